This is an optimization exercise on Yosys and OpenROAD, whose aim is small area, a short achievable clock period and few clock cycles per item, not a production implementation. At most, simulation tests tie the RTL to the original design; equivalence was not proved. The runs stand in the order in which they began. Some may have run side by side, so a run need not build on the results above it, and the first need not be the original design. Some runs may be left out. An edit can pass the tests and still lose a function that they never use. Function not checked in runs 1, 2, 4, 6 to 10, 12 to 14, 16 to 20 and 26: the RTL went through the layout flow alone. Power is estimated from default activity; no workload was simulated.

<file path="design.v">
module hft_div (
    input  wire        clk,
    input  wire        rst_n,
    input  wire        start,
    input  wire [31:0] dividend,
    input  wire [31:0] divisor,
    output reg         busy,
    output reg         done,
    output reg  [31:0] quotient
);
    reg [31:0] rem;
    reg [31:0] dvs;
    reg [5:0]  count;
    wire [32:0] trial = {rem, quotient[31]} - {1'b0, dvs};
    always @(posedge clk) begin
        if (!rst_n) begin
            busy  <= 0;
            done  <= 0;
            count <= 0;
        end else begin
            done <= 0;
            if (!busy) begin
                if (start) begin
                    busy     <= 1;
                    rem      <= 0;
                    quotient <= dividend;
                    dvs      <= divisor;
                    count    <= 0;
                end
            end else begin
                if (trial[32]) begin
                    rem      <= {rem[30:0], quotient[31]};
                    quotient <= {quotient[30:0], 1'b0};
                end else begin
                    rem      <= trial[31:0];
                    quotient <= {quotient[30:0], 1'b1};
                end
                count <= count + 1;
                if (count == 31) begin
                    busy <= 0;
                    done <= 1;
                end
            end
        end
    end
endmodule
module hft #(
    parameter N_SHORT = 12,
    parameter N_LONG  = 26,
    parameter N_RSI = 14
)(
    input  wire        s_aclk,
    input  wire        s_aresetn,
    input  wire        s_axis_tvalid,
    input  wire        m_axis_tready,
    input  wire        s_axis_tlast,
    input  wire [31:0] s_axis_tdata,
    output reg         s_axis_tready,
    output reg         m_axis_tvalid,
    output reg         m_axis_tlast,
    output reg [31:0]  m_axis_macd_tdata,
    output reg [31:0]  m_axis_rsi_tdata
);
    reg [31:0] samples_short [0:N_SHORT-1];
    reg [31:0] samples_long  [0:N_LONG-1];
    reg [$clog2(N_SHORT)-1:0] wr_ptr_short;
    reg [$clog2(N_LONG)-1:0]  wr_ptr_long;
    reg [31:0]  prev_price;
    reg [31:0]  gains [0:N_RSI-1];
    reg [31:0]  losses[0:N_RSI-1];
    reg [$clog2(N_RSI)-1:0] wr_ptr;
    reg [31:0]  delta;
    reg [31:0]  avg_gain, avg_loss;
    reg [31:0]  numerator, denominator;
    reg [31+$clog2(N_SHORT):0] sum_short;
    reg [31+$clog2(N_LONG):0]  sum_long;
    reg [31+$clog2(N_RSI):0]  gain_sum;
    reg [31+$clog2(N_RSI):0]  loss_sum;
    reg [31:0] inData;
    reg isLast;
    integer i;
    reg         div_start;
    wire        div_busy;
    wire        div_done;
    wire [31:0] div_quotient;
    hft_div u_div (
        .clk      (s_aclk),
        .rst_n    (s_aresetn),
        .start    (div_start),
        .dividend (numerator),
        .divisor  (denominator),
        .busy     (div_busy),
        .done     (div_done),
        .quotient (div_quotient)
    );
    localparam  IDLE       = 0,
                READ       = 1,
                RSI_DELTA  = 2,
                RSI_UPDATE = 3,
                RSI_AVG    = 4,
                RSI_RATIO  = 5,
                RSI_OUTPUT = 6,
                COMPUTE    = 7,
                DIVIDER    = 10,
                WRITE      = 11;
    reg [3:0] state;
    always @(posedge s_aclk) begin
        if (!s_aresetn) begin
            wr_ptr_short <= 0;
            wr_ptr_long  <= 0;
            sum_short    <= 0;
            sum_long     <= 0;
            s_axis_tready <= 0;
            m_axis_macd_tdata <= 0;
            m_axis_rsi_tdata <= 0;
            m_axis_tvalid <= 0;
            m_axis_tlast  <= 0;
            wr_ptr <= 0;
            gain_sum <= 0;
            loss_sum <= 0;
            prev_price <= 0;
            div_start <= 0;
            state <= IDLE;
            for (i = 0; i < N_SHORT; i = i+1) samples_short[i] <= 0;
            for (i = 0; i < N_LONG;  i = i+1) samples_long[i]  <= 0;
            for (i = 0; i < N_RSI; i = i+1) begin
                gains[i] <= 0;
                losses[i] <= 0;
            end
        end else begin
            case (state)
                IDLE: begin
                    if (s_axis_tready && s_axis_tvalid) begin
                        s_axis_tready <= 0;
                        inData <= s_axis_tdata;
                        isLast <= s_axis_tlast;
                        state  <= READ;
                    end else begin
                        s_axis_tready <= 1;
                    end
                end
                READ: begin
                    sum_short <= sum_short - samples_short[wr_ptr_short] + inData;
                    sum_long  <= sum_long  - samples_long[wr_ptr_long]  + inData;
                    samples_short[wr_ptr_short] <= inData;
                    samples_long[wr_ptr_long]   <= inData;
                    wr_ptr_short <= (wr_ptr_short == N_SHORT-1) ? 0 : wr_ptr_short + 1;
                    wr_ptr_long  <= (wr_ptr_long  == N_LONG-1)  ? 0 : wr_ptr_long  + 1;
                    state <= RSI_DELTA;
                end
                RSI_DELTA: begin
                    if (prev_price != 0) begin
                        if (inData > prev_price)
                            delta <= inData - prev_price;
                        else
                            delta <= prev_price - inData;
                    end
                    state <= RSI_UPDATE;
                end
                RSI_UPDATE: begin
                    if (prev_price != 0) begin
                        if (inData > prev_price) begin
                            gain_sum <= gain_sum - gains[wr_ptr] + delta;
                            loss_sum <= loss_sum - losses[wr_ptr];
                            gains[wr_ptr] <= delta;
                            losses[wr_ptr] <= 0;
                        end else begin
                            gain_sum <= gain_sum - gains[wr_ptr];
                            loss_sum <= loss_sum - losses[wr_ptr] + delta;
                            gains[wr_ptr] <= 0;
                            losses[wr_ptr] <= delta;
                        end
                    end
                    wr_ptr <= (wr_ptr == N_RSI-1) ? 0 : wr_ptr + 1;
                    state <= RSI_AVG;
                end
                RSI_AVG: begin
                    avg_gain <= (gain_sum * 73) / 1024;
                    avg_loss <= (loss_sum * 73) / 1024;
                    prev_price <= inData;
                    state <= RSI_RATIO;
                end
                RSI_RATIO: begin
                if (avg_loss == 0) begin
                    numerator  <= 100;
                    denominator <= 1;
                end else begin
                    numerator  <= 100 * avg_gain;
                    denominator <= avg_loss + avg_gain;
                end
                state <= RSI_OUTPUT;
                end
                RSI_OUTPUT: begin
                m_axis_macd_tdata <= (sum_short * 85 / 1024) - (sum_long * 39 / 1024);
                div_start <= 1;
                state <= COMPUTE;
                end
                COMPUTE: begin
                    div_start <= 0;
                    state <= DIVIDER;
                end
                DIVIDER: begin
                    if (div_done) begin
                        m_axis_rsi_tdata <= div_quotient;
                        m_axis_tlast <= isLast;
                        m_axis_tvalid <= 1;
                        state <= WRITE;
                    end
                end
                WRITE: begin
                    if (m_axis_tready) begin
                        m_axis_tvalid <= 0;
                        s_axis_tready <= 1;
                        state <= IDLE;
                    end
                end
                default: state <= IDLE;
            endcase
        end
    end
endmodule
</file>
<file path="run.sh">
#!/bin/bash
# synth_recipe.tcl (not shown) runs the flow's synth.tcl, then flattens the netlist and writes it again
# the make line also repeats each setting of config.mk as NAME=value (left out here)
make -C /OpenROAD-flow-scripts/flow DESIGN_CONFIG=/design/flow/config.mk WORK_HOME=/design/flow/orfs CLKGATE_MAP_FILE= SYNTH_SCRIPT=/design/flow/synth_recipe.tcl finish
</file>
<file path="config.mk">
export PLATFORM = sky130hd
export DESIGN_NAME = hft
export DESIGN_NICKNAME = hft
export VERILOG_FILES = /design/flow/design.v
export SDC_FILE = /design/flow/constraint.sdc
export NUM_CORES = 4
export LEC_CHECK = 0
export CAP_MARGIN = 20
export CORE_MARGIN = 2
export CORE_UTILIZATION = 40
export SLEW_MARGIN = 20
</file>
<file path="constraint.sdc">
create_clock -name core_clock -period 8.0 [get_ports {s_aclk}]
set_input_delay 1.6000 -clock core_clock [delete_from_list [all_inputs] [get_ports {s_aclk}]]
set_output_delay 1.6000 -clock core_clock [all_outputs]
set_load 0.01 [all_outputs]
</file>
==> run summary, run 1 <==
* Vias in the first global route at between 100k and 150k
* Synth Cell Area at 164000 sq um
* Clk buf depth at 4
* Pwr dens at 309 nW/um^2
* Clock Skew at 0.0705 ns
* Nets at 13925
* Leakage at roughly 68 nW
* Tot Pwr at ~57 mW
* Arrival time of the worst setup path at 8.21 ns
* Area delta synth->final at 11.6%
* CTS tree: built
* Post-DP Area at 172000 sq um
* Dpl ws at 0.732 ns
* Post-CTS resize count at 0
* WHS Endpoint: u_div.dvs[6]$_DFFE_PP_
* # hold bufs at CTS at 0
* Final setup margin at 0.652 ns
* Routability cong. at 0.936
* Post-synth top area cell: edfxtp_1
* Synth cell count leaders: 2825 x edfxtp_1, 1277 x nor2_1, 1094 x inv_1
* R2r endpoint: gain_sum[35]$_SDFFE_PN0P_
* Largest net degree at the start of global routing at between 100 and 150
* Asr flop ratio synth at 0%
* H-tree depth at 5
* Worst reg-to-reg setup slack at about 0.65 ns
* Fillers at between 30000 and 40000
* Setup_tns at 0 ns
* Postcts setup bufs at 0
* Final ANT Viol Nets at 0
* Final Cell Area at 184000 sq um
* Final setup fails at 0
* Min-Delay Path Class: flip-flop to flip-flop
* Final wirelength at between 400 and 500 mm
* Boundary Pins at 104
* Worst EP required at 8.86 ns
* Routed via count at about 110k
* Worst Min Path Start: denominator[6]$_SDFFCE_PN0P_
* GR Util All Layers at between 20% and 30%
* Post-Syn Area per Cell at 12.7 sq um
* Kind of cell adding the most delay to the critical path: compound AO/OA/AOI/OAI gates
* Peak Freq at 136 MHz
* Clock slew at reported path FFs at 0.06 ns
* # rows at 235
* Synthesized flop and latch total at 3104
* Critical Path Max Stage Delay at 0.56 ns
* First-pass GRT wire length at 725 mm
* Congestion Overflow GR at 0
* Critical path endpoint category: flip-flop
* Register area share after synthesis at a little over half
* Worst slew margin at between 15 and 20%
* HPWL after DPL at roughly 310 mm
* Buffers and inverters on the worst path at 3
* CTS Root Cell: clkbuf_16
* Dpl cells at ~18000
* Unrepaired setup endpoints after global routing: no
* Fin. max-slew vios at 0
* # Max-Cap Violations at 0
* Slowest CP cell: mux4_2
* DIE AREA at approximately 420000 sq um
* Skew-Pair Late Insertion Delay at 1.00 ns
* DRC violations left at 0
* Max IR drop VDD at 716 uV
* Layout cells sized above 1 at 14.2%
* Iter 0 DRT Violations at 12361
* Synth Instances at 12979
* Synth Flop Type: edfxtp_1
* Synth area leaders: edfxtp_1 52%, mux4_2 11%, ha_1 5.9%
* Top cell type's share of synthesized area at 51.6%
* Status: finished clean
* Die W at 645 um
* Final hold slack at 0.371 ns
* Routed len/inst at roughly 27 um
* Hold Fails Final Rpt at 0
* Fin crit share at between 90% and 100%
* Clock period minus worst slack at 7.35 ns
* Critical path peak fanout at 32
* Yosys cell types at 110
* Final Util at about 45%
* Clock Sinks at 3104
* Initial antenna violation count at 23
* Worst Reg-to-Reg Cells at 26
* Yosys warnings at 2
* Num CTS Buffers at about 340
* Hold path cells at 0
* Setup Crit Path Kind: flip-flop to flip-flop
* EDFF count, synth at 2825
* DRT Pass-1 Iters at 5
* Core area at ~410000 sq um
* Setup crit start kind: flip-flop
* Starting Density at roughly 40%
* Buffers on Ports at slightly above 100
* Die Ht at 645 um
* Vias per std cell at 5.82
* Most frequent cell after synthesis: edfxtp_1
* Non-filler cells, final at around 19000
* Worst Tran Pin Value at 1.23 ns
[layout make-up]
cell class              count  area (sq um)  share of cell area [%]
clock inverters           212          2080                    1.13
inverters                1130          4250                    2.32
flip-flops and latches   3104         90500                    49.3
repair buffers            410          3700                    2.01
diodes                     15          37.5                  0.0205
multi-input cells        7855         67100                    36.5
clock buffers             424          9110                    4.96
well taps                5451          6820                    3.72
[metal layers]
metal	global-route usage (%)	up-vias	share of wire (%)
met5	0	-	0.0066
met4	7.84	6	3.7
met3	3.86	712	8.9
met2	36.0	4821	45
met1	33.8	55238	43
li1	-	47440	-
[how the worst max path moves through the flow]
| stage | startpoint | end | slack [ns] | cells after the start |
|---|---|---|---|---|
| global route | flip-flop | gain_sum[34]$_SDFFE_PN0P_ | 0.21 | 24 |
| floorplan | s_aresetn | gains[15][0]$_DFFE_PP_ | 0.99 | 3 |
| detailed placement | flip-flop | gain_sum[35]$_SDFFE_PN0P_ | 0.73 | 26 |
| CTS | flip-flop | gain_sum[35]$_SDFFE_PN0P_ | 0.69 | 26 |
| finish | flip-flop | gain_sum[35]$_SDFFE_PN0P_ | 0.65 | 26 |
| global placement | flip-flop | gain_sum[35]$_SDFFE_PN0P_ | 0.76 | 26 |
[worst reg2reg max path, cell delays in order, from the launching register on]
cell	delay, ns
dfxtp_4	0.53
buf_12	0.33
buf_4	0.53
mux4_2	0.56
mux4_2	0.51
inv_1	0.09
ha_1	0.28
a211oi_1	0.39
o21bai_1	0.25
a41oi_2	0.45
o21ai_2	0.14
a41o_1	0.30
o41ai_2	0.31
o21ba_2	0.23
o21bai_1	0.10
a21oi_1	0.18
xnor2_1	0.08
ha_1	0.40
nand3_1	0.15
nor2_1	0.16
o21ai_0	0.10
o32ai_1	0.11
nor2b_1	0.13
a211o_1	0.30
a211oi_1	0.30
a21oi_1	0.08
nor4_1	0.26
[power by group]
group / switching [mW] / internal (mW) / total [mW]
sequential: 0.733 / 18.4 / 19.2
clock: 6.84 / 9.06 / 15.9
combinational: 12.7 / 8.96 / 21.7
total: 20.3 / 36.5 / 56.8
[logic make-up (layout without fill, tap and decap cells)]
| family | Yosys count | after routing | share of synthesized area [%] |
|---|---|---|---|
| adders and majority gates | 1044 | 1044 | 9.20 |
| AOI/OAI and AO/OA | 1667 | 1667 | 6.50 |
| DFF | 3104 | 3104 | 55.0 |
| xor gates and xnor gates | 367 | 367 | 1.96 |
| other | 0 | 15 | 0 |
| buffers and inverters | 2020 | 2176 | 4.69 |
| muxes | 900 | 900 | 11.6 |
| and+or+nand+nor | 3877 | 3877 | 11.0 |
[placed cells by master (no fill, tap or decap), types with 123 or more instances in the layout]
cell type	count
nor2_1	1263
nor3_1	950
nand2_1	665
xnor2_1	259
a21o_1	172
ha_1	765
nand3_1	123
buf_4	280
fa_1	275
clkbuf_16	349
and2_1	156
edfxtp_1	2825
inv_1	1094
dfxtp_1	265
and3_1	294
a21oi_1	568
o21ai_0	280
mux4_2	800
[flip-flops by register name, summed over array words and instances (netlist names), 28 cells and up, named ones only]
signal and count:
numerator 30, prev_price 32, loss_sum 36, gain_sum 36, sum_short 36, delta 32, samples_long 1024, losses 512
u_div.quotient 32, gains 512, m_axis_macd_tdata 28, sum_long 37, samples_short 512, u_div.rem 32, inData 32, m_axis_rsi_tdata 32
==> inputs of run 2 (changes only) <==
==> design.v (replaced) <==
module hft_div (
    input  wire        clk,
    input  wire        rst_n,
    input  wire        en,
    input  wire        in_v,
    input  wire [31:0] num,
    input  wire [26:0] den,
    input  wire [28:0] side_in,
    output wire        out_v,
    output wire [6:0]  quotient,
    output wire [28:0] side_out
);
    function [27:0] step;
        input [26:0] r;
        input        b;
        input [26:0] d;
        reg   [28:0] t;
        begin
            t = {1'b0, r, b} - {2'b0, d};
            if (t[28]) step = {1'b0, r[25:0], b};
            else       step = {1'b1, t[26:0]};
        end
    endfunction
    reg        va, vb, vc, vd;
    reg [26:0] ra, rb, rc;
    reg [26:0] da, db, dc;
    reg [4:0]  na;   
    reg [2:0]  nb;   
    reg        nc;   
    reg [1:0]  qa;
    reg [3:0]  qb;
    reg [5:0]  qc;
    reg [6:0]  qd;
    reg [28:0] sa, sb, sc, sd;
    wire [27:0] a6 = step({2'b0, num[31:7]}, num[6], den);
    wire [27:0] a5 = step(a6[26:0], num[5], den);
    wire [27:0] b4 = step(ra, na[4], da);
    wire [27:0] b3 = step(b4[26:0], na[3], da);
    wire [27:0] c2 = step(rb, nb[2], db);
    wire [27:0] c1 = step(c2[26:0], nb[1], db);
    wire [27:0] d0 = step(rc, nc, dc);
    always @(posedge clk) begin
        if (!rst_n) begin
            va <= 0; vb <= 0; vc <= 0; vd <= 0;
        end else if (en) begin
            va <= in_v; vb <= va; vc <= vb; vd <= vc;
        end
    end
    always @(posedge clk) begin
        if (en) begin
            ra <= a5[26:0]; da <= den; na <= num[4:0]; qa <= {a6[27], a5[27]}; sa <= side_in;
            rb <= b3[26:0]; db <= da;  nb <= na[2:0];  qb <= {qa, b4[27], b3[27]}; sb <= sa;
            rc <= c1[26:0]; dc <= db;  nc <= nb[0];    qc <= {qb, c2[27], c1[27]}; sc <= sb;
            qd <= {qc, d0[27]}; sd <= sc;
        end
    end
    assign out_v    = vd;
    assign quotient = qd;
    assign side_out = sd;
endmodule
module hft #(
    parameter N_SHORT = 12,
    parameter N_LONG  = 26,
    parameter N_RSI = 14
)(
    input  wire        s_aclk,
    input  wire        s_aresetn,
    input  wire        s_axis_tvalid,
    input  wire        m_axis_tready,
    input  wire        s_axis_tlast,
    input  wire [31:0] s_axis_tdata,
    output wire        s_axis_tready,
    output wire        m_axis_tvalid,
    output wire        m_axis_tlast,
    output wire [31:0] m_axis_macd_tdata,
    output wire [31:0] m_axis_rsi_tdata
);
    integer i;
    reg        ov, kv;
    reg [27:0] o_macd, k_macd;
    reg [6:0]  o_rsi, k_rsi;
    reg        o_last, k_last;
    wire adv = ~kv;
    assign s_axis_tready = ~kv;
    reg        v0, t0;
    reg [31:0] x0;
    always @(posedge s_aclk) begin
        if (!s_aresetn) v0 <= 0;
        else if (adv)   v0 <= s_axis_tvalid;
        if (adv) begin
            x0 <= s_axis_tdata;
            t0 <= s_axis_tlast;
        end
    end
    reg [31:0] w [0:N_LONG-1];
    reg [4:0]  cnt;                  
    reg        f1, f12, f14, f26;    
    reg [35:0] s12;
    reg [36:0] s26;
    reg        v1, t1, pnz1, sv1;
    reg [32:0] d1;
    wire [31:0] prev  = f1  ? w[0]  : 32'd0;
    wire [31:0] old12 = f12 ? w[N_SHORT-1] : 32'd0;
    wire [31:0] old26 = f26 ? w[N_LONG-1]  : 32'd0;
    wire        go1   = adv & v0;
    wire [4:0]  cnt_n = (cnt == 5'd26) ? cnt : cnt + 5'd1;
    always @(posedge s_aclk) begin
        if (go1) begin
            w[0] <= x0;
            for (i = 1; i < N_LONG; i = i + 1) w[i] <= w[i-1];
        end
        if (adv) begin
            d1   <= {1'b0, x0} - {1'b0, prev};
            pnz1 <= |prev;
            sv1  <= f14;
            t1   <= t0;
        end
    end
    always @(posedge s_aclk) begin
        if (!s_aresetn) begin
            cnt <= 0; f1 <= 0; f12 <= 0; f14 <= 0; f26 <= 0;
            s12 <= 0; s26 <= 0; v1 <= 0;
        end else begin
            if (adv) v1 <= v0;
            if (go1) begin
                cnt <= cnt_n;
                f1  <= 1'b1;
                f12 <= cnt_n >= 5'd12;
                f14 <= cnt_n >= 5'd14;
                f26 <= cnt_n >= 5'd26;
                s12 <= s12 + {4'd0, x0} - {4'd0, old12};
                s26 <= s26 + {5'd0, x0} - {5'd0, old26};
            end
        end
    end
    reg [32:0] sl [0:N_RSI-1];
    reg [35:0] gs, ls;
    reg        v2, t2;
    reg [26:0] ah2, bh2;
    wire [32:0] sold = sv1 ? sl[N_RSI-1] : 33'd0;
    wire        go2  = adv & v1;
    wire [35:0] g_new = d1[32]   ? 36'd0 : {4'd0, d1[31:0]};
    wire [35:0] g_old = sold[32] ? 36'd0 : {4'd0, sold[31:0]};
    wire [35:0] m_new = d1[32]   ? {{3{1'b1}}, d1}   : 36'd0;    
    wire [35:0] m_old = sold[32] ? {{3{1'b1}}, sold} : 36'd0;
    wire [36:0] a_full = ({1'b0, s12} << 6) + ({1'b0, s12} << 4) + ({1'b0, s12} << 2) + {1'b0, s12};
    wire [36:0] b_full = (s26 << 5) + (s26 << 2) + (s26 << 1) + s26;
    always @(posedge s_aclk) begin
        if (go2) begin
            sl[0] <= pnz1 ? d1 : sold;
            for (i = 1; i < N_RSI; i = i + 1) sl[i] <= sl[i-1];
        end
        if (adv) begin
            ah2 <= a_full[36:10];
            bh2 <= b_full[36:10];
            t2  <= t1;
        end
    end
    always @(posedge s_aclk) begin
        if (!s_aresetn) begin
            gs <= 0; ls <= 0; v2 <= 0;
        end else begin
            if (adv) v2 <= v1;
            if (go2 && pnz1) begin
                gs <= gs + g_new - g_old;
                ls <= ls - m_new + m_old;
            end
        end
    end
    reg        v3, t3;
    reg [25:0] ag3, al3;
    reg [27:0] macd3;
    wire [35:0] ag_full = (gs << 6) + (gs << 3) + gs;
    wire [35:0] al_full = (ls << 6) + (ls << 3) + ls;
    always @(posedge s_aclk) begin
        if (!s_aresetn) v3 <= 0;
        else if (adv)   v3 <= v2;
        if (adv) begin
            ag3   <= ag_full[35:10];
            al3   <= al_full[35:10];
            macd3 <= {1'b0, ah2} - {1'b0, bh2};
            t3    <= t2;
        end
    end
    reg        v4, t4, lz4;
    reg [31:0] num4;
    reg [26:0] den4;
    reg [27:0] macd4;
    wire [31:0] ag3w = {6'd0, ag3};
    wire [31:0] num_full = (ag3w << 6) + (ag3w << 5) + (ag3w << 2);
    always @(posedge s_aclk) begin
        if (!s_aresetn) v4 <= 0;
        else if (adv)   v4 <= v3;
        if (adv) begin
            num4  <= num_full;
            den4  <= {1'b0, ag3} + {1'b0, al3};
            lz4   <= ~|al3;
            macd4 <= macd3;
            t4    <= t3;
        end
    end
    wire        vq;
    wire [6:0]  q;
    wire [28:0] side;
    hft_div u_div (
        .clk      (s_aclk),
        .rst_n    (s_aresetn),
        .en       (adv),
        .in_v     (v4),
        .num      (num4),
        .den      (den4),
        .side_in  ({t4, macd4}),
        .out_v    (vq),
        .quotient (q),
        .side_out (side)
    );
    reg         lz5, lz6, lz7, lz8;
    always @(posedge s_aclk) if (adv) begin
        lz5 <= lz4; lz6 <= lz5; lz7 <= lz6; lz8 <= lz7;
    end
    wire [6:0]  rsi_n  = lz8 ? 7'd100 : q;
    wire [27:0] macd_n = side[27:0];
    wire        last_n = side[28];
    wire push   = adv & vq;
    wire o_load = ~ov | m_axis_tready;
    always @(posedge s_aclk) begin
        if (!s_aresetn) begin
            ov <= 0; kv <= 0;
        end else begin
            if (o_load) begin
                ov <= kv | push;
                kv <= 1'b0;
            end else if (push) begin
                kv <= 1'b1;
            end
        end
        if (o_load) begin
            o_macd <= kv ? k_macd : macd_n;
            o_rsi  <= kv ? k_rsi  : rsi_n;
            o_last <= kv ? k_last : last_n;
        end
        if (adv) begin
            k_macd <= macd_n;
            k_rsi  <= rsi_n;
            k_last <= last_n;
        end
    end
    assign m_axis_tvalid     = ov;
    assign m_axis_tlast      = o_last;
    assign m_axis_macd_tdata = {{4{o_macd[27]}}, o_macd};
    assign m_axis_rsi_tdata  = {25'd0, o_rsi};
endmodule
--- a/config.mk
+++ b/config.mk
@@ -5,7 +5,9 @@
 export SDC_FILE = /design/flow/constraint.sdc
 export NUM_CORES = 4
 export LEC_CHECK = 0
+export ABC_CLOCK_PERIOD_IN_PS = 2500
 export CAP_MARGIN = 20
 export CORE_MARGIN = 2
-export CORE_UTILIZATION = 40
+export CORE_UTILIZATION = 55
+export SETUP_SLACK_MARGIN = 5
 export SLEW_MARGIN = 20
==> run 2 against run 1 <==
Wire length decreased by 54%. Setup slack improved by 1.1 ns. Global-route usage rose by 0.16 points. Cell area decreased by 32%. Highest routed layer is now met4.
==> run summary, run 2 <==
* Status: finished clean
* HPWL after DPL at between 100 and 150 mm
* Most frequent cell after synthesis: edfxtp_1
* Clock Sinks at 2128
* Layout cells sized above 1 at 23.8%
* First-pass GRT wire length at 349 mm
* Vias in the first global route at 61158
* Yosys cell types at 95
* Setup crit start kind: flip-flop
* Nets at around 9300
* Clock Skew at just over 0.08 ns
* Biggest regs: w: 832 flops, sl: 462 flops, s26: 37 flops
* Top cell type's share of synthesized area at 56.5%
* Worst EP required at 8.59 ns
* Max reg flops at around 830
* Routed via count at 61240
* # Max-Cap Violations at 0
* Final ANT Viol Nets at 0
* Critical path endpoint category: flip-flop
* Buffers on Ports at a little under 80
* Peak Freq at 160 MHz
* DRC violations left at 0
* Min-Delay Path Class: flip-flop to flip-flop
* Routed len/inst at 20.7 um
* Synth Flop Type: edfxtp_1
* Dpl cells at approximately 10000
* # rows at between 150 and 200
* Final setup fails at 0
* H-tree depth at 4
* Final wirelength at 228 mm
* Largest net degree at the start of global routing at about 210
* Largest Register: w
* CTS Root Cell: clkbuf_16
* DRT Pass-1 Iters at 6
* Num CTS Buffers at between 200 and 250
* Synth Cell Area at 102000 sq um
* Vias per std cell at 5.57
* Core area at 185000 sq um
* Routability cong. at 0.891
* Boundary Pins at 104
* Synth Instances at 7602
* Arrival time of the worst setup path at 6.85 ns
* Starting Density at 55.2%
* DIE AREA at between 150000 and 200000 sq um
* Most frequent cells in the layout: 1927 x edfxtp_1, 651 x inv_1, 444 x ha_1, 442 x nand2_1, 339 x buf_4
* Iter 0 DRT Violations at 4755
* GR Util All Layers at roughly a quarter
* Initial antenna violation count at 8
* Synthesized flop and latch total at 2128
* Clk buf depth at 3
* Hold Fails Final Rpt at 0
* Yosys warnings at 4
* Clock period minus worst slack at 6.25 ns
* Setup Crit Path Kind: flip-flop to flip-flop
* Fin. max-slew vios at 0
* Die W at between 400 and 500 um
* EDFF count, synth at slightly below 2000
* Clock slew at reported path FFs at 0.06 ns
* Asr flop ratio synth at 0%
* Worst slew margin at ~25%
* Post-synth top area cell: edfxtp_1
* Final Cell Area at 125000 sq um
* Area delta synth->final at 21.7%
* Critical path peak fanout at 8
* Most common cell after layout, fill and taps aside: edfxtp_1
* Post-Syn Area per Cell at 13.5 sq um
* Fillers at 13083
* CTS tree: built
* Worst Tran Pin Value at ~1.1 ns
* Synth area leaders: edfxtp_1 57%, ha_1 7.1%, fa_1 6.8%
* Skew-Pair Late Insertion Delay at 0.89 ns
* Register area share after synthesis at 60.5%
* Congestion Overflow GR at 0
* Fin crit share at approximately four fifths
* Synth cell count leaders: 1927 x edfxtp_1, 691 x inv_1, 583 x ha_1
* Final Util at 67.3%
* Die Ht at 435 um
* Unrepaired setup endpoints after global routing: yes
* Post-DP Area at 106000 sq um
* Non-filler cells, final at roughly 11000
run 2: timing repair:
action / in CTS / in global routing
hold buffers: 0 / 0
cloned: 18 / 3
setup endpoints to repair: 1021 / 1068
pin swaps: 476 / 375
buffers inserted: 356 / 157
resized for setup: 1281 / 467
run 2: cell families after synthesis:
logic type | Yosys count | share of synthesized area (%)
flip-flops | 2128 | 60.5
AND/OR/NAND/NOR | 1633 | 7.69
AO/OA/AOI/OAI | 1477 | 9.28
adder cells (fa/ha/maj) | 929 | 13.9
buffers and inverters | 854 | 3.29
XOR/XNOR | 410 | 3.51
multiplexers | 170 | 1.86
other | 1 | 0.00366
run 2: routing by layer:
metal / GRT usage (%) / wire, um / vias up
met4: 8.18 / 7730 / 0
met1: 33.7 / 104000 / 30460
met3: 2.90 / 9760 / 400
met5: 0 / 0 / -
li1: - / - / 29010
met2: 37.6 / 106000 / 1370
run 2: worst max-delay path, cell delays in order (launching register included):
cell and delay (ns):
edfxtp_1 0.43, ha_4 0.20, fa_2 0.42, nor2b_4 0.15, o31ai_4 0.09, a211oi_2 0.18
buf_4 0.17, o41ai_4 0.08, buf_4 0.16, o311ai_4 0.36, o22ai_2 0.17, o21ai_4 0.24
buf_12 0.17, mux2_4 0.32, ha_4 0.23, a21o_1 0.20, a21o_1 0.16, a221o_1 0.35
or3b_4 0.40, o221ai_4 0.22, o21ai_4 0.09, a41oi_2 0.21, or3b_4 0.49, buf_12 0.18
mux2_4 0.29
run 2: path summary, 6_finish.rpt:
kind | start | to | slack [ns] | cells past startpoint
min | w[24][16]$_DFFE_PP_ | w[25][16]$_DFFE_PP_ | 0.38 | 0
max reg2reg | u_div.da[0]$_DFFE_PN_ | u_div.rb[19]$_DFFE_PN_ | 1.75 | 24
max | u_div.da[0]$_DFFE_PN_ | u_div.rb[19]$_DFFE_PN_ | 1.75 | 24
min reg2reg | w[24][16]$_DFFE_PP_ | w[25][16]$_DFFE_PP_ | 0.38 | 0
run 2: metrics by stage:
step | TNS [ns] | hold slack [ns] | setup slack [ns]
global route | 0 | 0.390 | 1.61
detailed placement | 0 | 0.405 | 0.510
CTS | 0 | 0.380 | 1.73
floorplan | -3902.01 | 0.400 | -3.09
global placement | 0 | 0.400 | 0.644
finish | 0 | 0.384 | 1.75
run 2: final cells by class:
cell class	count	area [sq um]	area share (%)
clock inverter	142	1730	1.39
tap	2480	3100	2.49
antenna	1	2.50	0.00201
sequential	2128	62100	49.9
clock buffer	262	5610	4.50
timing repair inverter	1	8.76	0.00703
timing repair buffer	652	6390	5.13
multi-input combinational	4646	43000	34.5
inverter	692	2640	2.12
Power of run 2 is not shown: the default activity estimate is doubtful for this run.
==> inputs of run 3 (changes only) <==
--- a/design.v
+++ b/design.v
@@ -1,62 +1,54 @@
-module hft_div (
-    input  wire        clk,
-    input  wire        rst_n,
-    input  wire        en,
-    input  wire        in_v,
-    input  wire [31:0] num,
-    input  wire [26:0] den,
-    input  wire [28:0] side_in,
-    output wire        out_v,
-    output wire [6:0]  quotient,
-    output wire [28:0] side_out
+module hft_div #(
+    parameter SW = 30
+)(
+    input  wire          clk,
+    input  wire          rst_n,
+    input  wire          en,
+    input  wire          in_v,
+    input  wire [31:0]   num,
+    input  wire [26:0]   den,
+    input  wire [SW-1:0] side_in,
+    output wire          out_v,
+    output wire [6:0]    quotient,
+    output wire [SW-1:0] side_out
 );
-    function [27:0] step;
-        input [26:0] r;
-        input        b;
-        input [26:0] d;
-        reg   [28:0] t;
-        begin
-            t = {1'b0, r, b} - {2'b0, d};
-            if (t[28]) step = {1'b0, r[25:0], b};
-            else       step = {1'b1, t[26:0]};
-        end
-    endfunction
-    reg        va, vb, vc, vd;
-    reg [26:0] ra, rb, rc;
-    reg [26:0] da, db, dc;
-    reg [4:0]  na;   
-    reg [2:0]  nb;   
-    reg        nc;   
-    reg [1:0]  qa;
-    reg [3:0]  qb;
-    reg [5:0]  qc;
-    reg [6:0]  qd;
-    reg [28:0] sa, sb, sc, sd;
-    wire [27:0] a6 = step({2'b0, num[31:7]}, num[6], den);
-    wire [27:0] a5 = step(a6[26:0], num[5], den);
-    wire [27:0] b4 = step(ra, na[4], da);
-    wire [27:0] b3 = step(b4[26:0], na[3], da);
-    wire [27:0] c2 = step(rb, nb[2], db);
-    wire [27:0] c1 = step(c2[26:0], nb[1], db);
-    wire [27:0] d0 = step(rc, nc, dc);
+    reg [26:0]   r  [0:6];
+    reg [26:0]   d  [0:6];
+    reg [6:0]    nq [0:6];    
+    reg [SW-1:0] sd [0:6];
+    reg [6:0]    v;
+    integer k;
+    reg [26:0] ri, di;
+    reg [6:0]  ni;
+    reg [28:0] t;
     always @(posedge clk) begin
-        if (!rst_n) begin
-            va <= 0; vb <= 0; vc <= 0; vd <= 0;
-        end else if (en) begin
-            va <= in_v; vb <= va; vc <= vb; vd <= vc;
-        end
+        if (!rst_n)  v <= 0;
+        else if (en) v <= {v[5:0], in_v};
     end
     always @(posedge clk) begin
         if (en) begin
-            ra <= a5[26:0]; da <= den; na <= num[4:0]; qa <= {a6[27], a5[27]}; sa <= side_in;
-            rb <= b3[26:0]; db <= da;  nb <= na[2:0];  qb <= {qa, b4[27], b3[27]}; sb <= sa;
-            rc <= c1[26:0]; dc <= db;  nc <= nb[0];    qc <= {qb, c2[27], c1[27]}; sc <= sb;
-            qd <= {qc, d0[27]}; sd <= sc;
-        end
-    end
-    assign out_v    = vd;
-    assign quotient = qd;
-    assign side_out = sd;
+            for (k = 0; k < 7; k = k + 1) begin
+                if (k == 0) begin
+                    ri = {2'b0, num[31:7]};
+                    di = den;
+                    ni = num[6:0];
+                    sd[0] <= side_in;
+                end else begin
+                    ri = r[k-1];
+                    di = d[k-1];
+                    ni = nq[k-1];
+                    sd[k] <= sd[k-1];
+                end
+                t = {1'b0, ri, ni[6]} - {2'b0, di};
+                r[k]  <= t[28] ? {ri[25:0], ni[6]} : t[26:0];
+                nq[k] <= {ni[5:0], ~t[28]};
+                d[k]  <= di;
+            end
+        end
+    end
+    assign out_v    = v[6];
+    assign quotient = nq[6];
+    assign side_out = sd[6];
 endmodule
 module hft #(
     parameter N_SHORT = 12,
@@ -201,24 +193,20 @@
     end
     wire        vq;
     wire [6:0]  q;
-    wire [28:0] side;
-    hft_div u_div (
+    wire [29:0] side;
+    hft_div #(.SW(30)) u_div (
         .clk      (s_aclk),
         .rst_n    (s_aresetn),
         .en       (adv),
         .in_v     (v4),
         .num      (num4),
         .den      (den4),
-        .side_in  ({t4, macd4}),
+        .side_in  ({lz4, t4, macd4}),
         .out_v    (vq),
         .quotient (q),
         .side_out (side)
     );
-    reg         lz5, lz6, lz7, lz8;
-    always @(posedge s_aclk) if (adv) begin
-        lz5 <= lz4; lz6 <= lz5; lz7 <= lz6; lz8 <= lz7;
-    end
-    wire [6:0]  rsi_n  = lz8 ? 7'd100 : q;
+    wire [6:0]  rsi_n  = side[29] ? 7'd100 : q;
     wire [27:0] macd_n = side[27:0];
     wire        last_n = side[28];
     wire push   = adv & vq;
--- a/config.mk
+++ b/config.mk
@@ -5,9 +5,7 @@
 export SDC_FILE = /design/flow/constraint.sdc
 export NUM_CORES = 4
 export LEC_CHECK = 0
-export ABC_CLOCK_PERIOD_IN_PS = 2500
 export CAP_MARGIN = 20
 export CORE_MARGIN = 2
 export CORE_UTILIZATION = 55
-export SETUP_SLACK_MARGIN = 5
 export SLEW_MARGIN = 20
==> run 3 against run 2 <==
Still clean. Setup slack improved by 0.97 ns. First-iteration DRC count fell by 9.5%. Die area rose by 8.0%. Register-to-register slack improved by 0.97 ns. Utilization fell by 6.0 points. Sequential share of layout area rose by 7.3 points. Area after synthesis rose by 8.1%.
==> run summary, run 3 <==
* Status: finished clean
* Max IR drop VDD at 237 uV
* Final wirelength at roughly 210 mm
* Register area share after synthesis at 63.2%
* Dpl ws at roughly 2.8 ns
* # Max-Cap Violations at 0
* # rows at 164
* CTS tree: built
* Arrival time of the worst setup path at 5.95 ns
* Worst EP required at slightly below 9 ns
* # hold bufs at CTS at 0
* EDFF count, synth at 2194
* Worst reg-to-reg setup slack at 2.71 ns
* Switching portion of total power at 32.3%
* Worst Reg-to-Reg Cells at 18
* Worst Tran Pin Value at roughly 1.1 ns
* Pwr dens at between 300 and 400 nW/um^2
* Most common cell after layout, fill and taps aside: edfxtp_1
* Min-Delay Path Class: flip-flop to flip-flop
* Skew-Pair Late Insertion Delay at 0.91 ns
* Area delta synth->final at 10.7%
* Synth Cell Area at between 100000 and 150000 sq um
* Max reg flops at roughly 830
* Synth area leaders: edfxtp_1 60%, ha_1 6.6%, fa_1 6.2%
* Postcts setup bufs at 0
* Top sig layer: met4
* Synth Instances at 8046
* Vias per std cell at 5.34
* Largest net degree at the start of global routing at 198
* Dpl cells at 10676
* R2r endpoint: gs[35]$_SDFFE_PN0P_
* Nets at 9226
* Die W at between 400 and 500 um
* Post-CTS resize count at 0
* WHS Endpoint: w[18][6]$_DFFE_PP_
* Int Power at 30.7 mW
* Setup crit start kind: flip-flop
* Hold Fails Final Rpt at 0
* Fin. max-slew vios at 0
* GR Util All Layers at 20.6%
* Starting Density at 55.4%
* Iter 0 DRT Violations at 4302
* Peak Freq at 189 MHz
* Final setup margin at 2.71 ns
* Post-Syn Area per Cell at 13.8 sq um
* DIE AREA at 205000 sq um
* HPWL after DPL at 148 mm
* Worst slew margin at between 20 and 30%
* DRC violations left at 0
* Non-filler cells, final at approximately 11000
* Final ANT Viol Nets at 0
* Post-DP Area at 114000 sq um
* Buffers on Ports at between 70 and 80
* Clock Sinks at 2398
* Sw power at 14.7 mW
* Die Ht at 453 um
* Yosys warnings at 8
* Most frequent cells in the layout: 2194 x edfxtp_1, 896 x inv_1, 585 x ha_1, 569 x nand2_1, 481 x a21oi_1
* Routed via count at slightly below 60000
* Setup Crit Path Kind: flip-flop to flip-flop
* First-pass GRT wire length at 330 mm
* Metal-1 WL at 101 mm
* Final Cell Area at roughly 120000 sq um
* Core area at 200000 sq um
* Synth Flop Type: edfxtp_1
* Num CTS Buffers at 238
* Routed len/inst at 18.8 um
* Largest Register: w
* H-tree depth at 4
* Worst Min Path Start: w[17][6]$_DFFE_PP_
* Synth cell count leaders: 2194 x edfxtp_1, 898 x inv_1, 585 x ha_1
* Most frequent cell after synthesis: edfxtp_1
* Congestion Overflow GR at 0
* Yosys cell types at between 90 and 100
* Final setup fails at 0
* Clock Skew at around 0.092 ns
* Hold path cells at 0
* Critical path peak fanout at 33
* Setup_tns at 0 ns
* Layout cells sized above 1 at 6.45%
* Unrepaired setup endpoints after global routing: no
* CTS Root Cell: clkbuf_16
* Vias in the first global route at 59813
* Routability cong. at 0.862
* Metal2 WL at around 96 mm
* Initial antenna violation count at 10
* Biggest regs: w: 832 flops, sl: 462 flops, u_div.sd: 210 flops
* Synthesized flop and latch total at 2398
* Combinational power share at 34.6%
* Critical path endpoint category: flip-flop
* Post-synth top area cell: edfxtp_1
* Fin crit share at 66.1%
* Clk buf depth at 3
* Clock network power share at about a quarter
* DRT Pass-1 Iters at 5
* Seq pwr share at about two fifths
* RR Startpoint: sv1$_DFFE_PN_
* Boundary Pins at 104
* Leakage at 48.4 nW
* Top cell type's share of synthesized area at about three fifths
* Clock period minus worst slack at 5.29 ns
* Asr flop ratio synth at 0%
* Met3 routed WL at 7.61 mm
* Clock slew at reported path FFs at 0.06 ns
-- run 3: critical path, cell delays in order (launching register included) --
cell and delay [ns]:
edfxtp_1 0.35, buf_4 0.41, nor2b_1 0.19, buf_4 0.29
and2_1 0.19, fa_1 0.41, inv_1 0.10, ha_1 0.23
a21oi_1 0.20, o21ai_0 0.18, a31oi_1 0.32, a31oi_1 0.21
nor4_1 0.65, o21ai_0 0.41, a32oi_1 0.41, o21bai_1 0.17
mux2i_1 0.22, a21o_1 0.14, a21oi_1 0.06
-- run 3: power by group through the flow --
stage | Combinational (mW) | Sequential, mW | Clock, mW
final | 15.7 | 18.6 | 11.1
after global routing | 17.7 | 18.9 | 11.9
after CTS | 15.7 | 18.6 | 11.4
after detailed placement | 15.6 | 18.9 | 0
after global placement | 15.2 | 18.8 | 0
after floorplan | 12.4 | 18.4 | 0
-- run 3: cell families (layout without fill, tap and decap cells) --
kind of cell | count (synthesis) | count (layout) | share of synthesized area, %
buffers and inverters | 1068 | 1462 | 3.78
xor gates and xnor gates | 426 | 426 | 3.37
AOI/OAI and AO/OA | 1546 | 1546 | 8.84
adders and majority gates | 929 | 929 | 12.8
other | 1 | 28 | 0.00339
and+or+nand+nor | 1569 | 1569 | 6.80
DFF | 2398 | 2398 | 63.2
muxes | 109 | 109 | 1.14
-- run 3: stage by stage --
step                      utilization, %  hold WS, ns  power [mW]
after floorplan                        -        0.400        30.8
after global placement              57.3        0.400        34.0
after detailed placement            57.3        0.405        34.5
after CTS                           61.3        0.342        45.8
after global routing                61.3        0.347        48.5
final                               61.3        0.344        45.3
-- run 3: metal layers --
layer / GRT usage, % / vias to the layer above
li1: - / 29250
met1: 30.4 / 28884
met2: 32.6 / 949
met3: 2.73 / 265
met4: 5.26 / 0
met5: 0 / -
-- run 3: worst max-delay path by stage --
stage | from | endpoint | slack [ns] | depth (start not counted)
floorplan | kv$_SDFFE_PP0P_ | w[0][0]$_DFFE_PP_ | -7.11 | 6
global placement | sl[13][32]$_DFFE_PP_ | ls[34]$_SDFFE_PN0P_ | 2.86 | 16
detailed placement | sv1$_DFFE_PN_ | gs[35]$_SDFFE_PN0P_ | 2.83 | 18
CTS | sv1$_DFFE_PN_ | gs[35]$_SDFFE_PN0P_ | 2.82 | 18
global route | sv1$_DFFE_PN_ | gs[35]$_SDFFE_PN0P_ | 2.32 | 18
finish | sv1$_DFFE_PN_ | gs[35]$_SDFFE_PN0P_ | 2.71 | 18
-- run 3: cell type report --
cell class | instances | area [sq um]
antenna | 2 | 5.00
clock buffer | 290 | 6230
clock inverter | 155 | 1740
fill | 15286 | 77400
inverter | 899 | 3390
multi-input combinational | 4605 | 36600
sequential | 2398 | 70000
tap | 2656 | 3320
timing repair buffer | 118 | 1160
Testbench counts for the RTL of run 3, summed over its fixed seeds: cycles 2,152, items 2,048.
==> inputs of run 4 (changes only) <==
--- a/design.v
+++ b/design.v
@@ -68,12 +68,12 @@
     output wire [31:0] m_axis_rsi_tdata
 );
     integer i;
-    reg        ov, kv;
+    reg        ov, kv, rdy;
     reg [27:0] o_macd, k_macd;
     reg [6:0]  o_rsi, k_rsi;
     reg        o_last, k_last;
     wire adv = ~kv;
-    assign s_axis_tready = ~kv;
+    assign s_axis_tready = rdy;      
     reg        v0, t0;
     reg [31:0] x0;
     always @(posedge s_aclk) begin
@@ -87,10 +87,8 @@
     reg [31:0] w [0:N_LONG-1];
     reg [4:0]  cnt;                  
     reg        f1, f12, f14, f26;    
-    reg [35:0] s12;
-    reg [36:0] s26;
     reg        v1, t1, pnz1, sv1;
-    reg [32:0] d1;
+    reg [32:0] d1, e12, e26;
     wire [31:0] prev  = f1  ? w[0]  : 32'd0;
     wire [31:0] old12 = f12 ? w[N_SHORT-1] : 32'd0;
     wire [31:0] old26 = f26 ? w[N_LONG-1]  : 32'd0;
@@ -103,6 +101,8 @@
         end
         if (adv) begin
             d1   <= {1'b0, x0} - {1'b0, prev};
+            e12  <= {1'b0, x0} - {1'b0, old12};
+            e26  <= {1'b0, x0} - {1'b0, old26};
             pnz1 <= |prev;
             sv1  <= f14;
             t1   <= t0;
@@ -110,8 +110,7 @@
     end
     always @(posedge s_aclk) begin
         if (!s_aresetn) begin
-            cnt <= 0; f1 <= 0; f12 <= 0; f14 <= 0; f26 <= 0;
-            s12 <= 0; s26 <= 0; v1 <= 0;
+            cnt <= 0; f1 <= 0; f12 <= 0; f14 <= 0; f26 <= 0; v1 <= 0;
         end else begin
             if (adv) v1 <= v0;
             if (go1) begin
@@ -120,75 +119,95 @@
                 f12 <= cnt_n >= 5'd12;
                 f14 <= cnt_n >= 5'd14;
                 f26 <= cnt_n >= 5'd26;
-                s12 <= s12 + {4'd0, x0} - {4'd0, old12};
-                s26 <= s26 + {5'd0, x0} - {5'd0, old26};
             end
         end
     end
     reg [32:0] sl [0:N_RSI-1];
-    reg [35:0] gs, ls;
+    reg [35:0] s12;
+    reg [36:0] s26;
     reg        v2, t2;
-    reg [26:0] ah2, bh2;
+    reg [32:0] gd2, ld2;
     wire [32:0] sold = sv1 ? sl[N_RSI-1] : 33'd0;
     wire        go2  = adv & v1;
-    wire [35:0] g_new = d1[32]   ? 36'd0 : {4'd0, d1[31:0]};
-    wire [35:0] g_old = sold[32] ? 36'd0 : {4'd0, sold[31:0]};
-    wire [35:0] m_new = d1[32]   ? {{3{1'b1}}, d1}   : 36'd0;    
-    wire [35:0] m_old = sold[32] ? {{3{1'b1}}, sold} : 36'd0;
-    wire [36:0] a_full = ({1'b0, s12} << 6) + ({1'b0, s12} << 4) + ({1'b0, s12} << 2) + {1'b0, s12};
-    wire [36:0] b_full = (s26 << 5) + (s26 << 2) + (s26 << 1) + s26;
+    wire [32:0] g_new = (pnz1 & ~d1[32])   ? {1'b0, d1[31:0]}   : 33'd0;
+    wire [32:0] g_old = (pnz1 & ~sold[32]) ? {1'b0, sold[31:0]} : 33'd0;
+    wire [32:0] m_new = (pnz1 & d1[32])    ? d1   : 33'd0;    
+    wire [32:0] m_old = (pnz1 & sold[32])  ? sold : 33'd0;
     always @(posedge s_aclk) begin
         if (go2) begin
             sl[0] <= pnz1 ? d1 : sold;
             for (i = 1; i < N_RSI; i = i + 1) sl[i] <= sl[i-1];
         end
         if (adv) begin
-            ah2 <= a_full[36:10];
-            bh2 <= b_full[36:10];
+            gd2 <= g_new - g_old;       
+            ld2 <= m_old - m_new;       
             t2  <= t1;
         end
     end
     always @(posedge s_aclk) begin
         if (!s_aresetn) begin
-            gs <= 0; ls <= 0; v2 <= 0;
+            s12 <= 0; s26 <= 0; v2 <= 0;
         end else begin
             if (adv) v2 <= v1;
-            if (go2 && pnz1) begin
-                gs <= gs + g_new - g_old;
-                ls <= ls - m_new + m_old;
-            end
-        end
-    end
+            if (go2) begin
+                s12 <= s12 + {{3{e12[32]}}, e12};
+                s26 <= s26 + {{4{e26[32]}}, e26};
+            end
+        end
+    end
+    reg [35:0] gs, ls;
+    reg [36:0] p3, q3;
     reg        v3, t3;
-    reg [25:0] ag3, al3;
-    reg [27:0] macd3;
-    wire [35:0] ag_full = (gs << 6) + (gs << 3) + gs;
+    wire       go3 = adv & v2;
+    always @(posedge s_aclk) begin
+        if (!s_aresetn) begin
+            gs <= 0; ls <= 0; v3 <= 0;
+        end else begin
+            if (adv) v3 <= v2;
+            if (go3) begin
+                gs <= gs + {{3{gd2[32]}}, gd2};
+                ls <= ls + {{3{ld2[32]}}, ld2};
+            end
+        end
+        if (adv) begin
+            p3 <= {1'b0, s12} + ({1'b0, s12} << 2);
+            q3 <= s26 + (s26 << 1);
+            t3 <= t2;
+        end
+    end
+    reg        v4, t4;
+    reg [25:0] ag4, al4;
+    reg [26:0] ah4, bh4;
+    wire [35:0] ag_full = (gs << 6) + (gs << 3) + gs;    
     wire [35:0] al_full = (ls << 6) + (ls << 3) + ls;
-    always @(posedge s_aclk) begin
-        if (!s_aresetn) v3 <= 0;
-        else if (adv)   v3 <= v2;
-        if (adv) begin
-            ag3   <= ag_full[35:10];
-            al3   <= al_full[35:10];
-            macd3 <= {1'b0, ah2} - {1'b0, bh2};
-            t3    <= t2;
-        end
-    end
-    reg        v4, t4, lz4;
-    reg [31:0] num4;
-    reg [26:0] den4;
-    reg [27:0] macd4;
-    wire [31:0] ag3w = {6'd0, ag3};
-    wire [31:0] num_full = (ag3w << 6) + (ag3w << 5) + (ag3w << 2);
+    wire [36:0] a_full  = p3 + (p3 << 4);                
+    wire [36:0] b_full  = q3 + (q3 << 2) + (q3 << 3);    
     always @(posedge s_aclk) begin
         if (!s_aresetn) v4 <= 0;
         else if (adv)   v4 <= v3;
         if (adv) begin
-            num4  <= num_full;
-            den4  <= {1'b0, ag3} + {1'b0, al3};
-            lz4   <= ~|al3;
-            macd4 <= macd3;
-            t4    <= t3;
+            ag4 <= ag_full[35:10];
+            al4 <= al_full[35:10];
+            ah4 <= a_full[36:10];
+            bh4 <= b_full[36:10];
+            t4  <= t3;
+        end
+    end
+    reg        v5, t5, lz5;
+    reg [31:0] num5;
+    reg [26:0] den5;
+    reg [27:0] macd5;
+    wire [31:0] ag4w = {6'd0, ag4};
+    wire [31:0] num_full = (ag4w << 6) + (ag4w << 5) + (ag4w << 2);
+    always @(posedge s_aclk) begin
+        if (!s_aresetn) v5 <= 0;
+        else if (adv)   v5 <= v4;
+        if (adv) begin
+            num5  <= num_full;
+            den5  <= {1'b0, ag4} + {1'b0, al4};
+            lz5   <= ~|al4;
+            macd5 <= {1'b0, ah4} - {1'b0, bh4};
+            t5    <= t4;
         end
     end
     wire        vq;
@@ -198,10 +217,10 @@
         .clk      (s_aclk),
         .rst_n    (s_aresetn),
         .en       (adv),
-        .in_v     (v4),
-        .num      (num4),
-        .den      (den4),
-        .side_in  ({lz4, t4, macd4}),
+        .in_v     (v5),
+        .num      (num5),
+        .den      (den5),
+        .side_in  ({lz5, t5, macd5}),
         .out_v    (vq),
         .quotient (q),
         .side_out (side)
@@ -213,13 +232,15 @@
     wire o_load = ~ov | m_axis_tready;
     always @(posedge s_aclk) begin
         if (!s_aresetn) begin
-            ov <= 0; kv <= 0;
+            ov <= 0; kv <= 0; rdy <= 1'b1;
         end else begin
             if (o_load) begin
-                ov <= kv | push;
-                kv <= 1'b0;
+                ov  <= kv | push;
+                kv  <= 1'b0;
+                rdy <= 1'b1;
             end else if (push) begin
-                kv <= 1'b1;
+                kv  <= 1'b1;
+                rdy <= 1'b0;
             end
         end
         if (o_load) begin
--- a/config.mk
+++ b/config.mk
@@ -8,4 +8,5 @@
 export CAP_MARGIN = 20
 export CORE_MARGIN = 2
 export CORE_UTILIZATION = 55
+export SETUP_SLACK_MARGIN = 4.8
 export SLEW_MARGIN = 20
==> run 4 against run 3 <==
Area after synthesis rose by 7.2%. Via count is 18% higher. Clock skew decreased by 0.0033 ns. Non-clock buffer count grew 499. Cell area grew 16%. Worst hold slack better by 0.033 ns. Utilization grew 5.1 points. Flip-flop and latch count grew 181. Sequential power rose by 5%. First-iteration DRC count rose by 5.1%. Highest routed layer unchanged. Critical path type unchanged.
==> run summary, run 4 <==
* Boundary Pins at 104
* Layout cells sized above 1 at 19.9%
* Vias per std cell at 5.59
* Synth Instances at slightly below 9000
* Synth cell count leaders: 2373 x edfxtp_1, 769 x ha_1, 689 x a21oi_1
* DIE AREA at between 200000 and 250000 sq um
* Most frequent cells in the layout: 2373 x edfxtp_1, 680 x ha_1, 581 x nand2_1, 532 x a21oi_1, 411 x inv_1
* Largest Register: w
* Most common cell after layout, fill and taps aside: edfxtp_1
* Tot Pwr at 49.7 mW
* Routed via count at roughly 70000
* Worst Tran Pin Value at 1.14 ns
* Nets at 10450
* Worst slew margin at 23.7%
* Vias in the first global route at 69393
* Asr flop ratio synth at 0%
* Peak Freq at 254 MHz
* # rows at 170
* Critical path endpoint category: flip-flop
* Die W at 468 um
* Core area at about 210000 sq um
* Clock period minus worst slack at 3.94 ns
* Max reg flops at 832
* Hold Fails Final Rpt at 0
* Max IR drop VDD at 243 uV
* Final ANT Viol Nets at 0
* Synth Cell Area at 119000 sq um
* Synth Flop Type: edfxtp_1
* Congestion Overflow GR at 0
* Arrival time of the worst setup path at 4.57 ns
* Yosys cell types at 103
* Clock Sinks at 2579
* Die Ht at 468 um
* Starting Density at 55.3%
* Area of the multi-input gates at 46200 sq um
* Unrepaired setup endpoints after global routing: yes
* Top cell type's share of synthesized area at about three fifths
* FF+latch area at around 76000 sq um
* Register area share after synthesis at about 64%
* GR Util All Layers at roughly 21%
* First-pass GRT wire length at approximately 370 mm
* DRC violations left at 0
* Yosys warnings at 8
* Largest net degree at the start of global routing at ~190
* Num CTS Buffers at 286
* Setup Crit Path Kind: flip-flop to flip-flop
* Status: finished clean
* EDFF count, synth at 2373
* Fin crit share at 49.2%
* Leakage at 56.2 nW
* Routability cong. at just under 0.9
* Fillers at 15220
* Initial antenna violation count at 8
* Setup crit start kind: flip-flop
* Setup_tns at 0 ns
* Worst EP required at 8.63 ns
* Clock slew at reported path FFs at 0.07 ns
* DRT Pass-1 Iters at 6
* Post-synth top area cell: edfxtp_1
* Most frequent cell after synthesis: edfxtp_1
* Post-Syn Area per Cell at between 10 and 15 sq um
* Clk buf depth at 4
* # Max-Cap Violations at 0
* Critical path peak fanout at 8
* Area delta synth->final at 20.0%
* Fin. max-slew vios at 0
* Skew-Pair Late Insertion Delay at 0.96 ns
* Post-DP Area at between 100000 and 150000 sq um
* Synthesized flop and latch total at between 2000 and 3000
* CTS tree: built
* Routed len/inst at roughly 19 um
* Final wirelength at approximately 240 mm
* Synth area leaders: edfxtp_1 60%, ha_1 8.1%, dfxtp_1 3.5%
* Final Cell Area at about 140000 sq um
* HPWL after DPL at 154 mm
* Iter 0 DRT Violations at 4522
* H-tree depth at 5
* Min-Delay Path Class: flip-flop to flip-flop
* Biggest regs: w: 832 flops, sl: 462 flops, u_div.sd: 210 flops
* Clock Skew at 0.0889 ns
* CTS Root Cell: clkbuf_16
* Pwr dens at around 350 nW/um^2
* Buffers on Ports at 78
* Final setup fails at 0
run 4: logic make-up after synthesis:
family,after synthesis,synth area share [%]
simple gates,1887,7.49
buf+inv,624,2.11
flops,2579,63.6
other cells,1,0.00316
compound gates,2079,11.3
fa+ha+maj,902,10.4
mux,86,0.811
xor+xnor,595,4.39
run 4: path summary, 6_finish.rpt:
path,startpoint,endpoint,slack (ns),depth (start not counted)
hold / removal,sl[11][18]$_DFFE_PP_,sl[12][18]$_DFFE_PP_,0.38,0
hold reg to reg,sl[11][18]$_DFFE_PP_,sl[12][18]$_DFFE_PP_,0.38,0
setup / recovery,pnz1$_DFFE_PN_,ld2[32]$_DFFE_PN_,4.06,16
setup reg to reg,pnz1$_DFFE_PN_,ld2[32]$_DFFE_PN_,4.06,16
run 4: stage by stage:
stage	instances	worst slack, ns	hold WS, ns	util (%)
final	12558	4.06	0.377	66.4
after floorplan	8778	-20.91	0.400	-
after detailed placement	11561	3.00	0.405	57.2
after global routing	12557	3.93	0.376	66.4
after CTS	12377	4.04	0.366	64.5
after global placement	11561	2.96	0.400	57.2
run 4: area by class of cell:
cell class / instances / share of cell area [%]
timing repair inverter: 1 / 0.00351
sequential: 2579 / 53.0
clock buffer: 370 / 5.41
inverter: 443 / 1.19
antenna: 4 / 0.00703
tap: 2838 / 2.49
clock inverter: 123 / 0.850
timing repair buffer: 617 / 4.57
multi-input combinational: 5583 / 32.4
run 4: power by group:
part           switching (mW)  internal (mW)  leakage (nW)
Sequential               1.40           18.2          25.6
Combinational            9.08           8.49          26.2
Clock                    5.01           7.50          4.36
run 4: critical path, stage by stage (launching register included):
cell and delay [ns]:
edfxtp_1 0.42, buf_12 0.17, and3_4 0.16, buf_12 0.14, buf_8 0.14, and2_1 0.16
ha_2 0.35, a21o_1 0.22, a211oi_2 0.28, a21oi_2 0.11, a41oi_2 0.28, o31ai_2 0.13
or4b_4 0.53, a31oi_4 0.24, o221ai_2 0.12, a21oi_2 0.14, xnor2_1 0.07
run 4: what timing repair did:
item,CTS,global route
pin swaps,335,390
hold buffers,0,0
resized for setup,938,617
endpoints found under the hold margin,0,0
gates cloned,37,11
setup buffers,286,165
endpoints found under the setup margin,1223,1193
run 4: layer usage:
metal  global-route usage, %  wire length [um]
met5                       0                 0
met4                    8.19              9190
met3                    2.75              8660
met2                    35.9            117000
met1                    28.8            109000
==> inputs of run 5 (changes only) <==
==> design.v: back to that of run 3 <==
--- a/config.mk
+++ b/config.mk
@@ -8,5 +8,5 @@
 export CAP_MARGIN = 20
 export CORE_MARGIN = 2
 export CORE_UTILIZATION = 55
-export SETUP_SLACK_MARGIN = 4.8
+export SETUP_SLACK_MARGIN = 5
 export SLEW_MARGIN = 20
==> run 5 against run 4 <==
Via count shrank 9.3%. Power grew 6.5%. Critical endpoint is now s26[36]$_SDFFE_PN0P_. Worst hold slack lost 0.032 ns. Critical path type unchanged. Count of clock-buffer cells in the layout shrank 80. Non-clock buffer count grew 149. Setup slack lost 0.28 ns. Wire length shrank 3.2%. Synthesized cell count shrank 8.1%. Area after synthesis shrank 6.7%. Global-route usage grew 1.3 points. Final cell count shrank 6.2%.
==> run summary, run 5 <==
* Status: finished clean
* Arrival time of the worst setup path at 5.01 ns
* Final Cell Area at 136000 sq um
* Yosys warnings at 8
* Area delta synth->final at 22.9%
* Post-synth top area cell: edfxtp_1
* Synth cell count leaders: 2194 x edfxtp_1, 898 x inv_1, 585 x ha_1
* HPWL after DPL at 148 mm
* Core area at around 200000 sq um
* Final hold slack at 0.345 ns
* Iter 0 DRT Violations at 4330
* Die Ht at 453 um
* H-tree depth at 4
* Synth Instances at between 8000 and 9000
* Max IR drop VDD at 241 uV
* Pwr dens at around 390 nW/um^2
* Largest net degree at the start of global routing at 198
* DRT Pass-1 Iters at 7
* Critical path endpoint category: flip-flop
* Critical Path Max Stage Delay at roughly 0.56 ns
* DIE AREA at 205000 sq um
* Setup Crit Path Kind: flip-flop to flip-flop
* Fin. max-slew vios at 0
* Critical path peak fanout at 3
* Die W at 453 um
* DRC violations left at 0
* Clock Sinks at 2398
* Vias in the first global route at around 64000
* Top cell type's share of synthesized area at between 50 and 60%
* Synth Flop Type: edfxtp_1
* Fillers at 13873
* Biggest regs: w: 832 flops, sl: 462 flops, u_div.sd: 210 flops
* Final wirelength at 236 mm
* Largest Register: w
* First-pass GRT wire length at between 300 and 400 mm
* Synth Cell Area at between 100000 and 150000 sq um
* Unrepaired setup endpoints after global routing: yes
* Final ANT Viol Nets at 0
* Setup crit start kind: flip-flop
* Slowest CP cell: fa_1
* Clk buf depth at 3
* Initial antenna violation count at 9
* Most frequent cells in the layout: 2194 x edfxtp_1, 811 x inv_1, 480 x nand2_1, 476 x ha_1, 404 x buf_4
* Num CTS Buffers at 238
* Layout cells sized above 1 at 25.0%
* Final Util at just under 70%
* Worst EP required at 8.79 ns
* Worst reg-to-reg setup slack at roughly 3.8 ns
* Min-Delay Path Class: flip-flop to flip-flop
* GR Util All Layers at 22.7%
* Routability cong. at 0.862
* Nets at about 9900
* EDFF count, synth at 2194
* Starting Density at a little under three fifths
* Setup_tns at 0 ns
* Hold Fails Final Rpt at 0
* Worst Tran Pin Value at 1.09 ns
* Most common cell after layout, fill and taps aside: edfxtp_1
* # hold bufs at CTS at 0
* Peak Freq at 237 MHz
* Routed via count at 63707
* Tot Pwr at 52.9 mW
* Leakage at 54.0 nW
* Synth area leaders: edfxtp_1 60%, ha_1 6.6%, fa_1 6.2%
* Synthesized flop and latch total at 2398
* Congestion Overflow GR at 0
* Routed len/inst at 20.0 um
* Skew-Pair Late Insertion Delay at 0.92 ns
* Vias per std cell at 5.41
* Boundary Pins at approximately 100
* Register area share after synthesis at 63.2%
* Yosys cell types at between 90 and 100
* Critical path cell sequence: clkinvlp_4 -> fa_1 -> inv_2 -> ha_4 -> o21a_1 -> o211ai_1 -> buf_4 -> o32ai_4 -> o211ai_1 -> buf_4 -> o21ai_4 -> a41oi_2 -> nor4b_4 -> o31ai_2 -> xnor2_1 -> or3_1 -> a21oi_1
* Most frequent cell after synthesis: edfxtp_1
* CTS Root Cell: clkbuf_16
* # Max-Cap Violations at 0
* CTS tree: built
* Fin crit share at 52.7%
* Post-Syn Area per Cell at roughly 14 sq um
* Buffers on Ports at 78
* Post-DP Area at 114000 sq um
* Max reg flops at 832
* Asr flop ratio synth at 0%
* Clock slew at reported path FFs at 0.06 ns
* Clock Skew at 0.0903 ns
* Final setup fails at 0
* # rows at 164
* Worst slew margin at 27.1%
* Clock period minus worst slack at 4.22 ns
==> run 5: worst max-delay path, delay by kind of cell, from the launching register on <==
family / cells / cell delay (ns)
DFF: 1 / 0.52
and+or+nand+nor: 2 / 0.50
AOI/OAI and AO/OA: 8 / 1.44
xor gates and xnor gates: 1 / 0.11
buffers and inverters: 4 / 0.72
adders and majority gates: 2 / 0.81
==> run 5: cells by family (layout without fill, tap and decap cells) <==
family | count (synthesis) | count (layout) | synth area share (%)
compound gates | 1546 | 1546 | 8.84
mux | 109 | 109 | 1.14
buf+inv | 1068 | 2112 | 3.78
fa+ha+maj | 929 | 929 | 12.8
xor+xnor | 426 | 426 | 3.37
other cells | 1 | 28 | 0.00339
simple gates | 1569 | 1570 | 6.80
flops | 2398 | 2398 | 63.2
==> run 5: report_power, final <==
group	switching, mW	leakage, nW	internal, mW
Sequential	1.40	23.6	17.3
Clock	4.79	3.84	6.33
Combinational	11.7	26.5	11.3
Total	17.9	54.0	35.0
==> run 5: routing by layer <==
layer	global-route usage [%]	share of wire (%)	vias to the layer above
li1	-	-	30595
met1	32.2	45	31538
met2	36.9	48	1214
met3	3.00	4.0	360
met4	7.17	2.9	0
met5	0	0	-
==> run 5: final timing paths <==
check	endpoint	cells past startpoint	start
max	s26[36]$_SDFFE_PN0P_	17	x0[6]$_DFFE_PN_
min reg2reg	w[18][6]$_DFFE_PP_	0	w[17][6]$_DFFE_PP_
min	w[18][6]$_DFFE_PP_	0	w[17][6]$_DFFE_PP_
max reg2reg	s26[36]$_SDFFE_PN0P_	17	x0[6]$_DFFE_PN_
==> run 5: stage by stage <==
| step | instances | setup slack (ns) |
|---|---|---|
| after CTS | 11595 | 3.84 |
| final | 11774 | 3.78 |
| after detailed placement | 10676 | 2.83 |
| after global placement | 10676 | 2.86 |
| after global routing | 11773 | 3.66 |
| after floorplan | 8071 | -7.11 |
==> run 5: final cells by class <==
cell class | count | area (sq um) | area share [%]
Clock inverter | 155 | 1740 | 1.28
Clock buffer | 290 | 6230 | 4.58
Multi-Input combinational cell | 4606 | 42900 | 31.6
Antenna cell | 2 | 5.00 | 0.00368
Timing Repair inverter | 2 | 10.0 | 0.00736
Tap cell | 2656 | 3320 | 2.44
Inverter | 899 | 3530 | 2.59
Sequential cell | 2398 | 70100 | 51.6
Timing Repair Buffer | 766 | 8040 | 5.92
==> run 5: repair_timing <==
action	in CTS	in global routing
gates resized for setup	1502	557
pin swaps	608	408
endpoints found under the setup margin	2302	756
hold endpoints to repair	0	0
buffers inserted	425	172
gates cloned	49	4
Testbench counts for the RTL of run 5, summed over its fixed seeds: cycles 2,152, items 2,048.
==> inputs of run 6 (changes only) <==
==> design.v (replaced) <==
module hft_div #(
    parameter SW = 30
)(
    input  wire          clk,
    input  wire          rst_n,
    input  wire          en,
    input  wire          in_v,
    input  wire [31:0]   num,
    input  wire [26:0]   den,
    input  wire [SW-1:0] side_in,
    output wire          out_v,
    output wire [6:0]    quotient,
    output wire [SW-1:0] side_out
);
    reg [27:0]   r  [0:6];    
    reg [26:0]   d  [0:6];
    reg [6:0]    nq [0:6];    
    reg [SW-1:0] sd [0:6];
    reg [6:0]    v;
    integer k;
    reg [27:0] ri;
    reg [26:0] di;
    reg [6:0]  ni;
    reg [28:0] t;
    always @(posedge clk) begin
        if (!rst_n)  v <= 0;
        else if (en) v <= {v[5:0], in_v};
    end
    always @(posedge clk) begin
        if (en) begin
            for (k = 0; k < 7; k = k + 1) begin
                if (k == 0) begin
                    ri = {3'b0, num[31:7]};
                    di = den;
                    ni = num[6:0];
                    sd[0] <= side_in;
                end else begin
                    ri = r[k-1];
                    di = d[k-1];
                    ni = nq[k-1];
                    sd[k] <= sd[k-1];
                end
                if (ri[27]) t = {ri, ni[6]} + {2'b0, di};
                else        t = {ri, ni[6]} - {2'b0, di};
                r[k]  <= t[27:0];
                nq[k] <= {ni[5:0], ~t[28]};
                d[k]  <= di;
            end
        end
    end
    assign out_v    = v[6];
    assign quotient = nq[6];
    assign side_out = sd[6];
endmodule
module hft #(
    parameter N_SHORT = 12,
    parameter N_LONG  = 26,
    parameter N_RSI = 14
)(
    input  wire        s_aclk,
    input  wire        s_aresetn,
    input  wire        s_axis_tvalid,
    input  wire        m_axis_tready,
    input  wire        s_axis_tlast,
    input  wire [31:0] s_axis_tdata,
    output wire        s_axis_tready,
    output wire        m_axis_tvalid,
    output wire        m_axis_tlast,
    output wire [31:0] m_axis_macd_tdata,
    output wire [31:0] m_axis_rsi_tdata
);
    integer i;
    reg        ov, kv, rdy;
    reg [27:0] o_macd, k_macd;
    reg [6:0]  o_rsi, k_rsi;
    reg        o_last, k_last;
    wire adv = ~kv;
    assign s_axis_tready = rdy;      
    reg        v0, t0;
    reg [31:0] x0;
    always @(posedge s_aclk) begin
        if (!s_aresetn) v0 <= 0;
        else if (adv)   v0 <= s_axis_tvalid;
        if (adv) begin
            x0 <= s_axis_tdata;
            t0 <= s_axis_tlast;
        end
    end
    reg [31:0] w [0:N_LONG-1];
    reg [4:0]  cnt;                  
    reg        f1, f12, f14, f26;    
    reg        v1, t1, pnz1;
    reg [32:0] d1, e12, e26, so1;
    reg [32:0] sl [0:N_RSI-1];
    wire [31:0] prev  = f1  ? w[0]  : 32'd0;
    wire [31:0] old12 = f12 ? w[N_SHORT-1] : 32'd0;
    wire [31:0] old26 = f26 ? w[N_LONG-1]  : 32'd0;
    wire        go1   = adv & v0;
    wire [4:0]  cnt_n = (cnt == 5'd26) ? cnt : cnt + 5'd1;
    always @(posedge s_aclk) begin
        if (go1) begin
            w[0] <= x0;
            for (i = 1; i < N_LONG; i = i + 1) w[i] <= w[i-1];
        end
        if (adv) begin
            d1   <= {1'b0, x0} - {1'b0, prev};
            e12  <= {1'b0, x0} - {1'b0, old12};
            e26  <= {1'b0, x0} - {1'b0, old26};
            pnz1 <= |prev;
            so1  <= f14 ? (v1 ? sl[N_RSI-2] : sl[N_RSI-1]) : 33'd0;
            t1   <= t0;
        end
    end
    always @(posedge s_aclk) begin
        if (!s_aresetn) begin
            cnt <= 0; f1 <= 0; f12 <= 0; f14 <= 0; f26 <= 0; v1 <= 0;
        end else begin
            if (adv) v1 <= v0;
            if (go1) begin
                cnt <= cnt_n;
                f1  <= 1'b1;
                f12 <= cnt_n >= 5'd12;
                f14 <= cnt_n >= 5'd14;
                f26 <= cnt_n >= 5'd26;
            end
        end
    end
    reg [35:0] s12;
    reg [36:0] s26;
    reg        v2, t2, pnz2;
    reg [32:0] gd2, ld2;
    wire        go2  = adv & v1;
    wire [32:0] g_new = d1[32]  ? 33'd0 : {1'b0, d1[31:0]};
    wire [32:0] g_old = so1[32] ? 33'd0 : {1'b0, so1[31:0]};
    wire [32:0] m_new = d1[32]  ? d1  : 33'd0;    
    wire [32:0] m_old = so1[32] ? so1 : 33'd0;
    always @(posedge s_aclk) begin
        if (go2) begin
            sl[0] <= pnz1 ? d1 : so1;
            for (i = 1; i < N_RSI; i = i + 1) sl[i] <= sl[i-1];
        end
        if (adv) begin
            gd2 <= g_new - g_old;       
            pnz2 <= pnz1;
            ld2 <= m_old - m_new;       
            t2  <= t1;
        end
    end
    always @(posedge s_aclk) begin
        if (!s_aresetn) begin
            s12 <= 0; s26 <= 0; v2 <= 0;
        end else begin
            if (adv) v2 <= v1;
            if (go2) begin
                s12 <= s12 + {{3{e12[32]}}, e12};
                s26 <= s26 + {{4{e26[32]}}, e26};
            end
        end
    end
    reg [35:0] gs, ls;
    reg [36:0] p3, q3;
    reg        v3, t3;
    wire       go3 = adv & v2 & pnz2;
    always @(posedge s_aclk) begin
        if (!s_aresetn) begin
            gs <= 0; ls <= 0; v3 <= 0;
        end else begin
            if (adv) v3 <= v2;
            if (go3) begin
                gs <= gs + {{3{gd2[32]}}, gd2};
                ls <= ls + {{3{ld2[32]}}, ld2};
            end
        end
        if (adv) begin
            p3 <= {1'b0, s12} + ({1'b0, s12} << 2);
            q3 <= s26 + (s26 << 1);
            t3 <= t2;
        end
    end
    reg        v4, t4;
    reg [25:0] ag4, al4;
    reg [26:0] ah4, bh4;
    wire [35:0] ag_full = (gs << 6) + (gs << 3) + gs;    
    wire [35:0] al_full = (ls << 6) + (ls << 3) + ls;
    wire [36:0] a_full  = p3 + (p3 << 4);                
    wire [36:0] b_full  = q3 + (q3 << 2) + (q3 << 3);    
    always @(posedge s_aclk) begin
        if (!s_aresetn) v4 <= 0;
        else if (adv)   v4 <= v3;
        if (adv) begin
            ag4 <= ag_full[35:10];
            al4 <= al_full[35:10];
            ah4 <= a_full[36:10];
            bh4 <= b_full[36:10];
            t4  <= t3;
        end
    end
    reg        v5, t5, lz5;
    reg [31:0] num5;
    reg [26:0] den5;
    reg [27:0] macd5;
    wire [31:0] ag4w = {6'd0, ag4};
    wire [31:0] num_full = (ag4w << 6) + (ag4w << 5) + (ag4w << 2);
    always @(posedge s_aclk) begin
        if (!s_aresetn) v5 <= 0;
        else if (adv)   v5 <= v4;
        if (adv) begin
            num5  <= num_full;
            den5  <= {1'b0, ag4} + {1'b0, al4};
            lz5   <= ~|al4;
            macd5 <= {1'b0, ah4} - {1'b0, bh4};
            t5    <= t4;
        end
    end
    wire        vq;
    wire [6:0]  q;
    wire [29:0] side;
    hft_div #(.SW(30)) u_div (
        .clk      (s_aclk),
        .rst_n    (s_aresetn),
        .en       (adv),
        .in_v     (v5),
        .num      (num5),
        .den      (den5),
        .side_in  ({lz5, t5, macd5}),
        .out_v    (vq),
        .quotient (q),
        .side_out (side)
    );
    wire [6:0]  rsi_n  = side[29] ? 7'd100 : q;
    wire [27:0] macd_n = side[27:0];
    wire        last_n = side[28];
    wire push   = adv & vq;
    wire o_load = ~ov | m_axis_tready;
    always @(posedge s_aclk) begin
        if (!s_aresetn) begin
            ov <= 0; kv <= 0; rdy <= 1'b1;
        end else begin
            if (o_load) begin
                ov  <= kv | push;
                kv  <= 1'b0;
                rdy <= 1'b1;
            end else if (push) begin
                kv  <= 1'b1;
                rdy <= 1'b0;
            end
        end
        if (o_load) begin
            o_macd <= kv ? k_macd : macd_n;
            o_rsi  <= kv ? k_rsi  : rsi_n;
            o_last <= kv ? k_last : last_n;
        end
        if (adv) begin
            k_macd <= macd_n;
            k_rsi  <= rsi_n;
            k_last <= last_n;
        end
    end
    assign m_axis_tvalid     = ov;
    assign m_axis_tlast      = o_last;
    assign m_axis_macd_tdata = {{4{o_macd[27]}}, o_macd};
    assign m_axis_rsi_tdata  = {25'd0, o_rsi};
endmodule
--- a/config.mk
+++ b/config.mk
@@ -8,5 +8,5 @@
 export CAP_MARGIN = 20
 export CORE_MARGIN = 2
 export CORE_UTILIZATION = 55
-export SETUP_SLACK_MARGIN = 5
+export SETUP_SLACK_MARGIN = 4.8
 export SLEW_MARGIN = 20
==> run 6 against run 5 <==
Clock skew up 0.0043 ns. Register-to-register slack about the same. Synthesized cell count up 12%. First-iteration DRC count up 9.9%. Critical path type unchanged. Highest routed layer is now met5.
==> run summary, run 6 <==
* Status: finished clean
* Post-Syn Area per Cell at 13.5 sq um
* Boundary Pins at approximately 100
* WHS Endpoint: w[21][7]$_DFFE_PP_
* Routability cong. at about 0.9
* Clock Sinks at ~2600
* Dpl ws at 2.99 ns
* Most frequent cell after synthesis: edfxtp_1
* Largest Register: w
* Routed via count at 73837
* # hold bufs at CTS at 0
* Die W at 475 um
* Synth area leaders: edfxtp_1 59%, ha_1 8.2%, dfxtp_1 3.4%
* Num CTS Buffers at 290
* # Max-Cap Violations at 0
* Worst reg-to-reg setup slack at 3.79 ns
* Hold Fails Final Rpt at 0
* Min-Delay Path Class: flip-flop to flip-flop
* DIE AREA at 225000 sq um
* Vias per std cell at 5.64
* Register area share after synthesis at between 60% and 70%
* Max reg flops at 832
* Critical path peak fanout at 4
* First-pass GRT wire length at 410 mm
* GR Util All Layers at a little under a quarter
* Most common cell after layout, fill and taps aside: edfxtp_1
* Met3 Track Usage GR at 3.03%
* Fin crit share at about 53%
* Hold path cells at 0
* Worst EP required at 8.63 ns
* Clk buf depth at 4
* Nets at 10877
* HPWL after DPL at 179 mm
* Most frequent cells in the layout: 2411 x edfxtp_1, 695 x ha_1, 559 x a21oi_1, 553 x nand2_1, 478 x nor2_1
* Fillers at between 15000 and 20000
* EDFF count, synth at approximately 2400
* Yosys warnings at 8
* Worst slew margin at 30.0%
* Peak Freq at around 240 MHz
* Layout cells sized above 1 at between 20% and 30%
* Vias in the first global route at 73237
* Final ANT Viol Nets at 0
* Clock Skew at 0.0946 ns
* Largest net degree at the start of global routing at 187
* Final setup margin at approximately 3.8 ns
* Initial antenna violation count at 7
* Congestion Overflow GR at 0
* Synth Instances at 9034
* RR Startpoint: u_div.d[4][4]$_DFFE_PN_
* Area delta synth->final at 20.3%
* Final setup fails at 0
* Worst Tran Pin Value at ~1.0 ns
* Met1 capacity usage during global routing at between 30 and 40%
* Final Util at 66.6%
* R2r endpoint: u_div.r[5][25]$_DFFE_PN_
* CTS tree: built
* Buffers on Ports at 78
* Synth Flop Type: edfxtp_1
* Top cell type's share of synthesized area at 59.5%
* # rows at 172
* Yosys cell types at 90
* Fin. max-slew vios at 0
* Arrival time of the worst setup path at 4.83 ns
* Leakage at 57.7 nW
* Die Ht at ~470 um
* Routing usage on met2 at roughly 40%
* Unrepaired setup endpoints after global routing: yes
* Skew-Pair Late Insertion Delay at about 0.96 ns
* Critical path endpoint category: flip-flop
* Synth Cell Area at 122000 sq um
* Final wirelength at 270 mm
* Asr flop ratio synth at 0%
* Synth cell count leaders: 2411 x edfxtp_1, 795 x ha_1, 725 x a21oi_1
* Synthesized flop and latch total at about 2600
* GR peak layer: met2
* Starting Density at a little under three fifths
* CTS Root Cell: clkbuf_16
* Pwr dens at around 360 nW/um^2
* Max IR drop VDD at 215 uV
* Worst Min Path Start: w[20][7]$_DFFE_PP_
* Clock period minus worst slack at ~4.2 ns
* Setup crit start kind: flip-flop
* Biggest regs: w: 832 flops, sl: 462 flops, u_div.sd: 210 flops
* Routed len/inst at 20.7 um
* DRT Pass-1 Iters at 7
* Worst Reg-to-Reg Cells at 18
* CP Launch Point: u_div.d[4][4]$_DFFE_PN_
* H-tree depth at 5
* DRC violations left at 0
* Post-synth top area cell: edfxtp_1
* Core area at 220000 sq um
* Clock slew at reported path FFs at approximately 0.06 ns
* Setup Crit Path Kind: flip-flop to flip-flop
* Iter 0 DRT Violations at 4759
-- run 6: changes by cell type after synthesis, sizes merged, moves of 195 or more --
cell / before / now
a21oi: 482 / 726
edfxtp: 2194 / 2411
fa: 344 / 133
ha: 585 / 795
inv: 899 / 362
nor2: 312 / 530
xnor2: 266 / 461
-- run 6: layer usage --
metal	vias to the layer above	share of wire [%]	routed length, um
li1	35465	-	-
met1	36291	43	115000
met2	1510	50	135000
met3	569	3.9	10400
met4	2	3.8	10200
met5	-	0.0048	13
-- run 6: cells by family after synthesis --
logic type / after synthesis / synth area share [%]
flops: 2617 / 62.8
simple gates: 2102 / 8.33
compound gates: 1987 / 10.3
fa+ha+maj: 928 / 10.4
xor+xnor: 751 / 5.40
buf+inv: 530 / 1.73
mux: 118 / 1.04
other cells: 1 / 0.00308
-- run 6: worst max path at each step --
stage                          endpoint  slack, ns  depth (start not counted)
6_report       u_div.r[5][25]$_DFFE_PN_       3.79                         18
5_1_grt        u_div.r[5][25]$_DFFE_PN_       3.61                         20
4_1_cts        u_div.r[5][25]$_DFFE_PN_       3.66                         20
3_5_place_dp   u_div.r[4][25]$_DFFE_PN_       2.99                         14
3_3_place_gp   u_div.r[5][25]$_DFFE_PN_       2.94                         20
2_1_floorplan         w[0][0]$_DFFE_PP_      -7.95                          4
-- run 6: final cells by class --
cell class | instances | area, sq um | share of cell area (%)
Antenna cell | 5 | 12.5 | 0.00854
Timing Repair Buffer | 726 | 6700 | 4.58
Inverter | 364 | 1410 | 0.963
Timing Repair inverter | 2 | 21.3 | 0.0145
Multi-Input combinational cell | 5911 | 48800 | 33.3
Tap cell | 2958 | 3700 | 2.53
Sequential cell | 2617 | 76700 | 52.4
Clock inverter | 132 | 1290 | 0.881
Clock buffer | 368 | 7820 | 5.34
-- run 6: per-stage QoR --
step / TNS, ns / hold WS, ns / power (mW) / area [sq um] / std cells
2_1_floorplan: -6665.95 / 0.400 / 31.4 / 122000 / 9058
3_3_place_gp: 0 / 0.400 / 35.0 / 126000 / 11990
3_5_place_dp: 0 / 0.405 / 35.2 / 126000 / 11991
4_1_cts: 0 / 0.340 / 50.7 / 142000 / 12867
5_1_grt: 0 / 0.342 / 55.8 / 146000 / 13080
6_report: 0 / 0.342 / 52.7 / 146000 / 13083
-- run 6: power breakdown --
part | switching [mW] | internal, mW
logic | 10.4 | 9.38
registers | 1.47 | 18.6
clock network | 5.19 | 7.61
total | 17.1 | 35.6
-- run 6: worst max-delay path: stages (launching register included) --
cell and delay [ns]:
edfxtp_1 0.39, nor3_2 0.22, nand2_1 0.10, or3_4 0.35
buf_4 0.16, nor4_4 0.18, a21oi_1 0.12, xor2_1 0.15
ha_1 0.38, a211o_1 0.32, a211o_1 0.25, a221oi_2 0.30
nand2b_4 0.20, a21oi_4 0.08, o41ai_4 0.26, a2bb2oi_2 0.20
nand2b_1 0.08, a21oi_2 0.15, xnor2_1 0.08
-- run 6: repair_timing --
item	4_1_cts	5_1_grt
pin swaps	469	482
setup endpoints to repair	1961	781
endpoints found under the hold margin	0	0
resized for setup	978	605
cloned	10	4
buffers inserted	366	207
==> inputs of run 7 (changes only) <==
--- a/design.v
+++ b/design.v
@@ -76,6 +76,8 @@
     reg        o_last, k_last;
     wire adv = ~kv;
     assign s_axis_tready = rdy;      
+    reg clr;
+    always @(posedge s_aclk) clr <= ~s_aresetn;
     reg        v0, t0;
     reg [31:0] x0;
     always @(posedge s_aclk) begin
@@ -87,15 +89,18 @@
         end
     end
     reg [31:0] w [0:N_LONG-1];
+    reg [32:0] sl [0:N_RSI-1];
     reg [4:0]  cnt;                  
     reg        f1, f12, f14, f26;    
     reg        v1, t1, pnz1;
-    reg [32:0] d1, e12, e26, so1;
-    reg [32:0] sl [0:N_RSI-1];
+    reg [32:0] d1, so1;
+    reg [35:0] s12;
+    reg [36:0] s26;
     wire [31:0] prev  = f1  ? w[0]  : 32'd0;
-    wire [31:0] old12 = f12 ? w[N_SHORT-1] : 32'd0;
-    wire [31:0] old26 = f26 ? w[N_LONG-1]  : 32'd0;
     wire        go1   = adv & v0;
+    wire [31:0] in1   = go1 ? x0 : 32'd0;
+    wire [31:0] old12 = (go1 & f12) ? w[N_SHORT-1] : 32'd0;
+    wire [31:0] old26 = (go1 & f26) ? w[N_LONG-1]  : 32'd0;
     wire [4:0]  cnt_n = (cnt == 5'd26) ? cnt : cnt + 5'd1;
     always @(posedge s_aclk) begin
         if (go1) begin
@@ -104,12 +109,12 @@
         end
         if (adv) begin
             d1   <= {1'b0, x0} - {1'b0, prev};
-            e12  <= {1'b0, x0} - {1'b0, old12};
-            e26  <= {1'b0, x0} - {1'b0, old26};
             pnz1 <= |prev;
             so1  <= f14 ? (v1 ? sl[N_RSI-2] : sl[N_RSI-1]) : 33'd0;
             t1   <= t0;
         end
+        s12 <= (clr ? 36'd0 : s12) + {4'd0, in1} - {4'd0, old12};
+        s26 <= (clr ? 37'd0 : s26) + {5'd0, in1} - {5'd0, old26};
     end
     always @(posedge s_aclk) begin
         if (!s_aresetn) begin
@@ -125,91 +130,65 @@
             end
         end
     end
-    reg [35:0] s12;
-    reg [36:0] s26;
-    reg        v2, t2, pnz2;
-    reg [32:0] gd2, ld2;
-    wire        go2  = adv & v1;
-    wire [32:0] g_new = d1[32]  ? 33'd0 : {1'b0, d1[31:0]};
-    wire [32:0] g_old = so1[32] ? 33'd0 : {1'b0, so1[31:0]};
-    wire [32:0] m_new = d1[32]  ? d1  : 33'd0;    
-    wire [32:0] m_old = so1[32] ? so1 : 33'd0;
+    reg [35:0] gs, ls;
+    reg [36:0] p2, q2;
+    reg        v2, t2;
+    wire        go2   = adv & v1;
+    wire        wr2   = go2 & pnz1;           
+    wire [31:0] g_new = (wr2 & ~d1[32])  ? d1[31:0]  : 32'd0;
+    wire [31:0] g_old = (wr2 & ~so1[32]) ? so1[31:0] : 32'd0;
+    wire [32:0] m_new = (wr2 & d1[32])   ? d1  : 33'd0;    
+    wire [32:0] m_old = (wr2 & so1[32])  ? so1 : 33'd0;
     always @(posedge s_aclk) begin
         if (go2) begin
             sl[0] <= pnz1 ? d1 : so1;
             for (i = 1; i < N_RSI; i = i + 1) sl[i] <= sl[i-1];
         end
         if (adv) begin
-            gd2 <= g_new - g_old;       
-            pnz2 <= pnz1;
-            ld2 <= m_old - m_new;       
-            t2  <= t1;
-        end
-    end
-    always @(posedge s_aclk) begin
-        if (!s_aresetn) begin
-            s12 <= 0; s26 <= 0; v2 <= 0;
-        end else begin
-            if (adv) v2 <= v1;
-            if (go2) begin
-                s12 <= s12 + {{3{e12[32]}}, e12};
-                s26 <= s26 + {{4{e26[32]}}, e26};
-            end
-        end
-    end
-    reg [35:0] gs, ls;
-    reg [36:0] p3, q3;
+            p2 <= {1'b0, s12} + ({1'b0, s12} << 2);
+            q2 <= s26 + (s26 << 1);
+            t2 <= t1;
+        end
+        gs <= (clr ? 36'd0 : gs) + {4'd0, g_new} - {4'd0, g_old};
+        ls <= (clr ? 36'd0 : ls) - {{3{m_new[32]}}, m_new} + {{3{m_old[32]}}, m_old};
+    end
+    always @(posedge s_aclk) begin
+        if (!s_aresetn) v2 <= 0;
+        else if (adv)   v2 <= v1;
+    end
     reg        v3, t3;
-    wire       go3 = adv & v2 & pnz2;
-    always @(posedge s_aclk) begin
-        if (!s_aresetn) begin
-            gs <= 0; ls <= 0; v3 <= 0;
-        end else begin
-            if (adv) v3 <= v2;
-            if (go3) begin
-                gs <= gs + {{3{gd2[32]}}, gd2};
-                ls <= ls + {{3{ld2[32]}}, ld2};
-            end
-        end
-        if (adv) begin
-            p3 <= {1'b0, s12} + ({1'b0, s12} << 2);
-            q3 <= s26 + (s26 << 1);
-            t3 <= t2;
-        end
-    end
-    reg        v4, t4;
-    reg [25:0] ag4, al4;
-    reg [26:0] ah4, bh4;
+    reg [25:0] ag3, al3;
+    reg [26:0] ah3, bh3;
     wire [35:0] ag_full = (gs << 6) + (gs << 3) + gs;    
     wire [35:0] al_full = (ls << 6) + (ls << 3) + ls;
-    wire [36:0] a_full  = p3 + (p3 << 4);                
-    wire [36:0] b_full  = q3 + (q3 << 2) + (q3 << 3);    
+    wire [36:0] a_full  = p2 + (p2 << 4);                
+    wire [36:0] b_full  = q2 + (q2 << 2) + (q2 << 3);    
+    always @(posedge s_aclk) begin
+        if (!s_aresetn) v3 <= 0;
+        else if (adv)   v3 <= v2;
+        if (adv) begin
+            ag3 <= ag_full[35:10];
+            al3 <= al_full[35:10];
+            ah3 <= a_full[36:10];
+            bh3 <= b_full[36:10];
+            t3  <= t2;
+        end
+    end
+    reg        v4, t4, lz4;
+    reg [31:0] num4;
+    reg [26:0] den4;
+    reg [27:0] macd4;
+    wire [31:0] ag3w = {6'd0, ag3};
+    wire [31:0] num_full = (ag3w << 6) + (ag3w << 5) + (ag3w << 2);
     always @(posedge s_aclk) begin
         if (!s_aresetn) v4 <= 0;
         else if (adv)   v4 <= v3;
         if (adv) begin
-            ag4 <= ag_full[35:10];
-            al4 <= al_full[35:10];
-            ah4 <= a_full[36:10];
-            bh4 <= b_full[36:10];
-            t4  <= t3;
-        end
-    end
-    reg        v5, t5, lz5;
-    reg [31:0] num5;
-    reg [26:0] den5;
-    reg [27:0] macd5;
-    wire [31:0] ag4w = {6'd0, ag4};
-    wire [31:0] num_full = (ag4w << 6) + (ag4w << 5) + (ag4w << 2);
-    always @(posedge s_aclk) begin
-        if (!s_aresetn) v5 <= 0;
-        else if (adv)   v5 <= v4;
-        if (adv) begin
-            num5  <= num_full;
-            den5  <= {1'b0, ag4} + {1'b0, al4};
-            lz5   <= ~|al4;
-            macd5 <= {1'b0, ah4} - {1'b0, bh4};
-            t5    <= t4;
+            num4  <= num_full;
+            den4  <= {1'b0, ag3} + {1'b0, al3};
+            lz4   <= ~|al3;
+            macd4 <= {1'b0, ah3} - {1'b0, bh3};
+            t4    <= t3;
         end
     end
     wire        vq;
@@ -219,10 +198,10 @@
         .clk      (s_aclk),
         .rst_n    (s_aresetn),
         .en       (adv),
-        .in_v     (v5),
-        .num      (num5),
-        .den      (den5),
-        .side_in  ({lz5, t5, macd5}),
+        .in_v     (v4),
+        .num      (num4),
+        .den      (den4),
+        .side_in  ({lz4, t4, macd4}),
         .out_v    (vq),
         .quotient (q),
         .side_out (side)
==> run 7 against run 6 <==
Still clean. Wire length fell by 11%. Register-to-register slack improved by 0.09 ns. Flip-flop and latch count fell by 134. Setup slack improved by 0.094 ns. Die area fell by 5.7%. Sequential share of layout area fell by 0.40 points. Utilization rose by 0.82 points. Synthesized cell count fell by 8.8%. Area after synthesis fell by 5.7%. Non-clock buffer count rose by 1. Largest cell class unchanged.
==> run summary, run 7 <==
* Max reg flops at 832
* Clock Sinks at between 2000 and 2500
* Most frequent cells in the layout: 2277 x edfxtp_1, 509 x ha_1, 473 x inv_1, 467 x buf_4, 400 x nor2_1
* Starting Density at 55.4%
* Worst EP required at 8.75 ns
* Final setup fails at 0
* # hold bufs at CTS at 0
* Synth Instances at roughly 8200
* Boundary Pins at 104
* Biggest regs: w: 832 flops, sl: 462 flops, u_div.sd: 210 flops
* Final hold slack at between 0.3 and 0.4 ns
* Setup crit start kind: flip-flop
* Most frequent cell after synthesis: edfxtp_1
* Critical Path Max Stage Delay at roughly 0.52 ns
* First-pass GRT wire length at 368 mm
* Clock Skew at 0.0736 ns
* Peak Freq at 243 MHz
* DIE AREA at 212000 sq um
* Critical path endpoint category: flip-flop
* Kind of cell adding the most delay to the critical path: simple AND/OR/NAND/NOR gates
* Nets at 10076
* Asr flop ratio synth at 0%
* Slowest CP cell: fa_1
* Dpl ws at 1.82 ns
* Skew-Pair Late Insertion Delay at 0.93 ns
* Final ANT Viol Nets at 0
* Largest Register: w
* Yosys warnings at 8
* Critical path peak fanout at 6
* CTS tree: built
* Buffers on Ports at 78
* H-tree depth at 5
* Buffers and inverters on the worst path at 7
* Synth Flop Type: edfxtp_1
* Core area at 207000 sq um
* Num CTS Buffers at 279
* Clk buf depth at 4
* Fin crit share at 51.4%
* Routed via count at 66837
* CTS Root Cell: clkbuf_16
* Fillers at 14421
* Die Ht at ~460 um
* Vias per std cell at around 5.5
* Vias in the first global route at 66180
* HPWL after DPL at approximately 160 mm
* Die W at 461 um
* Setup Crit Path Kind: flip-flop to flip-flop
* Most common cell after layout, fill and taps aside: edfxtp_1
* Fin. max-slew vios at 0
* Worst reg-to-reg setup slack at 3.89 ns
* Unrepaired setup endpoints after global routing: yes
* Final setup margin at 3.89 ns
* # rows at around 170
* Iter 0 DRT Violations at 4548
* DRC violations left at 0
* Congestion Overflow GR at 0
* Register area share after synthesis at 63.1%
* Post-synth top area cell: edfxtp_1
* Synth area leaders: edfxtp_1 60%, ha_1 7.2%, fa_1 4.5%
* Layout cells sized above 1 at 22.8%
* Initial antenna violation count at 13
* Critical path cell sequence: buf_12 -> nor2b_4 -> buf_12 -> nand2_8 -> nor2_4 -> buf_6 -> buf_12 -> nand2_4 -> fa_1 -> inv_2 -> ha_4 -> nand3_4 -> buf_4 -> a21oi_2 -> o211ai_1 -> nand3_2 -> a41oi_4 -> nor2_2 -> nor4bb_4 -> buf_4 -> o21ai_2 -> a31o_1 -> xor2_1
* Post-Syn Area per Cell at 13.9 sq um
* EDFF count, synth at approximately 2300
* Synthesized flop and latch total at 2483
* Synth Cell Area at 115000 sq um
* Arrival time of the worst setup path at 4.87 ns
* Routed len/inst at 19.9 um
* DRT Pass-1 Iters at 6
* Status: finished clean
* # Max-Cap Violations at 0
* Worst slew margin at 27.3%
* Yosys cell types at 86
* Clock slew at reported path FFs at 0.06 ns
* Setup_tns at 0 ns
* Hold Fails Final Rpt at 0
* Worst Tran Pin Value at ~1.1 ns
* GR Util All Layers at about 22%
* Min-Delay Path Class: flip-flop to flip-flop
* Top cell type's share of synthesized area at approximately three fifths
* Clock period minus worst slack at 4.11 ns
* Largest net degree at the start of global routing at 204
* Area delta synth->final at 21.7%
* Routability cong. at roughly 0.85
* Synth cell count leaders: 2277 x edfxtp_1, 657 x ha_1, 548 x a21oi_1
* CP most frequent cell: buf_12
* Final wirelength at 241 mm
## run 7: changes by cell type after synthesis, sizes merged, moves of 79 or more
cell    change
a21oi     -178
edfxtp    -134
fa        +123
ha        -138
inv       +146
nand2     -241
nand2b     +82
nor2       -79
o21ai      -95
## run 7: final timing paths
| path | end | cells past startpoint | startpoint |
|---|---|---|---|
| min reg2reg | w[13][2]$_DFFE_PN_ | 0 | w[12][2]$_DFFE_PN_ |
| max reg2reg | gs[35]$_DFF_P_ | 23 | kv$_SDFFE_PP0P_ |
| min | w[13][2]$_DFFE_PN_ | 0 | w[12][2]$_DFFE_PN_ |
| max | gs[35]$_DFF_P_ | 23 | kv$_SDFFE_PP0P_ |
## run 7: final cells by class
class | instances | area, sq um | area share [%]
Timing Repair Buffer | 727 | 6830 | 4.89
Clock inverter | 134 | 1170 | 0.840
Sequential cell | 2483 | 72600 | 52.0
Antenna cell | 1 | 2.50 | 0.00179
Timing Repair inverter | 7 | 78.8 | 0.0564
Multi-Input combinational cell | 5119 | 46100 | 33.0
Inverter | 509 | 1940 | 1.39
Tap cell | 2788 | 3490 | 2.50
Clock buffer | 347 | 7500 | 5.36
## run 7: logic make-up (layout without fill, tap and decap cells)
family / count (synthesis) / after routing / share of synthesized area, %
flip-flops: 2483 / 2483 / 63.1
buffers and inverters: 660 / 1724 / 2.25
other: 1 / 26 / 0.00327
AO/OA/AOI/OAI: 1608 / 1608 / 8.97
XOR/XNOR: 673 / 673 / 5.13
adder cells (fa/ha/maj): 913 / 913 / 11.6
multiplexers: 115 / 115 / 1.08
AND/OR/NAND/NOR: 1784 / 1785 / 7.79
## run 7: through the flow
stage	utilization, %	area (sq um)	std cells
floorplan	-	115000	8261
global placement	57.5	119000	11021
detailed placement	57.5	119000	11021
CTS	65.5	136000	11902
global route	67.4	140000	12115
finish	67.4	140000	12115
## run 7: per-layer routing
metal	global-route usage (%)	share of wire (%)	vias up
met5	0	0	-
met4	8.28	3.8	0
met3	2.73	3.8	487
met2	34.7	46	1361
met1	32.0	46	32907
li1	-	-	32082
## run 7: worst reg2reg max path, delay by kind of cell (launching register included)
family,cells,cell delay (ns)
xor+xnor,1,0.13
simple gates,8,1.00
flops,1,0.36
fa+ha+maj,2,0.83
compound gates,5,0.75
buf+inv,7,0.90
## run 7: repair_timing
action / in CTS / in global routing
hold endpoints to repair: 0 / 0
setup endpoints to repair: 1547 / 527
pin swaps: 511 / 496
setup buffers: 380 / 210
resized for setup: 1028 / 534
cloned: 20 / 2
Power of run 7 is left out: the tool's default activity adds up to more than one toggle a clock period on the data nets, which glitch-free logic cannot reach.
==> inputs of run 8 (changes only) <==
--- a/design.v
+++ b/design.v
@@ -12,14 +12,13 @@
     output wire [6:0]    quotient,
     output wire [SW-1:0] side_out
 );
-    reg [27:0]   r  [0:6];    
+    reg [26:0]   r  [0:6];
     reg [26:0]   d  [0:6];
     reg [6:0]    nq [0:6];    
     reg [SW-1:0] sd [0:6];
     reg [6:0]    v;
     integer k;
-    reg [27:0] ri;
-    reg [26:0] di;
+    reg [26:0] ri, di;
     reg [6:0]  ni;
     reg [28:0] t;
     always @(posedge clk) begin
@@ -30,7 +29,7 @@
         if (en) begin
             for (k = 0; k < 7; k = k + 1) begin
                 if (k == 0) begin
-                    ri = {3'b0, num[31:7]};
+                    ri = {2'b0, num[31:7]};
                     di = den;
                     ni = num[6:0];
                     sd[0] <= side_in;
@@ -40,9 +39,8 @@
                     ni = nq[k-1];
                     sd[k] <= sd[k-1];
                 end
-                if (ri[27]) t = {ri, ni[6]} + {2'b0, di};
-                else        t = {ri, ni[6]} - {2'b0, di};
-                r[k]  <= t[27:0];
+                t = {1'b0, ri, ni[6]} - {2'b0, di};
+                r[k]  <= t[28] ? {ri[25:0], ni[6]} : t[26:0];
                 nq[k] <= {ni[5:0], ~t[28]};
                 d[k]  <= di;
             end
@@ -76,8 +74,6 @@
     reg        o_last, k_last;
     wire adv = ~kv;
     assign s_axis_tready = rdy;      
-    reg clr;
-    always @(posedge s_aclk) clr <= ~s_aresetn;
     reg        v0, t0;
     reg [31:0] x0;
     always @(posedge s_aclk) begin
@@ -89,18 +85,15 @@
         end
     end
     reg [31:0] w [0:N_LONG-1];
-    reg [32:0] sl [0:N_RSI-1];
     reg [4:0]  cnt;                  
     reg        f1, f12, f14, f26;    
     reg        v1, t1, pnz1;
-    reg [32:0] d1, so1;
-    reg [35:0] s12;
-    reg [36:0] s26;
+    reg [32:0] d1, e12, e26, so1;
+    reg [32:0] sl [0:N_RSI-1];
     wire [31:0] prev  = f1  ? w[0]  : 32'd0;
+    wire [31:0] old12 = f12 ? w[N_SHORT-1] : 32'd0;
+    wire [31:0] old26 = f26 ? w[N_LONG-1]  : 32'd0;
     wire        go1   = adv & v0;
-    wire [31:0] in1   = go1 ? x0 : 32'd0;
-    wire [31:0] old12 = (go1 & f12) ? w[N_SHORT-1] : 32'd0;
-    wire [31:0] old26 = (go1 & f26) ? w[N_LONG-1]  : 32'd0;
     wire [4:0]  cnt_n = (cnt == 5'd26) ? cnt : cnt + 5'd1;
     always @(posedge s_aclk) begin
         if (go1) begin
@@ -109,12 +102,12 @@
         end
         if (adv) begin
             d1   <= {1'b0, x0} - {1'b0, prev};
+            e12  <= {1'b0, x0} - {1'b0, old12};
+            e26  <= {1'b0, x0} - {1'b0, old26};
             pnz1 <= |prev;
             so1  <= f14 ? (v1 ? sl[N_RSI-2] : sl[N_RSI-1]) : 33'd0;
             t1   <= t0;
         end
-        s12 <= (clr ? 36'd0 : s12) + {4'd0, in1} - {4'd0, old12};
-        s26 <= (clr ? 37'd0 : s26) + {5'd0, in1} - {5'd0, old26};
     end
     always @(posedge s_aclk) begin
         if (!s_aresetn) begin
@@ -130,65 +123,91 @@
             end
         end
     end
-    reg [35:0] gs, ls;
-    reg [36:0] p2, q2;
-    reg        v2, t2;
-    wire        go2   = adv & v1;
-    wire        wr2   = go2 & pnz1;           
-    wire [31:0] g_new = (wr2 & ~d1[32])  ? d1[31:0]  : 32'd0;
-    wire [31:0] g_old = (wr2 & ~so1[32]) ? so1[31:0] : 32'd0;
-    wire [32:0] m_new = (wr2 & d1[32])   ? d1  : 33'd0;    
-    wire [32:0] m_old = (wr2 & so1[32])  ? so1 : 33'd0;
+    reg [35:0] s12;
+    reg [36:0] s26;
+    reg        v2, t2, pnz2;
+    reg [32:0] gd2, ld2;
+    wire        go2  = adv & v1;
+    wire [32:0] g_new = d1[32]  ? 33'd0 : {1'b0, d1[31:0]};
+    wire [32:0] g_old = so1[32] ? 33'd0 : {1'b0, so1[31:0]};
+    wire [32:0] m_new = d1[32]  ? d1  : 33'd0;    
+    wire [32:0] m_old = so1[32] ? so1 : 33'd0;
     always @(posedge s_aclk) begin
         if (go2) begin
             sl[0] <= pnz1 ? d1 : so1;
             for (i = 1; i < N_RSI; i = i + 1) sl[i] <= sl[i-1];
         end
         if (adv) begin
-            p2 <= {1'b0, s12} + ({1'b0, s12} << 2);
-            q2 <= s26 + (s26 << 1);
-            t2 <= t1;
-        end
-        gs <= (clr ? 36'd0 : gs) + {4'd0, g_new} - {4'd0, g_old};
-        ls <= (clr ? 36'd0 : ls) - {{3{m_new[32]}}, m_new} + {{3{m_old[32]}}, m_old};
-    end
-    always @(posedge s_aclk) begin
-        if (!s_aresetn) v2 <= 0;
-        else if (adv)   v2 <= v1;
-    end
+            gd2 <= g_new - g_old;       
+            pnz2 <= pnz1;
+            ld2 <= m_old - m_new;       
+            t2  <= t1;
+        end
+    end
+    always @(posedge s_aclk) begin
+        if (!s_aresetn) begin
+            s12 <= 0; s26 <= 0; v2 <= 0;
+        end else begin
+            if (adv) v2 <= v1;
+            if (go2) begin
+                s12 <= s12 + {{3{e12[32]}}, e12};
+                s26 <= s26 + {{4{e26[32]}}, e26};
+            end
+        end
+    end
+    reg [35:0] gs, ls;
+    reg [36:0] p3, q3;
     reg        v3, t3;
-    reg [25:0] ag3, al3;
-    reg [26:0] ah3, bh3;
+    wire       go3 = adv & v2 & pnz2;
+    always @(posedge s_aclk) begin
+        if (!s_aresetn) begin
+            gs <= 0; ls <= 0; v3 <= 0;
+        end else begin
+            if (adv) v3 <= v2;
+            if (go3) begin
+                gs <= gs + {{3{gd2[32]}}, gd2};
+                ls <= ls + {{3{ld2[32]}}, ld2};
+            end
+        end
+        if (adv) begin
+            p3 <= {1'b0, s12} + ({1'b0, s12} << 2);
+            q3 <= s26 + (s26 << 1);
+            t3 <= t2;
+        end
+    end
+    reg        v4, t4;
+    reg [25:0] ag4, al4;
+    reg [26:0] ah4, bh4;
     wire [35:0] ag_full = (gs << 6) + (gs << 3) + gs;    
     wire [35:0] al_full = (ls << 6) + (ls << 3) + ls;
-    wire [36:0] a_full  = p2 + (p2 << 4);                
-    wire [36:0] b_full  = q2 + (q2 << 2) + (q2 << 3);    
-    always @(posedge s_aclk) begin
-        if (!s_aresetn) v3 <= 0;
-        else if (adv)   v3 <= v2;
-        if (adv) begin
-            ag3 <= ag_full[35:10];
-            al3 <= al_full[35:10];
-            ah3 <= a_full[36:10];
-            bh3 <= b_full[36:10];
-            t3  <= t2;
-        end
-    end
-    reg        v4, t4, lz4;
-    reg [31:0] num4;
-    reg [26:0] den4;
-    reg [27:0] macd4;
-    wire [31:0] ag3w = {6'd0, ag3};
-    wire [31:0] num_full = (ag3w << 6) + (ag3w << 5) + (ag3w << 2);
+    wire [36:0] a_full  = p3 + (p3 << 4);                
+    wire [36:0] b_full  = q3 + (q3 << 2) + (q3 << 3);    
     always @(posedge s_aclk) begin
         if (!s_aresetn) v4 <= 0;
         else if (adv)   v4 <= v3;
         if (adv) begin
-            num4  <= num_full;
-            den4  <= {1'b0, ag3} + {1'b0, al3};
-            lz4   <= ~|al3;
-            macd4 <= {1'b0, ah3} - {1'b0, bh3};
-            t4    <= t3;
+            ag4 <= ag_full[35:10];
+            al4 <= al_full[35:10];
+            ah4 <= a_full[36:10];
+            bh4 <= b_full[36:10];
+            t4  <= t3;
+        end
+    end
+    reg        v5, t5, lz5;
+    reg [31:0] num5;
+    reg [26:0] den5;
+    reg [27:0] macd5;
+    wire [31:0] ag4w = {6'd0, ag4};
+    wire [31:0] num_full = (ag4w << 6) + (ag4w << 5) + (ag4w << 2);
+    always @(posedge s_aclk) begin
+        if (!s_aresetn) v5 <= 0;
+        else if (adv)   v5 <= v4;
+        if (adv) begin
+            num5  <= num_full;
+            den5  <= {1'b0, ag4} + {1'b0, al4};
+            lz5   <= ~|al4;
+            macd5 <= {1'b0, ah4} - {1'b0, bh4};
+            t5    <= t4;
         end
     end
     wire        vq;
@@ -198,10 +217,10 @@
         .clk      (s_aclk),
         .rst_n    (s_aresetn),
         .en       (adv),
-        .in_v     (v4),
-        .num      (num4),
-        .den      (den4),
-        .side_in  ({lz4, t4, macd4}),
+        .in_v     (v5),
+        .num      (num5),
+        .den      (den5),
+        .side_in  ({lz5, t5, macd5}),
         .out_v    (vq),
         .quotient (q),
         .side_out (side)
==> run 8 against run 7 <==
Still clean on timing, DRC and antenna. Global-route usage down 0.88 points. Non-clock buffer count down 17. Register-to-register slack better by 0.30 ns. Count of clock-buffer cells in the layout up 29. Critical path depth down 8. Final cell count up 5.5%. Sequential share of layout area up 0.42 points. Maximum frequency up 7.9%. Die area up 4.8%. Synthesized cell count up 7.7%. Critical endpoint is now gd2[31]$_DFFE_PN_.
==> run summary, run 8 <==
* Status: finished clean
* # hold bufs at CTS at 0
* Yosys warnings at 8
* Nets at between 10000 and 15000
* Seq pwr share at between 30% and 40%
* Worst Tran Pin Value at between 0.9 and 1 ns
* Worst EP required at 8.61 ns
* Vias per std cell at 5.58
* Critical path cell sequence: buf_6 -> buf_12 -> nor2b_2 -> ha_4 -> a21o_1 -> a211oi_2 -> nor2_2 -> a2bb2o_4 -> a311o_1 -> o31a_1 -> a41o_1 -> o21bai_2 -> a21boi_2 -> o41a_1 -> xor2_1
* Max IR drop VDD at 263 uV
* Area delta synth->final at 21.4%
* # Max-Cap Violations at 0
* DRC violations left at 0
* Final setup margin at between 4 and 5 ns
* Arrival time of the worst setup path at 4.42 ns
* Dpl cells at 11690
* Final hold slack at 0.388 ns
* # rows at 171
* Iter 0 DRT Violations at 5116
* Worst reg-to-reg setup slack at between 4 and 5 ns
* Non-filler cells, final at 12777
* RR Startpoint: d1[32]$_DFFE_PN_
* Largest Register: w
* Core area at 217000 sq um
* Min-Delay Path Class: flip-flop to flip-flop
* Largest net degree at the start of global routing at 203
* Clk buf depth at 4
* Setup_tns at 0 ns
* Die Ht at 472 um
* Routability cong. at approximately 0.9
* Critical path endpoint category: flip-flop
* Pwr dens at approximately 340 nW/um^2
* Max reg flops at 832
* Post-synth top area cell: edfxtp_1
* Setup Crit Path Kind: flip-flop to flip-flop
* Buffers on Ports at 78
* Clock period minus worst slack at 3.81 ns
* Fin. max-slew vios at 0
* CTS tree: built
* Critical path peak fanout at 5
* Fillers at roughly 15000
* Layout cells sized above 1 at a little over a fifth
* Most frequent cell after synthesis: edfxtp_1
* Skew-Pair Late Insertion Delay at 0.94 ns
* Slowest CP cell: edfxtp_1
* Hold Fails Final Rpt at 0
* Initial antenna violation count at 7
* Final ANT Viol Nets at 0
* Most common cell after layout, fill and taps aside: edfxtp_1
* Fin crit share at 47.6%
* Critical Path Max Stage Delay at approximately 0.39 ns
* Synth cell count leaders: 2406 x edfxtp_1, 769 x ha_1, 597 x nand2_1
* Synth Flop Type: edfxtp_1
* First-pass GRT wire length at 377 mm
* Dpl ws at ~3.3 ns
* Int Power at 34.0 mW
* Combinational power share at 34.2%
* Worst slew margin at 36.5%
* CTS Root Cell: clkbuf_16
* Peak Freq at between 200 and 300 MHz
* Post-Syn Area per Cell at 13.6 sq um
* Asr flop ratio synth at 0%
* Top cell type's share of synthesized area at between 60% and 70%
* DRT Pass-1 Iters at 6
* FF+latch area at between 70000 and 80000 sq um
* H-tree depth at 5
* R2r endpoint: gd2[31]$_DFFE_PN_
* Sw power at 15.1 mW
* Biggest regs: w: 832 flops, sl: 462 flops, u_div.sd: 210 flops
* Unrepaired setup endpoints after global routing: yes
* Synth area leaders: edfxtp_1 60%, ha_1 8.0%, dfxtp_1 3.4%
* Synth Instances at 8871
* Final setup fails at 0
* Hold path cells at 0
* Num CTS Buffers at approximately 290
* Routed len/inst at 19.3 um
* Clock Sinks at 2612
* Die W at 472 um
* Setup crit start kind: flip-flop
* DIE AREA at 223000 sq um
* Congestion Overflow GR at 0
* Synthesized flop and latch total at about 2600
* Worst Reg-to-Reg Cells at 15
* Area of the multi-input gates at approximately 48000 sq um
* Starting Density at 55.4%
* Final wirelength at around 250 mm
* Switching portion of total power at 30.7%
* Vias in the first global route at approximately 70000
* Clock network power share at 25.9%
* Boundary Pins at 104
* Yosys cell types at 97
* Register area share after synthesis at 63.4%
* Synth Cell Area at 120000 sq um
* Most frequent cells in the layout: 2406 x edfxtp_1, 638 x ha_1, 514 x nand2_1, 433 x a21oi_1, 405 x buf_4
* WHS Endpoint: w[4][5]$_DFFE_PP_
* Clock Skew at 0.0957 ns
* Routed via count at 71312
* Worst Min Path Start: w[3][5]$_DFFE_PP_
* Clock slew at reported path FFs at 0.06 ns
* HPWL after DPL at 155 mm
* Leakage at 57.3 nW
* GR Util All Layers at 21.3%
* EDFF count, synth at 2406
[run 8: cell types whose count changed after synthesis, sizes merged, moves of 49 or more]
cell,previous run,this run
nand2b,211,148
o21ai,246,476
and3,120,46
inv,508,428
nand2,346,598
and2,103,152
fa,256,133
nor2b,111,189
edfxtp,2277,2406
ha,657,769
[run 8: metrics by stage]
step	util [%]	cell area [sq um]	total power, mW
4_1_cts	65.3	142000	47.5
3_5_place_dp	57.3	125000	31.2
6_report	67.2	146000	49.1
2_1_floorplan	-	121000	28.3
5_1_grt	67.2	146000	51.7
3_3_place_gp	57.3	125000	30.8
[run 8: power by group through the flow]
stage | combinational (mW) | clock [mW] | sequential, mW
floorplan | 9.10 | 0 | 19.2
global placement | 11.2 | 0 | 19.6
detailed placement | 11.5 | 0 | 19.7
CTS | 15.0 | 13.1 | 19.5
global route | 18.3 | 13.6 | 19.8
finish | 16.8 | 12.7 | 19.6
[run 8: worst max-delay path by stage]
stage                              to        startpoint  slack (ns)
floorplan           w[0][0]$_DFFE_PP_   kv$_SDFFE_PP0P_       -7.86
CTS                 bh4[26]$_DFFE_PN_  q3[11]$_DFFE_PN_        4.20
finish              gd2[31]$_DFFE_PN_  d1[32]$_DFFE_PN_        4.19
global route        gd2[31]$_DFFE_PN_  d1[32]$_DFFE_PN_        4.12
global placement    bh4[26]$_DFFE_PN_   q3[4]$_DFFE_PN_        3.35
detailed placement  bh4[26]$_DFFE_PN_   q3[4]$_DFFE_PN_        3.28
[run 8: cell type report]
class                      count  share of cell area [%]
clock buffer                 376                    5.39
antenna                        1                 0.00171
tap                         2854                    2.44
sequential                  2612                    52.4
multi-input combinational   5668                    32.6
timing repair buffer         710                    5.16
clock inverter               123                   0.839
inverter                     430                    1.15
timing repair inverter         3                  0.0180
[run 8: timing repair]
| action | in CTS | in global routing |
|---|---|---|
| endpoints found under the setup margin | 1312 | 948 |
| setup buffers | 361 | 178 |
| pin swaps | 389 | 367 |
| gates resized for setup | 1176 | 647 |
| gates cloned | 42 | 6 |
[run 8: cells by family after synthesis]
logic type | count (synthesis) | share of synthesized area [%]
buf+inv | 616 | 2.01
flops | 2612 | 63.4
compound gates | 2013 | 10.6
simple gates | 1984 | 8.08
fa+ha+maj | 902 | 10.2
mux | 136 | 1.22
other cells | 1 | 0.00311
xor+xnor | 607 | 4.42
[run 8: critical path, delay by kind of cell (launching register included)]
family                     cells  cell delay (ns)
adders and majority gates      1             0.24
buffers and inverters          2             0.33
and+or+nand+nor                2             0.26
AOI/OAI and AO/OA              9             2.13
xor gates and xnor gates       1             0.15
DFF                            1             0.39
[run 8: layer usage]
layer / global-route usage (%) / routed length, um
met4: 8.08 / 9300
met2: 34.5 / 116000
met5: 0 / 9
met3: 2.95 / 9560
met1: 29.4 / 112000
==> inputs of run 9 (changes only) <==
==> design.v (replaced) <==
module hft_div #(
    parameter SW = 30
)(
    input  wire          clk,
    input  wire          rst_n,
    input  wire          en,
    input  wire          in_v,
    input  wire [31:0]   num,
    input  wire [26:0]   den,
    input  wire [SW-1:0] side_in,
    output wire          out_v,
    output wire [6:0]    quotient,
    output wire [SW-1:0] side_out
);
    reg [27:0]   r  [0:6];    
    reg [26:0]   d  [0:6];
    reg [6:0]    nq [0:6];    
    reg [SW-1:0] sd [0:6];
    reg [6:0]    v;
    integer k;
    reg [27:0] ri;
    reg [26:0] di;
    reg [6:0]  ni;
    reg [28:0] t;
    always @(posedge clk) begin
        if (!rst_n)  v <= 0;
        else if (en) v <= {v[5:0], in_v};
    end
    always @(posedge clk) begin
        if (en) begin
            for (k = 0; k < 7; k = k + 1) begin
                if (k == 0) begin
                    ri = {3'b0, num[31:7]};
                    di = den;
                    ni = num[6:0];
                    sd[0] <= side_in;
                end else begin
                    ri = r[k-1];
                    di = d[k-1];
                    ni = nq[k-1];
                    sd[k] <= sd[k-1];
                end
                if (ri[27]) t = {ri, ni[6]} + {2'b0, di};
                else        t = {ri, ni[6]} - {2'b0, di};
                r[k]  <= t[27:0];
                nq[k] <= {ni[5:0], ~t[28]};
                d[k]  <= di;
            end
        end
    end
    assign out_v    = v[6];
    assign quotient = nq[6];
    assign side_out = sd[6];
endmodule
module hft #(
    parameter N_SHORT = 12,
    parameter N_LONG  = 26,
    parameter N_RSI = 14
)(
    input  wire        s_aclk,
    input  wire        s_aresetn,
    input  wire        s_axis_tvalid,
    input  wire        m_axis_tready,
    input  wire        s_axis_tlast,
    input  wire [31:0] s_axis_tdata,
    output wire        s_axis_tready,
    output wire        m_axis_tvalid,
    output wire        m_axis_tlast,
    output wire [31:0] m_axis_macd_tdata,
    output wire [31:0] m_axis_rsi_tdata
);
    integer i;
    reg        ov, kv, rdy;
    reg [27:0] o_macd, k_macd;
    reg [6:0]  o_rsi, k_rsi;
    reg        o_last, k_last;
    wire adv = ~kv;
    assign s_axis_tready = rdy;      
    reg clr;
    always @(posedge s_aclk) clr <= ~s_aresetn;
    reg        v0, t0;
    reg [31:0] x0;
    always @(posedge s_aclk) begin
        if (!s_aresetn) v0 <= 0;
        else if (adv)   v0 <= s_axis_tvalid;
        if (adv) begin
            x0 <= s_axis_tdata;
            t0 <= s_axis_tlast;
        end
    end
    reg [31:0] w [0:N_LONG-1];
    reg [32:0] sl [0:N_RSI-1];
    reg [4:0]  cnt;                  
    reg        f1, f12, f14, f26;    
    reg        v1, t1, pnz1;
    reg [32:0] d1, so1;
    reg [35:0] s12;
    reg [36:0] s26;
    wire [31:0] prev  = f1  ? w[0]  : 32'd0;
    wire        go1   = adv & v0;
    wire        ac1   = rdy & v0;
    wire [31:0] in1   = ac1 ? x0 : 32'd0;
    wire [31:0] old12 = (ac1 & f12) ? w[N_SHORT-1] : 32'd0;
    wire [31:0] old26 = (ac1 & f26) ? w[N_LONG-1]  : 32'd0;
    wire [4:0]  cnt_n = (cnt == 5'd26) ? cnt : cnt + 5'd1;
    always @(posedge s_aclk) begin
        if (go1) begin
            w[0] <= x0;
            for (i = 1; i < N_LONG; i = i + 1) w[i] <= w[i-1];
        end
        if (adv) begin
            d1   <= {1'b0, x0} - {1'b0, prev};
            pnz1 <= |prev;
            so1  <= f14 ? (v1 ? sl[N_RSI-2] : sl[N_RSI-1]) : 33'd0;
            t1   <= t0;
        end
        s12 <= (clr ? 36'd0 : s12) + {4'd0, in1} - {4'd0, old12};
        s26 <= (clr ? 37'd0 : s26) + {5'd0, in1} - {5'd0, old26};
    end
    always @(posedge s_aclk) begin
        if (!s_aresetn) begin
            cnt <= 0; f1 <= 0; f12 <= 0; f14 <= 0; f26 <= 0; v1 <= 0;
        end else begin
            if (adv) v1 <= v0;
            if (go1) begin
                cnt <= cnt_n;
                f1  <= 1'b1;
                f12 <= cnt_n >= 5'd12;
                f14 <= cnt_n >= 5'd14;
                f26 <= cnt_n >= 5'd26;
            end
        end
    end
    reg [35:0] gs, ls;
    reg [36:0] p2, q2;
    reg        v2, t2;
    wire        go2   = adv & v1;
    wire        wr2   = rdy & v1 & pnz1;    
    wire [31:0] g_new = (wr2 & ~d1[32])  ? d1[31:0]  : 32'd0;
    wire [31:0] g_old = (wr2 & ~so1[32]) ? so1[31:0] : 32'd0;
    wire [32:0] m_new = (wr2 & d1[32])   ? d1  : 33'd0;    
    wire [32:0] m_old = (wr2 & so1[32])  ? so1 : 33'd0;
    always @(posedge s_aclk) begin
        if (go2) begin
            sl[0] <= pnz1 ? d1 : so1;
            for (i = 1; i < N_RSI; i = i + 1) sl[i] <= sl[i-1];
        end
        if (adv) begin
            p2 <= {1'b0, s12} + ({1'b0, s12} << 2);
            q2 <= s26 + (s26 << 1);
            t2 <= t1;
        end
        gs <= (clr ? 36'd0 : gs) + {4'd0, g_new} - {4'd0, g_old};
        ls <= (clr ? 36'd0 : ls) - {{3{m_new[32]}}, m_new} + {{3{m_old[32]}}, m_old};
    end
    always @(posedge s_aclk) begin
        if (!s_aresetn) v2 <= 0;
        else if (adv)   v2 <= v1;
    end
    reg        v3, t3;
    reg [25:0] ag3, al3;
    reg [26:0] ah3, bh3;
    wire [35:0] ag_full = (gs << 6) + (gs << 3) + gs;    
    wire [35:0] al_full = (ls << 6) + (ls << 3) + ls;
    wire [36:0] a_full  = p2 + (p2 << 4);                
    wire [36:0] b_full  = q2 + (q2 << 2) + (q2 << 3);    
    always @(posedge s_aclk) begin
        if (!s_aresetn) v3 <= 0;
        else if (adv)   v3 <= v2;
        if (adv) begin
            ag3 <= ag_full[35:10];
            al3 <= al_full[35:10];
            ah3 <= a_full[36:10];
            bh3 <= b_full[36:10];
            t3  <= t2;
        end
    end
    reg        v4, t4, lz4;
    reg [31:0] num4;
    reg [26:0] den4;
    reg [27:0] macd4;
    wire [31:0] ag3w = {6'd0, ag3};
    wire [31:0] num_full = (ag3w << 6) + (ag3w << 5) + (ag3w << 2);
    always @(posedge s_aclk) begin
        if (!s_aresetn) v4 <= 0;
        else if (adv)   v4 <= v3;
        if (adv) begin
            num4  <= num_full;
            den4  <= {1'b0, ag3} + {1'b0, al3};
            lz4   <= ~|al3;
            macd4 <= {1'b0, ah3} - {1'b0, bh3};
            t4    <= t3;
        end
    end
    wire        vq;
    wire [6:0]  q;
    wire [29:0] side;
    hft_div #(.SW(30)) u_div (
        .clk      (s_aclk),
        .rst_n    (s_aresetn),
        .en       (adv),
        .in_v     (v4),
        .num      (num4),
        .den      (den4),
        .side_in  ({lz4, t4, macd4}),
        .out_v    (vq),
        .quotient (q),
        .side_out (side)
    );
    wire [6:0]  rsi_n  = side[29] ? 7'd100 : q;
    wire [27:0] macd_n = side[27:0];
    wire        last_n = side[28];
    wire push   = adv & vq;
    wire o_load = ~ov | m_axis_tready;
    always @(posedge s_aclk) begin
        if (!s_aresetn) begin
            ov <= 0; kv <= 0; rdy <= 1'b1;
        end else begin
            if (o_load) begin
                ov  <= kv | push;
                kv  <= 1'b0;
                rdy <= 1'b1;
            end else if (push) begin
                kv  <= 1'b1;
                rdy <= 1'b0;
            end
        end
        if (o_load) begin
            o_macd <= kv ? k_macd : macd_n;
            o_rsi  <= kv ? k_rsi  : rsi_n;
            o_last <= kv ? k_last : last_n;
        end
        if (adv) begin
            k_macd <= macd_n;
            k_rsi  <= rsi_n;
            k_last <= last_n;
        end
    end
    assign m_axis_tvalid     = ov;
    assign m_axis_tlast      = o_last;
    assign m_axis_macd_tdata = {{4{o_macd[27]}}, o_macd};
    assign m_axis_rsi_tdata  = {25'd0, o_rsi};
endmodule
==> run 9 against run 8 <==
Still clean. Utilization grew 0.092 points. Clock skew fell by 0.016 ns. Global-route usage grew 1.7 points. Area after synthesis down 4.2%. Register-to-register slack worse by 0.34 ns. Wire length grew 2.5%. Critical path depth increased by 3. Sequential share of layout area down 0.74 points. Critical path type unchanged.
==> run summary, run 9 <==
* Status: finished clean
* Layout cells sized above 1 at 22.9%
* Setup_tns at 0 ns
* Top cell type's share of synthesized area at 59.3%
* Vias in the first global route at between 60000 and 70000
* Most frequent cell after synthesis: edfxtp_1
* Critical path peak fanout at 7
* Nets at roughly 10000
* Starting Density at 55.2%
* DRT Pass-1 Iters at 5
* Congestion Overflow GR at 0
* Buffers on Ports at 78
* Worst EP required at 8.87 ns
* Min-Delay Path Class: flip-flop to flip-flop
* Iter 0 DRT Violations at 4589
* Vias per std cell at 5.57
* Critical path endpoint category: flip-flop
* Synthesized flop and latch total at 2483
* Num CTS Buffers at roughly 280
* # hold bufs at CTS at 0
* Arrival time of the worst setup path at around 5 ns
* Die W at 462 um
* GR Util All Layers at a little under a quarter
* Core area at 209000 sq um
* R2r endpoint: ls[21]$_DFF_P_
* First-pass GRT wire length at 381 mm
* Hold Fails Final Rpt at 0
* Most frequent cells in the layout: 2277 x edfxtp_1, 526 x ha_1, 474 x inv_1, 462 x buf_4, 405 x nor2_1
* CTS Root Cell: clkbuf_16
* Asr flop ratio synth at 0%
* # Max-Cap Violations at 0
* Worst slew margin at 34.4%
* Synth Instances at 8341
* Unrepaired setup endpoints after global routing: yes
* CTS tree: built
* DRC violations left at 0
* Final wirelength at 252 mm
* # rows at around 170
* Register area share after synthesis at about 63%
* Post-synth top area cell: edfxtp_1
* Yosys warnings at 8
* Routed len/inst at 20.6 um
* Max reg flops at 832
* Clock Skew at 0.0798 ns
* Largest net degree at the start of global routing at roughly 210
* Area delta synth->final at 21.9%
* Worst reg-to-reg setup slack at a little under 4 ns
* Clk buf depth at 4
* Synth Flop Type: edfxtp_1
* RR Startpoint: pnz1$_DFFE_PN_
* Worst Tran Pin Value at 0.985 ns
* Setup Crit Path Kind: flip-flop to flip-flop
* Clock period minus worst slack at 4.16 ns
* Clock Sinks at between 2000 and 2500
* Clock slew at reported path FFs at 0.07 ns
* Die Ht at 462 um
* CP Launch Point: pnz1$_DFFE_PN_
* Fin. max-slew vios at 0
* Final setup fails at 0
* Initial antenna violation count at 11
* Setup crit start kind: flip-flop
* Yosys cell types at 98
* Routability cong. at around 0.87
* Post-Syn Area per Cell at 13.8 sq um
* Skew-Pair Late Insertion Delay at between 0.9 and 1 ns
* Synth area leaders: edfxtp_1 59%, ha_1 7.1%, fa_1 4.4%
* Most common cell after layout, fill and taps aside: edfxtp_1
* Peak Freq at 241 MHz
* Worst Reg-to-Reg Cells at 18
* Fin crit share at 51.9%
* Routed via count at 68272
* Largest Register: w
* Setup crit end: ls[21]$_DFF_P_
* Boundary Pins at around 100
* DIE AREA at between 200000 and 250000 sq um
* EDFF count, synth at 2277
* Final ANT Viol Nets at 0
* Biggest regs: w: 832 flops, sl: 462 flops, u_div.sd: 210 flops
* Synth cell count leaders: 2277 x edfxtp_1, 657 x ha_1, 576 x a21oi_1
* H-tree depth at 5
* HPWL after DPL at about 170 mm
* Synth Cell Area at about 120000 sq um
## run 9: final cells by class
| type | instances | area, sq um |
|---|---|---|
| inverters | 513 | 1940 |
| clock inverters | 111 | 1030 |
| multi-input cells | 5210 | 46500 |
| fillers | 14868 | 68300 |
| well taps | 2805 | 3510 |
| flip-flops and latches | 2483 | 72600 |
| repair inverters | 1 | 5.00 |
| diodes | 4 | 10.0 |
| clock buffers | 359 | 7530 |
| repair buffers | 768 | 7470 |
## run 9: worst max-delay path: stages (launching register included)
cell	delay, ns
edfxtp_1	0.39
buf_12	0.14
and3_4	0.22
buf_12	0.12
and2_4	0.20
nand2_2	0.07
fa_1	0.53
inv_2	0.05
ha_4	0.24
a21oi_2	0.13
o21ai_2	0.08
or4_4	0.49
a21oi_4	0.19
o21bai_4	0.08
or3_4	0.36
a31oi_4	0.20
o21bai_4	0.09
or4_1	0.41
nand4_1	0.10
## run 9: logic make-up (layout without fill, tap and decap cells)
kind of cell | Yosys count | after routing | share of synthesized area (%)
muxes | 116 | 116 | 1.08
and+or+nand+nor | 1834 | 1840 | 8.02
xor gates and xnor gates | 655 | 655 | 4.97
adders and majority gates | 913 | 913 | 11.6
other | 1 | 29 | 0.00325
buffers and inverters | 678 | 1752 | 2.30
DFF | 2483 | 2483 | 62.8
AOI/OAI and AO/OA | 1661 | 1661 | 9.22
## run 9: worst min path at each step
stage / from / to / slack (ns) / depth (start not counted)
global route: sl[10][9]$_DFFE_PP_ / sl[11][9]$_DFFE_PP_ / 0.37 / 0
floorplan: sl[9][0]$_DFFE_PP_ / sl[10][0]$_DFFE_PP_ / 0.40 / 0
CTS: sl[10][9]$_DFFE_PP_ / sl[11][9]$_DFFE_PP_ / 0.36 / 0
detailed placement: sl[9][15]$_DFFE_PP_ / sl[10][15]$_DFFE_PP_ / 0.40 / 0
finish: sl[10][9]$_DFFE_PP_ / sl[11][9]$_DFFE_PP_ / 0.36 / 0
global placement: w[10][6]$_DFFE_PP_ / w[11][6]$_DFFE_PP_ / 0.40 / 0
## run 9: metal layers
| metal | track usage, % | wire, um | vias up |
|---|---|---|---|
| li1 | - | - | 32565 |
| met1 | 32.2 | 113000 | 33820 |
| met2 | 37.7 | 121000 | 1431 |
| met3 | 3.01 | 9760 | 456 |
| met4 | 7.40 | 8130 | 0 |
| met5 | 0 | 0 | - |
## run 9: stage by stage
stage | utilization (%) | hold slack [ns] | cells | setup slack, ns | instance area, sq um
after CTS | 65.3 | 0.364 | 12047 | 3.88 | 136000
final | 67.3 | 0.358 | 12254 | 3.84 | 141000
after floorplan | - | 0.400 | 8365 | -19.35 | 115000
after global placement | 57.2 | 0.400 | 11128 | 2.34 | 119000
after global routing | 67.3 | 0.374 | 12252 | 3.73 | 141000
after detailed placement | 57.2 | 0.405 | 11128 | 2.33 | 119000
## run 9: what timing repair did
| item | 4_1_cts | 5_1_grt |
|---|---|---|
| setup buffers | 430 | 198 |
| pin swaps | 516 | 437 |
| endpoints found under the setup margin | 1758 | 760 |
| gates cloned | 19 | 3 |
| resized for setup | 1091 | 570 |
Power of run 9 is not shown: default switching activity piles up to over one toggle a cycle in this logic, so the estimate is an artifact.
==> inputs of run 10 (changes only) <==
==> design.v: back to that of run 8 <==
--- a/config.mk
+++ b/config.mk
@@ -8,5 +8,8 @@
 export CAP_MARGIN = 20
 export CORE_MARGIN = 2
 export CORE_UTILIZATION = 55
+export CTS_BUF_LIST = sky130_fd_sc_hd__clkbuf_8 sky130_fd_sc_hd__clkbuf_16
+export CTS_CLUSTER_DIAMETER = 80
+export CTS_CLUSTER_SIZE = 30
 export SETUP_SLACK_MARGIN = 4.8
 export SLEW_MARGIN = 20
==> run 10 against run 9 <==
Still clean on timing, DRC and antenna. Non-clock buffer count decreased by 68. Count of clock-buffer cells in the layout decreased by 208. Worst hold slack improved by 0.039 ns. Setup slack improved by 0.38 ns. Maximum frequency increased by 10%. Sequential share of layout area increased by 2.6 points. Area after synthesis increased by 4.4%. Via count increased by 3.2%. Die area increased by 4.3%. First-iteration DRC count increased by 16%. Cell area increased by 0.37%. Synthesized cell count increased by 6.4%.
==> run summary, run 10 <==
* Vias in the first global route at 68775
* # Max-Cap Violations at 0
* Status: finished clean
* Clock Skew at 0.0561 ns
* Clock Sinks at 2612
* Worst Tran Pin Value at 0.982 ns
* Area delta synth->final at 17.3%
* DIE AREA at 223000 sq um
* Largest net degree at the start of global routing at ~200
* Boundary Pins at 104
* Fin. max-slew vios at 0
* Starting Density at 55.4%
* Yosys warnings at 8
* Clock network power share at 18.9%
* Synthesized flop and latch total at 2612
* Clock period minus worst slack at 3.77 ns
* Synth area leaders: edfxtp_1 60%, ha_1 8.0%, dfxtp_1 3.4%
* Register area share after synthesis at 63.4%
* Fin crit share at between 40% and 50%
* Nets at 10496
* Critical path cell sequence: fa_1 -> ha_4 -> and3_4 -> a221o_1 -> a221oi_2 -> o211ai_1 -> o31ai_4 -> o21ai_2 -> or2_4 -> a21o_1 -> a21oi_2 -> xnor2_1
* Layout cells sized above 1 at 19.8%
* Max IR drop VDD at 237 uV
* Dpl ws at 3.28 ns
* Critical path peak fanout at 3
* Min-Delay Path Class: flip-flop to flip-flop
* Post-synth top area cell: edfxtp_1
* DRT Pass-1 Iters at 6
* Clock slew at reported path FFs at 0.11 ns
* Skew-Pair Late Insertion Delay at 0.84 ns
* Synth Flop Type: edfxtp_1
* CTS tree: built
* Num CTS Buffers at 142
* Max reg flops at 832
* H-tree depth at 4
* Post-Syn Area per Cell at 13.6 sq um
* Int Power at 29.9 mW
* Asr flop ratio synth at 0%
* CTS Root Cell: clkbuf_16
* Most frequent cell after synthesis: edfxtp_1
* Worst EP required at 8.58 ns
* Critical path endpoint category: flip-flop
* Initial antenna violation count at 4
* Synth cell count leaders: 2406 x edfxtp_1, 769 x ha_1, 597 x nand2_1
* First-pass GRT wire length at 370 mm
* Final setup margin at 4.23 ns
* GR Util All Layers at 20.9%
* Setup Crit Path Kind: flip-flop to flip-flop
* Final wirelength at between 200 and 250 mm
* Slowest CP cell: fa_1
* Iter 0 DRT Violations at 5327
* Buffers on Ports at between 70 and 80
* Routed via count at approximately 70000
* Congestion Overflow GR at 0
* Final Cell Area at 141000 sq um
* Most common cell after layout, fill and taps aside: edfxtp_1
* Sw power at about 14 mW
* Final setup fails at 0
* HPWL after DPL at 155 mm
* Clk buf depth at 3
* Die W at ~470 um
* Unrepaired setup endpoints after global routing: yes
* Tot Pwr at 44.2 mW
* # rows at 171
* EDFF count, synth at 2406
* # hold bufs at CTS at 0
* Final ANT Viol Nets at 0
* Hold Fails Final Rpt at 0
* Die Ht at 472 um
* Core area at 217000 sq um
* Switching portion of total power at between 30% and 40%
* Largest Register: w
* DRC violations left at 0
* Setup_tns at 0 ns
* Combinational power share at between 30% and 40%
* Critical Path Max Stage Delay at 0.61 ns
* Pwr dens at approximately 310 nW/um^2
* Peak Freq at about 270 MHz
* Worst slew margin at 34.5%
* Biggest regs: w: 832 flops, sl: 462 flops, u_div.sd: 210 flops
* Synth Instances at 8871
* Routability cong. at 0.888
* Leakage at 55.1 nW
* Arrival time of the worst setup path at around 4.4 ns
* Setup crit start kind: flip-flop
* Routed len/inst at 19.2 um
* Post-DP Area at 125000 sq um
* Most frequent cells in the layout: 2406 x edfxtp_1, 651 x ha_1, 525 x nand2_1, 465 x a21oi_1, 409 x buf_4
* Synth Cell Area at 120000 sq um
* Yosys cell types at 97
* Top cell type's share of synthesized area at 60.0%
* Seq pwr share at roughly 44%
* Vias per std cell at between 5 and 6
[run 10: layout make-up]
cell class / count / area, sq um
Timing Repair inverter: 3 / 26.3
Clock buffer: 151 / 3760
Multi-Input combinational cell: 5668 / 47200
Tap cell: 2854 / 3570
Antenna cell: 1 / 2.50
Clock inverter: 90 / 1110
Sequential cell: 2612 / 76600
Inverter: 430 / 1680
Fill cell: 15435 / 76200
Timing Repair Buffer: 700 / 7250
[run 10: repair_timing]
| item | CTS | global route |
|---|---|---|
| resized for setup | 1020 | 658 |
| gates cloned | 36 | 6 |
| endpoints found under the setup margin | 1312 | 1022 |
| pin swaps | 371 | 390 |
| buffers inserted | 370 | 165 |
[run 10: critical path, delay by kind of cell, from the launching register on]
kind	cells	cell delay (ns)
compound gates	7	1.73
simple gates	2	0.42
xor+xnor	1	0.07
flops	1	0.48
fa+ha+maj	2	0.83
[run 10: final timing paths]
kind / startpoint / endpoint / slack (ns) / cells after the start
setup / recovery: q3[11]$_DFFE_PN_ / bh4[26]$_DFFE_PN_ / 4.23 / 12
hold / removal: w[23][1]$_DFFE_PP_ / w[24][1]$_DFFE_PP_ / 0.40 / 0
setup reg to reg: q3[11]$_DFFE_PN_ / bh4[26]$_DFFE_PN_ / 4.23 / 12
hold reg to reg: w[23][1]$_DFFE_PP_ / w[24][1]$_DFFE_PP_ / 0.40 / 0
[run 10: through the flow]
stage | util [%] | hold slack, ns | instances
global placement | 57.3 | 0.400 | 11690
finish | 64.9 | 0.397 | 12509
global route | 64.9 | 0.396 | 12509
detailed placement | 57.3 | 0.405 | 11690
CTS | 63.1 | 0.405 | 12337
floorplan | - | 0.400 | 8896
[run 10: logic make-up (layout without fill, tap and decap cells)]
logic type	after synthesis	in the layout	synth area share [%]
DFF	2612	2612	63.4
AOI/OAI and AO/OA	2013	2013	10.6
and+or+nand+nor	1984	1984	8.08
adders and majority gates	902	902	10.2
buffers and inverters	616	1374	2.01
xor gates and xnor gates	607	607	4.42
muxes	136	136	1.22
other	1	27	0.00311
[run 10: per-layer routing]
metal  vias up  share of wire, %  GRT usage, %
met5         -                 0             0
met4         0               3.3          7.09
met3       410               3.0          2.13
met2      1238                47          34.3
met1     34496                46          29.3
li1      34286                 -             -
[run 10: power groups by stage]
stage / registers, mW / clock network [mW] / logic, mW
floorplan: 19.2 / 0 / 9.10
global placement: 19.6 / 0 / 11.2
detailed placement: 19.7 / 0 / 11.5
CTS: 19.4 / 8.62 / 14.6
global route: 19.7 / 9.06 / 17.9
finish: 19.5 / 8.34 / 16.4
==> inputs of run 11 (changes only) <==
--- a/design.v
+++ b/design.v
@@ -3,52 +3,68 @@
 )(
     input  wire          clk,
     input  wire          rst_n,
-    input  wire          en,
+    input  wire          full,       
     input  wire          in_v,
     input  wire [31:0]   num,
     input  wire [26:0]   den,
     input  wire [SW-1:0] side_in,
-    output wire          out_v,
+    output wire          adv,        
+    output wire          out_v,      
     output wire [6:0]    quotient,
     output wire [SW-1:0] side_out
 );
-    reg [26:0]   r  [0:6];
-    reg [26:0]   d  [0:6];
+    reg [26:0]   r  [0:5];
+    reg [26:0]   d  [0:5];
     reg [6:0]    nq [0:6];    
     reg [SW-1:0] sd [0:6];
-    reg [6:0]    v;
+    reg [6:0]    v;           
+    reg [6:0]    p;           
+    reg [2:0]    wt;          
+    wire rot = (wt != 3'd0) | (v[6] & full);
+    assign adv      = ~rot;
+    assign out_v    = v[6] & ~rot;
+    assign quotient = nq[6];
+    assign side_out = sd[6];
     integer k;
     reg [26:0] ri, di;
     reg [6:0]  ni;
     reg [28:0] t;
     always @(posedge clk) begin
-        if (!rst_n)  v <= 0;
-        else if (en) v <= {v[5:0], in_v};
+        if (!rst_n) begin
+            v  <= 0;
+            wt <= 0;
+        end else begin
+            v <= {v[5:0], rot ? v[6] : in_v};
+            if (wt != 3'd0)          wt <= wt - 3'd1;
+            else if (v[6] & full)    wt <= 3'd6;
+        end
     end
     always @(posedge clk) begin
-        if (en) begin
-            for (k = 0; k < 7; k = k + 1) begin
-                if (k == 0) begin
-                    ri = {2'b0, num[31:7]};
-                    di = den;
-                    ni = num[6:0];
-                    sd[0] <= side_in;
-                end else begin
-                    ri = r[k-1];
-                    di = d[k-1];
-                    ni = nq[k-1];
-                    sd[k] <= sd[k-1];
-                end
-                t = {1'b0, ri, ni[6]} - {2'b0, di};
-                r[k]  <= t[28] ? {ri[25:0], ni[6]} : t[26:0];
-                nq[k] <= {ni[5:0], ~t[28]};
-                d[k]  <= di;
-            end
-        end
-    end
-    assign out_v    = v[6];
-    assign quotient = nq[6];
-    assign side_out = sd[6];
+        p <= {p[5:0], rot};
+        for (k = 0; k < 7; k = k + 1) begin
+            if (k == 0) begin
+                ri = {2'b0, num[31:7]};
+                di = den;
+                ni = num[6:0];
+            end else begin
+                ri = r[k-1];
+                di = d[k-1];
+                ni = nq[k-1];
+            end
+            t = {1'b0, ri, ni[6]} - {2'b0, di};
+            if (k < 6) begin
+                r[k] <= t[28] ? {ri[25:0], ni[6]} : t[26:0];
+                d[k] <= di;
+            end
+            if (k == 0) begin
+                nq[0] <= rot ? {nq[6][5:0], nq[6][6]} : {ni[5:0], ~t[28]};
+                sd[0] <= rot ? sd[6] : side_in;
+            end else begin
+                nq[k] <= {ni[5:0], p[k-1] ? ni[6] : ~t[28]};
+                sd[k] <= sd[k-1];
+            end
+        end
+    end
 endmodule
 module hft #(
     parameter N_SHORT = 12,
@@ -68,12 +84,12 @@
     output wire [31:0] m_axis_rsi_tdata
 );
     integer i;
-    reg        ov, kv, rdy;
+    reg        ov, kv;
     reg [27:0] o_macd, k_macd;
     reg [6:0]  o_rsi, k_rsi;
     reg        o_last, k_last;
-    wire adv = ~kv;
-    assign s_axis_tready = rdy;      
+    wire adv;                        
+    assign s_axis_tready = adv;
     reg        v0, t0;
     reg [31:0] x0;
     always @(posedge s_aclk) begin
@@ -216,11 +232,12 @@
     hft_div #(.SW(30)) u_div (
         .clk      (s_aclk),
         .rst_n    (s_aresetn),
-        .en       (adv),
+        .full     (kv),
         .in_v     (v5),
         .num      (num5),
         .den      (den5),
         .side_in  ({lz5, t5, macd5}),
+        .adv      (adv),
         .out_v    (vq),
         .quotient (q),
         .side_out (side)
@@ -228,19 +245,17 @@
     wire [6:0]  rsi_n  = side[29] ? 7'd100 : q;
     wire [27:0] macd_n = side[27:0];
     wire        last_n = side[28];
-    wire push   = adv & vq;
+    wire push   = vq;
     wire o_load = ~ov | m_axis_tready;
     always @(posedge s_aclk) begin
         if (!s_aresetn) begin
-            ov <= 0; kv <= 0; rdy <= 1'b1;
+            ov <= 0; kv <= 0;
         end else begin
             if (o_load) begin
                 ov  <= kv | push;
                 kv  <= 1'b0;
-                rdy <= 1'b1;
             end else if (push) begin
                 kv  <= 1'b1;
-                rdy <= 1'b0;
             end
         end
         if (o_load) begin
@@ -248,7 +263,7 @@
             o_rsi  <= kv ? k_rsi  : rsi_n;
             o_last <= kv ? k_last : last_n;
         end
-        if (adv) begin
+        if (!kv) begin
             k_macd <= macd_n;
             k_rsi  <= rsi_n;
             k_last <= last_n;
--- a/config.mk
+++ b/config.mk
@@ -8,8 +8,5 @@
 export CAP_MARGIN = 20
 export CORE_MARGIN = 2
 export CORE_UTILIZATION = 55
-export CTS_BUF_LIST = sky130_fd_sc_hd__clkbuf_8 sky130_fd_sc_hd__clkbuf_16
-export CTS_CLUSTER_DIAMETER = 80
-export CTS_CLUSTER_SIZE = 30
 export SETUP_SLACK_MARGIN = 4.8
 export SLEW_MARGIN = 20
==> run 11 against run 10 <==
Die area down 3.2%. Via count up 3.1%. Area after synthesis decreased by 3.3%. Synthesized cell count rose by 3.1%. Cell area decreased by 1.8%. Maximum frequency up 5.3%. Global-route usage grew 4.1 points. Utilization up 1.1 points. Wire length is 16% higher. Worst hold slack lost 0.11 ns. Largest cell class unchanged. Non-clock buffer count decreased by 176.
==> run summary, run 11 <==
* Clock Skew at between 0.09 and 0.1 ns
* DRC violations left at 0
* Arrival time of the worst setup path at slightly below 2 ns
* Asr flop ratio synth at 0%
* Min-Delay Path Class: flip-flop to flip-flop
* Post-Syn Area per Cell at 12.7 sq um
* Yosys cell types at 97
* GR Util All Layers at between 20% and 30%
* Boundary Pins at roughly 100
* Hold path cells at 0
* Met3 Track Usage GR at roughly 3.4%
* Critical path endpoint category: output port
* Largest Register: w
* Compound-Gate Fraction of Synth Area at 11.5%
* DIE AREA at 215000 sq um
* Routed via count at 72613
* Synth area leaders: edfxtp_1 47%, dfxtp_1 14%, ha_1 8.3%
* Routed len/inst at around 22 um
* # rows at 168
* Simple-gate area share of the yosys netlist at between 8 and 9%
* Buffers and inverters on the worst path at 4
* Biggest regs: w: 832 flops, sl: 462 flops, u_div.sd: 210 flops
* Largest family of logic cells by synthesized area: compound AO/OA/AOI/OAI gates
* CTS tree: built
* Worst EP required at 6.40 ns
* Congestion Overflow GR at 0
* Skew-Pair Late Insertion Delay at 0.95 ns
* Initial antenna violation count at 6
* Starting Density at a little under three fifths
* Top cell type's share of synthesized area at 47.3%
* H-tree depth at 5
* Largest net degree at the start of global routing at 145
* Num CTS Buffers at 289
* Synth Cell Area at 116000 sq um
* Vias per std cell at 5.67
* Most common cell after layout, fill and taps aside: edfxtp_1
* Status: finished clean
* Setup Crit Path Kind: flip-flop to output port
* Synthesized flop and latch total at 2631
* Final Util at 66.0%
* Xor and xnor fraction of the mapped netlist area at 4.30%
* Clock Sinks at 2631
* Layout cells sized above 1 at 18.3%
* Yosys warnings at 8
* First-pass GRT wire length at 416 mm
* Kind of cell adding the most delay to the critical path: buffers and inverters
* Register area share after synthesis at 61.0%
* Area delta synth->final at 19.0%
* Met1 capacity usage during global routing at 31.7%
* Cell count along the critical path at 7
* Final setup fails at 0
* Critical Path Max Stage Delay at 0.32 ns
* Fin. max-slew vios at 0
* Mux cell area share after synthesis at under 10%
* Synth cell count leaders: 1834 x edfxtp_1, 797 x dfxtp_1, 772 x ha_1
* Routability cong. at 0.897
* # hold bufs at CTS at 0
* DRT Pass-1 Iters at 10
* Clock slew at reported path FFs at 0.06 ns
* Setup_tns at 0 ns
* HPWL after DPL at between 150 and 200 mm
* Core area at 210000 sq um
* Fin crit share at 44.8%
* Max reg flops at 832
* Post-synth top area cell: edfxtp_1
* Routing usage on met2 at 43.2%
* Most frequent cell after synthesis: edfxtp_1
* CTS Root Cell: clkbuf_16
* Fillers at 15177
* Nets at 10738
* Worst Tran Pin Value at about 1.1 ns
* Final hold slack at between 0.2 and 0.3 ns
* Clk buf depth at 4
* Final wirelength at ~280 mm
* Unrepaired setup endpoints after global routing: yes
* Vias in the first global route at 71698
* Clock period minus worst slack at 3.58 ns
* Critical path cell sequence: inv_2 -> ha_4 -> nor2b_4 -> nand2_4 -> buf_12 -> clkinv_16 -> buf_8
* Hold Fails Final Rpt at 0
* Setup crit start kind: flip-flop
* Most frequent cells in the layout: 1834 x edfxtp_1, 726 x nand2_1, 717 x dfxtp_1, 672 x ha_1, 559 x a21oi_1
* GR peak layer: met2
* Worst Reg-to-Reg Cells at 13
* Worst slew margin at a little over a quarter
* Synth Flop Type: edfxtp_1
* Iter 0 DRT Violations at 4470
* Die W at ~460 um
* Slowest CP cell: dfxtp_2
* EDFF count, synth at about 1800
* Buffers on Ports at 78
* Critical path peak fanout at 2
* # Max-Cap Violations at 0
* Peak Freq at 279 MHz
* Synth Instances at 9147
* Post-Synth Adder-Cell Area at 10.6%
* Die Ht at between 400 and 500 um
* Final ANT Viol Nets at 0
## run 11: cell types whose count changed after synthesis, sizes merged, moves of 45 or more
cell / previous run / this run
nand2: 598 / 766
o21ai: 476 / 370
xor2: 234 / 189
nor2: 421 / 488
edfxtp: 2406 / 1834
dfxtp: 206 / 797
a21oi: 593 / 655
and2: 152 / 67
## run 11: path summary, 6_finish.rpt
kind                                                from                      end  slack (ns)
worst max-delay path            u_div.wt[1]$_SDFFE_PN0N_            s_axis_tready        4.42
worst max register to register          q3[11]$_DFFE_PP_        bh4[26]$_DFFE_PP_        4.49
worst min-delay path             u_div.sd[5][29]$_DFF_P_  u_div.sd[6][29]$_DFF_P_        0.29
worst min register to register   u_div.sd[5][29]$_DFF_P_  u_div.sd[6][29]$_DFF_P_        0.29
## run 11: worst reg2reg max path, stage by stage, from the launching register on
cell and delay [ns]:
edfxtp_1 0.45, buf_4 0.17, fa_1 0.49, ha_4 0.20
a2111oi_4 0.31, o21ai_2 0.12, a32oi_2 0.23, o31ai_4 0.14
a21oi_4 0.21, o31ai_4 0.09, a221o_1 0.34, buf_4 0.16
o41ai_2 0.24, xnor2_1 0.09
## run 11: cell type report
class / count / area [sq um] / share of cell area (%)
Timing Repair inverter: 3 / 48.8 / 0.0352
Inverter: 425 / 1660 / 1.20
Sequential cell: 2631 / 71200 / 51.4
Tap cell: 2805 / 3510 / 2.53
Clock buffer: 372 / 7870 / 5.67
Multi-Input combinational cell: 5922 / 47500 / 34.3
Timing Repair Buffer: 524 / 5620 / 4.05
Antenna cell: 7 / 17.5 / 0.0126
Clock inverter: 126 / 1160 / 0.836
## run 11: kinds of logic (layout without fill, tap and decap cells)
group                      count (synthesis)  in the layout
xor gates and xnor gates                 572            572
and+or+nand+nor                         2170           2171
AOI/OAI and AO/OA                       2072           2072
buffers and inverters                    619           1450
adders and majority gates                905            905
other                                      1             32
DFF                                     2631           2631
muxes                                    177            177
## run 11: what timing repair did
action	CTS	global route
buffers inserted	206	151
setup endpoints to repair	1739	754
cloned	40	8
resized for setup	889	472
hold endpoints to repair	0	0
pin swaps	279	312
## run 11: metal layers
layer  up-vias  wire (um)
li1      34846          -
met1     35662     117000
met2      1539     138000
met3       562      10500
met4         4      12600
met5         -         25
## run 11: per-stage QoR
| stage | instances | cell area, sq um | setup WS, ns |
|---|---|---|---|
| 6_report | 12815 | 139000 | 4.42 |
| 5_1_grt | 12811 | 139000 | 4.33 |
| 4_1_cts | 12649 | 135000 | 4.34 |
| 3_5_place_dp | 11905 | 120000 | 3.74 |
| 3_3_place_gp | 11905 | 120000 | 3.73 |
| 2_1_floorplan | 9171 | 117000 | 4.28 |
Testbench counts for the RTL of run 11, summed over its fixed seeds: cycles 2,160, items 2,048.
Power of run 11 is not shown: the default activity estimate is doubtful for this run.
==> inputs of run 12 (changes only) <==
--- a/design.v
+++ b/design.v
@@ -4,11 +4,13 @@
     input  wire          clk,
     input  wire          rst_n,
     input  wire          full,       
+    input  wire          full_nx,    
     input  wire          in_v,
     input  wire [31:0]   num,
     input  wire [26:0]   den,
     input  wire [SW-1:0] side_in,
     output wire          adv,        
+    output reg           rdy,        
     output wire          out_v,      
     output wire [6:0]    quotient,
     output wire [SW-1:0] side_out
@@ -29,14 +31,16 @@
     reg [26:0] ri, di;
     reg [6:0]  ni;
     reg [28:0] t;
+    wire [2:0] wt_nx = (wt != 3'd0) ? wt - 3'd1 : ((v[6] & full) ? 3'd6 : 3'd0);
     always @(posedge clk) begin
         if (!rst_n) begin
-            v  <= 0;
-            wt <= 0;
-        end else begin
-            v <= {v[5:0], rot ? v[6] : in_v};
-            if (wt != 3'd0)          wt <= wt - 3'd1;
-            else if (v[6] & full)    wt <= 3'd6;
+            v   <= 0;
+            wt  <= 0;
+            rdy <= 1'b1;
+        end else begin
+            v   <= {v[5:0], rot ? v[6] : in_v};
+            wt  <= wt_nx;
+            rdy <= ~((wt_nx != 3'd0) | (v[5] & full_nx));
         end
     end
     always @(posedge clk) begin
@@ -89,7 +93,8 @@
     reg [6:0]  o_rsi, k_rsi;
     reg        o_last, k_last;
     wire adv;                        
-    assign s_axis_tready = adv;
+    wire rdy;                        
+    assign s_axis_tready = rdy;
     reg        v0, t0;
     reg [31:0] x0;
     always @(posedge s_aclk) begin
@@ -227,17 +232,20 @@
         end
     end
     wire        vq;
+    wire        kv_nx = ~(~ov | m_axis_tready) & (kv | vq);    
     wire [6:0]  q;
     wire [29:0] side;
     hft_div #(.SW(30)) u_div (
         .clk      (s_aclk),
         .rst_n    (s_aresetn),
         .full     (kv),
+        .full_nx  (kv_nx),
         .in_v     (v5),
         .num      (num5),
         .den      (den5),
         .side_in  ({lz5, t5, macd5}),
         .adv      (adv),
+        .rdy      (rdy),
         .out_v    (vq),
         .quotient (q),
         .side_out (side)
--- a/config.mk
+++ b/config.mk
@@ -8,5 +8,8 @@
 export CAP_MARGIN = 20
 export CORE_MARGIN = 2
 export CORE_UTILIZATION = 55
+export CTS_BUF_LIST = sky130_fd_sc_hd__clkbuf_8 sky130_fd_sc_hd__clkbuf_16
+export CTS_CLUSTER_DIAMETER = 80
+export CTS_CLUSTER_SIZE = 30
 export SETUP_SLACK_MARGIN = 4.8
 export SLEW_MARGIN = 20
==> run 12 against run 11 <==
Still clean. Setup slack worse by 0.29 ns. Via count down 5.3%. Synthesized cell count down 3.6%. Wire length down 6.8%. Flip-flop and latch count up 1. Cell area down 2.6%. Register-to-register slack worse by 0.36 ns. Worst hold slack better by 0.041 ns. Sequential share of layout area up 1.4 points. Largest cell class unchanged.
==> run summary, run 12 <==
* Status: finished clean
* Max reg flops at around 830
* RR Startpoint: so1[32]$_SDFFCE_PN0P_
* H-tree depth at 4
* Worst reg-to-reg setup slack at 4.13 ns
* Routed via count at 68747
* Biggest regs: w: 832 flops, sl: 462 flops, u_div.sd: 210 flops
* Routed len/inst at 20.9 um
* EDFF count, synth at 1834
* Worst slew margin at 25.8%
* First-pass GRT wire length at 386 mm
* Slowest CP cell: edfxtp_1
* Yosys cell types at 98
* Hold Fails Final Rpt at 0
* Peak Freq at roughly 260 MHz
* CTS tree: built
* Num CTS Buffers at 141
* Fin. max-slew vios at 0
* DRC violations left at 0
* Arrival time of the worst setup path at 4.45 ns
* Yosys warnings at 8
* Routability cong. at 0.919
* Vias per std cell at 5.55
* # rows at roughly 170
* Final setup fails at 0
* Most frequent cells in the layout: 1834 x edfxtp_1, 708 x dfxtp_1, 667 x nand2_1, 661 x ha_1, 499 x a21oi_1
* Synth Flop Type: edfxtp_1
* Starting Density at around 55%
* Setup_tns at 0 ns
* Unrepaired setup endpoints after global routing: yes
* Clock Sinks at 2632
* Post-synth top area cell: edfxtp_1
* Worst Tran Pin Value at 1.11 ns
* Nets at between 10000 and 15000
* Most frequent cell after synthesis: edfxtp_1
* Area delta synth->final at 17.7%
* Boundary Pins at 104
* Clock slew at reported path FFs at between 0.1 and 0.15 ns
* Post-Syn Area per Cell at approximately 13 sq um
* Critical path endpoint category: flip-flop
* Asr flop ratio synth at 0%
* Vias in the first global route at between 60000 and 70000
* Buffers on Ports at 78
* Dpl ws at 3.34 ns
* Clock Skew at 0.0540 ns
* Setup Crit Path Kind: flip-flop to flip-flop
* Worst EP required at 8.57 ns
* Register area share after synthesis at 61.9%
* Top cell type's share of synthesized area at 48.0%
* Fin crit share at 48.4%
* Non-filler cells, final at ~12000
* Die W at 461 um
* Congestion Overflow GR at 0
* Core area at 207000 sq um
* Skew-Pair Late Insertion Delay at 0.85 ns
* Largest Register: w
* Final wirelength at roughly 260 mm
* Synthesized flop and latch total at 2632
* Hold path cells at 0
* Post-DP Area at 119000 sq um
* Buffers and inverters on the worst path at 1
* # Max-Cap Violations at 0
* Iter 0 DRT Violations at 4502
* Critical path cell sequence: nand2_2 -> ha_4 -> inv_2 -> fa_2 -> a21o_1 -> a21oi_2 -> o21ai_2 -> a2111oi_4 -> a211oi_2 -> o2111ai_2 -> a21oi_2 -> or2_1 -> a221o_1 -> a41o_1 -> mux2i_1 -> nand4_1
* CP most frequent cell: a21oi_2
* Synth area leaders: edfxtp_1 48%, dfxtp_1 14%, ha_1 8.4%
* R2r endpoint: ld2[32]$_DFFE_PP_
* DIE AREA at around 210000 sq um
* DRT Pass-1 Iters at 5
* Clock period minus worst slack at just under 4 ns
* Die Ht at 461 um
* Final Cell Area at 135000 sq um
* CTS Root Cell: clkbuf_16
* Layout cells sized above 1 at 20.3%
* Largest net degree at the start of global routing at 200
* Setup crit start kind: flip-flop
* Initial antenna violation count at 7
* Synth Cell Area at 115000 sq um
* Synth Instances at 8822
* HPWL after DPL at approximately 170 mm
* Kind of cell adding the most delay to the critical path: compound AO/OA/AOI/OAI gates
* GR Util All Layers at 23.6%
* Critical Path Max Stage Delay at ~0.5 ns
* Final ANT Viol Nets at 0
* Synth cell count leaders: 1834 x edfxtp_1, 798 x dfxtp_1, 772 x ha_1
* Clk buf depth at 3
* Most common cell after layout, fill and taps aside: edfxtp_1
* Worst Min Path Start: u_div.nq[3][0]$_DFF_P_
* Fillers at between 15000 and 20000
* Min-Delay Path Class: flip-flop to flip-flop
* Final setup margin at 4.13 ns
* Worst Reg-to-Reg Cells at 16
* Dpl cells at 11582
* Critical path peak fanout at 6
* WHS Endpoint: u_div.nq[4][1]$_DFF_P_
run 12: cell count changes after synthesis, moves of 18 or more:
cell / before / now
o21ai_2: 22 / 1
o31ai_1: 42 / 24
mux2_1: 40 / 5
clkbuf_1: 143 / 114
xnor2_1: 383 / 430
mux2_2: 79 / 134
nand4_1: 68 / 44
o211ai_1: 46 / 18
nor2b_1: 165 / 186
a211oi_1: 96 / 59
nor3_1: 122 / 89
nor2_1: 487 / 411
nand2_1: 748 / 726
run 12: through the flow:
stage / util [%] / hold WS [ns]
after floorplan: - / 0.310
after global placement: 57.3 / 0.310
after detailed placement: 57.3 / 0.312
after CTS: 63.2 / 0.326
after global routing: 65.2 / 0.332
final: 65.2 / 0.327
run 12: cell type report:
type	instances	area [sq um]	area share [%]
multi-input combinational	5610	47000	34.8
timing repair buffer	663	6740	4.99
antenna	4	10.0	0.00741
sequential	2632	71200	52.8
tap	2788	3490	2.58
timing repair inverter	1	11.3	0.00834
inverter	436	1730	1.28
clock buffer	145	3620	2.68
clock inverter	99	1200	0.888
run 12: cells by family after synthesis:
kind of cell | after synthesis | share of synthesized area, %
flip-flops | 2632 | 61.9
AND/OR/NAND/NOR | 1982 | 8.19
AO/OA/AOI/OAI | 1884 | 10.5
adder cells (fa/ha/maj) | 905 | 10.7
XOR/XNOR | 619 | 4.73
buffers and inverters | 607 | 2.10
multiplexers | 192 | 1.83
other | 1 | 0.00327
run 12: worst reg2reg max path, stage by stage (launching register included):
cell,delay [ns]
edfxtp_1,0.50
nand2_2,0.14
ha_4,0.15
inv_2,0.04
fa_2,0.34
a21o_1,0.17
a21oi_2,0.18
o21ai_2,0.11
a2111oi_4,0.34
a211oi_2,0.11
o2111ai_2,0.28
a21oi_2,0.12
or2_1,0.24
a221o_1,0.37
a41o_1,0.24
mux2i_1,0.17
nand4_1,0.09
run 12: worst max path at each step:
stage | slack (ns) | from | cells past startpoint | end
global route | 4.02 | so1[32]$_SDFFCE_PN0P_ | 16 | ld2[32]$_DFFE_PP_
detailed placement | 3.34 | f1$_SDFFE_PN0P_ | 16 | d1[32]$_DFFE_PP_
CTS | 4.07 | d1[32]$_DFFE_PP_ | 16 | ld2[32]$_DFFE_PP_
finish | 4.13 | so1[32]$_SDFFCE_PN0P_ | 16 | ld2[32]$_DFFE_PP_
global placement | 3.38 | f1$_SDFFE_PN0P_ | 16 | d1[32]$_DFFE_PP_
floorplan | 4.29 | so1[32]$_SDFFCE_PN0P_ | 18 | ld2[32]$_DFFE_PP_
run 12: timing repair:
item	4_1_cts	5_1_grt
hold buffers	0	0
endpoints found under the hold margin	0	0
endpoints found under the setup margin	995	1287
cloned	29	16
pin swaps	447	446
setup buffers	321	182
resized for setup	1085	568
run 12: layer usage:
metal,part of all wire [%],GRT usage [%]
met5,0.0050,0
met4,4.9,10.2
met3,2.8,2.56
met2,52,43.2
met1,41,28.1
Power of run 12 is not shown: the default activity estimate is doubtful for this run.
==> inputs of run 13 (changes only) <==
--- a/design.v
+++ b/design.v
@@ -144,15 +144,19 @@
             end
         end
     end
-    reg [35:0] s12;
-    reg [36:0] s26;
+    reg clr;
+    always @(posedge s_aclk) clr <= ~s_aresetn;
+    reg [36:0] p2, q2;               
     reg        v2, t2, pnz2;
     reg [32:0] gd2, ld2;
     wire        go2  = adv & v1;
+    wire        ac2  = rdy & v1;     
     wire [32:0] g_new = d1[32]  ? 33'd0 : {1'b0, d1[31:0]};
     wire [32:0] g_old = so1[32] ? 33'd0 : {1'b0, so1[31:0]};
     wire [32:0] m_new = d1[32]  ? d1  : 33'd0;    
     wire [32:0] m_old = so1[32] ? so1 : 33'd0;
+    wire [36:0] e12x  = ac2 ? {{4{e12[32]}}, e12} : 37'd0;
+    wire [36:0] e26x  = ac2 ? {{4{e26[32]}}, e26} : 37'd0;
     always @(posedge s_aclk) begin
         if (go2) begin
             sl[0] <= pnz1 ? d1 : so1;
@@ -164,54 +168,43 @@
             ld2 <= m_old - m_new;       
             t2  <= t1;
         end
-    end
-    always @(posedge s_aclk) begin
-        if (!s_aresetn) begin
-            s12 <= 0; s26 <= 0; v2 <= 0;
-        end else begin
-            if (adv) v2 <= v1;
-            if (go2) begin
-                s12 <= s12 + {{3{e12[32]}}, e12};
-                s26 <= s26 + {{4{e26[32]}}, e26};
-            end
-        end
+        p2 <= (clr ? 37'd0 : p2) + e12x + (e12x << 2);
+        q2 <= (clr ? 37'd0 : q2) + e26x + (e26x << 1);
+    end
+    always @(posedge s_aclk) begin
+        if (!s_aresetn) v2 <= 0;
+        else if (adv)   v2 <= v1;
     end
     reg [35:0] gs, ls;
-    reg [36:0] p3, q3;
+    reg [26:0] ah3, bh3;
     reg        v3, t3;
-    wire       go3 = adv & v2 & pnz2;
-    always @(posedge s_aclk) begin
-        if (!s_aresetn) begin
-            gs <= 0; ls <= 0; v3 <= 0;
-        end else begin
-            if (adv) v3 <= v2;
-            if (go3) begin
-                gs <= gs + {{3{gd2[32]}}, gd2};
-                ls <= ls + {{3{ld2[32]}}, ld2};
-            end
-        end
-        if (adv) begin
-            p3 <= {1'b0, s12} + ({1'b0, s12} << 2);
-            q3 <= s26 + (s26 << 1);
-            t3 <= t2;
+    wire       ac3 = rdy & v2 & pnz2;
+    wire [36:0] a_full = p2 + (p2 << 4);                
+    wire [36:0] b_full = q2 + (q2 << 2) + (q2 << 3);    
+    always @(posedge s_aclk) begin
+        if (!s_aresetn) v3 <= 0;
+        else if (adv)   v3 <= v2;
+        gs <= (clr ? 36'd0 : gs) + (ac3 ? {{3{gd2[32]}}, gd2} : 36'd0);
+        ls <= (clr ? 36'd0 : ls) + (ac3 ? {{3{ld2[32]}}, ld2} : 36'd0);
+        if (adv) begin
+            ah3 <= a_full[36:10];
+            bh3 <= b_full[36:10];
+            t3  <= t2;
         end
     end
     reg        v4, t4;
     reg [25:0] ag4, al4;
-    reg [26:0] ah4, bh4;
+    reg [27:0] macd4;
     wire [35:0] ag_full = (gs << 6) + (gs << 3) + gs;    
     wire [35:0] al_full = (ls << 6) + (ls << 3) + ls;
-    wire [36:0] a_full  = p3 + (p3 << 4);                
-    wire [36:0] b_full  = q3 + (q3 << 2) + (q3 << 3);    
     always @(posedge s_aclk) begin
         if (!s_aresetn) v4 <= 0;
         else if (adv)   v4 <= v3;
         if (adv) begin
-            ag4 <= ag_full[35:10];
-            al4 <= al_full[35:10];
-            ah4 <= a_full[36:10];
-            bh4 <= b_full[36:10];
-            t4  <= t3;
+            ag4   <= ag_full[35:10];
+            al4   <= al_full[35:10];
+            macd4 <= {1'b0, ah3} - {1'b0, bh3};
+            t4    <= t3;
         end
     end
     reg        v5, t5, lz5;
@@ -227,7 +220,7 @@
             num5  <= num_full;
             den5  <= {1'b0, ag4} + {1'b0, al4};
             lz5   <= ~|al4;
-            macd5 <= {1'b0, ah4} - {1'b0, bh4};
+            macd5 <= macd4;
             t5    <= t4;
         end
     end
==> run 13 against run 12 <==
Still clean. Sequential share of layout area is 1.0 points lower. Synthesized cell count is 5.3% lower. Count of clock-buffer cells in the layout is 3 lower.
==> run summary, run 13 <==
* Status: finished clean
* Congestion Overflow GR at 0
* Final setup fails at 0
* Post-Synth Adder-Cell Area at 11.4%
* Yosys warnings at 8
* Vias per std cell at 5.51
* Met3 Track Usage GR at approximately 2.7%
* CTS Root Cell: clkbuf_16
* Hold Fails Final Rpt at 0
* Biggest regs: w: 832 flops, sl: 462 flops, u_div.sd: 210 flops
* Fin crit share at 51.9%
* Nets at 10125
* Clock slew at reported path FFs at 0.10 ns
* Most frequent cells in the layout: 1788 x edfxtp_1, 714 x dfxtp_1, 564 x ha_1, 475 x buf_4, 469 x nand2_1
* Fin. max-slew vios at 0
* Die W at 455 um
* Clock Sinks at 2588
* Final ANT Viol Nets at 0
* Routing usage on met2 at 38.6%
* Top cell type's share of synthesized area at between 40 and 50%
* Worst Tran Pin Value at 0.970 ns
* Post-DP Area at ~120000 sq um
* Mux cell area share after synthesis at under 10%
* Arrival time of the worst setup path at 4.87 ns
* Final wirelength at approximately 250 mm
* Setup crit start kind: flip-flop
* DIE AREA at 207000 sq um
* Most common cell after layout, fill and taps aside: edfxtp_1
* Synth area leaders: edfxtp_1 48%, dfxtp_1 14%, ha_1 7.9%
* WHS Endpoint: u_div.nq[6][4]$_DFF_P_
* # rows at 165
* Synth cell count leaders: 1788 x edfxtp_1, 800 x dfxtp_1, 709 x ha_1
* Vias in the first global route at 64997
* Synth Flop Type: edfxtp_1
* Peak Freq at 241 MHz
* Most frequent cell after synthesis: edfxtp_1
* Min-Delay Path Class: flip-flop to flip-flop
* Iter 0 DRT Violations at approximately 4300
* Hold path cells at 0
* Worst slew margin at between 30% and 40%
* Buffers on Ports at 78
* Setup Crit Path Kind: flip-flop to flip-flop
* Skew-Pair Late Insertion Delay at 0.83 ns
* Core area at 202000 sq um
* Post-synth top area cell: edfxtp_1
* Synth Instances at 8353
* Routability cong. at 0.864
* Worst EP required at roughly 8.7 ns
* HPWL after DPL at 158 mm
* # Max-Cap Violations at 0
* Synth Cell Area at 112000 sq um
* Num CTS Buffers at about 130
* Routed via count at 65879
* Clock period minus worst slack at 4.16 ns
* Synthesized flop and latch total at 2588
* Worst Reg-to-Reg Cells at 22
* Routed len/inst at ~21 um
* Register area share after synthesis at 62.4%
* Worst reg-to-reg setup slack at 3.84 ns
* Initial antenna violation count at 3
* R2r endpoint: p2[36]$_DFF_P_
* Largest family of logic cells by synthesized area: adder cells
* Clock Skew at ~0.036 ns
* Die Ht at 455 um
* Area delta synth->final at 20.9%
* Largest Register: w
* Layout cells sized above 1 at between 20% and 30%
* EDFF count, synth at 1788
* Largest net degree at the start of global routing at 156
* Worst Min Path Start: u_div.nq[5][3]$_DFF_P_
* Met1 capacity usage during global routing at 31.9%
* Starting Density at roughly 55%
* Max reg flops at 832
* DRT Pass-1 Iters at 6
* Simple-gate area share of the yosys netlist at 8.65%
* Final Cell Area at 135000 sq um
* First-pass GRT wire length at roughly 370 mm
* Critical path peak fanout at 8
* Boundary Pins at roughly 100
* GR Util All Layers at between 20% and 30%
* Post-Syn Area per Cell at 13.4 sq um
* GR peak layer: met2
* H-tree depth at 4
* Yosys cell types at 88
* Xor and xnor fraction of the mapped netlist area at 4.31%
* Asr flop ratio synth at 0%
* DRC violations left at 0
* Critical path endpoint category: flip-flop
* Compound-Gate Fraction of Synth Area at 9.22%
* RR Startpoint: v1$_SDFFE_PN0P_
* Unrepaired setup endpoints after global routing: yes
* CTS tree: built
* Clk buf depth at 3
run 13: cell count changes after synthesis, moves of 46 or more:
cell	change
nor2b_1	+139
a21oi_1	-132
nand3_1	-52
and2_1	+63
fa_1	+59
edfxtp_1	-46
and3_1	+53
ha_1	-63
nand2_1	-200
a21o_1	-50
run 13: worst max-delay path: stages, from the launching register on:
cell      delay (ns)
dfxtp_4         0.39
buf_12          0.13
buf_16          0.12
and3_4          0.18
inv_2           0.04
fa_1            0.49
inv_2           0.05
buf_6           0.11
buf_6           0.10
buf_6           0.11
ha_4            0.25
a21o_1          0.15
a21oi_4         0.07
o211ai_1        0.34
a21oi_2         0.12
o31a_1          0.31
o21ai_2         0.18
nand4_1         0.11
nand4b_1        0.14
a21oi_2         0.10
o21ai_2         0.24
a41oi_2         0.15
xnor2_1         0.14
run 13: per-stage QoR:
stage          worst slack [ns]  hold slack [ns]  instances  utilization, %  TNS (ns)
3_3_place_gp               2.19            0.310      10994            57.2         0
4_1_cts                    3.96            0.322      11735            64.7         0
2_1_floorplan            -0.337            0.310       8377               -   -155.86
3_5_place_dp               2.24            0.312      10994            57.2         0
5_1_grt                    3.71            0.318      11944            66.9         0
6_report                   3.84            0.318      11946            66.9         0
run 13: cell type report:
cell class / instances / area, sq um
Sequential cell: 2588 / 69900
Timing Repair inverter: 2 / 21.3
Inverter: 416 / 1620
Timing Repair Buffer: 844 / 9080
Multi-Input combinational cell: 5201 / 46500
Tap cell: 2672 / 3340
Clock buffer: 142 / 3530
Antenna cell: 3 / 7.51
Fill cell: 14302 / 66900
Clock inverter: 78 / 1110
run 13: cells by family (layout without fill, tap and decap cells):
logic type,after synthesis,after routing
buffers and inverters,589,1482
AOI/OAI and AO/OA,1610,1610
and+or+nand+nor,1922,1923
other,1,28
muxes,192,192
DFF,2588,2588
xor gates and xnor gates,550,550
adders and majority gates,901,901
run 13: metal layers:
metal / part of all wire (%) / wire length [um] / vias up
met5: 0 / 0 / -
met4: 4.2 / 10400 / 0
met3: 3.2 / 7960 / 393
met2: 48 / 119000 / 1155
met1: 45 / 112000 / 32546
li1: - / - / 31785
run 13: how the worst max path moves through the flow:
stage / startpoint / to
floorplan: u_div.wt[0]$_SDFF_PN0_ / sl[0][0]$_DFFE_PP_
global placement: v1$_SDFFE_PN0P_ / p2[33]$_DFF_P_
detailed placement: v1$_SDFFE_PN0P_ / p2[33]$_DFF_P_
CTS: v1$_SDFFE_PN0P_ / p2[35]$_DFF_P_
global route: v1$_SDFFE_PN0P_ / p2[30]$_DFF_P_
finish: v1$_SDFFE_PN0P_ / p2[36]$_DFF_P_
run 13: what timing repair did:
| item | in CTS | in global routing |
|---|---|---|
| gates cloned | 47 | 6 |
| setup endpoints to repair | 1616 | 659 |
| pin swaps | 532 | 479 |
| hold buffers | 0 | 0 |
| buffers inserted | 474 | 202 |
| resized for setup | 1344 | 614 |
Power of run 13 is not shown: the default activity estimate is doubtful for this run.
==> inputs of run 14 (changes only) <==
--- a/config.mk
+++ b/config.mk
@@ -11,5 +11,5 @@
 export CTS_BUF_LIST = sky130_fd_sc_hd__clkbuf_8 sky130_fd_sc_hd__clkbuf_16
 export CTS_CLUSTER_DIAMETER = 80
 export CTS_CLUSTER_SIZE = 30
-export SETUP_SLACK_MARGIN = 4.8
+export SETUP_SLACK_MARGIN = 4.5
 export SLEW_MARGIN = 20
==> run 14 against run 13 <==
Critical endpoint is now p2[29]$_DFF_P_. Still clean. Clock skew rose by 0.0070 ns. Final cell count fell by 2.5%. Area after synthesis did not move. Worst hold slack got worse by 0.0050 ns. Largest cell class unchanged. Sequential share of layout area rose by 2.5 points. Die area did not move. Register-to-register slack improved by 0.21 ns. Flip-flop and latch count did not move. Wire length fell by 6.1%. Setup slack improved by 0.21 ns. Maximum frequency rose by 5.3%.
==> run summary, run 14 <==
* Critical path peak fanout at 4
* Setup Crit Path Kind: flip-flop to flip-flop
* Largest family of logic cells by synthesized area: adder cells
* Congestion Overflow GR at 0
* Min-Delay Path Class: flip-flop to flip-flop
* Largest net degree at the start of global routing at 179
* Nets at between 9000 and 10000
* Non-filler cells, final at 11651
* Clk buf depth at 3
* Most common cell after layout, fill and taps aside: edfxtp_1
* Num CTS Buffers at 131
* Post-synth top area cell: edfxtp_1
* Final ANT Viol Nets at 0
* Synth Flop Type: edfxtp_1
* Clock Skew at 0.0433 ns
* Dpl ws at 2.30 ns
* # rows at around 170
* Synth Cell Area at 112000 sq um
* HPWL after DPL at ~160 mm
* Arrival time of the worst setup path at 4.65 ns
* Final setup fails at 0
* Hold path cells at 0
* Worst Min Path Start: u_div.nq[0][5]$_DFF_P_
* Status: finished clean
* WHS Endpoint: u_div.nq[1][6]$_DFF_P_
* Post-Synth Adder-Cell Area at 11.4%
* First-pass GRT wire length at roughly 350 mm
* CTS tree: built
* Most frequent cells in the layout: 1788 x edfxtp_1, 734 x dfxtp_1, 620 x ha_1, 501 x nand2_1, 407 x a21oi_1
* Unrepaired setup endpoints after global routing: yes
* Critical path endpoint category: flip-flop
* Yosys cell types at 88
* Final wirelength at 234 mm
* Slowest CP cell: fa_1
* Xor and xnor fraction of the mapped netlist area at between 4 and 5%
* DIE AREA at 207000 sq um
* Dpl cells at 10996
* Die Ht at 455 um
* Skew-Pair Late Insertion Delay at around 0.81 ns
* Worst Reg-to-Reg Cells at 19
* Worst reg-to-reg setup slack at 4.05 ns
* Routed len/inst at around 20 um
* GR Util All Layers at 21.9%
* Starting Density at ~55%
* Worst Tran Pin Value at ~0.99 ns
* DRT Pass-1 Iters at 5
* Final setup margin at 4.05 ns
* Asr flop ratio synth at 0%
* Clock period minus worst slack at 3.95 ns
* EDFF count, synth at 1788
* Synthesized flop and latch total at 2588
* Final Cell Area at approximately 130000 sq um
* Post-Syn Area per Cell at 13.4 sq um
* Top cell type's share of synthesized area at roughly half
* Setup_tns at 0 ns
* Iter 0 DRT Violations at 4439
* Clock slew at reported path FFs at 0.11 ns
* Vias in the first global route at ~62000
* Setup crit start kind: flip-flop
* RR Startpoint: u_div.rdy$_SDFF_PN1_
* Die W at 455 um
* Synth Instances at around 8400
* Area delta synth->final at 15.3%
* Worst EP required at 8.71 ns
* Fin. max-slew vios at 0
* Most frequent cell after synthesis: edfxtp_1
* # Max-Cap Violations at 0
* Fillers at 15114
* Boundary Pins at 104
* R2r endpoint: p2[29]$_DFF_P_
* Largest Register: w
* Synth cell count leaders: 1788 x edfxtp_1, 800 x dfxtp_1, 709 x ha_1
* Routed via count at 63897
* Register area share after synthesis at 62.4%
* Compound-Gate Fraction of Synth Area at 9.22%
* Max reg flops at between 800 and 900
* Routability cong. at 0.901
* # hold bufs at CTS at 0
* Layout cells sized above 1 at 17.0%
* Initial antenna violation count at 8
* DRC violations left at 0
* Biggest regs: w: 832 flops, sl: 462 flops, u_div.sd: 210 flops
* Simple-gate area share of the yosys netlist at 8.65%
* Critical path cell sequence: buf_12 -> buf_12 -> and3_4 -> inv_2 -> fa_1 -> inv_2 -> fa_2 -> a21oi_4 -> o31ai_2 -> a21oi_2 -> o21ai_2 -> o21ai_1 -> buf_4 -> a32oi_4 -> a2111o_1 -> a31oi_2 -> o21ai_1 -> a21oi_1 -> xnor2_1
* H-tree depth at 4
* CTS Root Cell: clkbuf_16
* Critical Path Max Stage Delay at 0.52 ns
* Buffers on Ports at 78
* Yosys warnings at 8
* Post-DP Area at around 120000 sq um
* Hold Fails Final Rpt at 0
* Peak Freq at about 250 MHz
* Clock Sinks at 2588
* Core area at approximately 200000 sq um
* Vias per std cell at ~5.5
* Fin crit share at about half
* Synth area leaders: edfxtp_1 48%, dfxtp_1 14%, ha_1 7.9%
* Worst slew margin at 34.0%
* Mux cell area share after synthesis at roughly 1.9%
-- run 14: cell counts after synthesis --
Identical to the previous run, type by type.
-- run 14: critical path, delay by kind of cell (launching register included) --
| kind | cells | cell delay (ns) |
|---|---|---|
| AO/OA/AOI/OAI | 10 | 1.77 |
| XOR/XNOR | 1 | 0.15 |
| adder cells (fa/ha/maj) | 2 | 0.90 |
| buffers and inverters | 5 | 0.45 |
| AND/OR/NAND/NOR | 1 | 0.19 |
| flip-flops | 1 | 0.41 |
-- run 14: how the worst max path moves through the flow --
stage / start / endpoint / slack [ns] / depth (start not counted)
after floorplan: u_div.wt[0]$_SDFF_PN0_ / sl[0][0]$_DFFE_PP_ / -0.34 / 8
after global placement: v1$_SDFFE_PN0P_ / p2[33]$_DFF_P_ / 2.22 / 18
after detailed placement: v1$_SDFFE_PN0P_ / p2[33]$_DFF_P_ / 2.30 / 18
after CTS: u_div.rdy$_SDFF_PN1_ / p2[35]$_DFF_P_ / 4.05 / 19
after global routing: u_div.rdy$_SDFF_PN1_ / p2[33]$_DFF_P_ / 3.89 / 20
final: u_div.rdy$_SDFF_PN1_ / p2[29]$_DFF_P_ / 4.05 / 19
-- run 14: final cells by class --
| type | instances | area [sq um] | area share [%] |
|---|---|---|---|
| Tap cell | 2672 | 3340 | 2.60 |
| Timing Repair Buffer | 554 | 5850 | 4.54 |
| Clock buffer | 139 | 3470 | 2.69 |
| Clock inverter | 77 | 987 | 0.766 |
| Sequential cell | 2588 | 69800 | 54.2 |
| Inverter | 416 | 1620 | 1.26 |
| Multi-Input combinational cell | 5201 | 43700 | 33.9 |
| Antenna cell | 2 | 5.00 | 0.00389 |
| Timing Repair inverter | 2 | 16.3 | 0.0126 |
-- run 14: through the flow --
stage | utilization (%) | hold slack, ns
after floorplan | - | 0.310
after global placement | 57.2 | 0.310
after detailed placement | 57.2 | 0.312
after CTS | 62.0 | 0.327
after global routing | 63.8 | 0.339
final | 63.8 | 0.313
-- run 14: what timing repair did --
action | CTS | global route
buffers inserted | 241 | 158
pin swaps | 272 | 337
endpoints found under the setup margin | 1379 | 709
gates cloned | 24 | 14
resized for setup | 618 | 475
-- run 14: cells by family after synthesis --
group / after synthesis
mux: 192
fa+ha+maj: 901
buf+inv: 589
compound gates: 1610
flops: 2588
other cells: 1
simple gates: 1922
xor+xnor: 550
-- run 14: routing by layer --
layer	share of wire [%]	track usage [%]
met5	0	0
met4	3.3	6.69
met3	3.4	2.49
met2	47	35.6
met1	46	30.9
Power of run 14 is not shown: the default activity estimate is doubtful for this run.
==> inputs of run 15 (changes only) <==
==> design.v: back to that of run 11 <==
--- a/config.mk
+++ b/config.mk
@@ -11,5 +11,5 @@
 export CTS_BUF_LIST = sky130_fd_sc_hd__clkbuf_8 sky130_fd_sc_hd__clkbuf_16
 export CTS_CLUSTER_DIAMETER = 80
 export CTS_CLUSTER_SIZE = 30
-export SETUP_SLACK_MARGIN = 4.5
+export SETUP_SLACK_MARGIN = 4.8
 export SLEW_MARGIN = 20
==> run 15 against run 14 <==
Sequential share of layout area fell by 1.2 points. Via count rose by 12%. Worst hold slack got worse by 0.010 ns. Setup slack improved by 0.42 ns. Critical endpoint is now s_axis_tready. Wire length rose by 17%. Global-route usage rose by 2.6 points. Synthesized cell count rose by 9.5%. Critical path depth fell by 12. Still clean on timing, DRC and antenna. Utilization rose by 0.12 points. First-iteration DRC count rose by 5.5%. Die area rose by 4.2%.
==> run summary, run 15 <==
* Status: finished clean
* Final wirelength at ~270 mm
* Setup crit start kind: flip-flop
* Synth Cell Area at around 120000 sq um
* Worst Reg-to-Reg Cells at 12
* Num CTS Buffers at 141
* Starting Density at 55.5%
* Nets at 10584
* Critical path endpoint category: output port
* Area of the multi-input gates at 47500 sq um
* Worst Tran Pin Value at 1.01 ns
* EDFF count, synth at 1834
* Fin crit share at 44.1%
* # Max-Cap Violations at 0
* Clock Sinks at 2631
* GR Util All Layers at 24.5%
* H-tree depth at 4
* Largest net degree at the start of global routing at 215
* Skew-Pair Late Insertion Delay at 0.85 ns
* Peak Freq at 283 MHz
* Synth area leaders: edfxtp_1 47%, dfxtp_1 14%, ha_1 8.3%
* Vias in the first global route at 69757
* # hold bufs at CTS at 0
* Synthesized flop and latch total at 2631
* Vias per std cell at 5.68
* Boundary Pins at between 100 and 150
* Congestion Overflow GR at 0
* Fillers at 15615
* Arrival time of the worst setup path at 1.93 ns
* Post-synth top area cell: edfxtp_1
* Final ANT Viol Nets at 0
* Worst EP required at 6.40 ns
* # rows at 168
* Critical path peak fanout at 5
* Clock Skew at 0.0525 ns
* Most frequent cells in the layout: 1834 x edfxtp_1, 727 x nand2_1, 714 x dfxtp_1, 662 x ha_1, 555 x a21oi_1
* Register area share after synthesis at 61.0%
* Dpl ws at ~3.7 ns
* Asr flop ratio synth at 0%
* Synth Instances at between 9000 and 10000
* HPWL after DPL at about 180 mm
* Layout cells sized above 1 at 16.6%
* Max reg flops at 832
* Min-Delay Path Class: flip-flop to flip-flop
* Most frequent cell after synthesis: edfxtp_1
* Setup_tns at 0 ns
* Clock period minus worst slack at 3.53 ns
* Core area at 210000 sq um
* Routed len/inst at 21.7 um
* Routed via count at ~71000
* Synth cell count leaders: 1834 x edfxtp_1, 797 x dfxtp_1, 772 x ha_1
* DIE AREA at 215000 sq um
* Post-DP Area at 120000 sq um
* Buffers on Ports at 78
* Die Ht at 464 um
* Biggest regs: w: 832 flops, sl: 462 flops, u_div.sd: 210 flops
* Final Cell Area at 134000 sq um
* Synth Flop Type: edfxtp_1
* Area delta synth->final at 15.2%
* DRT Pass-1 Iters at 6
* Post-Syn Area per Cell at around 13 sq um
* Hold path cells at 0
* Yosys cell types at 97
* Final setup margin at 4.47 ns
* CTS tree: built
* Iter 0 DRT Violations at 4681
* Final setup fails at 0
* Hold Fails Final Rpt at 0
* First-pass GRT wire length at about 400 mm
* Top cell type's share of synthesized area at 47.3%
* Unrepaired setup endpoints after global routing: yes
* Setup Crit Path Kind: flip-flop to output port
* DRC violations left at 0
* Die W at ~460 um
* Worst slew margin at 32.9%
* Most common cell after layout, fill and taps aside: edfxtp_1
* CTS Root Cell: clkbuf_16
* Initial antenna violation count at 3
* Fin. max-slew vios at 0
* Routability cong. at 0.897
* Largest Register: w
* Yosys warnings at 8
* Clock slew at reported path FFs at roughly 0.1 ns
* FF+latch area at 71200 sq um
* Clk buf depth at 3
run 15: cell types whose count changed after synthesis, moves of 46 or more:
| cell | delta |
|---|---|
| ha_1 | +63 |
| a211oi_1 | +66 |
| edfxtp_1 | +46 |
| a21o_1 | +52 |
| nor3_1 | +54 |
| a21oi_1 | +137 |
| nand2_1 | +222 |
| nor2_1 | +89 |
| nor2b_1 | -160 |
| and3_1 | -56 |
| nand3_1 | +54 |
| fa_1 | -59 |
| and2_1 | -67 |
run 15: final timing paths:
path	from	end	slack (ns)
max reg2reg	q3[11]$_DFFE_PP_	bh4[26]$_DFFE_PP_	4.48
min	u_div.sd[5][21]$_DFF_P_	u_div.sd[6][21]$_DFF_P_	0.30
max	u_div.wt[0]$_SDFFE_PN0N_	s_axis_tready	4.47
min reg2reg	u_div.sd[5][21]$_DFF_P_	u_div.sd[6][21]$_DFF_P_	0.30
run 15: timing repair:
item,4_1_cts,5_1_grt
pin swaps,292,271
buffers inserted,219,138
gates cloned,35,7
endpoints found under the setup margin,1752,880
gates resized for setup,844,450
run 15: critical path: stages (launching register included):
cell	delay, ns
dfxtp_2	0.36
inv_2	0.05
ha_4	0.15
nor2b_4	0.13
nand2_4	0.07
buf_12	0.13
clkinv_16	0.06
buf_8	0.13
run 15: layout make-up:
type                            count  share of cell area, %
Inverter                          425                   1.23
Clock buffer                      150                   2.77
Sequential cell                  2631                   53.1
Multi-Input combinational cell   5922                   35.4
Antenna cell                        2                0.00373
Clock inverter                     90                  0.867
Timing Repair Buffer              518                   4.02
Tap cell                         2805                   2.62
Timing Repair inverter              3                 0.0364
run 15: cells by family after synthesis:
logic type	Yosys count	share of synthesized area (%)
flip-flops	2631	61.0
other	1	0.00322
XOR/XNOR	572	4.30
AND/OR/NAND/NOR	2170	8.84
AO/OA/AOI/OAI	2072	11.5
multiplexers	177	1.65
adder cells (fa/ha/maj)	905	10.6
buffers and inverters	619	2.14
run 15: through the flow:
stage	utilization [%]	hold WS, ns	cells
floorplan	-	0.310	9171
global placement	57.4	0.309	11905
detailed placement	57.4	0.312	11905
CTS	62.3	0.301	12399
global route	63.9	0.309	12545
finish	63.9	0.303	12546
run 15: layer usage:
| layer | up-vias | part of all wire (%) | global-route usage (%) |
|---|---|---|---|
| met3 | 434 | 3.0 | 2.51 |
| met4 | 0 | 4.5 | 9.40 |
| met1 | 35069 | 43 | 31.4 |
| met5 | - | 0 | 0 |
| li1 | 34431 | - | - |
| met2 | 1323 | 50 | 42.6 |
Testbench counts for the RTL of run 15, summed over its fixed seeds: cycles 2,160, items 2,048.
Power of run 15 is not shown: the default activity estimate is doubtful for this run.
==> inputs of run 16 (changes only) <==
--- a/design.v
+++ b/design.v
@@ -4,11 +4,13 @@
     input  wire          clk,
     input  wire          rst_n,
     input  wire          full,       
+    input  wire          full_nx,    
     input  wire          in_v,
     input  wire [31:0]   num,
     input  wire [26:0]   den,
     input  wire [SW-1:0] side_in,
     output wire          adv,        
+    output reg           rdy,        
     output wire          out_v,      
     output wire [6:0]    quotient,
     output wire [SW-1:0] side_out
@@ -29,14 +31,16 @@
     reg [26:0] ri, di;
     reg [6:0]  ni;
     reg [28:0] t;
+    wire [2:0] wt_nx = (wt != 3'd0) ? wt - 3'd1 : ((v[6] & full) ? 3'd6 : 3'd0);
     always @(posedge clk) begin
         if (!rst_n) begin
-            v  <= 0;
-            wt <= 0;
-        end else begin
-            v <= {v[5:0], rot ? v[6] : in_v};
-            if (wt != 3'd0)          wt <= wt - 3'd1;
-            else if (v[6] & full)    wt <= 3'd6;
+            v   <= 0;
+            wt  <= 0;
+            rdy <= 1'b1;
+        end else begin
+            v   <= {v[5:0], rot ? v[6] : in_v};
+            wt  <= wt_nx;
+            rdy <= ~((wt_nx != 3'd0) | (v[5] & full_nx));
         end
     end
     always @(posedge clk) begin
@@ -89,7 +93,8 @@
     reg [6:0]  o_rsi, k_rsi;
     reg        o_last, k_last;
     wire adv;                        
-    assign s_axis_tready = adv;
+    wire rdy;                        
+    assign s_axis_tready = rdy;
     reg        v0, t0;
     reg [31:0] x0;
     always @(posedge s_aclk) begin
@@ -227,17 +232,20 @@
         end
     end
     wire        vq;
+    wire        kv_nx = ~(~ov | m_axis_tready) & (kv | vq);    
     wire [6:0]  q;
     wire [29:0] side;
     hft_div #(.SW(30)) u_div (
         .clk      (s_aclk),
         .rst_n    (s_aresetn),
         .full     (kv),
+        .full_nx  (kv_nx),
         .in_v     (v5),
         .num      (num5),
         .den      (den5),
         .side_in  ({lz5, t5, macd5}),
         .adv      (adv),
+        .rdy      (rdy),
         .out_v    (vq),
         .quotient (q),
         .side_out (side)
--- a/config.mk
+++ b/config.mk
@@ -11,5 +11,5 @@
 export CTS_BUF_LIST = sky130_fd_sc_hd__clkbuf_8 sky130_fd_sc_hd__clkbuf_16
 export CTS_CLUSTER_DIAMETER = 80
 export CTS_CLUSTER_SIZE = 30
-export SETUP_SLACK_MARGIN = 4.8
+export SETUP_SLACK_MARGIN = 4.2
 export SLEW_MARGIN = 20
==> run 16 against run 15 <==
Still clean. First-iteration DRC count fell by 2.1%. Area after synthesis fell by 1.5%. Non-clock buffer count fell by 287. Wire length fell by 14%. Flip-flop and latch count rose by 1. Sequential share of layout area rose by 3.5 points. Synthesized cell count fell by 3.6%.
==> run summary, run 16 <==
* CTS Root Cell: clkbuf_16
* Most frequent cells in the layout: 1834 x edfxtp_1, 760 x ha_1, 759 x dfxtp_1, 722 x nand2_1, 624 x a21oi_1
* HPWL after DPL at between 150 and 200 mm
* GR peak layer: met2
* Num CTS Buffers at 138
* Final wirelength at 233 mm
* DRC violations left at 0
* Skew-Pair Late Insertion Delay at 0.84 ns
* Routing usage on met2 at 36.7%
* First-pass GRT wire length at around 360 mm
* Most common cell after layout, fill and taps aside: edfxtp_1
* Largest Register: w
* Core area at between 200000 and 250000 sq um
* Met1 capacity usage during global routing at around 30%
* Most frequent cell after synthesis: edfxtp_1
* EDFF count, synth at 1834
* Synth Cell Area at 115000 sq um
* Met3 Track Usage GR at 2.40%
* Die Ht at 461 um
* Worst Tran Pin Value at 1.10 ns
* Critical path peak fanout at 5
* CTS tree: built
* FF+latch area at 71100 sq um
* Clock slew at reported path FFs at 0.10 ns
* Area of the multi-input gates at roughly 42000 sq um
* Worst EP required at 8.59 ns
* Layout cells sized above 1 at roughly 8.6%
* Status: finished clean
* Arrival time of the worst setup path at 4.54 ns
* Post-Syn Area per Cell at 13.0 sq um
* Congestion Overflow GR at 0
* H-tree depth at 4
* Area delta synth->final at 9.68%
* Post-synth top area cell: edfxtp_1
* DIE AREA at 212000 sq um
* Biggest regs: w: 832 flops, sl: 462 flops, u_div.sd: 210 flops
* Final setup fails at 0
* Min-Delay Path Class: flip-flop to flip-flop
* Iter 0 DRT Violations at 4581
* DRT Pass-1 Iters at 5
* Clock Sinks at 2632
* Vias per std cell at 5.51
* Synth Instances at 8822
* Buffers on Ports at 78
* Largest net degree at the start of global routing at 220
* Synth cell count leaders: 1834 x edfxtp_1, 798 x dfxtp_1, 772 x ha_1
* Asr flop ratio synth at 0%
* Register area share after synthesis at 61.9%
* Final ANT Viol Nets at 0
* Yosys warnings at 8
* Starting Density at 55.3%
* Yosys cell types at 98
* Vias in the first global route at 64443
* Setup_tns at 0 ns
* Synth area leaders: edfxtp_1 48%, dfxtp_1 14%, ha_1 8.4%
* Max reg flops at 832
* Clk buf depth at 3
* Synth Flop Type: edfxtp_1
* Fillers at 16217
* Synthesized flop and latch total at 2632
* # Max-Cap Violations at 0
* Setup Crit Path Kind: flip-flop to flip-flop
* Peak Freq at 253 MHz
* Hold Fails Final Rpt at 0
* Die W at 461 um
* # rows at 167
* Fin. max-slew vios at 0
* Routed via count at 65806
* Setup crit start kind: flip-flop
* Fin crit share at 49.4%
* Worst slew margin at 26.8%
* Unrepaired setup endpoints after global routing: yes
* Clock period minus worst slack at ~4 ns
* Routed len/inst at 19.5 um
* Initial antenna violation count at 2
* Top cell type's share of synthesized area at between 40% and 50%
* Clock Skew at between 0.04 and 0.05 ns
* Routability cong. at about 0.89
* Boundary Pins at between 100 and 150
* GR Util All Layers at between 20% and 30%
* Critical path endpoint category: flip-flop
* Nets at 9989
[run 16: changes by cell type in the layout (fill, tap and decap cells not counted), sizes merged, moves of 24 or more]
cell / change
nand2: -38
nor2: -76
clkdlybuf4s50: +42
a211oi: -37
nor3: -33
inv: +30
nand4: -24
o211ai: -28
xnor2: +47
buf: -303
[run 16: final timing paths]
| check | end | slack, ns | depth (start not counted) | from |
|---|---|---|---|---|
| worst max-delay path | ld2[30]$_DFFE_PP_ | 4.05 | 17 | so1[32]$_SDFFCE_PN0P_ |
| worst min-delay path | u_div.sd[1][14]$_DFF_P_ | 0.31 | 0 | u_div.sd[0][14]$_DFF_P_ |
| worst max register to register | ld2[30]$_DFFE_PP_ | 4.05 | 17 | so1[32]$_SDFFCE_PN0P_ |
| worst min register to register | u_div.sd[1][14]$_DFF_P_ | 0.31 | 0 | u_div.sd[0][14]$_DFF_P_ |
[run 16: critical path: stages (launching register included)]
cell       delay, ns
edfxtp_1        0.51
buf_6           0.18
nand2_4         0.05
ha_4            0.12
inv_2           0.04
fa_2            0.36
a21o_1          0.18
a21oi_2         0.18
o21ai_2         0.11
a2111oi_4       0.39
a211oi_2        0.11
o2111ai_2       0.28
a21oi_2         0.12
or2_1           0.24
a221o_1         0.35
a41o_1          0.22
buf_4           0.14
xor2_1          0.13
[run 16: stage by stage]
| stage | hold slack (ns) | area, sq um | std cells | util (%) | setup WS [ns] |
|---|---|---|---|---|---|
| 3_3_place_gp | 0.310 | 119000 | 11584 | 57.3 | 3.43 |
| 6_report | 0.310 | 126000 | 11937 | 60.7 | 4.05 |
| 5_1_grt | 0.321 | 126000 | 11937 | 60.7 | 3.88 |
| 4_1_cts | 0.314 | 125000 | 11875 | 60.1 | 4.16 |
| 3_5_place_dp | 0.312 | 119000 | 11584 | 57.3 | 3.44 |
| 2_1_floorplan | 0.310 | 115000 | 8846 | - | 3.92 |
[run 16: kinds of logic after synthesis]
group                      Yosys count  share of synthesized area, %
other                                1                       0.00327
buffers and inverters              607                          2.10
muxes                              192                          1.83
and+or+nand+nor                   1982                          8.19
xor gates and xnor gates           619                          4.73
adders and majority gates          905                          10.7
AOI/OAI and AO/OA                 1884                          10.5
DFF                               2632                          61.9
[run 16: layout make-up]
class	instances	area share [%]
Clock buffer	147	2.90
Sequential cell	2632	56.5
Tap cell	2788	2.77
Multi-Input combinational cell	5608	33.7
Clock inverter	94	0.848
Antenna cell	1	0.00199
Inverter	436	1.34
Timing Repair Buffer	231	1.86
[run 16: repair_timing]
item / in CTS / in global routing
setup buffers: 47 / 56
hold buffers: 0 / 0
resized for setup: 162 / 169
gates cloned: 3 / 4
hold endpoints to repair: 0 / 0
setup endpoints to repair: 328 / 529
pin swaps: 59 / 91
[run 16: routing by layer]
metal	part of all wire, %	wire, um
met3	3.2	7530
met2	48	112000
met1	46	106000
met5	0	0
met4	3.2	7380
Power of run 16 is not shown: the default activity estimate is doubtful for this run.
==> inputs of run 17 (changes only) <==
--- a/config.mk
+++ b/config.mk
@@ -11,5 +11,5 @@
 export CTS_BUF_LIST = sky130_fd_sc_hd__clkbuf_8 sky130_fd_sc_hd__clkbuf_16
 export CTS_CLUSTER_DIAMETER = 80
 export CTS_CLUSTER_SIZE = 30
-export SETUP_SLACK_MARGIN = 4.2
+export SETUP_SLACK_MARGIN = 4.5
 export SLEW_MARGIN = 20
==> run 17 against run 16 <==
Highest routed layer is now met5. Count of clock-buffer cells in the layout is 1 higher. Global-route usage up 0.51 points. Final cell count increased by 1.4%. Critical path type unchanged. Now fails the layout checks on capacitance limit, slew limit. Area after synthesis stayed put. Clock skew is 0.0084 ns higher. Critical path depth shrank 1.
==> run summary, run 17 <==
* Synth area leaders: edfxtp_1 48%, dfxtp_1 14%, ha_1 8.4%
* Clock period minus worst slack at 3.84 ns
* Worst slew margin at -19.3%
* # Max-Cap Violations at 1
* Vias in the first global route at between 60000 and 70000
* Final setup margin at 4.16 ns
* DRC violations left at 0
* Boundary Pins at 104
* Critical path peak fanout at 5
* Biggest regs: w: 832 flops, sl: 462 flops, u_div.sd: 210 flops
* CTS tree: built
* Die Ht at 461 um
* Initial antenna violation count at 4
* Setup crit end: ld2[32]$_DFFE_PP_
* Worst Tran Pin Value at 1.78 ns
* Compound-Gate Fraction of Synth Area at 10.5%
* HPWL after DPL at 165 mm
* Area delta synth->final at 12.9%
* Met1 capacity usage during global routing at 30.4%
* Vias per std cell at 5.50
* Clock slew at reported path FFs at 0.11 ns
* CTS Root Cell: clkbuf_16
* Final wirelength at ~240 mm
* Unrepaired setup endpoints after global routing: yes
* Congestion Overflow GR at 0
* GR Util All Layers at 22.3%
* First-pass GRT wire length at 367 mm
* DIE AREA at 212000 sq um
* Slowest CP cell: edfxtp_1
* Top cell type's share of synthesized area at 48.0%
* Hold Fails Final Rpt at 0
* DRT Pass-1 Iters at 7
* Critical Path Max Stage Delay at 0.50 ns
* Arrival time of the worst setup path at 4.41 ns
* Max reg flops at 832
* Asr flop ratio synth at 0%
* RR Startpoint: so1[32]$_SDFFCE_PN0P_
* Setup_tns at 0 ns
* Core area at 207000 sq um
* Routing usage on met2 at 37.3%
* Clk buf depth at 3
* Setup Crit Path Kind: flip-flop to flip-flop
* Cell count along the critical path at 16
* Mux cell area share after synthesis at 1.83%
* Synth Flop Type: edfxtp_1
* Die W at 461 um
* Clock Skew at 0.0499 ns
* # rows at 167
* Yosys warnings at 8
* Worst reg-to-reg setup slack at around 4.2 ns
* Most frequent cells in the layout: 1834 x edfxtp_1, 726 x dfxtp_1, 713 x nand2_1, 707 x ha_1, 571 x a21oi_1
* Worst EP required at around 8.6 ns
* Synth Cell Area at 115000 sq um
* Routability cong. at around 0.90
* Kind of cell adding the most delay to the critical path: compound AO/OA/AOI/OAI gates
* Setup crit start kind: flip-flop
* Most frequent cell after synthesis: edfxtp_1
* Most common cell after layout, fill and taps aside: edfxtp_1
* Num CTS Buffers at 140
* Synth cell count leaders: 1834 x edfxtp_1, 798 x dfxtp_1, 772 x ha_1
* Fail Reasons: capacitance limit, slew limit
* Met3 Track Usage GR at under 10%
* Critical path endpoint category: flip-flop
* Post-synth top area cell: edfxtp_1
* Iter 0 DRT Violations at ~4400
* Nets at 10168
* H-tree depth at 4
* Post-Syn Area per Cell at 13.0 sq um
* Dpl ws at 3.34 ns
* GR peak layer: met2
* CP Launch Point: so1[32]$_SDFFCE_PN0P_
* R2r endpoint: ld2[32]$_DFFE_PP_
* Post-DP Area at 119000 sq um
* Largest Register: w
* Synth Instances at 8822
* Post-Synth Adder-Cell Area at 10.7%
* Largest family of logic cells by synthesized area: adder cells
* Critical path cell sequence: nand2_1 -> ha_2 -> inv_2 -> fa_2 -> a21o_1 -> a21oi_4 -> o21ai_4 -> a2111oi_4 -> a211oi_2 -> o2111ai_2 -> a21oi_2 -> or2_1 -> a221o_1 -> a41o_1 -> mux2i_1 -> nand4_1
* # hold bufs at CTS at 0
* Status: complete, but fails checks
* Routed len/inst at about 20 um
* Xor and xnor fraction of the mapped netlist area at 4.73%
* Routed via count at 66645
* Worst Reg-to-Reg Cells at 16
* Starting Density at 55.3%
* Buffers on Ports at between 70 and 80
* EDFF count, synth at 1834
* Register area share after synthesis at roughly three fifths
* Synthesized flop and latch total at 2632
* Buffers and inverters on the worst path at 1
* Largest net degree at the start of global routing at 196
* Final setup fails at 0
* Peak Freq at between 200 and 300 MHz
* Simple-gate area share of the yosys netlist at 8.19%
* Clock Sinks at 2632
* Fin. max-slew vios at 6
* Final Cell Area at 130000 sq um
* Fin crit share at 48.0%
* Layout cells sized above 1 at about an eighth
* Yosys cell types at 98
* Min-Delay Path Class: flip-flop to flip-flop
* Final ANT Viol Nets at 0
* Skew-Pair Late Insertion Delay at 0.84 ns
## run 17: cell counts after synthesis
No cell type changed its count.
## run 17: worst reg2reg max path, cell delays in order, from the launching register on
cell	delay (ns)
edfxtp_1	0.50
nand2_1	0.12
ha_2	0.19
inv_2	0.04
fa_2	0.34
a21o_1	0.19
a21oi_4	0.19
o21ai_4	0.10
a2111oi_4	0.32
a211oi_2	0.11
o2111ai_2	0.29
a21oi_2	0.13
or2_1	0.26
a221o_1	0.34
a41o_1	0.22
mux2i_1	0.17
nand4_1	0.09
## run 17: worst min-delay path by stage
stage	startpoint	end	slack [ns]	cells past startpoint
CTS	u_div.sd[2][29]$_DFF_P_	u_div.sd[3][29]$_DFF_P_	0.32	0
global route	u_div.sd[0][23]$_DFF_P_	u_div.sd[1][23]$_DFF_P_	0.33	0
finish	u_div.sd[2][29]$_DFF_P_	u_div.sd[3][29]$_DFF_P_	0.32	0
global placement	u_div.sd[3][9]$_DFF_P_	u_div.sd[4][9]$_DFF_P_	0.31	0
detailed placement	u_div.nq[5][1]$_DFF_P_	u_div.nq[6][2]$_DFF_P_	0.31	0
floorplan	u_div.nq[0][0]$_DFF_P_	u_div.nq[1][1]$_DFF_P_	0.31	0
## run 17: logic make-up after synthesis
kind of cell               Yosys count
AOI/OAI and AO/OA                 1884
xor gates and xnor gates           619
adders and majority gates          905
buffers and inverters              607
DFF                               2632
muxes                              192
other                                1
and+or+nand+nor                   1982
## run 17: through the flow
stage | instances | util, % | hold slack, ns
after floorplan | 8846 | - | 0.310
after global placement | 11583 | 57.3 | 0.310
after detailed placement | 11583 | 57.3 | 0.312
after CTS | 11981 | 61.1 | 0.325
after global routing | 12108 | 62.5 | 0.328
final | 12109 | 62.5 | 0.324
## run 17: layer usage
layer	vias up	part of all wire (%)
met5	-	0.0054
met1	32410	46
met3	377	3.2
met2	1088	48
li1	32768	-
met4	2	3.7
## run 17: cell type report
type	count	area (sq um)
fillers	15800	77800
flip-flops and latches	2632	71200
clock inverters	86	1100
multi-input cells	5610	44200
clock buffers	148	3680
well taps	2788	3490
inverters	436	1700
repair buffers	406	4160
diodes	3	7.51
## run 17: timing repair
| action | CTS | global route |
|---|---|---|
| gates cloned | 14 | 8 |
| buffers inserted | 150 | 117 |
| pin swaps | 155 | 232 |
| setup endpoints to repair | 1001 | 707 |
| resized for setup | 401 | 379 |
Power of run 17 is not shown: the default activity estimate is doubtful for this run.
==> inputs of run 18 (changes only) <==
--- a/config.mk
+++ b/config.mk
@@ -11,5 +11,5 @@
 export CTS_BUF_LIST = sky130_fd_sc_hd__clkbuf_8 sky130_fd_sc_hd__clkbuf_16
 export CTS_CLUSTER_DIAMETER = 80
 export CTS_CLUSTER_SIZE = 30
-export SETUP_SLACK_MARGIN = 4.5
+export SETUP_SLACK_MARGIN = 3.8
 export SLEW_MARGIN = 20
==> run 18 against run 17 <==
The run now finishes clean. Maximum frequency is 4.7% lower. Non-clock buffer count fell by 269. Register-to-register slack got worse by 0.19 ns. Die area unchanged. Flip-flop and latch count stayed put. Utilization down 2.6 points. Via count is 2.5% lower.
==> run summary, run 18 <==
* Status: finished clean
* Dpl ws at 3.34 ns
* # rows at 167
* Most common cell after layout, fill and taps aside: edfxtp_1
* Initial antenna violation count at 2
* # hold bufs at CTS at 0
* Fin. max-slew vios at 0
* Setup_tns at 0 ns
* Critical path peak fanout at 5
* Synth area leaders: edfxtp_1 48%, dfxtp_1 14%, ha_1 8.4%
* Fillers at approximately 16000
* Num CTS Buffers at 141
* DIE AREA at 212000 sq um
* Final Util at 59.9%
* CP most frequent cell: inv_1
* DRC violations left at 0
* Iter 0 DRT Violations at between 4000 and 5000
* Vias per std cell at 5.49
* Worst EP required at around 8.6 ns
* Routed via count at around 65000
* Post-Syn Area per Cell at 13.0 sq um
* Clock Skew at between 0.04 and 0.05 ns
* WHS Endpoint: u_div.nq[3][3]$_DFF_P_
* Synth cell count leaders: 1834 x edfxtp_1, 798 x dfxtp_1, 772 x ha_1
* Final setup fails at 0
* Vias in the first global route at about 64000
* Congestion Overflow GR at 0
* Non-filler cells, final at 11842
* H-tree depth at 4
* FF+latch area at between 70000 and 80000 sq um
* Layout cells sized above 1 at 6.11%
* Clock Sinks at 2632
* Boundary Pins at 104
* Critical path endpoint category: flip-flop
* Hold path cells at 0
* Synth Flop Type: edfxtp_1
* Worst reg-to-reg setup slack at 3.97 ns
* Unrepaired setup endpoints after global routing: yes
* Post-synth top area cell: edfxtp_1
* Area delta synth->final at 8.17%
* Setup Crit Path Kind: flip-flop to flip-flop
* EDFF count, synth at approximately 1800
* CTS tree: built
* DRT Pass-1 Iters at 7
* Worst Min Path Start: u_div.nq[2][2]$_DFF_P_
* Buffers on Ports at 78
* Die Ht at ~460 um
* Slowest CP cell: fa_1
* Setup crit start kind: flip-flop
* Worst Tran Pin Value at 1.02 ns
* Synth Cell Area at around 110000 sq um
* Worst slew margin at 32.2%
* Critical Path Max Stage Delay at around 0.54 ns
* Worst Reg-to-Reg Cells at 16
* Dpl cells at 11585
* Yosys warnings at 8
* HPWL after DPL at 166 mm
* Most frequent cells in the layout: 1834 x edfxtp_1, 783 x dfxtp_1, 772 x ha_1, 724 x nand2_1, 643 x a21oi_1
* Critical path cell sequence: inv_1 -> fa_1 -> inv_1 -> ha_1 -> a41o_1 -> a221oi_1 -> o21a_1 -> nor3b_1 -> o31a_1 -> a31o_4 -> nand4b_1 -> and3_1 -> o21ai_0 -> or2_2 -> a21oi_2 -> xnor2_1
* Skew-Pair Late Insertion Delay at 0.84 ns
* Clock period minus worst slack at 4.03 ns
* Yosys cell types at 98
* Core area at approximately 210000 sq um
* # Max-Cap Violations at 0
* Arrival time of the worst setup path at 4.62 ns
* Min-Delay Path Class: flip-flop to flip-flop
* Synthesized flop and latch total at 2632
* First-pass GRT wire length at ~350 mm
* Hold Fails Final Rpt at 0
* CTS Root Cell: clkbuf_16
* Fin crit share at 50.4%
* Routability cong. at 0.887
* Clock slew at reported path FFs at 0.11 ns
* Peak Freq at between 200 and 250 MHz
* Final setup margin at 3.97 ns
* RR Startpoint: q3[2]$_DFFE_PP_
* Largest net degree at the start of global routing at 203
* Final wirelength at 229 mm
* Synth Instances at 8822
* Max reg flops at 832
* Register area share after synthesis at 61.9%
* Biggest regs: w: 832 flops, sl: 462 flops, u_div.sd: 210 flops
* Final ANT Viol Nets at 0
* Largest Register: w
* Nets at 9897
* Area of the multi-input gates at around 42000 sq um
* GR Util All Layers at 21.5%
* Most frequent cell after synthesis: edfxtp_1
* R2r endpoint: bh4[26]$_DFFE_PP_
* Routed len/inst at around 19 um
* Die W at 461 um
* Top cell type's share of synthesized area at 48.0%
* Clk buf depth at 3
* Starting Density at approximately 55%
* Asr flop ratio synth at 0%
-- run 18: critical path, delay by kind of cell (launching register included) --
family	cells	cell delay, ns
compound gates	7	1.70
xor+xnor	1	0.07
fa+ha+maj	2	0.80
buf+inv	2	0.13
flops	1	0.37
simple gates	4	0.73
-- run 18: worst max-delay path by stage --
stage | from | endpoint | depth (start not counted)
after CTS | ls[7]$_SDFFE_PN0P_ | al4[25]$_DFFE_PP_ | 16
final | q3[2]$_DFFE_PP_ | bh4[26]$_DFFE_PP_ | 16
after detailed placement | f26$_SDFFE_PN0P_ | e26[30]$_DFFE_PP_ | 16
after global routing | f26$_SDFFE_PN0P_ | e26[30]$_DFFE_PP_ | 16
after floorplan | u_div.wt[0]$_SDFF_PN0_ | s26[21]$_SDFFE_PN0P_ | 10
after global placement | f26$_SDFFE_PN0P_ | e26[30]$_DFFE_PP_ | 16
-- run 18: metal layers --
| metal | routed length (um) | GRT usage (%) |
|---|---|---|
| met3 | 6160 | 2.19 |
| met4 | 7430 | 7.04 |
| met1 | 106000 | 29.2 |
| met2 | 110000 | 36.3 |
| met5 | 0 | 0 |
-- run 18: cells by family (layout without fill, tap and decap cells) --
kind of cell               count (synthesis)  count (layout)  synth area share, %
other                                      1              28              0.00327
buffers and inverters                    607             812                 2.10
DFF                                     2632            2632                 61.9
and+or+nand+nor                         1982            1982                 8.19
AOI/OAI and AO/OA                       1884            1884                 10.5
adders and majority gates                905             905                 10.7
xor gates and xnor gates                 619             619                 4.73
muxes                                    192             192                 1.83
-- run 18: final cells by class --
cell class,count,area share [%]
diodes,3,0.00605
clock buffers,149,2.99
clock inverters,90,0.914
inverters,436,1.35
multi-input cells,5607,33.5
flip-flops and latches,2632,57.3
well taps,2788,2.81
repair buffers,137,1.10
-- run 18: per-stage QoR --
| stage | cell area (sq um) | hold slack (ns) |
|---|---|---|
| finish | 124000 | 0.315 |
| detailed placement | 119000 | 0.312 |
| CTS | 124000 | 0.317 |
| floorplan | 115000 | 0.310 |
| global placement | 119000 | 0.310 |
| global route | 124000 | 0.325 |
-- run 18: what timing repair did --
| item | in CTS | in global routing |
|---|---|---|
| buffers inserted | 3 | 10 |
| endpoints found under the setup margin | 133 | 395 |
| pin swaps | 2 | 15 |
| gates resized for setup | 34 | 51 |
| cloned | 0 | 2 |
Power of run 18 is not shown: the default activity estimate is doubtful for this run.
==> inputs of run 19 (changes only) <==
--- a/config.mk
+++ b/config.mk
@@ -11,5 +11,6 @@
 export CTS_BUF_LIST = sky130_fd_sc_hd__clkbuf_8 sky130_fd_sc_hd__clkbuf_16
 export CTS_CLUSTER_DIAMETER = 80
 export CTS_CLUSTER_SIZE = 30
-export SETUP_SLACK_MARGIN = 3.8
+export SETUP_SLACK_MARGIN = 4.2
 export SLEW_MARGIN = 20
+export TNS_END_PERCENT = 5
==> run 19 against run 18 <==
Setup slack improved by 0.14 ns. Flip-flop and latch count is the same. Register-to-register slack improved by 0.14 ns. Synthesized cell count unchanged. Final cell count is 0.30% higher. Non-clock buffer count grew 35. Global-route usage increased by 0.22 points. Highest routed layer unchanged.
==> run summary, run 19 <==
* Die Ht at 461 um
* Worst EP required at 8.59 ns
* Status: finished clean
* Setup Crit Path Kind: flip-flop to flip-flop
* Boundary Pins at between 100 and 150
* CP most frequent cell: inv_1
* Routed via count at 65230
* Final wirelength at ~230 mm
* Clock Skew at 0.0455 ns
* # rows at roughly 170
* Largest Register: w
* Critical path peak fanout at 4
* RR Startpoint: q3[2]$_DFFE_PP_
* Max reg flops at 832
* # Max-Cap Violations at 0
* Fin. max-slew vios at 0
* Setup crit start kind: flip-flop
* Non-filler cells, final at 11878
* Die W at 461 um
* R2r endpoint: bh4[26]$_DFFE_PP_
* Worst Min Path Start: u_div.nq[2][2]$_DFF_P_
* Worst slew margin at 31.1%
* Clock period minus worst slack at 3.89 ns
* WHS Endpoint: u_div.nq[3][3]$_DFF_P_
* Final Cell Area at ~120000 sq um
* Critical path endpoint category: flip-flop
* Clock slew at reported path FFs at 0.11 ns
* Routability cong. at 0.887
* Layout cells sized above 1 at under 10%
* Fillers at approximately 16000
* Skew-Pair Late Insertion Delay at 0.84 ns
* Vias in the first global route at 64043
* Buffers on Ports at 78
* # hold bufs at CTS at 0
* Nets at just under 10000
* Vias per std cell at 5.49
* Most frequent cells in the layout: 1834 x edfxtp_1, 771 x dfxtp_1, 769 x ha_1, 724 x nand2_1, 634 x a21oi_1
* Critical Path Max Stage Delay at approximately 0.54 ns
* Post-Syn Area per Cell at 13.0 sq um
* Top cell type's share of synthesized area at ~48%
* DRT Pass-1 Iters at 7
* Yosys warnings at 8
* Synthesized flop and latch total at roughly 2600
* Starting Density at 55.3%
* HPWL after DPL at 166 mm
* GR Util All Layers at 21.7%
* Num CTS Buffers at 141
* Worst Tran Pin Value at approximately 1.0 ns
* Initial antenna violation count at 2
* Synth cell count leaders: 1834 x edfxtp_1, 798 x dfxtp_1, 772 x ha_1
* Post-DP Area at 119000 sq um
* Synth area leaders: edfxtp_1 48%, dfxtp_1 14%, ha_1 8.4%
* Most frequent cell after synthesis: edfxtp_1
* Synth Cell Area at 115000 sq um
* Iter 0 DRT Violations at 4497
* CTS tree: built
* Yosys cell types at 98
* Final setup fails at 0
* Clk buf depth at 3
* Core area at 207000 sq um
* Clock Sinks at 2632
* Worst Reg-to-Reg Cells at 16
* Fin crit share at 48.6%
* Area delta synth->final at 8.87%
* DIE AREA at 212000 sq um
* Worst reg-to-reg setup slack at between 4 and 5 ns
* Asr flop ratio synth at 0%
* Peak Freq at ~260 MHz
* Hold path cells at 0
* Setup_tns at 0 ns
* DRC violations left at 0
* H-tree depth at 4
* CTS Root Cell: clkbuf_16
* Synth Instances at 8822
* Slowest CP cell: fa_1
* Final ANT Viol Nets at 0
* Min-Delay Path Class: flip-flop to flip-flop
* EDFF count, synth at 1834
* Most common cell after layout, fill and taps aside: edfxtp_1
* Register area share after synthesis at roughly three fifths
* Hold Fails Final Rpt at 0
* Critical path cell sequence: inv_1 -> fa_1 -> inv_1 -> ha_1 -> a41o_1 -> a221oi_2 -> o21a_1 -> nor3b_1 -> o31a_1 -> a31o_2 -> nand4b_1 -> and3_4 -> o21ai_0 -> or2_2 -> a21oi_2 -> xnor2_1
* Unrepaired setup endpoints after global routing: yes
* Biggest regs: w: 832 flops, sl: 462 flops, u_div.sd: 210 flops
* Post-synth top area cell: edfxtp_1
* Congestion Overflow GR at 0
* Synth Flop Type: edfxtp_1
* Largest net degree at the start of global routing at 187
* Arrival time of the worst setup path at 4.48 ns
* First-pass GRT wire length at 358 mm
* Routed len/inst at 19.6 um
* Dpl cells at 11585
-- run 19: cell count changes in the layout (fill, tap and decap cells not counted), sizes merged --
| cell | change |
|---|---|
| buf | +30 |
| clkinv | +1 |
| bufbuf | +5 |
| nand2 | +1 |
| inv | -1 |
-- run 19: worst max path at each step --
stage | from | endpoint | slack (ns) | depth (start not counted)
floorplan | u_div.wt[0]$_SDFF_PN0_ | s26[21]$_SDFFE_PN0P_ | 3.92 | 10
global placement | f26$_SDFFE_PN0P_ | e26[30]$_DFFE_PP_ | 3.39 | 16
detailed placement | f26$_SDFFE_PN0P_ | e26[30]$_DFFE_PP_ | 3.34 | 16
CTS | u_div.wt[0]$_SDFF_PN0_ | den5[7]$_DFFE_PP_ | 4.02 | 8
global route | gd2[4]$_DFFE_PP_ | gs[33]$_SDFFE_PN0P_ | 3.95 | 13
finish | q3[2]$_DFFE_PP_ | bh4[26]$_DFFE_PP_ | 4.11 | 16
-- run 19: through the flow --
stage               hold WS, ns  util, %  setup WS (ns)
global route              0.325     60.2           3.95
CTS                       0.317     60.0           4.02
floorplan                 0.310        -           3.92
finish                    0.316     60.2           4.11
global placement          0.310     57.3           3.39
detailed placement        0.312     57.3           3.34
-- run 19: final cells by class --
type                            instances  area (sq um)  share of cell area (%)
Clock buffer                          149          3710                    2.97
Antenna cell                            3          7.51                 0.00601
Timing Repair Buffer                  172          1850                    1.48
Multi-Input combinational cell       5608         41900                    33.6
Inverter                              436          1690                    1.35
Clock inverter                         90          1130                   0.908
Sequential cell                      2632         71100                    56.9
Tap cell                             2788          3490                    2.79
-- run 19: what timing repair did --
action / 4_1_cts / 5_1_grt
pin swaps: 41 / 30
buffers inserted: 28 / 15
gates cloned: 6 / 2
resized for setup: 106 / 88
endpoints found under the setup margin: 623 / 929
-- run 19: per-layer routing --
| layer | global-route usage [%] | wire length [um] |
|---|---|---|
| met1 | 29.3 | 106000 |
| met2 | 36.9 | 112000 |
| met3 | 2.21 | 6500 |
| met4 | 7.09 | 7530 |
| met5 | 0 | 0 |
-- run 19: cells by family after synthesis --
logic type / count (synthesis) / synth area share [%]
flip-flops: 2632 / 61.9
AND/OR/NAND/NOR: 1982 / 8.19
AO/OA/AOI/OAI: 1884 / 10.5
adder cells (fa/ha/maj): 905 / 10.7
XOR/XNOR: 619 / 4.73
buffers and inverters: 607 / 2.10
multiplexers: 192 / 1.83
other: 1 / 0.00327
-- run 19: critical path: cells and delay by family, from the launching register on --
kind,cells,cell delay (ns)
flip-flops,1,0.37
AO/OA/AOI/OAI,7,1.56
buffers and inverters,2,0.13
adder cells (fa/ha/maj),2,0.80
AND/OR/NAND/NOR,4,0.73
XOR/XNOR,1,0.07
Power of run 19 is not shown: the default activity estimate is doubtful for this run.
==> inputs of run 20 (changes only) <==
--- a/config.mk
+++ b/config.mk
@@ -11,6 +11,6 @@
 export CTS_BUF_LIST = sky130_fd_sc_hd__clkbuf_8 sky130_fd_sc_hd__clkbuf_16
 export CTS_CLUSTER_DIAMETER = 80
 export CTS_CLUSTER_SIZE = 30
-export SETUP_SLACK_MARGIN = 4.2
+export SETUP_SLACK_MARGIN = 4.8
 export SLEW_MARGIN = 20
 export TNS_END_PERCENT = 5
==> run 20 against run 19 <==
Count of clock-buffer cells in the layout decreased by 2. Utilization grew 1.5 points. Clock skew is 0.0057 ns higher. Area after synthesis unchanged. Critical path depth did not move. Synthesized cell count unchanged.
==> run summary, run 20 <==
* Status: finished clean
* Final setup fails at 0
* Dpl cells at 11581
* Kind of cell adding the most delay to the critical path: compound AO/OA/AOI/OAI gates
* Worst Tran Pin Value at ~1.2 ns
* Register area share after synthesis at 61.9%
* Largest Register: w
* Setup_tns at 0 ns
* Yosys cell types at 98
* Arrival time of the worst setup path at 4.41 ns
* Critical path peak fanout at 8
* Synth cell count leaders: 1834 x edfxtp_1, 798 x dfxtp_1, 772 x ha_1
* Cell count along the critical path at 16
* Synth Cell Area at between 100000 and 150000 sq um
* Critical Path Max Stage Delay at 0.53 ns
* Setup crit end: ld2[32]$_DFFE_PP_
* Setup crit start kind: flip-flop
* Layout cells sized above 1 at 11.0%
* Buffers on Ports at 78
* Iter 0 DRT Violations at 4773
* Most common cell after layout, fill and taps aside: edfxtp_1
* Met3 routed WL at about 7.1 mm
* HPWL after DPL at 167 mm
* Fin crit share at 48.1%
* Asr flop ratio synth at 0%
* CP most frequent cell: a21oi_2
* Final ANT Viol Nets at 0
* Top cell type's share of synthesized area at 48.0%
* Routed via count at roughly 67000
* CTS Root Cell: clkbuf_16
* DRC violations left at 0
* Most frequent cells in the layout: 1834 x edfxtp_1, 749 x dfxtp_1, 717 x nand2_1, 717 x ha_1, 609 x a21oi_1
* Most frequent cell after synthesis: edfxtp_1
* Clock Sinks at 2632
* Routed len/inst at 20.3 um
* Worst Reg-to-Reg Cells at 16
* CTS tree: built
* Peak Freq at 260 MHz
* Hold Fails Final Rpt at 0
* Skew-Pair Late Insertion Delay at around 0.85 ns
* Routability cong. at 0.884
* Metal-1 WL at 105 mm
* Max reg flops at between 800 and 900
* Core area at 207000 sq um
* Die W at 461 um
* DIE AREA at 212000 sq um
* Biggest regs: w: 832 flops, sl: 462 flops, u_div.sd: 210 flops
* Post-Syn Area per Cell at around 13 sq um
* DRT Pass-1 Iters at 5
* Congestion Overflow GR at 0
* Setup Crit Path Kind: flip-flop to flip-flop
* Clock Skew at 0.0512 ns
* Non-filler cells, final at about 12000
* Top sig layer: met4
* Area delta synth->final at 11.6%
* Critical path endpoint category: flip-flop
* Critical path cell sequence: nand2_1 -> ha_2 -> inv_2 -> fa_2 -> a21o_1 -> a21oi_2 -> o21ai_2 -> a2111oi_4 -> a211oi_2 -> o2111ai_2 -> a21oi_2 -> or2_1 -> a221o_1 -> a41o_1 -> mux2i_1 -> nand4_1
* H-tree depth at 4
* First-pass GRT wire length at 370 mm
* Starting Density at a little under three fifths
* EDFF count, synth at roughly 1800
* Largest net degree at the start of global routing at 204
* GR Util All Layers at 22.5%
* Worst EP required at between 8 and 9 ns
* # rows at 167
* Synth area leaders: edfxtp_1 48%, dfxtp_1 14%, ha_1 8.4%
* Nets at 10102
* Fin. max-slew vios at 0
* R2r endpoint: ld2[32]$_DFFE_PP_
* Vias per std cell at 5.54
* Num CTS Buffers at 141
* # Max-Cap Violations at 0
* Vias in the first global route at 65993
* Initial antenna violation count at 3
* Yosys warnings at 8
* Buffers and inverters on the worst path at 1
* Post-synth top area cell: edfxtp_1
* Unrepaired setup endpoints after global routing: yes
* Worst reg-to-reg setup slack at roughly 4.2 ns
* Metal2 WL at 122 mm
* Final wirelength at 244 mm
* Min-Delay Path Class: flip-flop to flip-flop
* RR Startpoint: so1[32]$_SDFFCE_PN0P_
* Synth Instances at 8822
* Worst slew margin at 18.2%
* Clock period minus worst slack at 3.85 ns
* Slowest CP cell: edfxtp_1
* Synthesized flop and latch total at 2632
* Boundary Pins at between 100 and 150
* Synth Flop Type: edfxtp_1
* CP Launch Point: so1[32]$_SDFFCE_PN0P_
* Clock slew at reported path FFs at approximately 0.11 ns
* Clk buf depth at 3
* Die Ht at 461 um
## run 20: cell counts after synthesis
No cell type changed its count.
## run 20: worst reg2reg max path, cell delays in order (launching register included)
cell	delay, ns
edfxtp_1	0.53
nand2_1	0.12
ha_2	0.19
inv_2	0.04
fa_2	0.33
a21o_1	0.18
a21oi_2	0.17
o21ai_2	0.10
a2111oi_4	0.32
a211oi_2	0.09
o2111ai_2	0.31
a21oi_2	0.12
or2_1	0.23
a221o_1	0.34
a41o_1	0.24
mux2i_1	0.16
nand4_1	0.09
## run 20: routing by layer
metal / GRT usage [%] / up-vias
met5: 0 / -
met4: 8.15 / 0
met3: 2.40 / 400
met2: 39.6 / 1097
met1: 28.9 / 32609
li1: - / 32629
## run 20: kinds of logic (layout without fill, tap and decap cells)
logic type / after synthesis / after routing / share of synthesized area, %
adders and majority gates: 905 / 905 / 10.7
muxes: 192 / 192 / 1.83
and+or+nand+nor: 1982 / 1985 / 8.19
AOI/OAI and AO/OA: 1884 / 1884 / 10.5
buffers and inverters: 607 / 1015 / 2.10
xor gates and xnor gates: 619 / 619 / 4.73
other: 1 / 28 / 0.00327
DFF: 2632 / 2632 / 61.9
## run 20: per-stage QoR
stage	setup WS [ns]	hold WS (ns)	instance area, sq um	util, %
floorplan	4.29	0.310	115000	-
global placement	3.52	0.310	119000	57.3
detailed placement	3.50	0.312	119000	57.3
CTS	4.01	0.321	126000	60.9
global route	3.96	0.332	128000	61.8
finish	4.15	0.322	128000	61.8
## run 20: what timing repair did
item,CTS,global route
pin swaps,125,116
setup endpoints to repair,1261,1494
resized for setup,305,221
gates cloned,12,11
setup buffers,128,72
hold buffers,0,0
## run 20: cell type report
class / instances / area [sq um]
Timing Repair Buffer: 339 / 3500
Antenna cell: 3 / 7.51
Inverter: 436 / 1710
Multi-Input combinational cell: 5610 / 43400
Tap cell: 2788 / 3490
Clock inverter: 93 / 1190
Fill cell: 15974 / 79200
Clock buffer: 147 / 3640
Sequential cell: 2632 / 71200
## run 20: worst min path at each step
stage,start,endpoint,cells after the start
global placement,u_div.sd[3][26]$_DFF_P_,u_div.sd[4][26]$_DFF_P_,0
finish,u_div.sd[5][5]$_DFF_P_,u_div.sd[6][5]$_DFF_P_,0
detailed placement,u_div.nq[0][4]$_DFF_P_,u_div.nq[1][5]$_DFF_P_,0
global route,u_div.sd[5][5]$_DFF_P_,u_div.sd[6][5]$_DFF_P_,0
floorplan,u_div.nq[0][0]$_DFF_P_,u_div.nq[1][1]$_DFF_P_,0
CTS,u_div.sd[5][5]$_DFF_P_,u_div.sd[6][5]$_DFF_P_,0
Power of run 20 is not shown: the default activity estimate is doubtful for this run.
==> inputs of run 21 (changes only) <==
--- a/design.v
+++ b/design.v
@@ -4,13 +4,11 @@
     input  wire          clk,
     input  wire          rst_n,
     input  wire          full,       
-    input  wire          full_nx,    
     input  wire          in_v,
     input  wire [31:0]   num,
     input  wire [26:0]   den,
     input  wire [SW-1:0] side_in,
     output wire          adv,        
-    output reg           rdy,        
     output wire          out_v,      
     output wire [6:0]    quotient,
     output wire [SW-1:0] side_out
@@ -31,16 +29,14 @@
     reg [26:0] ri, di;
     reg [6:0]  ni;
     reg [28:0] t;
-    wire [2:0] wt_nx = (wt != 3'd0) ? wt - 3'd1 : ((v[6] & full) ? 3'd6 : 3'd0);
     always @(posedge clk) begin
         if (!rst_n) begin
-            v   <= 0;
-            wt  <= 0;
-            rdy <= 1'b1;
-        end else begin
-            v   <= {v[5:0], rot ? v[6] : in_v};
-            wt  <= wt_nx;
-            rdy <= ~((wt_nx != 3'd0) | (v[5] & full_nx));
+            v  <= 0;
+            wt <= 0;
+        end else begin
+            v <= {v[5:0], rot ? v[6] : in_v};
+            if (wt != 3'd0)          wt <= wt - 3'd1;
+            else if (v[6] & full)    wt <= 3'd6;
         end
     end
     always @(posedge clk) begin
@@ -93,8 +89,7 @@
     reg [6:0]  o_rsi, k_rsi;
     reg        o_last, k_last;
     wire adv;                        
-    wire rdy;                        
-    assign s_axis_tready = rdy;
+    assign s_axis_tready = adv;
     reg        v0, t0;
     reg [31:0] x0;
     always @(posedge s_aclk) begin
@@ -232,20 +227,17 @@
         end
     end
     wire        vq;
-    wire        kv_nx = ~(~ov | m_axis_tready) & (kv | vq);    
     wire [6:0]  q;
     wire [29:0] side;
     hft_div #(.SW(30)) u_div (
         .clk      (s_aclk),
         .rst_n    (s_aresetn),
         .full     (kv),
-        .full_nx  (kv_nx),
         .in_v     (v5),
         .num      (num5),
         .den      (den5),
         .side_in  ({lz5, t5, macd5}),
         .adv      (adv),
-        .rdy      (rdy),
         .out_v    (vq),
         .quotient (q),
         .side_out (side)
--- a/config.mk
+++ b/config.mk
@@ -11,6 +11,6 @@
 export CTS_BUF_LIST = sky130_fd_sc_hd__clkbuf_8 sky130_fd_sc_hd__clkbuf_16
 export CTS_CLUSTER_DIAMETER = 80
 export CTS_CLUSTER_SIZE = 30
-export SETUP_SLACK_MARGIN = 4.8
+export SETUP_SLACK_MARGIN = 4.2
 export SLEW_MARGIN = 20
 export TNS_END_PERCENT = 5
==> run 21 against run 20 <==
Register-to-register slack better by 0.08 ns. Utilization down 1.9 points. Die area up 1.5%. Still clean on timing, DRC and antenna. Flip-flop and latch count down 1. Clock skew about the same. Setup slack better by 0.061 ns. Synthesized cell count up 3.7%. Cell area down 1.8%. Global-route usage up 0.13 points. Critical path type is now flip-flop to output port. Area after synthesis up 1.5%. Via count up 2.6%.
==> run summary, run 21 <==
* Starting Density at a little under three fifths
* Worst slew margin at 26.8%
* Clock Sinks at 2631
* Fin. max-slew vios at 0
* Setup crit start kind: flip-flop
* DRC violations left at 0
* Routing usage on met2 at 39.3%
* Largest Register: w
* Post-DP Area at between 100000 and 150000 sq um
* Asr flop ratio synth at 0%
* # Max-Cap Violations at 0
* Critical path peak fanout at 29
* Post-Syn Area per Cell at approximately 13 sq um
* Num CTS Buffers at 139
* Post-synth top area cell: edfxtp_1
* Die W at 464 um
* Most frequent cell after synthesis: edfxtp_1
* Layout cells sized above 1 at 5.71%
* Final setup fails at 0
* Vias per std cell at roughly 5.6
* H-tree depth at 4
* Dpl cells at roughly 12000
* Unrepaired setup endpoints after global routing: yes
* Max reg flops at 832
* Synthesized flop and latch total at 2631
* Synth cell count leaders: 1834 x edfxtp_1, 797 x dfxtp_1, 772 x ha_1
* Hold Fails Final Rpt at 0
* CTS tree: built
* Boundary Pins at 104
* Peak Freq at about 260 MHz
* Yosys cell types at 97
* Most frequent cells in the layout: 1834 x edfxtp_1, 781 x dfxtp_1, 772 x ha_1, 745 x nand2_1, 650 x a21oi_1
* Area delta synth->final at 7.99%
* Clock slew at reported path FFs at 0.09 ns
* Yosys warnings at 8
* Skew-Pair Late Insertion Delay at 0.84 ns
* Largest net degree at the start of global routing at around 190
* Routed len/inst at ~20 um
* DRT Pass-1 Iters at 7
* Routed via count at 68456
* Fin crit share at between 40% and 50%
* Final wirelength at ~250 mm
* Iter 0 DRT Violations at 4545
* Final Cell Area at 126000 sq um
* Routability cong. at 0.895
* Final ANT Viol Nets at 0
* CTS Root Cell: clkbuf_16
* Biggest regs: w: 832 flops, sl: 462 flops, u_div.sd: 210 flops
* Non-filler cells, final at 12165
* Fillers at around 16000
* Met1 capacity usage during global routing at between 20% and 30%
* Congestion Overflow GR at 0
* Critical path endpoint category: output port
* GR peak layer: met2
* GR Util All Layers at 22.7%
* Register area share after synthesis at 61.0%
* DIE AREA at ~220000 sq um
* Min-Delay Path Class: flip-flop to flip-flop
* Area of the multi-input gates at 43400 sq um
* Top cell type's share of synthesized area at 47.3%
* Buffers on Ports at ~80
* Die Ht at 464 um
* Met3 Track Usage GR at 2.54%
* Arrival time of the worst setup path at 2.19 ns
* FF+latch area at 71100 sq um
* Worst EP required at ~6.4 ns
* Core area at between 200000 and 250000 sq um
* Worst Tran Pin Value at about 1.1 ns
* First-pass GRT wire length at between 300 and 400 mm
* EDFF count, synth at ~1800
* Nets at ~10000
* Synth area leaders: edfxtp_1 47%, dfxtp_1 14%, ha_1 8.3%
* # hold bufs at CTS at 0
* Vias in the first global route at 66499
* Setup_tns at 0 ns
* Setup Crit Path Kind: flip-flop to output port
* Initial antenna violation count at 6
* Status: finished clean
* Clk buf depth at 3
* Clock Skew at 0.0509 ns
* HPWL after DPL at 183 mm
* Most common cell after layout, fill and taps aside: edfxtp_1
* Clock period minus worst slack at 3.79 ns
* Synth Instances at 9147
* # rows at 168
* Synth Cell Area at 116000 sq um
* Synth Flop Type: edfxtp_1
## run 21: cell count changes in the layout (fill, tap and decap cells not counted), sizes merged, moves of 15 or more
cell	delta
xnor2	-47
nand4	+24
a211oi	+37
nor2	+76
o211ai	+28
o31ai	+15
buf	-183
nor3	+33
o21ai	+17
nor2b	-21
o21bai	+16
mux2	-20
nand2	+36
## run 21: cells by family (layout without fill, tap and decap cells)
logic type / count (synthesis) / in the layout / synth area share (%)
muxes: 177 / 177 / 1.65
DFF: 2631 / 2631 / 61.0
buffers and inverters: 619 / 804 / 2.14
other: 1 / 29 / 0.00322
AOI/OAI and AO/OA: 2072 / 2072 / 11.5
xor gates and xnor gates: 572 / 572 / 4.30
and+or+nand+nor: 2170 / 2170 / 8.84
adders and majority gates: 905 / 905 / 10.6
## run 21: final cells by class
class                      instances  share of cell area, %
inverter                         425                   1.30
timing repair inverter             1                0.00696
multi-input combinational       5921                   34.5
clock buffer                     143                   2.83
antenna                            4                0.00796
sequential                      2631                   56.5
timing repair buffer             146                   1.16
tap                             2805                   2.79
clock inverter                    89                  0.892
## run 21: timing repair
action,4_1_cts,5_1_grt
cloned,2,2
setup buffers,3,18
setup endpoints to repair,386,795
resized for setup,21,78
endpoints found under the hold margin,0,0
pin swaps,3,17
## run 21: final timing paths
check,slack [ns],cells after the start,endpoint,startpoint
max,4.21,6,s_axis_tready,u_div.wt[0]$_SDFFE_PN0N_
max reg2reg,4.23,11,q3[34]$_DFFE_PP_,s26[1]$_SDFFE_PN0P_
min reg2reg,0.30,0,u_div.sd[3][18]$_DFF_P_,u_div.sd[2][18]$_DFF_P_
min,0.30,0,u_div.sd[3][18]$_DFF_P_,u_div.sd[2][18]$_DFF_P_
## run 21: layer usage
metal  part of all wire [%]  wire, um  up-vias
met2                     50    123000     1139
met3                    2.9      7240      354
met4                    3.2      7860        2
met1                     44    110000    33294
li1                       -         -    33667
met5                 0.0052        13        -
## run 21: per-stage QoR
stage | utilization [%] | hold WS [ns] | setup WS [ns]
finish | 59.9 | 0.301 | 4.21
global placement | 57.3 | 0.309 | 3.60
global route | 59.9 | 0.308 | 4.02
detailed placement | 57.3 | 0.312 | 3.54
CTS | 59.6 | 0.303 | 3.88
floorplan | - | 0.310 | 4.16
## run 21: worst max-delay path, cell delays in order (launching register included)
cell and delay [ns]:
dfxtp_1 0.37, inv_1 0.07, ha_1 0.23, nor2b_4 0.15, nand2_4 0.17, clkinv_16 0.15, buf_2 0.21
Testbench counts for the RTL of run 21, summed over its fixed seeds: cycles 2,160, items 2,048.
Power of run 21 is not shown: the default activity estimate is doubtful for this run.
==> inputs of run 22 (changes only) <==
--- a/config.mk
+++ b/config.mk
@@ -11,6 +11,6 @@
 export CTS_BUF_LIST = sky130_fd_sc_hd__clkbuf_8 sky130_fd_sc_hd__clkbuf_16
 export CTS_CLUSTER_DIAMETER = 80
 export CTS_CLUSTER_SIZE = 30
-export SETUP_SLACK_MARGIN = 4.2
+export SETUP_SLACK_MARGIN = 4.8
 export SLEW_MARGIN = 20
 export TNS_END_PERCENT = 5
==> run 22 against run 21 <==
Still clean on timing, DRC and antenna. Critical path depth is 5 higher. Worst hold slack better by 0.00083 ns. Global-route usage is 1.0 points higher. Synthesized cell count stayed put. Wire length is 6.2% higher. Non-clock buffer count is 201 higher. Via count is 2.4% higher. Final cell count is 1.8% higher. Setup slack better by 0.20 ns.
==> run summary, run 22 <==
* Biggest regs: w: 832 flops, sl: 462 flops, u_div.sd: 210 flops
* Fillers at 16011
* CTS tree: built
* Final setup fails at 0
* DIE AREA at 215000 sq um
* Fin crit share at 44.8%
* CP most frequent cell: a21oi_1
* Register area share after synthesis at about three fifths
* Most common cell after layout, fill and taps aside: edfxtp_1
* CP Launch Point: x0[5]$_DFFE_PP_
* Dpl ws at 3.74 ns
* # Max-Cap Violations at 0
* Hold path cells at 0
* Skew-Pair Late Insertion Delay at about 0.86 ns
* Final wirelength at 264 mm
* EDFF count, synth at 1834
* Critical path peak fanout at 4
* Clock Sinks at around 2600
* H-tree depth at 4
* Mux cell area share after synthesis at under 10%
* Arrival time of the worst setup path at approximately 4.2 ns
* Final Util at 62.2%
* Fin. max-slew vios at 0
* Critical path cell sequence: ha_1 -> o21a_1 -> o211ai_1 -> a31o_2 -> a21oi_1 -> nor2_1 -> o31ai_1 -> or4_1 -> nand3_1 -> a21oi_1 -> xor2_1
* Asr flop ratio synth at 0%
* Die Ht at 464 um
* Post-Syn Area per Cell at 12.7 sq um
* Min-Delay Path Class: flip-flop to flip-flop
* Num CTS Buffers at 141
* Cell count along the critical path at 11
* Congestion Overflow GR at 0
* Starting Density at between 50 and 60%
* Final ANT Viol Nets at 0
* Routability cong. at 0.897
* Largest family of logic cells by synthesized area: compound AO/OA/AOI/OAI gates
* Setup crit start kind: flip-flop
* Synth cell count leaders: 1834 x edfxtp_1, 797 x dfxtp_1, 772 x ha_1
* Worst slew margin at a little over a quarter
* Worst Min Path Start: u_div.sd[5][21]$_DFF_P_
* Top cell type's share of synthesized area at 47.3%
* Final hold slack at 0.302 ns
* Hold Fails Final Rpt at 0
* Yosys warnings at 8
* First-pass GRT wire length at 395 mm
* Area of the multi-input gates at 45700 sq um
* CTS Root Cell: clkbuf_16
* Post-synth top area cell: edfxtp_1
* Routed len/inst at 21.3 um
* Clk buf depth at 3
* Buffers and inverters on the worst path at 0
* Clock period minus worst slack at 3.58 ns
* Yosys cell types at 97
* Critical path endpoint category: flip-flop
* Vias in the first global route at 68537
* Most frequent cells in the layout: 1834 x edfxtp_1, 735 x nand2_1, 733 x dfxtp_1, 704 x ha_1, 605 x a21oi_1
* Worst Tran Pin Value at 1.11 ns
* Synth Flop Type: edfxtp_1
* Kind of cell adding the most delay to the critical path: compound AO/OA/AOI/OAI gates
* Routed via count at 70116
* Nets at 10412
* Core area at ~210000 sq um
* Worst Reg-to-Reg Cells at 11
* R2r endpoint: e12[31]$_DFFE_PP_
* Critical Path Max Stage Delay at 0.59 ns
* Peak Freq at 279 MHz
* Area delta synth->final at 12.1%
* Die W at 464 um
* Synth area leaders: edfxtp_1 47%, dfxtp_1 14%, ha_1 8.3%
* RR Startpoint: x0[5]$_DFFE_PP_
* Iter 0 DRT Violations at 4665
* Most frequent cell after synthesis: edfxtp_1
* Compound-Gate Fraction of Synth Area at between 10% and 20%
* Clock Skew at 0.0534 ns
* Slowest CP cell: edfxtp_1
* Worst EP required at 8.59 ns
* Buffers on Ports at 78
* DRC violations left at 0
* Largest net degree at the start of global routing at around 220
* Simple-gate area share of the yosys netlist at slightly below 9%
* DRT Pass-1 Iters at 5
* Synth Cell Area at between 100000 and 150000 sq um
* Initial antenna violation count at 5
* Worst reg-to-reg setup slack at 4.42 ns
* Synthesized flop and latch total at 2631
* Status: finished clean
* Clock slew at reported path FFs at 0.10 ns
* Layout cells sized above 1 at a little under an eighth
* HPWL after DPL at between 150 and 200 mm
* Largest Register: w
* Final setup margin at 4.42 ns
* GR Util All Layers at 23.7%
* FF+latch area at 71200 sq um
* Synth Instances at 9147
* # rows at roughly 170
* Unrepaired setup endpoints after global routing: yes
* Setup crit end: e12[31]$_DFFE_PP_
* Vias per std cell at 5.66
* Post-Synth Adder-Cell Area at 10.6%
* Setup_tns at 0 ns
* Setup Crit Path Kind: flip-flop to flip-flop
* Xor and xnor fraction of the mapped netlist area at 4.30%
* Max reg flops at 832
* Boundary Pins at 104
## run 22: routing by layer
| layer | vias up | track usage (%) | wire, um |
|---|---|---|---|
| met1 | 34386 | 31.0 | 114000 |
| met3 | 388 | 2.47 | 8120 |
| met5 | - | 0 | 0 |
| met2 | 1270 | 40.8 | 131000 |
| li1 | 34072 | - | - |
| met4 | 0 | 8.49 | 10400 |
## run 22: area by class of cell
| cell class | count | share of cell area [%] |
|---|---|---|
| clock inverter | 90 | 0.891 |
| timing repair buffer | 347 | 2.77 |
| multi-input combinational | 5921 | 35.0 |
| inverter | 425 | 1.26 |
| tap | 2805 | 2.69 |
| clock buffer | 150 | 2.85 |
| sequential | 2631 | 54.5 |
| antenna | 8 | 0.0153 |
| timing repair inverter | 3 | 0.0374 |
## run 22: cells by family (layout without fill, tap and decap cells)
group / Yosys count / in the layout
AO/OA/AOI/OAI: 2072 / 2072
XOR/XNOR: 572 / 572
adder cells (fa/ha/maj): 905 / 905
buffers and inverters: 619 / 1015
flip-flops: 2631 / 2631
multiplexers: 177 / 177
other: 1 / 33
AND/OR/NAND/NOR: 2170 / 2170
## run 22: per-stage QoR
stage / cell area, sq um / instances
after floorplan: 117000 / 9171
after global placement: 120000 / 11905
after detailed placement: 120000 / 11905
after CTS: 128000 / 12286
after global routing: 131000 / 12379
final: 131000 / 12380
## run 22: worst min path at each step
stage                              endpoint  slack, ns
finish              u_div.sd[6][21]$_DFF_P_       0.30
CTS                 u_div.sd[6][21]$_DFF_P_       0.30
floorplan            u_div.nq[1][1]$_DFF_P_       0.31
global placement    u_div.sd[5][17]$_DFF_P_       0.31
global route        u_div.sd[6][21]$_DFF_P_       0.31
detailed placement   u_div.sd[6][3]$_DFF_P_       0.31
## run 22: repair_timing
action,4_1_cts,5_1_grt
buffers inserted,125,73
endpoints found under the hold margin,0,0
pin swaps,156,141
gates cloned,16,11
gates resized for setup,402,299
hold buffers,0,0
setup endpoints to repair,1752,1309
Power of run 22 is not shown: the default activity estimate is doubtful for this run.
==> inputs of run 23 (changes only) <==
--- a/config.mk
+++ b/config.mk
@@ -11,6 +11,6 @@
 export CTS_BUF_LIST = sky130_fd_sc_hd__clkbuf_8 sky130_fd_sc_hd__clkbuf_16
 export CTS_CLUSTER_DIAMETER = 80
 export CTS_CLUSTER_SIZE = 30
-export SETUP_SLACK_MARGIN = 4.8
+export SETUP_SLACK_MARGIN = 4.5
 export SLEW_MARGIN = 20
 export TNS_END_PERCENT = 5
==> run 23 against run 22 <==
Still clean. Via count fell by 1.8%. First-iteration DRC count rose by 1.5%. Critical path depth fell by 10. Flip-flop and latch count did not move. Sequential share of layout area rose by 1.4 points. Setup slack got worse by 0.13 ns. Die area did not move. Count of clock-buffer cells in the layout rose by 8. Synthesized cell count did not move. Largest cell class unchanged.
==> run summary, run 23 <==
* Most frequent cells in the layout: 1834 x edfxtp_1, 765 x ha_1, 762 x dfxtp_1, 745 x nand2_1, 637 x a21oi_1
* Synthesized flop and latch total at 2631
* Status: finished clean
* Largest net degree at the start of global routing at around 190
* # Max-Cap Violations at 0
* Top cell type's share of synthesized area at 47.3%
* Non-filler cells, final at 12224
* Final ANT Viol Nets at 0
* Worst EP required at 6.40 ns
* Synth Flop Type: edfxtp_1
* Routed via count at ~69000
* Num CTS Buffers at around 140
* Synth area leaders: edfxtp_1 47%, dfxtp_1 14%, ha_1 8.3%
* Dpl cells at 11914
* EDFF count, synth at 1834
* Worst Tran Pin Value at 1.02 ns
* Core area at around 210000 sq um
* Min-Delay Path Class: flip-flop to flip-flop
* Setup crit start kind: flip-flop
* Largest Register: w
* Critical path cell sequence: clkdlybuf4s50_1
* Buffers on Ports at 78
* Unrepaired setup endpoints after global routing: yes
* Synth cell count leaders: 1834 x edfxtp_1, 797 x dfxtp_1, 772 x ha_1
* # rows at 168
* Yosys cell types at 97
* Iter 0 DRT Violations at 4735
* Initial antenna violation count at 9
* Clock Skew at 0.0497 ns
* Yosys warnings at 8
* Met3 routed WL at 7.98 mm
* Clk buf depth at 3
* Fin crit share at 46.4%
* Routed len/inst at slightly above 20 um
* Clock slew at reported path FFs at 0.10 ns
* HPWL after DPL at 179 mm
* Setup_tns at 0 ns
* Final hold slack at between 0.3 and 0.4 ns
* Most frequent cell after synthesis: edfxtp_1
* Critical path peak fanout at 2
* Vias in the first global route at 68469
* Top sig layer: met4
* Final setup fails at 0
* Area delta synth->final at 9.13%
* Setup Crit Path Kind: flip-flop to output port
* CTS Root Cell: clkbuf_16
* DRC violations left at 0
* Final Util at between 60% and 70%
* CTS tree: built
* Starting Density at 55.5%
* Buffers and inverters on the worst path at 1
* Max reg flops at 832
* Critical Path Max Stage Delay at around 0.66 ns
* Synth Instances at about 9100
* Post-Syn Area per Cell at roughly 13 sq um
* Synth Cell Area at 116000 sq um
* Routability cong. at between 0.9 and 1
* Register area share after synthesis at 61.0%
* Hold Fails Final Rpt at 0
* H-tree depth at 4
* DRT Pass-1 Iters at 8
* Metal2 WL at around 120 mm
* Fillers at 16395
* GR Util All Layers at 22.6%
* Clock period minus worst slack at 3.71 ns
* Die Ht at 464 um
* Vias per std cell at 5.63
* Worst slew margin at 32.0%
* Final wirelength at 247 mm
* Peak Freq at 269 MHz
* First-pass GRT wire length at 381 mm
* Nets at 10253
* Boundary Pins at 104
* Congestion Overflow GR at 0
* Slowest CP cell: dfxtp_1
* Asr flop ratio synth at 0%
* Die W at 464 um
* Metal-1 WL at approximately 110 mm
* DIE AREA at 215000 sq um
* Post-synth top area cell: edfxtp_1
* Arrival time of the worst setup path at 2.11 ns
* Most common cell after layout, fill and taps aside: edfxtp_1
* Critical path endpoint category: output port
* Kind of cell adding the most delay to the critical path: flip-flops
* Fin. max-slew vios at 0
* Skew-Pair Late Insertion Delay at approximately 0.83 ns
* Clock Sinks at approximately 2600
* Layout cells sized above 1 at 7.20%
* Biggest regs: w: 832 flops, sl: 462 flops, u_div.sd: 210 flops
[run 23: cell types whose count changed in the layout (fill, tap and decap cells not counted), moves of 18 or more]
cell | before | now
a21oi_1 | 605 | 637
a21oi_2 | 42 | 16
buf_4 | 203 | 80
dfxtp_1 | 733 | 762
dfxtp_4 | 29 | 7
ha_1 | 704 | 765
ha_2 | 26 | 2
ha_4 | 42 | 5
inv_1 | 417 | 435
o21ai_0 | 279 | 301
o21ai_2 | 46 | 27
[run 23: metal layers]
| layer | vias to the layer above | GRT usage, % |
|---|---|---|
| met5 | - | 0 |
| li1 | 33752 | - |
| met4 | 0 | 8.35 |
| met1 | 33484 | 28.6 |
| met2 | 1181 | 39.9 |
| met3 | 426 | 2.42 |
[run 23: stage by stage]
step	area, sq um	worst slack (ns)
after floorplan	117000	4.27
after global placement	121000	3.37
after detailed placement	121000	3.31
after CTS	127000	4.22
after global routing	127000	4.19
final	127000	4.29
[run 23: what timing repair did]
| action | CTS | global route |
|---|---|---|
| gates cloned | 5 | 1 |
| hold buffers | 0 | 0 |
| endpoints found under the setup margin | 972 | 1093 |
| gates resized for setup | 161 | 75 |
| buffers inserted | 40 | 12 |
| pin swaps | 42 | 16 |
[run 23: area by class of cell]
type | instances | area [sq um] | share of cell area [%]
Sequential cell | 2631 | 71100 | 55.9
Antenna cell | 1 | 2.50 | 0.00197
Timing Repair inverter | 2 | 32.5 | 0.0256
Inverter | 425 | 1650 | 1.30
Timing Repair Buffer | 188 | 1970 | 1.55
Clock buffer | 158 | 3910 | 3.08
Multi-Input combinational cell | 5921 | 43900 | 34.5
Clock inverter | 93 | 1070 | 0.839
Tap cell | 2805 | 3510 | 2.76
[run 23: cell families (layout without fill, tap and decap cells)]
| kind of cell | count (synthesis) | in the layout | share of synthesized area (%) |
|---|---|---|---|
| flip-flops | 2631 | 2631 | 61.0 |
| AND/OR/NAND/NOR | 2170 | 2170 | 8.84 |
| AO/OA/AOI/OAI | 2072 | 2072 | 11.5 |
| adder cells (fa/ha/maj) | 905 | 905 | 10.6 |
| buffers and inverters | 619 | 866 | 2.14 |
| XOR/XNOR | 572 | 572 | 4.30 |
| multiplexers | 177 | 177 | 1.65 |
| other | 1 | 26 | 0.00322 |
[run 23: final timing paths]
| path | startpoint | endpoint | slack (ns) | depth (start not counted) |
|---|---|---|---|---|
| hold / removal | u_div.nq[5][0]$_DFF_P_ | u_div.nq[6][1]$_DFF_P_ | 0.33 | 0 |
| setup / recovery | ov$_SDFFE_PN0P_ | m_axis_tvalid | 4.29 | 1 |
| setup reg to reg | bh4[0]$_DFFE_PP_ | macd5[26]$_DFFE_PP_ | 4.35 | 12 |
| hold reg to reg | u_div.nq[5][0]$_DFF_P_ | u_div.nq[6][1]$_DFF_P_ | 0.33 | 0 |
[run 23: worst reg2reg max path, delay by kind of cell (launching register included)]
kind            cells  cell delay (ns)
compound gates      8             2.11
xor+xnor            1             0.12
fa+ha+maj           2             0.63
flops               1             0.38
simple gates        1             0.12
Power of run 23 is not shown: the default activity estimate is doubtful for this run.
==> inputs of run 24 (changes only) <==
--- a/config.mk
+++ b/config.mk
@@ -11,6 +11,7 @@
 export CTS_BUF_LIST = sky130_fd_sc_hd__clkbuf_8 sky130_fd_sc_hd__clkbuf_16
 export CTS_CLUSTER_DIAMETER = 80
 export CTS_CLUSTER_SIZE = 30
+export PLACE_DENSITY = 0.65
 export SETUP_SLACK_MARGIN = 4.5
 export SLEW_MARGIN = 20
 export TNS_END_PERCENT = 5
==> run 24 against run 23 <==
Synthesized cell count unchanged. Critical endpoint is now m_axis_macd_tdata[19]. First-iteration DRC count increased by 9.1%. Still clean. Largest cell class unchanged. Die area unchanged. Global-route usage decreased by 0.93 points.
==> run summary, run 24 <==
* Top cell type's share of synthesized area at 47.3%
* Area delta synth->final at 9.19%
* Nets at roughly 10000
* Routed via count at between 60000 and 70000
* Register area share after synthesis at 61.0%
* Initial antenna violation count at 10
* Final hold slack at around 0.31 ns
* EDFF count, synth at around 1800
* Synth Instances at 9147
* Critical path cell sequence: clkdlybuf4s50_1
* Biggest regs: w: 832 flops, sl: 462 flops, u_div.sd: 210 flops
* Vias in the first global route at 65992
* Clock period minus worst slack at about 3.6 ns
* Boundary Pins at 104
* CTS tree: built
* Critical path endpoint category: output port
* Post-synth top area cell: edfxtp_1
* Clock Skew at a little under 0.04 ns
* Fillers at 16418
* Most frequent cell after synthesis: edfxtp_1
* Die Ht at around 460 um
* Min-Delay Path Class: flip-flop to flip-flop
* Synth Cell Area at 116000 sq um
* HPWL after DPL at 172 mm
* Worst Tran Pin Value at 1.14 ns
* Buffers on Ports at 78
* Die W at 464 um
* Worst EP required at roughly 6.4 ns
* Buffers and inverters on the worst path at 1
* Final Util at 60.6%
* DRT Pass-1 Iters at 5
* Setup Crit Path Kind: flip-flop to output port
* # Max-Cap Violations at 0
* Clock slew at reported path FFs at 0.11 ns
* Congestion Overflow GR at 0
* GR peak layer: met2
* Num CTS Buffers at approximately 140
* Met3 Track Usage GR at approximately 2.3%
* Yosys cell types at 97
* Fin. max-slew vios at 0
* Synth cell count leaders: 1834 x edfxtp_1, 797 x dfxtp_1, 772 x ha_1
* Peak Freq at 278 MHz
* Setup crit start kind: flip-flop
* Core area at 210000 sq um
* Routed len/inst at between 15 and 20 um
* Clock Sinks at 2631
* Met1 capacity usage during global routing at 30.9%
* Worst reg-to-reg setup slack at 4.45 ns
* Layout cells sized above 1 at 7.58%
* Most frequent cells in the layout: 1834 x edfxtp_1, 759 x dfxtp_1, 756 x ha_1, 744 x nand2_1, 635 x a21oi_1
* Post-DP Area at 120000 sq um
* Critical Path Max Stage Delay at roughly 0.6 ns
* Unrepaired setup endpoints after global routing: yes
* Largest net degree at the start of global routing at 200
* DRC violations left at 0
* Status: finished clean
* H-tree depth at 4
* First-pass GRT wire length at about 370 mm
* # rows at around 170
* Clk buf depth at 3
* Post-Syn Area per Cell at approximately 13 sq um
* Fin crit share at 45.0%
* Worst slew margin at 23.7%
* Skew-Pair Late Insertion Delay at ~0.85 ns
* Arrival time of the worst setup path at around 2.0 ns
* Critical path peak fanout at 1
* Max reg flops at 832
* Vias per std cell at 5.60
* Final wirelength at 240 mm
* Kind of cell adding the most delay to the critical path: buffers and inverters
* # hold bufs at CTS at 0
* Yosys warnings at 8
* Setup_tns at 0 ns
* GR Util All Layers at 21.7%
* Final setup fails at 0
* Synth Flop Type: edfxtp_1
* Most common cell after layout, fill and taps aside: edfxtp_1
* Slowest CP cell: clkdlybuf4s50_1
* Routability cong. at 0.910
* Hold Fails Final Rpt at 0
* Routing usage on met2 at 35.4%
* Starting Density at 55.5%
* CTS Root Cell: clkbuf_16
* Synthesized flop and latch total at 2631
* Final ANT Viol Nets at 0
* Iter 0 DRT Violations at 5166
* Synth area leaders: edfxtp_1 47%, dfxtp_1 14%, ha_1 8.3%
* DIE AREA at 215000 sq um
* Largest Register: w
* Asr flop ratio synth at 0%
* Final Cell Area at 127000 sq um
==> run 24: changes by cell type in the layout (fill, tap and decap cells not counted), moves of 6 or more <==
| cell | change |
|---|---|
| buf_4 | +15 |
| clkinv_8 | +10 |
| inv_1 | -10 |
| dfxtp_4 | +9 |
| ha_1 | -9 |
| clkbuf_16 | -8 |
| inv_8 | +8 |
| ha_4 | +7 |
| inv_12 | -7 |
| clkinv_1 | -6 |
| dfxtp_2 | -6 |
==> run 24: metal layers <==
layer	up-vias	wire (um)
met5	-	13
met4	2	6420
met3	300	8410
met2	1195	113000
met1	33193	113000
li1	33768	-
==> run 24: per-stage QoR <==
| stage | setup slack [ns] | instances |
|---|---|---|
| after global routing | 4.29 | 12216 |
| after detailed placement | 3.62 | 11898 |
| final | 4.40 | 12217 |
| after CTS | 4.25 | 12141 |
| after floorplan | 4.27 | 9171 |
| after global placement | 3.66 | 11898 |
==> run 24: final cells by class <==
cell class / instances / area (sq um) / area share (%)
flip-flops and latches: 2631 / 71100 / 55.9
clock inverters: 86 / 1170 / 0.924
repair inverters: 3 / 48.8 / 0.0384
diodes: 2 / 5.00 / 0.00394
inverters: 425 / 1640 / 1.29
repair buffers: 202 / 2070 / 1.62
multi-input cells: 5922 / 44100 / 34.7
clock buffers: 141 / 3520 / 2.77
well taps: 2805 / 3510 / 2.76
==> run 24: path summary, 6_finish.rpt <==
check,cells after the start,endpoint,from
max,1,m_axis_macd_tdata[19],o_macd[19]$_DFFE_PP_
min,0,u_div.sd[5][25]$_DFF_P_,u_div.sd[4][25]$_DFF_P_
max reg2reg,13,num5[30]$_DFFE_PP_,ag4[1]$_DFFE_PP_
min reg2reg,0,u_div.sd[5][25]$_DFF_P_,u_div.sd[4][25]$_DFF_P_
==> run 24: logic make-up after synthesis <==
| logic type | after synthesis | synth area share (%) |
|---|---|---|
| flip-flops | 2631 | 61.0 |
| AND/OR/NAND/NOR | 2170 | 8.84 |
| AO/OA/AOI/OAI | 2072 | 11.5 |
| adder cells (fa/ha/maj) | 905 | 10.6 |
| buffers and inverters | 619 | 2.14 |
| XOR/XNOR | 572 | 4.30 |
| multiplexers | 177 | 1.65 |
| other | 1 | 0.00322 |
==> run 24: timing repair <==
item	in CTS	in global routing
endpoints found under the setup margin	528	587
gates resized for setup	68	211
buffers inserted	12	67
gates cloned	4	7
pin swaps	9	85
Power of run 24 is not shown: the default activity estimate is doubtful for this run.
==> inputs of run 25 (changes only) <==
--- a/config.mk
+++ b/config.mk
@@ -11,7 +11,7 @@
 export CTS_BUF_LIST = sky130_fd_sc_hd__clkbuf_8 sky130_fd_sc_hd__clkbuf_16
 export CTS_CLUSTER_DIAMETER = 80
 export CTS_CLUSTER_SIZE = 30
-export PLACE_DENSITY = 0.65
+export PLACE_DENSITY = 0.7
 export SETUP_SLACK_MARGIN = 4.5
 export SLEW_MARGIN = 20
 export TNS_END_PERCENT = 5
==> run 25 against run 24 <==
Utilization is 0.21 points lower. Flip-flop and latch count stayed put. Clock skew is 0.032 ns higher. Count of clock-buffer cells in the layout is 8 lower. Sequential share of layout area is 0.20 points higher.
==> run summary, run 25 <==
* Layout cells sized above 1 at between 7 and 8%
* Clock slew at reported path FFs at about 0.10 ns
* Unrepaired setup endpoints after global routing: yes
* Synthesized flop and latch total at 2631
* Vias per std cell at roughly 5.6
* Die Ht at 464 um
* Routed len/inst at approximately 19 um
* Routed via count at a little under 70000
* Arrival time of the worst setup path at 1.97 ns
* Clk buf depth at 3
* Area delta synth->final at 8.80%
* Biggest regs: w: 832 flops, sl: 462 flops, u_div.sd: 210 flops
* Worst reg-to-reg setup slack at between 4 and 5 ns
* Yosys warnings at 8
* Congestion Overflow GR at 0
* RR Startpoint: x0[1]$_DFFE_PP_
* Most common cell after layout, fill and taps aside: edfxtp_1
* WHS Endpoint: u_div.sd[5][29]$_DFF_P_
* EDFF count, synth at 1834
* Peak Freq at 280 MHz
* Fin crit share at 44.6%
* Slowest CP cell: clkdlybuf4s50_1
* DIE AREA at 215000 sq um
* CTS tree: built
* Metal-1 WL at 109 mm
* Metal2 WL at between 100 and 150 mm
* Skew-Pair Late Insertion Delay at 0.88 ns
* Buffers and inverters on the worst path at 1
* Critical path peak fanout at 1
* H-tree depth at 4
* First-pass GRT wire length at 363 mm
* Synth cell count leaders: 1834 x edfxtp_1, 797 x dfxtp_1, 772 x ha_1
* Die W at 464 um
* Synth Instances at 9147
* Setup_tns at 0 ns
* Setup crit start kind: flip-flop
* Hold Fails Final Rpt at 0
* Fin. max-slew vios at 0
* HPWL after DPL at 163 mm
* Setup Crit Path Kind: flip-flop to output port
* Buffers on Ports at around 80
* Critical Path Max Stage Delay at 0.60 ns
* DRC violations left at 0
* Worst Min Path Start: u_div.sd[4][29]$_DFF_P_
* Worst Tran Pin Value at 1.06 ns
* Asr flop ratio synth at 0%
* Dpl ws at 3.54 ns
* Final Util at 60.3%
* Clock Sinks at 2631
* GR Util All Layers at a little over a fifth
* # hold bufs at CTS at 0
* Final ANT Viol Nets at 0
* Worst EP required at 6.40 ns
* Worst Reg-to-Reg Cells at 13
* # Max-Cap Violations at 0
* R2r endpoint: e26[32]$_DFFE_PP_
* Top cell type's share of synthesized area at 47.3%
* Nets at 10247
* Critical path endpoint category: output port
* Clock period minus worst slack at about 3.6 ns
* Synth Flop Type: edfxtp_1
* Final wirelength at 231 mm
* Max reg flops at 832
* CTS Root Cell: clkbuf_16
* Routability cong. at about 0.9
* Final setup margin at 4.43 ns
* Vias in the first global route at ~67000
* Boundary Pins at 104
* Num CTS Buffers at between 100 and 150
* Post-synth top area cell: edfxtp_1
* Min-Delay Path Class: flip-flop to flip-flop
* Most frequent cell after synthesis: edfxtp_1
* Met3 routed WL at 8.65 mm
* Hold path cells at 0
* Most frequent cells in the layout: 1834 x edfxtp_1, 762 x ha_1, 756 x dfxtp_1, 745 x nand2_1, 631 x a21oi_1
* Starting Density at between 50 and 60%
* Largest net degree at the start of global routing at 216
* Initial antenna violation count at 7
* Worst slew margin at 29.2%
* Status: finished clean
* Core area at 210000 sq um
* Post-Syn Area per Cell at 12.7 sq um
* Iter 0 DRT Violations at about 5700
* Register area share after synthesis at between 60% and 70%
* Synth Cell Area at ~120000 sq um
* Top sig layer: met4
* Clock Skew at 0.0709 ns
* Final setup fails at 0
* Largest Register: w
* Critical path cell sequence: clkdlybuf4s50_1
* Kind of cell adding the most delay to the critical path: buffers and inverters
* Synth area leaders: edfxtp_1 47%, dfxtp_1 14%, ha_1 8.3%
* DRT Pass-1 Iters at 5
* Yosys cell types at 97
* # rows at about 170
-- run 25: cell count changes in the layout (fill, tap and decap cells not counted), sizes merged --
cell and change:
buf -4, bufinv +1, clkbuf -15, clkinv +7, clkinvlp +3, inv -11
-- run 25: what timing repair did --
action / CTS / global route
buffers inserted: 40 / 32
resized for setup: 103 / 169
gates cloned: 5 / 1
setup endpoints to repair: 1531 / 713
pin swaps: 40 / 61
-- run 25: layer usage --
layer	track usage, %	vias up
li1	-	33718
met1	29.8	33093
met2	34.7	1279
met3	2.42	290
met4	5.81	0
met5	0	-
-- run 25: layout make-up --
class,count,area (sq um)
Sequential cell,2631,71100
Antenna cell,2,5.00
Timing Repair Buffer,191,1860
Timing Repair inverter,4,65.1
Clock buffer,133,3310
Multi-Input combinational cell,5922,44000
Tap cell,2805,3510
Inverter,425,1640
Clock inverter,85,1160
Fill cell,16175,83300
-- run 25: how the worst max path moves through the flow --
stage / end / cells after the start / from
5_1_grt: e26[32]$_DFFE_PP_ / 13 / x0[1]$_DFFE_PP_
3_3_place_gp: s_axis_tready / 4 / kv$_SDFFE_PP0P_
6_report: m_axis_macd_tdata[24] / 1 / o_macd[24]$_DFFE_PP_
2_1_floorplan: s_axis_tready / 6 / u_div.wt[1]$_SDFFE_PN0N_
4_1_cts: ag4[24]$_DFFE_PP_ / 12 / gs[15]$_SDFFE_PN0P_
3_5_place_dp: s_axis_tready / 4 / kv$_SDFFE_PP0P_
-- run 25: cell families (layout without fill, tap and decap cells) --
group                      after synthesis  after routing  synth area share [%]
AOI/OAI and AO/OA                     2072           2073                  11.5
muxes                                  177            177                  1.65
and+or+nand+nor                       2170           2170                  8.84
adders and majority gates              905            905                  10.6
buffers and inverters                  619            838                  2.14
xor gates and xnor gates               572            572                  4.30
other                                    1             27               0.00322
DFF                                   2631           2631                  61.0
-- run 25: stage by stage --
stage	area [sq um]	hold slack, ns	std cells
6_report	127000	0.314	12198
3_5_place_dp	120000	0.312	11898
4_1_cts	126000	0.315	12161
2_1_floorplan	117000	0.310	9171
3_3_place_gp	120000	0.310	11898
5_1_grt	127000	0.320	12197
Power of run 25 is not shown: the default activity estimate is doubtful for this run.
==> inputs of run 26 (changes only) <==
--- a/design.v
+++ b/design.v
@@ -4,11 +4,13 @@
     input  wire          clk,
     input  wire          rst_n,
     input  wire          full,       
+    input  wire          full_nx,    
     input  wire          in_v,
     input  wire [31:0]   num,
     input  wire [26:0]   den,
     input  wire [SW-1:0] side_in,
     output wire          adv,        
+    output reg           rdy,        
     output wire          out_v,      
     output wire [6:0]    quotient,
     output wire [SW-1:0] side_out
@@ -29,14 +31,16 @@
     reg [26:0] ri, di;
     reg [6:0]  ni;
     reg [28:0] t;
+    wire [2:0] wt_nx = (wt != 3'd0) ? wt - 3'd1 : ((v[6] & full) ? 3'd6 : 3'd0);
     always @(posedge clk) begin
         if (!rst_n) begin
-            v  <= 0;
-            wt <= 0;
-        end else begin
-            v <= {v[5:0], rot ? v[6] : in_v};
-            if (wt != 3'd0)          wt <= wt - 3'd1;
-            else if (v[6] & full)    wt <= 3'd6;
+            v   <= 0;
+            wt  <= 0;
+            rdy <= 1'b1;
+        end else begin
+            v   <= {v[5:0], rot ? v[6] : in_v};
+            wt  <= wt_nx;
+            rdy <= ~((wt_nx != 3'd0) | (v[5] & full_nx));
         end
     end
     always @(posedge clk) begin
@@ -89,7 +93,8 @@
     reg [6:0]  o_rsi, k_rsi;
     reg        o_last, k_last;
     wire adv;                        
-    assign s_axis_tready = adv;
+    wire rdy;                        
+    assign s_axis_tready = rdy;
     reg        v0, t0;
     reg [31:0] x0;
     always @(posedge s_aclk) begin
@@ -227,17 +232,20 @@
         end
     end
     wire        vq;
+    wire        kv_nx = ~(~ov | m_axis_tready) & (kv | vq);    
     wire [6:0]  q;
     wire [29:0] side;
     hft_div #(.SW(30)) u_div (
         .clk      (s_aclk),
         .rst_n    (s_aresetn),
         .full     (kv),
+        .full_nx  (kv_nx),
         .in_v     (v5),
         .num      (num5),
         .den      (den5),
         .side_in  ({lz5, t5, macd5}),
         .adv      (adv),
+        .rdy      (rdy),
         .out_v    (vq),
         .quotient (q),
         .side_out (side)
--- a/config.mk
+++ b/config.mk
@@ -11,7 +11,7 @@
 export CTS_BUF_LIST = sky130_fd_sc_hd__clkbuf_8 sky130_fd_sc_hd__clkbuf_16
 export CTS_CLUSTER_DIAMETER = 80
 export CTS_CLUSTER_SIZE = 30
-export PLACE_DENSITY = 0.7
+export PLACE_DENSITY = 0.65
 export SETUP_SLACK_MARGIN = 4.5
 export SLEW_MARGIN = 20
 export TNS_END_PERCENT = 5
==> run 26 against run 25 <==
Still clean on timing, DRC and antenna. Global-route usage increased by 0.56 points. Register-to-register slack got worse by 0.28 ns. Count of clock-buffer cells in the layout increased by 9. Area after synthesis decreased by 1.5%. Cell area increased by 0.46%. Sequential share of layout area decreased by 0.20 points. Synthesized cell count decreased by 3.6%. Setup slack got worse by 0.25 ns. Non-clock buffer count increased by 132. Final cell count decreased by 1.5%. Highest routed layer unchanged.
==> run summary, run 26 <==
* Status: finished clean
* Clk buf depth at 3
* Routed len/inst at 19.7 um
* Min-Delay Path Class: flip-flop to flip-flop
* DIE AREA at 212000 sq um
* Vias in the first global route at 65180
* Hold path cells at 0
* H-tree depth at 4
* Largest Register: w
* Synth Cell Area at 115000 sq um
* Hold Fails Final Rpt at 0
* Critical path peak fanout at 7
* Largest net degree at the start of global routing at 195
* Initial antenna violation count at 5
* Critical path endpoint category: flip-flop
* # Max-Cap Violations at 0
* Core area at about 210000 sq um
* Clock period minus worst slack at 3.82 ns
* CTS tree: built
* Buffers on Ports at 78
* Final Cell Area at 127000 sq um
* Clock slew at reported path FFs at 0.11 ns
* # hold bufs at CTS at 0
* Layout cells sized above 1 at 10.9%
* Post-Syn Area per Cell at approximately 13 sq um
* Die Ht at 461 um
* First-pass GRT wire length at 359 mm
* Fin crit share at 47.7%
* Routing usage on met2 at 36.4%
* GR peak layer: met2
* Skew-Pair Late Insertion Delay at approximately 0.84 ns
* Most frequent cell after synthesis: edfxtp_1
* Asr flop ratio synth at 0%
* Clock Skew at 0.0440 ns
* Starting Density at a little under three fifths
* Unrepaired setup endpoints after global routing: yes
* Final setup fails at 0
* Yosys warnings at 8
* R2r endpoint: ld2[32]$_DFFE_PP_
* Final Util at between 60% and 70%
* Boundary Pins at 104
* Nets at 10077
* Num CTS Buffers at 133
* Setup crit start kind: flip-flop
* Worst EP required at 8.56 ns
* Fin. max-slew vios at 0
* Yosys cell types at just under 100
* Synth Instances at 8822
* Routed via count at 66709
* GR Util All Layers at 21.7%
* Die W at around 460 um
* EDFF count, synth at 1834
* Setup_tns at 0 ns
* CTS Root Cell: clkbuf_16
* Peak Freq at 262 MHz
* Synth Flop Type: edfxtp_1
* Worst reg-to-reg setup slack at ~4.2 ns
* DRC violations left at 0
* Most frequent cells in the layout: 1834 x edfxtp_1, 738 x dfxtp_1, 724 x ha_1, 715 x nand2_1, 600 x a21oi_1
* Most common cell after layout, fill and taps aside: edfxtp_1
* Iter 0 DRT Violations at 4788
* Met3 Track Usage GR at 2.51%
* Worst Tran Pin Value at 1.08 ns
* WHS Endpoint: u_div.sd[4][2]$_DFF_P_
* Top cell type's share of synthesized area at 48.0%
* Final ANT Viol Nets at 0
* Final setup margin at roughly 4.2 ns
* HPWL after DPL at 166 mm
* # rows at ~170
* Worst Reg-to-Reg Cells at 15
* RR Startpoint: so1[32]$_SDFFCE_PN0P_
* Setup Crit Path Kind: flip-flop to flip-flop
* Register area share after synthesis at 61.9%
* DRT Pass-1 Iters at 7
* Routability cong. at between 0.9 and 1
* Congestion Overflow GR at 0
* Vias per std cell at 5.55
* Worst slew margin at 27.9%
* Area delta synth->final at 11.0%
* Clock Sinks at approximately 2600
* Biggest regs: w: 832 flops, sl: 462 flops, u_div.sd: 210 flops
* Dpl ws at roughly 3.3 ns
* Synthesized flop and latch total at 2632
* Synth area leaders: edfxtp_1 48%, dfxtp_1 14%, ha_1 8.4%
* Post-DP Area at 119000 sq um
* Worst Min Path Start: u_div.sd[3][2]$_DFF_P_
* Met1 capacity usage during global routing at 29.4%
* Synth cell count leaders: 1834 x edfxtp_1, 798 x dfxtp_1, 772 x ha_1
* Post-synth top area cell: edfxtp_1
* Arrival time of the worst setup path at 4.38 ns
* Max reg flops at ~830
* Final wirelength at 237 mm
==> run 26: changes by cell type after synthesis, moves of 33 or more <==
cell	delta
a211oi_1	-37
mux2_1	-35
mux2_2	+55
nor2_1	-76
nor3_1	-33
xnor2_1	+47
==> run 26: layer usage <==
metal	routed length, um	part of all wire [%]
met5	0	0
met4	8490	3.6
met3	8860	3.7
met2	114000	48
met1	106000	45
==> run 26: kinds of logic after synthesis <==
logic type / count (synthesis) / share of synthesized area (%)
flip-flops: 2632 / 61.9
AND/OR/NAND/NOR: 1982 / 8.19
AO/OA/AOI/OAI: 1884 / 10.5
adder cells (fa/ha/maj): 905 / 10.7
XOR/XNOR: 619 / 4.73
buffers and inverters: 607 / 2.10
multiplexers: 192 / 1.83
other: 1 / 0.00327
==> run 26: timing repair <==
item / in CTS / in global routing
endpoints found under the setup margin: 1954 / 1253
gates cloned: 6 / 13
gates resized for setup: 134 / 408
buffers inserted: 38 / 142
pin swaps: 42 / 188
==> run 26: per-stage QoR <==
stage,hold slack [ns],cells
after detailed placement,0.312,11588
after global placement,0.310,11588
after floorplan,0.310,8846
final,0.304,12017
after global routing,0.302,12015
after CTS,0.306,11856
==> run 26: layout make-up <==
cell class,count,area (sq um)
diodes,5,12.5
clock buffers,142,3520
clock inverters,82,895
well taps,2788,3490
repair inverters,1,16.3
repair buffers,323,3210
multi-input cells,5608,43300
flip-flops and latches,2632,71200
inverters,436,1680
fillers,15826,80000
==> run 26: how the worst max path moves through the flow <==
stage / start / cells after the start / slack (ns) / end
finish: so1[32]$_SDFFCE_PN0P_ / 15 / 4.18 / ld2[32]$_DFFE_PP_
global route: u_div.nq[1][6]$_DFF_P_ / 14 / 3.99 / u_div.r[2][8]$_DFF_P_
CTS: so1[32]$_SDFFCE_PN0P_ / 17 / 4.17 / ld2[32]$_DFFE_PP_
detailed placement: kv$_SDFFE_PP0P_ / 7 / 3.35 / w[25][23]$_DFFE_PP_
global placement: kv$_SDFFE_PP0P_ / 7 / 3.40 / w[23][22]$_DFFE_PP_
floorplan: d1[32]$_DFFE_PP_ / 16 / 3.98 / ld2[32]$_DFFE_PP_
==> run 26: worst max-delay path, cell delays in order, from the launching register on <==
cell       delay, ns
edfxtp_1        0.45
buf_12          0.17
and2_1          0.17
fa_2            0.41
a21o_1          0.20
a21oi_4         0.19
o21ai_4         0.09
a2111oi_4       0.32
a211oi_2        0.09
o2111ai_2       0.26
a21oi_2         0.11
or2_1           0.24
a221o_1         0.33
a41o_1          0.23
mux2i_1         0.16
nand4_1         0.10
Power of run 26 is not shown: the default activity estimate is doubtful for this run.
==> inputs of run 27 (changes only) <==
--- a/design.v
+++ b/design.v
@@ -4,13 +4,11 @@
     input  wire          clk,
     input  wire          rst_n,
     input  wire          full,       
-    input  wire          full_nx,    
     input  wire          in_v,
     input  wire [31:0]   num,
     input  wire [26:0]   den,
     input  wire [SW-1:0] side_in,
     output wire          adv,        
-    output reg           rdy,        
     output wire          out_v,      
     output wire [6:0]    quotient,
     output wire [SW-1:0] side_out
@@ -31,16 +29,14 @@
     reg [26:0] ri, di;
     reg [6:0]  ni;
     reg [28:0] t;
-    wire [2:0] wt_nx = (wt != 3'd0) ? wt - 3'd1 : ((v[6] & full) ? 3'd6 : 3'd0);
     always @(posedge clk) begin
         if (!rst_n) begin
-            v   <= 0;
-            wt  <= 0;
-            rdy <= 1'b1;
-        end else begin
-            v   <= {v[5:0], rot ? v[6] : in_v};
-            wt  <= wt_nx;
-            rdy <= ~((wt_nx != 3'd0) | (v[5] & full_nx));
+            v  <= 0;
+            wt <= 0;
+        end else begin
+            v <= {v[5:0], rot ? v[6] : in_v};
+            if (wt != 3'd0)          wt <= wt - 3'd1;
+            else if (v[6] & full)    wt <= 3'd6;
         end
     end
     always @(posedge clk) begin
@@ -93,8 +89,7 @@
     reg [6:0]  o_rsi, k_rsi;
     reg        o_last, k_last;
     wire adv;                        
-    wire rdy;                        
-    assign s_axis_tready = rdy;
+    assign s_axis_tready = adv;
     reg        v0, t0;
     reg [31:0] x0;
     always @(posedge s_aclk) begin
@@ -232,20 +227,17 @@
         end
     end
     wire        vq;
-    wire        kv_nx = ~(~ov | m_axis_tready) & (kv | vq);    
     wire [6:0]  q;
     wire [29:0] side;
     hft_div #(.SW(30)) u_div (
         .clk      (s_aclk),
         .rst_n    (s_aresetn),
         .full     (kv),
-        .full_nx  (kv_nx),
         .in_v     (v5),
         .num      (num5),
         .den      (den5),
         .side_in  ({lz5, t5, macd5}),
         .adv      (adv),
-        .rdy      (rdy),
         .out_v    (vq),
         .quotient (q),
         .side_out (side)
--- a/config.mk
+++ b/config.mk
@@ -12,6 +12,6 @@
 export CTS_CLUSTER_DIAMETER = 80
 export CTS_CLUSTER_SIZE = 30
 export PLACE_DENSITY = 0.65
-export SETUP_SLACK_MARGIN = 4.5
+export SETUP_SLACK_MARGIN = 4.8
 export SLEW_MARGIN = 20
 export TNS_END_PERCENT = 5
==> run 27 against run 26 <==
Still clean. Count of clock-buffer cells in the layout is 1 higher. Global-route usage is 0.15 points higher. First-iteration DRC count is 4.9% higher. Critical path depth is 4 lower. Wire length is 2.5% higher. Critical endpoint is now al4[25]$_DFFE_PP_. Largest cell class unchanged.
==> run summary, run 27 <==
* Status: finished clean
* Top cell type's share of synthesized area at 47.3%
* CTS Root Cell: clkbuf_16
* Dpl ws at 3.55 ns
* # rows at 168
* Fin crit share at roughly 45%
* Most common cell after layout, fill and taps aside: edfxtp_1
* Worst Tran Pin Value at 0.999 ns
* Buffers on Ports at 78
* Final setup fails at 0
* Clock period minus worst slack at 3.58 ns
* Routed len/inst at between 15 and 20 um
* Asr flop ratio synth at 0%
* DRC violations left at 0
* Synthesized flop and latch total at 2631
* Clock Skew at roughly 0.046 ns
* Max reg flops at 832
* Vias in the first global route at around 67000
* Register area share after synthesis at 61.0%
* Largest Register: w
* Synth Cell Area at 116000 sq um
* Most frequent cells in the layout: 1834 x edfxtp_1, 743 x nand2_1, 736 x dfxtp_1, 723 x ha_1, 617 x a21oi_1
* Clock slew at reported path FFs at 0.11 ns
* Skew-Pair Late Insertion Delay at 0.84 ns
* Peak Freq at roughly 280 MHz
* Hold Fails Final Rpt at 0
* CTS tree: built
* Synth Flop Type: edfxtp_1
* Layout cells sized above 1 at 9.93%
* Setup_tns at 0 ns
* Synth area leaders: edfxtp_1 47%, dfxtp_1 14%, ha_1 8.3%
* Final setup margin at between 4 and 5 ns
* Routability cong. at 0.877
* Final hold slack at 0.301 ns
* Starting Density at 55.5%
* # Max-Cap Violations at 0
* Area delta synth->final at 10.8%
* DIE AREA at 215000 sq um
* Setup Crit Path Kind: flip-flop to flip-flop
* Largest net degree at the start of global routing at 197
* Iter 0 DRT Violations at 5023
* H-tree depth at 4
* Core area at 210000 sq um
* Die Ht at about 460 um
* Arrival time of the worst setup path at around 4.1 ns
* Biggest regs: w: 832 flops, sl: 462 flops, u_div.sd: 210 flops
* Worst slew margin at 33.4%
* Final ANT Viol Nets at 0
* Post-Syn Area per Cell at 12.7 sq um
* GR Util All Layers at approximately 22%
* Fin. max-slew vios at 0
* Unrepaired setup endpoints after global routing: yes
* Post-synth top area cell: edfxtp_1
* Most frequent cell after synthesis: edfxtp_1
* Clock Sinks at 2631
* Fillers at 16125
* Worst EP required at ~8.6 ns
* Min-Delay Path Class: flip-flop to flip-flop
* Critical Path Max Stage Delay at 0.59 ns
* Die W at 464 um
* Critical path peak fanout at 4
* HPWL after DPL at ~170 mm
* Clk buf depth at 3
* Initial antenna violation count at 17
* Yosys cell types at 97
* Critical path endpoint category: flip-flop
* Num CTS Buffers at between 100 and 150
* Vias per std cell at 5.61
* Critical path cell sequence: fa_1 -> ha_4 -> and3_4 -> a221o_1 -> a221oi_4 -> or3_4 -> a21bo_4 -> o311ai_4 -> a2111o_1 -> a31o_1 -> xnor2_1
* Setup crit start kind: flip-flop
* EDFF count, synth at 1834
* Final wirelength at 243 mm
* First-pass GRT wire length at 371 mm
* Nets at roughly 10000
* DRT Pass-1 Iters at 6
* Yosys warnings at 8
* Slowest CP cell: fa_1
* Boundary Pins at 104
* Routed via count at between 60000 and 70000
* Synth Instances at between 9000 and 10000
* Final Util at between 60 and 70%
* Congestion Overflow GR at 0
* Synth cell count leaders: 1834 x edfxtp_1, 797 x dfxtp_1, 772 x ha_1
[run 27: cell count changes in the layout (fill, tap and decap cells not counted), sizes merged, moves of 22 or more]
cell	delta
a211oi	+37
o211ai	+28
nor3	+33
nor2	+76
buf	-60
nand2	+38
xnor2	-47
clkdlybuf4s50	-22
nand4	+24
[run 27: routing by layer]
metal | share of wire, % | global-route usage [%] | vias up
met2 | 46 | 35.2 | 1307
met4 | 3.0 | 6.51 | 0
li1 | - | - | 33936
met3 | 3.4 | 2.31 | 321
met1 | 47 | 31.3 | 33397
met5 | 0 | 0 | -
[run 27: metrics by stage]
| stage | cell area, sq um | std cells |
|---|---|---|
| after CTS | 126000 | 12189 |
| after detailed placement | 120000 | 11901 |
| final | 129000 | 12291 |
| after floorplan | 117000 | 9171 |
| after global placement | 120000 | 11901 |
| after global routing | 129000 | 12289 |
[run 27: area by class of cell]
type                       count  area, sq um  share of cell area, %
clock inverter                89         1160                  0.901
antenna                        4         10.0                0.00776
tap                         2805         3510                   2.72
inverter                     425         1650                   1.28
clock buffer                 143         3570                   2.76
multi-input combinational   5923        45000                   34.9
timing repair inverter         4         65.1                 0.0504
timing repair buffer         267         2900                   2.24
sequential                  2631        71200                   55.1
[run 27: final timing paths]
path / to / from / slack, ns / depth (start not counted)
worst max-delay path: al4[25]$_DFFE_PP_ / ls[5]$_SDFFE_PN0P_ / 4.42 / 11
worst min-delay path: u_div.nq[5][5]$_DFF_P_ / u_div.nq[4][4]$_DFF_P_ / 0.30 / 0
worst max register to register: al4[25]$_DFFE_PP_ / ls[5]$_SDFFE_PN0P_ / 4.42 / 11
worst min register to register: u_div.nq[5][5]$_DFF_P_ / u_div.nq[4][4]$_DFF_P_ / 0.30 / 0
[run 27: critical path: cells and delay by family, from the launching register on]
| kind | cells | cell delay [ns] |
|---|---|---|
| AO/OA/AOI/OAI | 6 | 1.61 |
| adder cells (fa/ha/maj) | 2 | 0.81 |
| XOR/XNOR | 1 | 0.12 |
| flip-flops | 1 | 0.38 |
| AND/OR/NAND/NOR | 2 | 0.40 |
[run 27: what timing repair did]
action,4_1_cts,5_1_grt
resized for setup,174,365
hold buffers,0,0
endpoints found under the setup margin,1893,1537
setup buffers,43,83
pin swaps,42,166
cloned,13,15
[run 27: logic make-up after synthesis]
logic type	Yosys count	share of synthesized area (%)
other	1	0.00322
buffers and inverters	619	2.14
AND/OR/NAND/NOR	2170	8.84
AO/OA/AOI/OAI	2072	11.5
adder cells (fa/ha/maj)	905	10.6
XOR/XNOR	572	4.30
multiplexers	177	1.65
flip-flops	2631	61.0
Testbench counts for the RTL of run 27, summed over its fixed seeds: cycles 2,160, items 2,048.
Power of run 27 is not shown: the default activity estimate is doubtful for this run.
==> inputs of run 28 (changes only) <==
--- a/config.mk
+++ b/config.mk
@@ -7,11 +7,11 @@
 export LEC_CHECK = 0
 export CAP_MARGIN = 20
 export CORE_MARGIN = 2
-export CORE_UTILIZATION = 55
+export CORE_UTILIZATION = 60
 export CTS_BUF_LIST = sky130_fd_sc_hd__clkbuf_8 sky130_fd_sc_hd__clkbuf_16
 export CTS_CLUSTER_DIAMETER = 80
 export CTS_CLUSTER_SIZE = 30
 export PLACE_DENSITY = 0.65
-export SETUP_SLACK_MARGIN = 4.8
+export SETUP_SLACK_MARGIN = 4.5
 export SLEW_MARGIN = 20
 export TNS_END_PERCENT = 5
==> run 28 against run 27 <==
Utilization is 4.2 points higher. Critical path depth decreased by 10. Sequential share of layout area rose by 1.0 points. Critical path type is now flip-flop to output port. Count of clock-buffer cells in the layout fell by 1. Still clean.
==> run summary, run 28 <==
* Clock period minus worst slack at 3.68 ns
* Routed len/inst at between 15 and 20 um
* Critical Path Max Stage Delay at 0.77 ns
* Yosys warnings at 8
* DIE AREA at 198000 sq um
* Critical path cell sequence: clkdlybuf4s50_1
* Vias in the first global route at 66562
* Skew-Pair Late Insertion Delay at 0.85 ns
* Clock Sinks at 2631
* Final Cell Area at approximately 130000 sq um
* Iter 0 DRT Violations at 4467
* GR Util All Layers at 23.2%
* Clock Skew at 0.0537 ns
* Die W at 445 um
* Nets at 10258
* CP Launch Point: o_macd[5]$_DFFE_PP_
* Slowest CP cell: clkdlybuf4s50_1
* Biggest regs: w: 832 flops, sl: 462 flops, u_div.sd: 210 flops
* Worst EP required at 6.40 ns
* Max reg flops at between 800 and 900
* Most frequent cell after synthesis: edfxtp_1
* Post-synth top area cell: edfxtp_1
* EDFF count, synth at roughly 1800
* Clock slew at reported path FFs at roughly 0.10 ns
* Synth Cell Area at 116000 sq um
* Setup crit start kind: flip-flop
* DRT Pass-1 Iters at 6
* Synthesized flop and latch total at 2631
* Setup_tns at 0 ns
* # Max-Cap Violations at 0
* HPWL after DPL at roughly 170 mm
* CTS tree: built
* Starting Density at 60.4%
* Post-Syn Area per Cell at 12.7 sq um
* Post-DP Area at 120000 sq um
* Vias per std cell at 5.73
* Clk buf depth at 3
* Status: finished clean
* Kind of cell adding the most delay to the critical path: buffers and inverters
* Most frequent cells in the layout: 1834 x edfxtp_1, 763 x dfxtp_1, 757 x ha_1, 745 x nand2_1, 638 x a21oi_1
* Critical path peak fanout at 1
* H-tree depth at 4
* Min-Delay Path Class: flip-flop to flip-flop
* Asr flop ratio synth at 0%
* Synth Instances at 9147
* Worst slew margin at 23.5%
* Arrival time of the worst setup path at 2.08 ns
* RR Startpoint: s26[0]$_SDFFE_PN0P_
* Fin crit share at 46.0%
* Congestion Overflow GR at 0
* Final Util at 65.6%
* Synth area leaders: edfxtp_1 47%, dfxtp_1 14%, ha_1 8.3%
* Synth cell count leaders: 1834 x edfxtp_1, 797 x dfxtp_1, 772 x ha_1
* Synth Flop Type: edfxtp_1
* Routability cong. at 0.901
* Register area share after synthesis at between 60% and 70%
* Worst Tran Pin Value at 1.15 ns
* Unrepaired setup endpoints after global routing: yes
* # rows at 161
* # hold bufs at CTS at 0
* Yosys cell types at 97
* Routed via count at 68428
* Largest net degree at the start of global routing at 201
* DRC violations left at 0
* Buffers on Ports at 78
* Largest Register: w
* Final setup fails at 0
* Fin. max-slew vios at 0
* Die Ht at between 400 and 500 um
* CTS Root Cell: clkbuf_16
* Final wirelength at 233 mm
* Critical path endpoint category: output port
* Initial antenna violation count at 11
* Peak Freq at 271 MHz
* Core area at approximately 190000 sq um
* Setup Crit Path Kind: flip-flop to output port
* Final ANT Viol Nets at 0
* Hold Fails Final Rpt at 0
* Boundary Pins at 104
* Buffers and inverters on the worst path at 1
* Most common cell after layout, fill and taps aside: edfxtp_1
* Num CTS Buffers at 138
* Top cell type's share of synthesized area at 47.3%
* First-pass GRT wire length at approximately 360 mm
* Worst Min Path Start: u_div.d[1][24]$_DFF_P_
* Area delta synth->final at 8.66%
* Layout cells sized above 1 at ~7.2%
==> run 28: cell count changes in the layout (fill, tap and decap cells not counted), sizes merged, moves of 2 or more <==
| cell | delta |
|---|---|
| buf | -62 |
| bufbuf | -5 |
| clkbuf | -7 |
| clkdlybuf4s50 | +20 |
| clkinv | -16 |
| clkinvlp | +2 |
| dlygate4sd2 | -20 |
| inv | +21 |
==> run 28: metal layers <==
metal	routed length [um]	global-route usage, %
met1	109000	33.2
met2	106000	37.2
met3	8770	2.70
met4	8510	7.97
met5	0	0
==> run 28: cell type report <==
type / instances / area (sq um)
diodes: 3 / 7.51
clock buffers: 142 / 3540
clock inverters: 98 / 1130
fillers: 14085 / 66200
inverters: 425 / 1660
multi-input cells: 5922 / 44000
flip-flops and latches: 2631 / 71100
well taps: 2526 / 3160
repair buffers: 195 / 1940
repair inverters: 3 / 48.8
==> run 28: cells by family after synthesis <==
logic type	share of synthesized area [%]
flops	61.0
simple gates	8.84
compound gates	11.5
fa+ha+maj	10.6
buf+inv	2.14
xor+xnor	4.30
mux	1.65
other cells	0.00322
==> run 28: per-stage QoR <==
stage                     hold WS (ns)  std cells  setup WS [ns]
after floorplan                  0.310       9171           4.27
after global placement           0.310      11627           3.79
after detailed placement         0.312      11627           3.73
after CTS                        0.325      11910           4.28
after global routing             0.332      11945           4.21
final                            0.324      11945           4.32
==> run 28: final timing paths <==
kind / end / cells past startpoint / slack [ns]
hold reg to reg: u_div.d[2][24]$_DFF_P_ / 0 / 0.32
hold / removal: u_div.d[2][24]$_DFF_P_ / 0 / 0.32
setup reg to reg: q3[33]$_DFFE_PP_ / 12 / 4.41
setup / recovery: m_axis_macd_tdata[5] / 1 / 4.32
==> run 28: timing repair <==
item,CTS,global route
setup endpoints to repair,1153,874
pin swaps,34,38
gates cloned,5,6
setup buffers,38,26
gates resized for setup,123,110
Power of run 28 is not shown: the default activity estimate is doubtful for this run.
==> inputs of run 29 (changes only) <==
--- a/config.mk
+++ b/config.mk
@@ -7,11 +7,11 @@
 export LEC_CHECK = 0
 export CAP_MARGIN = 20
 export CORE_MARGIN = 2
-export CORE_UTILIZATION = 60
+export CORE_UTILIZATION = 55
 export CTS_BUF_LIST = sky130_fd_sc_hd__clkbuf_8 sky130_fd_sc_hd__clkbuf_16
 export CTS_CLUSTER_DIAMETER = 80
 export CTS_CLUSTER_SIZE = 30
 export PLACE_DENSITY = 0.65
-export SETUP_SLACK_MARGIN = 4.5
+export SETUP_SLACK_MARGIN = 4.3
 export SLEW_MARGIN = 20
 export TNS_END_PERCENT = 5
==> run 29 against run 28 <==
Still clean on timing, DRC and antenna. Global-route usage decreased by 2.2 points. Critical path depth increased by 11. Wire length is 1.1% lower. Via count fell by 0.69%. Die area is 9.0% higher. Flip-flop and latch count unchanged. Critical endpoint is now u_div.r[0][3]$_DFF_P_. Highest routed layer unchanged.
==> run summary, run 29 <==
* Routability cong. at 0.914
* Dpl ws at between 3 and 4 ns
* Hold path cells at 0
* Hold Fails Final Rpt at 0
* CTS tree: built
* Iter 0 DRT Violations at 4989
* Routed len/inst at 18.9 um
* H-tree depth at 4
* Num CTS Buffers at 136
* Layout cells sized above 1 at 6.20%
* Critical path endpoint category: flip-flop
* HPWL after DPL at between 150 and 200 mm
* CP most frequent cell: or3_4
* DRC violations left at 0
* Clock period minus worst slack at 3.77 ns
* Starting Density at roughly 55%
* Vias in the first global route at 66152
* Max reg flops at 832
* Clock Skew at 0.0479 ns
* Biggest regs: w: 832 flops, sl: 462 flops, u_div.sd: 210 flops
* Peak Freq at roughly 270 MHz
* Critical path peak fanout at 52
* Worst Tran Pin Value at 1.11 ns
* Final setup margin at 4.23 ns
* Clock Sinks at 2631
* Worst Reg-to-Reg Cells at 12
* CTS Root Cell: clkbuf_16
* Unrepaired setup endpoints after global routing: yes
* Clock slew at reported path FFs at 0.11 ns
* Largest net degree at the start of global routing at approximately 210
* Setup crit start kind: flip-flop
* Synthesized flop and latch total at 2631
* Worst Min Path Start: u_div.sd[1][24]$_DFF_P_
* Status: finished clean
* Top cell type's share of synthesized area at 47.3%
* Fin crit share at 47.1%
* Area of the multi-input gates at 43600 sq um
* Min-Delay Path Class: flip-flop to flip-flop
* Core area at ~210000 sq um
* Nets at 10217
* Most common cell after layout, fill and taps aside: edfxtp_1
* Area delta synth->final at 8.21%
* Synth Flop Type: edfxtp_1
* Routed via count at 67955
* R2r endpoint: u_div.r[0][3]$_DFF_P_
* Boundary Pins at 104
* Arrival time of the worst setup path at 4.49 ns
* # Max-Cap Violations at 0
* # rows at 168
* Initial antenna violation count at 11
* # hold bufs at CTS at 0
* Most frequent cells in the layout: 1834 x edfxtp_1, 779 x dfxtp_1, 769 x ha_1, 745 x nand2_1, 645 x a21oi_1
* Skew-Pair Late Insertion Delay at 0.84 ns
* Yosys warnings at 8
* Fin. max-slew vios at 0
* RR Startpoint: num5[11]$_DFFE_PP_
* Register area share after synthesis at 61.0%
* FF+latch area at 71100 sq um
* GR Util All Layers at 21.1%
* Worst slew margin at a little over a quarter
* Yosys cell types at 97
* Die W at 464 um
* DRT Pass-1 Iters at 6
* Post-Syn Area per Cell at 12.7 sq um
* Post-synth top area cell: edfxtp_1
* Synth cell count leaders: 1834 x edfxtp_1, 797 x dfxtp_1, 772 x ha_1
* WHS Endpoint: u_div.sd[2][24]$_DFF_P_
* Synth Instances at 9147
* Worst EP required at 8.72 ns
* Die Ht at approximately 460 um
* Kind of cell adding the most delay to the critical path: simple AND/OR/NAND/NOR gates
* Largest Register: w
* Buffers on Ports at between 70 and 80
* Worst reg-to-reg setup slack at 4.23 ns
* Setup Crit Path Kind: flip-flop to flip-flop
* Asr flop ratio synth at 0%
* Slowest CP cell: buf_4
* Most frequent cell after synthesis: edfxtp_1
* DIE AREA at 215000 sq um
* Synth Cell Area at 116000 sq um
* Vias per std cell at 5.58
* Final setup fails at 0
* Final ANT Viol Nets at 0
* Synth area leaders: edfxtp_1 47%, dfxtp_1 14%, ha_1 8.3%
* Critical Path Max Stage Delay at 0.61 ns
* Clk buf depth at 3
* Congestion Overflow GR at 0
* Fillers at 16325
* Final wirelength at 230 mm
* Buffers and inverters on the worst path at 1
* CP Launch Point: num5[11]$_DFFE_PP_
* First-pass GRT wire length at 361 mm
* EDFF count, synth at between 1500 and 2000
* Critical path cell sequence: ha_1 -> or3_4 -> or2_4 -> or3_4 -> a31oi_4 -> o21ai_2 -> o31ai_2 -> nor2_2 -> o41ai_4 -> buf_4 -> nand2_1 -> o31ai_1
* Setup_tns at 0 ns
run 29: timing repair:
| action | 4_1_cts | 5_1_grt |
|---|---|---|
| resized for setup | 47 | 83 |
| endpoints found under the setup margin | 440 | 515 |
| endpoints found under the hold margin | 0 | 0 |
| cloned | 3 | 0 |
| pin swaps | 6 | 31 |
| setup buffers | 8 | 26 |
run 29: how the worst max path moves through the flow:
stage | endpoint | slack [ns] | cells past startpoint
global placement | bh4[25]$_DFFE_PP_ | 3.72 | 14
detailed placement | u_div.r[3][15]$_DFF_P_ | 3.62 | 13
global route | al4[25]$_DFFE_PP_ | 4.07 | 13
finish | u_div.r[0][3]$_DFF_P_ | 4.23 | 12
floorplan | s_axis_tready | 4.23 | 6
CTS | bh4[25]$_DFFE_PP_ | 4.20 | 14
run 29: layout make-up:
cell class | instances | share of cell area (%)
Inverter | 425 | 1.30
Timing Repair Buffer | 157 | 1.19
Sequential cell | 2631 | 56.4
Clock buffer | 142 | 2.79
Antenna cell | 1 | 0.00199
Clock inverter | 87 | 0.937
Tap cell | 2805 | 2.79
Timing Repair inverter | 2 | 0.0258
Multi-Input combinational cell | 5922 | 34.6
run 29: worst reg2reg max path, cell delays in order, from the launching register on:
cell	delay (ns)
edfxtp_1	0.43
ha_1	0.25
or3_4	0.41
or2_4	0.25
or3_4	0.41
a31oi_4	0.23
o21ai_2	0.10
o31ai_2	0.42
nor2_2	0.09
o41ai_4	0.20
buf_4	0.61
nand2_1	0.19
o31ai_1	0.10
run 29: per-layer routing:
metal / track usage (%) / wire [um] / vias to the layer above
li1: - / - / 33626
met1: 30.0 / 109000 / 32875
met2: 33.8 / 105000 / 1137
met3: 2.29 / 7810 / 317
met4: 7.06 / 7940 / 0
met5: 0 / 0 / -
run 29: kinds of logic (layout without fill, tap and decap cells):
kind of cell	Yosys count	in the layout	share of synthesized area, %
AO/OA/AOI/OAI	2072	2072	11.5
other	1	26	0.00322
buffers and inverters	619	813	2.14
adder cells (fa/ha/maj)	905	905	10.6
flip-flops	2631	2631	61.0
multiplexers	177	177	1.65
XOR/XNOR	572	572	4.30
AND/OR/NAND/NOR	2170	2171	8.84
run 29: through the flow:
stage / cell area, sq um / utilization, % / hold slack [ns] / cells
global route: 126000 / 60.0 / 0.312 / 12172
detailed placement: 120000 / 57.4 / 0.312 / 11905
CTS: 125000 / 59.7 / 0.317 / 12145
finish: 126000 / 60.0 / 0.312 / 12172
global placement: 120000 / 57.4 / 0.310 / 11905
floorplan: 117000 / - / 0.310 / 9171
Power of run 29 is not shown: the default activity estimate is doubtful for this run.

==> what the ideal ports hide <==
How much do the figures lean on ideal ports? The routed layouts below were timed once more, with nothing changed but the port constraints.
Step 1 (the two cells are an assumption about what drives the block):
set clk [get_ports {s_aclk}]
set_driving_cell -lib_cell sky130_fd_sc_hd__clkbuf_16 $clk
set_driving_cell -lib_cell sky130_fd_sc_hd__buf_2 [delete_from_list [all_inputs] $clk]
Step 2 also shifts input and output timing later by t, the mid clock arrival at the registers, as if the neighbouring blocks saw the same clock.
Three values: ideal ports, drivers, drivers and shift; two values: the first two.
run | shift t [ns] | setup slack, ns | worst setup path at the end | worst register clock-pin slew, ns | cell pins on the clock port's net
run 1 | 1.055 | 0.652 / 0.652 / 0.652 | register to register | 0.08 / 0.08 | 1
run 2 | 0.928 | 1.746 / 1.746 / 1.746 | register to register | 0.07 / 0.07 | 1
run 3 | 0.953 | 2.715 / 2.715 / 2.715 | register to register | 0.07 / 0.07 | 1
run 4 | 0.989 | 4.064 / 4.064 / 3.991 | input to register | 0.07 / 0.07 | 1
run 5 | 0.961 | 3.780 / 3.780 / 3.780 | register to register | 0.07 / 0.07 | 1
run 6 | 0.996 | 3.792 / 3.792 / 3.792 | register to register | 0.07 / 0.07 | 1
run 7 | 0.978 | 3.886 / 3.886 / 3.886 | register to register | 0.07 / 0.07 | 1
run 8 | 0.982 | 4.188 / 4.188 / 4.188 | register to register | 0.07 / 0.07 | 1
run 9 | 0.983 | 3.844 / 3.844 / 3.844 | register to register | 0.07 / 0.07 | 1
run 10 | 0.905 | 4.227 / 4.227 / 4.227 | register to register | 0.11 / 0.11 | 1
run 11 | 1.002 | 4.417 / 4.325 / 4.080 | input to register | 0.07 / 0.07 | 1
run 12 | 0.910 | 4.126 / 4.126 / 4.040 | input to register | 0.11 / 0.11 | 1
run 13 | 0.897 | 3.844 / 3.844 / 3.844 | register to register | 0.11 / 0.11 | 1
run 14 | 0.875 | 4.055 / 4.055 / 4.055 | register to register | 0.11 / 0.11 | 1
run 15 | 0.914 | 4.471 / 4.379 / 4.060 | input to register | 0.11 / 0.11 | 1
run 16 | 0.908 | 4.050 / 4.050 / 4.050 | register to register | 0.11 / 0.11 | 1
run 17 | 0.898 | 4.157 / 4.157 / 4.079 | input to register | 0.11 / 0.11 | 1
run 18 | 0.901 | 3.967 / 3.967 / 3.752 | input to register | 0.11 / 0.11 | 1
run 19 | 0.901 | 4.109 / 4.109 / 3.754 | input to register | 0.11 / 0.11 | 1
run 20 | 0.910 | 4.151 / 4.151 / 3.900 | input to register | 0.11 / 0.11 | 1
run 21 | 0.906 | 4.212 / 4.123 / 4.230 | register to register | 0.11 / 0.11 | 1
run 22 | 0.913 | 4.417 / 4.347 / 4.110 | input to register | 0.11 / 0.11 | 1
run 23 | 0.892 | 4.288 / 4.200 / 4.330 | input to register | 0.11 / 0.11 | 1
run 24 | 0.909 | 4.403 / 4.317 / 4.075 | input to register | 0.12 / 0.12 | 1
run 25 | 0.928 | 4.432 / 4.344 / 4.077 | input to register | 0.11 / 0.11 | 1
run 26 | 0.913 | 4.180 / 4.180 / 4.180 | register to register | 0.11 / 0.11 | 1
run 27 | 0.909 | 4.420 / 4.420 / 4.420 | register to register | 0.11 / 0.11 | 1
run 28 | 0.907 | 4.317 / 4.228 / 4.052 | input to register | 0.11 / 0.11 | 1
run 29 | 0.905 | 4.233 / 4.232 / 4.168 | input to register | 0.11 / 0.11 | 1
For run 15, which loses most, drivers alone change the setup slack by -0.092 ns; drivers and shift together by -0.411 ns.
